Context: an optimization exercise on an open-source flow, tuned for small area and a short achievable clock period. The choices shown serve that exercise and are no tape-out recipe.
RTL that was checked went through simulation tests only; none was proved equivalent to the original.
Runs are listed by start time; runs that overlapped did not see each other's results, and the first one shown may already differ from the original design.
Not every run is shown, and edits may drop behaviour that the tests do not exercise.
For runs 3 to 11, 15 to 18, 20, 29, 33, 40 and 46, only the layout was checked, not whether the RTL still works.
Power and IR drop assume default switching activity.

==> flow/design.v <==
module ALU (
  input  logic [31:0] A, B,
  input  logic [3:0] ALUOp,
  output logic [31:0] Result,
  output logic Zero, Carry, Overflow, Negative
);
  logic [32:0] tmp;
  always_comb begin
    tmp = 33'd0;
    Carry = 0;
    Overflow = 0;
    case (ALUOp)
      4'b0000: begin  
        tmp = A + B;
        Result = tmp[31:0];
        Carry = tmp[32];
        Overflow = (~A[31] & ~B[31] & Result[31]) | (A[31] & B[31] & ~Result[31]);
      end
      4'b0001: begin  
        tmp = A - B;
        Result = tmp[31:0];
        Carry = tmp[32];
        Overflow = (A[31] & ~B[31] & ~Result[31]) | (~A[31] & B[31] & Result[31]);
      end
      4'b0010: Result = A & B;
      4'b0011: Result = A | B;
      4'b0100: Result = A ^ B;
      4'b0101: Result = ~A;
      4'b0110: Result = ~B;
      4'b0111: Result = A << B[4:0];
      4'b1000: Result = A >> B[4:0];
      4'b1001: Result = $signed(A) >>> B[4:0];
      default: Result = 32'd0;
    endcase
    Zero = (Result == 0);
    Negative = Result[31];
  end
endmodule
module ALUControl(
  input  logic [6:0] funct7,
  input  logic [2:0] funct3,
  input  logic [6:0] opcode,
  output logic [3:0] ALUOp
);
  always_comb begin
    case (opcode)
      7'b0110011: begin  
        case ({funct7, funct3})
          10'b0000000_000: ALUOp = 4'b0000;  
          10'b0100000_000: ALUOp = 4'b0001;  
          10'b0000000_111: ALUOp = 4'b0010;  
          10'b0000000_110: ALUOp = 4'b0011;  
          10'b0000000_100: ALUOp = 4'b0100;  
          10'b0000000_001: ALUOp = 4'b0111;  
          10'b0000000_101: ALUOp = 4'b1000;  
          10'b0100000_101: ALUOp = 4'b1001;  
          default: ALUOp = 4'b1111;
        endcase
      end
      default: ALUOp = 4'b1111;
    endcase
  end
endmodule
module InstructionDecoder(
  input  logic [31:0] instruction,
  output logic [6:0]  opcode,
  output logic [4:0]  rd,
  output logic [2:0]  funct3,
  output logic [4:0]  rs1,
  output logic [4:0]  rs2,
  output logic [6:0]  funct7
);
  assign opcode = instruction[6:0];
  assign rd     = instruction[11:7];
  assign funct3 = instruction[14:12];
  assign rs1    = instruction[19:15];
  assign rs2    = instruction[24:20];
  assign funct7 = instruction[31:25];
endmodule
module ALU_Pipeline(
  input  logic clk, rst,
  input  logic [31:0] A_in, B_in,
  input  logic [31:0] instr_in,
  output logic [31:0] Result_out,
  output logic Zero_out, Carry_out, Overflow_out, Negative_out
);
  logic [31:0] A_reg, B_reg;
  logic [3:0]  ALUOp;
  logic [31:0] instr_reg;
  logic [6:0] opcode, funct7;
  logic [4:0] rd, rs1, rs2;
  logic [2:0] funct3;
  logic [31:0] Result_comb;
  logic Zero_comb, Carry_comb, Overflow_comb, Negative_comb;
  always_ff @(posedge clk or posedge rst) begin
    if (rst) begin
      A_reg <= 0;
      B_reg <= 0;
      instr_reg <= 0;
    end else begin
      A_reg <= A_in;
      B_reg <= B_in;
      instr_reg <= instr_in;
    end
  end
  InstructionDecoder decoder (
    .instruction(instr_reg),
    .opcode(opcode),
    .rd(rd),
    .funct3(funct3),
    .rs1(rs1),
    .rs2(rs2),
    .funct7(funct7)
  );
  ALUControl control (
    .opcode(opcode),
    .funct3(funct3),
    .funct7(funct7),
    .ALUOp(ALUOp)
  );
  ALU alu_inst (
    .A(A_reg),
    .B(B_reg),
    .ALUOp(ALUOp),
    .Result(Result_comb),
    .Zero(Zero_comb),
    .Carry(Carry_comb),
    .Overflow(Overflow_comb),
    .Negative(Negative_comb)
  );
  always_ff @(posedge clk or posedge rst) begin
    if (rst) begin
      Result_out <= 0;
      Zero_out <= 0;
      Carry_out <= 0;
      Overflow_out <= 0;
      Negative_out <= 0;
    end else begin
      Result_out <= Result_comb;
      Zero_out <= Zero_comb;
      Carry_out <= Carry_comb;
      Overflow_out <= Overflow_comb;
      Negative_out <= Negative_comb;
    end
  end
endmodule
==> flow/run.sh <==
#!/bin/bash
# synth_recipe.tcl (not shown) runs the flow's synth.tcl, then flattens the netlist and writes it again
# the make line also repeats each setting of config.mk as NAME=value (left out here)
make -C /OpenROAD-flow-scripts/flow DESIGN_CONFIG=/design/flow/config.mk WORK_HOME=/design/flow/orfs CLKGATE_MAP_FILE= SYNTH_SCRIPT=/design/flow/synth_recipe.tcl finish
==> flow/config.mk <==
export PLATFORM = sky130hd
export DESIGN_NAME = ALU_Pipeline
export DESIGN_NICKNAME = ALU_Pipeline
export VERILOG_FILES = /design/flow/design.v
export SDC_FILE = /design/flow/constraint.sdc
export NUM_CORES = 4
export LEC_CHECK = 0
export CAP_MARGIN = 20
export CORE_MARGIN = 2
export CORE_UTILIZATION = 40
export SLEW_MARGIN = 20
==> flow/constraint.sdc <==
create_clock -name core_clock -period 7.0 [get_ports {clk}]
set_input_delay 1.4000 -clock core_clock [delete_from_list [all_inputs] [get_ports {clk}]]
set_output_delay 1.4000 -clock core_clock [all_outputs]
set_load 0.01 [all_outputs]
==> results of run 1 <==
worst min-delay path: cells and delay by family (launching register included):
family | cells | cell delay, ns
mux | 1 | 0.06
compound gates | 1 | 0.13
flops | 1 | 0.37
fa+ha+maj | 1 | 0.15
metrics by stage:
stage | area [sq um] | utilization | worst slack [ns]
floorplan | 13500 | - | 1.63
global placement | 14800 | 0.445 | 1.33
detailed placement | 14800 | 0.445 | 1.29
CTS | 15500 | 0.465 | 1.24
global route | 15500 | 0.465 | 0.769
finish | 15500 | 0.465 | 1.15
cell type report:
class	count	share of cell area
Clock inverter	14	0.0144
Tap cell	448	0.0362
Multi-Input combinational cell	1276	0.614
Clock buffer	18	0.0283
Timing Repair Buffer	155	0.0949
Sequential cell	116	0.188
Inverter	99	0.0241
per-layer routing:
layer,track usage,vias up,routed length (um)
li1,-,6181,-
met1,0.490,7021,26400
met2,0.522,891,26800
met3,0.0735,146,5860
met4,0.143,0,2480
met5,0,-,0
synthesized netlist by cell type, types with 15 or more instances:
library cell	count	share of area
a21o_1	21	0.012
a21oi_1	125	0.046
a221o_1	17	0.013
a22oi_1	21	0.012
a31oi_1	19	0.0088
buf_1	16	0.0045
buf_2	22	0.0082
clkbuf_1	82	0.023
dfrtp_1	116	0.22
ha_1	98	0.091
inv_1	97	0.027
mux2_2	34	0.028
mux2i_1	55	0.041
mux4_2	48	0.080
nand2_1	158	0.044
nand3_1	37	0.014
nor2_1	141	0.039
nor3_1	41	0.015
nor4_1	17	0.0079
o2111ai_1	17	0.011
o211ai_1	18	0.010
o21ai_0	90	0.033
o221ai_1	15	0.0098
o22ai_1	22	0.010
cells in the final DEF, fill, tap and decap left out, types with 17 or more instances in the layout:
| master | instances |
|---|---|
| dfrtp_1 | 111 |
| o211ai_1 | 18 |
| a21oi_1 | 125 |
| ha_1 | 98 |
| nor3_1 | 41 |
| inv_1 | 96 |
| mux4_2 | 48 |
| clkbuf_16 | 17 |
| nor2_1 | 141 |
| a31oi_1 | 19 |
| o22ai_1 | 22 |
| a221o_1 | 17 |
| buf_4 | 36 |
| a21o_1 | 21 |
| clkdlybuf4s50_1 | 118 |
| nand2_1 | 158 |
| o21ai_0 | 89 |
| mux2i_1 | 55 |
| o2111ai_1 | 17 |
| a22oi_1 | 21 |
| nand3_1 | 37 |
| nor4_1 | 17 |
| mux2_2 | 34 |
power by group through the flow:
stage,sequential (uW),clock (uW),combinational [uW]
finish,774,1020,883
global route,779,1060,938
CTS,771,1040,853
detailed placement,783,0,848
global placement,782,0,845
floorplan,745,0,575
kinds of logic after synthesis:
group           count (synthesis)
compound gates                522
xor+xnor                       13
fa+ha+maj                     100
buf+inv                       235
flops                         116
mux                           145
simple gates                  496
path summary, 6_finish.rpt:
check	cells after the start	to	slack, ns
worst min-delay path	3	Overflow_out$_DFF_PP0_	0.78
min in group asynchronous	2	A_reg[20]$_DFF_PP0_	1.36
worst max-delay path	14	Zero_out$_DFF_PP0_	1.15
worst max register to register	14	Zero_out$_DFF_PP0_	1.15
worst min register to register	3	Overflow_out$_DFF_PP0_	0.78
max in group asynchronous	3	B_reg[11]$_DFF_PP0_	4.39
==> impl_metrics.tcl, run 1 <==
set metrics [dict create \
    crit_buf_inv 1 \
    track_usage 0.349 \
    synth.avg_cell_area_sq_um 8.27 \
    crit_type "reg -> reg" \
    place_hpwl_mm 46.9 \
    antenna_left 0 \
    multiInputGateArea_sq_mm 0.00952 \
    cts-htree-levels 4 \
    drtIter0Drc 2173 \
    finalWirelength_mm 61.5 \
    path_cells "inv_1 > ha_1 > nand2_1 > o21ai_0 > a222oi_1 > o2111ai_1 > a2111oi_0 > o21ai_0 > nor4_1 > nand4bb_1 > or4_1 > or4_1 > or4_1 > nor4_2" \
    start_util 0.403 \
    num_vias 14200 \
    cap_violations 0 \
    cts_tree "yes" \
    synth_simple_gate_area_frac 0.172 \
    clockBufferDepth 2 \
    p_int_uw 1690 \
    clk_pin_slew_worst_paths_ns 0.08 \
    io_buffers 118 \
    worstPathRequired_ns 7.36 \
    ctsResizeCount 0 \
    synthToLayoutAreaGrowth_pct 15.2 \
    finalSetupViolations 0 \
    p_total_uw 2680 \
    p_sw_frac 0.368 \
    gp_congestion 1.02 \
    layout-drive-gt1-share 0.110 \
    p_leak_uw 0.00647 \
    min_period_over_period 0.835 \
    cts_buffers 17 \
    synth_top_family_by_area "compound AO/OA/AOI/OAI gates" \
    drt-wirelength-per-cell_um 28.9 \
    holdWs_ns 0.777 \
    power.share.combinational 0.329 \
    nNetsFinal 1863 \
    switchingPower_uw 987 \
    clkPwrFrac 0.382 \
    firstDrtPassIters 6 \
    hold_buffers 0 \
    synthArstFlopShare 1.00 \
    hp-start "B_reg[31]$_DFF_PP0_" \
    post_cts_buffers 0 \
    root_buffer "clkbuf_16" \
    rsz0062_at_grt "no" \
    io_pins 134 \
    drc 0 \
    antenna_found_initial 0 \
    synth_seq_area_share 0.216 \
    startpoint_type "flop" \
    fin_tns_setup_ns 0 \
    core_sq_mm 0.0334 \
    synthesis.nets 1825 \
    r2r-start "B_reg[0]$_DFF_PP0_" \
    clock-sinks 116 \
    grt_pass1_wl_mm 91.0 \
    antenna_cells 0 \
    layout.cells.non_filler 2126 \
    grt_overflow_total 0 \
    dieArea_sq_mm 0.0351 \
    synth_xor_area_frac 0.00846 \
    critPathMostFrequentCell "or4_1" \
    synth-edff-count 0 \
    fillCellCount 3367 \
    worst-path-max-fanout 22 \
    maxSlewHeadroom 0.248 \
    finalCriticalPeriod_ns 5.85 \
    fin_worst_skew_ns 0.0251 \
    synthAdderAreaFrac 0.0941 \
    die_h_um 187 \
    grt_max_degree 71 \
    chipWidth_um 187 \
    syn_inst 1627 \
    slowest_stage "dfrtp_2" \
    min_path_type "reg -> reg" \
    ys_ff_latch 116 \
    crit_arrival_ns 6.21 \
    drt-vias-per-instance 6.70 \
    grt_pass1_vias 13600 \
    critical_path.max_stage_delay_ns 0.74 \
    clock.fmax_mhz 171 \
    crit_path_end_kind "flop" \
    synth.distinct_cells 94 \
    synthMuxAreaShare 0.165 \
    dp_cells 2094 \
    synth_compound_area_frac 0.268 \
    num_rows 67 \
    clk_latency_ns 0.48 \
    status "finished clean" \
    max-vdd-ir-drop_mv 0.190 \
    yosys_warnings 3 \
    crit_start "B_reg[0]$_DFF_PP0_" \
    cp_top_family "simple AND/OR/NAND/NOR gates" \
    timing.final.hold_violations 0 \
    power_density_mw_per_mm2 173 \
    worst-slew-pin-transition_ns 1.11 \
    drv_slew 0 \
    ys_dominant_reg_cell "dfrtp_1" \
    synth_area_sq_mm 0.0135 \
    seq_area_sq_mm 0.00291 \
    p_seq_frac 0.289 \
]
==> run 2: changes to the inputs <==
==> flow/design.v (replaced) <==
module ALUPre (
  input  logic [31:0] A, B,
  input  logic op_add, op_sub, op_and, op_or, op_xor, op_sll, op_srl, op_sra,
  output logic [31:0] X, Y,
  output logic cin
);
  logic [31:0] Ar, s0, s1, s2, s3, s4, Sr;
  logic fill;
  always_comb
    for (int i = 0; i < 32; i++) Ar[i] = op_sll ? A[31-i] : A[i];
  assign fill = op_sra & A[31];
  assign s0 = B[0] ? {fill, Ar[31:1]}       : Ar;
  assign s1 = B[1] ? {{2{fill}}, s0[31:2]}  : s0;
  assign s2 = B[2] ? {{4{fill}}, s1[31:4]}  : s1;
  assign s3 = B[3] ? {{8{fill}}, s2[31:8]}  : s2;
  assign s4 = B[4] ? {{16{fill}}, s3[31:16]} : s3;
  always_comb
    for (int i = 0; i < 32; i++) Sr[i] = op_sll ? s4[31-i] : s4[i];
  assign X = ((op_add | op_xor) ? (A ^ B)  : 32'd0)
           | (op_sub            ? ~(A ^ B) : 32'd0)
           | (op_and            ? (A & B)  : 32'd0)
           | (op_or             ? (A | B)  : 32'd0)
           | ((op_sll | op_srl | op_sra) ? Sr : 32'd0);
  assign Y = (op_add ? (A & B) : 32'd0) | (op_sub ? (A & ~B) : 32'd0);
  assign cin = op_sub;
endmodule
module ALU (
  input  logic [31:0] X, Y,
  input  logic cin,
  output logic [31:0] Result,
  output logic Zero, Carry, Overflow
);
  logic [32:0] c;
  logic [31:0] zt;
  logic [31:0] g0, p0;
  assign g0 = {Y[31:1], Y[0] | (X[0] & cin)};
  assign p0 = X | Y;
  genvar l, i;
  generate
    for (l = 0; l <= 5; l++) begin : lv
      logic [31:0] g, p;
      if (l == 0) begin : base
        assign g = g0;
        assign p = p0;
      end else begin : node
        for (i = 0; i < 32; i++) begin : b
          if (((i >> (l-1)) & 1) == 1) begin : m
            localparam int J = ((i >> (l-1)) << (l-1)) - 1;
            assign g[i] = lv[l-1].g[i] | (lv[l-1].p[i] & lv[l-1].g[J]);
            assign p[i] = lv[l-1].p[i] & lv[l-1].p[J];
          end else begin : t
            assign g[i] = lv[l-1].g[i];
            assign p[i] = lv[l-1].p[i];
          end
        end
      end
    end
  endgenerate
  assign c = {lv[5].g, cin};
  assign Result = X ^ c[31:0];
  assign Carry = c[32] ^ cin;
  assign Overflow = c[32] ^ c[31];
  assign zt = X ^ {X[30:0] | Y[30:0], cin};
  assign Zero = ~|zt;
endmodule
module ALUControl(
  input  logic [6:0] funct7,
  input  logic [2:0] funct3,
  input  logic [6:0] opcode,
  output logic op_add, op_sub, op_and, op_or, op_xor, op_sll, op_srl, op_sra
);
  logic rtype, f7z, f7s;
  assign rtype = (opcode == 7'b0110011);
  assign f7z   = rtype & (funct7 == 7'b0000000);
  assign f7s   = rtype & (funct7 == 7'b0100000);
  assign op_add = f7z & (funct3 == 3'b000);
  assign op_sub = f7s & (funct3 == 3'b000);
  assign op_and = f7z & (funct3 == 3'b111);
  assign op_or  = f7z & (funct3 == 3'b110);
  assign op_xor = f7z & (funct3 == 3'b100);
  assign op_sll = f7z & (funct3 == 3'b001);
  assign op_srl = f7z & (funct3 == 3'b101);
  assign op_sra = f7s & (funct3 == 3'b101);
endmodule
module InstructionDecoder(
  input  logic [31:0] instruction,
  output logic [6:0]  opcode,
  output logic [2:0]  funct3,
  output logic [6:0]  funct7
);
  assign opcode = instruction[6:0];
  assign funct3 = instruction[14:12];
  assign funct7 = instruction[31:25];
endmodule
module ALU_Pipeline(
  input  logic clk, rst,
  input  logic [31:0] A_in, B_in,
  input  logic [31:0] instr_in,
  output logic [31:0] Result_out,
  output logic Zero_out, Carry_out, Overflow_out, Negative_out
);
  logic [6:0] opcode, funct7;
  logic [2:0] funct3;
  logic op_add, op_sub, op_and, op_or, op_xor, op_sll, op_srl, op_sra;
  logic [31:0] X_d, Y_d;
  logic cin_d;
  logic [31:0] X_reg, Y_reg;
  logic cin_reg;
  logic [31:0] Result_comb;
  logic Zero_comb, Carry_comb, Overflow_comb;
  InstructionDecoder decoder (
    .instruction(instr_in),
    .opcode(opcode),
    .funct3(funct3),
    .funct7(funct7)
  );
  ALUControl control (
    .opcode(opcode), .funct3(funct3), .funct7(funct7),
    .op_add(op_add), .op_sub(op_sub), .op_and(op_and), .op_or(op_or),
    .op_xor(op_xor), .op_sll(op_sll), .op_srl(op_srl), .op_sra(op_sra)
  );
  ALUPre pre (
    .A(A_in), .B(B_in),
    .op_add(op_add), .op_sub(op_sub), .op_and(op_and), .op_or(op_or),
    .op_xor(op_xor), .op_sll(op_sll), .op_srl(op_srl), .op_sra(op_sra),
    .X(X_d), .Y(Y_d), .cin(cin_d)
  );
  always_ff @(posedge clk or posedge rst) begin
    if (rst) begin
      X_reg <= 0;
      Y_reg <= 0;
      cin_reg <= 0;
    end else begin
      X_reg <= X_d;
      Y_reg <= Y_d;
      cin_reg <= cin_d;
    end
  end
  ALU alu_inst (
    .X(X_reg), .Y(Y_reg), .cin(cin_reg),
    .Result(Result_comb),
    .Zero(Zero_comb),
    .Carry(Carry_comb),
    .Overflow(Overflow_comb)
  );
  always_ff @(posedge clk or posedge rst) begin
    if (rst) begin
      Result_out <= 0;
      Zero_out <= 0;
      Carry_out <= 0;
      Overflow_out <= 0;
    end else begin
      Result_out <= Result_comb;
      Zero_out <= Zero_comb;
      Carry_out <= Carry_comb;
      Overflow_out <= Overflow_comb;
    end
  end
  assign Negative_out = Result_out[31];
endmodule
==> run 2 against run 1 <==
  * Final cell count shrank 34%
  * Non-clock buffer count fell by 28
  * Global-route usage shrank 10 points
  * Clock-buffer cell count fell by 8
  * Flip-flop and latch count down 16
  * Register-to-register slack better by 2.7 ns
  * Core utilization up 1.6 points
  * First-iteration DRC count is 68% lower
  * Clock power is 54% lower
  * Worst hold slack worse by 0.24 ns
==> impl_metrics.tcl, run 2 <==
set metrics [dict create \
    drt-wirelength-per-cell_um 21.2 \
    fin_tns_setup_ns 0 \
    drv_slew 0 \
    synth.area.top_cells "dfrtp_1 (27%), ha_1 (13%), mux4_2 (10%), a21oi_1 (5.2%), nand2_1 (3.8%)" \
    die_h_um 156 \
    hold_buffers 0 \
    status "finished clean" \
    dieArea_sq_mm 0.0242 \
    layout.cells.non_filler 1393 \
    clock-sinks 100 \
    num_rows 55 \
    ys_ff_latch 100 \
    firstDrtPassIters 5 \
    chipWidth_um 156 \
    layout-drive-gt1-share 0.0740 \
    timing.final.hold_violations 0 \
    crit_path_end_kind "flop" \
    crit_arrival_ns 5.21 \
    grt_overflow_total 0 \
    grt_pass1_vias 7678 \
    synth.avg_cell_area_sq_um 8.96 \
    start_util 0.407 \
    synthArstFlopShare 1.00 \
    drt-vias-per-instance 5.96 \
    io_buffers 118 \
    rsz0062_at_grt "no" \
    antenna_cells 0 \
    critical_path.max_stage_delay_ns 0.61 \
    max-vdd-ir-drop_mv 0.102 \
    finalCriticalPeriod_ns 4.98 \
    power_density_mw_per_mm2 149 \
    clk_latency_ns 0.35 \
    crit_buf_inv 2 \
    grt_pass1_wl_mm 45.5 \
    dp_cells 1377 \
    antenna_found_initial 1 \
    cts_buffers 9 \
    path_cells "clkdlybuf4s50_1 > nor4_4 > nand4b_4 > nor4_4 > buf_4 > mux4_2 > a211oi_1 > mux2i_1 > a21boi_0 > o221ai_1 > a21o_1" \
    synth_seq_area_share 0.273 \
    min_delay_path_depth 1 \
    crit_type "in -> reg" \
    clock.fmax_mhz 201 \
    clk_pin_slew_worst_paths_ns 0.07 \
    track_usage 0.246 \
    ctsResizeCount 0 \
    root_buffer "clkbuf_16" \
    final_area_sq_mm 0.0108 \
    critPathMostFrequentCell "nor4_4" \
    min_path_type "reg -> reg" \
    layout_common_cells "clkdlybuf4s50_1 (117), dfrtp_1 (100), ha_1 (97), a21oi_1 (95), nand2_1 (92)" \
    worst-slew-pin-transition_ns 1.09 \
    antenna_left 0 \
    place_area_sq_mm 0.0106 \
    yosys_warnings 2 \
    synth_largest_area_cell "dfrtp_1" \
    synth_common_cells "dfrtp_1 (100), ha_1 (97), a21oi_1 (95)" \
    slowest_stage "mux4_2" \
    p_leak_uw 0.00490 \
    synthToLayoutAreaGrowth_pct 18.1 \
    place_hpwl_mm 22.8 \
    cap_violations 0 \
    ys_dominant_reg_cell "dfrtp_1" \
    drc 0 \
    syn_inst 1025 \
    cp_top_family "compound AO/OA/AOI/OAI gates" \
    post_cts_buffers 0 \
    worstPathRequired_ns 7.23 \
    io_pins 134 \
    finalSetupViolations 0 \
    maxSlewHeadroom 0.268 \
    synth.distinct_cells 64 \
    min_period_over_period 0.711 \
    fin_util 0.480 \
    drtIter0Drc 699 \
    yosysMostFrequentCell "dfrtp_1" \
    fin_worst_skew_ns 0.00686 \
    startpoint_type "primary input" \
    cts_tree "yes" \
    synthesis.nets 1220 \
    worst_slack_ns 2.02 \
    cts-htree-levels 3 \
    synth_area_sq_mm 0.00918 \
    num_vias 8300 \
    gp_congestion 1.01 \
    clockBufferDepth 2 \
    rr_worst_depth 10 \
    grt_max_degree 79 \
    place_ws_ns 1.69 \
    core_sq_mm 0.0226 \
    synth_top_area_share 0.273 \
    worst-path-max-fanout 28 \
    synth-edff-count 0 \
    nNetsFinal 1298 \
    path_depth 11 \
    finalWirelength_mm 29.6 \
    layout_commonest_cell "clkdlybuf4s50_1" \
]
-- run 2: changes by cell type after synthesis, moves of 24 or more --
cell	before	now
nor3_1	41	17
a22o_1	2	33
clkbuf_1	82	48
nand2_1	158	92
a21oi_1	125	95
mux2i_1	55	29
mux2_2	34	2
nor2_1	141	88
-- run 2: worst paths after layout --
path	from	to	slack, ns
min in group asynchronous	rst	Result_out[22]$_DFF_PP0_	1.35
max in group asynchronous	rst	Result_out[1]$_DFF_PP0_	4.45
hold / removal	X_reg[11]$_DFF_PP0_	Result_out[11]$_DFF_PP0_	0.54
setup / recovery	instr_in[6]	X_reg[25]$_DFF_PP0_	2.02
hold reg to reg	X_reg[11]$_DFF_PP0_	Result_out[11]$_DFF_PP0_	0.54
setup reg to reg	cin_reg$_DFF_PP0_	Overflow_out$_DFF_PP0_	3.81
-- run 2: routing by layer --
metal,vias up,global-route usage,part of all wire
li1,3906,-,-
met2,311,0.389,0.46
met1,4047,0.357,0.46
met5,-,0,0
met3,36,0.0343,0.064
met4,0,0.0607,0.020
-- run 2: where the power goes --
group,internal [uW],total [uW],leakage [uW],switching (uW)
Combinational,223,494,0.00344,271
Clock,245,468,0.000134,223
Sequential,615,654,0.00133,39.3
Total,1080,1620,0.00490,533
-- run 2: logic make-up after synthesis --
logic type / after synthesis / synth area share
compound gates: 318 / 0.228
flops: 100 / 0.273
xor+xnor: 51 / 0.0486
simple gates: 247 / 0.123
mux: 73 / 0.137
buf+inv: 139 / 0.0583
fa+ha+maj: 97 / 0.132
-- run 2: layout make-up --
cell class	count	area, sq um
Clock buffer	10	229
Fill cell	2203	11700
Inverter	79	299
Timing Repair Buffer	127	1240
Tap cell	285	357
Clock inverter	6	47.5
Multi-Input combinational cell	786	6170
Sequential cell	100	2500
-- run 2: metrics by stage --
step | power, uW | hold WS, ns
after floorplan | 944 | 0.482
after global placement | 1150 | 0.516
after global routing | 1700 | 0.554
final | 1620 | 0.541
after detailed placement | 1150 | 0.526
after CTS | 1620 | 0.538
==> run 3: changes to the inputs <==
--- a/flow/design.v
+++ b/flow/design.v
@@ -1,27 +1,33 @@
 module ALUPre (
   input  logic [31:0] A, B,
+  input  logic [6:0] funct7,
+  input  logic [2:0] funct3,
   input  logic op_add, op_sub, op_and, op_or, op_xor, op_sll, op_srl, op_sra,
   output logic [31:0] X, Y,
   output logic cin
 );
-  logic [31:0] Ar, s0, s1, s2, s3, s4, Sr;
-  logic fill;
+  logic [31:0] Ar, s0, s1, s2, s3, s4, Sl;
+  logic left, fill, k11, k10, k01, k00, sh_r, sh_l;
+  assign left = ~funct3[2];
+  assign fill = funct7[5] & A[31];
   always_comb
-    for (int i = 0; i < 32; i++) Ar[i] = op_sll ? A[31-i] : A[i];
-  assign fill = op_sra & A[31];
+    for (int i = 0; i < 32; i++) Ar[i] = left ? A[31-i] : A[i];
   assign s0 = B[0] ? {fill, Ar[31:1]}       : Ar;
   assign s1 = B[1] ? {{2{fill}}, s0[31:2]}  : s0;
   assign s2 = B[2] ? {{4{fill}}, s1[31:4]}  : s1;
   assign s3 = B[3] ? {{8{fill}}, s2[31:8]}  : s2;
   assign s4 = B[4] ? {{16{fill}}, s3[31:16]} : s3;
   always_comb
-    for (int i = 0; i < 32; i++) Sr[i] = op_sll ? s4[31-i] : s4[i];
-  assign X = ((op_add | op_xor) ? (A ^ B)  : 32'd0)
-           | (op_sub            ? ~(A ^ B) : 32'd0)
-           | (op_and            ? (A & B)  : 32'd0)
-           | (op_or             ? (A | B)  : 32'd0)
-           | ((op_sll | op_srl | op_sra) ? Sr : 32'd0);
-  assign Y = (op_add ? (A & B) : 32'd0) | (op_sub ? (A & ~B) : 32'd0);
+    for (int i = 0; i < 32; i++) Sl[i] = s4[31-i];
+  assign k11 = op_sub | op_and | op_or;
+  assign k10 = op_add | op_xor | op_or;
+  assign k01 = op_add | op_xor | op_or;
+  assign k00 = op_sub;
+  assign sh_r = op_srl | op_sra;
+  assign sh_l = op_sll;
+  assign X = (A & B & {32{k11}}) | (A & ~B & {32{k10}}) | (~A & B & {32{k01}})
+           | (~A & ~B & {32{k00}}) | (s4 & {32{sh_r}}) | (Sl & {32{sh_l}});
+  assign Y = (A & B & {32{op_add}}) | (A & ~B & {32{op_sub}});
   assign cin = op_sub;
 endmodule
 module ALU (
@@ -120,7 +126,7 @@
     .op_xor(op_xor), .op_sll(op_sll), .op_srl(op_srl), .op_sra(op_sra)
   );
   ALUPre pre (
-    .A(A_in), .B(B_in),
+    .A(A_in), .B(B_in), .funct7(funct7), .funct3(funct3),
     .op_add(op_add), .op_sub(op_sub), .op_and(op_and), .op_or(op_or),
     .op_xor(op_xor), .op_sll(op_sll), .op_srl(op_srl), .op_sra(op_sra),
     .X(X_d), .Y(Y_d), .cin(cin_d)
--- a/flow/config.mk
+++ b/flow/config.mk
@@ -5,7 +5,9 @@
 export SDC_FILE = /design/flow/constraint.sdc
 export NUM_CORES = 4
 export LEC_CHECK = 0
+export ABC_CLOCK_PERIOD_IN_PS = 3000
 export CAP_MARGIN = 20
 export CORE_MARGIN = 2
 export CORE_UTILIZATION = 40
+export SETUP_SLACK_MARGIN = 4.0
 export SLEW_MARGIN = 20
==> run 3 against run 2 <==
  * Synthesized area is 9.8% lower
  * Flip-flop and latch count stayed put
  * Final area is 6.7% higher
  * Highest routed layer unchanged
==> impl_metrics.tcl, run 3 <==
set metrics [dict create \
    antenna_left 0 \
    layout-drive-gt1-share 0.281 \
    synth_area_sq_mm 0.00829 \
    root_buffer "clkbuf_16" \
    grt_pass1_wl_mm 43.3 \
    crit_path_end_kind "flop" \
    synth_common_cells "a21oi_1 (125), nor2_1 (120), dfrtp_1 (100)" \
    antenna_cells 0 \
    min_path_type "reg -> reg" \
    clock-sinks 100 \
    grt_max_degree 80 \
    cts-htree-levels 3 \
    cts_tree "yes" \
    antenna_found_initial 0 \
    max-vdd-ir-drop_mv 0.108 \
    synthArstFlopShare 1.00 \
    worst-slew-pin-transition_ns 0.958 \
    gp_congestion 0.927 \
    layout_commonest_cell "nor2_1" \
    worstPathRequired_ns 7.22 \
    drv_slew 0 \
    timing.final.hold_violations 0 \
    synthToLayoutAreaGrowth_pct 39.7 \
    chipWidth_um 148 \
    drtIter0Drc 855 \
    clk_pin_slew_worst_paths_ns 0.07 \
    start_util 0.408 \
    clockBufferDepth 2 \
    die_h_um 148 \
    drt-vias-per-instance 6.09 \
    grt_pass1_vias 7677 \
    finalCriticalPeriod_ns 3.15 \
    ys_dominant_reg_cell "dfrtp_1" \
    yosys_warnings 2 \
    finalWirelength_mm 29.2 \
    hold_buffers 0 \
    worst-path-max-fanout 8 \
    num_rows 52 \
    status "finished clean" \
    grt_overflow_total 0 \
    nNetsFinal 1169 \
    startpoint_type "primary input" \
    worst_slack_ns 3.85 \
    synth-edff-count 0 \
    synthesis.nets 1032 \
    crit_type "in -> reg" \
    crit_arrival_ns 3.37 \
    min_period_over_period 0.450 \
    core_sq_mm 0.0203 \
    clk_latency_ns 0.34 \
    ys_ff_latch 100 \
    cap_violations 0 \
    hp-start "cin_reg$_DFF_PP0_" \
    io_buffers 118 \
    num_vias 8194 \
    yosysMostFrequentCell "a21oi_1" \
    finalSetupViolations 0 \
    synth.avg_cell_area_sq_um 8.88 \
    dieArea_sq_mm 0.0219 \
    io_pins 134 \
    synth_seq_area_share 0.302 \
    synth.area.top_cells "dfrtp_1 (30%), mux4_2 (12%), a21oi_1 (7.5%), mux2i_1 (6.5%), nor2_1 (5.4%)" \
    power_density_mw_per_mm2 137 \
    place_ws_ns 2.42 \
    rsz0062_at_grt "yes" \
    cts_buffers 9 \
    synth.distinct_cells 70 \
    place_hpwl_mm 19.1 \
    r2r-start "X_reg[0]$_DFF_PP0_" \
    fin_tns_setup_ns 0 \
    drc 0 \
    fin_worst_skew_ns 0.0143 \
    syn_inst 933 \
    drt-wirelength-per-cell_um 21.7 \
    synth_top_area_share 0.302 \
    crit_start "instr_in[14]" \
    synth_largest_area_cell "dfrtp_1" \
    clock.fmax_mhz 318 \
    track_usage 0.253 \
    layout_common_cells "nor2_1 (113), a21oi_1 (111), dfrtp_1 (100), clkdlybuf4s50_1 (65), buf_4 (54)" \
    firstDrtPassIters 5 \
    maxSlewHeadroom 0.361 \
    p_leak_uw 0.00484 \
]
run 3: cell count changes after synthesis, sizes merged, moves of 31 or more:
cell,delta
ha,-96
inv,-59
nand2,-43
a22o,-33
nor2,+32
a21oi,+31
nor2b,+31
run 3: report_power, final:
| part | switching, uW | internal, uW |
|---|---|---|
| clock | 204 | 250 |
| combinational | 268 | 258 |
| sequential | 14.6 | 593 |
| total | 487 | 1100 |
run 3: final cells by class:
type	count	area (sq um)
multi-input combinational	742	6090
inverter	20	104
timing repair buffer	197	2270
tap	270	338
fill	1781	8720
clock buffer	12	246
sequential	100	2500
clock inverter	4	25.0
run 3: metrics by stage:
step / utilization / hold slack, ns / area, sq um / std cells / total power, uW
floorplan: - / 0.449 / 8530 / 933 / 868
global placement: 0.478 / 0.485 / 9710 / 1262 / 1010
detailed placement: 0.478 / 0.486 / 9710 / 1262 / 1020
CTS: 0.546 / 0.496 / 11100 / 1329 / 1560
global route: 0.570 / 0.532 / 11600 / 1345 / 1650
finish: 0.570 / 0.491 / 11600 / 1345 / 1590
run 3: repair_timing:
item | in CTS | in global routing
pin swaps | 26 | 20
setup endpoints to repair | 65 | 45
buffers inserted | 40 | 7
gates cloned | 11 | 9
gates resized for setup | 342 | 80
run 3: final timing paths:
check	slack [ns]	cells after the start	end
max	3.85	9	X_reg[1]$_DFF_PP0_
min	0.49	1	Carry_out$_DFF_PP0_
max reg2reg	4.21	8	Overflow_out$_DFF_PP0_
min reg2reg	0.49	1	Carry_out$_DFF_PP0_
max in group asynchronous	4.30	3	X_reg[17]$_DFF_PP0_
min in group asynchronous	1.42	2	Carry_out$_DFF_PP0_
run 3: kinds of logic (layout without fill, tap and decap cells):
family,Yosys count,count (layout),share of synthesized area
AO/OA/AOI/OAI,318,319,0.249
AND/OR/NAND/NOR,261,261,0.145
multiplexers,120,120,0.214
flip-flops,100,100,0.302
buffers and inverters,92,233,0.0459
XOR/XNOR,41,41,0.0433
adder cells (fa/ha/maj),1,1,0.00151
run 3: critical path: stages:
cell and delay [ns]:
buf_16 0.13, buf_16 0.14, xor2_1 0.19, mux2_4 0.35, mux2i_4 0.25, mux2i_4 0.13, a21o_1 0.18, mux2_2 0.27
a221o_1 0.33
run 3: layer usage:
metal / GRT usage / vias up / share of wire
met5: 0 / - / 0
met4: 0.0910 / 0 / 0.033
met3: 0.0364 / 69 / 0.085
met2: 0.403 / 443 / 0.47
met1: 0.353 / 3887 / 0.41
li1: - / 3795 / -
==> run 4: changes to the inputs <==
--- a/flow/config.mk
+++ b/flow/config.mk
@@ -5,9 +5,7 @@
 export SDC_FILE = /design/flow/constraint.sdc
 export NUM_CORES = 4
 export LEC_CHECK = 0
-export ABC_CLOCK_PERIOD_IN_PS = 3000
 export CAP_MARGIN = 20
 export CORE_MARGIN = 2
 export CORE_UTILIZATION = 40
-export SETUP_SLACK_MARGIN = 4.0
 export SLEW_MARGIN = 20
==> run 4 against run 3 <==
  * Die area is the same
  * Wire length decreased by 14%
  * Register-to-register slack worse by 0.23 ns
  * Clock power about the same
  * Non-clock buffer count decreased by 66
  * Worst setup slack worse by 1.2 ns
  * Critical path depth did not move
  * Still clean
  * Combinational power decreased by 26%
  * First-iteration DRC count down 15%
==> impl_metrics.tcl, run 4 <==
set metrics [dict create \
    status "finished clean" \
    synth.area.top_cells "dfrtp_1 (30%), mux4_2 (12%), a21oi_1 (7.5%), mux2i_1 (6.5%), nor2_1 (5.4%)" \
    wl_met2_mm 11.6 \
    min_path_type "reg -> reg" \
    io_pins 134 \
    min_period_over_period 0.614 \
    hold_buffers 0 \
    synth.distinct_cells 70 \
    cts-htree-levels 3 \
    fin_worst_skew_ns 0.00930 \
    rsz0062_at_grt "no" \
    drt-wirelength-per-cell_um 19.8 \
    met3_length_mm 1.45 \
    clk_latency_ns 0.34 \
    nNetsFinal 1102 \
    layout_commonest_cell "a21oi_1" \
    cts_buffers 9 \
    synth.avg_cell_area_sq_um 8.88 \
    hp-start "cin_reg$_DFF_PP0_" \
    track_usage 0.233 \
    drc 0 \
    maxSlewHeadroom 0.372 \
    cap_violations 0 \
    drt-vias-per-instance 5.94 \
    core_sq_mm 0.0203 \
    reg2reg_slack_ns 3.98 \
    layout_common_cells "a21oi_1 (125), nor2_1 (120), clkdlybuf4s50_1 (115), dfrtp_1 (100), mux2i_1 (54)" \
    synth_seq_area_share 0.302 \
    synth_common_cells "a21oi_1 (125), nor2_1 (120), dfrtp_1 (100)" \
    worst-path-max-fanout 35 \
    path_cells "buf_2 > buf_4 > mux2_2 > mux4_2 > nand2_1 > o21ai_0 > a211oi_1 > a21oi_1 > a211o_1" \
    final_area_sq_mm 0.00988 \
    die_h_um 148 \
    multiInputGateArea_sq_mm 0.00543 \
    p_leak_uw 0.00406 \
    grt_overflow_total 0 \
    met1Wirelength_mm 11.6 \
    startpoint_type "primary input" \
    synth_area_sq_mm 0.00829 \
    ctsResizeCount 0 \
    place_hpwl_mm 19.2 \
    chipWidth_um 148 \
    ys_ff_latch 100 \
    worst-slew-pin-transition_ns 0.943 \
    clk_pin_slew_worst_paths_ns 0.06 \
    finalWirelength_mm 25.2 \
    ys_dominant_reg_cell "dfrtp_1" \
    path_depth 9 \
    timing.final.hold_violations 0 \
    seq_area_sq_mm 0.00250 \
    io_buffers 118 \
    grt_max_degree 80 \
    post_cts_buffers 0 \
    yosysMostFrequentCell "a21oi_1" \
    r2r-start "X_reg[0]$_DFF_PP0_" \
    finalSetupViolations 0 \
    holdPathEnd "Carry_out$_DFF_PP0_" \
    crit_buf_inv 2 \
    num_vias 7579 \
    gp_congestion 0.946 \
    fin_tns_setup_ns 0 \
    num_rows 52 \
    slowest_stage "buf_2" \
    cts_tree "yes" \
    top_layer_used "met4" \
    antenna_cells 0 \
    cp_top_family "buffers and inverters" \
    clock.fmax_mhz 233 \
    power_density_mw_per_mm2 147 \
    synthesis.nets 1032 \
    synth-edff-count 0 \
    root_buffer "clkbuf_16" \
    synthToLayoutAreaGrowth_pct 19.2 \
    grt_pass1_vias 6883 \
    layout-drive-gt1-share 0.106 \
    min_delay_path_depth 1 \
    dieArea_sq_mm 0.0219 \
    antenna_found_initial 0 \
    synthArstFlopShare 1.00 \
    crit_path_end_kind "flop" \
    synth_largest_area_cell "dfrtp_1" \
    syn_inst 933 \
    drv_slew 0 \
    synth_top_area_share 0.302 \
    place_area_sq_mm 0.00961 \
    crit_arrival_ns 4.52 \
    firstDrtPassIters 6 \
    yosys_warnings 2 \
    antenna_left 0 \
    worstPathRequired_ns 7.22 \
    grt_pass1_wl_mm 39.7 \
    finalCriticalPeriod_ns 4.30 \
    rr_worst_depth 8 \
    clock-sinks 100 \
    critical_path.max_stage_delay_ns 0.67 \
    start_util 0.408 \
    crit_type "in -> reg" \
    r2r_end "Overflow_out$_DFF_PP0_" \
    max-vdd-ir-drop_mv 0.114 \
    drtIter0Drc 731 \
    clockBufferDepth 2 \
    fillCellCount 1966 \
]
[run 4: area by class of cell]
| class | instances | share of cell area |
|---|---|---|
| Tap cell | 270 | 0.0342 |
| Inverter | 20 | 0.00785 |
| Multi-Input combinational cell | 741 | 0.550 |
| Clock buffer | 10 | 0.0242 |
| Sequential cell | 100 | 0.253 |
| Timing Repair Buffer | 131 | 0.128 |
| Clock inverter | 4 | 0.00266 |
[run 4: metal layers]
metal,up-vias,GRT usage
met5,-,0
met2,275,0.356
met1,3616,0.353
li1,3655,-
met4,0,0.0638
met3,33,0.0222
[run 4: worst max-delay path by stage]
stage,startpoint,to,slack (ns)
2_1_floorplan,rst,Carry_out$_DFF_PP0_,2.98
3_3_place_gp,B_in[1],X_reg[7]$_DFF_PP0_,2.37
3_5_place_dp,B_in[1],X_reg[3]$_DFF_PP0_,2.35
4_1_cts,B_in[1],X_reg[3]$_DFF_PP0_,2.73
5_1_grt,B_in[1],X_reg[3]$_DFF_PP0_,2.56
6_report,B_in[1],X_reg[24]$_DFF_PP0_,2.70
[run 4: logic make-up (layout without fill, tap and decap cells)]
family / Yosys count / after routing / share of synthesized area
AND/OR/NAND/NOR: 261 / 261 / 0.145
AO/OA/AOI/OAI: 318 / 318 / 0.249
buffers and inverters: 92 / 165 / 0.0459
multiplexers: 120 / 120 / 0.214
adder cells (fa/ha/maj): 1 / 1 / 0.00151
flip-flops: 100 / 100 / 0.302
XOR/XNOR: 41 / 41 / 0.0433
[run 4: report_power, final]
part | switching (uW) | total [uW] | internal, uW
logic | 210 | 391 | 180
clock network | 209 | 456 | 247
registers | 15.4 | 608 | 593
[run 4: stage by stage]
step / hold slack (ns) / power (uW) / worst slack (ns) / instances / util
after floorplan: 0.449 / 851 / 2.98 / 933 / -
after global placement: 0.488 / 1000 / 2.37 / 1262 / 0.473
after detailed placement: 0.483 / 1010 / 2.35 / 1262 / 0.473
after CTS: 0.493 / 1460 / 2.73 / 1276 / 0.486
after global routing: 0.507 / 1520 / 2.56 / 1276 / 0.487
final: 0.485 / 1450 / 2.70 / 1276 / 0.487
==> run 5: changes to the inputs <==
==> flow/design.v (replaced) <==
module ALUPre #(parameter int NS1 = 2) (
  input  logic [31:0] A, B,
  input  logic [6:0] funct7,
  input  logic [2:0] funct3,
  input  logic v_logic, v_arith, v_shift, v_sll,
  output logic [31:0] X, Y,
  output logic cin,
  output logic [4-NS1:0] shamt,
  output logic fill, sel_r, sel_l
);
  logic [31:0] Ar, F;
  logic [31:0] s [0:NS1];
  logic left, sub, k11, k10;
  assign left = ~funct3[2];
  assign sub = funct7[5];
  assign fill = sub & A[31];
  always_comb
    for (int i = 0; i < 32; i++) Ar[i] = left ? A[31-i] : A[i];
  assign s[0] = Ar;
  genvar l;
  generate
    for (l = 0; l < NS1; l++) begin : sh
      localparam int D = 16 >> l;
      assign s[l+1] = B[4-l] ? {{D{fill}}, s[l][31:D]} : s[l];
    end
  endgenerate
  assign k11 = sub | funct3[1];
  assign k10 = ~sub & ~funct3[0];
  assign F = (A & B & {32{k11}}) | ((A ^ B) & {32{k10}}) | (~A & ~B & {32{sub}});
  assign X = (F & {32{v_logic}}) | (s[NS1] & {32{v_shift}});
  assign Y = A & (B ^ {32{sub}}) & {32{v_arith}};
  assign cin = v_arith & sub;
  assign shamt = B[4-NS1:0];
  assign sel_r = v_shift & ~v_sll;
  assign sel_l = v_sll;
endmodule
module ALU #(parameter int NS1 = 2) (
  input  logic [31:0] X, Y,
  input  logic cin,
  input  logic [4-NS1:0] shamt,
  input  logic fill, sel_r, sel_l,
  output logic [31:0] Result,
  output logic Zero, Carry, Overflow
);
  logic [32:0] c;
  logic [31:0] zt, sum;
  logic [31:0] g0, p0;
  logic [31:0] t [0:5-NS1];
  logic [31:0] S;
  logic zadd;
  assign g0 = {Y[31:1], Y[0] | (X[0] & cin)};
  assign p0 = X | Y;
  genvar l, i;
  generate
    for (l = 0; l <= 5; l++) begin : lv
      logic [31:0] g, p;
      if (l == 0) begin : base
        assign g = g0;
        assign p = p0;
      end else begin : node
        for (i = 0; i < 32; i++) begin : b
          if (((i >> (l-1)) & 1) == 1) begin : m
            localparam int J = ((i >> (l-1)) << (l-1)) - 1;
            assign g[i] = lv[l-1].g[i] | (lv[l-1].p[i] & lv[l-1].g[J]);
            assign p[i] = lv[l-1].p[i] & lv[l-1].p[J];
          end else begin : t
            assign g[i] = lv[l-1].g[i];
            assign p[i] = lv[l-1].p[i];
          end
        end
      end
    end
  endgenerate
  assign c = {lv[5].g, cin};
  assign sum = X ^ c[31:0];
  assign zt = X ^ {X[30:0] | Y[30:0], cin};
  assign zadd = ~|zt;
  assign t[0] = X;
  generate
    for (l = 0; l < 5 - NS1; l++) begin : sh
      localparam int D = 1 << (4 - NS1 - l);
      assign t[l+1] = shamt[4-NS1-l] ? {{D{fill}}, t[l][31:D]} : t[l];
    end
  endgenerate
  assign S = t[5-NS1];
  always_comb
    for (int k = 0; k < 32; k++)
      Result[k] = (sel_r & S[k]) | (sel_l & S[31-k]) | (~(sel_r | sel_l) & sum[k]);
  assign Zero = (sel_r | sel_l) ? ~|S : zadd;
  assign Carry = c[32] ^ cin;
  assign Overflow = c[32] ^ c[31];
endmodule
module ALUControl(
  input  logic [6:0] funct7,
  input  logic [2:0] funct3,
  input  logic [6:0] opcode,
  output logic v_logic,   
  output logic v_arith,   
  output logic v_shift,   
  output logic v_sll      
);
  logic rtype, f7z, f7s;
  assign rtype = (opcode == 7'b0110011);
  assign f7z   = rtype & (funct7 == 7'b0000000);
  assign f7s   = rtype & (funct7 == 7'b0100000);
  assign v_arith = (f7z | f7s) & (funct3 == 3'b000);
  assign v_logic = v_arith | (f7z & funct3[2] & ~funct3[0])        
                           | (f7z & (funct3 == 3'b111));            
  assign v_shift = (f7z & (funct3[1:0] == 2'b01)) | (f7s & (funct3 == 3'b101));
  assign v_sll   = f7z & (funct3 == 3'b001);
endmodule
module InstructionDecoder(
  input  logic [31:0] instruction,
  output logic [6:0]  opcode,
  output logic [2:0]  funct3,
  output logic [6:0]  funct7
);
  assign opcode = instruction[6:0];
  assign funct3 = instruction[14:12];
  assign funct7 = instruction[31:25];
endmodule
module ALU_Pipeline(
  input  logic clk, rst,
  input  logic [31:0] A_in, B_in,
  input  logic [31:0] instr_in,
  output logic [31:0] Result_out,
  output logic Zero_out, Carry_out, Overflow_out, Negative_out
);
  localparam int NS1 = 2;
  logic [6:0] opcode, funct7;
  logic [2:0] funct3;
  logic v_logic, v_arith, v_shift, v_sll;
  logic [31:0] X_d, Y_d;
  logic cin_d, fill_d, sel_r_d, sel_l_d;
  logic [4-NS1:0] shamt_d;
  logic [31:0] X_reg, Y_reg;
  logic cin_reg, fill_reg, sel_r_reg, sel_l_reg;
  logic [4-NS1:0] shamt_reg;
  logic [31:0] Result_comb;
  logic Zero_comb, Carry_comb, Overflow_comb;
  InstructionDecoder decoder (
    .instruction(instr_in),
    .opcode(opcode),
    .funct3(funct3),
    .funct7(funct7)
  );
  ALUControl control (
    .opcode(opcode), .funct3(funct3), .funct7(funct7),
    .v_logic(v_logic), .v_arith(v_arith), .v_shift(v_shift), .v_sll(v_sll)
  );
  ALUPre #(.NS1(NS1)) pre (
    .A(A_in), .B(B_in), .funct7(funct7), .funct3(funct3),
    .v_logic(v_logic), .v_arith(v_arith), .v_shift(v_shift), .v_sll(v_sll),
    .X(X_d), .Y(Y_d), .cin(cin_d), .shamt(shamt_d),
    .fill(fill_d), .sel_r(sel_r_d), .sel_l(sel_l_d)
  );
  always_ff @(posedge clk or posedge rst) begin
    if (rst) begin
      X_reg <= 0;
      Y_reg <= 0;
      cin_reg <= 0;
      shamt_reg <= 0;
      fill_reg <= 0;
      sel_r_reg <= 0;
      sel_l_reg <= 0;
    end else begin
      X_reg <= X_d;
      Y_reg <= Y_d;
      cin_reg <= cin_d;
      shamt_reg <= shamt_d;
      fill_reg <= fill_d;
      sel_r_reg <= sel_r_d;
      sel_l_reg <= sel_l_d;
    end
  end
  ALU #(.NS1(NS1)) alu_inst (
    .X(X_reg), .Y(Y_reg), .cin(cin_reg), .shamt(shamt_reg),
    .fill(fill_reg), .sel_r(sel_r_reg), .sel_l(sel_l_reg),
    .Result(Result_comb),
    .Zero(Zero_comb),
    .Carry(Carry_comb),
    .Overflow(Overflow_comb)
  );
  always_ff @(posedge clk or posedge rst) begin
    if (rst) begin
      Result_out <= 0;
      Zero_out <= 0;
      Carry_out <= 0;
      Overflow_out <= 0;
    end else begin
      Result_out <= Result_comb;
      Zero_out <= Zero_comb;
      Carry_out <= Carry_comb;
      Overflow_out <= Overflow_comb;
    end
  end
  assign Negative_out = Result_out[31];
endmodule
--- a/flow/config.mk
+++ b/flow/config.mk
@@ -8,4 +8,5 @@
 export CAP_MARGIN = 20
 export CORE_MARGIN = 2
 export CORE_UTILIZATION = 40
+export SETUP_SLACK_MARGIN = 4.0
 export SLEW_MARGIN = 20
==> run 5 against run 4 <==
  * Register-to-register slack better by 0.20 ns
  * Final cell count is 18% higher
  * Critical path type unchanged
  * Combinational power is 18% lower
==> impl_metrics.tcl, run 5 <==
set metrics [dict create \
    status "finished clean" \
    synth_xor_area_frac 0.0685 \
    gp_congestion 0.911 \
    path_cells "buf_6 > or4_4 > nor4_4 > nand4_1 > buf_4 > buf_6 > a211o_4 > buf_12 > buf_16 > o32ai_4" \
    power_density_mw_per_mm2 120 \
    crit_path_end_kind "flop" \
    drv_slew 0 \
    slowest_stage "or4_4" \
    grt-busiest-layer "met2" \
    p_int_uw 1000 \
    finalSetupViolations 0 \
    place_hpwl_mm 22.1 \
    rsz0062_at_grt "yes" \
    cp_top_family "simple AND/OR/NAND/NOR gates" \
    drt-vias-per-instance 5.90 \
    synth_common_cells "nor2_1 (109), dfrtp_1 (106), o21ai_0 (88)" \
    p_sw_frac 0.308 \
    synthAdderAreaFrac 0.0871 \
    firstDrtPassIters 5 \
    min_period_over_period 0.444 \
    synth.area.top_cells "dfrtp_1 (28%), ha_1 (8.7%), mux2i_1 (6.6%), xor2_1 (5.0%), o21ai_0 (4.7%)" \
    layout-drive-gt1-share 0.134 \
    synthMuxAreaShare 0.111 \
    use_met2 0.416 \
    num_vias 8897 \
    yosys_warnings 5 \
    root_buffer "clkbuf_16" \
    synth_largest_area_cell "dfrtp_1" \
    synth.distinct_cells 65 \
    clock-sinks 106 \
    grt_overflow_total 0 \
    holdWs_ns 0.551 \
    fin_worst_skew_ns 0.0152 \
    finalCriticalPeriod_ns 3.11 \
    ys_dominant_reg_cell "dfrtp_1" \
    use_met3 0.0235 \
    antenna_found_initial 0 \
    crit_buf_inv 5 \
    grt_pass1_wl_mm 47.6 \
    synthesis.nets 1281 \
    worstPathRequired_ns 7.26 \
    drc 0 \
    num_rows 55 \
    yosysMostFrequentCell "nor2_1" \
    io_pins 134 \
    antenna_left 0 \
    clockBufferDepth 2 \
    grt_max_degree 68 \
    p_leak_uw 0.00530 \
    place_area_sq_mm 0.0109 \
    ys_ff_latch 106 \
    crit_arrival_ns 3.37 \
    max-vdd-ir-drop_mv 0.0982 \
    io_buffers 118 \
    clock.fmax_mhz 322 \
    layout_common_cells "clkdlybuf4s50_1 (111), nor2_1 (108), dfrtp_1 (105), o21ai_0 (88), inv_1 (75)" \
    synth_simple_gate_area_frac 0.161 \
    nNetsFinal 1355 \
    core_sq_mm 0.0228 \
    maxSlewHeadroom 0.363 \
    power.share.combinational 0.220 \
    synth_seq_area_share 0.284 \
    critPathMostFrequentCell "buf_6" \
    hold_buffers 0 \
    clk_latency_ns 0.36 \
    cts_tree "yes" \
    clkPwrFrac 0.352 \
    worst-slew-pin-transition_ns 0.955 \
    synthArstFlopShare 1.00 \
    drtIter0Drc 869 \
    synth-edff-count 0 \
    p_seq_frac 0.427 \
    fin_tns_setup_ns 0 \
    worst_slack_ns 3.89 \
    switchingPower_uw 446 \
    crit_type "in -> reg" \
    synthToLayoutAreaGrowth_pct 28.9 \
    worst-path-max-fanout 5 \
    met1_usage 0.347 \
    startpoint_type "primary input" \
    synth_compound_area_frac 0.216 \
    final_area_sq_mm 0.0120 \
    synth_top_family_by_area "compound AO/OA/AOI/OAI gates" \
    cts_buffers 9 \
    die_h_um 157 \
    drt-wirelength-per-cell_um 20.7 \
    layout_commonest_cell "clkdlybuf4s50_1" \
    track_usage 0.255 \
    antenna_cells 0 \
    cts-htree-levels 3 \
    synth.avg_cell_area_sq_um 8.35 \
    fin_util 0.528 \
    syn_inst 1118 \
    start_util 0.410 \
    finalWirelength_mm 31.2 \
    cap_violations 0 \
    min_path_type "reg -> reg" \
    grt_pass1_vias 8405 \
    chipWidth_um 157 \
    synth_top_area_share 0.284 \
    dieArea_sq_mm 0.0246 \
    critical_path.max_stage_delay_ns 0.53 \
    place_ws_ns 2.82 \
    synth_area_sq_mm 0.00934 \
    clk_pin_slew_worst_paths_ns 0.08 \
    timing.final.hold_violations 0 \
]
run 5: layer usage:
metal,share of wire,vias to the layer above
met2,0.47,372
met5,0,-
met1,0.44,4313
li1,-,4143
met3,0.051,69
met4,0.037,0
run 5: layout make-up:
| cell class | instances | area (sq um) |
|---|---|---|
| fill | 2110 | 10700 |
| multi-input combinational | 840 | 6640 |
| sequential | 106 | 2650 |
| timing repair buffer | 157 | 1770 |
| tap | 313 | 392 |
| inverter | 78 | 300 |
| clock buffer | 10 | 239 |
| clock inverter | 5 | 46.3 |
run 5: repair_timing:
action                     in CTS  in global routing
setup buffers                  13                  1
gates resized for setup        72                 25
cloned                          9                  1
setup endpoints to repair      67                137
pin swaps                       8                  8
run 5: cells by family (layout without fill, tap and decap cells):
| kind of cell | after synthesis | count (layout) |
|---|---|---|
| buffers and inverters | 172 | 250 |
| AOI/OAI and AO/OA | 306 | 306 |
| muxes | 97 | 97 |
| and+or+nand+nor | 299 | 299 |
| DFF | 106 | 106 |
| xor gates and xnor gates | 73 | 73 |
| adders and majority gates | 65 | 65 |
run 5: power groups by stage:
stage	combinational [uW]	clock [uW]	sequential, uW
2_1_floorplan	181	0	626
3_3_place_gp	283	0	630
3_5_place_dp	289	0	631
4_1_cts	308	519	618
5_1_grt	348	542	619
6_report	319	510	619
run 5: final timing paths:
check                                     from                        to  slack (ns)  cells after the start
hold / removal               cin_reg$_DFF_PP0_       Carry_out$_DFF_PP0_        0.55                      1
max in group asynchronous                  rst       Y_reg[18]$_DFF_PP0_        4.42                      3
setup / recovery                  instr_in[31]        X_reg[2]$_DFF_PP0_        3.89                     10
setup reg to reg           sel_r_reg$_DFF_PP0_        Zero_out$_DFF_PP0_        4.18                      7
min in group asynchronous                  rst  Result_out[31]$_DFF_PP0_        1.54                      2
hold reg to reg              cin_reg$_DFF_PP0_       Carry_out$_DFF_PP0_        0.55                      1
run 5: metrics by stage:
step	cells	total power, uW
floorplan	1118	807
finish	1509	1450
CTS	1507	1440
detailed placement	1470	920
global route	1509	1510
global placement	1470	914
==> run 6: changes to the inputs <==
--- a/flow/design.v
+++ b/flow/design.v
@@ -2,18 +2,17 @@
   input  logic [31:0] A, B,
   input  logic [6:0] funct7,
   input  logic [2:0] funct3,
-  input  logic v_logic, v_arith, v_shift, v_sll,
+  input  logic op_add, op_sub, op_and, op_or, op_xor, op_sll, op_srl, op_sra,
   output logic [31:0] X, Y,
   output logic cin,
   output logic [4-NS1:0] shamt,
   output logic fill, sel_r, sel_l
 );
-  logic [31:0] Ar, F;
+  logic [31:0] Ar;
   logic [31:0] s [0:NS1];
-  logic left, sub, k11, k10;
+  logic left, fillbit, k11, k10, k01, k00;
   assign left = ~funct3[2];
-  assign sub = funct7[5];
-  assign fill = sub & A[31];
+  assign fillbit = funct7[5] & A[31];
   always_comb
     for (int i = 0; i < 32; i++) Ar[i] = left ? A[31-i] : A[i];
   assign s[0] = Ar;
@@ -21,18 +20,21 @@
   generate
     for (l = 0; l < NS1; l++) begin : sh
       localparam int D = 16 >> l;
-      assign s[l+1] = B[4-l] ? {{D{fill}}, s[l][31:D]} : s[l];
+      assign s[l+1] = B[4-l] ? {{D{fillbit}}, s[l][31:D]} : s[l];
     end
   endgenerate
-  assign k11 = sub | funct3[1];
-  assign k10 = ~sub & ~funct3[0];
-  assign F = (A & B & {32{k11}}) | ((A ^ B) & {32{k10}}) | (~A & ~B & {32{sub}});
-  assign X = (F & {32{v_logic}}) | (s[NS1] & {32{v_shift}});
-  assign Y = A & (B ^ {32{sub}}) & {32{v_arith}};
-  assign cin = v_arith & sub;
+  assign k11 = op_sub | op_and | op_or;
+  assign k10 = op_add | op_xor | op_or;
+  assign k01 = op_add | op_xor | op_or;
+  assign k00 = op_sub;
+  assign X = (A & B & {32{k11}}) | (A & ~B & {32{k10}}) | (~A & B & {32{k01}})
+           | (~A & ~B & {32{k00}}) | (s[NS1] & {32{op_sll | op_srl | op_sra}});
+  assign Y = (A & B & {32{op_add}}) | (A & ~B & {32{op_sub}});
+  assign cin = op_sub;
   assign shamt = B[4-NS1:0];
-  assign sel_r = v_shift & ~v_sll;
-  assign sel_l = v_sll;
+  assign fill = fillbit & op_sra;
+  assign sel_r = op_srl | op_sra;
+  assign sel_l = op_sll;
 endmodule
 module ALU #(parameter int NS1 = 2) (
   input  logic [31:0] X, Y,
@@ -94,20 +96,20 @@
   input  logic [6:0] funct7,
   input  logic [2:0] funct3,
   input  logic [6:0] opcode,
-  output logic v_logic,   
-  output logic v_arith,   
-  output logic v_shift,   
-  output logic v_sll      
+  output logic op_add, op_sub, op_and, op_or, op_xor, op_sll, op_srl, op_sra
 );
   logic rtype, f7z, f7s;
   assign rtype = (opcode == 7'b0110011);
   assign f7z   = rtype & (funct7 == 7'b0000000);
   assign f7s   = rtype & (funct7 == 7'b0100000);
-  assign v_arith = (f7z | f7s) & (funct3 == 3'b000);
-  assign v_logic = v_arith | (f7z & funct3[2] & ~funct3[0])        
-                           | (f7z & (funct3 == 3'b111));            
-  assign v_shift = (f7z & (funct3[1:0] == 2'b01)) | (f7s & (funct3 == 3'b101));
-  assign v_sll   = f7z & (funct3 == 3'b001);
+  assign op_add = f7z & (funct3 == 3'b000);
+  assign op_sub = f7s & (funct3 == 3'b000);
+  assign op_and = f7z & (funct3 == 3'b111);
+  assign op_or  = f7z & (funct3 == 3'b110);
+  assign op_xor = f7z & (funct3 == 3'b100);
+  assign op_sll = f7z & (funct3 == 3'b001);
+  assign op_srl = f7z & (funct3 == 3'b101);
+  assign op_sra = f7s & (funct3 == 3'b101);
 endmodule
 module InstructionDecoder(
   input  logic [31:0] instruction,
@@ -129,7 +131,7 @@
   localparam int NS1 = 2;
   logic [6:0] opcode, funct7;
   logic [2:0] funct3;
-  logic v_logic, v_arith, v_shift, v_sll;
+  logic op_add, op_sub, op_and, op_or, op_xor, op_sll, op_srl, op_sra;
   logic [31:0] X_d, Y_d;
   logic cin_d, fill_d, sel_r_d, sel_l_d;
   logic [4-NS1:0] shamt_d;
@@ -146,11 +148,13 @@
   );
   ALUControl control (
     .opcode(opcode), .funct3(funct3), .funct7(funct7),
-    .v_logic(v_logic), .v_arith(v_arith), .v_shift(v_shift), .v_sll(v_sll)
+    .op_add(op_add), .op_sub(op_sub), .op_and(op_and), .op_or(op_or),
+    .op_xor(op_xor), .op_sll(op_sll), .op_srl(op_srl), .op_sra(op_sra)
   );
   ALUPre #(.NS1(NS1)) pre (
     .A(A_in), .B(B_in), .funct7(funct7), .funct3(funct3),
-    .v_logic(v_logic), .v_arith(v_arith), .v_shift(v_shift), .v_sll(v_sll),
+    .op_add(op_add), .op_sub(op_sub), .op_and(op_and), .op_or(op_or),
+    .op_xor(op_xor), .op_sll(op_sll), .op_srl(op_srl), .op_sra(op_sra),
     .X(X_d), .Y(Y_d), .cin(cin_d), .shamt(shamt_d),
     .fill(fill_d), .sel_r(sel_r_d), .sel_l(sel_l_d)
   );
==> run 6 against run 5 <==
  * Final cell count down 9.1%
  * Register-to-register slack about the same
  * Synthesized area is 7.7% lower
  * Largest cell class unchanged
  * Still clean
  * Clock-buffer cell count is the same
  * Fmax fell by 2.3%
  * Critical endpoint is now X_reg[11]$_DFF_PP0_
  * Die area shrank 7.5%
  * Via count shrank 7.8%
  * First-iteration DRC count down 30%
  * Sequential power rose by 7.6%
  * Clock power increased by 4.5%
  * Flip-flop and latch count unchanged
==> impl_metrics.tcl, run 6 <==
set metrics [dict create \
    status "finished clean" \
    hp-start "cin_reg$_DFF_PP0_" \
    num_vias 8206 \
    clock.fmax_mhz 314 \
    critical_path.max_stage_delay_ns 0.53 \
    slowest_stage "or4_4" \
    antenna_found_initial 0 \
    grt_max_degree 78 \
    antenna_left 0 \
    ys_dominant_reg_cell "dfrtp_1" \
    synth_seq_area_share 0.308 \
    crit_path_end_kind "flop" \
    synth.avg_cell_area_sq_um 8.51 \
    layout-drive-gt1-share 0.177 \
    grt_pass1_wl_mm 42.8 \
    num_rows 53 \
    maxSlewHeadroom 0.325 \
    r2r_end "Overflow_out$_DFF_PP0_" \
    drc 0 \
    finalWirelength_mm 28.4 \
    cts-htree-levels 3 \
    fillCellCount 2071 \
    root_buffer "clkbuf_16" \
    synth_top_area_share 0.308 \
    p_total_uw 1560 \
    fin_worst_skew_ns 0.00890 \
    path_depth 10 \
    min_period_over_period 0.455 \
    synthArstFlopShare 1.00 \
    clock-sinks 106 \
    drt-vias-per-instance 5.98 \
    rr_worst_depth 9 \
    layout_commonest_cell "dfrtp_1" \
    io_pins 134 \
    yosysMostFrequentCell "nor2_1" \
    max-vdd-ir-drop_mv 0.131 \
    place_area_sq_mm 0.00993 \
    cts_tree "yes" \
    crit_start "instr_in[26]" \
    grt_overflow_total 0 \
    start_util 0.409 \
    grt_pass1_vias 7497 \
    p_leak_uw 0.00422 \
    power_density_mw_per_mm2 146 \
    worstPathRequired_ns 7.26 \
    core_sq_mm 0.0211 \
    gp_congestion 0.970 \
    r2r-start "X_reg[0]$_DFF_PP0_" \
    clockBufferDepth 2 \
    synth-edff-count 0 \
    syn_inst 1013 \
    final_area_sq_mm 0.0107 \
    finalSetupViolations 0 \
    reg2reg_slack_ns 4.17 \
    min_path_type "reg -> reg" \
    chipWidth_um 151 \
    synth.area.top_cells "dfrtp_1 (31%), mux2_2 (6.4%), mux2i_1 (6.4%), mux4_2 (6.3%), o21ai_0 (5.7%)" \
    drt-wirelength-per-cell_um 20.7 \
    layout.cells.non_filler 1372 \
    firstDrtPassIters 7 \
    synth_largest_area_cell "dfrtp_1" \
    worst-path-max-fanout 8 \
    fin_tns_setup_ns 0 \
    timing.final.hold_violations 0 \
    worst-slew-pin-transition_ns 1.01 \
    dp_cells 1334 \
    synthesis.nets 1112 \
    seq_area_sq_mm 0.00266 \
    cap_violations 0 \
    synthToLayoutAreaGrowth_pct 24.3 \
    ys_ff_latch 106 \
    synth.distinct_cells 69 \
    rsz0062_at_grt "yes" \
    io_buffers 118 \
    cts_buffers 9 \
    clk_latency_ns 0.36 \
    clk_pin_slew_worst_paths_ns 0.08 \
    crit_type "in -> reg" \
    antenna_cells 0 \
    path_cells "dlygate4sd2_1 > nor4b_4 > nand3_2 > or4_4 > inv_4 > a31oi_4 > clkbuf_16 > a21oi_2 > nor2b_1 > o22ai_2" \
    yosys_warnings 5 \
    holdPathEnd "Carry_out$_DFF_PP0_" \
    dieArea_sq_mm 0.0227 \
    crit_arrival_ns 3.45 \
    crit_buf_inv 3 \
    layout_common_cells "dfrtp_1 (105), nor2_1 (103), clkdlybuf4s50_1 (103), o21ai_0 (88), a21oi_1 (71)" \
    startpoint_type "primary input" \
    multiInputGateArea_sq_mm 0.00583 \
    drv_slew 0 \
    min_delay_path_depth 1 \
    drtIter0Drc 611 \
    nNetsFinal 1191 \
    cp_top_family "simple AND/OR/NAND/NOR gates" \
    synth_area_sq_mm 0.00862 \
    synth_common_cells "nor2_1 (116), dfrtp_1 (106), o21ai_0 (99)" \
    track_usage 0.248 \
    finalCriticalPeriod_ns 3.18 \
    place_hpwl_mm 20.0 \
    die_h_um 151 \
]
==> run 6: cell types whose count changed after synthesis, moves of 22 or more <==
cell and delta:
o32ai_1 -33, and3_1 -31, xor2_1 -32, nor3b_1 -33
inv_1 -64, a21oi_1 +37, nor2b_1 +48, ha_1 -64
clkbuf_1 -25, mux4_2 +22
==> run 6: kinds of logic after synthesis <==
kind of cell	share of synthesized area
AO/OA/AOI/OAI	0.240
AND/OR/NAND/NOR	0.171
multiplexers	0.192
flip-flops	0.308
buffers and inverters	0.0495
XOR/XNOR	0.0386
adder cells (fa/ha/maj)	0.00145
==> run 6: power breakdown <==
group / total, uW / switching (uW) / internal, uW / leakage [uW]
clock: 533 / 246 / 286 / 0.000153
sequential: 666 / 34.8 / 632 / 0.00141
combinational: 360 / 187 / 174 / 0.00266
total: 1560 / 468 / 1090 / 0.00422
==> run 6: how the worst max path moves through the flow <==
| stage | endpoint | slack (ns) |
|---|---|---|
| 3_3_place_gp | X_reg[5]$_DFF_PP0_ | 2.27 |
| 6_report | X_reg[11]$_DFF_PP0_ | 3.82 |
| 3_5_place_dp | X_reg[13]$_DFF_PP0_ | 2.18 |
| 4_1_cts | X_reg[13]$_DFF_PP0_ | 3.85 |
| 2_1_floorplan | X_reg[13]$_DFF_PP0_ | 3.73 |
| 5_1_grt | X_reg[9]$_DFF_PP0_ | 3.75 |
==> run 6: cell type report <==
type                       instances  share of cell area
clock buffer                      10              0.0214
clock inverter                     6             0.00829
inverter                          16             0.00654
multi-input combinational        812               0.544
sequential                       106               0.248
tap                              275              0.0321
timing repair buffer             147               0.140
==> run 6: metrics by stage <==
stage,util,worst slack (ns),hold slack [ns]
2_1_floorplan,-,3.73,0.446
3_3_place_gp,0.471,2.27,0.513
3_5_place_dp,0.471,2.18,0.510
4_1_cts,0.499,3.85,0.520
5_1_grt,0.508,3.75,0.531
6_report,0.508,3.82,0.507
==> run 6: layer usage <==
layer / up-vias / track usage / wire length, um
met2: 391 / 0.377 / 12600
li1: 3876 / - / -
met1: 3866 / 0.360 / 12800
met4: 0 / 0.100 / 1120
met3: 73 / 0.0283 / 1890
met5: - / 0 / 0
==> run 6: worst reg2reg max path, delay by kind of cell, from the launching register on <==
family / cells / cell delay (ns)
mux: 1 / 0.32
fa+ha+maj: 1 / 0.24
compound gates: 7 / 1.74
flops: 1 / 0.41
==> run 6: timing repair <==
| item | 4_1_cts | 5_1_grt |
|---|---|---|
| endpoints found under the setup margin | 67 | 148 |
| hold endpoints to repair | 0 | 0 |
| cloned | 6 | 3 |
| pin swaps | 16 | 31 |
| hold buffers | 0 | 0 |
| buffers inserted | 7 | 6 |
| resized for setup | 59 | 41 |
==> run 7: changes to the inputs <==
==> flow/flow/run.sh (new file) <==
#!/bin/bash
# The standard layout, with the ports buffered by the smallest buffer (the resizer sizes
# them up where timing needs it) instead of buffer_ports' default delay buffer.
set -euo pipefail
bash standard.sh synth > synth.log 2>&1
export BUFFER_PORTS_ARGS="-buffer_cell sky130_fd_sc_hd__buf_1"
bash standard.sh finish > layout.log 2>&1
==> flow/standard.sh (new file) <==
#!/bin/bash
# synth_recipe.tcl (not shown) runs the flow's synth.tcl, then flattens the netlist and writes it again
# the make line also repeats each setting of config.mk as NAME=value (left out here)
make -C /OpenROAD-flow-scripts/flow DESIGN_CONFIG=/design/flow/config.mk WORK_HOME=/design/flow/orfs CLKGATE_MAP_FILE= SYNTH_SCRIPT=/design/flow/synth_recipe.tcl "${@:-finish}"
removed: flow/run.sh
==> run 7 against run 6 <==
  * Synthesized area did not move
  * Critical path depth rose by 1
  * Critical path type unchanged
  * Worst hold slack got worse by 0.0019 ns
==> impl_metrics.tcl, run 7 <==
set metrics [dict create \
    drc 0 \
    io_pins 134 \
    synth_common_cells "nor2_1 (116), dfrtp_1 (106), o21ai_0 (99)" \
    synth_top_area_share 0.308 \
    power_density_mw_per_mm2 149 \
    yosys_warnings 5 \
    timing.final.hold_violations 0 \
    synth.distinct_cells 69 \
    antenna_found_initial 0 \
    die_h_um 151 \
    cts-htree-levels 3 \
    use_met2 0.375 \
    num_rows 53 \
    clock-sinks 106 \
    num_vias 8265 \
    clockBufferDepth 2 \
    layout_commonest_cell "buf_1" \
    use_met3 0.0277 \
    finalCriticalPeriod_ns 3.12 \
    antenna_cells 0 \
    synth_largest_area_cell "dfrtp_1" \
    min_delay_path_depth 1 \
    io_buffers 118 \
    min_period_over_period 0.446 \
    r2r-start "X_reg[10]$_DFF_PP0_" \
    max-vdd-ir-drop_mv 0.118 \
    holdPathEnd "Carry_out$_DFF_PP0_" \
    worst-path-max-fanout 8 \
    dieArea_sq_mm 0.0227 \
    fin_tns_setup_ns 0 \
    synth_area_sq_mm 0.00862 \
    worst-slew-pin-transition_ns 0.976 \
    fin_worst_skew_ns 0.00791 \
    critical_path.max_stage_delay_ns 0.46 \
    rsz0062_at_grt "yes" \
    min_path_type "reg -> reg" \
    ys_dominant_reg_cell "dfrtp_1" \
    syn_inst 1013 \
    synthArstFlopShare 1.00 \
    yosysMostFrequentCell "nor2_1" \
    maxSlewHeadroom 0.349 \
    finalSetupViolations 0 \
    holdWs_ns 0.505 \
    synth.area.top_cells "dfrtp_1 (31%), mux2_2 (6.4%), mux2i_1 (6.4%), mux4_2 (6.3%), o21ai_0 (5.7%)" \
    start_util 0.409 \
    nNetsFinal 1189 \
    antenna_left 0 \
    reg2reg_slack_ns 4.17 \
    p_leak_uw 0.00387 \
    synthesis.nets 1112 \
    firstDrtPassIters 5 \
    track_usage 0.247 \
    startpoint_type "primary input" \
    drt-vias-per-instance 6.03 \
    clock.fmax_mhz 320 \
    slowest_stage "or4_4" \
    grt_pass1_vias 7264 \
    core_sq_mm 0.0211 \
    drtIter0Drc 648 \
    clk_latency_ns 0.36 \
    gp_congestion 0.933 \
    crit_arrival_ns 3.35 \
    synth_seq_area_share 0.308 \
    drv_slew 0 \
    cts_buffers 9 \
    status "finished clean" \
    cap_violations 0 \
    layout-drive-gt1-share 0.170 \
    hp-start "cin_reg$_DFF_PP0_" \
    met1_usage 0.365 \
    crit_path_end_kind "flop" \
    grt-busiest-layer "met2" \
    layout_common_cells "buf_1 (117), dfrtp_1 (105), nor2_1 (99), a21oi_1 (83), o21ai_0 (78)" \
    cts_tree "yes" \
    r2r_end "Overflow_out$_DFF_PP0_" \
    synth-edff-count 0 \
    worstPathRequired_ns 7.23 \
    place_hpwl_mm 19.8 \
    grt_overflow_total 0 \
    grt_max_degree 72 \
    grt_pass1_wl_mm 42.7 \
    synth.avg_cell_area_sq_um 8.51 \
    path_cells "buf_1 > nand4b_1 > nor4b_2 > nand3_2 > or4_4 > inv_4 > a31oi_4 > buf_12 > a21oi_1 > mux2i_1 > o21ai_0" \
    rr_worst_depth 8 \
    synthToLayoutAreaGrowth_pct 15.7 \
    crit_type "in -> reg" \
    finalWirelength_mm 28.5 \
    chipWidth_um 151 \
    drt-wirelength-per-cell_um 20.8 \
    ys_ff_latch 106 \
    root_buffer "clkbuf_16" \
    clk_pin_slew_worst_paths_ns 0.07 \
]
-- run 7: cell counts after synthesis --
Identical to the previous run, type by type.
-- run 7: worst max-delay path by stage --
stage	startpoint	end	slack [ns]	cells after the start
CTS	instr_in[6]	X_reg[6]$_DFF_PP0_	3.91	11
floorplan	instr_in[6]	X_reg[13]$_DFF_PP0_	3.73	11
global route	instr_in[6]	X_reg[27]$_DFF_PP0_	3.77	11
finish	instr_in[6]	X_reg[26]$_DFF_PP0_	3.88	11
detailed placement	instr_in[14]	X_reg[20]$_DFF_PP0_	2.50	11
global placement	instr_in[14]	X_reg[26]$_DFF_PP0_	2.54	11
-- run 7: layout make-up --
| class | count | area, sq um |
|---|---|---|
| Tap cell | 275 | 344 |
| Inverter | 16 | 68.8 |
| Timing Repair Buffer | 144 | 769 |
| Clock inverter | 7 | 72.6 |
| Multi-Input combinational cell | 813 | 5830 |
| Fill cell | 2139 | 11100 |
| Clock buffer | 9 | 225 |
| Sequential cell | 106 | 2660 |
-- run 7: kinds of logic after synthesis --
logic type | Yosys count | share of synthesized area
AOI/OAI and AO/OA | 337 | 0.240
xor gates and xnor gates | 38 | 0.0386
adders and majority gates | 1 | 0.00145
buffers and inverters | 99 | 0.0495
DFF | 106 | 0.308
muxes | 129 | 0.192
and+or+nand+nor | 303 | 0.171
-- run 7: through the flow --
| step | utilization | worst slack (ns) | std cells | power (uW) | instance area (sq um) |
|---|---|---|---|---|---|
| 2_1_floorplan | - | 3.73 | 1013 | 876 | 8690 |
| 3_3_place_gp | 0.436 | 2.54 | 1334 | 975 | 9190 |
| 5_1_grt | 0.473 | 3.77 | 1370 | 1550 | 9970 |
| 4_1_cts | 0.462 | 3.91 | 1363 | 1490 | 9750 |
| 6_report | 0.473 | 3.88 | 1370 | 1490 | 9970 |
| 3_5_place_dp | 0.436 | 2.50 | 1334 | 979 | 9190 |
-- run 7: report_power, final --
part           leakage [uW]  total [uW]  internal [uW]  switching [uW]
Combinational       0.00232         315            132             183
Sequential          0.00141         667            631            35.4
Clock              0.000146         504            251             253
Total               0.00387        1490           1010             471
-- run 7: what timing repair did --
action	in CTS	in global routing
gates cloned	8	3
hold buffers	0	0
endpoints found under the setup margin	67	67
resized for setup	45	47
pin swaps	10	14
setup buffers	5	4
-- run 7: layer usage --
layer  up-vias  wire length (um)
met3        64              2050
met2       385             12500
li1       3871                 -
met5         -                 0
met1      3945             12800
met4         0              1080
-- run 7: critical path: cells and delay by family --
| family | cells | cell delay (ns) |
|---|---|---|
| AO/OA/AOI/OAI | 3 | 0.36 |
| buffers and inverters | 3 | 0.40 |
| multiplexers | 1 | 0.09 |
| AND/OR/NAND/NOR | 4 | 1.09 |
==> run 8: changes to the inputs <==
==> flow/design.v (replaced) <==
module ALUPre #(parameter int NS1 = 2) (
  input  logic [31:0] A, B,
  input  logic [6:0] funct7,
  input  logic [2:0] funct3,
  output logic [31:0] X, Y,
  output logic cin,
  output logic [4-NS1:0] shamt,
  output logic fill
);
  logic [31:0] Ar, F;
  logic [31:0] s [0:NS1];
  logic left, sub, arith, shift, k11, k10;
  assign left  = ~funct3[2];                
  assign shift = ~funct3[1] & funct3[0];    
  assign arith = (funct3 == 3'b000);        
  assign sub   = funct7[5];
  assign fill  = sub & A[31];
  always_comb
    for (int i = 0; i < 32; i++) Ar[i] = left ? A[31-i] : A[i];
  assign s[0] = Ar;
  genvar l;
  generate
    for (l = 0; l < NS1; l++) begin : sh
      localparam int D = 16 >> l;
      assign s[l+1] = B[4-l] ? {{D{fill}}, s[l][31:D]} : s[l];
    end
  endgenerate
  assign k11 = sub | funct3[1];
  assign k10 = ~sub & ~funct3[0];
  always_comb
    for (int i = 0; i < 32; i++)
      F[i] = B[i] ? (A[i] ? k11 : k10) : (A[i] ? k10 : sub);
  assign X = shift ? s[NS1] : F;
  assign Y = A & (B ^ {32{sub}}) & {32{arith}};
  assign cin = arith & sub;
  assign shamt = B[4-NS1:0];
endmodule
module ALU #(parameter int NS1 = 2) (
  input  logic [31:0] X, Y,
  input  logic cin,
  input  logic [4-NS1:0] shamt,
  input  logic fill, sel_sum, sel_r, sel_l,
  output logic [31:0] Result,
  output logic Zero, Carry, Overflow
);
  logic [32:0] c;
  logic [31:0] zt, sum;
  logic [31:0] g0, p0;
  logic [31:0] t [0:5-NS1];
  logic [31:0] S;
  logic zadd;
  assign g0 = {Y[31:1], Y[0] | (X[0] & cin)};
  assign p0 = X | Y;
  genvar l, i;
  generate
    for (l = 0; l <= 5; l++) begin : lv
      logic [31:0] g, p;
      if (l == 0) begin : base
        assign g = g0;
        assign p = p0;
      end else begin : node
        for (i = 0; i < 32; i++) begin : b
          if (((i >> (l-1)) & 1) == 1) begin : m
            localparam int J = ((i >> (l-1)) << (l-1)) - 1;
            assign g[i] = lv[l-1].g[i] | (lv[l-1].p[i] & lv[l-1].g[J]);
            assign p[i] = lv[l-1].p[i] & lv[l-1].p[J];
          end else begin : t
            assign g[i] = lv[l-1].g[i];
            assign p[i] = lv[l-1].p[i];
          end
        end
      end
    end
  endgenerate
  assign c = {lv[5].g, cin};
  assign sum = X ^ c[31:0];
  assign zt = X ^ {X[30:0] | Y[30:0], cin};
  assign zadd = ~|zt;
  assign t[0] = X;
  generate
    for (l = 0; l < 5 - NS1; l++) begin : sh
      localparam int D = 1 << (4 - NS1 - l);
      assign t[l+1] = shamt[4-NS1-l] ? {{D{fill}}, t[l][31:D]} : t[l];
    end
  endgenerate
  assign S = t[5-NS1];
  always_comb
    for (int k = 0; k < 32; k++)
      Result[k] = (sel_r & S[k]) | (sel_l & S[31-k]) | (sel_sum & sum[k]);
  assign Zero = ((sel_r | sel_l) & ~|S) | (sel_sum & zadd) | ~(sel_r | sel_l | sel_sum);
  assign Carry = sel_sum & (c[32] ^ cin);
  assign Overflow = sel_sum & (c[32] ^ c[31]);
endmodule
module ALUControl(
  input  logic [6:0] funct7,
  input  logic [2:0] funct3,
  input  logic [6:0] opcode,
  output logic sel_sum,   
  output logic sel_r,     
  output logic sel_l      
);
  logic rtype, f7z, f7s;
  assign rtype = (opcode == 7'b0110011);
  assign f7z   = rtype & (funct7 == 7'b0000000);
  assign f7s   = rtype & (funct7 == 7'b0100000);
  assign sel_sum = ((f7z | f7s) & (funct3 == 3'b000))
                 | (f7z & funct3[2] & ~funct3[0])        
                 | (f7z & (funct3 == 3'b111));           
  assign sel_r = (f7z | f7s) & (funct3 == 3'b101);
  assign sel_l = f7z & (funct3 == 3'b001);
endmodule
module InstructionDecoder(
  input  logic [31:0] instruction,
  output logic [6:0]  opcode,
  output logic [2:0]  funct3,
  output logic [6:0]  funct7
);
  assign opcode = instruction[6:0];
  assign funct3 = instruction[14:12];
  assign funct7 = instruction[31:25];
endmodule
module ALU_Pipeline(
  input  logic clk, rst,
  input  logic [31:0] A_in, B_in,
  input  logic [31:0] instr_in,
  output logic [31:0] Result_out,
  output logic Zero_out, Carry_out, Overflow_out, Negative_out
);
  localparam int NS1 = 2;
  logic [6:0] opcode, funct7;
  logic [2:0] funct3;
  logic [31:0] X_d, Y_d;
  logic cin_d, fill_d, sel_sum_d, sel_r_d, sel_l_d;
  logic [4-NS1:0] shamt_d;
  logic [31:0] X_reg, Y_reg;
  logic cin_reg, fill_reg, sel_sum_reg, sel_r_reg, sel_l_reg;
  logic [4-NS1:0] shamt_reg;
  logic [31:0] Result_comb;
  logic Zero_comb, Carry_comb, Overflow_comb;
  InstructionDecoder decoder (
    .instruction(instr_in),
    .opcode(opcode),
    .funct3(funct3),
    .funct7(funct7)
  );
  ALUControl control (
    .opcode(opcode), .funct3(funct3), .funct7(funct7),
    .sel_sum(sel_sum_d), .sel_r(sel_r_d), .sel_l(sel_l_d)
  );
  ALUPre #(.NS1(NS1)) pre (
    .A(A_in), .B(B_in), .funct7(funct7), .funct3(funct3),
    .X(X_d), .Y(Y_d), .cin(cin_d), .shamt(shamt_d), .fill(fill_d)
  );
  always_ff @(posedge clk or posedge rst) begin
    if (rst) begin
      X_reg <= 0;
      Y_reg <= 0;
      cin_reg <= 0;
      shamt_reg <= 0;
      fill_reg <= 0;
      sel_sum_reg <= 0;
      sel_r_reg <= 0;
      sel_l_reg <= 0;
    end else begin
      X_reg <= X_d;
      Y_reg <= Y_d;
      cin_reg <= cin_d;
      shamt_reg <= shamt_d;
      fill_reg <= fill_d;
      sel_sum_reg <= sel_sum_d;
      sel_r_reg <= sel_r_d;
      sel_l_reg <= sel_l_d;
    end
  end
  ALU #(.NS1(NS1)) alu_inst (
    .X(X_reg), .Y(Y_reg), .cin(cin_reg), .shamt(shamt_reg), .fill(fill_reg),
    .sel_sum(sel_sum_reg), .sel_r(sel_r_reg), .sel_l(sel_l_reg),
    .Result(Result_comb),
    .Zero(Zero_comb),
    .Carry(Carry_comb),
    .Overflow(Overflow_comb)
  );
  always_ff @(posedge clk or posedge rst) begin
    if (rst) begin
      Result_out <= 0;
      Zero_out <= 0;
      Carry_out <= 0;
      Overflow_out <= 0;
    end else begin
      Result_out <= Result_comb;
      Zero_out <= Zero_comb;
      Carry_out <= Carry_comb;
      Overflow_out <= Overflow_comb;
    end
  end
  assign Negative_out = Result_out[31];
endmodule
==> run 8 against run 7 <==
  * Still clean
  * Die area grew 3.3%
  * Flip-flop and latch count grew 1
  * Power grew 22%
  * Fmax grew 7.2%
  * Synthesized area grew 3.4%
  * First-iteration DRC count grew 50%
  * Wire length grew 0.56%
  * Worst hold slack gained 0.099 ns
  * Non-clock buffer count shrank 14
  * Clock skew grew 0.0034 ns
  * Worst setup slack gained 0.21 ns
  * Core utilization shrank 2.4 points
  * Largest cell class unchanged
  * Highest routed layer unchanged
==> impl_metrics.tcl, run 8 <==
set metrics [dict create \
    p_sw_frac 0.371 \
    dieArea_sq_mm 0.0235 \
    clkPwrFrac 0.300 \
    place_hpwl_mm 21.4 \
    p_int_uw 1140 \
    yosysMostFrequentCell "nand2_1" \
    drtIter0Drc 973 \
    fillCellCount 2209 \
    syn_inst 1082 \
    critical_path.max_stage_delay_ns 0.49 \
    clk_latency_ns 0.36 \
    fin_tns_setup_ns 0 \
    worst-path-max-fanout 37 \
    grt_pass1_vias 7601 \
    status "finished clean" \
    track_usage 0.240 \
    layout-drive-gt1-share 0.0773 \
    timing.final.hold_violations 0 \
    worst-slew-pin-transition_ns 0.836 \
    io_pins 134 \
    place_area_sq_mm 0.00940 \
    clk_pin_slew_worst_paths_ns 0.08 \
    worstPathRequired_ns 7.21 \
    core_sq_mm 0.0218 \
    clock.fmax_mhz 343 \
    cts-htree-levels 3 \
    ys_ff_latch 107 \
    layout_common_cells "nand2_1 (147), buf_1 (114), dfrtp_1 (106), nor2_1 (88), mux2i_1 (82)" \
    synth.distinct_cells 81 \
    finalCriticalPeriod_ns 2.91 \
    crit_arrival_ns 3.12 \
    power.share.combinational 0.294 \
    synth_largest_area_cell "dfrtp_1" \
    drt-vias-per-instance 5.94 \
    clock-sinks 107 \
    num_vias 8418 \
    p_leak_uw 0.00431 \
    drv_slew 0 \
    drt-wirelength-per-cell_um 20.2 \
    synth-edff-count 0 \
    chipWidth_um 153 \
    synthArstFlopShare 1.00 \
    maxSlewHeadroom 0.442 \
    die_h_um 153 \
    crit_type "in -> reg" \
    nNetsFinal 1232 \
    final_area_sq_mm 0.00979 \
    hp-start "cin_reg$_DFF_PP0_" \
    num_rows 54 \
    start_util 0.408 \
    startpoint_type "primary input" \
    crit_buf_inv 1 \
    synthesis.nets 1181 \
    grt_max_degree 63 \
    finalWirelength_mm 28.6 \
    ys_dominant_reg_cell "dfrtp_1" \
    io_buffers 118 \
    crit_start "instr_in[14]" \
    synth_area_sq_mm 0.00891 \
    antenna_left 0 \
    antenna_found_initial 0 \
    crit_path_end_kind "flop" \
    cts_tree "yes" \
    synth_common_cells "nand2_1 (148), dfrtp_1 (107), nor2_1 (88)" \
    gp_congestion 0.928 \
    r2r-start "X_reg[0]$_DFF_PP0_" \
    min_period_over_period 0.416 \
    antenna_cells 0 \
    cap_violations 0 \
    slowest_stage "clkbuf_4" \
    path_cells "clkbuf_4 > mux2_2 > a21oi_1 > mux2i_1 > a22oi_1 > o21ai_0" \
    layout_commonest_cell "nand2_1" \
    synthToLayoutAreaGrowth_pct 9.80 \
    cts_buffers 9 \
    firstDrtPassIters 6 \
    post_cts_buffers 0 \
    synth.area.top_cells "dfrtp_1 (30%), mux2i_1 (9.2%), nand2_1 (6.2%), xnor2_1 (5.2%), xor2_1 (4.4%)" \
    clockBufferDepth 2 \
    synth_top_area_share 0.300 \
    drc 0 \
    p_total_uw 1810 \
    switchingPower_uw 673 \
    cp_top_family "compound AO/OA/AOI/OAI gates" \
    grt_overflow_total 0 \
    root_buffer "clkbuf_16" \
    min_path_type "reg -> reg" \
    synth_seq_area_share 0.300 \
    p_seq_frac 0.406 \
    rsz0062_at_grt "no" \
    grt_pass1_wl_mm 44.2 \
    synth.avg_cell_area_sq_um 8.24 \
    yosys_warnings 5 \
    max-vdd-ir-drop_mv 0.124 \
    power_density_mw_per_mm2 185 \
    fin_worst_skew_ns 0.0114 \
    finalSetupViolations 0 \
]
[run 8: cell type report]
| cell class | count | area, sq um | area share |
|---|---|---|---|
| tap | 280 | 350 | 0.0358 |
| sequential | 107 | 2680 | 0.274 |
| inverter | 26 | 108 | 0.0110 |
| clock buffer | 10 | 229 | 0.0234 |
| clock inverter | 6 | 82.6 | 0.00844 |
| multi-input combinational | 859 | 5750 | 0.588 |
| timing repair buffer | 130 | 581 | 0.0593 |
[run 8: per-stage QoR]
step                      setup slack [ns]  utilization  hold WS (ns)  std cells
after floorplan                       4.02            -         0.518       1082
after global placement                3.13        0.431         0.588       1401
after detailed placement              3.06        0.431         0.602       1401
after CTS                             3.93        0.447         0.606       1417
after global routing                  4.03        0.448         0.615       1418
final                                 4.09        0.448         0.605       1418
[run 8: power by group through the flow]
| stage | sequential, uW | combinational (uW) | clock [uW] |
|---|---|---|---|
| after floorplan | 675 | 428 | 0 |
| after global placement | 746 | 515 | 0 |
| after detailed placement | 746 | 518 | 0 |
| after CTS | 733 | 522 | 552 |
| after global routing | 743 | 581 | 576 |
| final | 736 | 533 | 545 |
[run 8: routing by layer]
layer	up-vias	track usage	wire, um
li1	3993	-	-
met1	3998	0.354	13500
met2	374	0.355	12400
met3	53	0.0295	1770
met4	0	0.0970	1030
met5	-	0	0
[run 8: timing repair]
item,in CTS,in global routing
hold buffers,0,0
pin swaps,0,0
setup endpoints to repair,50,10
resized for setup,9,6
[run 8: logic make-up (layout without fill, tap and decap cells)]
family / Yosys count / count (layout) / share of synthesized area
AOI/OAI and AO/OA: 273 / 273 / 0.212
xor gates and xnor gates: 98 / 98 / 0.0963
adders and majority gates: 1 / 1 / 0.00140
buffers and inverters: 116 / 172 / 0.0559
DFF: 107 / 107 / 0.300
muxes: 116 / 116 / 0.142
and+or+nand+nor: 371 / 371 / 0.192
[run 8: worst paths after layout]
check                      slack, ns                       end  cells past startpoint
setup / recovery                4.09        X_reg[3]$_DFF_PP0_                      6
hold / removal                  0.60       Carry_out$_DFF_PP0_                      2
max in group asynchronous       4.66    shamt_reg[1]$_DFF_PP0_                      4
hold reg to reg                 0.60       Carry_out$_DFF_PP0_                      2
setup reg to reg                4.22  Result_out[22]$_DFF_PP0_                      8
min in group asynchronous       1.01  Result_out[29]$_DFF_PP0_                      2
[run 8: worst register-to-register path: cells and delay by family (launching register included)]
kind / cells / cell delay [ns]
fa+ha+maj: 1 / 0.21
flops: 1 / 0.41
compound gates: 6 / 1.82
simple gates: 1 / 0.18
==> run 9: changes to the inputs <==
--- a/flow/design.v
+++ b/flow/design.v
@@ -126,7 +126,7 @@
   output logic [31:0] Result_out,
   output logic Zero_out, Carry_out, Overflow_out, Negative_out
 );
-  localparam int NS1 = 2;
+  localparam int NS1 = 1;
   logic [6:0] opcode, funct7;
   logic [2:0] funct3;
   logic [31:0] X_d, Y_d;
@@ -153,24 +153,21 @@
   );
   always_ff @(posedge clk or posedge rst) begin
     if (rst) begin
-      X_reg <= 0;
-      Y_reg <= 0;
-      cin_reg <= 0;
-      shamt_reg <= 0;
-      fill_reg <= 0;
       sel_sum_reg <= 0;
       sel_r_reg <= 0;
       sel_l_reg <= 0;
     end else begin
-      X_reg <= X_d;
-      Y_reg <= Y_d;
-      cin_reg <= cin_d;
-      shamt_reg <= shamt_d;
-      fill_reg <= fill_d;
       sel_sum_reg <= sel_sum_d;
       sel_r_reg <= sel_r_d;
       sel_l_reg <= sel_l_d;
     end
+  end
+  always_ff @(posedge clk) begin
+    X_reg <= X_d;
+    Y_reg <= Y_d;
+    cin_reg <= cin_d;
+    shamt_reg <= shamt_d;
+    fill_reg <= fill_d;
   end
   ALU #(.NS1(NS1)) alu_inst (
     .X(X_reg), .Y(Y_reg), .cin(cin_reg), .shamt(shamt_reg), .fill(fill_reg),
==> run 9 against run 8 <==
  * Critical endpoint is now Zero_out$_DFF_PP0_
  * Synthesized cell count grew 0.92%
  * Sequential share of layout area shrank 2.7 points
  * Fmax shrank 0.24%
  * Critical path type is now reg -> reg
  * Still clean on timing, DRC and antenna
  * Core utilization is 0.27 points higher
  * Critical path depth grew 1
  * Non-clock buffer count grew 6
  * Die area decreased by 2.9%
  * Combinational power shrank 1%
  * Final cell count rose by 0.35%
==> impl_metrics.tcl, run 9 <==
set metrics [dict create \
    status "finished clean" \
    p_total_uw 1800 \
    num_vias 8578 \
    max-vdd-ir-drop_mv 0.0921 \
    clk_pin_slew_worst_paths_ns 0.08 \
    fin_tns_setup_ns 0 \
    worst-path-max-fanout 41 \
    cp_top_family "multiplexers" \
    clk_latency_ns 0.36 \
    worst-slew-pin-transition_ns 0.789 \
    finalCriticalPeriod_ns 2.92 \
    startpoint_type "flop" \
    synth_largest_area_cell "dfxtp_1" \
    root_buffer "clkbuf_16" \
    critPathMostFrequentCell "mux2_2" \
    grt_overflow_total 0 \
    synth.area.top_cells "dfxtp_1 (16%), dfrtp_1 (11%), mux2i_1 (8.1%), nand2_1 (6.1%), mux4_2 (5.7%)" \
    chipWidth_um 151 \
    io_pins 134 \
    track_usage 0.253 \
    p_int_uw 1150 \
    grt_max_degree 69 \
    drt-vias-per-instance 6.03 \
    p_sw_frac 0.364 \
    clock.fmax_mhz 343 \
    grt_pass1_vias 7572 \
    layout-drive-gt1-share 0.0767 \
    finalSetupViolations 0 \
    grt_pass1_wl_mm 43.8 \
    ys_ff_latch 108 \
    rsz0062_at_grt "no" \
    clkPwrFrac 0.297 \
    holdWs_ns 0.525 \
    synth_area_sq_mm 0.00865 \
    yosys_warnings 5 \
    gp_congestion 0.944 \
    synth_common_cells "nand2_1 (141), nor2_1 (117), clkbuf_1 (72)" \
    synthArstFlopShare 0.352 \
    worstPathRequired_ns 7.30 \
    p_seq_frac 0.411 \
    firstDrtPassIters 5 \
    synth.avg_cell_area_sq_um 7.92 \
    final_area_sq_mm 0.00954 \
    slowest_stage "mux4_2" \
    ys_dominant_reg_cell "dfxtp_1" \
    cts_buffers 9 \
    synthToLayoutAreaGrowth_pct 10.3 \
    layout_common_cells "nand2_1 (141), nor2_1 (117), buf_1 (116), mux2i_1 (70), dfxtp_1 (69)" \
    timing.final.hold_violations 0 \
    fin_worst_skew_ns 0.0105 \
    cts-htree-levels 3 \
    cap_violations 0 \
    drc 0 \
    antenna_found_initial 0 \
    power.share.combinational 0.292 \
    min_period_over_period 0.417 \
    crit_buf_inv 1 \
    crit_path_end_kind "flop" \
    layout_commonest_cell "nand2_1" \
    yosysMostFrequentCell "nand2_1" \
    drt-wirelength-per-cell_um 20.4 \
    start_util 0.409 \
    crit_type "reg -> reg" \
    critical_path.max_stage_delay_ns 0.60 \
    p_leak_uw 0.00393 \
    maxSlewHeadroom 0.474 \
    synth_top_area_share 0.162 \
    hold_buffers 0 \
    min_path_type "reg -> reg" \
    finalWirelength_mm 29.0 \
    clockBufferDepth 2 \
    core_sq_mm 0.0212 \
    drtIter0Drc 951 \
    synthesis.nets 1191 \
    io_buffers 118 \
    switchingPower_uw 657 \
    dieArea_sq_mm 0.0228 \
    place_area_sq_mm 0.00916 \
    synth_seq_area_share 0.272 \
    num_rows 53 \
    die_h_um 151 \
    place_hpwl_mm 21.5 \
    syn_inst 1092 \
    path_cells "buf_12 > mux4_2 > mux2_2 > mux2_2 > or4b_1 > nor3_2 > a41o_1" \
    nNetsFinal 1242 \
    crit_arrival_ns 3.22 \
    antenna_cells 0 \
    power_density_mw_per_mm2 189 \
    clock-sinks 108 \
    cts_tree "yes" \
    antenna_left 0 \
    synth-edff-count 0 \
    synth.distinct_cells 72 \
    drv_slew 0 \
]
-- run 9: cell types whose count changed after synthesis, moves of 11 or more --
cell      delta
a21oi_1     +15
a22oi_1     -21
nor3_1      +19
dfxtp_1     +70
xnor2_1     -14
o21ai_0     -24
nor2_1      +29
nor4_1      -11
dfrtp_1     -69
a31oi_1     +15
clkbuf_1    +14
mux4_2      +17
mux2i_1     -12
-- run 9: final cells by class --
cell class / count / area, sq um
Fill cell: 2201 / 11600
Clock buffer: 10 / 229
Clock inverter: 6 / 70.1
Timing Repair Buffer: 136 / 599
Tap cell: 275 / 344
Multi-Input combinational cell: 866 / 5860
Sequential cell: 108 / 2350
Inverter: 22 / 90.1
-- run 9: cell families (layout without fill, tap and decap cells) --
| family | count (synthesis) | after routing | share of synthesized area |
|---|---|---|---|
| AOI/OAI and AO/OA | 260 | 260 | 0.200 |
| xor gates and xnor gates | 91 | 91 | 0.0921 |
| adders and majority gates | 1 | 1 | 0.00145 |
| buffers and inverters | 118 | 174 | 0.0552 |
| DFF | 108 | 108 | 0.272 |
| muxes | 114 | 114 | 0.168 |
| and+or+nand+nor | 400 | 400 | 0.212 |
-- run 9: what timing repair did --
item,CTS,global route
buffers inserted,4,0
gates cloned,0,0
pin swaps,0,1
setup endpoints to repair,10,5
gates resized for setup,5,5
-- run 9: power by group through the flow --
stage	Clock [uW]	Combinational [uW]	Sequential, uW
floorplan	0	419	675
global placement	0	508	751
detailed placement	0	509	751
CTS	542	515	737
global route	567	571	748
finish	536	526	742
-- run 9: stage by stage --
step | instances | setup WS (ns) | utilization
3_3_place_gp | 1403 | 3.77 | 0.433
6_report | 1423 | 4.08 | 0.451
4_1_cts | 1423 | 3.94 | 0.450
3_5_place_dp | 1403 | 3.76 | 0.433
2_1_floorplan | 1092 | 4.03 | -
5_1_grt | 1423 | 4.03 | 0.451
-- run 9: final timing paths --
check	from	end	slack, ns	cells past startpoint
max	shamt_reg[1]$_DFF_P_	Zero_out$_DFF_PP0_	4.08	7
min	Y_reg[31]$_DFF_P_	Overflow_out$_DFF_PP0_	0.52	2
max reg2reg	shamt_reg[1]$_DFF_P_	Zero_out$_DFF_PP0_	4.08	7
min reg2reg	Y_reg[31]$_DFF_P_	Overflow_out$_DFF_PP0_	0.52	2
max in group asynchronous	rst	Result_out[20]$_DFF_PP0_	5.55	3
min in group asynchronous	rst	sel_l_reg$_DFF_PP0_	1.11	3
-- run 9: worst register-to-register path, cell delays in order (launching register included) --
cell and delay [ns]:
dfxtp_2 0.34, buf_12 0.25, mux4_2 0.64, mux2_2 0.29
mux2_2 0.30, or4b_1 0.53, nor3_2 0.29, a41o_1 0.22
-- run 9: per-layer routing --
metal	up-vias	wire length, um	part of all wire	track usage
li1	4058	-	-	-
met1	4016	13300	0.46	0.370
met2	452	12100	0.42	0.371
met3	52	2460	0.085	0.0443
met4	0	1080	0.037	0.0958
met5	-	0	0	0
==> run 10: changes to the inputs <==
--- a/flow/design.v
+++ b/flow/design.v
@@ -126,7 +126,7 @@
   output logic [31:0] Result_out,
   output logic Zero_out, Carry_out, Overflow_out, Negative_out
 );
-  localparam int NS1 = 1;
+  localparam int NS1 = 2;
   logic [6:0] opcode, funct7;
   logic [2:0] funct3;
   logic [31:0] X_d, Y_d;
--- a/flow/config.mk
+++ b/flow/config.mk
@@ -8,5 +8,5 @@
 export CAP_MARGIN = 20
 export CORE_MARGIN = 2
 export CORE_UTILIZATION = 40
-export SETUP_SLACK_MARGIN = 4.0
+export SETUP_SLACK_MARGIN = 4.5
 export SLEW_MARGIN = 20
==> run 10 against run 9 <==
  * Non-clock buffer count grew 6
  * Combinational power grew 7.8%
  * Synthesized area shrank 0.97%
  * First-iteration DRC count shrank 9.1%
  * Critical endpoint is now X_reg[13]$_DFF_P_
==> impl_metrics.tcl, run 10 <==
set metrics [dict create \
    grt_overflow_total 0 \
    timing.final.hold_violations 0 \
    ys_ff_latch 107 \
    worst-path-max-fanout 36 \
    fin_tns_setup_ns 0 \
    crit_type "in -> reg" \
    max-vdd-ir-drop_mv 0.0724 \
    p_seq_frac 0.403 \
    layout-drive-gt1-share 0.118 \
    place_hpwl_mm 21.0 \
    clock.fmax_mhz 396 \
    die_h_um 150 \
    antenna_cells 0 \
    synth_xor_area_frac 0.100 \
    synthAdderAreaFrac 0.00146 \
    r2r-start "shamt_reg[1]$_DFF_P_" \
    fin_worst_skew_ns 0.00745 \
    synthToLayoutAreaGrowth_pct 15.1 \
    syn_inst 1082 \
    core_sq_mm 0.0210 \
    synth_top_area_share 0.161 \
    antenna_found_initial 0 \
    yosysMostFrequentCell "nand2_1" \
    switchingPower_uw 682 \
    yosys_warnings 5 \
    clk_pin_slew_worst_paths_ns 0.08 \
    p_leak_uw 0.00419 \
    grt-busiest-layer "met2" \
    synthesis.nets 1181 \
    r2r_end "Zero_out$_DFF_PP0_" \
    cap_violations 0 \
    num_vias 8546 \
    finalSetupViolations 0 \
    root_buffer "clkbuf_16" \
    start_util 0.408 \
    synth.area.top_cells "dfxtp_1 (16%), dfrtp_1 (11%), mux2i_1 (9.6%), nand2_1 (6.5%), xnor2_1 (5.4%)" \
    io_pins 134 \
    gp_congestion 0.887 \
    power.share.combinational 0.313 \
    track_usage 0.253 \
    startpoint_type "primary input" \
    worst-slew-pin-transition_ns 0.824 \
    power_density_mw_per_mm2 184 \
    rr_worst_depth 7 \
    place_area_sq_mm 0.00913 \
    drt-vias-per-instance 6.00 \
    use_met3 0.0288 \
    synth.distinct_cells 82 \
    drt-wirelength-per-cell_um 20.4 \
    drv_slew 0 \
    antenna_left 0 \
    synth_common_cells "nand2_1 (148), nor2_1 (88), mux2i_1 (82)" \
    maxSlewHeadroom 0.450 \
    io_buffers 118 \
    hold_buffers 0 \
    grt_pass1_wl_mm 43.9 \
    synth_seq_area_share 0.272 \
    met1_usage 0.369 \
    p_sw_frac 0.376 \
    clockBufferDepth 2 \
    crit_start "instr_in[12]" \
    synth_area_sq_mm 0.00857 \
    min_period_over_period 0.361 \
    synth_top_family_by_area "compound AO/OA/AOI/OAI gates" \
    synth_compound_area_frac 0.220 \
    chipWidth_um 150 \
    drtIter0Drc 864 \
    grt_max_degree 62 \
    clock-sinks 107 \
    synth_simple_gate_area_frac 0.200 \
    clk_latency_ns 0.37 \
    synthArstFlopShare 0.355 \
    num_rows 53 \
    cp-endpoint "X_reg[13]$_DFF_P_" \
    synth.avg_cell_area_sq_um 7.92 \
    final_area_sq_mm 0.00986 \
    synth-edff-count 0 \
    grt_pass1_vias 7763 \
    p_int_uw 1130 \
    crit_arrival_ns 2.80 \
    p_total_uw 1810 \
    fillCellCount 2124 \
    firstDrtPassIters 5 \
    nNetsFinal 1244 \
    cts_tree "yes" \
    reg2reg_slack_ns 4.59 \
    worstPathRequired_ns 7.27 \
    finalCriticalPeriod_ns 2.53 \
    min_path_type "reg -> reg" \
    layout_commonest_cell "nand2_1" \
    layout_common_cells "nand2_1 (147), buf_1 (113), nor2_1 (88), mux2i_1 (79), dfxtp_1 (61)" \
    crit_path_end_kind "flop" \
    synth_largest_area_cell "dfxtp_1" \
    finalWirelength_mm 29.0 \
    synthMuxAreaShare 0.148 \
    rsz0062_at_grt "yes" \
    ys_dominant_reg_cell "dfxtp_1" \
    drc 0 \
    status "finished clean" \
    dieArea_sq_mm 0.0226 \
    clkPwrFrac 0.284 \
    use_met2 0.374 \
    cts_buffers 9 \
    cts-htree-levels 3 \
]
-- run 10: area by class of cell --
| cell class | instances | area, sq um | share of cell area |
|---|---|---|---|
| Timing Repair Buffer | 142 | 816 | 0.0828 |
| Multi-Input combinational cell | 859 | 5950 | 0.603 |
| Clock buffer | 10 | 239 | 0.0242 |
| Tap cell | 275 | 344 | 0.0349 |
| Sequential cell | 107 | 2350 | 0.238 |
| Inverter | 26 | 108 | 0.0109 |
| Clock inverter | 6 | 56.3 | 0.00571 |
-- run 10: worst min-delay path by stage --
stage	endpoint	start	slack, ns	depth (start not counted)
3_5_place_dp	Carry_out$_DFF_PP0_	cin_reg$_DFF_P_	0.51	2
6_report	Carry_out$_DFF_PP0_	cin_reg$_DFF_P_	0.50	2
3_3_place_gp	Carry_out$_DFF_PP0_	cin_reg$_DFF_P_	0.52	2
4_1_cts	Carry_out$_DFF_PP0_	cin_reg$_DFF_P_	0.52	2
5_1_grt	Carry_out$_DFF_PP0_	cin_reg$_DFF_P_	0.54	2
2_1_floorplan	Carry_out$_DFF_PP0_	cin_reg$_DFF_P_	0.44	2
-- run 10: power groups by stage --
stage	Sequential, uW	Clock (uW)	Combinational [uW]
after floorplan	672	0	436
after global placement	747	0	516
after detailed placement	747	0	519
after CTS	731	525	541
after global routing	739	548	612
final	732	515	567
-- run 10: stage by stage --
stage	hold slack [ns]	instances	util	setup WS, ns
2_1_floorplan	0.445	1082	-	4.42
3_3_place_gp	0.518	1397	0.434	3.30
3_5_place_dp	0.507	1397	0.434	3.26
4_1_cts	0.524	1421	0.461	4.43
5_1_grt	0.536	1425	0.469	4.41
6_report	0.498	1425	0.469	4.47
-- run 10: layer usage --
metal | part of all wire | up-vias
li1 | - | 4022
met1 | 0.46 | 4018
met2 | 0.43 | 439
met3 | 0.069 | 67
met4 | 0.039 | 0
met5 | 0 | -
-- run 10: worst max-delay path, stage by stage --
cell and delay, ns:
buf_1 0.08, buf_6 0.32, nor2b_1 0.38, buf_6 0.30, a22oi_1 0.13, o21ai_1 0.17
-- run 10: kinds of logic (layout without fill, tap and decap cells) --
group | after synthesis | after routing
AO/OA/AOI/OAI | 273 | 273
XOR/XNOR | 98 | 98
adder cells (fa/ha/maj) | 1 | 1
buffers and inverters | 116 | 184
flip-flops | 107 | 107
multiplexers | 116 | 116
AND/OR/NAND/NOR | 371 | 371
-- run 10: repair_timing --
action / CTS / global route
resized for setup: 35 / 31
pin swaps: 5 / 6
buffers inserted: 6 / 4
cloned: 2 / 0
endpoints found under the setup margin: 81 / 37
==> run 11: changes to the inputs <==
--- a/flow/design.v
+++ b/flow/design.v
@@ -126,7 +126,7 @@
   output logic [31:0] Result_out,
   output logic Zero_out, Carry_out, Overflow_out, Negative_out
 );
-  localparam int NS1 = 2;
+  localparam int NS1 = 1;
   logic [6:0] opcode, funct7;
   logic [2:0] funct3;
   logic [31:0] X_d, Y_d;
==> run 11 against run 10 <==
  * Register-to-register slack lost 0.26 ns
  * Non-clock buffer count rose by 12
  * Clock skew up 0.0050 ns
  * Die area grew 0.95%
  * Synthesized area increased by 0.98%
  * Synthesized cell count grew 0.92%
  * Clock-buffer cell count stayed put
  * Core utilization grew 0.32 points
  * Sequential share of layout area hardly changed
  * Still clean
  * Global-route usage grew 0.13 points
  * Via count up 1.8%
  * Critical endpoint is now Zero_out$_DFF_PP0_
  * Sequential power grew 2%
==> impl_metrics.tcl, run 11 <==
set metrics [dict create \
    status "finished clean" \
    worst-slew-pin-transition_ns 0.858 \
    p_leak_uw 0.00413 \
    multiInputGateArea_sq_mm 0.00602 \
    antenna_found_initial 0 \
    rsz0062_at_grt "yes" \
    finalWirelength_mm 29.0 \
    synthMuxAreaShare 0.168 \
    fillCellCount 2131 \
    ys_dominant_reg_cell "dfxtp_1" \
    syn_inst 1092 \
    crit_type "reg -> reg" \
    gp_congestion 0.957 \
    num_rows 53 \
    maxSlewHeadroom 0.428 \
    slowest_stage "or4b_4" \
    synth_top_family_by_area "simple AND/OR/NAND/NOR gates" \
    r2r_end "Zero_out$_DFF_PP0_" \
    layout_commonest_cell "nand2_1" \
    layout-drive-gt1-share 0.130 \
    critical_path.max_stage_delay_ns 0.56 \
    min_path_type "reg -> reg" \
    grt_pass1_vias 7726 \
    hp-start "Y_reg[31]$_DFF_P_" \
    synthesis.nets 1191 \
    fin_tns_setup_ns 0 \
    drt-wirelength-per-cell_um 20.2 \
    yosys_warnings 5 \
    synth_compound_area_frac 0.200 \
    worstPathRequired_ns 7.29 \
    yosysMostFrequentCell "nand2_1" \
    crit_path_end_kind "flop" \
    chipWidth_um 151 \
    synth.distinct_cells 72 \
    drc 0 \
    antenna_left 0 \
    clk_pin_slew_worst_paths_ns 0.08 \
    synth.avg_cell_area_sq_um 7.92 \
    finalSetupViolations 0 \
    worst-path-max-fanout 5 \
    cp_top_family "multiplexers" \
    p_seq_frac 0.411 \
    clock.fmax_mhz 374 \
    dieArea_sq_mm 0.0228 \
    place_hpwl_mm 20.7 \
    timing.final.hold_violations 0 \
    grt_overflow_total 0 \
    ys_ff_latch 108 \
    r2r-start "shamt_reg[1]$_DFF_P_" \
    firstDrtPassIters 6 \
    synth_top_area_share 0.162 \
    min_period_over_period 0.382 \
    drt-vias-per-instance 6.04 \
    p_sw_frac 0.364 \
    startpoint_type "flop" \
    synth_largest_area_cell "dfxtp_1" \
    p_int_uw 1150 \
    start_util 0.409 \
    synthArstFlopShare 0.352 \
    clock-sinks 108 \
    min_delay_path_depth 2 \
    path_cells "buf_12 > mux4_2 > mux2_2 > mux2_4 > or4b_4 > nor3_4 > a41o_1" \
    synth-edff-count 0 \
    drtIter0Drc 910 \
    max-vdd-ir-drop_mv 0.0957 \
    synth.area.top_cells "dfxtp_1 (16%), dfrtp_1 (11%), mux2i_1 (8.1%), nand2_1 (6.1%), mux4_2 (5.7%)" \
    clkPwrFrac 0.276 \
    nNetsFinal 1260 \
    reg2reg_slack_ns 4.33 \
    grt_max_degree 87 \
    cap_violations 0 \
    synthToLayoutAreaGrowth_pct 15.5 \
    synthAdderAreaFrac 0.00145 \
    cts_buffers 9 \
    root_buffer "clkbuf_16" \
    track_usage 0.254 \
    fin_util 0.472 \
    synth_common_cells "nand2_1 (141), nor2_1 (117), clkbuf_1 (72)" \
    layout_common_cells "nand2_1 (140), buf_1 (116), nor2_1 (114), mux2i_1 (67), a21oi_1 (65)" \
    switchingPower_uw 660 \
    fin_worst_skew_ns 0.0125 \
    synth_xor_area_frac 0.0921 \
    clockBufferDepth 2 \
    core_sq_mm 0.0212 \
    num_vias 8702 \
    synth_simple_gate_area_frac 0.212 \
    clk_latency_ns 0.37 \
    holdPathEnd "Overflow_out$_DFF_PP0_" \
    drv_slew 0 \
    antenna_cells 0 \
    die_h_um 151 \
    seq_area_sq_mm 0.00238 \
    synth_seq_area_share 0.272 \
    p_total_uw 1810 \
    power.share.combinational 0.313 \
    rr_worst_depth 7 \
    grt_pass1_wl_mm 44.2 \
    finalCriticalPeriod_ns 2.67 \
    io_pins 134 \
    power_density_mw_per_mm2 181 \
    cts_tree "yes" \
    cts-htree-levels 3 \
    crit_arrival_ns 2.96 \
    io_buffers 118 \
    crit_buf_inv 1 \
    synth_area_sq_mm 0.00865 \
]
run 11: per-stage QoR:
| step | area (sq um) | hold slack, ns | cells | setup slack, ns |
|---|---|---|---|---|
| floorplan | 8670 | 0.457 | 1092 | 4.44 |
| CTS | 9800 | 0.506 | 1437 | 4.39 |
| finish | 9990 | 0.503 | 1441 | 4.33 |
| global route | 9990 | 0.547 | 1441 | 4.28 |
| global placement | 9150 | 0.493 | 1402 | 3.31 |
| detailed placement | 9150 | 0.507 | 1402 | 3.28 |
run 11: layer usage:
metal / global-route usage / up-vias / wire length (um)
met5: 0 / - / 0
met4: 0.0930 / 0 / 924
met3: 0.0494 / 63 / 2490
met2: 0.372 / 442 / 12500
met1: 0.370 / 4114 / 13200
li1: - / 4083 / -
run 11: final cells by class:
type / count / area share
clock buffer: 10 / 0.0239
clock inverter: 6 / 0.00451
inverter: 22 / 0.00927
multi-input combinational: 866 / 0.603
sequential: 108 / 0.238
tap: 275 / 0.0344
timing repair buffer: 154 / 0.0869
run 11: power groups by stage:
| stage | clock (uW) | combinational (uW) | sequential [uW] |
|---|---|---|---|
| 2_1_floorplan | 0 | 421 | 675 |
| 3_3_place_gp | 0 | 502 | 748 |
| 3_5_place_dp | 0 | 504 | 748 |
| 4_1_cts | 509 | 532 | 737 |
| 5_1_grt | 533 | 615 | 750 |
| 6_report | 501 | 566 | 744 |
run 11: worst min-delay path, delay by kind of cell, from the launching register on:
| kind | cells | cell delay, ns |
|---|---|---|
| flip-flops | 1 | 0.34 |
| multiplexers | 1 | 0.06 |
| AND/OR/NAND/NOR | 1 | 0.07 |
run 11: worst max path at each step:
stage / startpoint / endpoint / slack, ns / depth (start not counted)
6_report: shamt_reg[1]$_DFF_P_ / Zero_out$_DFF_PP0_ / 4.33 / 7
5_1_grt: shamt_reg[1]$_DFF_P_ / Zero_out$_DFF_PP0_ / 4.28 / 7
4_1_cts: shamt_reg[1]$_DFF_P_ / Zero_out$_DFF_PP0_ / 4.39 / 8
3_5_place_dp: instr_in[12] / X_reg[29]$_DFF_P_ / 3.28 / 5
3_3_place_gp: instr_in[12] / X_reg[29]$_DFF_P_ / 3.31 / 5
2_1_floorplan: instr_in[6] / sel_sum_reg$_DFF_PP0_ / 4.44 / 4
run 11: repair_timing:
item,in CTS,in global routing
endpoints found under the hold margin,0,0
hold buffers,0,0
setup endpoints to repair,56,22
buffers inserted,16,3
cloned,3,1
pin swaps,7,7
gates resized for setup,42,42
run 11: cells by family (layout without fill, tap and decap cells):
group           Yosys count  in the layout
fa+ha+maj                 1              1
buf+inv                 118            192
simple gates            400            400
xor+xnor                 91             91
flops                   108            108
compound gates          260            260
mux                     114            114
==> run 12: changes to the inputs <==
--- a/flow/design.v
+++ b/flow/design.v
@@ -1,4 +1,4 @@
-module ALUPre #(parameter int NS1 = 2) (
+module ALUPre #(parameter int NS1 = 1) (
   input  logic [31:0] A, B,
   input  logic [6:0] funct7,
   input  logic [2:0] funct3,
@@ -7,35 +7,37 @@
   output logic [4-NS1:0] shamt,
   output logic fill
 );
-  logic [31:0] Ar, F;
+  logic [31:0] F, X0;
   logic [31:0] s [0:NS1];
-  logic left, sub, arith, shift, k11, k10;
-  assign left  = ~funct3[2];                
+  logic sub, arith, shift, sll, k11, k10, k01, k00;
+  assign sll   = (funct3 == 3'b001);
   assign shift = ~funct3[1] & funct3[0];    
   assign arith = (funct3 == 3'b000);        
   assign sub   = funct7[5];
   assign fill  = sub & A[31];
+  assign k11 = sub | funct3[1] | funct3[0];
+  assign k10 = funct3[0] ? ~funct3[1] : ~sub;
+  assign k01 = ~sub & ~funct3[0];
+  assign k00 = sub & ~funct3[0];
   always_comb
-    for (int i = 0; i < 32; i++) Ar[i] = left ? A[31-i] : A[i];
-  assign s[0] = Ar;
+    for (int i = 0; i < 32; i++)
+      F[i] = B[i] ? (A[i] ? k11 : k01) : (A[i] ? k10 : k00);
+  always_comb
+    for (int i = 0; i < 32; i++) X0[i] = sll ? A[31-i] : F[i];
+  assign s[0] = X0;
   genvar l;
   generate
     for (l = 0; l < NS1; l++) begin : sh
       localparam int D = 16 >> l;
-      assign s[l+1] = B[4-l] ? {{D{fill}}, s[l][31:D]} : s[l];
+      assign s[l+1] = (B[4-l] & shift) ? {{D{fill}}, s[l][31:D]} : s[l];
     end
   endgenerate
-  assign k11 = sub | funct3[1];
-  assign k10 = ~sub & ~funct3[0];
-  always_comb
-    for (int i = 0; i < 32; i++)
-      F[i] = B[i] ? (A[i] ? k11 : k10) : (A[i] ? k10 : sub);
-  assign X = shift ? s[NS1] : F;
-  assign Y = A & (B ^ {32{sub}}) & {32{arith}};
+  assign X = s[NS1];
+  assign Y = A & {32{arith}};
   assign cin = arith & sub;
   assign shamt = B[4-NS1:0];
 endmodule
-module ALU #(parameter int NS1 = 2) (
+module ALU #(parameter int NS1 = 1) (
   input  logic [31:0] X, Y,
   input  logic cin,
   input  logic [4-NS1:0] shamt,
@@ -49,7 +51,7 @@
   logic [31:0] t [0:5-NS1];
   logic [31:0] S;
   logic zadd;
-  assign g0 = {Y[31:1], Y[0] | (X[0] & cin)};
+  assign g0 = {Y[31:1] & ~X[31:1], (Y[0] & ~X[0]) | (X[0] & cin)};
   assign p0 = X | Y;
   genvar l, i;
   generate
==> run 12 against run 11 <==
  * Synthesized area decreased by 4.4%
  * First-iteration DRC count decreased by 24%
  * Combinational power increased by 18%
  * Sequential power increased by 3%
  * Critical path depth increased by 1
  * Clock-buffer cell count increased by 1
  * Fmax increased by 3.8%
  * Worst hold slack got worse by 0.012 ns
  * Clock skew decreased by 0.0015 ns
  * Via count decreased by 9.1%
  * Core utilization increased by 1.2 points
  * Still clean on timing, DRC and antenna
  * Largest cell class unchanged
==> impl_metrics.tcl, run 12 <==
set metrics [dict create \
    max-vdd-ir-drop_mv 0.0986 \
    ys_dominant_reg_cell "dfxtp_1" \
    synth_area_sq_mm 0.00827 \
    worst_slack_ns 4.43 \
    grt_pass1_vias 7364 \
    antenna_cells 0 \
    fin_util 0.484 \
    rsz0062_at_grt "yes" \
    grt_overflow_total 0 \
    synth_seq_area_share 0.285 \
    r2r-start "X_reg[0]$_DFF_P_" \
    worstPathRequired_ns 7.25 \
    holdPathEnd "Overflow_out$_DFF_PP0_" \
    synth_top_area_share 0.169 \
    finalWirelength_mm 27.5 \
    crit_type "reg -> reg" \
    grt-busiest-layer "met2" \
    synthArstFlopShare 0.352 \
    synth.avg_cell_area_sq_um 8.45 \
    use_met2 0.366 \
    drv_slew 0 \
    cap_violations 0 \
    clock-sinks 108 \
    synth_largest_area_cell "dfxtp_1" \
    rr_worst_depth 8 \
    place_hpwl_mm 19.7 \
    die_h_um 148 \
    min_path_type "reg -> reg" \
    drt-wirelength-per-cell_um 20.6 \
    dp_cells 1288 \
    clock.fmax_mhz 388 \
    dieArea_sq_mm 0.0218 \
    status "finished clean" \
    track_usage 0.248 \
    firstDrtPassIters 5 \
    ys_ff_latch 108 \
    layout_common_cells "buf_1 (115), nand2_1 (84), nor2_1 (65), xnor2_1 (55), xor2_1 (53)" \
    num_vias 7913 \
    io_buffers 118 \
    worst-path-max-fanout 4 \
    min_delay_path_depth 2 \
    core_sq_mm 0.0202 \
    synthToLayoutAreaGrowth_pct 18.4 \
    layout-drive-gt1-share 0.173 \
    root_buffer "clkbuf_16" \
    fillCellCount 1984 \
    met1_usage 0.354 \
    start_util 0.409 \
    grt_pass1_wl_mm 42.0 \
    crit_arrival_ns 2.82 \
    timing.final.hold_violations 0 \
    reg2reg_slack_ns 4.43 \
    place_ws_ns 3.11 \
    layout_commonest_cell "buf_1" \
    synth.distinct_cells 71 \
    use_met3 0.0426 \
    p_leak_uw 0.00377 \
    hp-start "Y_reg[31]$_DFF_P_" \
    cts-htree-levels 3 \
    crit_path_end_kind "flop" \
    yosysMostFrequentCell "nand2_1" \
    fin_worst_skew_ns 0.0110 \
    clk_latency_ns 0.37 \
    cts_tree "yes" \
    min_period_over_period 0.368 \
    num_rows 52 \
    grt_max_degree 41 \
    worst-slew-pin-transition_ns 0.777 \
    synthesis.nets 1077 \
    power_density_mw_per_mm2 202 \
    yosys_warnings 5 \
    finalSetupViolations 0 \
    antenna_left 0 \
    p_total_uw 1980 \
    drt-vias-per-instance 5.93 \
    layout.cells.non_filler 1334 \
    cts_buffers 9 \
    synth.area.top_cells "dfxtp_1 (17%), dfrtp_1 (12%), mux2i_1 (7.3%), xnor2_1 (5.9%), mux4_2 (5.7%)" \
    gp_congestion 0.927 \
    finalCriticalPeriod_ns 2.57 \
    syn_inst 979 \
    maxSlewHeadroom 0.482 \
    fin_tns_setup_ns 0 \
    startpoint_type "flop" \
    antenna_found_initial 0 \
    io_pins 134 \
    drc 0 \
    nNetsFinal 1157 \
    synth_common_cells "nand2_1 (86), clkbuf_1 (71), dfxtp_1 (70)" \
    clockBufferDepth 2 \
    r2r_end "Result_out[13]$_DFF_PP0_" \
    chipWidth_um 148 \
    drtIter0Drc 692 \
    clk_pin_slew_worst_paths_ns 0.08 \
    synth-edff-count 0 \
]
==> run 12: cell types whose count changed in the layout (fill, tap and decap cells not counted), moves of 21 or more <==
cell / delta
and2_1: +34
and3_1: -30
nor2_1: -49
nor3_1: -21
nand2_1: -56
a21oi_1: -30
==> run 12: cell families (layout without fill, tap and decap cells) <==
group | count (synthesis) | count (layout) | synth area share
buffers and inverters | 109 | 193 | 0.0510
AO/OA/AOI/OAI | 243 | 243 | 0.201
AND/OR/NAND/NOR | 302 | 303 | 0.180
flip-flops | 108 | 108 | 0.285
multiplexers | 108 | 108 | 0.168
XOR/XNOR | 109 | 109 | 0.115
==> run 12: critical path, stage by stage, from the launching register on <==
cell and delay, ns:
dfxtp_1 0.41, mux2i_2 0.34, a2111oi_4 0.14, o21ai_2 0.23, a21o_2 0.20, a311oi_4 0.10
a211oi_2 0.29, mux2_1 0.36, a311o_1 0.37
==> run 12: cell type report <==
type,count,area (sq um),share of cell area
Clock buffer,11,253,0.0258
Sequential cell,108,2410,0.246
Multi-Input combinational cell,763,5810,0.594
Timing Repair Buffer,157,840,0.0858
Tap cell,270,338,0.0345
Clock inverter,5,65.1,0.00665
Inverter,20,77.6,0.00793
==> run 12: metrics by stage <==
stage | cell area (sq um) | hold WS [ns]
after detailed placement | 8790 | 0.490
after CTS | 9540 | 0.488
after global placement | 8790 | 0.493
final | 9790 | 0.492
after floorplan | 8320 | 0.442
after global routing | 9790 | 0.533
==> run 12: report_power, final <==
| part | switching, uW | total (uW) | internal, uW | leakage (uW) |
|---|---|---|---|---|
| registers | 106 | 763 | 657 | 0.00111 |
| clock network | 249 | 552 | 303 | 0.000160 |
| logic | 371 | 666 | 295 | 0.00250 |
| total | 726 | 1980 | 1250 | 0.00377 |
==> run 12: worst max path at each step <==
stage	start	cells past startpoint	slack [ns]	endpoint
floorplan	instr_in[14]	6	4.48	X_reg[12]$_DFF_P_
global placement	instr_in[12]	6	3.20	X_reg[29]$_DFF_P_
detailed placement	instr_in[12]	6	3.11	X_reg[29]$_DFF_P_
CTS	shamt_reg[1]$_DFF_P_	8	4.50	Zero_out$_DFF_PP0_
global route	X_reg[0]$_DFF_P_	8	4.36	Result_out[13]$_DFF_PP0_
finish	X_reg[0]$_DFF_P_	8	4.43	Result_out[13]$_DFF_PP0_
==> run 12: layer usage <==
metal / wire length, um / up-vias
li1: - / 3728
met1: 12300 / 3735
met2: 11900 / 391
met3: 2280 / 59
met4: 1020 / 0
met5: 0 / -
==> run 12: timing repair <==
action                                 4_1_cts  5_1_grt
cloned                                       2        1
pin swaps                                   11        9
resized for setup                           78       37
setup endpoints to repair                   59       26
hold buffers                                 0        0
endpoints found under the hold margin        0        0
setup buffers                               14       13
==> run 13: changes to the inputs <==
--- a/flow/config.mk
+++ b/flow/config.mk
@@ -5,8 +5,9 @@
 export SDC_FILE = /design/flow/constraint.sdc
 export NUM_CORES = 4
 export LEC_CHECK = 0
+export ABC_AREA = 1
 export CAP_MARGIN = 20
 export CORE_MARGIN = 2
-export CORE_UTILIZATION = 40
+export CORE_UTILIZATION = 60
 export SETUP_SLACK_MARGIN = 4.5
 export SLEW_MARGIN = 20
==> run 13 against run 12 <==
  * Core utilization up 22 points
  * Worst setup slack worse by 0.0089 ns
  * Still clean
  * Highest routed layer unchanged
  * Final area down 5.1%
  * Combinational power down 16%
  * Critical path type is now in -> reg
  * Sequential power down 5.8%
  * Die area down 34%
  * First-iteration DRC count up 70%
  * Global-route usage up 16 points
  * Largest cell class unchanged
  * Final cell count up 20%
  * Non-clock buffer count down 6
  * Via count up 24%
==> impl_metrics.tcl, run 13 <==
set metrics [dict create \
    status "finished clean" \
    antenna_found_initial 0 \
    ys_dominant_reg_cell "dfxtp_1" \
    num_rows 42 \
    r2r-start "shamt_reg[2]$_DFF_P_" \
    core_sq_mm 0.0131 \
    crit_path_end_kind "flop" \
    chipWidth_um 120 \
    drtIter0Drc 1177 \
    reg2reg_slack_ns 4.63 \
    place_hpwl_mm 20.6 \
    crit_type "in -> reg" \
    hp-start "cin_reg$_DFF_P_" \
    min_period_over_period 0.369 \
    synth-edff-count 0 \
    cts_buffers 9 \
    synth_compound_area_frac 0.193 \
    layout_commonest_cell "nand2_1" \
    synthMuxAreaShare 0 \
    dp_cells 1562 \
    die_h_um 120 \
    drc 0 \
    max-vdd-ir-drop_mv 0.112 \
    worst_slack_ns 4.42 \
    p_leak_uw 0.00430 \
    fin_tns_setup_ns 0 \
    grt_pass1_vias 8447 \
    synthToLayoutAreaGrowth_pct 15.6 \
    rr_worst_depth 9 \
    holdWs_ns 0.667 \
    synth_simple_gate_area_frac 0.389 \
    start_util 0.611 \
    cts_tree "yes" \
    synthAdderAreaFrac 0 \
    timing.final.hold_violations 0 \
    clockBufferDepth 2 \
    cts-htree-levels 3 \
    r2r_end "Result_out[29]$_DFF_PP0_" \
    layout.cells.non_filler 1607 \
    maxSlewHeadroom 0.486 \
    crit_arrival_ns 2.80 \
    clock.fmax_mhz 387 \
    synth_area_sq_mm 0.00803 \
    place_ws_ns 3.31 \
    drt-vias-per-instance 6.11 \
    track_usage 0.407 \
    worst-path-max-fanout 5 \
    grt_pass1_wl_mm 45.2 \
    place_area_sq_mm 0.00847 \
    synth_xor_area_frac 0.0251 \
    worstPathRequired_ns 7.22 \
    antenna_cells 0 \
    layout-drive-gt1-share 0.0776 \
    synthArstFlopShare 0.352 \
    gp_congestion 1.00 \
    drt-wirelength-per-cell_um 18.3 \
    firstDrtPassIters 7 \
    synth.area.top_cells "dfxtp_1 (17%), nand2_1 (15%), nand3_1 (14%), dfrtp_1 (12%), o21ai_0 (6.6%)" \
    synth_common_cells "nand2_1 (324), nand3_1 (231), nor2_1 (134)" \
    min_delay_path_depth 2 \
    min_path_type "reg -> reg" \
    synth.avg_cell_area_sq_um 6.04 \
    antenna_left 0 \
    ys_ff_latch 108 \
    finalWirelength_mm 29.5 \
    syn_inst 1329 \
    clk_latency_ns 0.36 \
    startpoint_type "primary input" \
    layout_common_cells "nand2_1 (320), nand3_1 (231), nor2_1 (128), inv_1 (115), buf_1 (115)" \
    root_buffer "clkbuf_16" \
    clock-sinks 108 \
    synthesis.nets 1427 \
    synth_seq_area_share 0.293 \
    io_pins 134 \
    finalCriticalPeriod_ns 2.58 \
    io_buffers 118 \
    synth_largest_area_cell "dfxtp_1" \
    cap_violations 0 \
    finalSetupViolations 0 \
    grt_overflow_total 0 \
    hold_buffers 0 \
    grt_max_degree 64 \
    yosysMostFrequentCell "nand2_1" \
    nNetsFinal 1524 \
    rsz0062_at_grt "yes" \
    holdPathEnd "Carry_out$_DFF_PP0_" \
    fin_worst_skew_ns 0.00932 \
    final_area_sq_mm 0.00929 \
    num_vias 9824 \
    synth_top_family_by_area "simple AND/OR/NAND/NOR gates" \
    dieArea_sq_mm 0.0143 \
    drv_slew 0 \
    synth_top_area_share 0.174 \
    synth.distinct_cells 40 \
    yosys_warnings 5 \
    clk_pin_slew_worst_paths_ns 0.07 \
    worst-slew-pin-transition_ns 0.766 \
    power_density_mw_per_mm2 195 \
]
run 13: cells by family after synthesis:
kind of cell / after synthesis
buffers and inverters: 203
AND/OR/NAND/NOR: 728
XOR/XNOR: 23
flip-flops: 108
AO/OA/AOI/OAI: 267
run 13: layout make-up:
cell class | instances | area, sq um
Clock buffer | 9 | 225
Tap cell | 176 | 220
Timing Repair Buffer | 151 | 831
Inverter | 132 | 528
Fill cell | 1227 | 3850
Timing Repair inverter | 4 | 30.0
Sequential cell | 108 | 2350
Multi-Input combinational cell | 1020 | 5010
Clock inverter | 7 | 91.3
run 13: worst max-delay path, stage by stage:
cell        delay (ns)
buf_12            0.10
nor2_4            0.12
buf_12            0.12
clkinvlp_4        0.12
buf_12            0.16
nor2_4            0.14
buf_6             0.14
nand2_1           0.05
o211ai_1          0.08
nand3_1           0.08
o21ai_0           0.15
o21ai_0           0.12
run 13: where the power goes:
group | total (uW) | switching (uW) | leakage [uW] | internal [uW]
sequential | 719 | 70.4 | 0.00111 | 649
clock | 529 | 243 | 0.000151 | 286
combinational | 559 | 372 | 0.00304 | 187
total | 1810 | 686 | 0.00430 | 1120
run 13: repair_timing:
action | in CTS | in global routing
gates resized for setup | 51 | 42
setup endpoints to repair | 39 | 54
buffers inserted | 20 | 2
cloned | 6 | 1
pin swaps | 10 | 19
run 13: worst max path at each step:
| stage | start | to | slack (ns) |
|---|---|---|---|
| finish | instr_in[30] | X_reg[30]$_DFF_P_ | 4.42 |
| floorplan | instr_in[30] | X_reg[7]$_DFF_P_ | 4.44 |
| detailed placement | instr_in[30] | X_reg[8]$_DFF_P_ | 3.31 |
| CTS | instr_in[12] | X_reg[24]$_DFF_P_ | 4.48 |
| global placement | instr_in[30] | X_reg[8]$_DFF_P_ | 3.31 |
| global route | instr_in[30] | X_reg[2]$_DFF_P_ | 4.33 |
run 13: through the flow:
step | total power (uW) | util
5_1_grt | 1890 | 0.707
3_3_place_gp | 1220 | 0.645
4_1_cts | 1770 | 0.698
3_5_place_dp | 1230 | 0.645
6_report | 1810 | 0.707
2_1_floorplan | 1070 | -
run 13: per-layer routing:
metal / vias to the layer above / part of all wire / wire, um / global-route usage
met1: 4308 / 0.39 / 11500 / 0.545
met3: 139 / 0.11 / 3320 / 0.0656
met2: 728 / 0.43 / 12600 / 0.620
met4: 0 / 0.071 / 2090 / 0.238
li1: 4649 / - / - / -
met5: - / 0 / 0 / 0
==> run 14: changes to the inputs <==
--- a/flow/config.mk
+++ b/flow/config.mk
@@ -8,6 +8,6 @@
 export ABC_AREA = 1
 export CAP_MARGIN = 20
 export CORE_MARGIN = 2
-export CORE_UTILIZATION = 60
+export CORE_UTILIZATION = 40
 export SETUP_SLACK_MARGIN = 4.5
 export SLEW_MARGIN = 20
==> run 14 against run 13 <==
  * Fmax increased by 2.5%
  * Die area increased by 48%
  * Sequential power grew 0.8%
  * Sequential share of layout area increased by 0.071 points
  * Power is 1.9% lower
  * Final cell count up 5.2%
  * Register-to-register slack better by 0.06 ns
  * Worst setup slack better by 0.062 ns
  * Clock-buffer cell count grew 1
  * Global-route usage is 13 points lower
==> impl_metrics.tcl, run 14 <==
set metrics [dict create \
    drt-vias-per-instance 5.54 \
    min_path_type "reg -> reg" \
    cts_tree "yes" \
    yosysMostFrequentCell "nand2_1" \
    crit_type "in -> reg" \
    rsz0062_at_grt "yes" \
    synth_top_family_by_area "simple AND/OR/NAND/NOR gates" \
    worstPathRequired_ns 7.23 \
    synth_xor_area_frac 0.0251 \
    antenna_cells 0 \
    layout-drive-gt1-share 0.0708 \
    nNetsFinal 1519 \
    core_sq_mm 0.0196 \
    fillCellCount 2083 \
    drtIter0Drc 942 \
    crit_arrival_ns 2.75 \
    start_util 0.410 \
    place_hpwl_mm 22.6 \
    drc 0 \
    ys_dominant_reg_cell "dfxtp_1" \
    syn_inst 1329 \
    num_vias 9374 \
    synth-edff-count 0 \
    p_total_uw 1770 \
    fin_tns_setup_ns 0 \
    cts_buffers 9 \
    finalWirelength_mm 30.1 \
    track_usage 0.275 \
    max-vdd-ir-drop_mv 0.109 \
    dieArea_sq_mm 0.0212 \
    antenna_found_initial 0 \
    clk_pin_slew_worst_paths_ns 0.07 \
    synth.avg_cell_area_sq_um 6.04 \
    synth_common_cells "nand2_1 (324), nand3_1 (231), nor2_1 (134)" \
    clk_latency_ns 0.37 \
    cts-htree-levels 3 \
    drv_slew 0 \
    chipWidth_um 146 \
    root_buffer "clkbuf_16" \
    io_pins 134 \
    cap_violations 0 \
    layout_commonest_cell "nand2_1" \
    ys_ff_latch 108 \
    synth_area_sq_mm 0.00803 \
    p_leak_uw 0.00425 \
    min_period_over_period 0.360 \
    startpoint_type "primary input" \
    crit_path_end_kind "flop" \
    firstDrtPassIters 6 \
    worst-path-max-fanout 5 \
    status "finished clean" \
    grt_pass1_wl_mm 45.7 \
    synth_top_area_share 0.174 \
    synthArstFlopShare 0.352 \
    clock.fmax_mhz 397 \
    synthesis.nets 1427 \
    antenna_left 0 \
    gp_congestion 0.946 \
    die_h_um 146 \
    fin_util 0.474 \
    grt_pass1_vias 8032 \
    io_buffers 118 \
    grt_overflow_total 0 \
    synth_seq_area_share 0.293 \
    finalCriticalPeriod_ns 2.52 \
    power_density_mw_per_mm2 191 \
    num_rows 51 \
    timing.final.hold_violations 0 \
    fin_worst_skew_ns 0.0119 \
    synth_compound_area_frac 0.193 \
    synth.area.top_cells "dfxtp_1 (17%), nand2_1 (15%), nand3_1 (14%), dfrtp_1 (12%), o21ai_0 (6.6%)" \
    synth.distinct_cells 40 \
    synth_simple_gate_area_frac 0.389 \
    clock-sinks 108 \
    synth_largest_area_cell "dfxtp_1" \
    worst-slew-pin-transition_ns 0.735 \
    drt-wirelength-per-cell_um 17.8 \
    yosys_warnings 5 \
    clockBufferDepth 2 \
    maxSlewHeadroom 0.507 \
    synthMuxAreaShare 0 \
    hold_buffers 0 \
    synthAdderAreaFrac 0 \
    synthToLayoutAreaGrowth_pct 15.5 \
    layout_common_cells "nand2_1 (323), nand3_1 (231), nor2_1 (130), inv_1 (115), buf_1 (115)" \
    finalSetupViolations 0 \
    grt_max_degree 64 \
]
run 14: cell counts after synthesis:
Identical to the previous run, type by type.
run 14: kinds of logic after synthesis:
| group | after synthesis |
|---|---|
| buffers and inverters | 203 |
| xor gates and xnor gates | 23 |
| AOI/OAI and AO/OA | 267 |
| DFF | 108 |
| and+or+nand+nor | 728 |
run 14: worst paths after layout:
check                                  from                  endpoint  slack, ns  cells past startpoint
setup reg to reg           X_reg[3]$_DFF_P_  Result_out[16]$_DFF_PP0_       4.69                     10
hold / removal              cin_reg$_DFF_P_       Carry_out$_DFF_PP0_       0.62                      2
min in group asynchronous               rst   Result_out[4]$_DFF_PP0_       1.11                      3
max in group asynchronous               rst  Result_out[30]$_DFF_PP0_       5.53                      3
hold reg to reg             cin_reg$_DFF_P_       Carry_out$_DFF_PP0_       0.62                      2
setup / recovery               instr_in[12]         X_reg[25]$_DFF_P_       4.48                     11
run 14: through the flow:
step | hold WS, ns | std cells | area (sq um) | setup slack (ns)
after floorplan | 0.496 | 1329 | 8040 | 4.44
after global placement | 0.643 | 1650 | 8570 | 3.24
after detailed placement | 0.637 | 1650 | 8570 | 3.21
after global routing | 0.664 | 1691 | 9280 | 4.42
after CTS | 0.644 | 1689 | 9230 | 4.49
final | 0.621 | 1691 | 9280 | 4.48
run 14: repair_timing:
item	CTS	global route
endpoints found under the setup margin	51	52
resized for setup	59	24
pin swaps	5	13
setup buffers	18	1
gates cloned	5	1
run 14: worst max-delay path, cell delays in order:
cell,delay (ns)
buf_8,0.10
nor2_4,0.12
buf_12,0.12
clkinvlp_4,0.09
nor2_4,0.23
buf_6,0.16
nand2_1,0.04
o211ai_1,0.08
nand3_1,0.16
o21ai_2,0.14
o21ai_1,0.09
run 14: metal layers:
metal,up-vias,share of wire,track usage
li1,4628,-,-
met1,4191,0.44,0.383
met2,502,0.44,0.427
met3,53,0.080,0.0379
met4,0,0.038,0.117
met5,-,0,0
run 14: area by class of cell:
class,count,area [sq um],area share
Sequential cell,108,2360,0.254
Inverter,132,523,0.0564
Clock inverter,6,57.6,0.00620
Timing Repair inverter,4,30.0,0.00324
Tap cell,265,332,0.0357
Clock buffer,10,239,0.0258
Multi-Input combinational cell,1019,4980,0.536
Timing Repair Buffer,147,763,0.0823
run 14: report_power, final:
group	internal [uW]	switching, uW	leakage, uW
combinational	181	361	0.00300
clock	258	248	0.000140
sequential	649	76.2	0.00111
total	1090	685	0.00425
==> run 15: changes to the inputs <==
--- a/flow/design.v
+++ b/flow/design.v
@@ -46,38 +46,39 @@
   output logic Zero, Carry, Overflow
 );
   logic [32:0] c;
-  logic [31:0] zt, sum;
+  logic [31:0] sum;
   logic [31:0] g0, p0;
   logic [31:0] t [0:5-NS1];
   logic [31:0] S;
-  logic zadd;
   assign g0 = {Y[31:1] & ~X[31:1], (Y[0] & ~X[0]) | (X[0] & cin)};
   assign p0 = X | Y;
-  genvar l, i;
-  generate
-    for (l = 0; l <= 5; l++) begin : lv
-      logic [31:0] g, p;
-      if (l == 0) begin : base
-        assign g = g0;
-        assign p = p0;
-      end else begin : node
-        for (i = 0; i < 32; i++) begin : b
-          if (((i >> (l-1)) & 1) == 1) begin : m
-            localparam int J = ((i >> (l-1)) << (l-1)) - 1;
-            assign g[i] = lv[l-1].g[i] | (lv[l-1].p[i] & lv[l-1].g[J]);
-            assign p[i] = lv[l-1].p[i] & lv[l-1].p[J];
-          end else begin : t
-            assign g[i] = lv[l-1].g[i];
-            assign p[i] = lv[l-1].p[i];
-          end
+  logic [31:0] G [0:9];
+  logic [31:0] P [0:9];
+  always_comb begin
+    G[0] = g0;
+    P[0] = p0;
+    for (int k = 0; k < 5; k++) begin
+      G[k+1] = G[k];
+      P[k+1] = P[k];
+      for (int i = 0; i < 32; i++)
+        if ((i % (2 << k)) == (2 << k) - 1) begin
+          G[k+1][i] = G[k][i] | (P[k][i] & G[k][i - (1 << k)]);
+          P[k+1][i] = P[k][i] & P[k][i - (1 << k)];
         end
-      end
     end
-  endgenerate
-  assign c = {lv[5].g, cin};
+    for (int k = 3; k >= 0; k--) begin
+      G[9-k] = G[8-k];
+      P[9-k] = P[8-k];
+      for (int i = 0; i < 32; i++)
+        if ((i % (2 << k)) == (1 << k) - 1 && i >= (2 << k)) begin
+          G[9-k][i] = G[8-k][i] | (P[8-k][i] & G[8-k][i - (1 << k)]);
+          P[9-k][i] = P[8-k][i] & P[8-k][i - (1 << k)];
+        end
+    end
+  end
+  assign c = {G[9], cin};
   assign sum = X ^ c[31:0];
-  assign zt = X ^ {X[30:0] | Y[30:0], cin};
-  assign zadd = ~|zt;
+  genvar l;
   assign t[0] = X;
   generate
     for (l = 0; l < 5 - NS1; l++) begin : sh
@@ -89,7 +90,7 @@
   always_comb
     for (int k = 0; k < 32; k++)
       Result[k] = (sel_r & S[k]) | (sel_l & S[31-k]) | (sel_sum & sum[k]);
-  assign Zero = ((sel_r | sel_l) & ~|S) | (sel_sum & zadd) | ~(sel_r | sel_l | sel_sum);
+  assign Zero = ~|Result;
   assign Carry = sel_sum & (c[32] ^ cin);
   assign Overflow = sel_sum & (c[32] ^ c[31]);
 endmodule
==> run 15 against run 14 <==
  * Critical endpoint is now Zero_out$_DFF_PP0_
  * Core utilization rose by 4.6 points
  * Still clean
  * Synthesized area is 7.3% lower
  * Clock-buffer cell count stayed put
  * Worst setup slack improved by 0.013 ns
==> impl_metrics.tcl, run 15 <==
set metrics [dict create \
    finalWirelength_mm 26.9 \
    rsz0062_at_grt "yes" \
    use_met3 0.0362 \
    antenna_left 0 \
    p_leak_uw 0.00436 \
    grt_pass1_wl_mm 40.8 \
    clockBufferDepth 2 \
    synth.area.top_cells "dfxtp_1 (19%), nand2_1 (14%), dfrtp_1 (13%), nand3_1 (12%), o21ai_0 (10%)" \
    drtIter0Drc 705 \
    crit_type "reg -> reg" \
    worst_slack_ns 4.49 \
    start_util 0.412 \
    drt-vias-per-instance 5.51 \
    root_buffer "clkbuf_16" \
    status "finished clean" \
    yosys_warnings 7 \
    gp_congestion 0.940 \
    place_area_sq_mm 0.00799 \
    min_delay_path_depth 2 \
    clk_latency_ns 0.37 \
    clock.fmax_mhz 399 \
    antenna_found_initial 0 \
    yosysMostFrequentCell "nand2_1" \
    synth.distinct_cells 41 \
    cap_violations 0 \
    layout_common_cells "nand2_1 (269), nand3_1 (150), buf_1 (115), inv_1 (114), o21ai_0 (95)" \
    firstDrtPassIters 5 \
    cts_tree "yes" \
    worst-slew-pin-transition_ns 1.17 \
    fin_tns_setup_ns 0 \
    synth_area_sq_mm 0.00744 \
    place_ws_ns 3.10 \
    power.share.combinational 0.290 \
    synth_common_cells "nand2_1 (285), nand3_1 (174), o21ai_0 (149)" \
    die_h_um 140 \
    place_hpwl_mm 19.1 \
    drt-wirelength-per-cell_um 17.3 \
    clk_pin_slew_worst_paths_ns 0.08 \
    synth_top_area_share 0.188 \
    synth.avg_cell_area_sq_um 6.18 \
    finalSetupViolations 0 \
    drv_slew 0 \
    p_seq_frac 0.407 \
    synth_largest_area_cell "dfxtp_1" \
    rr_worst_depth 19 \
    met1_usage 0.369 \
    switchingPower_uw 627 \
    p_sw_frac 0.366 \
    fin_util 0.520 \
    min_path_type "reg -> reg" \
    clock-sinks 108 \
    synth-edff-count 0 \
    min_period_over_period 0.358 \
    grt_overflow_total 0 \
    track_usage 0.264 \
    p_total_uw 1710 \
    finalCriticalPeriod_ns 2.51 \
    core_sq_mm 0.0181 \
    io_pins 134 \
    p_int_uw 1090 \
    synth_seq_area_share 0.316 \
    cts_buffers 9 \
    layout-drive-gt1-share 0.167 \
    synthToLayoutAreaGrowth_pct 26.2 \
    clkPwrFrac 0.303 \
    worstPathRequired_ns 7.29 \
    dieArea_sq_mm 0.0197 \
    crit_path_end_kind "flop" \
    crit_arrival_ns 2.80 \
    grt-busiest-layer "met2" \
    grt_pass1_vias 7566 \
    ys_ff_latch 108 \
    ys_dominant_reg_cell "dfxtp_1" \
    layout_commonest_cell "nand2_1" \
    maxSlewHeadroom 0.220 \
    drc 0 \
    antenna_cells 0 \
    chipWidth_um 140 \
    synthesis.nets 1303 \
    timing.final.hold_violations 0 \
    synthArstFlopShare 0.352 \
    fin_worst_skew_ns 0.0124 \
    syn_inst 1205 \
    num_rows 49 \
    use_met2 0.415 \
    worst-path-max-fanout 7 \
    fillCellCount 1890 \
    nNetsFinal 1420 \
    final_area_sq_mm 0.00940 \
    io_buffers 118 \
    cts-htree-levels 3 \
    grt_max_degree 50 \
    num_vias 8577 \
    startpoint_type "flop" \
    power_density_mw_per_mm2 182 \
    max-vdd-ir-drop_mv 0.131 \
]
run 15: changes by cell type in the layout (fill, tap and decap cells not counted), moves of 24 or more:
cell,change
o21ai_1,+30
nand2_1,-54
nand3_1,-81
o21ai_2,+25
nand3_2,+24
nor2_1,-47
run 15: final cells by class:
cell class              count  area [sq um]  area share
clock buffers              10           239      0.0254
clock inverters             6          66.3     0.00706
inverters                 129           529      0.0563
multi-input cells         911          4870       0.518
flip-flops and latches    108          2380       0.253
well taps                 229           287      0.0305
repair buffers            160          1000       0.107
repair inverters            3          21.3     0.00226
run 15: final timing paths:
kind / startpoint / endpoint / slack [ns]
max reg2reg: shamt_reg[3]$_DFF_P_ / Zero_out$_DFF_PP0_ / 4.49
max: shamt_reg[3]$_DFF_P_ / Zero_out$_DFF_PP0_ / 4.49
max in group asynchronous: rst / Result_out[23]$_DFF_PP0_ / 5.57
min reg2reg: Y_reg[31]$_DFF_P_ / Overflow_out$_DFF_PP0_ / 0.50
min in group asynchronous: rst / Result_out[31]$_DFF_PP0_ / 1.11
min: Y_reg[31]$_DFF_P_ / Overflow_out$_DFF_PP0_ / 0.50
run 15: logic make-up (layout without fill, tap and decap cells):
logic type	count (synthesis)	in the layout	share of synthesized area
muxes	2	2	0.00269
and+or+nand+nor	600	603	0.347
buffers and inverters	189	308	0.102
DFF	108	108	0.316
AOI/OAI and AO/OA	306	306	0.232
run 15: per-stage QoR:
stage                     std cells  hold WS [ns]
after floorplan                1205         0.435
after global placement         1496         0.482
after detailed placement       1497         0.492
after CTS                      1537         0.495
after global routing           1556         0.545
final                          1556         0.496
run 15: routing by layer:
metal	wire length, um	vias to the layer above
li1	-	4277
met1	12000	3838
met2	12100	419
met3	2000	43
met4	759	0
met5	0	-
run 15: timing repair:
| item | 4_1_cts | 5_1_grt |
|---|---|---|
| pin swaps | 5 | 45 |
| hold buffers | 0 | 0 |
| buffers inserted | 19 | 13 |
| cloned | 5 | 6 |
| resized for setup | 56 | 167 |
| endpoints found under the setup margin | 57 | 38 |
run 15: critical path, cell delays in order (launching register included):
cell	delay (ns)
dfxtp_4	0.49
buf_12	0.16
buf_4	0.11
o21ai_2	0.07
or2_1	0.23
nand3_1	0.13
nand3_2	0.11
nand3_1	0.10
nand2_1	0.07
inv_1	0.06
nand2_2	0.06
nor2_2	0.10
nand3_2	0.11
nor2_2	0.12
nand2_1	0.06
nor2_1	0.10
nand2_1	0.06
nor2_2	0.15
nand2_1	0.09
nor2_2	0.07
run 15: power by group through the flow:
stage                     sequential, uW  clock [uW]  combinational [uW]
final                                698         519                 497
after floorplan                      685           0                 299
after CTS                            690         526                 435
after global routing                 703         550                 551
after detailed placement             709           0                 397
after global placement               709           0                 393
==> run 16: changes to the inputs <==
--- a/flow/design.v
+++ b/flow/design.v
@@ -46,10 +46,11 @@
   output logic Zero, Carry, Overflow
 );
   logic [32:0] c;
-  logic [31:0] sum;
+  logic [31:0] zt, sum;
   logic [31:0] g0, p0;
   logic [31:0] t [0:5-NS1];
   logic [31:0] S;
+  logic zadd;
   assign g0 = {Y[31:1] & ~X[31:1], (Y[0] & ~X[0]) | (X[0] & cin)};
   assign p0 = X | Y;
   logic [31:0] G [0:9];
@@ -78,6 +79,8 @@
   end
   assign c = {G[9], cin};
   assign sum = X ^ c[31:0];
+  assign zt = X ^ {X[30:0] | Y[30:0], cin};
+  assign zadd = ~|zt;
   genvar l;
   assign t[0] = X;
   generate
@@ -90,7 +93,7 @@
   always_comb
     for (int k = 0; k < 32; k++)
       Result[k] = (sel_r & S[k]) | (sel_l & S[31-k]) | (sel_sum & sum[k]);
-  assign Zero = ~|Result;
+  assign Zero = ((sel_r | sel_l) & ~|S) | (sel_sum & zadd) | ~(sel_r | sel_l | sel_sum);
   assign Carry = sel_sum & (c[32] ^ cin);
   assign Overflow = sel_sum & (c[32] ^ c[31]);
 endmodule
==> run 16 against run 15 <==
  * Still clean on timing, DRC and antenna
  * Largest power group unchanged
  * Sequential power about the same
  * Worst setup slack worse by 0.016 ns
  * Die area grew 3.6%
  * Power rose by 5.6%
  * Wire length up 3.1%
  * Critical path type is now in -> reg
==> impl_metrics.tcl, run 16 <==
set metrics [dict create \
    status "finished clean" \
    crit_buf_inv 5 \
    worstPathRequired_ns 7.24 \
    max-vdd-ir-drop_mv 0.106 \
    path_cells "buf_6 > nor2_4 > buf_12 > inv_4 > nor2_4 > buf_6 > inv_6 > nor2_1 > o221ai_1 > o21ai_1 > o21ai_0" \
    dieArea_sq_mm 0.0204 \
    power_density_mw_per_mm2 198 \
    cts_tree "yes" \
    crit_type "in -> reg" \
    grt_overflow_total 0 \
    antenna_left 0 \
    place_hpwl_mm 20.7 \
    p_leak_uw 0.00409 \
    yosysMostFrequentCell "nand2_1" \
    cts_buffers 9 \
    clock-sinks 108 \
    drc 0 \
    dp_cells 1514 \
    die_h_um 143 \
    clk_pin_slew_worst_paths_ns 0.07 \
    min_period_over_period 0.361 \
    antenna_cells 0 \
    yosys_warnings 7 \
    synth_top_area_share 0.181 \
    use_met3 0.0379 \
    cap_violations 0 \
    synth_common_cells "nand2_1 (292), o21ai_0 (132), nor2_1 (116)" \
    grt_pass1_vias 7475 \
    core_sq_mm 0.0188 \
    gp_congestion 0.979 \
    slowest_stage "o21ai_1" \
    drt-wirelength-per-cell_um 17.7 \
    p_int_uw 1130 \
    synth_seq_area_share 0.305 \
    cts-htree-levels 3 \
    synthesis.nets 1285 \
    io_pins 134 \
    num_rows 50 \
    track_usage 0.265 \
    grt_max_degree 64 \
    critical_path.max_stage_delay_ns 0.18 \
    layout_common_cells "nand2_1 (291), buf_1 (115), nor2_1 (109), inv_1 (100), o21ai_0 (98)" \
    nNetsFinal 1399 \
    root_buffer "clkbuf_16" \
    fin_tns_setup_ns 0 \
    crit_path_end_kind "flop" \
    switchingPower_uw 677 \
    io_buffers 118 \
    finalSetupViolations 0 \
    power.share.combinational 0.321 \
    clkPwrFrac 0.292 \
    synthArstFlopShare 0.352 \
    clock.fmax_mhz 396 \
    timing.final.hold_violations 0 \
    ys_ff_latch 108 \
    finalCriticalPeriod_ns 2.52 \
    layout.cells.non_filler 1566 \
    use_met2 0.408 \
    ys_dominant_reg_cell "dfxtp_1" \
    maxSlewHeadroom 0.395 \
    fin_worst_skew_ns 0.0103 \
    p_seq_frac 0.387 \
    min_path_type "reg -> reg" \
    grt_pass1_wl_mm 41.4 \
    finalWirelength_mm 27.8 \
    worst-slew-pin-transition_ns 0.907 \
    clockBufferDepth 2 \
    layout-drive-gt1-share 0.118 \
    antenna_found_initial 0 \
    synth.avg_cell_area_sq_um 6.51 \
    met1_usage 0.377 \
    drt-vias-per-instance 5.45 \
    rsz0062_at_grt "yes" \
    num_vias 8537 \
    drv_slew 0 \
    drtIter0Drc 662 \
    cp_top_family "buffers and inverters" \
    chipWidth_um 143 \
    start_util 0.410 \
    clk_latency_ns 0.37 \
    synth_area_sq_mm 0.00772 \
    startpoint_type "primary input" \
    worst-path-max-fanout 10 \
    grt-busiest-layer "met2" \
    firstDrtPassIters 5 \
    synth.area.top_cells "dfxtp_1 (18%), nand2_1 (14%), dfrtp_1 (12%), o21ai_0 (8.6%), nor2_1 (5.6%)" \
    syn_inst 1187 \
    synth_largest_area_cell "dfxtp_1" \
    synth.distinct_cells 48 \
    p_sw_frac 0.374 \
    synthToLayoutAreaGrowth_pct 18.6 \
    crit_arrival_ns 2.76 \
    synth-edff-count 0 \
    layout_commonest_cell "nand2_1" \
]
## run 16: cell types whose count changed in the layout (fill, tap and decap cells not counted), sizes merged, moves of 11 or more
cell    delta
o22ai     +14
nand3    -128
xor2      +16
o221ai    +21
nor2      +18
inv       -11
mux2i     +14
## run 16: final timing paths
kind / from / end / slack [ns] / depth (start not counted)
max in group asynchronous: rst / Result_out[29]$_DFF_PP0_ / 5.56 / 3
min reg2reg: sel_r_reg$_DFF_PP0_ / Result_out[11]$_DFF_PP0_ / 0.57 / 2
min: sel_r_reg$_DFF_PP0_ / Result_out[11]$_DFF_PP0_ / 0.57 / 2
min in group asynchronous: rst / Result_out[22]$_DFF_PP0_ / 1.11 / 3
max: instr_in[30] / X_reg[2]$_DFF_P_ / 4.48 / 11
max reg2reg: sel_sum_reg$_DFF_PP0_ / Zero_out$_DFF_PP0_ / 4.56 / 6
## run 16: routing by layer
metal / up-vias / part of all wire
met5: - / 0
met4: 0 / 0.031
met3: 46 / 0.074
met2: 396 / 0.44
met1: 3847 / 0.45
li1: 4248 / -
## run 16: cell families (layout without fill, tap and decap cells)
kind of cell,after synthesis,in the layout,share of synthesized area
and+or+nand+nor,517,517,0.287
muxes,16,16,0.0224
xor gates and xnor gates,16,16,0.0181
DFF,108,108,0.305
AOI/OAI and AO/OA,353,353,0.273
buffers and inverters,177,296,0.0946
## run 16: power by group through the flow
stage,logic [uW],clock network (uW),registers (uW)
5_1_grt,641,559,704
6_report,581,528,700
4_1_cts,552,542,699
2_1_floorplan,389,0,688
3_3_place_gp,525,0,713
3_5_place_dp,526,0,713
## run 16: cell type report
class | count | area (sq um)
repair buffers | 157 | 857
well taps | 260 | 325
fillers | 1954 | 9670
repair inverters | 6 | 57.6
clock buffers | 11 | 275
multi-input cells | 902 | 4780
inverters | 117 | 469
flip-flops and latches | 108 | 2350
clock inverters | 5 | 37.5
## run 16: tightest hold or removal path, stage by stage (launching register included)
cell and delay, ns:
dfrtp_1 0.38, nand2_1 0.06, nand3_1 0.08
## run 16: timing repair
action,in CTS,in global routing
pin swaps,6,12
gates cloned,4,4
endpoints found under the setup margin,37,35
buffers inserted,22,6
hold buffers,0,0
resized for setup,41,53
## run 16: metrics by stage
| step | power (uW) | utilization | instance area [sq um] | hold WS (ns) | setup WS, ns |
|---|---|---|---|---|---|
| floorplan | 1080 | - | 7730 | 0.504 | 4.45 |
| global placement | 1240 | 0.440 | 8280 | 0.533 | 3.38 |
| detailed placement | 1240 | 0.440 | 8280 | 0.559 | 3.39 |
| CTS | 1790 | 0.475 | 8940 | 0.573 | 4.48 |
| global route | 1900 | 0.486 | 9160 | 0.606 | 4.36 |
| finish | 1810 | 0.486 | 9160 | 0.568 | 4.48 |
==> run 17: changes to the inputs <==
--- a/flow/config.mk
+++ b/flow/config.mk
@@ -9,5 +9,6 @@
 export CAP_MARGIN = 20
 export CORE_MARGIN = 2
 export CORE_UTILIZATION = 40
+export CTS_BUF_LIST = sky130_fd_sc_hd__clkbuf_4 sky130_fd_sc_hd__clkbuf_8
 export SETUP_SLACK_MARGIN = 4.5
 export SLEW_MARGIN = 20
==> run 17 against run 16 <==
  * Wire length shrank 1.3%
  * Core utilization decreased by 0.90 points
  * Worst setup slack better by 0.064 ns
  * Register-to-register slack better by 0.02 ns
  * Clock skew increased by 0.0064 ns
  * Combinational power fell by 1%
  * Final cell count decreased by 0.13%
  * Highest routed layer unchanged
==> impl_metrics.tcl, run 17 <==
set metrics [dict create \
    status "finished clean" \
    reg2reg_slack_ns 4.58 \
    grt_max_degree 64 \
    finalSetupViolations 0 \
    clock-sinks 108 \
    slowest_stage "o211ai_1" \
    drt-vias-per-instance 5.44 \
    layout_commonest_cell "nand2_1" \
    drv_slew 0 \
    ys_ff_latch 108 \
    worst-path-max-fanout 16 \
    nNetsFinal 1397 \
    fin_util 0.477 \
    drc 0 \
    synth.avg_cell_area_sq_um 6.51 \
    synth-edff-count 0 \
    p_leak_uw 0.00403 \
    place_hpwl_mm 20.7 \
    grt_pass1_vias 7449 \
    min_period_over_period 0.351 \
    seq_area_sq_mm 0.00235 \
    crit_start "instr_in[12]" \
    synth_largest_area_cell "dfxtp_1" \
    root_buffer "clkbuf_8" \
    clockBufferDepth 2 \
    cap_violations 0 \
    track_usage 0.264 \
    yosys_warnings 7 \
    syn_inst 1187 \
    drtIter0Drc 659 \
    crit_path_end_kind "flop" \
    cts_buffers 9 \
    firstDrtPassIters 6 \
    max-vdd-ir-drop_mv 0.0901 \
    synthesis.nets 1285 \
    grt_overflow_total 0 \
    hp-start "sel_r_reg$_DFF_PP0_" \
    num_vias 8503 \
    io_pins 134 \
    antenna_left 0 \
    drt-wirelength-per-cell_um 17.5 \
    maxSlewHeadroom 0.398 \
    synth_common_cells "nand2_1 (292), o21ai_0 (132), nor2_1 (116)" \
    layout_common_cells "nand2_1 (291), buf_1 (115), nor2_1 (110), o21ai_0 (107), inv_1 (100)" \
    synth.area.top_cells "dfxtp_1 (18%), nand2_1 (14%), dfrtp_1 (12%), o21ai_0 (8.6%), nor2_1 (5.6%)" \
    finalCriticalPeriod_ns 2.46 \
    min_path_type "reg -> reg" \
    critical_path.max_stage_delay_ns 0.25 \
    startpoint_type "primary input" \
    clk_pin_slew_worst_paths_ns 0.10 \
    chipWidth_um 143 \
    ys_dominant_reg_cell "dfxtp_1" \
    io_buffers 118 \
    finalWirelength_mm 27.4 \
    antenna_found_initial 0 \
    clock.fmax_mhz 407 \
    synth_area_sq_mm 0.00772 \
    layout-drive-gt1-share 0.113 \
    synthArstFlopShare 0.352 \
    fillCellCount 1985 \
    fin_worst_skew_ns 0.0166 \
    r2r-start "shamt_reg[2]$_DFF_P_" \
    crit_buf_inv 6 \
    path_cells "clkbuf_2 > inv_2 > nor2_4 > inv_2 > nor2_4 > buf_12 > buf_4 > clkinv_8 > o211ai_1 > o21ai_0" \
    crit_arrival_ns 2.73 \
    antenna_cells 0 \
    synth.distinct_cells 48 \
    cts-htree-levels 3 \
    die_h_um 143 \
    synthToLayoutAreaGrowth_pct 16.4 \
    num_rows 50 \
    dieArea_sq_mm 0.0204 \
    worstPathRequired_ns 7.27 \
    multiInputGateArea_sq_mm 0.00473 \
    synth_top_area_share 0.181 \
    fin_tns_setup_ns 0 \
    clk_latency_ns 0.40 \
    start_util 0.410 \
    core_sq_mm 0.0188 \
    cp_top_family "buffers and inverters" \
    rsz0062_at_grt "yes" \
    grt_pass1_wl_mm 41.3 \
    synth_seq_area_share 0.305 \
    cts_tree "yes" \
    yosysMostFrequentCell "nand2_1" \
    crit_type "in -> reg" \
    gp_congestion 0.979 \
    worst-slew-pin-transition_ns 0.901 \
    timing.final.hold_violations 0 \
    power_density_mw_per_mm2 189 \
]
-- run 17: through the flow --
| step | instances | total power (uW) | area, sq um | worst slack (ns) | hold WS, ns |
|---|---|---|---|---|---|
| after floorplan | 1187 | 1080 | 7730 | 4.45 | 0.504 |
| after global placement | 1514 | 1240 | 8280 | 3.38 | 0.533 |
| after detailed placement | 1514 | 1240 | 8280 | 3.39 | 0.559 |
| after CTS | 1555 | 1690 | 8820 | 4.47 | 0.579 |
| after global routing | 1564 | 1790 | 8990 | 4.38 | 0.611 |
| final | 1564 | 1700 | 8990 | 4.54 | 0.572 |
-- run 17: layout make-up --
type,instances,area share
repair buffers,156,0.0938
repair inverters,5,0.00543
multi-input cells,902,0.526
inverters,117,0.0516
well taps,260,0.0362
flip-flops and latches,108,0.262
clock buffers,9,0.0138
clock inverters,7,0.0109
-- run 17: repair_timing --
action                                  in CTS  in global routing
gates cloned                                 3                  3
endpoints found under the setup margin      37                 35
hold buffers                                 0                  0
setup buffers                               22                  6
gates resized for setup                     33                 41
pin swaps                                    4                  8
-- run 17: final timing paths --
path / endpoint / depth (start not counted)
min in group asynchronous: Result_out[22]$_DFF_PP0_ / 3
max in group asynchronous: sel_sum_reg$_DFF_PP0_ / 3
min reg2reg: Result_out[11]$_DFF_PP0_ / 2
max reg2reg: Zero_out$_DFF_PP0_ / 13
min: Result_out[11]$_DFF_PP0_ / 2
max: X_reg[9]$_DFF_P_ / 10
-- run 17: cell families (layout without fill, tap and decap cells) --
family,count (synthesis),after routing,share of synthesized area
flip-flops,108,108,0.305
multiplexers,16,16,0.0224
XOR/XNOR,16,16,0.0181
AND/OR/NAND/NOR,517,517,0.287
buffers and inverters,177,294,0.0946
AO/OA/AOI/OAI,353,353,0.273
-- run 17: tightest hold or removal path: cells and delay by family, from the launching register on --
kind / cells / cell delay (ns)
flops: 1 / 0.39
simple gates: 2 / 0.14
-- run 17: report_power, final --
part / internal [uW] / switching, uW
Sequential: 649 / 51.3
Combinational: 193 / 380
Clock: 204 / 224
-- run 17: layer usage --
layer	wire length, um	part of all wire	up-vias	global-route usage
met5	0	0	-	0
met4	752	0.027	0	0.102
met3	1750	0.064	42	0.0305
met2	12200	0.45	366	0.406
met1	12700	0.46	3862	0.378
li1	-	-	4233	-
==> run 18: changes to the inputs <==
==> flow/config.mk (replaced) <==
export PLATFORM = sky130hd
export DESIGN_NAME = ALU_Pipeline
export DESIGN_NICKNAME = ALU_Pipeline
export VERILOG_FILES = /design/flow/design.v
export SDC_FILE = /design/flow/constraint.sdc
export NUM_CORES = 4
export LEC_CHECK = 0
export ABC_AREA = 1
export CAP_MARGIN = 10
export CORE_MARGIN = 2
export CORE_UTILIZATION = 40
export SETUP_SLACK_MARGIN = 4.5
export SLEW_MARGIN = 10
==> run 18 against run 17 <==
  * Worst setup slack got worse by 0.064 ns
  * Power grew 6.4%
  * Critical endpoint is now X_reg[2]$_DFF_P_
  * Via count is 0.40% higher
  * Flip-flop and latch count unchanged
  * Fmax is 2.6% lower
  * Highest routed layer unchanged
  * Core utilization increased by 0.90 points
  * Global-route usage grew 0.068 points
  * Worst hold slack lost 0.0048 ns
  * Synthesized cell count did not move
  * Die area unchanged
==> impl_metrics.tcl, run 18 <==
set metrics [dict create \
    crit_type "in -> reg" \
    worstPathRequired_ns 7.24 \
    gp_congestion 0.979 \
    worst_slack_ns 4.48 \
    grt_pass1_wl_mm 41.4 \
    antenna_cells 0 \
    synth.distinct_cells 48 \
    synthArstFlopShare 0.352 \
    final_area_sq_mm 0.00916 \
    worst-slew-pin-transition_ns 0.907 \
    timing.final.hold_violations 0 \
    cts_tree "yes" \
    p_leak_uw 0.00409 \
    synth_top_area_share 0.181 \
    fin_worst_skew_ns 0.0103 \
    layout_commonest_cell "nand2_1" \
    drt-wirelength-per-cell_um 17.7 \
    ys_ff_latch 108 \
    die_h_um 143 \
    clockBufferDepth 2 \
    grt_pass1_vias 7475 \
    root_buffer "clkbuf_16" \
    hold_buffers 0 \
    fin_tns_setup_ns 0 \
    synth_common_cells "nand2_1 (292), o21ai_0 (132), nor2_1 (116)" \
    grt_max_degree 64 \
    synth_seq_area_share 0.305 \
    synth_largest_area_cell "dfxtp_1" \
    grt_overflow_total 0 \
    rsz0062_at_grt "yes" \
    yosysMostFrequentCell "nand2_1" \
    finalWirelength_mm 27.8 \
    cts_buffers 9 \
    synth.area.top_cells "dfxtp_1 (18%), nand2_1 (14%), dfrtp_1 (12%), o21ai_0 (8.6%), nor2_1 (5.6%)" \
    max-vdd-ir-drop_mv 0.106 \
    num_rows 50 \
    start_util 0.410 \
    drc 0 \
    dieArea_sq_mm 0.0204 \
    cts-htree-levels 3 \
    synth.avg_cell_area_sq_um 6.51 \
    nNetsFinal 1399 \
    crit_path_end_kind "flop" \
    chipWidth_um 143 \
    drv_slew 0 \
    syn_inst 1187 \
    drtIter0Drc 662 \
    clk_latency_ns 0.37 \
    io_buffers 118 \
    place_hpwl_mm 20.7 \
    finalCriticalPeriod_ns 2.52 \
    clock.fmax_mhz 396 \
    status "finished clean" \
    drt-vias-per-instance 5.45 \
    antenna_found_initial 0 \
    cap_violations 0 \
    crit_arrival_ns 2.76 \
    track_usage 0.265 \
    layout_common_cells "nand2_1 (291), buf_1 (115), nor2_1 (109), inv_1 (100), o21ai_0 (98)" \
    num_vias 8537 \
    synth-edff-count 0 \
    firstDrtPassIters 5 \
    clock-sinks 108 \
    clk_pin_slew_worst_paths_ns 0.07 \
    maxSlewHeadroom 0.395 \
    ys_dominant_reg_cell "dfxtp_1" \
    synthesis.nets 1285 \
    place_ws_ns 3.39 \
    min_path_type "reg -> reg" \
    min_period_over_period 0.361 \
    startpoint_type "primary input" \
    worst-path-max-fanout 10 \
    power_density_mw_per_mm2 198 \
    layout-drive-gt1-share 0.118 \
    finalSetupViolations 0 \
    antenna_left 0 \
    core_sq_mm 0.0188 \
    io_pins 134 \
    synthToLayoutAreaGrowth_pct 18.6 \
    yosys_warnings 7 \
    synth_area_sq_mm 0.00772 \
    place_area_sq_mm 0.00828 \
]
## run 18: worst paths after layout
path / start / endpoint / slack, ns / cells past startpoint
max in group asynchronous: rst / Result_out[29]$_DFF_PP0_ / 5.56 / 3
worst min register to register: sel_r_reg$_DFF_PP0_ / Result_out[11]$_DFF_PP0_ / 0.57 / 2
worst max register to register: sel_sum_reg$_DFF_PP0_ / Zero_out$_DFF_PP0_ / 4.56 / 6
worst min-delay path: sel_r_reg$_DFF_PP0_ / Result_out[11]$_DFF_PP0_ / 0.57 / 2
min in group asynchronous: rst / Result_out[22]$_DFF_PP0_ / 1.11 / 3
worst max-delay path: instr_in[30] / X_reg[2]$_DFF_P_ / 4.48 / 11
## run 18: final cells by class
cell class,count,area [sq um]
fillers,1954,9670
multi-input cells,902,4780
flip-flops and latches,108,2350
repair buffers,157,857
inverters,117,469
well taps,260,325
clock buffers,11,275
repair inverters,6,57.6
clock inverters,5,37.5
## run 18: worst max-delay path, cell delays in order
cell,delay (ns)
buf_6,0.11
nor2_4,0.13
buf_12,0.13
inv_4,0.04
nor2_4,0.10
buf_6,0.17
inv_6,0.07
nor2_1,0.15
o221ai_1,0.15
o21ai_1,0.18
o21ai_0,0.12
## run 18: power by group
group | internal [uW] | switching, uW | total (uW) | leakage [uW]
Combinational | 196 | 385 | 581 | 0.00283
Clock | 287 | 241 | 528 | 0.000154
Sequential | 649 | 51.0 | 700 | 0.00111
## run 18: kinds of logic (layout without fill, tap and decap cells)
kind of cell              count (synthesis)  after routing  share of synthesized area
xor gates and xnor gates                 16             16                     0.0181
buffers and inverters                   177            296                     0.0946
DFF                                     108            108                      0.305
muxes                                    16             16                     0.0224
and+or+nand+nor                         517            517                      0.287
AOI/OAI and AO/OA                       353            353                      0.273
## run 18: what timing repair did
item	CTS	global route
resized for setup	41	53
cloned	4	4
buffers inserted	22	6
setup endpoints to repair	37	35
pin swaps	6	12
## run 18: per-stage QoR
stage	util	hold WS [ns]	cells	power [uW]
after detailed placement	0.440	0.559	1514	1240
after global routing	0.486	0.606	1566	1900
after CTS	0.475	0.573	1556	1790
after floorplan	-	0.504	1187	1080
final	0.486	0.568	1566	1810
after global placement	0.440	0.533	1514	1240
## run 18: routing by layer
layer  vias to the layer above  share of wire  wire, um  global-route usage
met1                      3847           0.45     12500               0.377
met5                         -              0         0                   0
li1                       4248              -         -                   -
met2                       396           0.44     12300               0.408
met4                         0          0.031       852              0.0943
met3                        46          0.074      2060              0.0379
==> run 19: changes to the inputs <==
--- a/flow/design.v
+++ b/flow/design.v
@@ -3,7 +3,7 @@
   input  logic [6:0] funct7,
   input  logic [2:0] funct3,
   output logic [31:0] X, Y,
-  output logic cin,
+  output logic cin, add,
   output logic [4-NS1:0] shamt,
   output logic fill
 );
@@ -33,13 +33,14 @@
     end
   endgenerate
   assign X = s[NS1];
-  assign Y = A & {32{arith}};
+  assign Y = A;
+  assign add = arith;
   assign cin = arith & sub;
   assign shamt = B[4-NS1:0];
 endmodule
 module ALU #(parameter int NS1 = 1) (
   input  logic [31:0] X, Y,
-  input  logic cin,
+  input  logic cin, add,
   input  logic [4-NS1:0] shamt,
   input  logic fill, sel_sum, sel_r, sel_l,
   output logic [31:0] Result,
@@ -51,8 +52,10 @@
   logic [31:0] t [0:5-NS1];
   logic [31:0] S;
   logic zadd;
-  assign g0 = {Y[31:1] & ~X[31:1], (Y[0] & ~X[0]) | (X[0] & cin)};
-  assign p0 = X | Y;
+  logic [31:0] g;
+  assign g = Y & ~X & {32{add}};
+  assign g0 = {g[31:1], g[0] | (X[0] & cin)};
+  assign p0 = X | g;
   logic [31:0] G [0:9];
   logic [31:0] P [0:9];
   always_comb begin
@@ -79,7 +82,7 @@
   end
   assign c = {G[9], cin};
   assign sum = X ^ c[31:0];
-  assign zt = X ^ {X[30:0] | Y[30:0], cin};
+  assign zt = X ^ {p0[30:0], cin};
   assign zadd = ~|zt;
   genvar l;
   assign t[0] = X;
@@ -136,10 +139,10 @@
   logic [6:0] opcode, funct7;
   logic [2:0] funct3;
   logic [31:0] X_d, Y_d;
-  logic cin_d, fill_d, sel_sum_d, sel_r_d, sel_l_d;
+  logic cin_d, add_d, fill_d, sel_sum_d, sel_r_d, sel_l_d;
   logic [4-NS1:0] shamt_d;
   logic [31:0] X_reg, Y_reg;
-  logic cin_reg, fill_reg, sel_sum_reg, sel_r_reg, sel_l_reg;
+  logic cin_reg, add_reg, fill_reg, sel_sum_reg, sel_r_reg, sel_l_reg;
   logic [4-NS1:0] shamt_reg;
   logic [31:0] Result_comb;
   logic Zero_comb, Carry_comb, Overflow_comb;
@@ -155,7 +158,7 @@
   );
   ALUPre #(.NS1(NS1)) pre (
     .A(A_in), .B(B_in), .funct7(funct7), .funct3(funct3),
-    .X(X_d), .Y(Y_d), .cin(cin_d), .shamt(shamt_d), .fill(fill_d)
+    .X(X_d), .Y(Y_d), .cin(cin_d), .add(add_d), .shamt(shamt_d), .fill(fill_d)
   );
   always_ff @(posedge clk or posedge rst) begin
     if (rst) begin
@@ -172,11 +175,12 @@
     X_reg <= X_d;
     Y_reg <= Y_d;
     cin_reg <= cin_d;
+    add_reg <= add_d;
     shamt_reg <= shamt_d;
     fill_reg <= fill_d;
   end
   ALU #(.NS1(NS1)) alu_inst (
-    .X(X_reg), .Y(Y_reg), .cin(cin_reg), .shamt(shamt_reg), .fill(fill_reg),
+    .X(X_reg), .Y(Y_reg), .cin(cin_reg), .add(add_reg), .shamt(shamt_reg), .fill(fill_reg),
     .sel_sum(sel_sum_reg), .sel_r(sel_r_reg), .sel_l(sel_l_reg),
     .Result(Result_comb),
     .Zero(Zero_comb),
--- a/flow/config.mk
+++ b/flow/config.mk
@@ -6,8 +6,8 @@
 export NUM_CORES = 4
 export LEC_CHECK = 0
 export ABC_AREA = 1
-export CAP_MARGIN = 10
+export CAP_MARGIN = 20
 export CORE_MARGIN = 2
 export CORE_UTILIZATION = 40
 export SETUP_SLACK_MARGIN = 4.5
-export SLEW_MARGIN = 10
+export SLEW_MARGIN = 20
==> run 19 against run 18 <==
  * Combinational power is 4.3% lower
  * Worst setup slack better by 0.064 ns
  * Power decreased by 0.61%
  * Wire length is essentially flat
  * Core utilization fell by 0.26 points
  * Critical path depth unchanged
  * Fmax rose by 2.6%
  * Clock skew up 0.0020 ns
  * Final area fell by 1.5%
  * Sequential power increased by 0.9%
==> impl_metrics.tcl, run 19 <==
set metrics [dict create \
    yosys_warnings 7 \
    grt_pass1_vias 7801 \
    synth_compound_area_frac 0.283 \
    max-vdd-ir-drop_mv 0.112 \
    clk_pin_slew_worst_paths_ns 0.07 \
    crit_type "in -> reg" \
    cp-endpoint "X_reg[11]$_DFF_P_" \
    clock-sinks 109 \
    antenna_cells 0 \
    layout_commonest_cell "nand2_1" \
    io_buffers 118 \
    min_path_type "reg -> reg" \
    clkPwrFrac 0.299 \
    p_total_uw 1800 \
    cts_tree "yes" \
    cap_violations 0 \
    finalWirelength_mm 27.8 \
    synth_largest_area_cell "dfxtp_1" \
    antenna_left 0 \
    antenna_found_initial 0 \
    min_period_over_period 0.351 \
    drt-wirelength-per-cell_um 18.6 \
    rr_worst_depth 19 \
    io_pins 134 \
    place_hpwl_mm 20.5 \
    startpoint_type "primary input" \
    synth.distinct_cells 53 \
    synth.area.top_cells "dfxtp_1 (19%), nand2_1 (14%), dfrtp_1 (13%), o21ai_0 (12%), nand3_1 (5.7%)" \
    syn_inst 1144 \
    hold_buffers 0 \
    synth_area_sq_mm 0.00760 \
    clk_latency_ns 0.37 \
    ys_dominant_reg_cell "dfxtp_1" \
    dieArea_sq_mm 0.0201 \
    yosysMostFrequentCell "nand2_1" \
    ys_ff_latch 109 \
    power.share.combinational 0.309 \
    worst-path-max-fanout 6 \
    clock.fmax_mhz 407 \
    clockBufferDepth 2 \
    power_density_mw_per_mm2 200 \
    synthToLayoutAreaGrowth_pct 18.7 \
    root_buffer "clkbuf_16" \
    cts_buffers 9 \
    rsz0062_at_grt "yes" \
    place_ws_ns 3.07 \
    r2r-start "add_reg$_DFF_P_" \
    synth_seq_area_share 0.312 \
    track_usage 0.277 \
    layout_common_cells "nand2_1 (285), o21ai_0 (136), buf_1 (115), inv_1 (101), nand3_1 (84)" \
    firstDrtPassIters 5 \
    finalCriticalPeriod_ns 2.46 \
    nNetsFinal 1353 \
    drc 0 \
    worst_slack_ns 4.54 \
    grt_max_degree 56 \
    r2r_end "Result_out[15]$_DFF_PP0_" \
    p_int_uw 1130 \
    p_sw_frac 0.370 \
    synth_xor_area_frac 0.00231 \
    p_leak_uw 0.00400 \
    status "finished clean" \
    synth_common_cells "nand2_1 (289), o21ai_0 (177), inv_1 (107)" \
    maxSlewHeadroom 0.389 \
    synthArstFlopShare 0.349 \
    worstPathRequired_ns 7.24 \
    synth_top_area_share 0.187 \
    worst-slew-pin-transition_ns 0.916 \
    num_rows 50 \
    drt-vias-per-instance 5.72 \
    drtIter0Drc 594 \
    die_h_um 142 \
    synthAdderAreaFrac 0.00165 \
    synthesis.nets 1243 \
    finalSetupViolations 0 \
    reg2reg_slack_ns 4.63 \
    fin_worst_skew_ns 0.0123 \
    p_seq_frac 0.392 \
    layout-drive-gt1-share 0.119 \
    core_sq_mm 0.0186 \
    gp_congestion 0.938 \
    fin_tns_setup_ns 0 \
    crit_arrival_ns 2.70 \
    start_util 0.407 \
    synthMuxAreaShare 0.0264 \
    drv_slew 0 \
    cts-htree-levels 3 \
    synth-edff-count 0 \
    num_vias 8536 \
    grt_overflow_total 0 \
    switchingPower_uw 665 \
    timing.final.hold_violations 0 \
    chipWidth_um 142 \
    synth_top_family_by_area "compound AO/OA/AOI/OAI gates" \
    crit_start "instr_in[30]" \
    final_area_sq_mm 0.00902 \
    synth.avg_cell_area_sq_um 6.64 \
    place_area_sq_mm 0.00815 \
    synth_simple_gate_area_frac 0.282 \
    grt_pass1_wl_mm 42.9 \
    crit_path_end_kind "flop" \
]
[run 19: changes by cell type in the layout (fill, tap and decap cells not counted), sizes merged, moves of 9 or more]
cell	delta
o21ai	-12
inv	-9
or2	-10
xor2	-14
a21oi	+9
nand3	+47
nor2	-76
[run 19: power by group through the flow]
stage          logic (uW)  clock network, uW  registers [uW]
2_1_floorplan         358                  0             695
3_3_place_gp          491                  0             717
3_5_place_dp          494                  0             716
4_1_cts               521                546             703
5_1_grt               618                570             709
6_report              556                537             706
[run 19: final cells by class]
cell class	instances	area, sq um
clock buffer	10	239
clock inverter	6	66.3
fill	1972	9630
inverter	110	433
multi-input combinational	867	4760
sequential	109	2380
tap	234	293
timing repair buffer	155	840
timing repair inverter	2	12.5
[run 19: worst min path at each step]
stage | slack [ns] | start | end | depth (start not counted)
global route | 0.59 | cin_reg$_DFF_P_ | Carry_out$_DFF_PP0_ | 2
global placement | 0.54 | cin_reg$_DFF_P_ | Carry_out$_DFF_PP0_ | 2
CTS | 0.56 | cin_reg$_DFF_P_ | Carry_out$_DFF_PP0_ | 2
finish | 0.55 | cin_reg$_DFF_P_ | Carry_out$_DFF_PP0_ | 2
floorplan | 0.49 | cin_reg$_DFF_P_ | Carry_out$_DFF_PP0_ | 2
detailed placement | 0.54 | cin_reg$_DFF_P_ | Carry_out$_DFF_PP0_ | 2
[run 19: stage by stage]
| stage | util | hold WS (ns) | instances |
|---|---|---|---|
| 3_3_place_gp | 0.437 | 0.536 | 1447 |
| 2_1_floorplan | - | 0.492 | 1144 |
| 4_1_cts | 0.469 | 0.559 | 1478 |
| 5_1_grt | 0.484 | 0.590 | 1493 |
| 3_5_place_dp | 0.437 | 0.544 | 1447 |
| 6_report | 0.484 | 0.553 | 1493 |
[run 19: what timing repair did]
action | CTS | global route
resized for setup | 51 | 70
gates cloned | 4 | 1
buffers inserted | 11 | 14
setup endpoints to repair | 56 | 50
pin swaps | 5 | 16
[run 19: logic make-up after synthesis]
logic type,after synthesis
fa+ha+maj,1
compound gates,362
xor+xnor,2
buf+inv,170
simple gates,480
flops,109
mux,20
[run 19: critical path, cell delays in order]
cell	delay [ns]
buf_8	0.11
nor2_4	0.05
buf_4	0.14
nor2_4	0.12
clkinvlp_4	0.10
buf_4	0.15
buf_6	0.13
o21ai_0	0.13
nand3_1	0.13
o21ai_2	0.11
o21ai_0	0.11
[run 19: per-layer routing]
metal  wire (um)  GRT usage
met1       12300      0.380
met2       12100      0.422
met3        2030     0.0371
met4        1290      0.152
met5           0          0
==> run 20: changes to the inputs <==
==> flow/design.v: back to that of run 16 <==
--- a/flow/config.mk
+++ b/flow/config.mk
@@ -9,5 +9,5 @@
 export CAP_MARGIN = 20
 export CORE_MARGIN = 2
 export CORE_UTILIZATION = 40
-export SETUP_SLACK_MARGIN = 4.5
+export SETUP_SLACK_MARGIN = 5.0
 export SLEW_MARGIN = 20
==> run 20 against run 19 <==
  * Critical endpoint is now sel_sum_reg$_DFF_PP0_
  * Via count rose by 6.9%
  * Critical path type unchanged
  * Flip-flop and latch count shrank 1
  * Fmax increased by 2.1%
==> impl_metrics.tcl, run 20 <==
set metrics [dict create \
    ys_dominant_reg_cell "dfxtp_1" \
    layout.cells.non_filler 1615 \
    finalSetupViolations 0 \
    core_sq_mm 0.0188 \
    drv_slew 0 \
    crit_arrival_ns 2.66 \
    startpoint_type "primary input" \
    worstPathRequired_ns 7.25 \
    layout-drive-gt1-share 0.326 \
    grt_overflow_total 0 \
    cts-htree-levels 3 \
    chipWidth_um 143 \
    clockBufferDepth 2 \
    die_h_um 143 \
    antenna_cells 0 \
    synthesis.nets 1285 \
    synth.avg_cell_area_sq_um 6.51 \
    clk_latency_ns 0.37 \
    p_leak_uw 0.00477 \
    power_density_mw_per_mm2 186 \
    synth.distinct_cells 48 \
    worst-path-max-fanout 2 \
    clk_pin_slew_worst_paths_ns 0.07 \
    antenna_left 0 \
    max-vdd-ir-drop_mv 0.102 \
    finalCriticalPeriod_ns 2.41 \
    synthAdderAreaFrac 0 \
    layout_common_cells "nand2_1 (251), inv_1 (95), nor2_1 (81), buf_1 (80), o21ai_2 (71)" \
    maxSlewHeadroom 0.322 \
    crit_type "in -> reg" \
    fin_tns_setup_ns 0 \
    fillCellCount 1840 \
    synth_largest_area_cell "dfxtp_1" \
    track_usage 0.301 \
    grt_max_degree 39 \
    synth.area.top_cells "dfxtp_1 (18%), nand2_1 (14%), dfrtp_1 (12%), o21ai_0 (8.6%), nor2_1 (5.6%)" \
    ys_ff_latch 108 \
    min_path_type "reg -> reg" \
    synthToLayoutAreaGrowth_pct 39.9 \
    io_buffers 118 \
    synth_top_family_by_area "simple AND/OR/NAND/NOR gates" \
    antenna_found_initial 0 \
    cts_tree "yes" \
    grt_pass1_vias 8434 \
    synth_xor_area_frac 0.0181 \
    drt-vias-per-instance 5.65 \
    rsz0062_at_grt "yes" \
    fin_worst_skew_ns 0.0183 \
    num_vias 9123 \
    crit_path_end_kind "flop" \
    cap_violations 0 \
    synth_seq_area_share 0.305 \
    timing.final.hold_violations 0 \
    min_period_over_period 0.344 \
    slowest_stage "or4_1" \
    synth_compound_area_frac 0.273 \
    yosys_warnings 7 \
    synth_common_cells "nand2_1 (292), o21ai_0 (132), nor2_1 (116)" \
    synthMuxAreaShare 0.0224 \
    dieArea_sq_mm 0.0204 \
    clock.fmax_mhz 415 \
    place_hpwl_mm 21.0 \
    gp_congestion 0.968 \
    synth_top_area_share 0.181 \
    yosysMostFrequentCell "nand2_1" \
    grt_pass1_wl_mm 46.9 \
    cp_top_family "simple AND/OR/NAND/NOR gates" \
    status "finished clean" \
    finalWirelength_mm 31.0 \
    dp_cells 1512 \
    clock-sinks 108 \
    drt-wirelength-per-cell_um 19.2 \
    critical_path.max_stage_delay_ns 0.50 \
    p_total_uw 2010 \
    layout_commonest_cell "nand2_1" \
    io_pins 134 \
    syn_inst 1187 \
    synth-edff-count 0 \
    drc 0 \
    path_cells "buf_1 > or4_1 > nor4_1 > and2_1 > nand2_2 > o32ai_4" \
    synth_area_sq_mm 0.00772 \
    worst-slew-pin-transition_ns 1.02 \
    cts_buffers 9 \
    firstDrtPassIters 6 \
    start_util 0.410 \
    drtIter0Drc 605 \
    nNetsFinal 1448 \
    synth_simple_gate_area_frac 0.287 \
    hold_buffers 0 \
    num_rows 50 \
    crit_buf_inv 1 \
    synthArstFlopShare 0.352 \
    root_buffer "clkbuf_16" \
]
[run 20: cell types whose count changed in the layout (fill, tap and decap cells not counted), moves of 26 or more]
cell      change
buf_1        -35
nor2_1       +41
o21ai_1      +31
nor2_2       +26
nand2_1      -34
dfxtp_1      -26
o21ai_0      -93
nand3_1      -46
o21ai_2      +60
clkbuf_2     +33
buf_4        +26
nand2_2      +26
[run 20: kinds of logic after synthesis]
kind of cell | after synthesis
flip-flops | 108
XOR/XNOR | 16
buffers and inverters | 177
multiplexers | 16
AO/OA/AOI/OAI | 353
AND/OR/NAND/NOR | 517
[run 20: layout make-up]
class                      count  area, sq um  area share
multi-input combinational    904         5650       0.523
sequential                   108         2410       0.223
timing repair buffer         206         1530       0.142
inverter                     117          523      0.0484
tap                          260          325      0.0301
clock buffer                  10          229      0.0212
clock inverter                 6         72.6     0.00672
timing repair inverter         4         60.1     0.00556
[run 20: what timing repair did]
item / 4_1_cts / 5_1_grt
setup endpoints to repair: 139 / 123
gates resized for setup: 229 / 185
gates cloned: 13 / 0
buffers inserted: 57 / 17
pin swaps: 62 / 48
[run 20: path summary, 6_finish.rpt]
path,from,end,slack (ns),cells past startpoint
min,cin_reg$_DFF_P_,Carry_out$_DFF_PP0_,0.53,2
max,instr_in[6],sel_sum_reg$_DFF_PP0_,4.59,6
min in group asynchronous,rst,Result_out[2]$_DFF_PP0_,1.16,2
max in group asynchronous,rst,sel_sum_reg$_DFF_PP0_,5.35,2
max reg2reg,shamt_reg[3]$_DFF_P_,Zero_out$_DFF_PP0_,4.85,14
min reg2reg,cin_reg$_DFF_P_,Carry_out$_DFF_PP0_,0.53,2
[run 20: power breakdown]
group	leakage (uW)	switching, uW	internal [uW]	total (uW)
clock network	0.000149	254	283	537
logic	0.00351	475	290	764
registers	0.00111	53.5	653	707
[run 20: per-stage QoR]
stage               setup WS (ns)  utilization  area, sq um  hold WS (ns)
finish                       4.59        0.574        10800         0.534
global route                 4.56        0.574        10800         0.579
CTS                          4.64        0.537        10100         0.539
detailed placement           3.06        0.443         8350         0.556
global placement             3.05        0.443         8350         0.544
floorplan                    4.45            -         7930         0.504
[run 20: worst register-to-register path, cell delays in order, from the launching register on]
cell     delay, ns
dfxtp_4       0.39
buf_6         0.14
buf_16        0.13
nand2_1       0.06
o21ai_1       0.11
or2_1         0.24
o21ai_2       0.12
nand2_1       0.14
a31oi_2       0.22
nand2_1       0.09
nor2_2        0.15
nand2_2       0.08
nor2_4        0.12
nand3_2       0.07
nand2_1       0.06
[run 20: per-layer routing]
layer  global-route usage  wire [um]
met1                0.399      13200
met2                0.479      14000
met3               0.0463       2340
met4                0.146       1500
met5                    0          0
==> run 21: changes to the inputs <==
==> flow/design.v: back to that of run 19 <==
--- a/flow/config.mk
+++ b/flow/config.mk
@@ -9,5 +9,7 @@
 export CAP_MARGIN = 20
 export CORE_MARGIN = 2
 export CORE_UTILIZATION = 40
-export SETUP_SLACK_MARGIN = 5.0
+export CTS_BUF_LIST = sky130_fd_sc_hd__clkbuf_4 sky130_fd_sc_hd__clkbuf_8
+export SETUP_SLACK_MARGIN = 4.5
 export SLEW_MARGIN = 20
+export TNS_END_PERCENT = 5
==> run 21 against run 20 <==
  * Worst setup slack worse by 0.099 ns
  * Synthesized area down 1.6%
  * Clock-buffer cell count down 1
  * Via count down 7.2%
  * Clock power down 18%
  * Final cell count down 7.5%
  * Clock skew down 0.0048 ns
  * Worst hold slack better by 0.013 ns
  * Combinational power down 28%
  * Highest routed layer unchanged
  * Die area down 1.6%
==> impl_metrics.tcl, run 21 <==
set metrics [dict create \
    yosys_warnings 7 \
    antenna_cells 0 \
    synth.avg_cell_area_sq_um 6.64 \
    crit_path_end_kind "flop" \
    status "finished clean" \
    synth_largest_area_cell "dfxtp_1" \
    use_met3 0.0280 \
    die_h_um 142 \
    start_util 0.407 \
    p_sw_frac 0.383 \
    worst_slack_ns 4.49 \
    num_rows 50 \
    startpoint_type "primary input" \
    place_ws_ns 3.20 \
    fin_worst_skew_ns 0.0135 \
    synth.distinct_cells 53 \
    root_buffer "clkbuf_8" \
    worst-path-max-fanout 8 \
    firstDrtPassIters 6 \
    worst-slew-pin-transition_ns 0.922 \
    grt_overflow_total 0 \
    dieArea_sq_mm 0.0201 \
    yosysMostFrequentCell "nand2_1" \
    clk_pin_slew_worst_paths_ns 0.11 \
    synth-edff-count 0 \
    grt-busiest-layer "met2" \
    use_met2 0.428 \
    layout-drive-gt1-share 0.109 \
    layout_common_cells "nand2_1 (286), o21ai_0 (153), buf_1 (115), inv_1 (102), nand3_1 (87)" \
    finalCriticalPeriod_ns 2.51 \
    synthToLayoutAreaGrowth_pct 16.9 \
    p_int_uw 1040 \
    seq_area_sq_mm 0.00238 \
    cts_buffers 9 \
    synthArstFlopShare 0.349 \
    grt_pass1_wl_mm 41.9 \
    drc 0 \
    track_usage 0.272 \
    cp_top_family "buffers and inverters" \
    p_seq_frac 0.417 \
    place_hpwl_mm 20.7 \
    max-vdd-ir-drop_mv 0.0896 \
    clock-sinks 109 \
    drt-wirelength-per-cell_um 18.7 \
    crit_type "in -> reg" \
    crit_arrival_ns 2.79 \
    synthesis.nets 1243 \
    path_cells "buf_8 > nor2_4 > buf_12 > clkinvlp_4 > nor2_4 > buf_12 > clkinvlp_4 > nor2_1 > o221ai_1 > o211ai_1 > o21ai_0" \
    ys_dominant_reg_cell "dfxtp_1" \
    met1_usage 0.381 \
    worstPathRequired_ns 7.28 \
    nNetsFinal 1354 \
    synth_common_cells "nand2_1 (289), o21ai_0 (177), inv_1 (107)" \
    synth.area.top_cells "dfxtp_1 (19%), nand2_1 (14%), dfrtp_1 (13%), o21ai_0 (12%), nand3_1 (5.7%)" \
    finalSetupViolations 0 \
    power.share.combinational 0.324 \
    antenna_left 0 \
    multiInputGateArea_sq_mm 0.00466 \
    fin_util 0.476 \
    crit_buf_inv 5 \
    cts-htree-levels 3 \
    ys_ff_latch 109 \
    syn_inst 1144 \
    critical_path.max_stage_delay_ns 0.20 \
    min_path_type "reg -> reg" \
    hold_buffers 0 \
    cap_violations 0 \
    synth_area_sq_mm 0.00760 \
    antenna_found_initial 0 \
    layout_commonest_cell "nand2_1" \
    fin_tns_setup_ns 0 \
    slowest_stage "clkinvlp_4" \
    timing.final.hold_violations 0 \
    clock.fmax_mhz 399 \
    synth_top_area_share 0.187 \
    grt_pass1_vias 7441 \
    io_buffers 118 \
    cts_tree "yes" \
    clkPwrFrac 0.260 \
    chipWidth_um 142 \
    drt-vias-per-instance 5.67 \
    clk_latency_ns 0.40 \
    io_pins 134 \
    synth_seq_area_share 0.312 \
    finalWirelength_mm 28.0 \
    power_density_mw_per_mm2 190 \
    num_vias 8466 \
    drv_slew 0 \
    drtIter0Drc 727 \
    clockBufferDepth 2 \
    p_leak_uw 0.00395 \
    core_sq_mm 0.0186 \
    fillCellCount 2017 \
    gp_congestion 0.983 \
    grt_max_degree 56 \
    switchingPower_uw 647 \
    min_period_over_period 0.358 \
    maxSlewHeadroom 0.385 \
    rsz0062_at_grt "yes" \
]
## run 21: path summary, 6_finish.rpt
check / startpoint / to / slack (ns) / cells past startpoint
setup / recovery: instr_in[12] / X_reg[8]$_DFF_P_ / 4.49 / 11
hold / removal: cin_reg$_DFF_P_ / Carry_out$_DFF_PP0_ / 0.55 / 2
setup reg to reg: add_reg$_DFF_P_ / Result_out[27]$_DFF_PP0_ / 4.53 / 17
hold reg to reg: cin_reg$_DFF_P_ / Carry_out$_DFF_PP0_ / 0.55 / 2
max in group asynchronous: rst / Result_out[6]$_DFF_PP0_ / 5.62 / 3
min in group asynchronous: rst / Result_out[29]$_DFF_PP0_ / 1.06 / 3
## run 21: worst reg2reg max path, delay by kind of cell, from the launching register on
kind	cells	cell delay [ns]
buffers and inverters	2	0.25
DFF	1	0.42
and+or+nand+nor	12	1.29
AOI/OAI and AO/OA	3	0.40
## run 21: cells by family after synthesis
| kind of cell | synth area share |
|---|---|
| simple gates | 0.282 |
| compound gates | 0.283 |
| buf+inv | 0.0921 |
| flops | 0.312 |
| mux | 0.0264 |
| xor+xnor | 0.00231 |
| fa+ha+maj | 0.00165 |
## run 21: area by class of cell
class                      instances  area share
timing repair buffer             156      0.0982
clock buffer                       9      0.0139
inverter                         110      0.0492
multi-input combinational        866       0.525
sequential                       109       0.268
tap                              234      0.0330
clock inverter                     7      0.0108
timing repair inverter             3     0.00197
## run 21: power by group through the flow
stage / sequential (uW) / clock (uW) / combinational (uW)
2_1_floorplan: 695 / 0 / 358
3_3_place_gp: 717 / 0 / 493
3_5_place_dp: 716 / 0 / 495
4_1_cts: 703 / 446 / 524
5_1_grt: 709 / 471 / 604
6_report: 705 / 439 / 547
## run 21: routing by layer
metal / vias to the layer above / wire [um] / part of all wire
met5: - / 0 / 0
li1: 4173 / - / -
met4: 0 / 984 / 0.035
met1: 3895 / 12600 / 0.45
met2: 348 / 12600 / 0.45
met3: 50 / 1730 / 0.062
## run 21: timing repair
item                       CTS  global route
setup endpoints to repair   55            50
pin swaps                    6             8
gates cloned                 3             3
buffers inserted            21             3
gates resized for setup     44            44
## run 21: stage by stage
stage | power [uW] | area [sq um] | cells | hold slack (ns)
final | 1690 | 8880 | 1494 | 0.548
after global routing | 1780 | 8880 | 1494 | 0.618
after global placement | 1210 | 8150 | 1448 | 0.537
after CTS | 1670 | 8730 | 1488 | 0.553
after detailed placement | 1210 | 8150 | 1448 | 0.538
after floorplan | 1050 | 7620 | 1144 | 0.492
==> run 22: changes to the inputs <==
--- a/flow/config.mk
+++ b/flow/config.mk
@@ -12,4 +12,3 @@
 export CTS_BUF_LIST = sky130_fd_sc_hd__clkbuf_4 sky130_fd_sc_hd__clkbuf_8
 export SETUP_SLACK_MARGIN = 4.5
 export SLEW_MARGIN = 20
-export TNS_END_PERCENT = 5
==> run 22 against run 21 <==
  * Still clean on timing, DRC and antenna
  * Final area is essentially flat
  * Synthesized area unchanged
  * Final cell count down 0.13%
  * Register-to-register slack better by 0.08 ns
  * Worst setup slack better by 0.025 ns
  * Sequential power about the same
  * Sequential share of layout area hardly changed
  * Clock power shrank 6.8%
  * Largest cell class unchanged
  * Largest power group unchanged
==> impl_metrics.tcl, run 22 <==
set metrics [dict create \
    status "finished clean" \
    worst-slew-pin-transition_ns 0.911 \
    timing.final.hold_violations 0 \
    dp_cells 1447 \
    cap_violations 0 \
    grt_pass1_vias 7740 \
    p_leak_uw 0.00394 \
    power_density_mw_per_mm2 188 \
    layout-drive-gt1-share 0.113 \
    rr_worst_depth 17 \
    ys_dominant_reg_cell "dfxtp_1" \
    rsz0062_at_grt "yes" \
    track_usage 0.276 \
    num_rows 50 \
    p_sw_frac 0.389 \
    synth.distinct_cells 53 \
    grt_pass1_wl_mm 42.9 \
    clock.fmax_mhz 403 \
    chipWidth_um 142 \
    synthesis.nets 1243 \
    min_period_over_period 0.355 \
    yosys_warnings 7 \
    antenna_cells 0 \
    reg2reg_slack_ns 4.61 \
    crit_path_end_kind "flop" \
    ys_ff_latch 109 \
    fin_worst_skew_ns 0.0156 \
    worst-path-max-fanout 9 \
    layout_commonest_cell "nand2_1" \
    crit_start "instr_in[30]" \
    gp_congestion 0.938 \
    clk_latency_ns 0.40 \
    synthArstFlopShare 0.349 \
    firstDrtPassIters 5 \
    synth_seq_area_share 0.312 \
    drc 0 \
    layout.cells.non_filler 1492 \
    synth_top_area_share 0.187 \
    antenna_found_initial 0 \
    crit_arrival_ns 2.76 \
    synth_area_sq_mm 0.00760 \
    power.share.combinational 0.332 \
    die_h_um 142 \
    io_buffers 118 \
    clock-sinks 109 \
    met3_length_mm 2.12 \
    finalWirelength_mm 27.8 \
    drt-vias-per-instance 5.73 \
    holdPathEnd "Carry_out$_DFF_PP0_" \
    core_sq_mm 0.0186 \
    synth-edff-count 0 \
    r2r-start "add_reg$_DFF_P_" \
    place_ws_ns 3.07 \
    min_delay_path_depth 2 \
    nNetsFinal 1352 \
    clk_pin_slew_worst_paths_ns 0.10 \
    grt_overflow_total 0 \
    drt-wirelength-per-cell_um 18.7 \
    clockBufferDepth 2 \
    top_layer_used "met4" \
    r2r_end "Result_out[27]$_DFF_PP0_" \
    met1Wirelength_mm 12.4 \
    wl_met2_mm 12.3 \
    max-vdd-ir-drop_mv 0.0842 \
    place_hpwl_mm 20.5 \
    crit_buf_inv 5 \
    io_pins 134 \
    finalSetupViolations 0 \
    syn_inst 1144 \
    hp-start "cin_reg$_DFF_P_" \
    min_path_type "reg -> reg" \
    synthToLayoutAreaGrowth_pct 17.0 \
    drtIter0Drc 637 \
    worst_slack_ns 4.52 \
    cts_buffers 9 \
    critical_path.max_stage_delay_ns 0.22 \
    crit_type "in -> reg" \
    synth_common_cells "nand2_1 (289), o21ai_0 (177), inv_1 (107)" \
    cts-htree-levels 3 \
    antenna_left 0 \
    finalCriticalPeriod_ns 2.48 \
    layout_common_cells "nand2_1 (285), o21ai_0 (145), buf_1 (115), inv_1 (101), nand3_1 (84)" \
    startpoint_type "primary input" \
    p_seq_frac 0.423 \
    slowest_stage "o221ai_1" \
    start_util 0.407 \
    fin_tns_setup_ns 0 \
    dieArea_sq_mm 0.0201 \
    maxSlewHeadroom 0.392 \
    switchingPower_uw 649 \
    synth_largest_area_cell "dfxtp_1" \
    synth.avg_cell_area_sq_um 6.64 \
    p_int_uw 1020 \
    hold_buffers 0 \
    num_vias 8547 \
    fillCellCount 2000 \
    yosysMostFrequentCell "nand2_1" \
    root_buffer "clkbuf_8" \
    synth.area.top_cells "dfxtp_1 (19%), nand2_1 (14%), dfrtp_1 (13%), o21ai_0 (12%), nand3_1 (5.7%)" \
    drv_slew 0 \
    worstPathRequired_ns 7.28 \
    cp_top_family "buffers and inverters" \
    clkPwrFrac 0.245 \
    grt_max_degree 56 \
    cts_tree "yes" \
    path_cells "buf_8 > nor2_4 > buf_4 > nor2_4 > buf_6 > clkinvlp_4 > buf_6 > a21oi_1 > o21ai_0 > o221ai_1 > o21ai_1" \
]
-- run 22: cell types whose count changed in the layout (fill, tap and decap cells not counted), sizes merged --
cell and delta:
bufbuf -1, bufinv -1, inv +1, nor2 +1
buf -1, clkinvlp -1
-- run 22: repair_timing --
action,4_1_cts,5_1_grt
pin swaps,5,11
cloned,4,2
resized for setup,47,59
endpoints found under the setup margin,56,40
setup buffers,11,12
endpoints found under the hold margin,0,0
-- run 22: metal layers --
metal	vias up	global-route usage
li1	4169	-
met1	3905	0.381
met2	404	0.428
met3	69	0.0391
met4	0	0.123
met5	-	0
-- run 22: logic make-up (layout without fill, tap and decap cells) --
| group | Yosys count | after routing | share of synthesized area |
|---|---|---|---|
| adder cells (fa/ha/maj) | 1 | 1 | 0.00165 |
| flip-flops | 109 | 109 | 0.312 |
| AO/OA/AOI/OAI | 362 | 362 | 0.283 |
| XOR/XNOR | 2 | 2 | 0.00231 |
| buffers and inverters | 170 | 282 | 0.0921 |
| AND/OR/NAND/NOR | 480 | 482 | 0.282 |
| multiplexers | 20 | 20 | 0.0264 |
-- run 22: worst max-delay path by stage --
stage          cells past startpoint  slack, ns                  endpoint
3_5_place_dp                       9       3.07          X_reg[9]$_DFF_P_
2_1_floorplan                      8       4.52         X_reg[12]$_DFF_P_
3_3_place_gp                       9       3.08          X_reg[3]$_DFF_P_
4_1_cts                           18       4.51  Result_out[23]$_DFF_PP0_
5_1_grt                           10       4.47        Zero_out$_DFF_PP0_
6_report                          11       4.52          X_reg[6]$_DFF_P_
-- run 22: power by group through the flow --
stage | Combinational [uW] | Sequential (uW) | Clock [uW]
floorplan | 358 | 695 | 0
global placement | 491 | 717 | 0
detailed placement | 494 | 716 | 0
CTS | 520 | 703 | 417
global route | 614 | 709 | 442
finish | 553 | 706 | 409
-- run 22: cell type report --
class | instances | area [sq um] | share of cell area
multi-input combinational | 867 | 4740 | 0.533
sequential | 109 | 2380 | 0.267
timing repair buffer | 153 | 825 | 0.0928
inverter | 110 | 433 | 0.0487
tap | 234 | 293 | 0.0329
clock buffer | 10 | 138 | 0.0155
clock inverter | 6 | 66.3 | 0.00746
timing repair inverter | 3 | 17.5 | 0.00197
-- run 22: through the flow --
step                      power [uW]  area [sq um]  utilization  hold slack, ns
after floorplan                 1050          7630            -           0.492
after global placement          1210          8150        0.437           0.536
after detailed placement        1210          8150        0.437           0.544
after CTS                       1640          8640        0.463           0.564
after global routing            1760          8890        0.477           0.598
final                           1670          8890        0.477           0.571
-- run 22: tightest hold or removal path, delay by kind of cell (launching register included) --
| family | cells | cell delay [ns] |
|---|---|---|
| DFF | 1 | 0.35 |
| xor gates and xnor gates | 1 | 0.15 |
| and+or+nand+nor | 1 | 0.05 |
==> run 23: changes to the inputs <==
--- a/flow/config.mk
+++ b/flow/config.mk
@@ -10,5 +10,5 @@
 export CORE_MARGIN = 2
 export CORE_UTILIZATION = 40
 export CTS_BUF_LIST = sky130_fd_sc_hd__clkbuf_4 sky130_fd_sc_hd__clkbuf_8
-export SETUP_SLACK_MARGIN = 4.5
+export SETUP_SLACK_MARGIN = 4.7
 export SLEW_MARGIN = 20
==> run 23 against run 22 <==
  * Largest cell class unchanged
  * Worst setup slack improved by 0.12 ns
  * Highest routed layer unchanged
  * Register-to-register slack improved by 0.07 ns
  * Global-route usage increased by 0.62 points
  * Final cell count is 1.4% higher
  * Still clean on timing, DRC and antenna
  * Sequential power rose by 0.8%
  * Flip-flop and latch count did not move
  * Wire length increased by 5.2%
  * Clock skew increased by 0.0034 ns
  * Largest power group unchanged
  * Fmax rose by 4.9%
  * Clock power up 13%
==> impl_metrics.tcl, run 23 <==
set metrics [dict create \
    layout-drive-gt1-share 0.220 \
    grt_pass1_wl_mm 43.6 \
    power.share.combinational 0.352 \
    synth_largest_area_cell "dfxtp_1" \
    p_seq_frac 0.392 \
    drt-wirelength-per-cell_um 19.4 \
    core_sq_mm 0.0186 \
    status "finished clean" \
    finalSetupViolations 0 \
    syn_inst 1144 \
    fin_worst_skew_ns 0.0189 \
    fillCellCount 1869 \
    synth.area.top_cells "dfxtp_1 (19%), nand2_1 (14%), dfrtp_1 (13%), o21ai_0 (12%), nand3_1 (5.7%)" \
    cts_buffers 9 \
    crit_type "in -> reg" \
    cts-htree-levels 3 \
    max-vdd-ir-drop_mv 0.0870 \
    start_util 0.407 \
    worstPathRequired_ns 7.28 \
    fin_tns_setup_ns 0 \
    io_pins 134 \
    synth_common_cells "nand2_1 (289), o21ai_0 (177), inv_1 (107)" \
    switchingPower_uw 697 \
    grt_pass1_vias 7878 \
    ys_dominant_reg_cell "dfxtp_1" \
    worst-slew-pin-transition_ns 0.951 \
    num_vias 8601 \
    holdWs_ns 0.563 \
    clock-sinks 109 \
    synth.distinct_cells 53 \
    crit_arrival_ns 2.65 \
    root_buffer "clkbuf_8" \
    io_buffers 118 \
    p_leak_uw 0.00440 \
    finalCriticalPeriod_ns 2.37 \
    drt-vias-per-instance 5.68 \
    crit_path_end_kind "flop" \
    clockBufferDepth 2 \
    layout_common_cells "nand2_1 (258), inv_1 (94), buf_1 (83), o21ai_0 (81), o21ai_1 (74)" \
    firstDrtPassIters 5 \
    gp_congestion 0.980 \
    clock.fmax_mhz 422 \
    num_rows 50 \
    hold_buffers 0 \
    track_usage 0.282 \
    grt_max_degree 56 \
    dieArea_sq_mm 0.0201 \
    min_period_over_period 0.338 \
    antenna_found_initial 0 \
    nNetsFinal 1373 \
    finalWirelength_mm 29.3 \
    yosys_warnings 7 \
    antenna_cells 0 \
    layout_commonest_cell "nand2_1" \
    cap_violations 0 \
    antenna_left 0 \
    cts_tree "yes" \
    clk_latency_ns 0.41 \
    p_sw_frac 0.384 \
    clk_pin_slew_worst_paths_ns 0.10 \
    power_density_mw_per_mm2 187 \
    ys_ff_latch 109 \
    min_path_type "reg -> reg" \
    synth_seq_area_share 0.312 \
    clkPwrFrac 0.255 \
    drtIter0Drc 617 \
    yosysMostFrequentCell "nand2_1" \
    startpoint_type "primary input" \
    drc 0 \
    rsz0062_at_grt "yes" \
    place_hpwl_mm 20.8 \
    die_h_um 142 \
    synth_area_sq_mm 0.00760 \
    synthToLayoutAreaGrowth_pct 28.0 \
    synth-edff-count 0 \
    synth_top_area_share 0.187 \
    synth.avg_cell_area_sq_um 6.64 \
    worst-path-max-fanout 8 \
    grt_overflow_total 0 \
    drv_slew 0 \
    timing.final.hold_violations 0 \
    synthesis.nets 1243 \
    chipWidth_um 142 \
    maxSlewHeadroom 0.365 \
    p_int_uw 1120 \
    synthArstFlopShare 0.349 \
]
[run 23: cell count changes in the layout (fill, tap and decap cells not counted), moves of 27 or more]
cell / delta
buf_1: -32
clkbuf_2: +32
o21ai_1: +46
o21ai_0: -64
nand2_1: -27
[run 23: power by group through the flow]
| stage | Combinational [uW] | Sequential (uW) | Clock, uW |
|---|---|---|---|
| floorplan | 370 | 695 | 0 |
| global placement | 499 | 719 | 0 |
| detailed placement | 502 | 718 | 0 |
| CTS | 560 | 706 | 467 |
| global route | 701 | 715 | 488 |
| finish | 639 | 712 | 464 |
[run 23: area by class of cell]
cell class              instances  area, sq um  share of cell area
multi-input cells             867         5190               0.533
repair inverters                3         20.0             0.00206
inverters                     110          465              0.0479
well taps                     234          293              0.0301
clock inverters                 4         75.1             0.00772
repair buffers                174         1140               0.117
clock buffers                  12          165              0.0170
flip-flops and latches        109         2380               0.245
[run 23: cells by family after synthesis]
family	after synthesis	synth area share
muxes	20	0.0264
and+or+nand+nor	480	0.282
xor gates and xnor gates	2	0.00231
AOI/OAI and AO/OA	362	0.283
adders and majority gates	1	0.00165
DFF	109	0.312
buffers and inverters	170	0.0921
[run 23: path summary, 6_finish.rpt]
path	slack [ns]	start	end	cells after the start
setup / recovery	4.63	instr_in[12]	X_reg[28]$_DFF_P_	10
hold / removal	0.56	cin_reg$_DFF_P_	Carry_out$_DFF_PP0_	2
setup reg to reg	4.68	add_reg$_DFF_P_	Result_out[31]$_DFF_PP0_	19
hold reg to reg	0.56	cin_reg$_DFF_P_	Carry_out$_DFF_PP0_	2
max in group asynchronous	5.62	rst	Result_out[6]$_DFF_PP0_	3
min in group asynchronous	1.06	rst	Result_out[10]$_DFF_PP0_	3
[run 23: repair_timing]
action	in CTS	in global routing
endpoints found under the setup margin	91	87
gates resized for setup	117	172
pin swaps	26	48
gates cloned	8	2
buffers inserted	21	20
[run 23: per-stage QoR]
step                      instance area (sq um)  power (uW)  std cells   util  setup WS [ns]
after floorplan                            7780        1070       1144      -           4.57
after global placement                     8220        1220       1446  0.441           2.94
after detailed placement                   8220        1220       1446  0.441           2.93
after CTS                                  9070        1730       1491  0.486           4.65
after global routing                       9730        1900       1513  0.522           4.56
final                                      9730        1820       1513  0.522           4.63
[run 23: layer usage]
metal	track usage	routed length, um
met3	0.0283	1660
met2	0.450	13400
met4	0.120	1070
met1	0.390	13100
met5	0	0
[run 23: worst max-delay path: stages]
cell        delay [ns]
buf_12            0.12
inv_12            0.05
nor2_4            0.04
nor2_4            0.12
clkinvlp_4        0.19
buf_8             0.19
o21ai_2           0.14
nand2_2           0.07
o22ai_4           0.20
o21ai_1           0.12
==> run 24: changes to the inputs <==
--- a/flow/config.mk
+++ b/flow/config.mk
@@ -10,5 +10,5 @@
 export CORE_MARGIN = 2
 export CORE_UTILIZATION = 40
 export CTS_BUF_LIST = sky130_fd_sc_hd__clkbuf_4 sky130_fd_sc_hd__clkbuf_8
-export SETUP_SLACK_MARGIN = 4.7
+export SETUP_SLACK_MARGIN = 4.3
 export SLEW_MARGIN = 20
==> run 24 against run 23 <==
  * Power shrank 12%
  * Critical endpoint is now X_reg[8]$_DFF_P_
  * First-iteration DRC count shrank 12%
  * Synthesized area is the same
  * Core utilization shrank 5.6 points
  * Worst setup slack lost 0.25 ns
==> impl_metrics.tcl, run 24 <==
set metrics [dict create \
    antenna_found_initial 0 \
    drtIter0Drc 540 \
    timing.final.hold_violations 0 \
    clock.fmax_mhz 382 \
    path_cells "clkbuf_2 > inv_1 > nor2_4 > inv_1 > nor2_4 > inv_1 > buf_6 > o21ai_0 > o22ai_1 > o21ai_0" \
    crit_type "in -> reg" \
    finalWirelength_mm 28.0 \
    place_hpwl_mm 20.9 \
    antenna_cells 0 \
    drv_slew 0 \
    dp_cells 1447 \
    cp_top_family "buffers and inverters" \
    firstDrtPassIters 5 \
    clk_latency_ns 0.39 \
    synth_seq_area_share 0.312 \
    hp-start "cin_reg$_DFF_P_" \
    die_h_um 142 \
    slowest_stage "buf_6" \
    grt_pass1_vias 7413 \
    startpoint_type "primary input" \
    start_util 0.407 \
    fillCellCount 2003 \
    clock-sinks 109 \
    rsz0062_at_grt "no" \
    clk_pin_slew_worst_paths_ns 0.10 \
    grt_overflow_total 0 \
    drt-vias-per-instance 5.62 \
    layout_common_cells "nand2_1 (286), o21ai_0 (163), buf_1 (115), inv_1 (103), nand3_1 (86)" \
    place_ws_ns 2.93 \
    fin_worst_skew_ns 0.0121 \
    r2r-start "X_reg[8]$_DFF_P_" \
    synth_largest_area_cell "dfxtp_1" \
    io_buffers 118 \
    synth.avg_cell_area_sq_um 6.64 \
    synth-edff-count 0 \
    cts_buffers 9 \
    crit_arrival_ns 2.87 \
    io_pins 134 \
    place_area_sq_mm 0.00813 \
    gp_congestion 0.974 \
    finalSetupViolations 0 \
    ys_dominant_reg_cell "dfxtp_1" \
    synth.area.top_cells "dfxtp_1 (19%), nand2_1 (14%), dfrtp_1 (13%), o21ai_0 (12%), nand3_1 (5.7%)" \
    yosysMostFrequentCell "nand2_1" \
    drt-wirelength-per-cell_um 18.9 \
    dieArea_sq_mm 0.0201 \
    worst-path-max-fanout 51 \
    nNetsFinal 1345 \
    maxSlewHeadroom 0.369 \
    worstPathRequired_ns 7.25 \
    drc 0 \
    min_path_type "reg -> reg" \
    core_sq_mm 0.0186 \
    crit_buf_inv 5 \
    synthToLayoutAreaGrowth_pct 14.4 \
    clockBufferDepth 2 \
    track_usage 0.272 \
    synth_top_area_share 0.187 \
    fin_tns_setup_ns 0 \
    synthesis.nets 1243 \
    cap_violations 0 \
    crit_path_end_kind "flop" \
    num_vias 8335 \
    fin_util 0.466 \
    layout-drive-gt1-share 0.0961 \
    root_buffer "clkbuf_8" \
    synth_area_sq_mm 0.00760 \
    power_density_mw_per_mm2 184 \
    min_period_over_period 0.374 \
    layout.cells.non_filler 1483 \
    ys_ff_latch 109 \
    grt_max_degree 56 \
    yosys_warnings 7 \
    num_rows 50 \
    final_area_sq_mm 0.00869 \
    worst-slew-pin-transition_ns 0.946 \
    antenna_left 0 \
    layout_commonest_cell "nand2_1" \
    synthArstFlopShare 0.349 \
    finalCriticalPeriod_ns 2.62 \
    synth.distinct_cells 53 \
    cts-htree-levels 3 \
    cts_tree "yes" \
    critical_path.max_stage_delay_ns 0.34 \
    chipWidth_um 142 \
    worst_slack_ns 4.38 \
    p_leak_uw 0.00386 \
    max-vdd-ir-drop_mv 0.0840 \
    critPathMostFrequentCell "inv_1" \
    status "finished clean" \
    synth_common_cells "nand2_1 (289), o21ai_0 (177), inv_1 (107)" \
    grt_pass1_wl_mm 41.9 \
    crit_start "instr_in[12]" \
    syn_inst 1144 \
]
[run 24: worst paths after layout]
kind | to | slack [ns] | cells past startpoint
max in group asynchronous | Result_out[25]$_DFF_PP0_ | 5.60 | 3
worst max-delay path | X_reg[8]$_DFF_P_ | 4.38 | 10
worst min-delay path | Carry_out$_DFF_PP0_ | 0.57 | 2
worst min register to register | Carry_out$_DFF_PP0_ | 0.57 | 2
min in group asynchronous | Result_out[8]$_DFF_PP0_ | 1.08 | 3
worst max register to register | Zero_out$_DFF_PP0_ | 4.47 | 12
[run 24: cells by family after synthesis]
family	share of synthesized area
xor+xnor	0.00231
buf+inv	0.0921
flops	0.312
compound gates	0.283
mux	0.0264
simple gates	0.282
fa+ha+maj	0.00165
[run 24: worst reg2reg max path: cells and delay by family, from the launching register on]
| kind | cells | cell delay, ns |
|---|---|---|
| flops | 1 | 0.44 |
| simple gates | 7 | 0.77 |
| buf+inv | 1 | 0.18 |
| compound gates | 4 | 1.03 |
[run 24: repair_timing]
| item | CTS | global route |
|---|---|---|
| gates resized for setup | 35 | 28 |
| cloned | 2 | 3 |
| setup endpoints to repair | 36 | 45 |
| hold buffers | 0 | 0 |
| hold endpoints to repair | 0 | 0 |
| setup buffers | 15 | 2 |
| pin swaps | 4 | 3 |
[run 24: metrics by stage]
step | total power, uW | hold slack (ns)
after floorplan | 1050 | 0.492
after global placement | 1210 | 0.543
after detailed placement | 1210 | 0.557
after CTS | 1580 | 0.568
after global routing | 1690 | 0.589
final | 1600 | 0.567
[run 24: routing by layer]
metal / track usage / wire, um
met5: 0 / 0
met4: 0.102 / 731
met3: 0.0327 / 1710
met2: 0.431 / 12800
met1: 0.379 / 12800
[run 24: power by group]
group	switching (uW)	leakage (uW)	internal (uW)
Combinational	365	0.00265	172
Sequential	46.8	0.00112	660
Clock	220	0.0000861	130
Total	632	0.00386	963
[run 24: area by class of cell]
class	count	area, sq um	share of cell area
clock buffer	10	131	0.0151
tap	234	293	0.0337
sequential	109	2370	0.273
multi-input combinational	865	4640	0.534
timing repair inverter	3	17.5	0.00202
inverter	110	433	0.0498
timing repair buffer	148	773	0.0890
clock inverter	4	25.0	0.00288
==> run 25: changes to the inputs <==
--- a/flow/config.mk
+++ b/flow/config.mk
@@ -10,5 +10,5 @@
 export CORE_MARGIN = 2
 export CORE_UTILIZATION = 40
 export CTS_BUF_LIST = sky130_fd_sc_hd__clkbuf_4 sky130_fd_sc_hd__clkbuf_8
-export SETUP_SLACK_MARGIN = 4.3
+export SETUP_SLACK_MARGIN = 4.6
 export SLEW_MARGIN = 20
==> run 25 against run 24 <==
  * Non-clock buffer count up 25
  * Clock-buffer cell count up 3
  * Synthesized area did not move
  * Still clean
  * Critical path type unchanged
  * Highest routed layer unchanged
  * Largest cell class unchanged
  * Power grew 6.2%
  * Via count grew 2.4%
  * Combinational power is 12% higher
==> impl_metrics.tcl, run 25 <==
set metrics [dict create \
    status "finished clean" \
    clkPwrFrac 0.228 \
    synth_top_area_share 0.187 \
    root_buffer "clkbuf_8" \
    clock.fmax_mhz 406 \
    yosys_warnings 7 \
    drv_slew 0 \
    maxSlewHeadroom 0.367 \
    crit_path_end_kind "flop" \
    drtIter0Drc 605 \
    crit_type "in -> reg" \
    clk_latency_ns 0.40 \
    fin_worst_skew_ns 0.0128 \
    num_vias 8536 \
    finalSetupViolations 0 \
    multiInputGateArea_sq_mm 0.00494 \
    power.share.combinational 0.355 \
    antenna_left 0 \
    p_sw_frac 0.392 \
    firstDrtPassIters 5 \
    max-vdd-ir-drop_mv 0.0888 \
    seq_area_sq_mm 0.00238 \
    power_density_mw_per_mm2 182 \
    ys_dominant_reg_cell "dfxtp_1" \
    antenna_cells 0 \
    drt-wirelength-per-cell_um 19.0 \
    synthToLayoutAreaGrowth_pct 22.5 \
    p_leak_uw 0.00410 \
    synth.avg_cell_area_sq_um 6.64 \
    switchingPower_uw 665 \
    synth.distinct_cells 53 \
    worst-path-max-fanout 11 \
    synth-edff-count 0 \
    synth_area_sq_mm 0.00760 \
    synthesis.nets 1243 \
    gp_congestion 0.949 \
    worstPathRequired_ns 7.27 \
    layout_common_cells "nand2_1 (271), o21ai_0 (116), buf_1 (115), inv_1 (93), nand3_1 (78)" \
    rsz0062_at_grt "yes" \
    die_h_um 142 \
    clockBufferDepth 2 \
    grt_overflow_total 0 \
    layout-drive-gt1-share 0.168 \
    drt-vias-per-instance 5.65 \
    timing.final.hold_violations 0 \
    drc 0 \
    worst-slew-pin-transition_ns 0.948 \
    min_path_type "reg -> reg" \
    start_util 0.407 \
    min_period_over_period 0.352 \
    ys_ff_latch 109 \
    clk_pin_slew_worst_paths_ns 0.10 \
    cap_violations 0 \
    synth_largest_area_cell "dfxtp_1" \
    antenna_found_initial 0 \
    dieArea_sq_mm 0.0201 \
    synth_common_cells "nand2_1 (289), o21ai_0 (177), inv_1 (107)" \
    synth.area.top_cells "dfxtp_1 (19%), nand2_1 (14%), dfrtp_1 (13%), o21ai_0 (12%), nand3_1 (5.7%)" \
    finalCriticalPeriod_ns 2.47 \
    io_pins 134 \
    p_int_uw 1030 \
    fin_tns_setup_ns 0 \
    nNetsFinal 1371 \
    cts-htree-levels 3 \
    num_rows 50 \
    finalWirelength_mm 28.6 \
    grt_max_degree 56 \
    chipWidth_um 142 \
    io_buffers 118 \
    crit_arrival_ns 2.74 \
    core_sq_mm 0.0186 \
    synth_seq_area_share 0.312 \
    track_usage 0.276 \
    yosysMostFrequentCell "nand2_1" \
    hold_buffers 0 \
    synthArstFlopShare 0.349 \
    grt_pass1_vias 7628 \
    grt_pass1_wl_mm 42.6 \
    p_seq_frac 0.417 \
    p_total_uw 1690 \
    cts_buffers 9 \
    startpoint_type "primary input" \
    fillCellCount 1949 \
    layout_commonest_cell "nand2_1" \
    syn_inst 1144 \
    cts_tree "yes" \
    place_hpwl_mm 21.0 \
    clock-sinks 109 \
]
[run 25: cell counts after synthesis]
Identical to the previous run, type by type.
[run 25: final cells by class]
type | instances | share of cell area
repair inverters | 2 | 0.00134
well taps | 234 | 0.0315
repair buffers | 173 | 0.112
clock inverters | 3 | 0.00282
multi-input cells | 867 | 0.530
clock buffers | 13 | 0.0179
flip-flops and latches | 109 | 0.256
inverters | 110 | 0.0481
[run 25: metrics by stage]
| stage | utilization | instance area, sq um | cells | setup WS [ns] | hold slack, ns |
|---|---|---|---|---|---|
| 2_1_floorplan | - | 7650 | 1144 | 4.57 | 0.492 |
| 3_3_place_gp | 0.437 | 8140 | 1445 | 3.06 | 0.541 |
| 3_5_place_dp | 0.437 | 8140 | 1445 | 3.09 | 0.555 |
| 4_1_cts | 0.468 | 8720 | 1483 | 4.61 | 0.574 |
| 5_1_grt | 0.499 | 9310 | 1511 | 4.45 | 0.603 |
| 6_report | 0.499 | 9310 | 1511 | 4.53 | 0.571 |
[run 25: critical path, cell delays in order]
cell	delay [ns]
buf_12	0.11
nor2_4	0.18
inv_4	0.06
nor2_4	0.16
buf_6	0.12
buf_12	0.12
nand2_1	0.05
o211ai_1	0.09
nand3_1	0.15
o21ai_2	0.16
o21ai_0	0.12
[run 25: repair_timing]
action | CTS | global route
gates cloned | 5 | 1
pin swaps | 11 | 36
hold endpoints to repair | 0 | 0
setup endpoints to repair | 66 | 50
gates resized for setup | 65 | 115
setup buffers | 17 | 27
[run 25: power by group through the flow]
stage          logic [uW]  clock network [uW]  registers [uW]
6_report              601                 386             707
5_1_grt               663                 413             712
4_1_cts               533                 392             703
3_5_place_dp          498                   0             716
3_3_place_gp          496                   0             718
2_1_floorplan         361                   0             695
[run 25: cells by family after synthesis]
family | Yosys count | synth area share
flops | 109 | 0.312
mux | 20 | 0.0264
simple gates | 480 | 0.282
buf+inv | 170 | 0.0921
xor+xnor | 2 | 0.00231
compound gates | 362 | 0.283
fa+ha+maj | 1 | 0.00165
[run 25: worst paths after layout]
kind,end,cells past startpoint,slack (ns),start
worst max-delay path,X_reg[31]$_DFF_P_,11,4.53,instr_in[30]
worst min-delay path,Carry_out$_DFF_PP0_,2,0.57,cin_reg$_DFF_P_
worst max register to register,Zero_out$_DFF_PP0_,7,4.63,shamt_reg[0]$_DFF_P_
worst min register to register,Carry_out$_DFF_PP0_,2,0.57,cin_reg$_DFF_P_
max in group asynchronous,Result_out[6]$_DFF_PP0_,3,5.62,rst
min in group asynchronous,Result_out[8]$_DFF_PP0_,3,1.07,rst
[run 25: metal layers]
metal / wire [um] / vias up / global-route usage
met1: 12700 / 3919 / 0.383
met2: 12900 / 354 / 0.435
li1: - / 4205 / -
met4: 1060 / 0 / 0.116
met3: 1930 / 58 / 0.0334
met5: 0 / - / 0
==> run 26: changes to the inputs <==
--- a/flow/config.mk
+++ b/flow/config.mk
@@ -10,5 +10,5 @@
 export CORE_MARGIN = 2
 export CORE_UTILIZATION = 40
 export CTS_BUF_LIST = sky130_fd_sc_hd__clkbuf_4 sky130_fd_sc_hd__clkbuf_8
-export SETUP_SLACK_MARGIN = 4.6
+export SETUP_SLACK_MARGIN = 4.4
 export SLEW_MARGIN = 20
==> run 26 against run 25 <==
  * First-iteration DRC count is 28% higher
  * Wire length is 3.7% lower
  * Synthesized area stayed put
  * Clock skew is 0.0052 ns higher
  * Worst hold slack worse by 0.0064 ns
  * Fmax is 3.9% lower
  * Clock-buffer cell count is 2 lower
  * Flip-flop and latch count stayed put
  * Critical path type unchanged
  * Largest cell class unchanged
  * Highest routed layer unchanged
==> impl_metrics.tcl, run 26 <==
set metrics [dict create \
    status "finished clean" \
    layout-drive-gt1-share 0.0986 \
    r2r_end "Zero_out$_DFF_PP0_" \
    io_buffers 118 \
    clock-sinks 109 \
    grt_max_degree 56 \
    finalWirelength_mm 27.6 \
    synth.distinct_cells 53 \
    maxSlewHeadroom 0.365 \
    synth.avg_cell_area_sq_um 6.64 \
    worst-slew-pin-transition_ns 0.951 \
    p_seq_frac 0.438 \
    p_leak_uw 0.00388 \
    fin_worst_skew_ns 0.0180 \
    synthesis.nets 1243 \
    synth_largest_area_cell "dfxtp_1" \
    dp_cells 1449 \
    hp-start "cin_reg$_DFF_P_" \
    drc 0 \
    num_rows 50 \
    die_h_um 142 \
    antenna_found_initial 0 \
    synth_top_area_share 0.187 \
    core_sq_mm 0.0186 \
    ys_dominant_reg_cell "dfxtp_1" \
    clock.fmax_mhz 390 \
    grt_pass1_vias 7686 \
    drv_slew 0 \
    rr_worst_depth 9 \
    r2r-start "shamt_reg[3]$_DFF_P_" \
    fin_tns_setup_ns 0 \
    rsz0062_at_grt "yes" \
    yosys_warnings 7 \
    ys_ff_latch 109 \
    clkPwrFrac 0.226 \
    layout.cells.non_filler 1482 \
    layout_common_cells "nand2_1 (286), o21ai_0 (155), buf_1 (115), inv_1 (103), nand3_1 (87)" \
    synthArstFlopShare 0.349 \
    timing.final.hold_violations 0 \
    start_util 0.407 \
    clk_pin_slew_worst_paths_ns 0.10 \
    syn_inst 1144 \
    switchingPower_uw 635 \
    synthToLayoutAreaGrowth_pct 15.2 \
    io_pins 134 \
    grt_pass1_wl_mm 42.3 \
    dieArea_sq_mm 0.0201 \
    worst-path-max-fanout 7 \
    holdPathEnd "Carry_out$_DFF_PP0_" \
    clk_latency_ns 0.40 \
    firstDrtPassIters 5 \
    finalCriticalPeriod_ns 2.56 \
    drtIter0Drc 777 \
    max-vdd-ir-drop_mv 0.127 \
    synth_area_sq_mm 0.00760 \
    num_vias 8448 \
    clockBufferDepth 2 \
    crit_type "in -> reg" \
    root_buffer "clkbuf_8" \
    chipWidth_um 142 \
    holdWs_ns 0.564 \
    p_total_uw 1610 \
    reg2reg_slack_ns 4.46 \
    startpoint_type "primary input" \
    gp_congestion 0.959 \
    cts_buffers 9 \
    layout_commonest_cell "nand2_1" \
    min_path_type "reg -> reg" \
    synth-edff-count 0 \
    synth_common_cells "nand2_1 (289), o21ai_0 (177), inv_1 (107)" \
    cts_tree "yes" \
    antenna_left 0 \
    synth_seq_area_share 0.312 \
    nNetsFinal 1344 \
    power.share.combinational 0.336 \
    min_period_over_period 0.366 \
    finalSetupViolations 0 \
    drt-wirelength-per-cell_um 18.6 \
    antenna_cells 0 \
    crit_arrival_ns 2.85 \
    yosysMostFrequentCell "nand2_1" \
    grt_overflow_total 0 \
    drt-vias-per-instance 5.70 \
    p_int_uw 977 \
    place_hpwl_mm 20.6 \
    worstPathRequired_ns 7.28 \
    power_density_mw_per_mm2 184 \
    track_usage 0.272 \
    fillCellCount 2006 \
    crit_path_end_kind "flop" \
    synth.area.top_cells "dfxtp_1 (19%), nand2_1 (14%), dfrtp_1 (13%), o21ai_0 (12%), nand3_1 (5.7%)" \
    cts-htree-levels 3 \
    cap_violations 0 \
    min_delay_path_depth 2 \
    p_sw_frac 0.394 \
]
==> run 26: worst max path at each step <==
stage,end,from,slack [ns]
2_1_floorplan,X_reg[1]$_DFF_P_,instr_in[12],4.40
3_3_place_gp,X_reg[19]$_DFF_P_,instr_in[12],3.21
3_5_place_dp,X_reg[19]$_DFF_P_,instr_in[12],3.16
4_1_cts,X_reg[2]$_DFF_P_,instr_in[30],4.37
5_1_grt,Zero_out$_DFF_PP0_,shamt_reg[3]$_DFF_P_,4.36
6_report,X_reg[5]$_DFF_P_,instr_in[12],4.44
==> run 26: layout make-up <==
class                   count  area, sq um  share of cell area
multi-input cells         865         4670               0.534
flip-flops and latches    109         2380               0.271
repair buffers            148          797              0.0911
inverters                 110          433              0.0495
well taps                 234          293              0.0335
clock buffers              11          145              0.0166
clock inverters             3         22.5             0.00257
repair inverters            2         12.5             0.00143
==> run 26: what timing repair did <==
action,4_1_cts,5_1_grt
cloned,3,2
hold buffers,0,0
pin swaps,3,6
gates resized for setup,41,38
endpoints found under the setup margin,47,47
setup buffers,9,5
==> run 26: routing by layer <==
metal	routed length (um)	share of wire	up-vias	global-route usage
li1	-	-	4163	-
met1	12600	0.46	3873	0.383
met2	12300	0.45	360	0.424
met3	1780	0.065	52	0.0368
met4	918	0.033	0	0.104
met5	0	0	-	0
==> run 26: metrics by stage <==
stage,area (sq um),setup slack [ns],utilization
after global placement,8150,3.21,0.437
final,8750,4.44,0.469
after global routing,8750,4.36,0.469
after detailed placement,8150,3.16,0.437
after CTS,8590,4.37,0.461
after floorplan,7610,4.40,-
==> run 26: cells by family (layout without fill, tap and decap cells) <==
kind of cell / Yosys count / in the layout / share of synthesized area
flops: 109 / 109 / 0.312
simple gates: 480 / 480 / 0.282
buf+inv: 170 / 274 / 0.0921
compound gates: 362 / 362 / 0.283
mux: 20 / 20 / 0.0264
xor+xnor: 2 / 2 / 0.00231
fa+ha+maj: 1 / 1 / 0.00165
==> run 26: power groups by stage <==
stage / sequential, uW / combinational [uW] / clock [uW]
2_1_floorplan: 695 / 357 / 0
3_3_place_gp: 718 / 491 / 0
3_5_place_dp: 717 / 494 / 0
4_1_cts: 703 / 517 / 368
5_1_grt: 710 / 600 / 390
6_report: 706 / 542 / 364
==> run 26: critical path, stage by stage <==
cell and delay (ns):
buf_2 0.14, nor2_4 0.14, buf_12 0.12, inv_1 0.05, nor2_4 0.14, buf_12 0.16
clkinvlp_4 0.18, nor2_1 0.12, o21ai_0 0.09, o21ai_0 0.18, o21ai_0 0.11
==> run 27: changes to the inputs <==
--- a/flow/design.v
+++ b/flow/design.v
@@ -135,7 +135,7 @@
   output logic [31:0] Result_out,
   output logic Zero_out, Carry_out, Overflow_out, Negative_out
 );
-  localparam int NS1 = 1;
+  localparam int NS1 = 0;
   logic [6:0] opcode, funct7;
   logic [2:0] funct3;
   logic [31:0] X_d, Y_d;
--- a/flow/config.mk
+++ b/flow/config.mk
@@ -10,5 +10,5 @@
 export CORE_MARGIN = 2
 export CORE_UTILIZATION = 40
 export CTS_BUF_LIST = sky130_fd_sc_hd__clkbuf_4 sky130_fd_sc_hd__clkbuf_8
-export SETUP_SLACK_MARGIN = 4.4
+export SETUP_SLACK_MARGIN = 4.6
 export SLEW_MARGIN = 20
==> run 27 against run 26 <==
  * Register-to-register slack improved by 0.15 ns
  * Clock power grew 15%
  * Worst setup slack gained 0.17 ns
  * Power rose by 2.9%
  * Global-route usage decreased by 1.7 points
  * Core utilization grew 1.8 points
  * Largest power group unchanged
  * Sequential share of layout area is 0.82 points lower
  * Critical endpoint is now Zero_out$_DFF_PP0_
  * Synthesized cell count is 4.9% higher
==> impl_metrics.tcl, run 27 <==
set metrics [dict create \
    ys_ff_latch 110 \
    cap_violations 0 \
    place_ws_ns 3.02 \
    synth_area_sq_mm 0.00770 \
    synth_seq_area_share 0.311 \
    min_period_over_period 0.342 \
    worst-slew-pin-transition_ns 0.661 \
    num_rows 50 \
    cts_buffers 9 \
    layout_common_cells "nand2_1 (309), inv_1 (118), buf_1 (115), o21ai_0 (96), nor2_1 (68)" \
    yosys_warnings 7 \
    synth.avg_cell_area_sq_um 6.42 \
    die_h_um 143 \
    final_area_sq_mm 0.00916 \
    cts-htree-levels 3 \
    antenna_cells 0 \
    reg2reg_slack_ns 4.61 \
    layout_commonest_cell "nand2_1" \
    firstDrtPassIters 5 \
    synth_largest_area_cell "dfxtp_1" \
    cts_tree "yes" \
    layout.cells.non_filler 1553 \
    clock.fmax_mhz 418 \
    dp_cells 1498 \
    fin_worst_skew_ns 0.0139 \
    synth-edff-count 0 \
    critical_path.max_stage_delay_ns 0.64 \
    worst_slack_ns 4.61 \
    synthArstFlopShare 0.345 \
    place_area_sq_mm 0.00823 \
    min_delay_path_depth 2 \
    antenna_found_initial 0 \
    cp_top_family "compound AO/OA/AOI/OAI gates" \
    synth.distinct_cells 47 \
    maxSlewHeadroom 0.559 \
    rr_worst_depth 5 \
    rsz0062_at_grt "yes" \
    crit_arrival_ns 2.73 \
    worstPathRequired_ns 7.33 \
    dieArea_sq_mm 0.0204 \
    fin_tns_setup_ns 0 \
    io_pins 134 \
    drtIter0Drc 882 \
    start_util 0.410 \
    path_depth 5 \
    grt_max_degree 66 \
    yosysMostFrequentCell "nand2_1" \
    drc 0 \
    track_usage 0.255 \
    crit_path_end_kind "flop" \
    synthToLayoutAreaGrowth_pct 18.9 \
    clk_pin_slew_worst_paths_ns 0.10 \
    slowest_stage "dfrtp_4" \
    crit_buf_inv 1 \
    layout-drive-gt1-share 0.132 \
    crit_type "reg -> reg" \
    num_vias 8546 \
    nNetsFinal 1413 \
    synth_common_cells "nand2_1 (327), inv_1 (125), o21ai_0 (114)" \
    synth_top_area_share 0.187 \
    clockBufferDepth 2 \
    finalCriticalPeriod_ns 2.39 \
    root_buffer "clkbuf_8" \
    startpoint_type "flop" \
    status "finished clean" \
    synth.area.top_cells "dfxtp_1 (19%), nand2_1 (16%), dfrtp_1 (12%), o21ai_0 (7.4%), inv_1 (6.1%)" \
    ys_dominant_reg_cell "dfxtp_1" \
    power_density_mw_per_mm2 181 \
    place_hpwl_mm 19.4 \
    clock-sinks 110 \
    grt_pass1_vias 7411 \
    io_buffers 118 \
    clk_latency_ns 0.40 \
    grt_overflow_total 0 \
    finalWirelength_mm 26.8 \
    path_cells "inv_1 > a2111o_1 > nor4_1 > a41oi_1 > nand2_1" \
    holdWs_ns 0.536 \
    syn_inst 1200 \
    drv_slew 0 \
    p_leak_uw 0.00412 \
    drt-vias-per-instance 5.50 \
    core_sq_mm 0.0188 \
    worst-path-max-fanout 24 \
    max-vdd-ir-drop_mv 0.0876 \
    finalSetupViolations 0 \
    min_path_type "reg -> reg" \
    timing.final.hold_violations 0 \
    gp_congestion 0.976 \
    synthesis.nets 1299 \
    grt_pass1_wl_mm 39.9 \
    antenna_left 0 \
    drt-wirelength-per-cell_um 17.3 \
    chipWidth_um 143 \
]
[run 27: worst min-delay path: stages, from the launching register on]
cell	delay, ns
dfrtp_1	0.37
nand2_1	0.06
o221ai_1	0.07
[run 27: kinds of logic after synthesis]
logic type / synth area share
AO/OA/AOI/OAI: 0.282
XOR/XNOR: 0.00910
flip-flops: 0.311
buffers and inverters: 0.105
multiplexers: 0.0156
adder cells (fa/ha/maj): 0.00162
AND/OR/NAND/NOR: 0.275
[run 27: report_power, final]
part           leakage [uW]  total (uW)  internal (uW)  switching [uW]
clock network      0.000112         418            189             229
logic               0.00288         524            180             345
registers           0.00113         716            663            52.1
[run 27: through the flow]
step / total power, uW / utilization
4_1_cts: 1600 / 0.462
5_1_grt: 1750 / 0.488
2_1_floorplan: 1040 / -
3_5_place_dp: 1170 / 0.438
3_3_place_gp: 1170 / 0.438
6_report: 1660 / 0.488
[run 27: cell type report]
cell class	instances	area, sq um
flip-flops and latches	110	2410
clock inverters	5	63.8
repair inverters	4	30.0
multi-input cells	895	4790
clock buffers	11	151
repair buffers	159	890
inverters	135	531
well taps	234	293
fillers	1964	9610
[run 27: worst paths after layout]
| kind | startpoint | to |
|---|---|---|
| max | sel_sum_reg$_DFF_PP0_ | Zero_out$_DFF_PP0_ |
| min in group asynchronous | rst | Result_out[3]$_DFF_PP0_ |
| min reg2reg | sel_r_reg$_DFF_PP0_ | Result_out[2]$_DFF_PP0_ |
| max in group asynchronous | rst | sel_sum_reg$_DFF_PP0_ |
| min | sel_r_reg$_DFF_PP0_ | Result_out[2]$_DFF_PP0_ |
| max reg2reg | sel_sum_reg$_DFF_PP0_ | Zero_out$_DFF_PP0_ |
[run 27: repair_timing]
| action | in CTS | in global routing |
|---|---|---|
| hold buffers | 0 | 0 |
| endpoints found under the setup margin | 68 | 48 |
| gates cloned | 6 | 4 |
| buffers inserted | 10 | 19 |
| pin swaps | 2 | 21 |
| hold endpoints to repair | 0 | 0 |
| resized for setup | 32 | 85 |
[run 27: per-layer routing]
layer | GRT usage | vias to the layer above | share of wire
met5 | 0 | - | 0
met4 | 0.101 | 0 | 0.030
met3 | 0.0379 | 40 | 0.061
met2 | 0.405 | 291 | 0.46
met1 | 0.350 | 3922 | 0.45
li1 | - | 4293 | -
==> run 28: changes to the inputs <==
--- a/flow/config.mk
+++ b/flow/config.mk
@@ -10,5 +10,5 @@
 export CORE_MARGIN = 2
 export CORE_UTILIZATION = 40
 export CTS_BUF_LIST = sky130_fd_sc_hd__clkbuf_4 sky130_fd_sc_hd__clkbuf_8
-export SETUP_SLACK_MARGIN = 4.6
+export SETUP_SLACK_MARGIN = 4.5
 export SLEW_MARGIN = 20
==> run 28 against run 27 <==
  * Still clean
  * Final area shrank 4.2%
  * Non-clock buffer count shrank 20
  * Critical path depth grew 3
  * Critical endpoint is now X_reg[8]$_DFF_P_
  * Largest cell class unchanged
==> impl_metrics.tcl, run 28 <==
set metrics [dict create \
    num_rows 50 \
    seq_area_sq_mm 0.00241 \
    yosysMostFrequentCell "nand2_1" \
    firstDrtPassIters 6 \
    worst-slew-pin-transition_ns 0.937 \
    die_h_um 143 \
    gp_congestion 0.984 \
    clk_pin_slew_worst_paths_ns 0.10 \
    rr_worst_depth 6 \
    yosys_warnings 7 \
    drt-wirelength-per-cell_um 17.0 \
    grt_pass1_wl_mm 39.9 \
    core_sq_mm 0.0188 \
    cts_tree "yes" \
    num_vias 8394 \
    layout_commonest_cell "nand2_1" \
    clock-sinks 110 \
    crit_path_end_kind "flop" \
    cts-htree-levels 3 \
    io_buffers 118 \
    cts_buffers 9 \
    place_hpwl_mm 19.7 \
    synthArstFlopShare 0.345 \
    drt-vias-per-instance 5.48 \
    worstPathRequired_ns 7.26 \
    antenna_found_initial 0 \
    grt_max_degree 66 \
    rsz0062_at_grt "yes" \
    synth_top_area_share 0.187 \
    crit_type "in -> reg" \
    layout_common_cells "nand2_1 (322), inv_1 (120), buf_1 (116), o21ai_0 (107)" \
    r2r-start "sel_sum_reg$_DFF_PP0_" \
    synth_largest_area_cell "dfxtp_1" \
    start_util 0.410 \
    drtIter0Drc 740 \
    holdPathEnd "Result_out[2]$_DFF_PP0_" \
    grt_overflow_total 0 \
    synth-edff-count 0 \
    reg2reg_slack_ns 4.62 \
    drv_slew 0 \
    io_pins 134 \
    layout-drive-gt1-share 0.0910 \
    fin_worst_skew_ns 0.00727 \
    fin_tns_setup_ns 0 \
    ys_dominant_reg_cell "dfxtp_1" \
    cap_violations 0 \
    synthToLayoutAreaGrowth_pct 13.9 \
    hold_buffers 0 \
    max-vdd-ir-drop_mv 0.121 \
    worst-path-max-fanout 24 \
    synth.distinct_cells 47 \
    finalSetupViolations 0 \
    synthesis.nets 1299 \
    nNetsFinal 1391 \
    power_density_mw_per_mm2 187 \
    finalWirelength_mm 26.1 \
    synth_common_cells "nand2_1 (327), inv_1 (125), o21ai_0 (114)" \
    p_leak_uw 0.00399 \
    worst_slack_ns 4.53 \
    fillCellCount 2047 \
    chipWidth_um 143 \
    timing.final.hold_violations 0 \
    min_path_type "reg -> reg" \
    ys_ff_latch 110 \
    clock.fmax_mhz 405 \
    antenna_left 0 \
    crit_arrival_ns 2.73 \
    dieArea_sq_mm 0.0204 \
    root_buffer "clkbuf_8" \
    maxSlewHeadroom 0.375 \
    startpoint_type "primary input" \
    synth.avg_cell_area_sq_um 6.42 \
    finalCriticalPeriod_ns 2.47 \
    drc 0 \
    synth.area.top_cells "dfxtp_1 (19%), nand2_1 (16%), dfrtp_1 (12%), o21ai_0 (7.4%), inv_1 (6.1%)" \
    multiInputGateArea_sq_mm 0.00461 \
    syn_inst 1200 \
    min_delay_path_depth 2 \
    r2r_end "Zero_out$_DFF_PP0_" \
    antenna_cells 0 \
    clk_latency_ns 0.40 \
    track_usage 0.255 \
    synth_seq_area_share 0.311 \
    place_ws_ns 3.43 \
    grt_pass1_vias 7387 \
    clockBufferDepth 2 \
    synth_area_sq_mm 0.00770 \
    holdWs_ns 0.512 \
    min_period_over_period 0.353 \
    hp-start "sel_r_reg$_DFF_PP0_" \
    status "finished clean" \
]
-- run 28: layout make-up --
class,count,share of cell area
clock buffers,9,0.0141
clock inverters,7,0.0123
inverters,135,0.0609
multi-input cells,894,0.525
flip-flops and latches,110,0.275
well taps,234,0.0334
repair buffers,139,0.0769
repair inverters,3,0.00257
-- run 28: per-stage QoR --
stage               cell area [sq um]  utilization  total power (uW)  std cells
finish                           8770        0.467              1640       1531
global route                     8770        0.467              1740       1531
CTS                              8590        0.458              1620       1523
detailed placement               8200        0.437              1170       1496
global placement                 8200        0.437              1170       1496
floorplan                        7720            -              1040       1200
-- run 28: critical path, stage by stage --
cell	delay, ns
buf_2	0.17
nor2_4	0.21
clkinv_4	0.13
nor2_1	0.13
buf_6	0.23
a21oi_1	0.10
o21ai_1	0.24
o21ai_0	0.13
-- run 28: metal layers --
layer / part of all wire / track usage
met5: 0 / 0
met4: 0.030 / 0.0896
met3: 0.055 / 0.0355
met2: 0.44 / 0.397
met1: 0.47 / 0.362
-- run 28: worst max-delay path by stage --
stage | from | endpoint | slack (ns) | cells past startpoint
global placement | instr_in[12] | X_reg[18]$_DFF_P_ | 3.47 | 6
CTS | shamt_reg[4]$_DFF_P_ | Zero_out$_DFF_PP0_ | 4.49 | 16
detailed placement | instr_in[12] | X_reg[18]$_DFF_P_ | 3.43 | 6
floorplan | instr_in[12] | X_reg[0]$_DFF_P_ | 4.52 | 6
global route | instr_in[12] | X_reg[18]$_DFF_P_ | 4.45 | 8
finish | instr_in[30] | X_reg[8]$_DFF_P_ | 4.53 | 8
-- run 28: timing repair --
| item | CTS | global route |
|---|---|---|
| pin swaps | 1 | 3 |
| resized for setup | 25 | 35 |
| endpoints found under the setup margin | 67 | 26 |
| buffers inserted | 7 | 6 |
| gates cloned | 4 | 2 |
-- run 28: power by group --
group	switching, uW	leakage (uW)	internal, uW
combinational	322	0.00274	157
clock	232	0.000117	207
sequential	55.7	0.00113	663
-- run 28: cells by family after synthesis --
| family | share of synthesized area |
|---|---|
| xor+xnor | 0.00910 |
| flops | 0.311 |
| fa+ha+maj | 0.00162 |
| buf+inv | 0.105 |
| simple gates | 0.275 |
| mux | 0.0156 |
| compound gates | 0.282 |
==> run 29: changes to the inputs <==
--- a/flow/design.v
+++ b/flow/design.v
@@ -33,7 +33,7 @@
     end
   endgenerate
   assign X = s[NS1];
-  assign Y = A;
+  assign Y = shift ? {A[31:6], fill, B[4:0]} : A;
   assign add = arith;
   assign cin = arith & sub;
   assign shamt = B[4-NS1:0];
@@ -142,8 +142,7 @@
   logic cin_d, add_d, fill_d, sel_sum_d, sel_r_d, sel_l_d;
   logic [4-NS1:0] shamt_d;
   logic [31:0] X_reg, Y_reg;
-  logic cin_reg, add_reg, fill_reg, sel_sum_reg, sel_r_reg, sel_l_reg;
-  logic [4-NS1:0] shamt_reg;
+  logic cin_reg, add_reg, sel_sum_reg, sel_r_reg, sel_l_reg;
   logic [31:0] Result_comb;
   logic Zero_comb, Carry_comb, Overflow_comb;
   InstructionDecoder decoder (
@@ -176,11 +175,9 @@
     Y_reg <= Y_d;
     cin_reg <= cin_d;
     add_reg <= add_d;
-    shamt_reg <= shamt_d;
-    fill_reg <= fill_d;
   end
   ALU #(.NS1(NS1)) alu_inst (
-    .X(X_reg), .Y(Y_reg), .cin(cin_reg), .add(add_reg), .shamt(shamt_reg), .fill(fill_reg),
+    .X(X_reg), .Y(Y_reg), .cin(cin_reg), .add(add_reg), .shamt(Y_reg[4-NS1:0]), .fill(Y_reg[5]),
     .sel_sum(sel_sum_reg), .sel_r(sel_r_reg), .sel_l(sel_l_reg),
     .Result(Result_comb),
     .Zero(Zero_comb),
==> run 29 against run 28 <==
  * Sequential share of layout area is 2.3 points lower
  * Register-to-register slack worse by 0.05 ns
  * Clock power is 4.6% lower
  * Flip-flop and latch count is 6 lower
  * Global-route usage is 0.73 points higher
  * Clock-buffer cell count is 1 higher
  * Core utilization is 2.1 points higher
  * First-iteration DRC count is 8.6% higher
  * Largest power group unchanged
==> impl_metrics.tcl, run 29 <==
set metrics [dict create \
    min_period_over_period 0.347 \
    track_usage 0.262 \
    gp_congestion 0.947 \
    power_density_mw_per_mm2 189 \
    crit_start "add_reg$_DFF_P_" \
    worst-slew-pin-transition_ns 0.910 \
    num_vias 8658 \
    fin_util 0.488 \
    core_sq_mm 0.0187 \
    drt-vias-per-instance 5.58 \
    num_rows 50 \
    worst-path-max-fanout 6 \
    io_pins 134 \
    drc 0 \
    synth_common_cells "nand2_1 (340), o21ai_0 (139), inv_1 (122)" \
    synthToLayoutAreaGrowth_pct 19.9 \
    finalSetupViolations 0 \
    grt_pass1_vias 7611 \
    worst_slack_ns 4.57 \
    synth_seq_area_share 0.298 \
    nNetsFinal 1413 \
    cts_buffers 9 \
    grt_overflow_total 0 \
    syn_inst 1200 \
    drtIter0Drc 804 \
    r2r_end "Result_out[31]$_DFF_PP0_" \
    layout.cells.non_filler 1553 \
    timing.final.hold_violations 0 \
    status "finished clean" \
    holdPathEnd "Result_out[15]$_DFF_PP0_" \
    synth_top_area_share 0.174 \
    firstDrtPassIters 6 \
    synth.area.top_cells "dfxtp_1 (17%), nand2_1 (17%), dfrtp_1 (12%), o21ai_0 (9.1%), inv_1 (6.0%)" \
    clk_pin_slew_worst_paths_ns 0.11 \
    dieArea_sq_mm 0.0202 \
    finalCriticalPeriod_ns 2.43 \
    clock-sinks 104 \
    io_buffers 118 \
    synth-edff-count 0 \
    maxSlewHeadroom 0.393 \
    final_area_sq_mm 0.00913 \
    drv_slew 0 \
    start_util 0.407 \
    crit_path_end_kind "flop" \
    hp-start "X_reg[15]$_DFF_P_" \
    crit_type "reg -> reg" \
    synth.distinct_cells 52 \
    antenna_left 0 \
    dp_cells 1493 \
    cap_violations 0 \
    rr_worst_depth 21 \
    drt-wirelength-per-cell_um 17.9 \
    fin_tns_setup_ns 0 \
    chipWidth_um 142 \
    max-vdd-ir-drop_mv 0.108 \
    place_hpwl_mm 20.3 \
    synthesis.nets 1299 \
    synth.avg_cell_area_sq_um 6.34 \
    yosysMostFrequentCell "nand2_1" \
    root_buffer "clkbuf_8" \
    layout_common_cells "nand2_1 (316), inv_1 (117), buf_1 (117), o21ai_0 (106), nor2_1 (73)" \
    die_h_um 142 \
    min_path_type "reg -> reg" \
    cts_tree "yes" \
    reg2reg_slack_ns 4.57 \
    layout-drive-gt1-share 0.133 \
    hold_buffers 0 \
    p_leak_uw 0.00420 \
    ys_ff_latch 104 \
    layout_commonest_cell "nand2_1" \
    grt_max_degree 66 \
    synth_largest_area_cell "dfxtp_1" \
    cts-htree-levels 3 \
    fin_worst_skew_ns 0.0174 \
    ys_dominant_reg_cell "dfxtp_1" \
    antenna_cells 0 \
    grt_pass1_wl_mm 41.0 \
    rsz0062_at_grt "yes" \
    clockBufferDepth 2 \
    synthArstFlopShare 0.365 \
    startpoint_type "flop" \
    finalWirelength_mm 27.8 \
    clock.fmax_mhz 411 \
    synth_area_sq_mm 0.00761 \
    clk_latency_ns 0.40 \
    place_ws_ns 3.12 \
    crit_arrival_ns 2.71 \
    yosys_warnings 7 \
    min_delay_path_depth 3 \
    antenna_found_initial 1 \
    worstPathRequired_ns 7.28 \
    r2r-start "add_reg$_DFF_P_" \
    fillCellCount 1991 \
    place_area_sq_mm 0.00810 \
]
[run 29: changes by cell type after synthesis, sizes merged, moves of 4 or more]
cell / delta
a211o: +4
a21oi: -7
a31oi: -13
clkbuf: +4
dfxtp: -6
inv: -6
nand2: +9
nor2: +4
nor3: -4
o22ai: +9
[run 29: worst max-delay path, cell delays in order (launching register included)]
cell,delay [ns]
dfxtp_4,0.43
buf_12,0.14
clkinvlp_4,0.13
buf_4,0.17
o21ai_4,0.14
nand2_2,0.07
inv_1,0.07
nand3_1,0.07
nor2_1,0.08
nand2_1,0.09
nand2_4,0.10
nand2_2,0.07
nand2_2,0.09
nand2_2,0.08
nand2_2,0.08
nand2_2,0.06
nand2_2,0.06
nand2_2,0.07
nand2_1,0.07
nand2_1,0.06
nand3_2,0.09
nand2_2,0.10
[run 29: worst max-delay path by stage]
stage | endpoint | slack (ns) | cells after the start
after floorplan | X_reg[2]$_DFF_P_ | 4.45 | 9
after global placement | Carry_out$_DFF_PP0_ | 3.09 | 13
after detailed placement | X_reg[3]$_DFF_P_ | 3.12 | 9
after CTS | Result_out[31]$_DFF_PP0_ | 4.41 | 21
after global routing | Result_out[31]$_DFF_PP0_ | 4.42 | 21
final | Result_out[31]$_DFF_PP0_ | 4.57 | 21
[run 29: per-layer routing]
layer,vias up,global-route usage,routed length [um]
li1,4314,-,-
met1,3924,0.368,12900
met2,368,0.411,12300
met3,52,0.0404,1890
met4,0,0.0911,706
met5,-,0,0
[run 29: what timing repair did]
action	4_1_cts	5_1_grt
endpoints found under the setup margin	68	53
hold endpoints to repair	0	0
buffers inserted	7	27
cloned	3	7
pin swaps	6	25
gates resized for setup	40	104
[run 29: layout make-up]
type,instances,area [sq um],area share
Clock buffer,10,138,0.0151
Clock inverter,6,83.8,0.00918
Inverter,128,517,0.0566
Multi-Input combinational cell,904,4840,0.530
Sequential cell,104,2300,0.252
Tap cell,234,293,0.0321
Timing Repair Buffer,164,943,0.103
Timing Repair inverter,3,18.8,0.00206
[run 29: where the power goes]
part	total, uW	internal, uW	switching, uW
clock	419	185	234
combinational	627	217	411
sequential	679	628	50.5
total	1730	1030	695
[run 29: cells by family (layout without fill, tap and decap cells)]
kind of cell               Yosys count  in the layout  share of synthesized area
muxes                               13             13                     0.0171
and+or+nand+nor                    520            522                      0.284
xor gates and xnor gates             8              8                    0.00920
adders and majority gates            1              1                    0.00164
buffers and inverters              194            311                      0.105
DFF                                104            104                      0.298
AOI/OAI and AO/OA                  360            360                      0.285
[run 29: metrics by stage]
stage          total power (uW)  hold WS, ns
5_1_grt                    1830        0.622
3_5_place_dp               1210        0.552
3_3_place_gp               1210        0.541
2_1_floorplan              1060        0.481
4_1_cts                    1650        0.568
6_report                   1730        0.572
==> run 30: changes to the inputs <==
--- a/flow/design.v
+++ b/flow/design.v
@@ -33,7 +33,7 @@
     end
   endgenerate
   assign X = s[NS1];
-  assign Y = shift ? {A[31:6], fill, B[4:0]} : A;
+  assign Y = A;
   assign add = arith;
   assign cin = arith & sub;
   assign shamt = B[4-NS1:0];
@@ -142,7 +142,8 @@
   logic cin_d, add_d, fill_d, sel_sum_d, sel_r_d, sel_l_d;
   logic [4-NS1:0] shamt_d;
   logic [31:0] X_reg, Y_reg;
-  logic cin_reg, add_reg, sel_sum_reg, sel_r_reg, sel_l_reg;
+  logic cin_reg, add_reg, fill_reg, sel_sum_reg, sel_r_reg, sel_l_reg;
+  logic [4-NS1:0] shamt_reg;
   logic [31:0] Result_comb;
   logic Zero_comb, Carry_comb, Overflow_comb;
   InstructionDecoder decoder (
@@ -175,9 +176,11 @@
     Y_reg <= Y_d;
     cin_reg <= cin_d;
     add_reg <= add_d;
+    shamt_reg <= shamt_d;
+    fill_reg <= fill_d;
   end
   ALU #(.NS1(NS1)) alu_inst (
-    .X(X_reg), .Y(Y_reg), .cin(cin_reg), .add(add_reg), .shamt(Y_reg[4-NS1:0]), .fill(Y_reg[5]),
+    .X(X_reg), .Y(Y_reg), .cin(cin_reg), .add(add_reg), .shamt(shamt_reg), .fill(fill_reg),
     .sel_sum(sel_sum_reg), .sel_r(sel_r_reg), .sel_l(sel_l_reg),
     .Result(Result_comb),
     .Zero(Zero_comb),
--- a/flow/config.mk
+++ b/flow/config.mk
@@ -10,5 +10,6 @@
 export CORE_MARGIN = 2
 export CORE_UTILIZATION = 40
 export CTS_BUF_LIST = sky130_fd_sc_hd__clkbuf_4 sky130_fd_sc_hd__clkbuf_8
+export PLACE_DENSITY = 0.92
 export SETUP_SLACK_MARGIN = 4.5
 export SLEW_MARGIN = 20
==> run 30 against run 29 <==
  * Register-to-register slack got worse by 0.12 ns
  * Synthesized cell count did not move
  * Final cell count fell by 1.5%
  * Critical path depth fell by 16
  * Fmax fell by 4.6%
  * Largest cell class unchanged
  * Clock skew rose by 0.0010 ns
  * Flip-flop and latch count rose by 6
  * Synthesized area rose by 1.1%
  * Sequential share of layout area rose by 2.3 points
  * Combinational power fell by 22%
==> impl_metrics.tcl, run 30 <==
set metrics [dict create \
    place_hpwl_mm 19.6 \
    ys_ff_latch 110 \
    cts_buffers 9 \
    synthArstFlopShare 0.345 \
    min_period_over_period 0.364 \
    root_buffer "clkbuf_8" \
    finalCriticalPeriod_ns 2.55 \
    layout-drive-gt1-share 0.0903 \
    clock-sinks 110 \
    grt_max_degree 66 \
    dp_cells 1497 \
    synth-edff-count 0 \
    p_total_uw 1600 \
    synthesis.nets 1299 \
    layout.cells.non_filler 1529 \
    cts-htree-levels 3 \
    power_density_mw_per_mm2 182 \
    status "finished clean" \
    rsz0062_at_grt "yes" \
    layout_commonest_cell "nand2_1" \
    worst-path-max-fanout 24 \
    io_pins 134 \
    nNetsFinal 1389 \
    gp_congestion 1.02 \
    crit_type "reg -> reg" \
    clk_pin_slew_worst_paths_ns 0.10 \
    clk_latency_ns 0.41 \
    num_vias 8589 \
    synthToLayoutAreaGrowth_pct 13.7 \
    timing.final.hold_violations 0 \
    grt_overflow_total 0 \
    maxSlewHeadroom 0.390 \
    finalWirelength_mm 26.1 \
    drtIter0Drc 856 \
    syn_inst 1200 \
    min_path_type "reg -> reg" \
    clockBufferDepth 2 \
    cap_violations 0 \
    startpoint_type "flop" \
    synth.avg_cell_area_sq_um 6.42 \
    start_util 0.410 \
    antenna_left 0 \
    ys_dominant_reg_cell "dfxtp_1" \
    antenna_cells 0 \
    antenna_found_initial 0 \
    synth_top_area_share 0.187 \
    grt_pass1_vias 7557 \
    max-vdd-ir-drop_mv 0.137 \
    dieArea_sq_mm 0.0204 \
    crit_path_end_kind "flop" \
    num_rows 50 \
    hold_buffers 0 \
    synth.area.top_cells "dfxtp_1 (19%), nand2_1 (16%), dfrtp_1 (12%), o21ai_0 (7.4%), inv_1 (6.1%)" \
    die_h_um 143 \
    p_leak_uw 0.00398 \
    drt-wirelength-per-cell_um 17.1 \
    chipWidth_um 143 \
    worst-slew-pin-transition_ns 0.914 \
    drt-vias-per-instance 5.62 \
    track_usage 0.251 \
    synth_area_sq_mm 0.00770 \
    drc 0 \
    finalSetupViolations 0 \
    yosysMostFrequentCell "nand2_1" \
    core_sq_mm 0.0188 \
    yosys_warnings 7 \
    synth_largest_area_cell "dfxtp_1" \
    crit_arrival_ns 2.89 \
    worstPathRequired_ns 7.34 \
    synth_seq_area_share 0.311 \
    grt_pass1_wl_mm 39.5 \
    io_buffers 118 \
    clock.fmax_mhz 393 \
    firstDrtPassIters 5 \
    drv_slew 0 \
    fin_tns_setup_ns 0 \
    cts_tree "yes" \
    layout_common_cells "nand2_1 (321), inv_1 (122), buf_1 (116), o21ai_0 (103)" \
    synth_common_cells "nand2_1 (327), inv_1 (125), o21ai_0 (114)" \
    synth.distinct_cells 47 \
    fin_worst_skew_ns 0.0184 \
]
run 30: cell types whose count changed after synthesis, moves of 6 or more:
cell and change:
a31oi_1 +13, o21ai_1 +29, dfxtp_1 +6, o22ai_1 -9, o21ai_0 -25, nand2_1 -13, a21oi_1 +6
run 30: metrics by stage:
stage                     cell area [sq um]   util  hold slack, ns  setup slack [ns]
final                                  8750  0.466           0.544              4.45
after floorplan                        7720      -           0.459              4.52
after global placement                 8200  0.437           0.510              3.45
after detailed placement               8200  0.437           0.525              3.41
after global routing                   8750  0.466           0.571              4.41
after CTS                              8560  0.456           0.549              4.47
run 30: critical path, cell delays in order (launching register included):
cell and delay, ns:
dfrtp_2 0.72, inv_1 0.44, a2111o_1 0.48, nor4_1 0.31, a41oi_1 0.37, nand2_1 0.14
run 30: cell families after synthesis:
| kind of cell | count (synthesis) | synth area share |
|---|---|---|
| and+or+nand+nor | 508 | 0.275 |
| AOI/OAI and AO/OA | 364 | 0.282 |
| buffers and inverters | 197 | 0.105 |
| DFF | 110 | 0.311 |
| muxes | 12 | 0.0156 |
| xor gates and xnor gates | 8 | 0.00910 |
| adders and majority gates | 1 | 0.00162 |
run 30: final cells by class:
cell class,count,area [sq um]
clock inverters,6,72.6
inverters,135,527
repair buffers,136,656
clock buffers,10,138
well taps,234,293
repair inverters,4,27.5
multi-input cells,894,4640
flip-flops and latches,110,2400
fillers,1956,10000
run 30: power by group:
group / switching [uW] / total [uW] / internal, uW / leakage, uW
Clock: 241 / 393 / 152 / 0.000107
Sequential: 51.4 / 715 / 663 / 0.00113
Combinational: 331 / 488 / 157 / 0.00274
run 30: final timing paths:
| kind | from | end | slack [ns] | depth (start not counted) |
|---|---|---|---|---|
| max | sel_sum_reg$_DFF_PP0_ | Zero_out$_DFF_PP0_ | 4.45 | 5 |
| min | sel_r_reg$_DFF_PP0_ | Result_out[2]$_DFF_PP0_ | 0.54 | 2 |
| max reg2reg | sel_sum_reg$_DFF_PP0_ | Zero_out$_DFF_PP0_ | 4.45 | 5 |
| min reg2reg | sel_r_reg$_DFF_PP0_ | Result_out[2]$_DFF_PP0_ | 0.54 | 2 |
| max in group asynchronous | rst | sel_sum_reg$_DFF_PP0_ | 5.60 | 3 |
| min in group asynchronous | rst | Result_out[10]$_DFF_PP0_ | 1.06 | 3 |
run 30: per-layer routing:
metal,vias up,wire (um),GRT usage,share of wire
li1,4250,-,-,-
met1,3921,11600,0.346,0.44
met2,373,11500,0.388,0.44
met3,45,2280,0.0553,0.087
met4,0,717,0.0881,0.027
met5,-,0,0,0
run 30: repair_timing:
item                                    CTS  global route
pin swaps                                 1             4
endpoints found under the setup margin   66            51
setup buffers                             6             3
resized for setup                        23            44
gates cloned                              4             3
==> run 31: changes to the inputs <==
--- a/flow/config.mk
+++ b/flow/config.mk
@@ -8,8 +8,8 @@
 export ABC_AREA = 1
 export CAP_MARGIN = 20
 export CORE_MARGIN = 2
-export CORE_UTILIZATION = 40
+export CORE_UTILIZATION = 55
 export CTS_BUF_LIST = sky130_fd_sc_hd__clkbuf_4 sky130_fd_sc_hd__clkbuf_8
-export PLACE_DENSITY = 0.92
+export PLACE_DENSITY = 0.8
 export SETUP_SLACK_MARGIN = 4.5
 export SLEW_MARGIN = 20
==> run 31 against run 30 <==
  * Still clean
  * Synthesized cell count unchanged
  * Clock power up 2%
  * Non-clock buffer count up 7
  * Clock-buffer cell count up 2
  * Critical endpoint unchanged
  * Largest power group unchanged
==> impl_metrics.tcl, run 31 <==
set metrics [dict create \
    num_vias 8654 \
    rsz0062_at_grt "yes" \
    layout-drive-gt1-share 0.0953 \
    antenna_found_initial 0 \
    cts_buffers 9 \
    synth.avg_cell_area_sq_um 6.42 \
    clockBufferDepth 2 \
    drtIter0Drc 835 \
    cts-htree-levels 3 \
    synthesis.nets 1299 \
    drc 0 \
    drt-vias-per-instance 5.84 \
    root_buffer "clkbuf_8" \
    max-vdd-ir-drop_mv 0.122 \
    reg2reg_slack_ns 4.47 \
    grt_pass1_vias 7359 \
    fin_worst_skew_ns 0.0138 \
    antenna_cells 0 \
    gp_congestion 1.01 \
    layout_common_cells "nand2_1 (320), inv_1 (122), buf_1 (116), o21ai_0 (104)" \
    crit_arrival_ns 2.86 \
    r2r-start "sel_sum_reg$_DFF_PP0_" \
    grt_overflow_total 0 \
    layout_commonest_cell "nand2_1" \
    ys_dominant_reg_cell "dfxtp_1" \
    fin_util 0.634 \
    synth.area.top_cells "dfxtp_1 (19%), nand2_1 (16%), dfrtp_1 (12%), o21ai_0 (7.4%), inv_1 (6.1%)" \
    clk_pin_slew_worst_paths_ns 0.10 \
    cts_tree "yes" \
    clock-sinks 110 \
    crit_type "reg -> reg" \
    slowest_stage "dfrtp_2" \
    clk_latency_ns 0.40 \
    synth_seq_area_share 0.311 \
    clock.fmax_mhz 396 \
    synth_area_sq_mm 0.00770 \
    firstDrtPassIters 5 \
    holdPathEnd "Result_out[2]$_DFF_PP0_" \
    yosys_warnings 7 \
    synth-edff-count 0 \
    synthArstFlopShare 0.345 \
    syn_inst 1200 \
    dieArea_sq_mm 0.0150 \
    cap_violations 0 \
    chipWidth_um 122 \
    ys_ff_latch 110 \
    fin_tns_setup_ns 0 \
    synth_largest_area_cell "dfxtp_1" \
    status "finished clean" \
    synthToLayoutAreaGrowth_pct 13.4 \
    track_usage 0.332 \
    grt_max_degree 66 \
    grt_pass1_wl_mm 38.0 \
    die_h_um 122 \
    r2r_end "Zero_out$_DFF_PP0_" \
    min_period_over_period 0.361 \
    drv_slew 0 \
    finalWirelength_mm 25.4 \
    power_density_mw_per_mm2 184 \
    worst-slew-pin-transition_ns 0.936 \
    synth.distinct_cells 47 \
    io_pins 134 \
    crit_path_end_kind "flop" \
    core_sq_mm 0.0138 \
    path_cells "inv_1 > a2111o_1 > nor4_1 > a41oi_1 > nand2_1" \
    maxSlewHeadroom 0.375 \
    worst-path-max-fanout 24 \
    finalSetupViolations 0 \
    yosysMostFrequentCell "nand2_1" \
    num_rows 43 \
    antenna_left 0 \
    synth_top_area_share 0.187 \
    critical_path.max_stage_delay_ns 0.71 \
    timing.final.hold_violations 0 \
    start_util 0.559 \
    worstPathRequired_ns 7.34 \
    finalCriticalPeriod_ns 2.53 \
    min_delay_path_depth 2 \
    startpoint_type "flop" \
    synth_common_cells "nand2_1 (327), inv_1 (125), o21ai_0 (114)" \
    p_leak_uw 0.00402 \
    min_path_type "reg -> reg" \
    nNetsFinal 1395 \
    place_hpwl_mm 18.3 \
    rr_worst_depth 5 \
    drt-wirelength-per-cell_um 17.1 \
    io_buffers 118 \
    hp-start "sel_r_reg$_DFF_PP0_" \
]
run 31: cell counts after synthesis:
Identical to the previous run, type by type.
run 31: layout make-up:
cell class | instances | area, sq um
timing repair inverter | 3 | 22.5
inverter | 135 | 527
timing repair buffer | 143 | 712
multi-input combinational | 894 | 4640
tap | 180 | 225
sequential | 110 | 2400
clock buffer | 12 | 146
fill | 1350 | 5040
clock inverter | 4 | 53.8
run 31: where the power goes:
group	leakage (uW)	internal, uW	total (uW)	switching [uW]
Clock	0.000108	181	402	221
Sequential	0.00113	663	714	51.3
Combinational	0.00278	162	492	330
Total	0.00402	1010	1610	602
run 31: repair_timing:
action | 4_1_cts | 5_1_grt
hold buffers | 0 | 0
pin swaps | 1 | 8
cloned | 4 | 3
endpoints found under the setup margin | 66 | 36
gates resized for setup | 18 | 52
setup buffers | 9 | 7
run 31: worst max-delay path by stage:
stage,slack (ns),from,endpoint,depth (start not counted)
after detailed placement,3.49,instr_in[12],X_reg[18]$_DFF_P_,6
after floorplan,4.52,instr_in[12],X_reg[0]$_DFF_P_,6
after global routing,4.44,add_reg$_DFF_P_,Result_out[31]$_DFF_PP0_,18
after CTS,4.44,shamt_reg[4]$_DFF_P_,Zero_out$_DFF_PP0_,13
after global placement,3.54,instr_in[12],X_reg[8]$_DFF_P_,8
final,4.47,sel_sum_reg$_DFF_PP0_,Zero_out$_DFF_PP0_,5
run 31: cell families after synthesis:
logic type	count (synthesis)	share of synthesized area
flip-flops	110	0.311
adder cells (fa/ha/maj)	1	0.00162
multiplexers	12	0.0156
AO/OA/AOI/OAI	364	0.282
XOR/XNOR	8	0.00910
buffers and inverters	197	0.105
AND/OR/NAND/NOR	508	0.275
run 31: worst max-delay path, delay by kind of cell (launching register included):
kind | cells | cell delay, ns
flip-flops | 1 | 0.71
buffers and inverters | 1 | 0.43
AO/OA/AOI/OAI | 2 | 0.82
AND/OR/NAND/NOR | 2 | 0.49
run 31: layer usage:
metal,global-route usage,vias up,share of wire
met5,0,-,0
met4,0.160,0,0.045
met3,0.0604,64,0.089
met2,0.508,422,0.45
met1,0.452,3908,0.42
li1,-,4260,-
run 31: per-stage QoR:
stage	std cells	setup slack, ns	hold slack, ns	cell area, sq um	total power [uW]
3_3_place_gp	1442	3.54	0.504	8130	1160
4_1_cts	1471	4.44	0.524	8490	1570
3_5_place_dp	1442	3.49	0.500	8130	1170
5_1_grt	1481	4.44	0.553	8730	1690
6_report	1481	4.47	0.517	8730	1610
2_1_floorplan	1200	4.52	0.459	7720	1040
==> run 32: changes to the inputs <==
--- a/flow/config.mk
+++ b/flow/config.mk
@@ -8,7 +8,7 @@
 export ABC_AREA = 1
 export CAP_MARGIN = 20
 export CORE_MARGIN = 2
-export CORE_UTILIZATION = 55
+export CORE_UTILIZATION = 40
 export CTS_BUF_LIST = sky130_fd_sc_hd__clkbuf_4 sky130_fd_sc_hd__clkbuf_8
 export PLACE_DENSITY = 0.8
 export SETUP_SLACK_MARGIN = 4.5
==> run 32 against run 31 <==
  * Sequential share of layout area is essentially flat
  * Register-to-register slack improved by 0.13 ns
  * Global-route usage down 8.1 points
  * Core utilization is 17 points lower
  * Highest routed layer unchanged
==> impl_metrics.tcl, run 32 <==
set metrics [dict create \
    synth_largest_area_cell "dfxtp_1" \
    place_hpwl_mm 19.6 \
    place_ws_ns 3.42 \
    power.share.combinational 0.313 \
    cts-htree-levels 3 \
    layout_common_cells "nand2_1 (320), inv_1 (122), buf_1 (116), o21ai_0 (105), nor2_1 (69)" \
    cts_tree "yes" \
    layout_commonest_cell "nand2_1" \
    dieArea_sq_mm 0.0204 \
    slowest_stage "o21ai_0" \
    antenna_left 0 \
    final_area_sq_mm 0.00875 \
    synth.area.top_cells "dfxtp_1 (19%), nand2_1 (16%), dfrtp_1 (12%), o21ai_0 (7.4%), inv_1 (6.1%)" \
    grt_overflow_total 0 \
    seq_area_sq_mm 0.00240 \
    use_met3 0.0453 \
    p_leak_uw 0.00398 \
    fillCellCount 1939 \
    place_area_sq_mm 0.00821 \
    clockBufferDepth 2 \
    drt-vias-per-instance 5.59 \
    root_buffer "clkbuf_8" \
    synthesis.nets 1299 \
    finalCriticalPeriod_ns 2.42 \
    finalWirelength_mm 26.3 \
    worst-path-max-fanout 10 \
    synth.distinct_cells 47 \
    timing.final.hold_violations 0 \
    track_usage 0.251 \
    clk_latency_ns 0.40 \
    fin_tns_setup_ns 0 \
    min_period_over_period 0.346 \
    crit_start "instr_in[12]" \
    io_buffers 118 \
    hold_buffers 0 \
    startpoint_type "primary input" \
    crit_arrival_ns 2.69 \
    worst_slack_ns 4.58 \
    drc 0 \
    crit_type "in -> reg" \
    p_seq_frac 0.455 \
    cap_violations 0 \
    clock.fmax_mhz 413 \
    ys_ff_latch 110 \
    p_int_uw 965 \
    maxSlewHeadroom 0.385 \
    synth.avg_cell_area_sq_um 6.42 \
    die_h_um 143 \
    yosysMostFrequentCell "nand2_1" \
    hp-start "sel_r_reg$_DFF_PP0_" \
    min_path_type "reg -> reg" \
    drv_slew 0 \
    clkPwrFrac 0.232 \
    synth_common_cells "nand2_1 (327), inv_1 (125), o21ai_0 (114)" \
    met1_usage 0.355 \
    ys_dominant_reg_cell "dfxtp_1" \
    grt_max_degree 66 \
    clock-sinks 110 \
    crit_path_end_kind "flop" \
    core_sq_mm 0.0188 \
    power_density_mw_per_mm2 180 \
    grt_pass1_vias 7426 \
    chipWidth_um 143 \
    critical_path.max_stage_delay_ns 0.36 \
    io_pins 134 \
    worst-slew-pin-transition_ns 0.922 \
    switchingPower_uw 606 \
    yosys_warnings 7 \
    crit_buf_inv 2 \
    cts_buffers 9 \
    synthArstFlopShare 0.345 \
    synth_top_area_share 0.187 \
    num_vias 8566 \
    p_sw_frac 0.386 \
    max-vdd-ir-drop_mv 0.0901 \
    status "finished clean" \
    gp_congestion 1.00 \
    cp_top_family "compound AO/OA/AOI/OAI gates" \
    r2r-start "add_reg$_DFF_P_" \
    nNetsFinal 1393 \
    synth_area_sq_mm 0.00770 \
    finalSetupViolations 0 \
    num_rows 50 \
    worstPathRequired_ns 7.27 \
    grt-busiest-layer "met2" \
    path_cells "buf_2 > nor2_4 > clkinv_4 > nor2_4 > a21oi_1 > o21ai_0 > o21ai_0" \
    layout-drive-gt1-share 0.0931 \
    synth_seq_area_share 0.311 \
    antenna_found_initial 0 \
    antenna_cells 0 \
    drt-wirelength-per-cell_um 17.2 \
    synth-edff-count 0 \
    drtIter0Drc 847 \
    reg2reg_slack_ns 4.60 \
    firstDrtPassIters 5 \
    start_util 0.410 \
    synthToLayoutAreaGrowth_pct 13.7 \
    multiInputGateArea_sq_mm 0.00463 \
    grt_pass1_wl_mm 39.4 \
    syn_inst 1200 \
    fin_worst_skew_ns 0.0121 \
    clk_pin_slew_worst_paths_ns 0.10 \
    rsz0062_at_grt "yes" \
    use_met2 0.379 \
]
-- run 32: cell type report --
class                           count  share of cell area
Clock buffer                       10              0.0157
Clock inverter                      6             0.00486
Inverter                          135              0.0602
Multi-Input combinational cell    894               0.529
Sequential cell                   110               0.275
Tap cell                          234              0.0335
Timing Repair Buffer              141              0.0794
Timing Repair inverter              3             0.00257
-- run 32: timing repair --
| item | CTS | global route |
|---|---|---|
| gates resized for setup | 16 | 49 |
| gates cloned | 3 | 4 |
| pin swaps | 1 | 0 |
| endpoints found under the setup margin | 66 | 35 |
| buffers inserted | 6 | 6 |
-- run 32: through the flow --
| step | instances | total power, uW | utilization | hold WS (ns) |
|---|---|---|---|---|
| after global routing | 1533 | 1670 | 0.466 | 0.574 |
| final | 1533 | 1570 | 0.466 | 0.539 |
| after global placement | 1498 | 1170 | 0.437 | 0.517 |
| after floorplan | 1200 | 1040 | - | 0.459 |
| after detailed placement | 1498 | 1170 | 0.437 | 0.538 |
| after CTS | 1523 | 1550 | 0.453 | 0.559 |
-- run 32: logic make-up (layout without fill, tap and decap cells) --
| family | count (synthesis) | count (layout) | synth area share |
|---|---|---|---|
| adder cells (fa/ha/maj) | 1 | 1 | 0.00162 |
| multiplexers | 12 | 12 | 0.0156 |
| AO/OA/AOI/OAI | 364 | 364 | 0.282 |
| flip-flops | 110 | 110 | 0.311 |
| buffers and inverters | 197 | 295 | 0.105 |
| AND/OR/NAND/NOR | 508 | 509 | 0.275 |
| XOR/XNOR | 8 | 8 | 0.00910 |
-- run 32: final timing paths --
path / end / cells after the start
max reg2reg: Result_out[27]$_DFF_PP0_ / 15
min reg2reg: Result_out[2]$_DFF_PP0_ / 2
min: Result_out[2]$_DFF_PP0_ / 2
max: X_reg[8]$_DFF_P_ / 7
min in group asynchronous: Result_out[31]$_DFF_PP0_ / 3
max in group asynchronous: Result_out[7]$_DFF_PP0_ / 3
-- run 32: layer usage --
layer | part of all wire | up-vias
li1 | - | 4254
met1 | 0.45 | 3900
met2 | 0.44 | 362
met3 | 0.077 | 50
met4 | 0.033 | 0
met5 | 0 | -
-- run 32: tightest hold or removal path, stage by stage, from the launching register on --
cell      delay [ns]
dfrtp_1         0.37
nand2_1         0.06
o221ai_1        0.07
-- run 32: power by group through the flow --
stage | registers [uW] | clock network (uW) | logic (uW)
floorplan | 699 | 0 | 338
global placement | 724 | 0 | 443
detailed placement | 725 | 0 | 449
CTS | 711 | 377 | 461
global route | 719 | 400 | 547
finish | 714 | 365 | 492
==> run 33: changes to the inputs <==
--- a/flow/design.v
+++ b/flow/design.v
@@ -82,8 +82,6 @@
   end
   assign c = {G[9], cin};
   assign sum = X ^ c[31:0];
-  assign zt = X ^ {p0[30:0], cin};
-  assign zadd = ~|zt;
   genvar l;
   assign t[0] = X;
   generate
@@ -96,7 +94,7 @@
   always_comb
     for (int k = 0; k < 32; k++)
       Result[k] = (sel_r & S[k]) | (sel_l & S[31-k]) | (sel_sum & sum[k]);
-  assign Zero = ((sel_r | sel_l) & ~|S) | (sel_sum & zadd) | ~(sel_r | sel_l | sel_sum);
+  assign Zero = ~|Result;
   assign Carry = sel_sum & (c[32] ^ cin);
   assign Overflow = sel_sum & (c[32] ^ c[31]);
 endmodule
==> run 33 against run 32 <==
  * Flip-flop and latch count did not move
  * Fmax fell by 4.6%
  * Worst hold slack got worse by 0.024 ns
  * First-iteration DRC count rose by 32%
  * Largest cell class unchanged
  * Final cell count rose by 3.8%
  * Power barely moved
  * Clock skew rose by 0.014 ns
  * Die area fell by 1.8%
  * Wire length rose by 0.51%
  * Combinational power fell by 6.9%
  * Synthesized area fell by 1.9%
==> impl_metrics.tcl, run 33 <==
set metrics [dict create \
    worst-path-max-fanout 13 \
    antenna_cells 0 \
    cap_violations 0 \
    crit_buf_inv 2 \
    firstDrtPassIters 6 \
    crit_type "reg -> reg" \
    grt_max_degree 63 \
    holdWs_ns 0.515 \
    grt_overflow_total 0 \
    gp_congestion 0.937 \
    crit_arrival_ns 2.87 \
    synth_top_area_share 0.191 \
    synthesis.nets 1334 \
    worstPathRequired_ns 7.33 \
    io_pins 134 \
    rsz0062_at_grt "yes" \
    path_cells "clkbuf_16 > buf_4 > nand2_8 > nand3_1 > nand3_1 > nand3_1 > nand2_2 > nand2_1 > nand3_1 > o21ai_2 > nor2_2 > nand2_1 > nor2_2 > nand3_1 > nor2_1 > nand3_1 > nor2_2 > nand2_2 > nor3_2" \
    synthToLayoutAreaGrowth_pct 24.4 \
    drv_slew 0 \
    clock-sinks 110 \
    synth_largest_area_cell "dfxtp_1" \
    rr_worst_depth 19 \
    track_usage 0.248 \
    fillCellCount 1895 \
    drtIter0Drc 1120 \
    synth_area_sq_mm 0.00755 \
    worst-slew-pin-transition_ns 0.948 \
    min_delay_path_depth 1 \
    fin_util 0.504 \
    layout-drive-gt1-share 0.169 \
    syn_inst 1235 \
    worst_slack_ns 4.46 \
    min_period_over_period 0.363 \
    crit_path_end_kind "flop" \
    yosys_warnings 7 \
    ys_dominant_reg_cell "dfxtp_1" \
    place_ws_ns 2.81 \
    start_util 0.405 \
    ys_ff_latch 110 \
    place_area_sq_mm 0.00813 \
    root_buffer "clkbuf_8" \
    finalSetupViolations 0 \
    fin_tns_setup_ns 0 \
    grt_pass1_wl_mm 39.5 \
    io_buffers 118 \
    path_depth 19 \
    r2r_end "Zero_out$_DFF_PP0_" \
    clock.fmax_mhz 394 \
    chipWidth_um 141 \
    layout_common_cells "nand2_1 (293), nand3_1 (239), buf_1 (115), inv_1 (111), o21ai_0 (71)" \
    synth.area.top_cells "dfxtp_1 (19%), nand3_1 (18%), nand2_1 (17%), dfrtp_1 (13%), inv_1 (6.0%)" \
    status "finished clean" \
    synthArstFlopShare 0.345 \
    timing.final.hold_violations 0 \
    synth_seq_area_share 0.317 \
    synth_common_cells "nand2_1 (336), nand3_1 (265), inv_1 (120)" \
    max-vdd-ir-drop_mv 0.0875 \
    p_leak_uw 0.00453 \
    drc 0 \
    yosysMostFrequentCell "nand2_1" \
    synth.avg_cell_area_sq_um 6.12 \
    core_sq_mm 0.0186 \
    cp_top_family "simple AND/OR/NAND/NOR gates" \
    synth-edff-count 0 \
    clk_pin_slew_worst_paths_ns 0.11 \
    min_path_type "reg -> reg" \
    grt_pass1_vias 7665 \
    holdPathEnd "Carry_out$_DFF_PP0_" \
    dieArea_sq_mm 0.0200 \
    die_h_um 141 \
    cts_buffers 9 \
    cts-htree-levels 3 \
    drt-wirelength-per-cell_um 16.6 \
    hp-start "cin_reg$_DFF_P_" \
    fin_worst_skew_ns 0.0259 \
    antenna_found_initial 0 \
    num_rows 50 \
    maxSlewHeadroom 0.368 \
    critical_path.max_stage_delay_ns 0.39 \
    num_vias 9057 \
    nNetsFinal 1454 \
    power_density_mw_per_mm2 167 \
    final_area_sq_mm 0.00940 \
    startpoint_type "flop" \
    clk_latency_ns 0.41 \
    finalCriticalPeriod_ns 2.54 \
    synth.distinct_cells 36 \
    reg2reg_slack_ns 4.46 \
    clockBufferDepth 2 \
    critPathMostFrequentCell "nand3_1" \
    slowest_stage "dfxtp_4" \
    antenna_left 0 \
    place_hpwl_mm 18.0 \
    drt-vias-per-instance 5.69 \
    r2r-start "shamt_reg[4]$_DFF_P_" \
    cts_tree "yes" \
    layout_commonest_cell "nand2_1" \
    finalWirelength_mm 26.5 \
]
## run 33: layer usage
layer | routed length (um) | vias up | GRT usage | share of wire
met5 | 0 | - | 0 | 0
met3 | 2760 | 90 | 0.0435 | 0.10
li1 | - | 4345 | - | -
met1 | 10900 | 4095 | 0.346 | 0.41
met2 | 11700 | 527 | 0.386 | 0.44
met4 | 1110 | 0 | 0.0879 | 0.042
## run 33: final cells by class
class	instances	area (sq um)	share of cell area
repair buffers	164	961	0.102
clock buffers	9	124	0.0132
clock inverters	5	67.6	0.00719
repair inverters	4	27.5	0.00293
well taps	234	293	0.0311
flip-flops and latches	110	2410	0.257
inverters	125	510	0.0543
multi-input cells	941	5010	0.532
## run 33: worst register-to-register path, cell delays in order (launching register included)
cell and delay [ns]:
dfxtp_4 0.39, clkbuf_16 0.18, buf_4 0.16, nand2_8 0.10
nand3_1 0.11, nand3_1 0.12, nand3_1 0.09, nand2_2 0.09
nand2_1 0.07, nand3_1 0.13, o21ai_2 0.10, nor2_2 0.16
nand2_1 0.08, nor2_2 0.13, nand3_1 0.08, nor2_1 0.10
nand3_1 0.10, nor2_2 0.15, nand2_2 0.08, nor3_2 0.09
## run 33: cells by family (layout without fill, tap and decap cells)
family,count (synthesis),in the layout,synth area share
DFF,110,110,0.317
AOI/OAI and AO/OA,217,217,0.162
adders and majority gates,1,1,0.00166
and+or+nand+nor,720,723,0.421
buffers and inverters,187,307,0.0984
## run 33: metrics by stage
stage | power (uW) | instances
floorplan | 978 | 1235
global placement | 1080 | 1531
detailed placement | 1080 | 1531
CTS | 1510 | 1565
global route | 1650 | 1592
finish | 1570 | 1592
## run 33: worst max-delay path by stage
stage / from / endpoint / slack (ns)
2_1_floorplan: instr_in[6] / sel_sum_reg$_DFF_PP0_ / 4.51
3_3_place_gp: shamt_reg[2]$_DFF_P_ / Zero_out$_DFF_PP0_ / 2.79
3_5_place_dp: shamt_reg[2]$_DFF_P_ / Zero_out$_DFF_PP0_ / 2.81
4_1_cts: add_reg$_DFF_P_ / Zero_out$_DFF_PP0_ / 4.44
5_1_grt: shamt_reg[3]$_DFF_P_ / Zero_out$_DFF_PP0_ / 4.30
6_report: shamt_reg[4]$_DFF_P_ / Zero_out$_DFF_PP0_ / 4.46
## run 33: where the power goes
part	leakage, uW	switching (uW)	total (uW)	internal [uW]
Clock	0.0000981	239	406	168
Combinational	0.00330	300	458	157
Sequential	0.00114	45.6	708	663
Total	0.00453	585	1570	987
## run 33: what timing repair did
item	4_1_cts	5_1_grt
pin swaps	7	36
setup buffers	13	23
endpoints found under the setup margin	67	19
resized for setup	63	121
hold buffers	0	0
endpoints found under the hold margin	0	0
gates cloned	7	4
==> run 34: changes to the inputs <==
--- a/flow/design.v
+++ b/flow/design.v
@@ -82,6 +82,8 @@
   end
   assign c = {G[9], cin};
   assign sum = X ^ c[31:0];
+  assign zt = X ^ {p0[30:0], cin};
+  assign zadd = ~|zt;
   genvar l;
   assign t[0] = X;
   generate
@@ -94,7 +96,7 @@
   always_comb
     for (int k = 0; k < 32; k++)
       Result[k] = (sel_r & S[k]) | (sel_l & S[31-k]) | (sel_sum & sum[k]);
-  assign Zero = ~|Result;
+  assign Zero = ((sel_r | sel_l) & ~|S) | (sel_sum & zadd) | ~(sel_r | sel_l | sel_sum);
   assign Carry = sel_sum & (c[32] ^ cin);
   assign Overflow = sel_sum & (c[32] ^ c[31]);
 endmodule
--- a/flow/flow/run.sh
+++ b/flow/flow/run.sh
@@ -4,4 +4,5 @@
 set -euo pipefail
 bash standard.sh synth > synth.log 2>&1
 export BUFFER_PORTS_ARGS="-buffer_cell sky130_fd_sc_hd__buf_1"
+export SKIP_GATE_CLONING=1
 bash standard.sh finish > layout.log 2>&1
==> run 34 against run 33 <==
  * Fmax is 6.3% higher
  * Synthesized area grew 1.9%
  * Largest cell class unchanged
  * Worst setup slack better by 0.15 ns
  * Synthesized cell count decreased by 2.8%
  * Wire length decreased by 2.5%
  * Sequential share of layout area rose by 2.0 points
  * Sequential power up 0.8%
  * Power fell by 0.68%
  * Worst hold slack better by 0.020 ns
  * Register-to-register slack better by 0.15 ns
  * Still clean
  * Critical path type unchanged
==> impl_metrics.tcl, run 34 <==
set metrics [dict create \
    status "finished clean" \
    place_ws_ns 3.42 \
    rsz0062_at_grt "yes" \
    synth_seq_area_share 0.311 \
    worst-path-max-fanout 11 \
    drt-vias-per-instance 5.56 \
    grt_overflow_total 0 \
    p_seq_frac 0.457 \
    start_util 0.410 \
    fin_worst_skew_ns 0.0115 \
    antenna_cells 0 \
    root_buffer "clkbuf_8" \
    synth-edff-count 0 \
    worst_slack_ns 4.61 \
    p_int_uw 962 \
    core_sq_mm 0.0188 \
    nNetsFinal 1387 \
    finalWirelength_mm 25.8 \
    io_pins 134 \
    num_rows 50 \
    finalSetupViolations 0 \
    clockBufferDepth 2 \
    grt_pass1_wl_mm 39.2 \
    layout-drive-gt1-share 0.0797 \
    synthArstFlopShare 0.345 \
    min_period_over_period 0.341 \
    grt_max_degree 66 \
    clk_pin_slew_worst_paths_ns 0.10 \
    drt-wirelength-per-cell_um 16.9 \
    drtIter0Drc 881 \
    place_hpwl_mm 19.6 \
    critical_path.max_stage_delay_ns 0.35 \
    path_cells "buf_12 > buf_8 > a21oi_1 > a21oi_1 > nand2_1 > a31oi_1 > a21oi_2 > nand2_2 > nand2_1 > nand2_1 > nand3_1 > nand2_1 > nand2_1 > nand2_1 > o21bai_1" \
    antenna_left 0 \
    holdPathEnd "Result_out[2]$_DFF_PP0_" \
    firstDrtPassIters 6 \
    r2r_end "Result_out[27]$_DFF_PP0_" \
    cts_tree "yes" \
    drv_slew 0 \
    clock.fmax_mhz 418 \
    synth.avg_cell_area_sq_um 6.42 \
    io_buffers 118 \
    worstPathRequired_ns 7.30 \
    min_path_type "reg -> reg" \
    clock-sinks 110 \
    cts-htree-levels 3 \
    antenna_found_initial 0 \
    layout_common_cells "nand2_1 (323), inv_1 (122), buf_1 (116), o21ai_0 (110), nor2_1 (71)" \
    power_density_mw_per_mm2 180 \
    synthesis.nets 1299 \
    synth_common_cells "nand2_1 (327), inv_1 (125), o21ai_0 (114)" \
    fillCellCount 1944 \
    synth_top_area_share 0.187 \
    synthToLayoutAreaGrowth_pct 12.6 \
    gp_congestion 1.00 \
    maxSlewHeadroom 0.391 \
    synth_area_sq_mm 0.00770 \
    yosys_warnings 7 \
    chipWidth_um 143 \
    yosysMostFrequentCell "nand2_1" \
    clkPwrFrac 0.234 \
    fin_tns_setup_ns 0 \
    slowest_stage "a21oi_1" \
    hp-start "sel_r_reg$_DFF_PP0_" \
    p_sw_frac 0.384 \
    timing.final.hold_violations 0 \
    reg2reg_slack_ns 4.61 \
    ys_ff_latch 110 \
    worst-slew-pin-transition_ns 0.912 \
    p_leak_uw 0.00397 \
    p_total_uw 1560 \
    layout_commonest_cell "nand2_1" \
    die_h_um 143 \
    critPathMostFrequentCell "nand2_1" \
    crit_path_end_kind "flop" \
    drc 0 \
    r2r-start "add_reg$_DFF_P_" \
    max-vdd-ir-drop_mv 0.0884 \
    hold_buffers 0 \
    power.share.combinational 0.309 \
    ys_dominant_reg_cell "dfxtp_1" \
    startpoint_type "flop" \
    dieArea_sq_mm 0.0204 \
    synth.area.top_cells "dfxtp_1 (19%), nand2_1 (16%), dfrtp_1 (12%), o21ai_0 (7.4%), inv_1 (6.1%)" \
    switchingPower_uw 600 \
    clk_latency_ns 0.41 \
    grt_pass1_vias 7404 \
    crit_arrival_ns 2.69 \
    syn_inst 1200 \
    rr_worst_depth 15 \
    track_usage 0.250 \
    cts_buffers 9 \
    crit_type "reg -> reg" \
    synth.distinct_cells 47 \
    min_delay_path_depth 2 \
    num_vias 8494 \
    synth_largest_area_cell "dfxtp_1" \
    cap_violations 0 \
    fin_util 0.462 \
    finalCriticalPeriod_ns 2.39 \
]
run 34: cell types whose count changed after synthesis, moves of 12 or more:
cell / change
o221ai_1: +25
a21oi_1: +15
nand3_1: -197
o21ai_1: +33
o22ai_1: +12
mux2i_1: +12
a31oi_1: +15
o211ai_1: +16
nor2_1: -16
o21ai_0: +25
run 34: cells by family after synthesis:
family,after synthesis,share of synthesized area
muxes,12,0.0156
adders and majority gates,1,0.00162
and+or+nand+nor,508,0.275
AOI/OAI and AO/OA,364,0.282
buffers and inverters,197,0.105
DFF,110,0.311
xor gates and xnor gates,8,0.00910
run 34: worst max-delay path: cells and delay by family, from the launching register on:
family | cells | cell delay, ns
AOI/OAI and AO/OA | 5 | 1.02
and+or+nand+nor | 8 | 0.61
DFF | 1 | 0.34
buffers and inverters | 2 | 0.29
run 34: final cells by class:
| cell class | instances | area [sq um] | share of cell area |
|---|---|---|---|
| multi-input cells | 893 | 4570 | 0.528 |
| flip-flops and latches | 110 | 2400 | 0.277 |
| repair buffers | 139 | 693 | 0.0800 |
| inverters | 135 | 527 | 0.0608 |
| clock buffers | 10 | 138 | 0.0159 |
| well taps | 234 | 293 | 0.0338 |
| clock inverters | 6 | 42.5 | 0.00491 |
run 34: timing repair:
item                                    in CTS  in global routing
endpoints found under the setup margin      66                 35
setup buffers                                9                  4
pin swaps                                    1                  0
gates resized for setup                     12                 29
run 34: power by group through the flow:
stage               clock network [uW]  logic, uW  registers (uW)
floorplan                            0        338             699
global placement                     0        443             724
detailed placement                   0        449             725
CTS                                377        462             711
global route                       400        539             718
finish                             365        483             714
run 34: worst max-delay path by stage:
stage | startpoint | to | slack [ns]
2_1_floorplan | instr_in[12] | X_reg[0]$_DFF_P_ | 4.52
3_3_place_gp | instr_in[12] | X_reg[30]$_DFF_P_ | 3.54
3_5_place_dp | instr_in[12] | X_reg[30]$_DFF_P_ | 3.42
4_1_cts | add_reg$_DFF_P_ | Result_out[23]$_DFF_PP0_ | 4.50
5_1_grt | shamt_reg[4]$_DFF_P_ | Zero_out$_DFF_PP0_ | 4.45
6_report | add_reg$_DFF_P_ | Result_out[27]$_DFF_PP0_ | 4.61
run 34: through the flow:
step	area [sq um]	hold slack [ns]	instances
2_1_floorplan	7720	0.459	1200
3_3_place_gp	8210	0.517	1498
3_5_place_dp	8210	0.538	1498
4_1_cts	8530	0.559	1523
5_1_grt	8670	0.574	1527
6_report	8670	0.535	1527
run 34: layer usage:
layer  GRT usage  routed length, um
met1       0.355              11700
met4      0.0896                650
met2       0.380              11500
met3      0.0446               1960
met5           0                  0
==> run 35: changes to the inputs <==
--- a/flow/flow/run.sh
+++ b/flow/flow/run.sh
@@ -4,5 +4,4 @@
 set -euo pipefail
 bash standard.sh synth > synth.log 2>&1
 export BUFFER_PORTS_ARGS="-buffer_cell sky130_fd_sc_hd__buf_1"
-export SKIP_GATE_CLONING=1
 bash standard.sh finish > layout.log 2>&1
--- a/flow/config.mk
+++ b/flow/config.mk
@@ -10,6 +10,7 @@
 export CORE_MARGIN = 2
 export CORE_UTILIZATION = 40
 export CTS_BUF_LIST = sky130_fd_sc_hd__clkbuf_4 sky130_fd_sc_hd__clkbuf_8
+export GPL_ROUTABILITY_DRIVEN = 0
 export PLACE_DENSITY = 0.8
 export SETUP_SLACK_MARGIN = 4.5
 export SLEW_MARGIN = 20
==> run 35 against run 34 <==
  * Critical path type unchanged
  * Sequential share of layout area fell by 0.28 points
  * Still clean
  * Global-route usage fell by 0.94 points
  * Register-to-register slack got worse by 0.08 ns
  * Die area did not move
  * Clock power rose by 11%
  * Final area rose by 1.1%
  * Combinational power barely moved
  * Clock-buffer cell count did not move
==> impl_metrics.tcl, run 35 <==
set metrics [dict create \
    finalCriticalPeriod_ns 2.47 \
    drc 0 \
    finalWirelength_mm 25.0 \
    p_leak_uw 0.00399 \
    clockBufferDepth 2 \
    synth.avg_cell_area_sq_um 6.42 \
    cts_buffers 9 \
    crit_arrival_ns 2.80 \
    synth-edff-count 0 \
    hold_buffers 0 \
    grt_max_degree 66 \
    layout_commonest_cell "nand2_1" \
    worst-slew-pin-transition_ns 0.931 \
    fin_worst_skew_ns 0.0118 \
    nNetsFinal 1393 \
    grt_pass1_wl_mm 38.6 \
    maxSlewHeadroom 0.379 \
    synth_seq_area_share 0.311 \
    drt-wirelength-per-cell_um 16.3 \
    min_period_over_period 0.353 \
    clock.fmax_mhz 404 \
    fin_tns_setup_ns 0 \
    start_util 0.410 \
    synthArstFlopShare 0.345 \
    crit_type "reg -> reg" \
    synth_area_sq_mm 0.00770 \
    worst_slack_ns 4.53 \
    num_vias 8768 \
    wl_met2_mm 11.0 \
    synth_largest_area_cell "dfxtp_1" \
    cap_violations 0 \
    place_hpwl_mm 18.4 \
    dieArea_sq_mm 0.0204 \
    drv_slew 0 \
    cts_tree "yes" \
    critical_path.max_stage_delay_ns 0.70 \
    startpoint_type "flop" \
    clk_latency_ns 0.40 \
    cts-htree-levels 3 \
    synth.area.top_cells "dfxtp_1 (19%), nand2_1 (16%), dfrtp_1 (12%), o21ai_0 (7.4%), inv_1 (6.1%)" \
    synth_compound_area_frac 0.282 \
    yosysMostFrequentCell "nand2_1" \
    timing.final.hold_violations 0 \
    synthAdderAreaFrac 0.00163 \
    antenna_left 0 \
    die_h_um 143 \
    clock-sinks 110 \
    synth.distinct_cells 47 \
    worstPathRequired_ns 7.33 \
    core_sq_mm 0.0188 \
    grt_overflow_total 0 \
    drt-vias-per-instance 5.72 \
    synthToLayoutAreaGrowth_pct 13.8 \
    synth_common_cells "nand2_1 (327), inv_1 (125), o21ai_0 (114)" \
    crit_path_end_kind "flop" \
    synth_simple_gate_area_frac 0.275 \
    root_buffer "clkbuf_8" \
    max-vdd-ir-drop_mv 0.115 \
    chipWidth_um 143 \
    slowest_stage "dfrtp_2" \
    num_rows 50 \
    antenna_found_initial 1 \
    syn_inst 1200 \
    synthesis.nets 1299 \
    ys_dominant_reg_cell "dfxtp_1" \
    yosys_warnings 7 \
    drtIter0Drc 1196 \
    synth_xor_area_frac 0.00910 \
    synthMuxAreaShare 0.0156 \
    min_path_type "reg -> reg" \
    grt_pass1_vias 7560 \
    layout_common_cells "nand2_1 (318), inv_1 (122), buf_1 (116), o21ai_0 (108), nor2_1 (70)" \
    track_usage 0.240 \
    power_density_mw_per_mm2 183 \
    io_pins 134 \
    clk_pin_slew_worst_paths_ns 0.11 \
    worst-path-max-fanout 24 \
    synth_top_area_share 0.187 \
    met1Wirelength_mm 10.7 \
    ys_ff_latch 110 \
    layout-drive-gt1-share 0.0908 \
    firstDrtPassIters 7 \
    io_buffers 118 \
    met3_length_mm 2.47 \
    finalSetupViolations 0 \
    synth_top_family_by_area "compound AO/OA/AOI/OAI gates" \
    top_layer_used "met4" \
    status "finished clean" \
    rsz0062_at_grt "yes" \
    place_ws_ns 3.50 \
    path_cells "inv_1 > a2111o_1 > nor4_1 > a41oi_1 > nand2_1" \
]
[run 35: cell counts after synthesis]
No cell type changed its count.
[run 35: stage by stage]
stage               instances  hold WS, ns  utilization  power, uW  area [sq um]
floorplan                1200        0.459            -       1040          7720
global placement         1495        0.518        0.436       1150          8190
detailed placement       1495        0.535        0.436       1160          8190
CTS                      1522        0.559        0.456       1580          8560
global route             1533        0.578        0.467       1700          8760
finish                   1534        0.547        0.467       1610          8760
[run 35: final cells by class]
| cell class | count | area (sq um) |
|---|---|---|
| Sequential cell | 110 | 2400 |
| Multi-Input combinational cell | 894 | 4610 |
| Antenna cell | 1 | 2.50 |
| Clock inverter | 6 | 80.1 |
| Fill cell | 1928 | 10000 |
| Clock buffer | 10 | 131 |
| Tap cell | 234 | 293 |
| Timing Repair inverter | 3 | 20.0 |
| Timing Repair Buffer | 141 | 699 |
| Inverter | 135 | 527 |
[run 35: cells by family after synthesis]
family	after synthesis
AO/OA/AOI/OAI	364
XOR/XNOR	8
adder cells (fa/ha/maj)	1
buffers and inverters	197
flip-flops	110
multiplexers	12
AND/OR/NAND/NOR	508
[run 35: what timing repair did]
action,in CTS,in global routing
pin swaps,1,6
gates resized for setup,20,35
endpoints found under the setup margin,66,45
buffers inserted,7,9
gates cloned,4,2
hold endpoints to repair,0,0
[run 35: per-layer routing]
layer,track usage,up-vias
met5,0,-
li1,-,4250
met3,0.0530,81
met2,0.368,507
met1,0.332,3930
met4,0.0902,0
[run 35: final timing paths]
path	start	end	slack (ns)	depth (start not counted)
max	sel_sum_reg$_DFF_PP0_	Zero_out$_DFF_PP0_	4.53	5
min	sel_r_reg$_DFF_PP0_	Result_out[2]$_DFF_PP0_	0.55	2
max reg2reg	sel_sum_reg$_DFF_PP0_	Zero_out$_DFF_PP0_	4.53	5
min reg2reg	sel_r_reg$_DFF_PP0_	Result_out[2]$_DFF_PP0_	0.55	2
max in group asynchronous	rst	sel_sum_reg$_DFF_PP0_	5.60	3
min in group asynchronous	rst	Result_out[29]$_DFF_PP0_	1.06	3
[run 35: where the power goes]
| group | internal [uW] | switching, uW | leakage [uW] |
|---|---|---|---|
| Combinational | 162 | 323 | 0.00275 |
| Clock | 176 | 228 | 0.000106 |
| Sequential | 663 | 53.0 | 0.00113 |
| Total | 1000 | 604 | 0.00399 |
[run 35: worst max-delay path, delay by kind of cell, from the launching register on]
kind                   cells  cell delay, ns
AOI/OAI and AO/OA          2            0.81
DFF                        1            0.70
and+or+nand+nor            2            0.44
buffers and inverters      1            0.43
==> run 36: changes to the inputs <==
--- a/flow/flow/run.sh
+++ b/flow/flow/run.sh
@@ -4,4 +4,6 @@
 set -euo pipefail
 bash standard.sh synth > synth.log 2>&1
 export BUFFER_PORTS_ARGS="-buffer_cell sky130_fd_sc_hd__buf_1"
+export SKIP_GATE_CLONING=1
+export SKIP_LAST_GASP=1
 bash standard.sh finish > layout.log 2>&1
--- a/flow/config.mk
+++ b/flow/config.mk
@@ -10,7 +10,6 @@
 export CORE_MARGIN = 2
 export CORE_UTILIZATION = 40
 export CTS_BUF_LIST = sky130_fd_sc_hd__clkbuf_4 sky130_fd_sc_hd__clkbuf_8
-export GPL_ROUTABILITY_DRIVEN = 0
 export PLACE_DENSITY = 0.8
 export SETUP_SLACK_MARGIN = 4.5
 export SLEW_MARGIN = 20
==> run 36 against run 35 <==
  * Synthesized cell count unchanged
  * Via count decreased by 3.1%
  * Fmax increased by 3.5%
  * Critical endpoint is now Result_out[27]$_DFF_PP0_
  * Still clean
  * Die area unchanged
  * Non-clock buffer count decreased by 2
==> impl_metrics.tcl, run 36 <==
set metrics [dict create \
    status "finished clean" \
    cap_violations 0 \
    maxSlewHeadroom 0.391 \
    synth.distinct_cells 47 \
    synth_area_sq_mm 0.00770 \
    clockBufferDepth 2 \
    synth_largest_area_cell "dfxtp_1" \
    r2r-start "add_reg$_DFF_P_" \
    synth.avg_cell_area_sq_um 6.42 \
    synth_common_cells "nand2_1 (327), inv_1 (125), o21ai_0 (114)" \
    antenna_cells 0 \
    layout-drive-gt1-share 0.0797 \
    drt-vias-per-instance 5.56 \
    root_buffer "clkbuf_8" \
    nNetsFinal 1387 \
    start_util 0.410 \
    rsz0062_at_grt "yes" \
    finalWirelength_mm 25.8 \
    worst-path-max-fanout 11 \
    min_period_over_period 0.341 \
    startpoint_type "flop" \
    num_rows 50 \
    reg2reg_slack_ns 4.61 \
    place_hpwl_mm 19.6 \
    clock.fmax_mhz 418 \
    timing.final.hold_violations 0 \
    path_cells "buf_12 > buf_8 > a21oi_1 > a21oi_1 > nand2_1 > a31oi_1 > a21oi_2 > nand2_2 > nand2_1 > nand2_1 > nand3_1 > nand2_1 > nand2_1 > nand2_1 > o21bai_1" \
    crit_start "add_reg$_DFF_P_" \
    p_leak_uw 0.00397 \
    gp_congestion 1.00 \
    firstDrtPassIters 6 \
    fin_tns_setup_ns 0 \
    syn_inst 1200 \
    die_h_um 143 \
    core_sq_mm 0.0188 \
    drt-wirelength-per-cell_um 16.9 \
    synthArstFlopShare 0.345 \
    io_pins 134 \
    clock-sinks 110 \
    worst-slew-pin-transition_ns 0.912 \
    finalSetupViolations 0 \
    num_vias 8494 \
    crit_path_end_kind "flop" \
    grt_pass1_vias 7404 \
    r2r_end "Result_out[27]$_DFF_PP0_" \
    critPathMostFrequentCell "nand2_1" \
    synth_seq_area_share 0.311 \
    yosys_warnings 7 \
    ys_ff_latch 110 \
    dieArea_sq_mm 0.0204 \
    drc 0 \
    io_buffers 118 \
    chipWidth_um 143 \
    drv_slew 0 \
    ys_dominant_reg_cell "dfxtp_1" \
    yosysMostFrequentCell "nand2_1" \
    track_usage 0.250 \
    synthesis.nets 1299 \
    antenna_found_initial 0 \
    fin_worst_skew_ns 0.0115 \
    critical_path.max_stage_delay_ns 0.35 \
    synthToLayoutAreaGrowth_pct 12.6 \
    cts_buffers 9 \
    cts-htree-levels 3 \
    min_path_type "reg -> reg" \
    power_density_mw_per_mm2 180 \
    max-vdd-ir-drop_mv 0.0884 \
    grt_pass1_wl_mm 39.2 \
    layout_commonest_cell "nand2_1" \
    crit_arrival_ns 2.69 \
    antenna_left 0 \
    finalCriticalPeriod_ns 2.39 \
    worstPathRequired_ns 7.30 \
    drtIter0Drc 881 \
    p_total_uw 1560 \
    clk_latency_ns 0.41 \
    cp-endpoint "Result_out[27]$_DFF_PP0_" \
    synth_top_area_share 0.187 \
    grt_max_degree 66 \
    rr_worst_depth 15 \
    clk_pin_slew_worst_paths_ns 0.10 \
    path_depth 15 \
    cp_top_family "compound AO/OA/AOI/OAI gates" \
    synth-edff-count 0 \
    grt_overflow_total 0 \
    crit_buf_inv 2 \
    cts_tree "yes" \
    synth.area.top_cells "dfxtp_1 (19%), nand2_1 (16%), dfrtp_1 (12%), o21ai_0 (7.4%), inv_1 (6.1%)" \
    slowest_stage "a21oi_1" \
    crit_type "reg -> reg" \
    layout_common_cells "nand2_1 (323), inv_1 (122), buf_1 (116), o21ai_0 (110), nor2_1 (71)" \
    fillCellCount 1944 \
]
## run 36: layout make-up
type | count | area, sq um | area share
Inverter | 135 | 527 | 0.0608
Sequential cell | 110 | 2400 | 0.277
Clock inverter | 6 | 42.5 | 0.00491
Multi-Input combinational cell | 893 | 4570 | 0.528
Tap cell | 234 | 293 | 0.0338
Clock buffer | 10 | 138 | 0.0159
Timing Repair Buffer | 139 | 693 | 0.0800
## run 36: where the power goes
part / leakage, uW / switching [uW] / total, uW / internal, uW
clock network: 0.0000988 / 223 / 365 / 141
logic: 0.00274 / 326 / 483 / 157
registers: 0.00113 / 50.0 / 714 / 664
total: 0.00397 / 600 / 1560 / 962
## run 36: through the flow
step | hold WS [ns] | worst slack [ns] | instance area (sq um) | utilization | cells
after floorplan | 0.459 | 4.52 | 7720 | - | 1200
after CTS | 0.559 | 4.50 | 8530 | 0.454 | 1523
after detailed placement | 0.538 | 3.42 | 8210 | 0.437 | 1498
final | 0.535 | 4.61 | 8670 | 0.462 | 1527
after global placement | 0.517 | 3.54 | 8210 | 0.437 | 1498
after global routing | 0.574 | 4.45 | 8670 | 0.462 | 1527
## run 36: cells by family (layout without fill, tap and decap cells)
| kind of cell | after synthesis | count (layout) | synth area share |
|---|---|---|---|
| and+or+nand+nor | 508 | 508 | 0.275 |
| muxes | 12 | 12 | 0.0156 |
| buffers and inverters | 197 | 290 | 0.105 |
| adders and majority gates | 1 | 1 | 0.00162 |
| AOI/OAI and AO/OA | 364 | 364 | 0.282 |
| DFF | 110 | 110 | 0.311 |
| xor gates and xnor gates | 8 | 8 | 0.00910 |
## run 36: how the worst min path moves through the flow
| stage | startpoint | end | slack (ns) | cells past startpoint |
|---|---|---|---|---|
| 2_1_floorplan | sel_r_reg$_DFF_PP0_ | Result_out[2]$_DFF_PP0_ | 0.46 | 2 |
| 3_3_place_gp | sel_r_reg$_DFF_PP0_ | Result_out[2]$_DFF_PP0_ | 0.52 | 2 |
| 3_5_place_dp | sel_r_reg$_DFF_PP0_ | Result_out[2]$_DFF_PP0_ | 0.54 | 2 |
| 4_1_cts | sel_r_reg$_DFF_PP0_ | Result_out[2]$_DFF_PP0_ | 0.56 | 2 |
| 5_1_grt | sel_r_reg$_DFF_PP0_ | Result_out[2]$_DFF_PP0_ | 0.57 | 2 |
| 6_report | sel_r_reg$_DFF_PP0_ | Result_out[2]$_DFF_PP0_ | 0.54 | 2 |
## run 36: worst reg2reg max path, delay by kind of cell, from the launching register on
family / cells / cell delay, ns
AOI/OAI and AO/OA: 5 / 1.03
and+or+nand+nor: 8 / 0.61
DFF: 1 / 0.34
buffers and inverters: 2 / 0.29
## run 36: repair_timing
item / in CTS / in global routing
pin swaps: 1 / 0
setup buffers: 9 / 4
hold buffers: 0 / 0
cloned: 0 / 0
gates resized for setup: 12 / 29
endpoints found under the setup margin: 66 / 35
## run 36: layer usage
metal	routed length (um)	track usage	up-vias
li1	-	-	4235
met1	11700	0.355	3880
met2	11500	0.380	340
met3	1960	0.0446	39
met4	650	0.0896	0
met5	0	0	-
==> run 37: changes to the inputs <==
==> flow/flow/run.sh (replaced) <==
#!/bin/bash
# The standard layout, with two changes to how it is made:
# - the ports are buffered by the smallest buffer (the resizer sizes them up where timing
#   needs it) instead of buffer_ports' default delay buffer;
# - timing repair does not clone gates (it sizes and buffers instead).
# Each step writes its full output to a log of its own here (synth.log, layout.log) and under
# orfs/logs/.
set -euo pipefail
bash standard.sh synth > synth.log 2>&1
export BUFFER_PORTS_ARGS="-buffer_cell sky130_fd_sc_hd__buf_1"
export SKIP_GATE_CLONING=1
bash standard.sh finish > layout.log 2>&1
==> run 37 against run 36 <==
  * Worst setup slack unchanged
  * Largest power group unchanged
  * Die area unchanged
  * Sequential power barely moved
  * Final cell count stayed put
  * Fmax is the same
  * Core utilization unchanged
  * Clock-buffer cell count stayed put
  * Critical path depth stayed put
  * Clock skew stayed put
  * Highest routed layer unchanged
  * Clock power is essentially flat
  * Power is the same
  * Final area unchanged
==> impl_metrics.tcl, run 37 <==
set metrics [dict create \
    p_sw_frac 0.384 \
    cts_tree "yes" \
    finalWirelength_mm 25.8 \
    fin_tns_setup_ns 0 \
    root_buffer "clkbuf_8" \
    startpoint_type "flop" \
    grt_overflow_total 0 \
    yosys_warnings 7 \
    rsz0062_at_grt "yes" \
    clock.fmax_mhz 418 \
    layout_common_cells "nand2_1 (323), inv_1 (122), buf_1 (116), o21ai_0 (110), nor2_1 (71)" \
    p_int_uw 962 \
    drtIter0Drc 881 \
    drc 0 \
    layout.cells.non_filler 1527 \
    dp_cells 1498 \
    gp_congestion 1.00 \
    syn_inst 1200 \
    num_vias 8494 \
    p_seq_frac 0.457 \
    cap_violations 0 \
    crit_type "reg -> reg" \
    grt_pass1_wl_mm 39.2 \
    antenna_left 0 \
    place_hpwl_mm 19.6 \
    worstPathRequired_ns 7.30 \
    min_path_type "reg -> reg" \
    crit_arrival_ns 2.69 \
    firstDrtPassIters 6 \
    power.share.combinational 0.309 \
    synthToLayoutAreaGrowth_pct 12.6 \
    fin_worst_skew_ns 0.0115 \
    finalSetupViolations 0 \
    crit_start "add_reg$_DFF_P_" \
    reg2reg_slack_ns 4.61 \
    p_leak_uw 0.00397 \
    nNetsFinal 1387 \
    ys_dominant_reg_cell "dfxtp_1" \
    switchingPower_uw 600 \
    yosysMostFrequentCell "nand2_1" \
    power_density_mw_per_mm2 180 \
    chipWidth_um 143 \
    die_h_um 143 \
    synth-edff-count 0 \
    synth_area_sq_mm 0.00770 \
    io_pins 134 \
    clk_latency_ns 0.41 \
    drt-wirelength-per-cell_um 16.9 \
    worst-path-max-fanout 11 \
    clock-sinks 110 \
    num_rows 50 \
    synth_common_cells "nand2_1 (327), inv_1 (125), o21ai_0 (114)" \
    cts_buffers 9 \
    worst-slew-pin-transition_ns 0.912 \
    maxSlewHeadroom 0.391 \
    hold_buffers 0 \
    cts-htree-levels 3 \
    clkPwrFrac 0.234 \
    crit_path_end_kind "flop" \
    synthesis.nets 1299 \
    antenna_cells 0 \
    synth.area.top_cells "dfxtp_1 (19%), nand2_1 (16%), dfrtp_1 (12%), o21ai_0 (7.4%), inv_1 (6.1%)" \
    core_sq_mm 0.0188 \
    grt_max_degree 66 \
    synth_seq_area_share 0.311 \
    hp-start "sel_r_reg$_DFF_PP0_" \
    synthArstFlopShare 0.345 \
    grt_pass1_vias 7404 \
    timing.final.hold_violations 0 \
    synth_top_area_share 0.187 \
    clockBufferDepth 2 \
    dieArea_sq_mm 0.0204 \
    synth.distinct_cells 47 \
    start_util 0.410 \
    r2r-start "add_reg$_DFF_P_" \
    synth_largest_area_cell "dfxtp_1" \
    synth.avg_cell_area_sq_um 6.42 \
    drv_slew 0 \
    track_usage 0.250 \
    antenna_found_initial 0 \
    max-vdd-ir-drop_mv 0.0884 \
    ys_ff_latch 110 \
    clk_pin_slew_worst_paths_ns 0.10 \
    layout_commonest_cell "nand2_1" \
    layout-drive-gt1-share 0.0797 \
    finalCriticalPeriod_ns 2.39 \
    io_buffers 118 \
    status "finished clean" \
    drt-vias-per-instance 5.56 \
    min_period_over_period 0.341 \
]
## run 37: cell counts after synthesis
Identical to the previous run, type by type.
## run 37: final timing paths
check | endpoint | cells past startpoint
worst max register to register | Result_out[27]$_DFF_PP0_ | 15
worst max-delay path | Result_out[27]$_DFF_PP0_ | 15
max in group asynchronous | Result_out[7]$_DFF_PP0_ | 3
min in group asynchronous | Result_out[31]$_DFF_PP0_ | 3
worst min-delay path | Result_out[2]$_DFF_PP0_ | 2
worst min register to register | Result_out[2]$_DFF_PP0_ | 2
## run 37: per-stage QoR
stage | cell area [sq um] | hold slack [ns] | setup WS (ns) | total power, uW | util
finish | 8670 | 0.535 | 4.61 | 1560 | 0.462
global route | 8670 | 0.574 | 4.45 | 1660 | 0.462
CTS | 8530 | 0.559 | 4.50 | 1550 | 0.454
detailed placement | 8210 | 0.538 | 3.42 | 1170 | 0.437
global placement | 8210 | 0.517 | 3.54 | 1170 | 0.437
floorplan | 7720 | 0.459 | 4.52 | 1040 | -
## run 37: power by group through the flow
stage	clock (uW)	sequential (uW)	combinational (uW)
floorplan	0	699	338
global placement	0	724	443
detailed placement	0	725	449
CTS	377	711	462
global route	400	718	539
finish	365	714	483
## run 37: repair_timing
action	CTS	global route
setup buffers	9	4
endpoints found under the hold margin	0	0
pin swaps	1	0
resized for setup	12	29
setup endpoints to repair	66	35
## run 37: cells by family (layout without fill, tap and decap cells)
kind of cell	after synthesis	count (layout)	synth area share
compound gates	364	364	0.282
xor+xnor	8	8	0.00910
fa+ha+maj	1	1	0.00162
buf+inv	197	290	0.105
flops	110	110	0.311
mux	12	12	0.0156
simple gates	508	508	0.275
## run 37: metal layers
layer	routed length (um)	track usage
met4	650	0.0896
met3	1960	0.0446
met2	11500	0.380
met1	11700	0.355
met5	0	0
## run 37: worst max-delay path: stages, from the launching register on
cell and delay [ns]:
dfxtp_2 0.34, buf_12 0.14, buf_8 0.15, a21oi_1 0.35, a21oi_1 0.10, nand2_1 0.08, a31oi_1 0.09, a21oi_2 0.26
nand2_2 0.13, nand2_1 0.08, nand2_1 0.06, nand3_1 0.08, nand2_1 0.07, nand2_1 0.06, nand2_1 0.05, o21bai_1 0.22
## run 37: area by class of cell
type | count | area, sq um
repair buffers | 139 | 693
clock buffers | 10 | 138
inverters | 135 | 527
multi-input cells | 893 | 4570
well taps | 234 | 293
clock inverters | 6 | 42.5
flip-flops and latches | 110 | 2400
fillers | 1944 | 10100
==> run 38: changes to the inputs <==
--- a/flow/config.mk
+++ b/flow/config.mk
@@ -11,5 +11,5 @@
 export CORE_UTILIZATION = 40
 export CTS_BUF_LIST = sky130_fd_sc_hd__clkbuf_4 sky130_fd_sc_hd__clkbuf_8
 export PLACE_DENSITY = 0.8
-export SETUP_SLACK_MARGIN = 4.5
+export SETUP_SLACK_MARGIN = 4.4
 export SLEW_MARGIN = 20
==> run 38 against run 37 <==
  * Still clean on timing, DRC and antenna
  * Clock power rose by 9.9%
  * Sequential share of layout area up 0.080 points
  * Power rose by 1.9%
  * Worst hold slack better by 0.0050 ns
  * Final cell count is 0.20% lower
  * Clock skew shrank 0.0011 ns
  * Critical endpoint is now Zero_out$_DFF_PP0_
  * Largest power group unchanged
  * Highest routed layer unchanged
==> impl_metrics.tcl, run 38 <==
set metrics [dict create \
    maxSlewHeadroom 0.381 \
    root_buffer "clkbuf_8" \
    finalSetupViolations 0 \
    status "finished clean" \
    antenna_cells 0 \
    drt-wirelength-per-cell_um 16.8 \
    synth_area_sq_mm 0.00770 \
    place_hpwl_mm 19.4 \
    clockBufferDepth 2 \
    grt_pass1_wl_mm 38.5 \
    max-vdd-ir-drop_mv 0.118 \
    clk_pin_slew_worst_paths_ns 0.11 \
    use_met3 0.0396 \
    cts-htree-levels 3 \
    place_area_sq_mm 0.00819 \
    synth_largest_area_cell "dfxtp_1" \
    nNetsFinal 1385 \
    hold_buffers 0 \
    use_met2 0.373 \
    antenna_found_initial 0 \
    io_pins 134 \
    drtIter0Drc 941 \
    start_util 0.410 \
    p_leak_uw 0.00396 \
    power_density_mw_per_mm2 184 \
    switchingPower_uw 601 \
    worstPathRequired_ns 7.33 \
    num_rows 50 \
    grt_max_degree 66 \
    slowest_stage "dfrtp_2" \
    power.share.combinational 0.300 \
    fin_worst_skew_ns 0.0104 \
    ys_dominant_reg_cell "dfxtp_1" \
    io_buffers 118 \
    finalCriticalPeriod_ns 2.63 \
    synth_common_cells "nand2_1 (327), inv_1 (125), o21ai_0 (114)" \
    antenna_left 0 \
    drt-vias-per-instance 5.57 \
    gp_congestion 0.960 \
    synthArstFlopShare 0.345 \
    layout-drive-gt1-share 0.0729 \
    startpoint_type "flop" \
    synth.avg_cell_area_sq_um 6.42 \
    final_area_sq_mm 0.00864 \
    worst_slack_ns 4.37 \
    p_total_uw 1590 \
    p_sw_frac 0.378 \
    syn_inst 1200 \
    clock.fmax_mhz 380 \
    clk_latency_ns 0.41 \
    clock-sinks 110 \
    worst-slew-pin-transition_ns 0.928 \
    die_h_um 143 \
    min_path_type "reg -> reg" \
    crit_type "reg -> reg" \
    cap_violations 0 \
    cp_top_family "compound AO/OA/AOI/OAI gates" \
    yosysMostFrequentCell "nand2_1" \
    synth.area.top_cells "dfxtp_1 (19%), nand2_1 (16%), dfrtp_1 (12%), o21ai_0 (7.4%), inv_1 (6.1%)" \
    finalWirelength_mm 25.7 \
    worst-path-max-fanout 24 \
    cts_tree "yes" \
    chipWidth_um 143 \
    path_cells "inv_1 > a2111o_1 > nor4_1 > a41oi_1 > nand2_1" \
    dieArea_sq_mm 0.0204 \
    timing.final.hold_violations 0 \
    track_usage 0.245 \
    grt_overflow_total 0 \
    crit_arrival_ns 2.96 \
    layout_common_cells "nand2_1 (324), inv_1 (122), buf_1 (116), o21ai_0 (110), a21oi_1 (73)" \
    num_vias 8482 \
    critical_path.max_stage_delay_ns 0.73 \
    firstDrtPassIters 6 \
    synthesis.nets 1299 \
    synth.distinct_cells 47 \
    synth_top_area_share 0.187 \
    p_int_uw 990 \
    crit_buf_inv 1 \
    fillCellCount 1972 \
    ys_ff_latch 110 \
    place_ws_ns 3.24 \
    layout_commonest_cell "nand2_1" \
    clkPwrFrac 0.252 \
    drv_slew 0 \
    synth-edff-count 0 \
    min_period_over_period 0.376 \
    crit_path_end_kind "flop" \
    fin_tns_setup_ns 0 \
    met1_usage 0.353 \
    cts_buffers 9 \
    grt_pass1_vias 7250 \
    synthToLayoutAreaGrowth_pct 12.2 \
    drc 0 \
    holdWs_ns 0.540 \
    yosys_warnings 7 \
    core_sq_mm 0.0188 \
    rsz0062_at_grt "yes" \
    grt-busiest-layer "met2" \
    p_seq_frac 0.448 \
    synth_seq_area_share 0.311 \
]
run 38: cell counts after synthesis:
Identical to the previous run, type by type.
run 38: worst min-delay path, stage by stage, from the launching register on:
cell,delay (ns)
dfrtp_1,0.38
nand2_1,0.06
o221ai_1,0.07
run 38: final timing paths:
| check | start | endpoint | slack [ns] | cells after the start |
|---|---|---|---|---|
| max | sel_sum_reg$_DFF_PP0_ | Zero_out$_DFF_PP0_ | 4.37 | 5 |
| min | sel_r_reg$_DFF_PP0_ | Result_out[2]$_DFF_PP0_ | 0.54 | 2 |
| max reg2reg | sel_sum_reg$_DFF_PP0_ | Zero_out$_DFF_PP0_ | 4.37 | 5 |
| min reg2reg | sel_r_reg$_DFF_PP0_ | Result_out[2]$_DFF_PP0_ | 0.54 | 2 |
| max in group asynchronous | rst | sel_sum_reg$_DFF_PP0_ | 5.59 | 3 |
| min in group asynchronous | rst | Result_out[30]$_DFF_PP0_ | 1.06 | 3 |
run 38: cell type report:
class | instances | area (sq um) | area share
timing repair buffer | 137 | 681 | 0.0788
sequential | 110 | 2400 | 0.278
inverter | 135 | 523 | 0.0605
clock inverter | 6 | 81.3 | 0.00941
multi-input combinational | 893 | 4540 | 0.525
tap | 234 | 293 | 0.0339
clock buffer | 9 | 124 | 0.0143
run 38: logic make-up (layout without fill, tap and decap cells):
| kind of cell | Yosys count | count (layout) | share of synthesized area |
|---|---|---|---|
| buf+inv | 197 | 287 | 0.105 |
| mux | 12 | 12 | 0.0156 |
| simple gates | 508 | 508 | 0.275 |
| flops | 110 | 110 | 0.311 |
| fa+ha+maj | 1 | 1 | 0.00162 |
| xor+xnor | 8 | 8 | 0.00910 |
| compound gates | 364 | 364 | 0.282 |
run 38: per-layer routing:
layer,vias up,share of wire
met5,-,0
met4,0,0.026
met3,38,0.081
met2,362,0.44
met1,3844,0.45
li1,4238,-
run 38: timing repair:
| item | in CTS | in global routing |
|---|---|---|
| buffers inserted | 8 | 5 |
| endpoints found under the setup margin | 65 | 53 |
| gates cloned | 0 | 0 |
| pin swaps | 1 | 0 |
| gates resized for setup | 11 | 24 |
run 38: stage by stage:
step	cells	util
2_1_floorplan	1200	-
3_3_place_gp	1496	0.436
3_5_place_dp	1496	0.436
4_1_cts	1519	0.454
5_1_grt	1524	0.460
6_report	1524	0.460
run 38: power groups by stage:
| stage | combinational (uW) | sequential (uW) | clock (uW) |
|---|---|---|---|
| detailed placement | 446 | 725 | 0 |
| global route | 534 | 718 | 429 |
| global placement | 440 | 724 | 0 |
| floorplan | 338 | 699 | 0 |
| finish | 477 | 713 | 401 |
| CTS | 459 | 711 | 410 |
==> run 39: changes to the inputs <==
--- a/flow/config.mk
+++ b/flow/config.mk
@@ -11,5 +11,5 @@
 export CORE_UTILIZATION = 40
 export CTS_BUF_LIST = sky130_fd_sc_hd__clkbuf_4 sky130_fd_sc_hd__clkbuf_8
 export PLACE_DENSITY = 0.8
-export SETUP_SLACK_MARGIN = 4.4
+export SETUP_SLACK_MARGIN = 4.6
 export SLEW_MARGIN = 20
==> run 39 against run 38 <==
  * Still clean
  * Synthesized area unchanged
  * Critical path type unchanged
  * Wire length increased by 5.0%
  * Via count increased by 2.2%
  * Sequential power increased by 0.7%
  * Critical endpoint is now Result_out[15]$_DFF_PP0_
==> impl_metrics.tcl, run 39 <==
set metrics [dict create \
    synthesis.nets 1299 \
    final_area_sq_mm 0.00895 \
    chipWidth_um 143 \
    rsz0062_at_grt "yes" \
    clockBufferDepth 2 \
    place_area_sq_mm 0.00821 \
    antenna_found_initial 0 \
    min_period_over_period 0.347 \
    synth_top_area_share 0.187 \
    max-vdd-ir-drop_mv 0.115 \
    synth_largest_area_cell "dfxtp_1" \
    synth.distinct_cells 47 \
    start_util 0.410 \
    layout_common_cells "nand2_1 (310), inv_1 (117), buf_1 (115), o21ai_0 (99), nor2_1 (69)" \
    ys_ff_latch 110 \
    root_buffer "clkbuf_8" \
    synth-edff-count 0 \
    drtIter0Drc 913 \
    finalSetupViolations 0 \
    critical_path.max_stage_delay_ns 0.35 \
    worstPathRequired_ns 7.25 \
    ys_dominant_reg_cell "dfxtp_1" \
    layout-drive-gt1-share 0.115 \
    core_sq_mm 0.0188 \
    critPathMostFrequentCell "nand2_1" \
    yosysMostFrequentCell "nand2_1" \
    finalWirelength_mm 27.0 \
    holdWs_ns 0.544 \
    dieArea_sq_mm 0.0204 \
    clock-sinks 110 \
    maxSlewHeadroom 0.376 \
    synthArstFlopShare 0.345 \
    fillCellCount 1973 \
    cap_violations 0 \
    grt_pass1_wl_mm 39.8 \
    power_density_mw_per_mm2 178 \
    drt-vias-per-instance 5.62 \
    grt_overflow_total 0 \
    syn_inst 1200 \
    num_rows 50 \
    drc 0 \
    min_path_type "reg -> reg" \
    worst-path-max-fanout 7 \
    synthToLayoutAreaGrowth_pct 16.2 \
    synth_common_cells "nand2_1 (327), inv_1 (125), o21ai_0 (114)" \
    die_h_um 143 \
    cts_tree "yes" \
    timing.final.hold_violations 0 \
    io_buffers 118 \
    synth_area_sq_mm 0.00770 \
    track_usage 0.254 \
    finalCriticalPeriod_ns 2.43 \
    drt-wirelength-per-cell_um 17.5 \
    drv_slew 0 \
    path_cells "buf_12 > buf_12 > buf_12 > a21oi_4 > inv_2 > nand2_1 > nor2_1 > nand2_1 > nand2_2 > buf_4 > nand3_1 > nand2_1 > inv_1 > o21bai_2 > nand2_1 > nand2_1 > nand2_1 > nand3_1 > o221ai_1" \
    clk_latency_ns 0.41 \
    status "finished clean" \
    num_vias 8665 \
    yosys_warnings 7 \
    synth_seq_area_share 0.311 \
    grt_pass1_vias 7514 \
    clk_pin_slew_worst_paths_ns 0.11 \
    slowest_stage "dfxtp_2" \
    startpoint_type "flop" \
    crit_path_end_kind "flop" \
    gp_congestion 0.977 \
    worst-slew-pin-transition_ns 0.934 \
    crit_arrival_ns 2.68 \
    firstDrtPassIters 6 \
    fin_worst_skew_ns 0.0128 \
    place_hpwl_mm 19.5 \
    antenna_left 0 \
    synth.avg_cell_area_sq_um 6.42 \
    cts_buffers 9 \
    layout_commonest_cell "nand2_1" \
    nNetsFinal 1401 \
    crit_type "reg -> reg" \
    io_pins 134 \
    cts-htree-levels 3 \
    antenna_cells 0 \
    fin_tns_setup_ns 0 \
    p_leak_uw 0.00408 \
    clock.fmax_mhz 411 \
    synth.area.top_cells "dfxtp_1 (19%), nand2_1 (16%), dfrtp_1 (12%), o21ai_0 (7.4%), inv_1 (6.1%)" \
    grt_max_degree 66 \
]
## run 39: worst paths after layout
path / from / endpoint / slack, ns / depth (start not counted)
max in group asynchronous: rst / sel_sum_reg$_DFF_PP0_ / 5.61 / 3
min: sel_l_reg$_DFF_PP0_ / Result_out[29]$_DFF_PP0_ / 0.54 / 2
max reg2reg: add_reg$_DFF_P_ / Result_out[15]$_DFF_PP0_ / 4.57 / 19
min reg2reg: sel_l_reg$_DFF_PP0_ / Result_out[29]$_DFF_PP0_ / 0.54 / 2
max: add_reg$_DFF_P_ / Result_out[15]$_DFF_PP0_ / 4.57 / 19
min in group asynchronous: rst / Carry_out$_DFF_PP0_ / 1.06 / 3
## run 39: timing repair
item / CTS / global route
cloned: 0 / 0
pin swaps: 2 / 7
gates resized for setup: 29 / 67
setup endpoints to repair: 68 / 48
setup buffers: 17 / 12
hold buffers: 0 / 0
## run 39: layout make-up
class                           instances  area (sq um)  share of cell area
Inverter                              135           534              0.0597
Clock buffer                           10           131              0.0147
Tap cell                              234           293              0.0327
Multi-Input combinational cell        893          4710               0.527
Sequential cell                       110          2400               0.268
Clock inverter                          6          56.3             0.00629
Timing Repair Buffer                  153           818              0.0915
## run 39: per-stage QoR
stage / total power, uW / setup WS, ns / util / cells
2_1_floorplan: 1040 / 4.55 / - / 1200
3_3_place_gp: 1170 / 3.04 / 0.438 / 1496
3_5_place_dp: 1170 / 3.00 / 0.438 / 1496
4_1_cts: 1550 / 4.61 / 0.461 / 1529
5_1_grt: 1680 / 4.44 / 0.477 / 1541
6_report: 1590 / 4.57 / 0.477 / 1541
## run 39: layer usage
layer	part of all wire	global-route usage	vias to the layer above
met4	0.030	0.0912	0
li1	-	-	4269
met1	0.43	0.344	3935
met2	0.45	0.396	409
met3	0.089	0.0614	52
met5	0	0	-
## run 39: kinds of logic (layout without fill, tap and decap cells)
family,count (synthesis),in the layout,share of synthesized area
simple gates,508,508,0.275
xor+xnor,8,8,0.00910
flops,110,110,0.311
compound gates,364,364,0.282
mux,12,12,0.0156
buf+inv,197,304,0.105
fa+ha+maj,1,1,0.00162
## run 39: report_power, final
group / leakage (uW) / total, uW / switching, uW / internal (uW)
combinational: 0.00285 / 507 / 337 / 170
clock: 0.0000974 / 368 / 228 / 139
sequential: 0.00113 / 718 / 54.3 / 664
## run 39: critical path: cells and delay by family, from the launching register on
family	cells	cell delay, ns
flip-flops	1	0.35
buffers and inverters	6	0.66
AND/OR/NAND/NOR	10	0.89
AO/OA/AOI/OAI	3	0.36
==> run 40: changes to the inputs <==
--- a/flow/design.v
+++ b/flow/design.v
@@ -10,9 +10,9 @@
   logic [31:0] F, X0;
   logic [31:0] s [0:NS1];
   logic sub, arith, shift, sll, k11, k10, k01, k00;
-  assign sll   = (funct3 == 3'b001);
+  assign sll   = ~funct3[2] & funct3[0];   
   assign shift = ~funct3[1] & funct3[0];    
-  assign arith = (funct3 == 3'b000);        
+  assign arith = ~funct3[2] & ~funct3[0];   
   assign sub   = funct7[5];
   assign fill  = sub & A[31];
   assign k11 = sub | funct3[1] | funct3[0];
--- a/flow/config.mk
+++ b/flow/config.mk
@@ -11,5 +11,5 @@
 export CORE_UTILIZATION = 40
 export CTS_BUF_LIST = sky130_fd_sc_hd__clkbuf_4 sky130_fd_sc_hd__clkbuf_8
 export PLACE_DENSITY = 0.8
-export SETUP_SLACK_MARGIN = 4.6
+export SETUP_SLACK_MARGIN = 4.5
 export SLEW_MARGIN = 20
==> run 40 against run 39 <==
  * Final cell count is 0.19% higher
  * Non-clock buffer count is 11 lower
  * Power is 1.7% higher
  * Core utilization is 1.5 points lower
  * Highest routed layer unchanged
  * Die area is 1.5% higher
  * Critical path type is now in -> reg
  * Combinational power is 3% higher
  * Sequential power hardly changed
  * First-iteration DRC count is 11% lower
  * Synthesized area is 1.5% higher
  * Clock skew is 0.0075 ns higher
  * Clock-buffer cell count stayed put
  * Synthesized cell count is 1.8% lower
==> impl_metrics.tcl, run 40 <==
set metrics [dict create \
    status "finished clean" \
    synth.area.top_cells "dfxtp_1 (18%), nand2_1 (15%), dfrtp_1 (12%), nand3_1 (5.8%), o21ai_0 (4.9%)" \
    num_vias 8590 \
    grt_max_degree 65 \
    clockBufferDepth 2 \
    finalCriticalPeriod_ns 2.46 \
    synth_largest_area_cell "dfxtp_1" \
    place_hpwl_mm 20.0 \
    synth.distinct_cells 56 \
    clock-sinks 110 \
    power.share.combinational 0.323 \
    fillCellCount 2017 \
    startpoint_type "primary input" \
    p_int_uw 980 \
    hold_buffers 0 \
    yosys_warnings 7 \
    maxSlewHeadroom 0.460 \
    gp_congestion 1.00 \
    antenna_left 0 \
    io_pins 134 \
    num_rows 51 \
    synth.avg_cell_area_sq_um 6.64 \
    nNetsFinal 1373 \
    hp-start "cin_reg$_DFF_P_" \
    root_buffer "clkbuf_8" \
    layout-drive-gt1-share 0.116 \
    fin_util 0.462 \
    core_sq_mm 0.0193 \
    reg2reg_slack_ns 4.65 \
    antenna_found_initial 0 \
    cts_tree "yes" \
    min_period_over_period 0.352 \
    multiInputGateArea_sq_mm 0.00486 \
    p_seq_frac 0.441 \
    crit_type "in -> reg" \
    ys_ff_latch 110 \
    max-vdd-ir-drop_mv 0.0979 \
    seq_area_sq_mm 0.00240 \
    min_delay_path_depth 2 \
    drv_slew 0 \
    synth-edff-count 0 \
    synth_top_area_share 0.184 \
    layout_common_cells "nand2_1 (305), buf_1 (116), inv_1 (92), nand3_1 (91), o21ai_0 (75)" \
    drc 0 \
    synth_common_cells "nand2_1 (312), inv_1 (94), nand3_1 (91)" \
    crit_arrival_ns 2.72 \
    synth_area_sq_mm 0.00782 \
    worstPathRequired_ns 7.26 \
    finalWirelength_mm 25.9 \
    finalSetupViolations 0 \
    die_h_um 144 \
    cts_buffers 9 \
    worst-slew-pin-transition_ns 0.809 \
    io_buffers 118 \
    p_total_uw 1620 \
    fin_worst_skew_ns 0.0203 \
    drtIter0Drc 813 \
    dieArea_sq_mm 0.0207 \
    fin_tns_setup_ns 0 \
    grt_pass1_wl_mm 39.9 \
    cts-htree-levels 3 \
    firstDrtPassIters 8 \
    rsz0062_at_grt "yes" \
    grt_overflow_total 0 \
    drt-vias-per-instance 5.56 \
    yosysMostFrequentCell "nand2_1" \
    track_usage 0.250 \
    chipWidth_um 144 \
    clkPwrFrac 0.235 \
    grt_pass1_vias 7482 \
    drt-wirelength-per-cell_um 16.8 \
    ys_dominant_reg_cell "dfxtp_1" \
    timing.final.hold_violations 0 \
    r2r_end "Zero_out$_DFF_PP0_" \
    synth_seq_area_share 0.306 \
    clock.fmax_mhz 406 \
    crit_path_end_kind "flop" \
    synthesis.nets 1277 \
    p_leak_uw 0.00402 \
    holdPathEnd "Carry_out$_DFF_PP0_" \
    r2r-start "shamt_reg[4]$_DFF_P_" \
    synthToLayoutAreaGrowth_pct 14.2 \
    layout_commonest_cell "nand2_1" \
    clk_pin_slew_worst_paths_ns 0.12 \
    min_path_type "reg -> reg" \
    start_util 0.404 \
    switchingPower_uw 640 \
    rr_worst_depth 14 \
    cap_violations 0 \
    power_density_mw_per_mm2 182 \
    p_sw_frac 0.395 \
    worst-path-max-fanout 3 \
    antenna_cells 0 \
    syn_inst 1178 \
    synthArstFlopShare 0.345 \
    clk_latency_ns 0.42 \
]
-- run 40: worst max-delay path by stage --
| stage | start | endpoint | depth (start not counted) |
|---|---|---|---|
| 6_report | instr_in[6] | sel_sum_reg$_DFF_PP0_ | 5 |
| 4_1_cts | shamt_reg[3]$_DFF_P_ | Zero_out$_DFF_PP0_ | 12 |
| 5_1_grt | instr_in[6] | sel_sum_reg$_DFF_PP0_ | 5 |
| 3_5_place_dp | instr_in[30] | X_reg[17]$_DFF_P_ | 6 |
| 2_1_floorplan | instr_in[6] | sel_sum_reg$_DFF_PP0_ | 4 |
| 3_3_place_gp | instr_in[30] | X_reg[0]$_DFF_P_ | 6 |
-- run 40: area by class of cell --
type	count	share of cell area
multi-input combinational	898	0.544
inverter	113	0.0509
clock buffer	10	0.0147
tap	265	0.0372
timing repair buffer	142	0.0765
sequential	110	0.269
clock inverter	6	0.00701
-- run 40: critical path, stage by stage --
cell and delay [ns]:
buf_1 0.07, or4_1 0.52, nor4_2 0.19, nand2_1 0.15, o41ai_1 0.40
-- run 40: metal layers --
metal | GRT usage | wire length (um)
met1 | 0.364 | 12000
met2 | 0.369 | 11100
met3 | 0.0450 | 2000
met4 | 0.0929 | 765
met5 | 0 | 0
-- run 40: power by group through the flow --
stage,Clock (uW),Sequential [uW],Combinational [uW]
2_1_floorplan,0,699,374
3_3_place_gp,0,725,478
3_5_place_dp,0,726,484
4_1_cts,389,712,493
5_1_grt,410,720,584
6_report,382,715,524
-- run 40: logic make-up after synthesis --
family	synth area share
compound gates	0.269
xor+xnor	0.00336
fa+ha+maj	0.00160
buf+inv	0.0892
flops	0.306
mux	0.0166
simple gates	0.315
-- run 40: metrics by stage --
stage / setup slack, ns / std cells / area (sq um) / hold WS [ns]
6_report: 4.54 / 1544 / 8920 / 0.542
2_1_floorplan: 4.47 / 1178 / 7830 / 0.476
3_5_place_dp: 3.07 / 1511 / 8390 / 0.534
3_3_place_gp: 3.12 / 1511 / 8390 / 0.526
4_1_cts: 4.49 / 1531 / 8700 / 0.545
5_1_grt: 4.46 / 1544 / 8920 / 0.593
-- run 40: repair_timing --
action,CTS,global route
gates resized for setup,27,30
endpoints found under the setup margin,67,25
endpoints found under the hold margin,0,0
setup buffers,4,13
pin swaps,0,3
==> run 41: changes to the inputs <==
--- a/flow/design.v
+++ b/flow/design.v
@@ -10,9 +10,9 @@
   logic [31:0] F, X0;
   logic [31:0] s [0:NS1];
   logic sub, arith, shift, sll, k11, k10, k01, k00;
-  assign sll   = ~funct3[2] & funct3[0];   
+  assign sll   = (funct3 == 3'b001);
   assign shift = ~funct3[1] & funct3[0];    
-  assign arith = ~funct3[2] & ~funct3[0];   
+  assign arith = (funct3 == 3'b000);        
   assign sub   = funct7[5];
   assign fill  = sub & A[31];
   assign k11 = sub | funct3[1] | funct3[0];
--- a/flow/config.mk
+++ b/flow/config.mk
@@ -10,6 +10,7 @@
 export CORE_MARGIN = 2
 export CORE_UTILIZATION = 40
 export CTS_BUF_LIST = sky130_fd_sc_hd__clkbuf_4 sky130_fd_sc_hd__clkbuf_8
+export CTS_CLUSTER_SIZE = 40
 export PLACE_DENSITY = 0.8
 export SETUP_SLACK_MARGIN = 4.5
 export SLEW_MARGIN = 20
==> run 41 against run 40 <==
  * Largest cell class unchanged
  * Synthesized area is 1.5% lower
  * Via count is 1.1% lower
  * Final area shrank 2.9%
  * Sequential share of layout area up 0.78 points
  * Wire length fell by 0.34%
  * Power shrank 3.6%
  * Sequential power hardly changed
  * Clock-buffer cell count unchanged
  * Largest power group unchanged
  * Critical endpoint is now Result_out[27]$_DFF_PP0_
  * Critical path type is now reg -> reg
  * Non-clock buffer count decreased by 3
  * Fmax increased by 3.0%
  * Worst setup slack improved by 0.072 ns
==> impl_metrics.tcl, run 41 <==
set metrics [dict create \
    drc 0 \
    use_met2 0.380 \
    die_h_um 143 \
    rsz0062_at_grt "yes" \
    finalCriticalPeriod_ns 2.39 \
    crit_type "reg -> reg" \
    worst-slew-pin-transition_ns 0.912 \
    clock-sinks 110 \
    grt_max_degree 66 \
    maxSlewHeadroom 0.391 \
    crit_arrival_ns 2.69 \
    hold_buffers 0 \
    dieArea_sq_mm 0.0204 \
    synthArstFlopShare 0.345 \
    synth_top_area_share 0.187 \
    num_vias 8494 \
    antenna_left 0 \
    finalSetupViolations 0 \
    clockBufferDepth 2 \
    fin_worst_skew_ns 0.0115 \
    drt-vias-per-instance 5.56 \
    synth_area_sq_mm 0.00770 \
    synth.avg_cell_area_sq_um 6.42 \
    chipWidth_um 143 \
    fin_util 0.462 \
    firstDrtPassIters 6 \
    core_sq_mm 0.0188 \
    synthToLayoutAreaGrowth_pct 12.6 \
    place_ws_ns 3.42 \
    yosysMostFrequentCell "nand2_1" \
    antenna_cells 0 \
    start_util 0.410 \
    met1_usage 0.355 \
    crit_path_end_kind "flop" \
    nNetsFinal 1387 \
    worst-path-max-fanout 11 \
    power_density_mw_per_mm2 180 \
    cts_tree "yes" \
    cts_buffers 9 \
    yosys_warnings 7 \
    ys_dominant_reg_cell "dfxtp_1" \
    worst_slack_ns 4.61 \
    place_hpwl_mm 19.6 \
    grt_overflow_total 0 \
    io_buffers 118 \
    fin_tns_setup_ns 0 \
    min_path_type "reg -> reg" \
    drtIter0Drc 881 \
    synth_common_cells "nand2_1 (327), inv_1 (125), o21ai_0 (114)" \
    drt-wirelength-per-cell_um 16.9 \
    grt_pass1_wl_mm 39.2 \
    grt-busiest-layer "met2" \
    timing.final.hold_violations 0 \
    finalWirelength_mm 25.8 \
    cts-htree-levels 3 \
    syn_inst 1200 \
    min_period_over_period 0.341 \
    p_leak_uw 0.00397 \
    synth_largest_area_cell "dfxtp_1" \
    cap_violations 0 \
    synth.area.top_cells "dfxtp_1 (19%), nand2_1 (16%), dfrtp_1 (12%), o21ai_0 (7.4%), inv_1 (6.1%)" \
    clock.fmax_mhz 418 \
    root_buffer "clkbuf_8" \
    use_met3 0.0446 \
    synth-edff-count 0 \
    synthesis.nets 1299 \
    clk_latency_ns 0.41 \
    worstPathRequired_ns 7.30 \
    status "finished clean" \
    grt_pass1_vias 7404 \
    synth.distinct_cells 47 \
    antenna_found_initial 0 \
    max-vdd-ir-drop_mv 0.0884 \
    gp_congestion 1.00 \
    io_pins 134 \
    num_rows 50 \
    layout-drive-gt1-share 0.0797 \
    startpoint_type "flop" \
    ys_ff_latch 110 \
    track_usage 0.250 \
    layout_common_cells "nand2_1 (323), inv_1 (122), buf_1 (116), o21ai_0 (110), nor2_1 (71)" \
    clk_pin_slew_worst_paths_ns 0.10 \
    drv_slew 0 \
    layout_commonest_cell "nand2_1" \
    synth_seq_area_share 0.311 \
]
-- run 41: kinds of logic (layout without fill, tap and decap cells) --
logic type | count (synthesis) | count (layout) | synth area share
compound gates | 364 | 364 | 0.282
xor+xnor | 8 | 8 | 0.00910
fa+ha+maj | 1 | 1 | 0.00162
buf+inv | 197 | 290 | 0.105
flops | 110 | 110 | 0.311
mux | 12 | 12 | 0.0156
simple gates | 508 | 508 | 0.275
-- run 41: critical path, stage by stage, from the launching register on --
cell	delay (ns)
dfxtp_2	0.34
buf_12	0.14
buf_8	0.15
a21oi_1	0.35
a21oi_1	0.10
nand2_1	0.08
a31oi_1	0.09
a21oi_2	0.26
nand2_2	0.13
nand2_1	0.08
nand2_1	0.06
nand3_1	0.08
nand2_1	0.07
nand2_1	0.06
nand2_1	0.05
o21bai_1	0.22
-- run 41: final timing paths --
| path | startpoint | endpoint | slack, ns | cells past startpoint |
|---|---|---|---|---|
| min | sel_r_reg$_DFF_PP0_ | Result_out[2]$_DFF_PP0_ | 0.54 | 2 |
| max | add_reg$_DFF_P_ | Result_out[27]$_DFF_PP0_ | 4.61 | 15 |
| min reg2reg | sel_r_reg$_DFF_PP0_ | Result_out[2]$_DFF_PP0_ | 0.54 | 2 |
| max in group asynchronous | rst | Result_out[7]$_DFF_PP0_ | 5.61 | 3 |
| max reg2reg | add_reg$_DFF_P_ | Result_out[27]$_DFF_PP0_ | 4.61 | 15 |
| min in group asynchronous | rst | Result_out[31]$_DFF_PP0_ | 1.07 | 3 |
-- run 41: final cells by class --
class                      count  area (sq um)
inverter                     135           527
clock inverter                 6          42.5
sequential                   110          2400
clock buffer                  10           138
tap                          234           293
timing repair buffer         139           693
multi-input combinational    893          4570
fill                        1944         10100
-- run 41: through the flow --
step	cell area [sq um]	instances	hold WS, ns	total power, uW
after floorplan	7720	1200	0.459	1040
after global placement	8210	1498	0.517	1170
after detailed placement	8210	1498	0.538	1170
after CTS	8530	1523	0.559	1550
after global routing	8670	1527	0.574	1660
final	8670	1527	0.535	1560
-- run 41: where the power goes --
part | switching (uW) | internal [uW]
clock | 223 | 141
sequential | 50.0 | 664
combinational | 326 | 157
total | 600 | 962
-- run 41: timing repair --
action                     CTS  global route
setup buffers                9             4
pin swaps                    1             0
resized for setup           12            29
setup endpoints to repair   66            35
-- run 41: routing by layer --
| layer | share of wire | vias to the layer above |
|---|---|---|
| met5 | 0 | - |
| met4 | 0.025 | 0 |
| met3 | 0.076 | 39 |
| met2 | 0.45 | 340 |
| met1 | 0.45 | 3880 |
| li1 | - | 4235 |
==> run 42: changes to the inputs <==
--- a/flow/config.mk
+++ b/flow/config.mk
@@ -8,9 +8,8 @@
 export ABC_AREA = 1
 export CAP_MARGIN = 20
 export CORE_MARGIN = 2
-export CORE_UTILIZATION = 40
+export CORE_UTILIZATION = 45
 export CTS_BUF_LIST = sky130_fd_sc_hd__clkbuf_4 sky130_fd_sc_hd__clkbuf_8
-export CTS_CLUSTER_SIZE = 40
 export PLACE_DENSITY = 0.8
 export SETUP_SLACK_MARGIN = 4.5
 export SLEW_MARGIN = 20
==> run 42 against run 41 <==
  * Still clean on timing, DRC and antenna
  * Fmax decreased by 4.2%
  * Final cell count decreased by 0.46%
  * Sequential power about the same
  * Worst setup slack got worse by 0.10 ns
  * Largest power group unchanged
==> impl_metrics.tcl, run 42 <==
set metrics [dict create \
    track_usage 0.272 \
    layout_common_cells "nand2_1 (324), inv_1 (122), buf_1 (116), o21ai_0 (111), nor2_1 (71)" \
    synthesis.nets 1299 \
    maxSlewHeadroom 0.489 \
    p_leak_uw 0.00400 \
    grt_pass1_wl_mm 38.8 \
    holdWs_ns 0.546 \
    antenna_cells 0 \
    fin_util 0.524 \
    fin_tns_setup_ns 0 \
    finalCriticalPeriod_ns 2.49 \
    cts_tree "yes" \
    grt_overflow_total 0 \
    clock-sinks 110 \
    core_sq_mm 0.0166 \
    synth.distinct_cells 47 \
    nNetsFinal 1394 \
    status "finished clean" \
    worst-path-max-fanout 11 \
    cts-htree-levels 3 \
    ys_ff_latch 110 \
    synth_area_sq_mm 0.00770 \
    clockBufferDepth 2 \
    drtIter0Drc 915 \
    dieArea_sq_mm 0.0182 \
    synthArstFlopShare 0.345 \
    grt_pass1_vias 7279 \
    min_path_type "reg -> reg" \
    io_buffers 118 \
    worst_slack_ns 4.51 \
    antenna_found_initial 0 \
    synth.area.top_cells "dfxtp_1 (19%), nand2_1 (16%), dfrtp_1 (12%), o21ai_0 (7.4%), inv_1 (6.1%)" \
    cap_violations 0 \
    p_total_uw 1570 \
    num_rows 47 \
    finalWirelength_mm 25.3 \
    start_util 0.463 \
    power_density_mw_per_mm2 181 \
    place_hpwl_mm 19.0 \
    gp_congestion 0.983 \
    startpoint_type "flop" \
    synth-edff-count 0 \
    synth.avg_cell_area_sq_um 6.42 \
    synth_largest_area_cell "dfxtp_1" \
    crit_path_end_kind "flop" \
    drt-wirelength-per-cell_um 16.6 \
    synth_seq_area_share 0.311 \
    timing.final.hold_violations 0 \
    layout-drive-gt1-share 0.0869 \
    drv_slew 0 \
    firstDrtPassIters 5 \
    rsz0062_at_grt "yes" \
    die_h_um 135 \
    min_period_over_period 0.356 \
    io_pins 134 \
    crit_type "reg -> reg" \
    synth_top_area_share 0.187 \
    fin_worst_skew_ns 0.0154 \
    num_vias 8557 \
    yosys_warnings 7 \
    grt_max_degree 66 \
    crit_arrival_ns 2.74 \
    root_buffer "clkbuf_8" \
    ys_dominant_reg_cell "dfxtp_1" \
    drt-vias-per-instance 5.63 \
    synth_common_cells "nand2_1 (327), inv_1 (125), o21ai_0 (114)" \
    max-vdd-ir-drop_mv 0.102 \
    clk_latency_ns 0.40 \
    layout_commonest_cell "nand2_1" \
    clk_pin_slew_worst_paths_ns 0.10 \
    chipWidth_um 135 \
    worst-slew-pin-transition_ns 0.766 \
    worstPathRequired_ns 7.24 \
    cts_buffers 9 \
    yosysMostFrequentCell "nand2_1" \
    synthToLayoutAreaGrowth_pct 13.3 \
    drc 0 \
    place_ws_ns 3.47 \
    clock.fmax_mhz 401 \
    antenna_left 0 \
    finalSetupViolations 0 \
    syn_inst 1200 \
]
-- run 42: cell counts after synthesis --
No cell type changed its count.
-- run 42: worst max-delay path, stage by stage (launching register included) --
cell      delay (ns)
dfxtp_2         0.34
buf_12          0.14
a21oi_1         0.29
inv_1           0.13
nand2_1         0.08
nor2_1          0.04
nand2_1         0.11
nand2_2         0.09
nand2_1         0.08
nand2_2         0.10
nand2_2         0.09
nand2_2         0.08
nand2_1         0.10
nand2_1         0.07
o21ai_0         0.39
o221ai_1        0.21
-- run 42: report_power, final --
group	leakage (uW)	switching, uW	total [uW]	internal, uW
clock network	0.0000954	230	374	144
registers	0.00113	48.5	712	664
logic	0.00277	328	488	161
total	0.00400	606	1570	969
-- run 42: repair_timing --
item,4_1_cts,5_1_grt
pin swaps,1,4
resized for setup,11,33
hold buffers,0,0
hold endpoints to repair,0,0
endpoints found under the setup margin,65,53
setup buffers,10,9
-- run 42: kinds of logic (layout without fill, tap and decap cells) --
kind of cell               count (synthesis)  count (layout)  synth area share
adders and majority gates                  1               1           0.00162
DFF                                      110             110             0.311
and+or+nand+nor                          508             508             0.275
buffers and inverters                    197             297             0.105
xor gates and xnor gates                   8               8           0.00910
muxes                                     12              12            0.0156
AOI/OAI and AO/OA                        364             364             0.282
-- run 42: metal layers --
| metal | track usage | up-vias | part of all wire |
|---|---|---|---|
| met3 | 0.0353 | 53 | 0.073 |
| li1 | - | 4248 | - |
| met5 | 0 | - | 0 |
| met4 | 0.0906 | 0 | 0.029 |
| met2 | 0.414 | 385 | 0.45 |
| met1 | 0.397 | 3871 | 0.45 |
-- run 42: stage by stage --
step           instances  instance area [sq um]
5_1_grt             1520                   8720
4_1_cts             1511                   8520
2_1_floorplan       1200                   7720
6_report            1520                   8720
3_5_place_dp        1485                   8200
3_3_place_gp        1485                   8200
-- run 42: path summary, 6_finish.rpt --
path / startpoint / to / slack (ns) / cells after the start
setup / recovery: add_reg$_DFF_P_ / Result_out[25]$_DFF_PP0_ / 4.51 / 15
hold / removal: sel_l_reg$_DFF_PP0_ / Result_out[29]$_DFF_PP0_ / 0.55 / 2
setup reg to reg: add_reg$_DFF_P_ / Result_out[25]$_DFF_PP0_ / 4.51 / 15
hold reg to reg: sel_l_reg$_DFF_PP0_ / Result_out[29]$_DFF_PP0_ / 0.55 / 2
max in group asynchronous: rst / sel_sum_reg$_DFF_PP0_ / 5.60 / 3
min in group asynchronous: rst / Result_out[12]$_DFF_PP0_ / 1.06 / 3
-- run 42: cell type report --
| type | count | area, sq um |
|---|---|---|
| clock buffer | 10 | 138 |
| clock inverter | 6 | 58.8 |
| fill | 1684 | 7920 |
| inverter | 135 | 529 |
| multi-input combinational | 893 | 4580 |
| sequential | 110 | 2400 |
| tap | 220 | 275 |
| timing repair buffer | 146 | 741 |
==> run 43: changes to the inputs <==
--- a/flow/config.mk
+++ b/flow/config.mk
@@ -8,7 +8,7 @@
 export ABC_AREA = 1
 export CAP_MARGIN = 20
 export CORE_MARGIN = 2
-export CORE_UTILIZATION = 45
+export CORE_UTILIZATION = 35
 export CTS_BUF_LIST = sky130_fd_sc_hd__clkbuf_4 sky130_fd_sc_hd__clkbuf_8
 export PLACE_DENSITY = 0.8
 export SETUP_SLACK_MARGIN = 4.5
==> run 43 against run 42 <==
  * Core utilization decreased by 11 points
  * Via count increased by 0.62%
  * Clock skew decreased by 0.00061 ns
  * Non-clock buffer count increased by 1
  * Die area increased by 28%
  * Register-to-register slack improved by 0.11 ns
  * Critical path depth decreased by 7
  * Final cell count increased by 3.9%
  * Synthesized cell count unchanged
  * Clock-buffer cell count decreased by 1
  * Largest cell class unchanged
==> impl_metrics.tcl, run 43 <==
set metrics [dict create \
    status "finished clean" \
    r2r-start "add_reg$_DFF_P_" \
    startpoint_type "primary input" \
    reg2reg_slack_ns 4.62 \
    yosysMostFrequentCell "nand2_1" \
    synth_area_sq_mm 0.00770 \
    cts_tree "yes" \
    worst-path-max-fanout 21 \
    antenna_left 0 \
    clk_latency_ns 0.40 \
    root_buffer "clkbuf_8" \
    max-vdd-ir-drop_mv 0.114 \
    clockBufferDepth 2 \
    finalCriticalPeriod_ns 2.41 \
    start_util 0.355 \
    place_hpwl_mm 20.3 \
    antenna_found_initial 0 \
    drc 0 \
    synth.area.top_cells "dfxtp_1 (19%), nand2_1 (16%), dfrtp_1 (12%), o21ai_0 (7.4%), inv_1 (6.1%)" \
    io_pins 134 \
    dp_cells 1543 \
    min_path_type "reg -> reg" \
    synthArstFlopShare 0.345 \
    syn_inst 1200 \
    grt_pass1_vias 7675 \
    cp-endpoint "X_reg[8]$_DFF_P_" \
    layout.cells.non_filler 1580 \
    cts-htree-levels 3 \
    maxSlewHeadroom 0.376 \
    drtIter0Drc 938 \
    min_period_over_period 0.344 \
    synthesis.nets 1299 \
    drt-vias-per-instance 5.45 \
    fin_tns_setup_ns 0 \
    p_leak_uw 0.00403 \
    drt-wirelength-per-cell_um 17.0 \
    io_buffers 118 \
    crit_start "instr_in[12]" \
    chipWidth_um 152 \
    dieArea_sq_mm 0.0232 \
    antenna_cells 0 \
    rr_worst_depth 11 \
    track_usage 0.224 \
    synthToLayoutAreaGrowth_pct 15.9 \
    firstDrtPassIters 6 \
    core_sq_mm 0.0217 \
    rsz0062_at_grt "yes" \
    grt_pass1_wl_mm 41.6 \
    synth-edff-count 0 \
    yosys_warnings 7 \
    clock-sinks 110 \
    power_density_mw_per_mm2 180 \
    finalWirelength_mm 26.8 \
    crit_type "in -> reg" \
    num_rows 54 \
    crit_arrival_ns 2.68 \
    grt_max_degree 66 \
    ys_dominant_reg_cell "dfxtp_1" \
    worst-slew-pin-transition_ns 0.935 \
    multiInputGateArea_sq_mm 0.00466 \
    num_vias 8610 \
    fillCellCount 2302 \
    finalSetupViolations 0 \
    synth.avg_cell_area_sq_um 6.42 \
    synth_common_cells "nand2_1 (327), inv_1 (125), o21ai_0 (114)" \
    layout_common_cells "nand2_1 (320), inv_1 (121), buf_1 (116), o21ai_0 (101), nor2_1 (68)" \
    worstPathRequired_ns 7.27 \
    synth_seq_area_share 0.311 \
    cts_buffers 9 \
    fin_worst_skew_ns 0.0148 \
    die_h_um 152 \
    layout_commonest_cell "nand2_1" \
    synth_largest_area_cell "dfxtp_1" \
    nNetsFinal 1395 \
    synth_top_area_share 0.187 \
    clk_pin_slew_worst_paths_ns 0.10 \
    grt_overflow_total 0 \
    clock.fmax_mhz 415 \
    gp_congestion 0.981 \
    ys_ff_latch 110 \
    r2r_end "Zero_out$_DFF_PP0_" \
    timing.final.hold_violations 0 \
    crit_path_end_kind "flop" \
    layout-drive-gt1-share 0.0992 \
    cap_violations 0 \
    synth.distinct_cells 47 \
    hold_buffers 0 \
    drv_slew 0 \
    seq_area_sq_mm 0.00240 \
]
==> run 43: cell counts after synthesis <==
Identical to the previous run, type by type.
==> run 43: what timing repair did <==
item,in CTS,in global routing
buffers inserted,12,10
resized for setup,17,59
endpoints found under the hold margin,0,0
setup endpoints to repair,67,51
pin swaps,1,4
==> run 43: how the worst min path moves through the flow <==
stage	cells past startpoint	slack [ns]	end	startpoint
6_report	2	0.55	Result_out[2]$_DFF_PP0_	sel_r_reg$_DFF_PP0_
5_1_grt	2	0.60	Result_out[2]$_DFF_PP0_	sel_r_reg$_DFF_PP0_
4_1_cts	2	0.57	Result_out[2]$_DFF_PP0_	sel_r_reg$_DFF_PP0_
3_5_place_dp	2	0.54	Result_out[2]$_DFF_PP0_	sel_r_reg$_DFF_PP0_
3_3_place_gp	2	0.51	Result_out[2]$_DFF_PP0_	sel_r_reg$_DFF_PP0_
2_1_floorplan	2	0.46	Result_out[2]$_DFF_PP0_	sel_r_reg$_DFF_PP0_
==> run 43: worst max-delay path, stage by stage <==
cell      delay (ns)
clkbuf_2        0.16
nor2_4          0.22
clkinv_4        0.14
nor2_4          0.15
buf_8           0.19
a21oi_1         0.08
o21ai_1         0.22
o21ai_0         0.11
==> run 43: layout make-up <==
type | instances | share of cell area
Tap cell | 280 | 0.0393
Timing Repair Buffer | 147 | 0.0870
Sequential cell | 110 | 0.269
Clock buffer | 9 | 0.0139
Multi-Input combinational cell | 893 | 0.522
Inverter | 135 | 0.0598
Clock inverter | 6 | 0.00898
==> run 43: kinds of logic (layout without fill, tap and decap cells) <==
family                   Yosys count  after routing  share of synthesized area
adder cells (fa/ha/maj)            1              1                    0.00162
XOR/XNOR                           8              8                    0.00910
flip-flops                       110            110                      0.311
AND/OR/NAND/NOR                  508            508                      0.275
multiplexers                      12             12                     0.0156
buffers and inverters            197            297                      0.105
AO/OA/AOI/OAI                    364            364                      0.282
==> run 43: layer usage <==
| metal | wire, um | share of wire | global-route usage | vias to the layer above |
|---|---|---|---|---|
| li1 | - | - | - | 4266 |
| met1 | 12100 | 0.45 | 0.322 | 3970 |
| met2 | 12400 | 0.46 | 0.357 | 345 |
| met3 | 1920 | 0.072 | 0.0341 | 29 |
| met4 | 371 | 0.014 | 0.0507 | 0 |
| met5 | 0 | 0 | 0 | - |
==> run 43: report_power, final <==
group / leakage [uW] / internal (uW) / switching (uW)
logic: 0.00279 / 165 / 332
clock network: 0.000104 / 170 / 224
registers: 0.00113 / 664 / 52.4
total: 0.00403 / 999 / 609
==> run 43: stage by stage <==
| step | hold slack (ns) | area (sq um) | util | setup slack, ns | total power, uW |
|---|---|---|---|---|---|
| finish | 0.550 | 8920 | 0.411 | 4.59 | 1610 |
| global route | 0.595 | 8920 | 0.411 | 4.42 | 1710 |
| CTS | 0.567 | 8650 | 0.399 | 4.35 | 1580 |
| detailed placement | 0.545 | 8260 | 0.381 | 3.35 | 1170 |
| global placement | 0.506 | 8260 | 0.381 | 3.37 | 1170 |
| floorplan | 0.459 | 7720 | - | 4.52 | 1040 |
==> run 44: changes to the inputs <==
--- a/flow/config.mk
+++ b/flow/config.mk
@@ -8,7 +8,7 @@
 export ABC_AREA = 1
 export CAP_MARGIN = 20
 export CORE_MARGIN = 2
-export CORE_UTILIZATION = 35
+export CORE_UTILIZATION = 30
 export CTS_BUF_LIST = sky130_fd_sc_hd__clkbuf_4 sky130_fd_sc_hd__clkbuf_8
 export PLACE_DENSITY = 0.8
 export SETUP_SLACK_MARGIN = 4.5
==> run 44 against run 43 <==
  * Die area rose by 16%
  * Flip-flop and latch count unchanged
  * Final area rose by 0.69%
  * Critical endpoint is now Result_out[27]$_DFF_PP0_
  * Clock-buffer cell count is the same
  * Still clean
  * Worst setup slack worse by 0.034 ns
  * Highest routed layer unchanged
  * Clock skew is essentially flat
  * Global-route usage shrank 2.2 points
  * Register-to-register slack got worse by 0.06 ns
  * Non-clock buffer count up 5
  * Power increased by 0.87%
==> impl_metrics.tcl, run 44 <==
set metrics [dict create \
    min_period_over_period 0.349 \
    drt-vias-per-instance 5.37 \
    layout_common_cells "nand2_1 (316), inv_1 (120), buf_1 (116), o21ai_0 (97)" \
    synth-edff-count 0 \
    ys_ff_latch 110 \
    grt_pass1_vias 7680 \
    crit_type "reg -> reg" \
    grt_pass1_wl_mm 41.9 \
    io_buffers 118 \
    io_pins 134 \
    root_buffer "clkbuf_8" \
    cts-htree-levels 3 \
    yosysMostFrequentCell "nand2_1" \
    gp_congestion 0.993 \
    hold_buffers 0 \
    rr_worst_depth 17 \
    num_vias 8778 \
    synth_largest_area_cell "dfxtp_1" \
    cts_buffers 9 \
    min_path_type "reg -> reg" \
    synth.avg_cell_area_sq_um 6.42 \
    p_leak_uw 0.00406 \
    synth_seq_area_share 0.311 \
    maxSlewHeadroom 0.359 \
    drv_slew 0 \
    synthArstFlopShare 0.345 \
    antenna_cells 0 \
    finalSetupViolations 0 \
    r2r_end "Result_out[27]$_DFF_PP0_" \
    synth_common_cells "nand2_1 (327), inv_1 (125), o21ai_0 (114)" \
    clock-sinks 110 \
    track_usage 0.203 \
    power_density_mw_per_mm2 181 \
    synth_area_sq_mm 0.00770 \
    cp-endpoint "Result_out[27]$_DFF_PP0_" \
    rsz0062_at_grt "yes" \
    max-vdd-ir-drop_mv 0.0951 \
    timing.final.hold_violations 0 \
    syn_inst 1200 \
    antenna_left 0 \
    drt-wirelength-per-cell_um 17.4 \
    status "finished clean" \
    die_h_um 164 \
    synth.area.top_cells "dfxtp_1 (19%), nand2_1 (16%), dfrtp_1 (12%), o21ai_0 (7.4%), inv_1 (6.1%)" \
    crit_start "add_reg$_DFF_P_" \
    place_hpwl_mm 21.1 \
    synthesis.nets 1299 \
    worst-path-max-fanout 11 \
    finalCriticalPeriod_ns 2.44 \
    clock.fmax_mhz 409 \
    finalWirelength_mm 28.5 \
    grt_overflow_total 0 \
    fillCellCount 2699 \
    nNetsFinal 1400 \
    dieArea_sq_mm 0.0270 \
    num_rows 58 \
    synth.distinct_cells 47 \
    final_area_sq_mm 0.00898 \
    worstPathRequired_ns 7.31 \
    place_area_sq_mm 0.00833 \
    core_sq_mm 0.0252 \
    chipWidth_um 164 \
    firstDrtPassIters 6 \
    startpoint_type "flop" \
    crit_path_end_kind "flop" \
    grt_max_degree 66 \
    synthToLayoutAreaGrowth_pct 16.7 \
    clockBufferDepth 2 \
    crit_arrival_ns 2.76 \
    yosys_warnings 7 \
    fin_tns_setup_ns 0 \
    layout_commonest_cell "nand2_1" \
    start_util 0.306 \
    worst-slew-pin-transition_ns 0.960 \
    place_ws_ns 3.45 \
    reg2reg_slack_ns 4.56 \
    antenna_found_initial 0 \
    drtIter0Drc 1075 \
    cts_tree "yes" \
    drc 0 \
    clk_pin_slew_worst_paths_ns 0.12 \
    clk_latency_ns 0.41 \
    worst_slack_ns 4.56 \
    cap_violations 0 \
    layout-drive-gt1-share 0.102 \
    r2r-start "add_reg$_DFF_P_" \
    fin_worst_skew_ns 0.0146 \
    ys_dominant_reg_cell "dfxtp_1" \
    synth_top_area_share 0.187 \
]
run 44: worst min path at each step:
stage | startpoint | cells past startpoint | end | slack (ns)
2_1_floorplan | sel_r_reg$_DFF_PP0_ | 2 | Result_out[2]$_DFF_PP0_ | 0.46
6_report | sel_r_reg$_DFF_PP0_ | 2 | Result_out[2]$_DFF_PP0_ | 0.54
3_3_place_gp | sel_r_reg$_DFF_PP0_ | 2 | Result_out[2]$_DFF_PP0_ | 0.51
4_1_cts | cin_reg$_DFF_P_ | 2 | Carry_out$_DFF_PP0_ | 0.55
5_1_grt | sel_r_reg$_DFF_PP0_ | 2 | Result_out[2]$_DFF_PP0_ | 0.57
3_5_place_dp | sel_r_reg$_DFF_PP0_ | 2 | Result_out[2]$_DFF_PP0_ | 0.53
run 44: cell type report:
class                   instances  area [sq um]  area share
multi-input cells             893          4630       0.515
flip-flops and latches        110          2400       0.267
repair buffers                152           806      0.0897
inverters                     135           529      0.0589
well taps                     330           413      0.0460
clock buffers                   9           124      0.0138
clock inverters                 7          85.1     0.00947
run 44: worst max-delay path, cell delays in order, from the launching register on:
cell and delay, ns:
dfxtp_2 0.35, buf_12 0.14, buf_12 0.15, buf_16 0.15, buf_6 0.16, a21oi_4 0.20
inv_1 0.08, nand2_2 0.09, o21ai_1 0.09, a21oi_2 0.19, nand2_2 0.11, nand2_1 0.08
nand2_1 0.07, nand3_1 0.09, nand2_1 0.08, nand2_1 0.06, nand2_1 0.06, o21bai_2 0.20
run 44: layer usage:
layer / vias up / GRT usage / part of all wire
met5: - / 0 / 0
met4: 0 / 0.0570 / 0.021
met2: 413 / 0.317 / 0.45
met3: 46 / 0.0364 / 0.088
met1: 4048 / 0.284 / 0.44
li1: 4271 / - / -
run 44: where the power goes:
part | internal, uW | leakage, uW | switching [uW]
combinational | 166 | 0.00282 | 344
clock | 146 | 0.000106 | 252
sequential | 664 | 0.00113 | 48.9
total | 976 | 0.00406 | 646
run 44: logic make-up (layout without fill, tap and decap cells):
logic type               after synthesis  count (layout)  share of synthesized area
flip-flops                           110             110                      0.311
buffers and inverters                197             303                      0.105
XOR/XNOR                               8               8                    0.00910
AND/OR/NAND/NOR                      508             508                      0.275
AO/OA/AOI/OAI                        364             364                      0.282
multiplexers                          12              12                     0.0156
adder cells (fa/ha/maj)                1               1                    0.00162
run 44: timing repair:
| item | CTS | global route |
|---|---|---|
| endpoints found under the hold margin | 0 | 0 |
| pin swaps | 1 | 6 |
| gates resized for setup | 16 | 56 |
| endpoints found under the setup margin | 64 | 50 |
| buffers inserted | 9 | 17 |
run 44: stage by stage:
| step | instances | hold slack, ns | utilization | total power, uW |
|---|---|---|---|---|
| after floorplan | 1200 | 0.459 | - | 1040 |
| after global placement | 1594 | 0.515 | 0.331 | 1170 |
| after detailed placement | 1594 | 0.528 | 0.331 | 1180 |
| after CTS | 1619 | 0.552 | 0.346 | 1590 |
| after global routing | 1636 | 0.571 | 0.357 | 1710 |
| final | 1636 | 0.544 | 0.357 | 1620 |
==> run 45: changes to the inputs <==
--- a/flow/config.mk
+++ b/flow/config.mk
@@ -8,8 +8,8 @@
 export ABC_AREA = 1
 export CAP_MARGIN = 20
 export CORE_MARGIN = 2
-export CORE_UTILIZATION = 30
-export CTS_BUF_LIST = sky130_fd_sc_hd__clkbuf_4 sky130_fd_sc_hd__clkbuf_8
+export CORE_UTILIZATION = 40
+export CTS_BUF_LIST = sky130_fd_sc_hd__clkbuf_2 sky130_fd_sc_hd__clkbuf_4 sky130_fd_sc_hd__clkbuf_8
 export PLACE_DENSITY = 0.8
 export SETUP_SLACK_MARGIN = 4.5
 export SLEW_MARGIN = 20
==> run 45 against run 44 <==
  * Still clean on timing, DRC and antenna
  * Fmax grew 2.2%
  * Global-route usage increased by 4.7 points
  * Critical path depth decreased by 2
  * Largest power group unchanged
==> impl_metrics.tcl, run 45 <==
set metrics [dict create \
    status "finished clean" \
    drc 0 \
    path_cells "buf_12 > buf_8 > a21oi_1 > a21oi_1 > nand2_1 > a31oi_1 > a21oi_2 > nand2_2 > nand2_1 > nand2_1 > nand3_1 > nand2_1 > nand2_1 > nand2_1 > o21bai_1" \
    synth_seq_area_share 0.311 \
    synth_area_sq_mm 0.00770 \
    chipWidth_um 143 \
    layout_commonest_cell "nand2_1" \
    place_hpwl_mm 19.6 \
    synth.distinct_cells 47 \
    fin_worst_skew_ns 0.0115 \
    dp_cells 1498 \
    clock-sinks 110 \
    synth_common_cells "nand2_1 (327), inv_1 (125), o21ai_0 (114)" \
    cp_top_family "compound AO/OA/AOI/OAI gates" \
    crit_type "reg -> reg" \
    crit_buf_inv 2 \
    place_ws_ns 3.42 \
    critPathMostFrequentCell "nand2_1" \
    start_util 0.410 \
    finalSetupViolations 0 \
    num_rows 50 \
    multiInputGateArea_sq_mm 0.00457 \
    grt_overflow_total 0 \
    clockBufferDepth 2 \
    worst-slew-pin-transition_ns 0.912 \
    rsz0062_at_grt "yes" \
    nNetsFinal 1387 \
    dieArea_sq_mm 0.0204 \
    die_h_um 143 \
    max-vdd-ir-drop_mv 0.0884 \
    firstDrtPassIters 6 \
    finalCriticalPeriod_ns 2.39 \
    worstPathRequired_ns 7.30 \
    yosys_warnings 7 \
    synthToLayoutAreaGrowth_pct 12.6 \
    layout_common_cells "nand2_1 (323), inv_1 (122), buf_1 (116), o21ai_0 (110), nor2_1 (71)" \
    clk_pin_slew_worst_paths_ns 0.10 \
    cts-htree-levels 3 \
    syn_inst 1200 \
    antenna_left 0 \
    antenna_cells 0 \
    crit_path_end_kind "flop" \
    grt_pass1_wl_mm 39.2 \
    synthArstFlopShare 0.345 \
    holdWs_ns 0.535 \
    drt-vias-per-instance 5.56 \
    slowest_stage "a21oi_1" \
    synth.area.top_cells "dfxtp_1 (19%), nand2_1 (16%), dfrtp_1 (12%), o21ai_0 (7.4%), inv_1 (6.1%)" \
    grt_pass1_vias 7404 \
    finalWirelength_mm 25.8 \
    seq_area_sq_mm 0.00240 \
    drv_slew 0 \
    synthesis.nets 1299 \
    final_area_sq_mm 0.00867 \
    io_pins 134 \
    io_buffers 118 \
    min_period_over_period 0.341 \
    drtIter0Drc 881 \
    root_buffer "clkbuf_8" \
    grt_max_degree 66 \
    cap_violations 0 \
    power_density_mw_per_mm2 180 \
    crit_arrival_ns 2.69 \
    layout-drive-gt1-share 0.0797 \
    maxSlewHeadroom 0.391 \
    worst-path-max-fanout 11 \
    timing.final.hold_violations 0 \
    min_path_type "reg -> reg" \
    fin_tns_setup_ns 0 \
    critical_path.max_stage_delay_ns 0.35 \
    track_usage 0.250 \
    drt-wirelength-per-cell_um 16.9 \
    num_vias 8494 \
    place_area_sq_mm 0.00821 \
    yosysMostFrequentCell "nand2_1" \
    clk_latency_ns 0.41 \
    p_leak_uw 0.00397 \
    synth-edff-count 0 \
    ys_dominant_reg_cell "dfxtp_1" \
    cts_tree "yes" \
    cts_buffers 9 \
    gp_congestion 1.00 \
    synth.avg_cell_area_sq_um 6.42 \
    fillCellCount 1944 \
    synth_top_area_share 0.187 \
    synth_largest_area_cell "dfxtp_1" \
    worst_slack_ns 4.61 \
    core_sq_mm 0.0188 \
    antenna_found_initial 0 \
    clock.fmax_mhz 418 \
    startpoint_type "flop" \
    layout.cells.non_filler 1527 \
    ys_ff_latch 110 \
]
[run 45: cell counts after synthesis]
No cell type changed its count.
[run 45: through the flow]
| stage | power (uW) | utilization |
|---|---|---|
| after floorplan | 1040 | - |
| after global placement | 1170 | 0.437 |
| after detailed placement | 1170 | 0.437 |
| after CTS | 1550 | 0.454 |
| after global routing | 1660 | 0.462 |
| final | 1560 | 0.462 |
[run 45: worst paths after layout]
check | slack, ns | startpoint | endpoint | cells past startpoint
max in group asynchronous | 5.61 | rst | Result_out[7]$_DFF_PP0_ | 3
worst min-delay path | 0.54 | sel_r_reg$_DFF_PP0_ | Result_out[2]$_DFF_PP0_ | 2
worst max-delay path | 4.61 | add_reg$_DFF_P_ | Result_out[27]$_DFF_PP0_ | 15
min in group asynchronous | 1.07 | rst | Result_out[31]$_DFF_PP0_ | 3
worst max register to register | 4.61 | add_reg$_DFF_P_ | Result_out[27]$_DFF_PP0_ | 15
worst min register to register | 0.54 | sel_r_reg$_DFF_PP0_ | Result_out[2]$_DFF_PP0_ | 2
[run 45: worst register-to-register path, delay by kind of cell, from the launching register on]
kind / cells / cell delay [ns]
AO/OA/AOI/OAI: 5 / 1.03
flip-flops: 1 / 0.34
AND/OR/NAND/NOR: 8 / 0.61
buffers and inverters: 2 / 0.29
[run 45: what timing repair did]
item	4_1_cts	5_1_grt
hold buffers	0	0
resized for setup	12	29
setup buffers	9	4
endpoints found under the setup margin	66	35
pin swaps	1	0
[run 45: final cells by class]
cell class                      instances  share of cell area
Sequential cell                       110               0.277
Timing Repair Buffer                  139              0.0800
Clock buffer                           10              0.0159
Multi-Input combinational cell        893               0.528
Clock inverter                          6             0.00491
Tap cell                              234              0.0338
Inverter                              135              0.0608
[run 45: layer usage]
metal | part of all wire | vias to the layer above | track usage | wire length [um]
li1 | - | 4235 | - | -
met1 | 0.45 | 3880 | 0.355 | 11700
met2 | 0.45 | 340 | 0.380 | 11500
met3 | 0.076 | 39 | 0.0446 | 1960
met4 | 0.025 | 0 | 0.0896 | 650
met5 | 0 | - | 0 | 0
[run 45: kinds of logic after synthesis]
family | Yosys count | share of synthesized area
adders and majority gates | 1 | 0.00162
and+or+nand+nor | 508 | 0.275
DFF | 110 | 0.311
buffers and inverters | 197 | 0.105
xor gates and xnor gates | 8 | 0.00910
muxes | 12 | 0.0156
AOI/OAI and AO/OA | 364 | 0.282
[run 45: where the power goes]
part / internal [uW] / switching, uW
combinational: 157 / 326
clock: 141 / 223
sequential: 664 / 50.0
total: 962 / 600
==> run 46: changes to the inputs <==
--- a/flow/design.v
+++ b/flow/design.v
@@ -15,15 +15,15 @@
   assign arith = (funct3 == 3'b000);        
   assign sub   = funct7[5];
   assign fill  = sub & A[31];
-  assign k11 = sub | funct3[1] | funct3[0];
-  assign k10 = funct3[0] ? ~funct3[1] : ~sub;
-  assign k01 = ~sub & ~funct3[0];
-  assign k00 = sub & ~funct3[0];
+  assign k11 = sub | funct3[1];
+  assign k10 = ~sub & ~funct3[0];
+  assign k01 = k10;
+  assign k00 = sub;
   always_comb
     for (int i = 0; i < 32; i++)
       F[i] = B[i] ? (A[i] ? k11 : k01) : (A[i] ? k10 : k00);
   always_comb
-    for (int i = 0; i < 32; i++) X0[i] = sll ? A[31-i] : F[i];
+    for (int i = 0; i < 32; i++) X0[i] = shift ? (funct3[2] ? A[i] : A[31-i]) : F[i];
   assign s[0] = X0;
   genvar l;
   generate
--- a/flow/config.mk
+++ b/flow/config.mk
@@ -9,7 +9,7 @@
 export CAP_MARGIN = 20
 export CORE_MARGIN = 2
 export CORE_UTILIZATION = 40
-export CTS_BUF_LIST = sky130_fd_sc_hd__clkbuf_2 sky130_fd_sc_hd__clkbuf_4 sky130_fd_sc_hd__clkbuf_8
+export CTS_BUF_LIST = sky130_fd_sc_hd__clkbuf_4 sky130_fd_sc_hd__clkbuf_8
 export PLACE_DENSITY = 0.8
 export SETUP_SLACK_MARGIN = 4.5
 export SLEW_MARGIN = 20
==> run 46 against run 45 <==
  * Largest power group unchanged
  * Register-to-register slack worse by 0.097 ns
  * Die area up 1.8%
  * Sequential share of layout area down 1.1 points
  * Via count up 4.6%
==> impl_metrics.tcl, run 46 <==
set metrics [dict create \
    fin_worst_skew_ns 0.0138 \
    power_density_mw_per_mm2 177 \
    fin_tns_setup_ns 0 \
    clockBufferDepth 2 \
    grt_max_degree 43 \
    antenna_found_initial 1 \
    ys_dominant_reg_cell "dfxtp_1" \
    crit_start "X_reg[18]$_DFF_P_" \
    synth.avg_cell_area_sq_um 6.40 \
    crit_path_end_kind "flop" \
    layout.cells.non_filler 1591 \
    nNetsFinal 1420 \
    startpoint_type "flop" \
    layout-drive-gt1-share 0.0935 \
    layout_common_cells "nand2_1 (369), o21ai_0 (123), buf_1 (118), inv_1 (109), nand3_1 (81)" \
    drt-vias-per-instance 5.59 \
    r2r_end "Zero_out$_DFF_PP0_" \
    synth_area_sq_mm 0.00784 \
    rr_worst_depth 9 \
    synthToLayoutAreaGrowth_pct 15.4 \
    antenna_cells 0 \
    core_sq_mm 0.0193 \
    worst-path-max-fanout 6 \
    cts_buffers 9 \
    finalSetupViolations 0 \
    clk_pin_slew_worst_paths_ns 0.11 \
    place_hpwl_mm 19.6 \
    synth_top_area_share 0.184 \
    finalWirelength_mm 26.4 \
    yosys_warnings 7 \
    synth_largest_area_cell "dfxtp_1" \
    min_period_over_period 0.355 \
    fin_util 0.468 \
    rsz0062_at_grt "yes" \
    grt_pass1_wl_mm 40.0 \
    crit_type "reg -> reg" \
    drtIter0Drc 964 \
    num_vias 8888 \
    synth_common_cells "nand2_1 (381), o21ai_0 (148), inv_1 (113)" \
    dieArea_sq_mm 0.0207 \
    num_rows 51 \
    max-vdd-ir-drop_mv 0.135 \
    maxSlewHeadroom 0.347 \
    cap_violations 0 \
    synthesis.nets 1325 \
    status "finished clean" \
    cts_tree "yes" \
    start_util 0.406 \
    cp-endpoint "Zero_out$_DFF_PP0_" \
    synth.area.top_cells "dfxtp_1 (18%), nand2_1 (18%), dfrtp_1 (12%), o21ai_0 (9.4%), o221ai_1 (6.6%)" \
    grt_pass1_vias 7559 \
    die_h_um 144 \
    antenna_left 0 \
    dp_cells 1553 \
    drt-wirelength-per-cell_um 16.6 \
    clock.fmax_mhz 402 \
    yosysMostFrequentCell "nand2_1" \
    gp_congestion 0.936 \
    min_path_type "reg -> reg" \
    drc 0 \
    timing.final.hold_violations 0 \
    clk_latency_ns 0.40 \
    worstPathRequired_ns 7.33 \
    chipWidth_um 144 \
    r2r-start "X_reg[18]$_DFF_P_" \
    hp-start "cin_reg$_DFF_P_" \
    finalCriticalPeriod_ns 2.49 \
    cts-htree-levels 3 \
    crit_arrival_ns 2.82 \
    clock-sinks 110 \
    grt_overflow_total 0 \
    synth.distinct_cells 50 \
    track_usage 0.248 \
    reg2reg_slack_ns 4.51 \
    root_buffer "clkbuf_8" \
    syn_inst 1226 \
    io_pins 134 \
    synth-edff-count 0 \
    io_buffers 118 \
    p_leak_uw 0.00409 \
    synthArstFlopShare 0.345 \
    worst-slew-pin-transition_ns 0.979 \
    synth_seq_area_share 0.305 \
    hold_buffers 0 \
    firstDrtPassIters 5 \
    layout_commonest_cell "nand2_1" \
    drv_slew 0 \
    ys_ff_latch 110 \
]
run 46: cell types whose count changed in the layout (fill, tap and decap cells not counted), sizes merged, moves of 7 or more:
| cell | change |
|---|---|
| nand2 | +55 |
| buf | +7 |
| inv | -16 |
| a21oi | -21 |
| o211ai | -10 |
| o221ai | +34 |
| nor2 | -13 |
| a31oi | -29 |
| nand3 | +18 |
run 46: cell families (layout without fill, tap and decap cells):
family	after synthesis	count (layout)	share of synthesized area
AOI/OAI and AO/OA	347	347	0.273
xor gates and xnor gates	5	5	0.00558
adders and majority gates	1	1	0.00160
buffers and inverters	181	281	0.0910
DFF	110	110	0.305
muxes	13	13	0.0166
and+or+nand+nor	569	569	0.307
run 46: through the flow:
step                worst slack (ns)  total power, uW  hold slack (ns)  instance area, sq um
floorplan                       4.45             1040            0.476                  7840
global placement                3.12             1170            0.509                  8400
detailed placement              2.98             1180            0.509                  8400
CTS                             4.52             1570            0.517                  8760
global route                    4.44             1690            0.555                  9050
finish                          4.51             1600            0.519                  9050
run 46: worst max-delay path, cell delays in order, from the launching register on:
cell	delay, ns
dfxtp_1	0.53
inv_1	0.18
nand3_1	0.17
nand2_1	0.12
xor2_1	0.16
a2111oi_1	0.55
nand3_1	0.13
nor3_1	0.41
nor2_1	0.08
nand2_1	0.09
run 46: layer usage:
| metal | GRT usage | share of wire | wire [um] | vias to the layer above |
|---|---|---|---|---|
| met4 | 0.0722 | 0.027 | 710 | 2 |
| li1 | - | - | - | 4383 |
| met5 | 0 | 0.00045 | 12 | - |
| met3 | 0.0507 | 0.093 | 2450 | 52 |
| met1 | 0.361 | 0.45 | 11900 | 4007 |
| met2 | 0.371 | 0.43 | 11400 | 444 |
run 46: how the worst min path moves through the flow:
stage / end / slack (ns) / cells past startpoint
2_1_floorplan: Carry_out$_DFF_PP0_ / 0.48 / 2
3_3_place_gp: Carry_out$_DFF_PP0_ / 0.51 / 2
3_5_place_dp: Carry_out$_DFF_PP0_ / 0.51 / 2
4_1_cts: Carry_out$_DFF_PP0_ / 0.52 / 2
5_1_grt: Carry_out$_DFF_PP0_ / 0.56 / 2
6_report: Carry_out$_DFF_PP0_ / 0.52 / 2
run 46: where the power goes:
part / total [uW] / internal, uW / switching (uW)
Sequential: 715 / 664 / 51.7
Combinational: 501 / 168 / 334
Clock: 383 / 148 / 235
run 46: timing repair:
action,CTS,global route
hold endpoints to repair,0,0
buffers inserted,7,15
endpoints found under the setup margin,70,53
pin swaps,1,13
resized for setup,25,67
run 46: final cells by class:
| cell class | count | area [sq um] |
|---|---|---|
| clock buffers | 10 | 138 |
| fillers | 1990 | 10300 |
| flip-flops and latches | 110 | 2410 |
| clock inverters | 6 | 66.3 |
| inverters | 119 | 472 |
| well taps | 265 | 332 |
| multi-input cells | 935 | 4910 |
| repair buffers | 146 | 726 |

==> what the ideal ports hide <==
The flow's constraints put no driver on any port. The routed layouts listed below were extracted and timed again, unchanged, in two steps. Step 1: set_driving_cell puts a clkbuf_16 on clk and a buf_2 on each other input, an assumption about the parent block. Step 2 times the ports against the registers' clock, not the clock port: input delays grow and output delays shrink by t, the midpoint of the rising clock arrivals with the driver on. Three values: no drivers, after step 1, after step 2; two values: the first two.
run	t, ns	slack for setup (ns)	worst setup path after step 2	latest minus earliest clock arrival (ns)	worst slew at a driven data input, ns
run 1	0.520	1.154 / 1.154 / 1.154	register to register	0.025 / 0.025	0.05
run 2	0.385	2.020 / 2.039 / 1.654	input to register	0.007 / 0.007	0.05
run 3	0.377	3.853 / 3.735 / 3.359	input to register	0.015 / 0.015	0.18
run 4	0.385	2.701 / 2.721 / 2.337	input to register	0.012 / 0.011	0.04
run 5	0.405	3.891 / 3.909 / 3.503	input to register	0.015 / 0.015	0.05
run 6	0.397	3.817 / 3.834 / 3.437	input to register	0.009 / 0.009	0.05
run 7	0.396	3.880 / 3.895 / 3.499	input to register	0.010 / 0.010	0.06
run 8	0.405	4.088 / 4.109 / 3.704	input to register	0.011 / 0.012	0.04
run 9	0.401	4.081 / 4.081 / 3.809	input to register	0.011 / 0.011	0.06
run 10	0.408	4.473 / 4.459 / 4.051	input to register	0.008 / 0.008	0.06
run 11	0.410	4.327 / 4.327 / 4.193	input to register	0.013 / 0.012	0.05
run 12	0.406	4.426 / 4.426 / 4.135	input to register	0.012 / 0.011	0.04
run 13	0.396	4.417 / 4.415 / 4.020	input to register	0.011 / 0.011	0.06
run 14	0.409	4.479 / 4.487 / 4.078	input to register	0.011 / 0.012	0.05
run 15	0.403	4.492 / 4.492 / 4.143	input to register	0.012 / 0.012	0.05
run 16	0.402	4.476 / 4.487 / 4.084	input to register	0.011 / 0.011	0.05
run 17	0.436	4.541 / 4.559 / 4.123	input to register	0.017 / 0.017	0.05
run 18	0.402	4.476 / 4.487 / 4.084	input to register	0.011 / 0.011	0.05
run 19	0.405	4.540 / 4.522 / 4.117	input to register	0.013 / 0.013	0.06
run 20	0.410	4.592 / 4.617 / 4.207	input to register	0.018 / 0.018	0.07
run 21	0.436	4.493 / 4.488 / 4.052	input to register	0.013 / 0.014	0.06
run 22	0.437	4.517 / 4.499 / 4.062	input to register	0.016 / 0.016	0.06
run 23	0.444	4.633 / 4.602 / 4.158	input to register	0.019 / 0.019	0.09
run 24	0.430	4.382 / 4.387 / 3.957	input to register	0.012 / 0.012	0.04
run 25	0.433	4.534 / 4.530 / 4.096	input to register	0.013 / 0.013	0.07
run 26	0.434	4.435 / 4.454 / 4.020	input to register	0.018 / 0.018	0.04
run 27	0.440	4.605 / 4.605 / 4.265	input to register	0.014 / 0.015	0.04
run 28	0.430	4.528 / 4.544 / 4.114	input to register	0.008 / 0.008	0.03
run 29	0.432	4.570 / 4.570 / 4.182	input to register	0.019 / 0.019	0.03
run 30	0.443	4.453 / 4.453 / 4.160	input to register	0.019 / 0.018	0.04
run 31	0.433	4.473 / 4.473 / 4.100	input to register	0.015 / 0.014	0.04
run 32	0.438	4.577 / 4.595 / 4.157	input to register	0.012 / 0.012	0.04
run 33	0.440	4.460 / 4.460 / 4.160	input to register	0.029 / 0.029	0.05
run 34	0.440	4.610 / 4.610 / 4.219	input to register	0.012 / 0.011	0.04
run 35	0.437	4.526 / 4.526 / 4.202	input to register	0.012 / 0.012	0.05
run 36	0.440	4.610 / 4.610 / 4.219	input to register	0.012 / 0.011	0.04
run 37	0.440	4.610 / 4.610 / 4.219	input to register	0.012 / 0.011	0.04
run 38	0.442	4.369 / 4.369 / 4.109	input to register	0.011 / 0.010	0.04
run 39	0.441	4.569 / 4.569 / 4.285	input to register	0.012 / 0.013	0.04
run 40	0.451	4.538 / 4.559 / 4.109	input to register	0.020 / 0.021	0.04
run 41	0.440	4.610 / 4.610 / 4.219	input to register	0.012 / 0.011	0.04
run 42	0.436	4.506 / 4.506 / 4.166	input to register	0.016 / 0.015	0.04
run 43	0.432	4.591 / 4.608 / 4.175	input to register	0.014 / 0.015	0.04
run 44	0.444	4.557 / 4.557 / 4.180	input to register	0.015 / 0.015	0.05
run 45	0.440	4.610 / 4.610 / 4.219	input to register	0.012 / 0.011	0.04
run 46	0.428	4.513 / 4.513 / 4.131	input to register	0.013 / 0.014	0.04
After both steps setup and hold are still met in every run listed. For run 3, which loses most, drivers alone change the setup slack by -0.118 ns; drivers and shift together by -0.494 ns.
